This design comes from an exercise in tuning for small area on the open sky130 flow, not from production work.
Only simulation tests tie the RTL to the original design; equivalence was not proved.
The runs stand in the order in which they began. Some may have run side by side, so a run need not build on the results above it, and the first need not be the original design.
Some runs may be left out. An edit can pass the tests and still lose a function that they never use.
Power figures rest on the tool's default switching activity, not on a simulated workload.

<file path="flow/run.sh">
#!/bin/bash
# synth_recipe.tcl (not shown) runs the flow's synth.tcl, then flattens the netlist and writes it again
# the make line also repeats each setting of config.mk as NAME=value (left out here)
make -C /OpenROAD-flow-scripts/flow DESIGN_CONFIG=/design/flow/config.mk WORK_HOME=/design/flow/orfs CLKGATE_MAP_FILE= SYNTH_SCRIPT=/design/flow/synth_recipe.tcl finish
</file>
<file path="flow/config.mk">
export PLATFORM = sky130hd
export DESIGN_NAME = pid
export DESIGN_NICKNAME = pid
export VERILOG_FILES = /design/flow/design.v
export SDC_FILE = /design/flow/constraint.sdc
export NUM_CORES = 4
export LEC_CHECK = 0
export CAP_MARGIN = 20
export CORE_MARGIN = 2
export CORE_UTILIZATION = 40
export SLEW_MARGIN = 20
</file>
<file path="flow/constraint.sdc">
create_clock -name core_clock -period 60.0 [get_ports {clk}]
set_input_delay 12.0000 -clock core_clock [delete_from_list [all_inputs] [get_ports {clk}]]
set_output_delay 12.0000 -clock core_clock [all_outputs]
set_load 0.01 [all_outputs]
</file>
<file path="flow/design.v">
module seven_segment (
	input en,
	input [3:0]i,
	output reg [6:0]o
);
always@(*)
	begin
		if (en)
			begin
				case (i)
					4'b0000: o = 7'b0000001;
					4'b0001: o = 7'b1001111;
					4'b0010: o = 7'b0010010;
					4'b0011: o = 7'b0000110;
					4'b0100: o = 7'b1001100;
					4'b0101: o = 7'b0100100;
					4'b0110: o = 7'b0100000;
					4'b0111: o = 7'b0001111;
					4'b1000: o = 7'b0000000;
					4'b1001: o = 7'b0000100;
					default: o = 7'b1111111;
				endcase
			end
		else
			begin
				o = 7'b1111111;
			end
	end
endmodule 
module seg7_act_val (
	input [11:0]val_p,
	input [11:0]val_i,
	input [11:0]val_d,
	input [15:0]val_c,
	input [3:0]ui_select,
	output reg [6:0]k_active,
	output reg [6:0]k_equals,
	output [6:0]seg7_thousands,
	output [6:0]seg7_hundreds,
	output [6:0]seg7_tens,
	output [6:0]seg7_ones
);
reg [3:0]res_thousands;
reg [3:0]res_hundreds;
reg [3:0]res_tens;
reg [3:0]res_ones;
reg disp_vals;
always @(*)
	begin
		case (ui_select)
			4'b1000:
				begin
					res_thousands = val_c / 1000;
					res_hundreds = (val_c / 100) % 10;
					res_tens = (val_c / 10) % 10;
					res_ones = val_c % 10;
					k_active = 7'b0110001;
					k_equals = 7'b1110110;
					disp_vals = 1'b1;
				end
			4'b0100:
				begin
					res_thousands = 4'd0;
					res_hundreds = val_p / 100;
					res_tens = (val_p / 10) % 10;
					res_ones = val_p % 10;
					k_active = 7'b0011000;
					k_equals = 7'b1110110;
					disp_vals = 1'b1;
				end
			4'b0010:
				begin
					res_thousands = 4'd0;
					res_hundreds = val_i / 100;
					res_tens = (val_i / 10) % 10;
					res_ones = val_i % 10;
					k_active = 7'b1111001;
					k_equals = 7'b1110110;
					disp_vals = 1'b1;
				end
			4'b0001:
				begin
					res_thousands = 4'd0;
					res_hundreds = val_d / 100;
					res_tens = (val_d / 10) % 10;
					res_ones = val_d % 10;
					k_active = 7'b1000010;
					k_equals = 7'b1110110;
					disp_vals = 1'b1;
				end
			default:
				begin
					res_thousands = 4'd0;
					res_hundreds = 4'd0;
					res_tens = 4'd0;
					res_ones = 4'd0;
					k_active = 7'b1111111;
					k_equals = 7'b1111111;
					disp_vals = 1'b0;
				end
		endcase
	end
seven_segment thousands(disp_vals, res_thousands, seg7_thousands);
seven_segment hundreds(disp_vals, res_hundreds, seg7_hundreds);
seven_segment tens(disp_vals, res_tens, seg7_tens);
seven_segment ones(disp_vals, res_ones, seg7_ones);
endmodule 
module decimal_val(
	input [11:0]val,
	output reg [7:0]ascii_hundreds,
	output reg [7:0]ascii_tens,
	output reg [7:0]ascii_ones
);
reg [3:0]dec_hundreds;
reg [3:0]dec_tens;
reg [3:0]dec_ones;
always @(*)
	begin
		dec_hundreds = val / 100;
		dec_tens = (val / 10) % 10;
		dec_ones = val % 10;
		case (dec_hundreds)
			4'd0:
				begin
					ascii_hundreds = 8'd48;
				end
			4'd1:
				begin
					ascii_hundreds = 8'd49;
				end
			4'd2:
				begin
					ascii_hundreds = 8'd50;
				end
			4'd3:
				begin
					ascii_hundreds = 8'd51;
				end
			4'd4:
				begin
					ascii_hundreds = 8'd52;
				end
			4'd5:
				begin
					ascii_hundreds = 8'd53;
				end
			4'd6:
				begin
					ascii_hundreds = 8'd54;
				end
			4'd7:
				begin
					ascii_hundreds = 8'd55;
				end
			4'd8:
				begin
					ascii_hundreds = 8'd56;
				end
			4'd9:
				begin
					ascii_hundreds = 8'd57;
				end
			default:
				begin
					ascii_hundreds = 8'd3;
				end
		endcase
		case (dec_tens)
			4'd0:
				begin
					ascii_tens = 8'd48;
				end
			4'd1:
				begin
					ascii_tens = 8'd49;
				end
			4'd2:
				begin
					ascii_tens = 8'd50;
				end
			4'd3:
				begin
					ascii_tens = 8'd51;
				end
			4'd4:
				begin
					ascii_tens = 8'd52;
				end
			4'd5:
				begin
					ascii_tens = 8'd53;
				end
			4'd6:
				begin
					ascii_tens = 8'd54;
				end
			4'd7:
				begin
					ascii_tens = 8'd55;
				end
			4'd8:
				begin
					ascii_tens = 8'd56;
				end
			4'd9:
				begin
					ascii_tens = 8'd57;
				end
			default:
				begin
					ascii_tens = 8'd3;
				end
		endcase
		case (dec_ones)
			4'd0:
				begin
					ascii_ones = 8'd48;
				end
			4'd1:
				begin
					ascii_ones = 8'd49;
				end
			4'd2:
				begin
					ascii_ones = 8'd50;
				end
			4'd3:
				begin
					ascii_ones = 8'd51;
				end
			4'd4:
				begin
					ascii_ones = 8'd52;
				end
			4'd5:
				begin
					ascii_ones = 8'd53;
				end
			4'd6:
				begin
					ascii_ones = 8'd54;
				end
			4'd7:
				begin
					ascii_ones = 8'd55;
				end
			4'd8:
				begin
					ascii_ones = 8'd56;
				end
			4'd9:
				begin
					ascii_ones = 8'd57;
				end
			default:
				begin
					ascii_ones = 8'd3;
				end
		endcase
	end
endmodule 
module velocity_decimal_val(
	input signed [15:0]val,
	output reg [7:0]ascii_thousands,
	output reg [7:0]ascii_hundreds,
	output reg [7:0]ascii_tens,
	output reg [7:0]ascii_ones
);
reg [3:0]dec_thousands;
reg [3:0]dec_hundreds;
reg [3:0]dec_tens;
reg [3:0]dec_ones;
always @(*)
	begin
		dec_thousands = val / 1000;
		dec_hundreds = (val / 100) % 10;
		dec_tens = (val / 10) % 10;
		dec_ones = val % 10;
		case (dec_thousands)
			4'd0:
				begin
					ascii_thousands = 8'd48;
				end
			4'd1:
				begin
					ascii_thousands = 8'd49;
				end
			4'd2:
				begin
					ascii_thousands = 8'd50;
				end
			4'd3:
				begin
					ascii_thousands = 8'd51;
				end
			4'd4:
				begin
					ascii_thousands = 8'd52;
				end
			4'd5:
				begin
					ascii_thousands = 8'd53;
				end
			4'd6:
				begin
					ascii_thousands = 8'd54;
				end
			4'd7:
				begin
					ascii_thousands = 8'd55;
				end
			4'd8:
				begin
					ascii_thousands = 8'd56;
				end
			4'd9:
				begin
					ascii_thousands = 8'd57;
				end
			default:
				begin
					ascii_thousands = 8'd3;
				end
		endcase
		case (dec_hundreds)
			4'd0:
				begin
					ascii_hundreds = 8'd48;
				end
			4'd1:
				begin
					ascii_hundreds = 8'd49;
				end
			4'd2:
				begin
					ascii_hundreds = 8'd50;
				end
			4'd3:
				begin
					ascii_hundreds = 8'd51;
				end
			4'd4:
				begin
					ascii_hundreds = 8'd52;
				end
			4'd5:
				begin
					ascii_hundreds = 8'd53;
				end
			4'd6:
				begin
					ascii_hundreds = 8'd54;
				end
			4'd7:
				begin
					ascii_hundreds = 8'd55;
				end
			4'd8:
				begin
					ascii_hundreds = 8'd56;
				end
			4'd9:
				begin
					ascii_hundreds = 8'd57;
				end
			default:
				begin
					ascii_hundreds = 8'd3;
				end
		endcase
		case (dec_tens)
			4'd0:
				begin
					ascii_tens = 8'd48;
				end
			4'd1:
				begin
					ascii_tens = 8'd49;
				end
			4'd2:
				begin
					ascii_tens = 8'd50;
				end
			4'd3:
				begin
					ascii_tens = 8'd51;
				end
			4'd4:
				begin
					ascii_tens = 8'd52;
				end
			4'd5:
				begin
					ascii_tens = 8'd53;
				end
			4'd6:
				begin
					ascii_tens = 8'd54;
				end
			4'd7:
				begin
					ascii_tens = 8'd55;
				end
			4'd8:
				begin
					ascii_tens = 8'd56;
				end
			4'd9:
				begin
					ascii_tens = 8'd57;
				end
			default:
				begin
					ascii_tens = 8'd3;
				end
		endcase
		case (dec_ones)
			4'd0:
				begin
					ascii_ones = 8'd48;
				end
			4'd1:
				begin
					ascii_ones = 8'd49;
				end
			4'd2:
				begin
					ascii_ones = 8'd50;
				end
			4'd3:
				begin
					ascii_ones = 8'd51;
				end
			4'd4:
				begin
					ascii_ones = 8'd52;
				end
			4'd5:
				begin
					ascii_ones = 8'd53;
				end
			4'd6:
				begin
					ascii_ones = 8'd54;
				end
			4'd7:
				begin
					ascii_ones = 8'd55;
				end
			4'd8:
				begin
					ascii_ones = 8'd56;
				end
			4'd9:
				begin
					ascii_ones = 8'd57;
				end
			default:
				begin
					ascii_ones = 8'd3;
				end
		endcase
	end
endmodule 
module motor_rpm_count(
	input clk,
	input res,
	input motor_rot_pulse,
	output wire [15:0]rpm_output
);
reg [31:0]pulse_count;
always @(posedge clk)
	begin
		if (res == 1'b0)
			begin
				pulse_count <= 32'd0;
			end
		else if (pulse_count == 31'd0)
			begin
				pulse_count <= 31'd2_000 - 1;
			end
		else
			begin
				pulse_count <= pulse_count - 1;
			end
	end
reg last_scan_value;
always @(posedge clk)
	begin
		if (res == 1'b0)
			last_scan_value <= 1'b0;
		else
			last_scan_value <= motor_rot_pulse;
	end
reg [15:0]pulse_count_qty;
reg [15:0]output_count_qty;
always @(posedge clk)
	begin
		if (res == 1'b0)
			begin
				output_count_qty <= 16'd0;
				pulse_count_qty <= 16'd0;
			end
		else if (pulse_count == 0)
			begin
				output_count_qty <= pulse_count_qty;
				pulse_count_qty <= 0;
			end
		else if (~last_scan_value && motor_rot_pulse)
			begin
				pulse_count_qty <= pulse_count_qty + 1;
			end
	end
assign rpm_output = output_count_qty;
endmodule 
module output_pwm_gen(
	input clk,
	input res,
	input [15:0]rpm_command,
	output pwm
);
reg [31:0]counter;
always @(posedge clk)
	begin
		if (res == 1'b0)
			begin
				counter <= 0;
			end
		else if (counter < 50000)
			begin
				counter <= counter + 1;
			end
		else
			begin
				counter <= 0;
			end
	end
assign pwm = (counter < (rpm_command * 5)) ? 1 : 0;
endmodule
module lcd(
	input clk,
	input rst_n,
	input step,
	input res,
	input [71:0]k_params,
	input [63:0]v_params,
	output reg lcd_rs,
	output lcd_rw,
	output lcd_en,
	output reg [7:0]lcd_data
);
parameter	INIT = 3'd0,
				LOAD = 3'd1,
				PUSH = 3'd2,
				IDLE = 3'd3;
reg [5:0] index;
reg [2:0]S;
always @(posedge clk) 
	begin
		if (!rst_n || !res) 
			begin
				index <= 0;
				S <= INIT;
			end
		else if (step)
			begin
				case (S)
					INIT: 
						begin
							index <= 0;
							S <= LOAD;
						end	
					LOAD: 
						begin
							if (index > 36)
								begin
									S <= IDLE;
								end
							else
								begin
									S <= PUSH;
								end							
						end
					PUSH: 
						begin
							index <= index + 1;
							S <= LOAD;
						end
					IDLE: 
						begin
							S <= IDLE;
						end
					default: 
						begin
							index <= 0;
							S <= INIT;
						end
				endcase
		end
	end
assign lcd_en = (S == PUSH);
assign lcd_rw = 0;
always @(*)
	begin
		case (index)
			0: {lcd_rs, lcd_data} = {1'b0, 8'b0011_1000};		 
			1: {lcd_rs, lcd_data} = {1'b0, 8'b0000_0110};		 
			2: {lcd_rs, lcd_data} = {1'b0, 8'b0000_0001};		 
			3: {lcd_rs, lcd_data} = {1'b1,  "K"};
			4: {lcd_rs, lcd_data} = {1'b1,  "p"};
			5: {lcd_rs, lcd_data} = {1'b1,  " "};
			6: {lcd_rs, lcd_data} = {1'b1,  " "};
			7: {lcd_rs, lcd_data} = {1'b1,  "K"};
			8: {lcd_rs, lcd_data} = {1'b1,  "i"};
			9: {lcd_rs, lcd_data} = {1'b1,  " "};
			10: {lcd_rs, lcd_data} = {1'b1,  " "};
			11: {lcd_rs, lcd_data} = {1'b1,  "K"};
			12: {lcd_rs, lcd_data} = {1'b1,  "d"};
			13: {lcd_rs, lcd_data} = {1'b1,  " "};
			14: {lcd_rs, lcd_data} = {1'b1,  " "};
			15: {lcd_rs, lcd_data} = {1'b1,  v_params[63:56]};
			16: {lcd_rs, lcd_data} = {1'b1,  v_params[55:48]};
			17: {lcd_rs, lcd_data} = {1'b1,  v_params[47:40]};
			18: {lcd_rs, lcd_data} = {1'b1,  v_params[39:32]};
			19: {lcd_rs, lcd_data} = {1'b0, 8'b1100_0000};		 
			20: {lcd_rs, lcd_data} = {1'b1,  k_params[71:64]};
			21: {lcd_rs, lcd_data} = {1'b1,  k_params[63:56]};
			22: {lcd_rs, lcd_data} = {1'b1,  k_params[55:48]};
			23: {lcd_rs, lcd_data} = {1'b1,  " "};
			24: {lcd_rs, lcd_data} = {1'b1,  k_params[47:40]};
			25: {lcd_rs, lcd_data} = {1'b1,  k_params[39:32]};
			26: {lcd_rs, lcd_data} = {1'b1,  k_params[31:24]};
			27: {lcd_rs, lcd_data} = {1'b1,  " "};
			28: {lcd_rs, lcd_data} = {1'b1,  k_params[23:16]};
			29: {lcd_rs, lcd_data} = {1'b1,  k_params[15:8]};
			30: {lcd_rs, lcd_data} = {1'b1,  k_params[7:0]};
			31: {lcd_rs, lcd_data} = {1'b1,  " "};
			32: {lcd_rs, lcd_data} = {1'b1,  v_params[31:24]};
			33: {lcd_rs, lcd_data} = {1'b1,  v_params[23:16]};
			34: {lcd_rs, lcd_data} = {1'b1,  v_params[15:8]};
			35: {lcd_rs, lcd_data} = {1'b1,  v_params[7:0]};
			default: {lcd_rs, lcd_data} = {1'b0, 8'b1000_0000};		 
		endcase 
	end
endmodule 
module pid (
	input clk,
	input res,
	input c_active,
	input kp_active,
	input ki_active,
	input kd_active,
	input inc_up,
	input inc_dn,
	input motor_rot_pulse,
	output disp_rs,
	output disp_rw,
	output disp_en,
	output display_on,
	output [7:0]disp_data,
	output [6:0]seg7_k,
	output [6:0]seg7_eq,
	output [6:0]seg7_thousands,
	output [6:0]seg7_hundreds,
	output [6:0]seg7_tens,
	output [6:0]seg7_ones,
	output velocity_command_pulse,
	output [15:0]command_speed_out
);
reg signed [15:0]command_speed;					 
reg signed [15:0]prev_command_speed; 			 
reg signed [15:0]current_error;					 
reg signed [15:0]last_error;						 
reg signed [15:0]prior_error;						 
reg signed [15:0]user_control_speed;			 
reg signed [15:0]feedback_speed;					 
wire [15:0]motor_rpm_return;						 
reg [71:0]kval_to_lcd;
reg [63:0]velocity_to_lcd;
reg signed [11:0]k_p;
reg signed [11:0]k_i;
reg signed [11:0]k_d;
wire [7:0]p100;
wire [7:0]p10;
wire [7:0]p1;
wire [7:0]i100;
wire [7:0]i10;
wire [7:0]i1;
wire [7:0]d100;
wire [7:0]d10;
wire [7:0]d1;
wire [7:0]c1000;
wire [7:0]c100;
wire [7:0]c10;
wire [7:0]c1;
wire [7:0]s1000;
wire [7:0]s100;
wire [7:0]s10;
wire [7:0]s1;
reg signed [15:0]k_1;
reg signed [15:0]k_2;
reg signed [15:0]k_3;
reg [3:0]active_ui_control;
reg [3:0]ui_clock_counter;
reg [15:0]lcd_clock_counter;
reg [31:0]lcd_reset_counter;
reg ui_clock_pulse;
reg lcd_clock_pulse;
reg lcd_reset_pulse;
wire ui_tick = (ui_clock_counter == 4'b1111) && !ui_clock_pulse;
wire lcd_tick = (lcd_clock_counter == 16'd4) && !lcd_clock_pulse;
 assign command_speed_out = command_speed;
 assign display_on = 1'b1;
 always @(posedge clk)
 	begin
		if (res == 1'b0)
			begin
				k_1 <= 16'd0;
				k_2 <= 16'd0;
				k_3 <= 16'd0;
			end
		else
			begin
 				k_1 <= k_p + k_i + k_d;
 				k_2 <= -k_p - (2 * k_d);
 				k_3 <= k_d; 
			end
 	end
always @(posedge clk)
	begin
		if (res == 1'b0)
			begin
				prev_command_speed <= 16'd0;
				current_error <= 16'd0;
				last_error <= 16'd0;
				prior_error <= 16'd0;
				command_speed <= 16'd0;
			end
		else
			begin
				prev_command_speed <= command_speed;
				prior_error <= last_error;
				last_error <= current_error;
				current_error <= user_control_speed - feedback_speed;
				command_speed <= prev_command_speed + (((k_1 * current_error) + (k_2 * last_error) + (k_3 * prior_error)) / 10000);
			end
	end
always @(posedge clk)
	begin
	if (res == 1'b0)
		begin
			active_ui_control <= 4'b0000;
			k_p <= 12'd0;
			k_i <= 12'd0;
			k_d <= 12'd0;
			user_control_speed <= 16'd1000;
			kval_to_lcd <= 72'd0;
			velocity_to_lcd <= 64'd0;
		end
	else if (ui_tick)
		begin
		active_ui_control<= {c_active, kp_active, ki_active, kd_active};
		case (active_ui_control)
		4'b1000:
			begin
				if (~inc_up && inc_dn && user_control_speed < 16'd9999)
					begin
						user_control_speed <= user_control_speed + 1'b1;
					end
				else if (~inc_up && inc_dn && user_control_speed == 16'd9999)
					begin
						user_control_speed <= 16'd0;
					end
				else if (inc_up && ~inc_dn && user_control_speed > 16'd0)
					begin
						user_control_speed <= user_control_speed - 1'b1;
					end
				else if (inc_up && ~inc_dn && user_control_speed == 16'd0)
					begin
						user_control_speed <= 16'd9999;
					end
				else
					begin
						user_control_speed <= user_control_speed;
					end
			end
		4'b0100:
			begin
				if (~inc_up && inc_dn && k_p < 12'd999)
					begin
						k_p <= k_p + 1'b1;
					end
				else if (~inc_up && inc_dn && k_p == 12'd999)
					begin
						k_p <= 12'd0;
					end
				else if (inc_up && ~inc_dn && k_p > 12'd0)
					begin
						k_p <= k_p - 1'b1;
					end
				else if (inc_up && ~inc_dn && k_p == 12'd0)
					begin
						k_p <= 12'd999;
					end
				else
					begin
						k_p <= k_p;
					end
			end
		4'b0010:
			begin
				if (~inc_up && inc_dn && k_i < 12'd999)
					begin
						k_i <= k_i + 1'b1;
					end
				else if (~inc_up && inc_dn && k_i == 12'd999)
					begin
						k_i <= 12'd0;
					end
				else if (inc_up && ~inc_dn && k_i > 12'd0)
					begin
						k_i <= k_i - 1'b1;
					end
				else if (inc_up && ~inc_dn && k_i == 12'd0)
					begin
						k_i <= 12'd999;
					end
				else
					begin
						k_i <= k_i;
					end
			end
		4'b0001:
			begin
				if (~inc_up && inc_dn && k_d < 12'd999)
					begin
						k_d <= k_d + 1'b1;
					end
				else if (~inc_up && inc_dn && k_d == 12'd999)
					begin
						k_d <= 12'd0;
					end
				else if (inc_up && ~inc_dn && k_d > 12'd0)
					begin
						k_d <= k_d - 1'b1;
					end
				else if (inc_up && ~inc_dn && k_d == 12'd0)
					begin
						k_d <= 12'd999;
					end
				else
					begin
						k_d <= k_d;
					end
			end
		default:
			begin
				k_p <= k_p;
				k_i <= k_i;
				k_d <= k_d;
				user_control_speed <= user_control_speed;
			end
		endcase
		kval_to_lcd <= {p100, p10, p1, i100, i10, i1, d100, d10, d1};
		velocity_to_lcd <= {c1000, c100, c10, c1, s1000, s100, s10, s1};
		end
	end
decimal_val kp_ascii(k_p, p100, p10, p1);
decimal_val ki_ascii(k_i, i100, i10, i1);
decimal_val kd_ascii(k_d, d100, d10, d1);
velocity_decimal_val comm_ascii(command_speed, c1000, c100, c10, c1);
velocity_decimal_val sens_ascii(feedback_speed, s1000, s100, s10, s1);
always @(posedge clk)
	begin
		ui_clock_counter <= ui_clock_counter + 1'b1;
		if (res == 1'b0)
			begin
				ui_clock_counter <= 4'd0;
				ui_clock_pulse <= 1'b0;
			end
		else if (ui_clock_counter == 4'b1111)
			begin
				ui_clock_counter <= 4'd0;
				ui_clock_pulse <= ~ui_clock_pulse;
			end
	end
always @(posedge clk)
	begin
		lcd_clock_counter <= lcd_clock_counter + 1'b1;
		if (res == 1'b0)
			begin
				lcd_clock_counter <= 16'd0;
				lcd_clock_pulse <= 1'b0;
			end
		else if (lcd_clock_counter == 16'd4)
			begin
				lcd_clock_counter <= 0;
				lcd_clock_pulse <= ~lcd_clock_pulse;
			end
	end
always @(posedge clk)
	begin
		if (res == 1'b0)
			begin
				lcd_reset_counter <= 32'd0;
				lcd_reset_pulse <= 1'b0;
			end
		else if (lcd_reset_counter == 32'd0)
			begin
				lcd_reset_counter <= 32'd1_000;
				lcd_reset_pulse <= ~lcd_reset_pulse;
			end
		else 
			begin
				lcd_reset_counter <= lcd_reset_counter - 1'b1;
			end
	end
motor_rpm_count count_pulse(clk, res, motor_rot_pulse, motor_rpm_return);
always @(*)
	begin
		feedback_speed <= motor_rpm_return;
	end
output_pwm_gen out_pulse(clk, res, command_speed, velocity_command_pulse);
seg7_act_val kval_disp(k_p, k_i, k_d, user_control_speed, active_ui_control, seg7_k, seg7_eq, seg7_thousands, seg7_hundreds, seg7_tens, seg7_ones);
lcd lcd(clk, res, lcd_tick, lcd_reset_pulse, kval_to_lcd, velocity_to_lcd, disp_rs, disp_rw, disp_en, disp_data);
endmodule 
</file>
==> impl_metrics.tcl, run 1 <==
set metrics [dict create \
    synth_ff_type "dfxtp_1" \
    rows 164 \
    crit_start "user_control_speed[14]$_SDFFE_PN0P_" \
    clk_pin_slew_ps 70 \
    synthCells 10640 \
    status "timing/DRC/antenna clean" \
    worst-setup-path-type "reg2out" \
    worstReg2RegStart "k_2[15]$_SDFF_PN0_" \
    required_ps 48000 \
    dp_cells 13004 \
    synth-edff-count 0 \
    portBuffers 72 \
    area_delta_synth_final_pct 6.40 \
    layout_common_cells "nand2_1 (1187), inv_1 (1028), nor2_1 (1000)" \
    final_common_cell "nand2_1" \
    peakVddDrop_uv 34.9 \
    drc 0 \
    period_share 0.582 \
    grt_pass1_vias 73078 \
    reg2reg_to "command_speed[15]$_SDFF_PN0_" \
    wl_per_cell_um 19.1 \
    min_period_ps 34930 \
    worst_setup_path_end_kind "output port" \
    rsz0062_at_grt "false" \
    synthDistinctLibCells 137 \
    antenna_found_initial 6 \
    slew_violations 0 \
    via_per_inst 5.78 \
    place_congestion 0.932 \
    cap_violations 0 \
    nets 11614 \
    post_cts_buffers 0 \
    avgSynthCellArea_um2 7.52 \
    firstDrtPassIters 7 \
    start_util 0.401 \
    drt_iter0_drc 6295 \
    cp_data_arrival_time_ps 22930 \
    tritoncts.num_buffers 54 \
    synth_seq_cells 423 \
    mappedNetlistArea_mm2 0.0800 \
    grt_max_degree 83 \
    die_area_mm2 0.204 \
    cts_resized 0 \
    wirelength_mm 250 \
    die_y_um 451 \
    yosysSeqAreaShare 0.106 \
    powerDensity_mw_per_mm2 9.18 \
    finalHoldViolCount 0 \
    leakage_nw 36.9 \
    reg2reg_depth 104 \
    slew-limit-headroom 0.239 \
    hpwl_mm 198 \
    die_w_um 451 \
    track_usage 0.239 \
    layout.cells.non_filler 13111 \
    hold_path_startpoint "lcd_reset_counter[0]$_SDFF_PP0_" \
    grt_pass1_wl_mm 402 \
    cts_tree "built" \
    clock_latency_ps 730 \
    num_vias 75765 \
    crit_slowest_cell "dfxtp_1" \
    crit_end "seg7_tens[6]" \
    async_reset_ff_frac 0 \
    h-tree-depth 2 \
    worstPathMaxFanout 25 \
    core-area_mm2 0.199 \
    cp_common_cell "a21oi_1" \
    max_clock_freq_mhz 28.6 \
    fin_setup_tns_ps 0 \
    antenna_left 0 \
    drive_above_1_share 0.0440 \
    num_io_pins 80 \
    cp-start-kind "flip-flop" \
    slowest_delay_ps 850 \
    reg2reg_slack_ps 25860 \
    cts-root-buf "clkbuf_16" \
    grt.overflow.total 0 \
    setup_violations 0 \
    synth_warnings 8 \
    cts_hold_buf 0 \
    cts_sinks 423 \
    skew_ps 114 \
    clockBufferDepth 3 \
    max_slew.worst_pin.slew_ps 1130 \
    hold_class "reg2reg" \
]
==> cells in the mapped netlist, types with 44 or more instances <==
library cell | count | area (µm²)
dfxtp_1 | 423 | 8470
a22oi_1 | 59 | 443
clkbuf_1 | 449 | 1690
xnor2_1 | 576 | 5040
o21ai_0 | 578 | 2890
a31oi_1 | 111 | 694
or4_1 | 48 | 360
a21o_1 | 84 | 631
fa_1 | 818 | 16400
nand2b_1 | 145 | 907
mux2i_1 | 104 | 1040
ha_1 | 378 | 4730
xor2_1 | 196 | 1720
o211ai_1 | 85 | 638
nand3_1 | 254 | 1270
o21a_1 | 58 | 435
o22ai_1 | 86 | 538
nor4_1 | 67 | 419
or3_1 | 98 | 613
a211oi_1 | 97 | 728
and2_1 | 355 | 2220
a21oi_1 | 718 | 3590
a221oi_1 | 46 | 403
nand4_1 | 81 | 507
and3_1 | 86 | 538
or2_2 | 63 | 394
nand2_1 | 1187 | 4460
nor3_1 | 291 | 1460
nor2b_1 | 75 | 469
o21ai_1 | 44 | 220
nor2_1 | 1003 | 3760
maj3_1 | 70 | 701
inv_1 | 1028 | 3860
o31ai_1 | 79 | 593
==> area by class of cell <==
cell class	instances	area, µm²
Timing Repair Buffer	197	1650
Clock buffer	67	1470
Tap cell	2656	3320
Sequential cell	423	8470
Inverter	1046	3930
Fill cell	20067	114000
Multi-Input combinational cell	8687	65800
Clock inverter	33	452
Antenna cell	2	5.00
==> logic make-up (layout without fill, tap and decap cells) <==
kind of cell,Yosys count,in the layout,share of synthesized area
buffers and inverters,1551,1343,0.0737
and+or+nand+nor,3885,3885,0.231
AOI/OAI and AO/OA,2590,2590,0.212
DFF,423,423,0.106
adders and majority gates,1266,1266,0.273
muxes,147,147,0.0193
xor gates and xnor gates,776,776,0.0853
other,2,25,0.0000939
==> worst max-delay path: cells and delay by family, from the launching register on <==
kind	cells	cell delay [ps]
mux	4	940
flops	1	850
compound gates	21	7220
fa+ha+maj	5	2030
simple gates	27	9140
xor+xnor	4	660
buf+inv	4	1330
==> state kept, by name, indices dropped and copies added (netlist names), 32 cells and up <==
name and count:
out_pulse.counter 32, kval_to_lcd 45, lcd_reset_counter 32, velocity_to_lcd 40
count_pulse.pulse_count 32
==> worst min-delay path by stage <==
stage          cells past startpoint  slack [ps]                         endpoint
4_1_cts                            1         440  lcd_reset_counter[0]$_SDFF_PP0_
6_report                           1         440  lcd_reset_counter[0]$_SDFF_PP0_
3_3_place_gp                       1         420  lcd_reset_counter[0]$_SDFF_PP0_
3_5_place_dp                       1         430  lcd_reset_counter[0]$_SDFF_PP0_
2_1_floorplan                      1         410  lcd_reset_counter[0]$_SDFF_PP0_
5_1_grt                            1         470  lcd_reset_counter[0]$_SDFF_PP0_
==> where the power goes <==
| group | total, mW | internal (mW) | switching [mW] |
|---|---|---|---|
| clock | 0.358 | 0.204 | 0.155 |
| combinational | 0.101 | 0.0426 | 0.0582 |
| sequential | 0.322 | 0.301 | 0.0210 |
| total | 0.782 | 0.547 | 0.234 |
==> through the flow <==
stage | worst slack [ps] | util | hold WS, ps | total power, mW | area [µm²]
global route | 22920 | 0.427 | 466 | 0.816 | 85100
detailed placement | 25680 | 0.417 | 434 | 0.429 | 83100
finish | 25070 | 0.427 | 442 | 0.782 | 85100
global placement | 26080 | 0.417 | 418 | 0.424 | 83100
floorplan | 30710 | - | 407 | 0.405 | 80100
CTS | 24770 | 0.427 | 442 | 0.789 | 85000
==> layer usage <==
metal / global-route usage / vias to the layer above / routed length (µm)
li1: - / 36156 / -
met1: 0.326 / 36869 / 111000
met2: 0.393 / 2354 / 115000
met3: 0.0302 / 386 / 15500
met4: 0.0737 / 0 / 8080
met5: 0 / - / 0
==> run 2, diff against run 1 <==
==> flow/design.v (replaced) <==
module csa_fa(input a, input b, input c, output s, output co);
  assign s = a ^ b ^ c;
  assign co = (a & b) | (a & c) | (b & c);
endmodule
module csa_ha(input a, input b, output s, output co);
  assign s = a ^ b;
  assign co = a & b;
endmodule
module rca #(parameter W = 8) (input [W-1:0] a, input [W-1:0] b, input ci, output [W-1:0] s);
  wire [W:0] c;
  assign c[0] = ci;
  genvar i;
  generate for (i = 0; i < W; i = i + 1) begin : g
    csa_fa f (a[i], b[i], c[i], s[i], c[i+1]);
  end endgenerate
endmodule
module seg_dec(input [3:0] d, output reg [6:0] o);
  always @(*)
    case (d)
      4'd0: o = 7'b0000001;
      4'd1: o = 7'b1001111;
      4'd2: o = 7'b0010010;
      4'd3: o = 7'b0000110;
      4'd4: o = 7'b1001100;
      4'd5: o = 7'b0100100;
      4'd6: o = 7'b0100000;
      4'd7: o = 7'b0001111;
      4'd8: o = 7'b0000000;
      default: o = 7'b0000100;
    endcase
endmodule
module pid_mac(input [9:0] kp, input [9:0] ki, input [9:0] kd,
               input [14:0] d1, input [14:0] e0, input [14:0] d2, output [26:0] s);
  wire [26:0] sx;
  wire m1, m2; csa_fa u_m1 (~(kp[0] & d1[0]), ~(ki[0] & e0[0]), ~(kd[0] & d2[0]), m1, m2);
  wire m3, m4; csa_fa u_m3 (~(kp[0] & d1[1]), ~(kp[1] & d1[0]), ~(ki[0] & e0[1]), m3, m4);
  wire m5, m6; csa_fa u_m5 (~(ki[1] & e0[0]), ~(kd[0] & d2[1]), ~(kd[1] & d2[0]), m5, m6);
  wire m7, m8; csa_fa u_m7 (m2, m3, m5, m7, m8);
  wire m9, m10; csa_fa u_m9 (~(kp[0] & d1[2]), ~(kp[1] & d1[1]), ~(kp[2] & d1[0]), m9, m10);
  wire m11, m12; csa_fa u_m11 (~(ki[0] & e0[2]), ~(ki[1] & e0[1]), ~(ki[2] & e0[0]), m11, m12);
  wire m13, m14; csa_fa u_m13 (~(kd[0] & d2[2]), ~(kd[1] & d2[1]), ~(kd[2] & d2[0]), m13, m14);
  wire m15, m16; csa_fa u_m15 (m4, m6, m9, m15, m16);
  wire m17, m18; csa_fa u_m17 (m11, m13, m8, m17, m18);
  wire m19 = ~(m15 ^ m17); wire m20 = m15 | m17;
  wire m21, m22; csa_fa u_m21 (~(kp[0] & d1[3]), ~(kp[1] & d1[2]), ~(kp[2] & d1[1]), m21, m22);
  wire m23, m24; csa_fa u_m23 (~(kp[3] & d1[0]), ~(ki[0] & e0[3]), ~(ki[1] & e0[2]), m23, m24);
  wire m25, m26; csa_fa u_m25 (~(ki[2] & e0[1]), ~(ki[3] & e0[0]), ~(kd[0] & d2[3]), m25, m26);
  wire m27, m28; csa_fa u_m27 (~(kd[1] & d2[2]), ~(kd[2] & d2[1]), ~(kd[3] & d2[0]), m27, m28);
  wire m29, m30; csa_fa u_m29 (m10, m12, m14, m29, m30);
  wire m31, m32; csa_fa u_m31 (m21, m23, m25, m31, m32);
  wire m33, m34; csa_fa u_m33 (m27, m16, m29, m33, m34);
  wire m35, m36; csa_fa u_m35 (m31, m18, m33, m35, m36);
  wire m37 = ~(m20 ^ m35); wire m38 = m20 | m35;
  wire m39, m40; csa_fa u_m39 (~(kp[0] & d1[4]), ~(kp[1] & d1[3]), ~(kp[2] & d1[2]), m39, m40);
  wire m41, m42; csa_fa u_m41 (~(kp[3] & d1[1]), ~(kp[4] & d1[0]), ~(ki[0] & e0[4]), m41, m42);
  wire m43, m44; csa_fa u_m43 (~(ki[1] & e0[3]), ~(ki[2] & e0[2]), ~(ki[3] & e0[1]), m43, m44);
  wire m45, m46; csa_fa u_m45 (~(ki[4] & e0[0]), ~(kd[0] & d2[4]), ~(kd[1] & d2[3]), m45, m46);
  wire m47, m48; csa_fa u_m47 (~(kd[2] & d2[2]), ~(kd[3] & d2[1]), ~(kd[4] & d2[0]), m47, m48);
  wire m49, m50; csa_fa u_m49 (m22, m24, m26, m49, m50);
  wire m51, m52; csa_fa u_m51 (m28, m39, m41, m51, m52);
  wire m53, m54; csa_fa u_m53 (m43, m45, m47, m53, m54);
  wire m55, m56; csa_fa u_m55 (m30, m32, m49, m55, m56);
  wire m57, m58; csa_fa u_m57 (m51, m53, m34, m57, m58);
  wire m59, m60; csa_fa u_m59 (m55, m36, m57, m59, m60);
  wire m61 = ~(m38 ^ m59); wire m62 = m38 | m59;
  wire m63, m64; csa_fa u_m63 (~(kp[0] & d1[5]), ~(kp[1] & d1[4]), ~(kp[2] & d1[3]), m63, m64);
  wire m65, m66; csa_fa u_m65 (~(kp[3] & d1[2]), ~(kp[4] & d1[1]), ~(kp[5] & d1[0]), m65, m66);
  wire m67, m68; csa_fa u_m67 (~(ki[0] & e0[5]), ~(ki[1] & e0[4]), ~(ki[2] & e0[3]), m67, m68);
  wire m69, m70; csa_fa u_m69 (~(ki[3] & e0[2]), ~(ki[4] & e0[1]), ~(ki[5] & e0[0]), m69, m70);
  wire m71, m72; csa_fa u_m71 (~(kd[0] & d2[5]), ~(kd[1] & d2[4]), ~(kd[2] & d2[3]), m71, m72);
  wire m73, m74; csa_fa u_m73 (~(kd[3] & d2[2]), ~(kd[4] & d2[1]), ~(kd[5] & d2[0]), m73, m74);
  wire m75, m76; csa_fa u_m75 (m40, m42, m44, m75, m76);
  wire m77, m78; csa_fa u_m77 (m46, m48, m63, m77, m78);
  wire m79, m80; csa_fa u_m79 (m65, m67, m69, m79, m80);
  wire m81, m82; csa_fa u_m81 (m71, m73, m50, m81, m82);
  wire m83, m84; csa_fa u_m83 (m52, m54, m75, m83, m84);
  wire m85, m86; csa_fa u_m85 (m77, m79, m56, m85, m86);
  wire m87, m88; csa_fa u_m87 (m81, m83, m58, m87, m88);
  wire m89, m90; csa_fa u_m89 (m85, m60, m87, m89, m90);
  wire m91 = ~(m62 ^ m89); wire m92 = m62 | m89;
  wire m93, m94; csa_fa u_m93 (~(kp[0] & d1[6]), ~(kp[1] & d1[5]), ~(kp[2] & d1[4]), m93, m94);
  wire m95, m96; csa_fa u_m95 (~(kp[3] & d1[3]), ~(kp[4] & d1[2]), ~(kp[5] & d1[1]), m95, m96);
  wire m97, m98; csa_fa u_m97 (~(kp[6] & d1[0]), ~(ki[0] & e0[6]), ~(ki[1] & e0[5]), m97, m98);
  wire m99, m100; csa_fa u_m99 (~(ki[2] & e0[4]), ~(ki[3] & e0[3]), ~(ki[4] & e0[2]), m99, m100);
  wire m101, m102; csa_fa u_m101 (~(ki[5] & e0[1]), ~(ki[6] & e0[0]), ~(kd[0] & d2[6]), m101, m102);
  wire m103, m104; csa_fa u_m103 (~(kd[1] & d2[5]), ~(kd[2] & d2[4]), ~(kd[3] & d2[3]), m103, m104);
  wire m105, m106; csa_fa u_m105 (~(kd[4] & d2[2]), ~(kd[5] & d2[1]), ~(kd[6] & d2[0]), m105, m106);
  wire m107, m108; csa_fa u_m107 (m64, m66, m68, m107, m108);
  wire m109, m110; csa_fa u_m109 (m70, m72, m74, m109, m110);
  wire m111, m112; csa_fa u_m111 (m93, m95, m97, m111, m112);
  wire m113, m114; csa_fa u_m113 (m99, m101, m103, m113, m114);
  wire m115, m116; csa_fa u_m115 (m105, m76, m78, m115, m116);
  wire m117, m118; csa_fa u_m117 (m80, m107, m109, m117, m118);
  wire m119, m120; csa_fa u_m119 (m111, m113, m82, m119, m120);
  wire m121, m122; csa_fa u_m121 (m84, m115, m117, m121, m122);
  wire m123, m124; csa_fa u_m123 (m86, m119, m121, m123, m124);
  wire m125, m126; csa_fa u_m125 (m88, m123, m90, m125, m126);
  wire m127 = ~(m92 ^ m125); wire m128 = m92 | m125;
  wire m129, m130; csa_fa u_m129 (~(kp[0] & d1[7]), ~(kp[1] & d1[6]), ~(kp[2] & d1[5]), m129, m130);
  wire m131, m132; csa_fa u_m131 (~(kp[3] & d1[4]), ~(kp[4] & d1[3]), ~(kp[5] & d1[2]), m131, m132);
  wire m133, m134; csa_fa u_m133 (~(kp[6] & d1[1]), ~(kp[7] & d1[0]), ~(ki[0] & e0[7]), m133, m134);
  wire m135, m136; csa_fa u_m135 (~(ki[1] & e0[6]), ~(ki[2] & e0[5]), ~(ki[3] & e0[4]), m135, m136);
  wire m137, m138; csa_fa u_m137 (~(ki[4] & e0[3]), ~(ki[5] & e0[2]), ~(ki[6] & e0[1]), m137, m138);
  wire m139, m140; csa_fa u_m139 (~(ki[7] & e0[0]), ~(kd[0] & d2[7]), ~(kd[1] & d2[6]), m139, m140);
  wire m141, m142; csa_fa u_m141 (~(kd[2] & d2[5]), ~(kd[3] & d2[4]), ~(kd[4] & d2[3]), m141, m142);
  wire m143, m144; csa_fa u_m143 (~(kd[5] & d2[2]), ~(kd[6] & d2[1]), ~(kd[7] & d2[0]), m143, m144);
  wire m145, m146; csa_fa u_m145 (m94, m96, m98, m145, m146);
  wire m147, m148; csa_fa u_m147 (m100, m102, m104, m147, m148);
  wire m149, m150; csa_fa u_m149 (m106, m129, m131, m149, m150);
  wire m151, m152; csa_fa u_m151 (m133, m135, m137, m151, m152);
  wire m153, m154; csa_fa u_m153 (m139, m141, m143, m153, m154);
  wire m155, m156; csa_fa u_m155 (m108, m110, m112, m155, m156);
  wire m157, m158; csa_fa u_m157 (m114, m145, m147, m157, m158);
  wire m159, m160; csa_fa u_m159 (m149, m151, m153, m159, m160);
  wire m161, m162; csa_fa u_m161 (m116, m118, m155, m161, m162);
  wire m163, m164; csa_fa u_m163 (m157, m159, m120, m163, m164);
  wire m165, m166; csa_fa u_m165 (m122, m161, m124, m165, m166);
  wire m167, m168; csa_fa u_m167 (m163, m165, m126, m167, m168);
  wire m169 = ~(m128 ^ m167); wire m170 = m128 | m167;
  wire m171, m172; csa_fa u_m171 (~(kp[0] & d1[8]), ~(kp[1] & d1[7]), ~(kp[2] & d1[6]), m171, m172);
  wire m173, m174; csa_fa u_m173 (~(kp[3] & d1[5]), ~(kp[4] & d1[4]), ~(kp[5] & d1[3]), m173, m174);
  wire m175, m176; csa_fa u_m175 (~(kp[6] & d1[2]), ~(kp[7] & d1[1]), ~(kp[8] & d1[0]), m175, m176);
  wire m177, m178; csa_fa u_m177 (~(ki[0] & e0[8]), ~(ki[1] & e0[7]), ~(ki[2] & e0[6]), m177, m178);
  wire m179, m180; csa_fa u_m179 (~(ki[3] & e0[5]), ~(ki[4] & e0[4]), ~(ki[5] & e0[3]), m179, m180);
  wire m181, m182; csa_fa u_m181 (~(ki[6] & e0[2]), ~(ki[7] & e0[1]), ~(ki[8] & e0[0]), m181, m182);
  wire m183, m184; csa_fa u_m183 (~(kd[0] & d2[8]), ~(kd[1] & d2[7]), ~(kd[2] & d2[6]), m183, m184);
  wire m185, m186; csa_fa u_m185 (~(kd[3] & d2[5]), ~(kd[4] & d2[4]), ~(kd[5] & d2[3]), m185, m186);
  wire m187, m188; csa_fa u_m187 (~(kd[6] & d2[2]), ~(kd[7] & d2[1]), ~(kd[8] & d2[0]), m187, m188);
  wire m189, m190; csa_fa u_m189 (m130, m132, m134, m189, m190);
  wire m191, m192; csa_fa u_m191 (m136, m138, m140, m191, m192);
  wire m193, m194; csa_fa u_m193 (m142, m144, m171, m193, m194);
  wire m195, m196; csa_fa u_m195 (m173, m175, m177, m195, m196);
  wire m197, m198; csa_fa u_m197 (m179, m181, m183, m197, m198);
  wire m199, m200; csa_fa u_m199 (m185, m187, m146, m199, m200);
  wire m201, m202; csa_fa u_m201 (m148, m150, m152, m201, m202);
  wire m203, m204; csa_fa u_m203 (m154, m189, m191, m203, m204);
  wire m205, m206; csa_fa u_m205 (m193, m195, m197, m205, m206);
  wire m207, m208; csa_fa u_m207 (m156, m158, m160, m207, m208);
  wire m209, m210; csa_fa u_m209 (m199, m201, m203, m209, m210);
  wire m211, m212; csa_fa u_m211 (m205, m162, m207, m211, m212);
  wire m213, m214; csa_fa u_m213 (m209, m164, m211, m213, m214);
  wire m215, m216; csa_fa u_m215 (m166, m213, m168, m215, m216);
  wire m217 = ~(m170 ^ m215); wire m218 = m170 | m215;
  wire m219, m220; csa_fa u_m219 (~(kp[0] & d1[9]), ~(kp[1] & d1[8]), ~(kp[2] & d1[7]), m219, m220);
  wire m221, m222; csa_fa u_m221 (~(kp[3] & d1[6]), ~(kp[4] & d1[5]), ~(kp[5] & d1[4]), m221, m222);
  wire m223, m224; csa_fa u_m223 (~(kp[6] & d1[3]), ~(kp[7] & d1[2]), ~(kp[8] & d1[1]), m223, m224);
  wire m225, m226; csa_fa u_m225 (~(kp[9] & d1[0]), ~(ki[0] & e0[9]), ~(ki[1] & e0[8]), m225, m226);
  wire m227, m228; csa_fa u_m227 (~(ki[2] & e0[7]), ~(ki[3] & e0[6]), ~(ki[4] & e0[5]), m227, m228);
  wire m229, m230; csa_fa u_m229 (~(ki[5] & e0[4]), ~(ki[6] & e0[3]), ~(ki[7] & e0[2]), m229, m230);
  wire m231, m232; csa_fa u_m231 (~(ki[8] & e0[1]), ~(ki[9] & e0[0]), ~(kd[0] & d2[9]), m231, m232);
  wire m233, m234; csa_fa u_m233 (~(kd[1] & d2[8]), ~(kd[2] & d2[7]), ~(kd[3] & d2[6]), m233, m234);
  wire m235, m236; csa_fa u_m235 (~(kd[4] & d2[5]), ~(kd[5] & d2[4]), ~(kd[6] & d2[3]), m235, m236);
  wire m237, m238; csa_fa u_m237 (~(kd[7] & d2[2]), ~(kd[8] & d2[1]), ~(kd[9] & d2[0]), m237, m238);
  wire m239, m240; csa_fa u_m239 (m172, m174, m176, m239, m240);
  wire m241, m242; csa_fa u_m241 (m178, m180, m182, m241, m242);
  wire m243, m244; csa_fa u_m243 (m184, m186, m188, m243, m244);
  wire m245, m246; csa_fa u_m245 (m219, m221, m223, m245, m246);
  wire m247, m248; csa_fa u_m247 (m225, m227, m229, m247, m248);
  wire m249, m250; csa_fa u_m249 (m231, m233, m235, m249, m250);
  wire m251, m252; csa_fa u_m251 (m237, m190, m192, m251, m252);
  wire m253, m254; csa_fa u_m253 (m194, m196, m198, m253, m254);
  wire m255, m256; csa_fa u_m255 (m239, m241, m243, m255, m256);
  wire m257, m258; csa_fa u_m257 (m245, m247, m249, m257, m258);
  wire m259, m260; csa_fa u_m259 (m200, m202, m204, m259, m260);
  wire m261, m262; csa_fa u_m261 (m206, m251, m253, m261, m262);
  wire m263, m264; csa_fa u_m263 (m255, m257, m208, m263, m264);
  wire m265, m266; csa_fa u_m265 (m210, m259, m261, m265, m266);
  wire m267, m268; csa_fa u_m267 (m212, m263, m265, m267, m268);
  wire m269, m270; csa_fa u_m269 (m214, m267, m216, m269, m270);
  wire m271 = ~(m218 ^ m269); wire m272 = m218 | m269;
  wire m273, m274; csa_fa u_m273 (~(kp[0] & d1[10]), ~(kp[1] & d1[9]), ~(kp[2] & d1[8]), m273, m274);
  wire m275, m276; csa_fa u_m275 (~(kp[3] & d1[7]), ~(kp[4] & d1[6]), ~(kp[5] & d1[5]), m275, m276);
  wire m277, m278; csa_fa u_m277 (~(kp[6] & d1[4]), ~(kp[7] & d1[3]), ~(kp[8] & d1[2]), m277, m278);
  wire m279, m280; csa_fa u_m279 (~(kp[9] & d1[1]), ~(ki[0] & e0[10]), ~(ki[1] & e0[9]), m279, m280);
  wire m281, m282; csa_fa u_m281 (~(ki[2] & e0[8]), ~(ki[3] & e0[7]), ~(ki[4] & e0[6]), m281, m282);
  wire m283, m284; csa_fa u_m283 (~(ki[5] & e0[5]), ~(ki[6] & e0[4]), ~(ki[7] & e0[3]), m283, m284);
  wire m285, m286; csa_fa u_m285 (~(ki[8] & e0[2]), ~(ki[9] & e0[1]), ~(kd[0] & d2[10]), m285, m286);
  wire m287, m288; csa_fa u_m287 (~(kd[1] & d2[9]), ~(kd[2] & d2[8]), ~(kd[3] & d2[7]), m287, m288);
  wire m289, m290; csa_fa u_m289 (~(kd[4] & d2[6]), ~(kd[5] & d2[5]), ~(kd[6] & d2[4]), m289, m290);
  wire m291, m292; csa_fa u_m291 (~(kd[7] & d2[3]), ~(kd[8] & d2[2]), ~(kd[9] & d2[1]), m291, m292);
  wire m293, m294; csa_fa u_m293 (m220, m222, m224, m293, m294);
  wire m295, m296; csa_fa u_m295 (m226, m228, m230, m295, m296);
  wire m297, m298; csa_fa u_m297 (m232, m234, m236, m297, m298);
  wire m299, m300; csa_fa u_m299 (m238, m273, m275, m299, m300);
  wire m301, m302; csa_fa u_m301 (m277, m279, m281, m301, m302);
  wire m303, m304; csa_fa u_m303 (m283, m285, m287, m303, m304);
  wire m305, m306; csa_fa u_m305 (m289, m291, m240, m305, m306);
  wire m307, m308; csa_fa u_m307 (m242, m244, m246, m307, m308);
  wire m309, m310; csa_fa u_m309 (m248, m250, m293, m309, m310);
  wire m311, m312; csa_fa u_m311 (m295, m297, m299, m311, m312);
  wire m313, m314; csa_fa u_m313 (m301, m303, m252, m313, m314);
  wire m315, m316; csa_fa u_m315 (m254, m256, m258, m315, m316);
  wire m317, m318; csa_fa u_m317 (m305, m307, m309, m317, m318);
  wire m319, m320; csa_fa u_m319 (m311, m260, m262, m319, m320);
  wire m321, m322; csa_fa u_m321 (m313, m315, m317, m321, m322);
  wire m323, m324; csa_fa u_m323 (m264, m266, m319, m323, m324);
  wire m325, m326; csa_fa u_m325 (m321, m268, m323, m325, m326);
  wire m327, m328; csa_fa u_m327 (m325, m270, m272, m327, m328);
  wire m329, m330; csa_fa u_m329 (~(kp[0] & d1[11]), ~(kp[1] & d1[10]), ~(kp[2] & d1[9]), m329, m330);
  wire m331, m332; csa_fa u_m331 (~(kp[3] & d1[8]), ~(kp[4] & d1[7]), ~(kp[5] & d1[6]), m331, m332);
  wire m333, m334; csa_fa u_m333 (~(kp[6] & d1[5]), ~(kp[7] & d1[4]), ~(kp[8] & d1[3]), m333, m334);
  wire m335, m336; csa_fa u_m335 (~(kp[9] & d1[2]), ~(ki[0] & e0[11]), ~(ki[1] & e0[10]), m335, m336);
  wire m337, m338; csa_fa u_m337 (~(ki[2] & e0[9]), ~(ki[3] & e0[8]), ~(ki[4] & e0[7]), m337, m338);
  wire m339, m340; csa_fa u_m339 (~(ki[5] & e0[6]), ~(ki[6] & e0[5]), ~(ki[7] & e0[4]), m339, m340);
  wire m341, m342; csa_fa u_m341 (~(ki[8] & e0[3]), ~(ki[9] & e0[2]), ~(kd[0] & d2[11]), m341, m342);
  wire m343, m344; csa_fa u_m343 (~(kd[1] & d2[10]), ~(kd[2] & d2[9]), ~(kd[3] & d2[8]), m343, m344);
  wire m345, m346; csa_fa u_m345 (~(kd[4] & d2[7]), ~(kd[5] & d2[6]), ~(kd[6] & d2[5]), m345, m346);
  wire m347, m348; csa_fa u_m347 (~(kd[7] & d2[4]), ~(kd[8] & d2[3]), ~(kd[9] & d2[2]), m347, m348);
  wire m349, m350; csa_fa u_m349 (m274, m276, m278, m349, m350);
  wire m351, m352; csa_fa u_m351 (m280, m282, m284, m351, m352);
  wire m353, m354; csa_fa u_m353 (m286, m288, m290, m353, m354);
  wire m355, m356; csa_fa u_m355 (m292, m329, m331, m355, m356);
  wire m357, m358; csa_fa u_m357 (m333, m335, m337, m357, m358);
  wire m359, m360; csa_fa u_m359 (m339, m341, m343, m359, m360);
  wire m361, m362; csa_fa u_m361 (m345, m347, m294, m361, m362);
  wire m363, m364; csa_fa u_m363 (m296, m298, m300, m363, m364);
  wire m365, m366; csa_fa u_m365 (m302, m304, m349, m365, m366);
  wire m367, m368; csa_fa u_m367 (m351, m353, m355, m367, m368);
  wire m369, m370; csa_fa u_m369 (m357, m359, m306, m369, m370);
  wire m371, m372; csa_fa u_m371 (m308, m310, m312, m371, m372);
  wire m373, m374; csa_fa u_m373 (m361, m363, m365, m373, m374);
  wire m375, m376; csa_fa u_m375 (m367, m314, m316, m375, m376);
  wire m377, m378; csa_fa u_m377 (m318, m369, m371, m377, m378);
  wire m379, m380; csa_fa u_m379 (m373, m320, m322, m379, m380);
  wire m381, m382; csa_fa u_m381 (m375, m377, m324, m381, m382);
  wire m383, m384; csa_fa u_m383 (m379, m326, m381, m383, m384);
  wire m385 = ~(m383 ^ m328); wire m386 = m383 | m328;
  wire m387, m388; csa_fa u_m387 (~(kp[0] & d1[12]), ~(kp[1] & d1[11]), ~(kp[2] & d1[10]), m387, m388);
  wire m389, m390; csa_fa u_m389 (~(kp[3] & d1[9]), ~(kp[4] & d1[8]), ~(kp[5] & d1[7]), m389, m390);
  wire m391, m392; csa_fa u_m391 (~(kp[6] & d1[6]), ~(kp[7] & d1[5]), ~(kp[8] & d1[4]), m391, m392);
  wire m393, m394; csa_fa u_m393 (~(kp[9] & d1[3]), ~(ki[0] & e0[12]), ~(ki[1] & e0[11]), m393, m394);
  wire m395, m396; csa_fa u_m395 (~(ki[2] & e0[10]), ~(ki[3] & e0[9]), ~(ki[4] & e0[8]), m395, m396);
  wire m397, m398; csa_fa u_m397 (~(ki[5] & e0[7]), ~(ki[6] & e0[6]), ~(ki[7] & e0[5]), m397, m398);
  wire m399, m400; csa_fa u_m399 (~(ki[8] & e0[4]), ~(ki[9] & e0[3]), ~(kd[0] & d2[12]), m399, m400);
  wire m401, m402; csa_fa u_m401 (~(kd[1] & d2[11]), ~(kd[2] & d2[10]), ~(kd[3] & d2[9]), m401, m402);
  wire m403, m404; csa_fa u_m403 (~(kd[4] & d2[8]), ~(kd[5] & d2[7]), ~(kd[6] & d2[6]), m403, m404);
  wire m405, m406; csa_fa u_m405 (~(kd[7] & d2[5]), ~(kd[8] & d2[4]), ~(kd[9] & d2[3]), m405, m406);
  wire m407, m408; csa_fa u_m407 (m330, m332, m334, m407, m408);
  wire m409, m410; csa_fa u_m409 (m336, m338, m340, m409, m410);
  wire m411, m412; csa_fa u_m411 (m342, m344, m346, m411, m412);
  wire m413, m414; csa_fa u_m413 (m348, m387, m389, m413, m414);
  wire m415, m416; csa_fa u_m415 (m391, m393, m395, m415, m416);
  wire m417, m418; csa_fa u_m417 (m397, m399, m401, m417, m418);
  wire m419, m420; csa_fa u_m419 (m403, m405, m350, m419, m420);
  wire m421, m422; csa_fa u_m421 (m352, m354, m356, m421, m422);
  wire m423, m424; csa_fa u_m423 (m358, m360, m407, m423, m424);
  wire m425, m426; csa_fa u_m425 (m409, m411, m413, m425, m426);
  wire m427, m428; csa_fa u_m427 (m415, m417, m362, m427, m428);
  wire m429, m430; csa_fa u_m429 (m364, m366, m368, m429, m430);
  wire m431, m432; csa_fa u_m431 (m419, m421, m423, m431, m432);
  wire m433, m434; csa_fa u_m433 (m425, m370, m372, m433, m434);
  wire m435, m436; csa_fa u_m435 (m374, m427, m429, m435, m436);
  wire m437, m438; csa_fa u_m437 (m431, m376, m378, m437, m438);
  wire m439, m440; csa_fa u_m439 (m433, m435, m380, m439, m440);
  wire m441, m442; csa_fa u_m441 (m437, m382, m439, m441, m442);
  wire m443, m444; csa_fa u_m443 (m384, m441, m386, m443, m444);
  wire m445, m446; csa_fa u_m445 (~(kp[0] & d1[13]), ~(kp[1] & d1[12]), ~(kp[2] & d1[11]), m445, m446);
  wire m447, m448; csa_fa u_m447 (~(kp[3] & d1[10]), ~(kp[4] & d1[9]), ~(kp[5] & d1[8]), m447, m448);
  wire m449, m450; csa_fa u_m449 (~(kp[6] & d1[7]), ~(kp[7] & d1[6]), ~(kp[8] & d1[5]), m449, m450);
  wire m451, m452; csa_fa u_m451 (~(kp[9] & d1[4]), ~(ki[0] & e0[13]), ~(ki[1] & e0[12]), m451, m452);
  wire m453, m454; csa_fa u_m453 (~(ki[2] & e0[11]), ~(ki[3] & e0[10]), ~(ki[4] & e0[9]), m453, m454);
  wire m455, m456; csa_fa u_m455 (~(ki[5] & e0[8]), ~(ki[6] & e0[7]), ~(ki[7] & e0[6]), m455, m456);
  wire m457, m458; csa_fa u_m457 (~(ki[8] & e0[5]), ~(ki[9] & e0[4]), ~(kd[0] & d2[13]), m457, m458);
  wire m459, m460; csa_fa u_m459 (~(kd[1] & d2[12]), ~(kd[2] & d2[11]), ~(kd[3] & d2[10]), m459, m460);
  wire m461, m462; csa_fa u_m461 (~(kd[4] & d2[9]), ~(kd[5] & d2[8]), ~(kd[6] & d2[7]), m461, m462);
  wire m463, m464; csa_fa u_m463 (~(kd[7] & d2[6]), ~(kd[8] & d2[5]), ~(kd[9] & d2[4]), m463, m464);
  wire m465, m466; csa_fa u_m465 (m388, m390, m392, m465, m466);
  wire m467, m468; csa_fa u_m467 (m394, m396, m398, m467, m468);
  wire m469, m470; csa_fa u_m469 (m400, m402, m404, m469, m470);
  wire m471, m472; csa_fa u_m471 (m406, m445, m447, m471, m472);
  wire m473, m474; csa_fa u_m473 (m449, m451, m453, m473, m474);
  wire m475, m476; csa_fa u_m475 (m455, m457, m459, m475, m476);
  wire m477, m478; csa_fa u_m477 (m461, m463, m408, m477, m478);
  wire m479, m480; csa_fa u_m479 (m410, m412, m414, m479, m480);
  wire m481, m482; csa_fa u_m481 (m416, m418, m465, m481, m482);
  wire m483, m484; csa_fa u_m483 (m467, m469, m471, m483, m484);
  wire m485, m486; csa_fa u_m485 (m473, m475, m420, m485, m486);
  wire m487, m488; csa_fa u_m487 (m422, m424, m426, m487, m488);
  wire m489, m490; csa_fa u_m489 (m477, m479, m481, m489, m490);
  wire m491, m492; csa_fa u_m491 (m483, m428, m430, m491, m492);
  wire m493, m494; csa_fa u_m493 (m432, m485, m487, m493, m494);
  wire m495, m496; csa_fa u_m495 (m489, m434, m436, m495, m496);
  wire m497, m498; csa_fa u_m497 (m491, m493, m438, m497, m498);
  wire m499, m500; csa_fa u_m499 (m495, m440, m497, m499, m500);
  wire m501, m502; csa_fa u_m501 (m442, m499, m444, m501, m502);
  wire m503, m504; csa_ha u_m503 ((kp[0] & d1[14]), ~(kp[1] & d1[13]), m503, m504);
  wire m505, m506; csa_fa u_m505 (~(kp[2] & d1[12]), ~(kp[3] & d1[11]), ~(kp[4] & d1[10]), m505, m506);
  wire m507, m508; csa_fa u_m507 (~(kp[5] & d1[9]), ~(kp[6] & d1[8]), ~(kp[7] & d1[7]), m507, m508);
  wire m509, m510; csa_fa u_m509 (~(kp[8] & d1[6]), ~(kp[9] & d1[5]), (ki[0] & e0[14]), m509, m510);
  wire m511, m512; csa_fa u_m511 (~(ki[1] & e0[13]), ~(ki[2] & e0[12]), ~(ki[3] & e0[11]), m511, m512);
  wire m513, m514; csa_fa u_m513 (~(ki[4] & e0[10]), ~(ki[5] & e0[9]), ~(ki[6] & e0[8]), m513, m514);
  wire m515, m516; csa_fa u_m515 (~(ki[7] & e0[7]), ~(ki[8] & e0[6]), ~(ki[9] & e0[5]), m515, m516);
  wire m517, m518; csa_fa u_m517 ((kd[0] & d2[14]), ~(kd[1] & d2[13]), ~(kd[2] & d2[12]), m517, m518);
  wire m519, m520; csa_fa u_m519 (~(kd[3] & d2[11]), ~(kd[4] & d2[10]), ~(kd[5] & d2[9]), m519, m520);
  wire m521, m522; csa_fa u_m521 (~(kd[6] & d2[8]), ~(kd[7] & d2[7]), ~(kd[8] & d2[6]), m521, m522);
  wire m523, m524; csa_fa u_m523 (~(kd[9] & d2[5]), m446, m448, m523, m524);
  wire m525, m526; csa_fa u_m525 (m450, m452, m454, m525, m526);
  wire m527, m528; csa_fa u_m527 (m456, m458, m460, m527, m528);
  wire m529, m530; csa_fa u_m529 (m462, m464, m503, m529, m530);
  wire m531, m532; csa_fa u_m531 (m505, m507, m509, m531, m532);
  wire m533, m534; csa_fa u_m533 (m511, m513, m515, m533, m534);
  wire m535, m536; csa_fa u_m535 (m517, m519, m521, m535, m536);
  wire m537, m538; csa_fa u_m537 (m466, m468, m470, m537, m538);
  wire m539, m540; csa_fa u_m539 (m472, m474, m476, m539, m540);
  wire m541, m542; csa_fa u_m541 (m523, m525, m527, m541, m542);
  wire m543, m544; csa_fa u_m543 (m529, m531, m533, m543, m544);
  wire m545, m546; csa_fa u_m545 (m535, m478, m480, m545, m546);
  wire m547, m548; csa_fa u_m547 (m482, m484, m537, m547, m548);
  wire m549, m550; csa_fa u_m549 (m539, m541, m543, m549, m550);
  wire m551, m552; csa_fa u_m551 (m486, m488, m490, m551, m552);
  wire m553, m554; csa_fa u_m553 (m545, m547, m549, m553, m554);
  wire m555, m556; csa_fa u_m555 (m492, m494, m551, m555, m556);
  wire m557, m558; csa_fa u_m557 (m553, m496, m555, m557, m558);
  wire m559, m560; csa_fa u_m559 (m498, m557, m500, m559, m560);
  wire m561 = ~(m559 ^ m502); wire m562 = m559 | m502;
  wire m563, m564; csa_ha u_m563 ((kp[1] & d1[14]), ~(kp[2] & d1[13]), m563, m564);
  wire m565, m566; csa_fa u_m565 (~(kp[3] & d1[12]), ~(kp[4] & d1[11]), ~(kp[5] & d1[10]), m565, m566);
  wire m567, m568; csa_fa u_m567 (~(kp[6] & d1[9]), ~(kp[7] & d1[8]), ~(kp[8] & d1[7]), m567, m568);
  wire m569, m570; csa_fa u_m569 (~(kp[9] & d1[6]), (ki[1] & e0[14]), ~(ki[2] & e0[13]), m569, m570);
  wire m571, m572; csa_fa u_m571 (~(ki[3] & e0[12]), ~(ki[4] & e0[11]), ~(ki[5] & e0[10]), m571, m572);
  wire m573, m574; csa_fa u_m573 (~(ki[6] & e0[9]), ~(ki[7] & e0[8]), ~(ki[8] & e0[7]), m573, m574);
  wire m575, m576; csa_fa u_m575 (~(ki[9] & e0[6]), (kd[1] & d2[14]), ~(kd[2] & d2[13]), m575, m576);
  wire m577, m578; csa_fa u_m577 (~(kd[3] & d2[12]), ~(kd[4] & d2[11]), ~(kd[5] & d2[10]), m577, m578);
  wire m579, m580; csa_fa u_m579 (~(kd[6] & d2[9]), ~(kd[7] & d2[8]), ~(kd[8] & d2[7]), m579, m580);
  wire m581, m582; csa_fa u_m581 (~(kd[9] & d2[6]), m504, m506, m581, m582);
  wire m583, m584; csa_fa u_m583 (m508, m510, m512, m583, m584);
  wire m585, m586; csa_fa u_m585 (m514, m516, m518, m585, m586);
  wire m587, m588; csa_fa u_m587 (m520, m522, m563, m587, m588);
  wire m589, m590; csa_fa u_m589 (m565, m567, m569, m589, m590);
  wire m591, m592; csa_fa u_m591 (m571, m573, m575, m591, m592);
  wire m593, m594; csa_fa u_m593 (m577, m579, m524, m593, m594);
  wire m595, m596; csa_fa u_m595 (m526, m528, m530, m595, m596);
  wire m597, m598; csa_fa u_m597 (m532, m534, m536, m597, m598);
  wire m599, m600; csa_fa u_m599 (m581, m583, m585, m599, m600);
  wire m601, m602; csa_fa u_m601 (m587, m589, m591, m601, m602);
  wire m603, m604; csa_fa u_m603 (m538, m540, m542, m603, m604);
  wire m605, m606; csa_fa u_m605 (m544, m593, m595, m605, m606);
  wire m607, m608; csa_fa u_m607 (m597, m599, m601, m607, m608);
  wire m609, m610; csa_fa u_m609 (m546, m548, m550, m609, m610);
  wire m611, m612; csa_fa u_m611 (m603, m605, m607, m611, m612);
  wire m613, m614; csa_fa u_m613 (m552, m554, m609, m613, m614);
  wire m615, m616; csa_fa u_m615 (m611, m556, m613, m615, m616);
  wire m617, m618; csa_fa u_m617 (m558, m615, m560, m617, m618);
  wire m619 = ~(m617 ^ m562); wire m620 = m617 | m562;
  wire m621, m622; csa_fa u_m621 ((kp[2] & d1[14]), ~(kp[3] & d1[13]), ~(kp[4] & d1[12]), m621, m622);
  wire m623, m624; csa_fa u_m623 (~(kp[5] & d1[11]), ~(kp[6] & d1[10]), ~(kp[7] & d1[9]), m623, m624);
  wire m625, m626; csa_fa u_m625 (~(kp[8] & d1[8]), ~(kp[9] & d1[7]), (ki[2] & e0[14]), m625, m626);
  wire m627, m628; csa_fa u_m627 (~(ki[3] & e0[13]), ~(ki[4] & e0[12]), ~(ki[5] & e0[11]), m627, m628);
  wire m629, m630; csa_fa u_m629 (~(ki[6] & e0[10]), ~(ki[7] & e0[9]), ~(ki[8] & e0[8]), m629, m630);
  wire m631, m632; csa_fa u_m631 (~(ki[9] & e0[7]), (kd[2] & d2[14]), ~(kd[3] & d2[13]), m631, m632);
  wire m633, m634; csa_fa u_m633 (~(kd[4] & d2[12]), ~(kd[5] & d2[11]), ~(kd[6] & d2[10]), m633, m634);
  wire m635, m636; csa_fa u_m635 (~(kd[7] & d2[9]), ~(kd[8] & d2[8]), ~(kd[9] & d2[7]), m635, m636);
  wire m637, m638; csa_fa u_m637 (m564, m566, m568, m637, m638);
  wire m639, m640; csa_fa u_m639 (m570, m572, m574, m639, m640);
  wire m641, m642; csa_fa u_m641 (m576, m578, m580, m641, m642);
  wire m643, m644; csa_fa u_m643 (m621, m623, m625, m643, m644);
  wire m645, m646; csa_fa u_m645 (m627, m629, m631, m645, m646);
  wire m647, m648; csa_fa u_m647 (m633, m635, m582, m647, m648);
  wire m649, m650; csa_fa u_m649 (m584, m586, m588, m649, m650);
  wire m651, m652; csa_fa u_m651 (m590, m592, m637, m651, m652);
  wire m653, m654; csa_fa u_m653 (m639, m641, m643, m653, m654);
  wire m655, m656; csa_fa u_m655 (m645, m594, m596, m655, m656);
  wire m657, m658; csa_fa u_m657 (m598, m600, m602, m657, m658);
  wire m659, m660; csa_fa u_m659 (m647, m649, m651, m659, m660);
  wire m661, m662; csa_fa u_m661 (m653, m604, m606, m661, m662);
  wire m663, m664; csa_fa u_m663 (m608, m655, m657, m663, m664);
  wire m665, m666; csa_fa u_m665 (m659, m610, m612, m665, m666);
  wire m667, m668; csa_fa u_m667 (m661, m663, m614, m667, m668);
  wire m669, m670; csa_fa u_m669 (m665, m616, m667, m669, m670);
  wire m671, m672; csa_fa u_m671 (m669, m618, m620, m671, m672);
  wire m673, m674; csa_fa u_m673 ((kp[3] & d1[14]), ~(kp[4] & d1[13]), ~(kp[5] & d1[12]), m673, m674);
  wire m675, m676; csa_fa u_m675 (~(kp[6] & d1[11]), ~(kp[7] & d1[10]), ~(kp[8] & d1[9]), m675, m676);
  wire m677, m678; csa_fa u_m677 (~(kp[9] & d1[8]), (ki[3] & e0[14]), ~(ki[4] & e0[13]), m677, m678);
  wire m679, m680; csa_fa u_m679 (~(ki[5] & e0[12]), ~(ki[6] & e0[11]), ~(ki[7] & e0[10]), m679, m680);
  wire m681, m682; csa_fa u_m681 (~(ki[8] & e0[9]), ~(ki[9] & e0[8]), (kd[3] & d2[14]), m681, m682);
  wire m683, m684; csa_fa u_m683 (~(kd[4] & d2[13]), ~(kd[5] & d2[12]), ~(kd[6] & d2[11]), m683, m684);
  wire m685, m686; csa_fa u_m685 (~(kd[7] & d2[10]), ~(kd[8] & d2[9]), ~(kd[9] & d2[8]), m685, m686);
  wire m687, m688; csa_fa u_m687 (m622, m624, m626, m687, m688);
  wire m689, m690; csa_fa u_m689 (m628, m630, m632, m689, m690);
  wire m691, m692; csa_fa u_m691 (m634, m636, m673, m691, m692);
  wire m693, m694; csa_fa u_m693 (m675, m677, m679, m693, m694);
  wire m695, m696; csa_fa u_m695 (m681, m683, m685, m695, m696);
  wire m697, m698; csa_fa u_m697 (m638, m640, m642, m697, m698);
  wire m699, m700; csa_fa u_m699 (m644, m646, m687, m699, m700);
  wire m701, m702; csa_fa u_m701 (m689, m691, m693, m701, m702);
  wire m703, m704; csa_fa u_m703 (m695, m648, m650, m703, m704);
  wire m705, m706; csa_fa u_m705 (m652, m654, m697, m705, m706);
  wire m707, m708; csa_fa u_m707 (m699, m701, m656, m707, m708);
  wire m709, m710; csa_fa u_m709 (m658, m660, m703, m709, m710);
  wire m711, m712; csa_fa u_m711 (m705, m662, m664, m711, m712);
  wire m713, m714; csa_fa u_m713 (m707, m709, m666, m713, m714);
  wire m715, m716; csa_fa u_m715 (m711, m668, m713, m715, m716);
  wire m717, m718; csa_fa u_m717 (m670, m715, m672, m717, m718);
  wire m719, m720; csa_fa u_m719 ((kp[4] & d1[14]), ~(kp[5] & d1[13]), ~(kp[6] & d1[12]), m719, m720);
  wire m721, m722; csa_fa u_m721 (~(kp[7] & d1[11]), ~(kp[8] & d1[10]), ~(kp[9] & d1[9]), m721, m722);
  wire m723, m724; csa_fa u_m723 ((ki[4] & e0[14]), ~(ki[5] & e0[13]), ~(ki[6] & e0[12]), m723, m724);
  wire m725, m726; csa_fa u_m725 (~(ki[7] & e0[11]), ~(ki[8] & e0[10]), ~(ki[9] & e0[9]), m725, m726);
  wire m727, m728; csa_fa u_m727 ((kd[4] & d2[14]), ~(kd[5] & d2[13]), ~(kd[6] & d2[12]), m727, m728);
  wire m729, m730; csa_fa u_m729 (~(kd[7] & d2[11]), ~(kd[8] & d2[10]), ~(kd[9] & d2[9]), m729, m730);
  wire m731, m732; csa_fa u_m731 (m674, m676, m678, m731, m732);
  wire m733, m734; csa_fa u_m733 (m680, m682, m684, m733, m734);
  wire m735, m736; csa_fa u_m735 (m686, m719, m721, m735, m736);
  wire m737, m738; csa_fa u_m737 (m723, m725, m727, m737, m738);
  wire m739, m740; csa_fa u_m739 (m729, m688, m690, m739, m740);
  wire m741, m742; csa_fa u_m741 (m692, m694, m696, m741, m742);
  wire m743, m744; csa_fa u_m743 (m731, m733, m735, m743, m744);
  wire m745, m746; csa_fa u_m745 (m737, m698, m700, m745, m746);
  wire m747, m748; csa_fa u_m747 (m702, m739, m741, m747, m748);
  wire m749, m750; csa_fa u_m749 (m743, m704, m706, m749, m750);
  wire m751, m752; csa_fa u_m751 (m745, m747, m708, m751, m752);
  wire m753, m754; csa_fa u_m753 (m710, m749, m712, m753, m754);
  wire m755, m756; csa_fa u_m755 (m751, m714, m753, m755, m756);
  wire m757, m758; csa_fa u_m757 (m716, m755, m718, m757, m758);
  wire m759, m760; csa_fa u_m759 ((kp[5] & d1[14]), ~(kp[6] & d1[13]), ~(kp[7] & d1[12]), m759, m760);
  wire m761, m762; csa_fa u_m761 (~(kp[8] & d1[11]), ~(kp[9] & d1[10]), (ki[5] & e0[14]), m761, m762);
  wire m763, m764; csa_fa u_m763 (~(ki[6] & e0[13]), ~(ki[7] & e0[12]), ~(ki[8] & e0[11]), m763, m764);
  wire m765, m766; csa_fa u_m765 (~(ki[9] & e0[10]), (kd[5] & d2[14]), ~(kd[6] & d2[13]), m765, m766);
  wire m767, m768; csa_fa u_m767 (~(kd[7] & d2[12]), ~(kd[8] & d2[11]), ~(kd[9] & d2[10]), m767, m768);
  wire m769, m770; csa_fa u_m769 (m720, m722, m724, m769, m770);
  wire m771, m772; csa_fa u_m771 (m726, m728, m730, m771, m772);
  wire m773, m774; csa_fa u_m773 (m759, m761, m763, m773, m774);
  wire m775, m776; csa_fa u_m775 (m765, m767, m732, m775, m776);
  wire m777, m778; csa_fa u_m777 (m734, m736, m738, m777, m778);
  wire m779, m780; csa_fa u_m779 (m769, m771, m773, m779, m780);
  wire m781, m782; csa_fa u_m781 (m740, m742, m744, m781, m782);
  wire m783, m784; csa_fa u_m783 (m775, m777, m779, m783, m784);
  wire m785, m786; csa_fa u_m785 (m746, m748, m781, m785, m786);
  wire m787, m788; csa_fa u_m787 (m783, m750, m785, m787, m788);
  wire m789, m790; csa_fa u_m789 (m752, m787, m754, m789, m790);
  wire m791, m792; csa_fa u_m791 (m756, m789, m758, m791, m792);
  wire m793, m794; csa_fa u_m793 ((kp[6] & d1[14]), ~(kp[7] & d1[13]), ~(kp[8] & d1[12]), m793, m794);
  wire m795, m796; csa_fa u_m795 (~(kp[9] & d1[11]), (ki[6] & e0[14]), ~(ki[7] & e0[13]), m795, m796);
  wire m797, m798; csa_fa u_m797 (~(ki[8] & e0[12]), ~(ki[9] & e0[11]), (kd[6] & d2[14]), m797, m798);
  wire m799, m800; csa_fa u_m799 (~(kd[7] & d2[13]), ~(kd[8] & d2[12]), ~(kd[9] & d2[11]), m799, m800);
  wire m801, m802; csa_fa u_m801 (m760, m762, m764, m801, m802);
  wire m803, m804; csa_fa u_m803 (m766, m768, m793, m803, m804);
  wire m805, m806; csa_fa u_m805 (m795, m797, m799, m805, m806);
  wire m807, m808; csa_fa u_m807 (m770, m772, m774, m807, m808);
  wire m809, m810; csa_fa u_m809 (m801, m803, m805, m809, m810);
  wire m811, m812; csa_fa u_m811 (m776, m778, m780, m811, m812);
  wire m813, m814; csa_fa u_m813 (m807, m809, m782, m813, m814);
  wire m815, m816; csa_fa u_m815 (m784, m811, m786, m815, m816);
  wire m817, m818; csa_fa u_m817 (m813, m788, m815, m817, m818);
  wire m819, m820; csa_fa u_m819 (m817, m790, m792, m819, m820);
  wire m821, m822; csa_fa u_m821 ((kp[7] & d1[14]), ~(kp[8] & d1[13]), ~(kp[9] & d1[12]), m821, m822);
  wire m823, m824; csa_fa u_m823 ((ki[7] & e0[14]), ~(ki[8] & e0[13]), ~(ki[9] & e0[12]), m823, m824);
  wire m825, m826; csa_fa u_m825 ((kd[7] & d2[14]), ~(kd[8] & d2[13]), ~(kd[9] & d2[12]), m825, m826);
  wire m827, m828; csa_fa u_m827 (m794, m796, m798, m827, m828);
  wire m829, m830; csa_fa u_m829 (m800, m821, m823, m829, m830);
  wire m831, m832; csa_fa u_m831 (m825, m802, m804, m831, m832);
  wire m833, m834; csa_fa u_m833 (m806, m827, m829, m833, m834);
  wire m835, m836; csa_fa u_m835 (m808, m810, m831, m835, m836);
  wire m837, m838; csa_fa u_m837 (m833, m812, m835, m837, m838);
  wire m839, m840; csa_fa u_m839 (m814, m837, m816, m839, m840);
  wire m841, m842; csa_fa u_m841 (m818, m839, m820, m841, m842);
  wire m843, m844; csa_fa u_m843 ((kp[8] & d1[14]), ~(kp[9] & d1[13]), (ki[8] & e0[14]), m843, m844);
  wire m845, m846; csa_fa u_m845 (~(ki[9] & e0[13]), (kd[8] & d2[14]), ~(kd[9] & d2[13]), m845, m846);
  wire m847, m848; csa_fa u_m847 (m822, m824, m826, m847, m848);
  wire m849, m850; csa_fa u_m849 (m843, m845, m828, m849, m850);
  wire m851, m852; csa_fa u_m851 (m830, m847, m832, m851, m852);
  wire m853, m854; csa_fa u_m853 (m834, m849, m836, m853, m854);
  wire m855, m856; csa_fa u_m855 (m851, m838, m853, m855, m856);
  wire m857, m858; csa_fa u_m857 (m855, m840, m842, m857, m858);
  wire m859, m860; csa_fa u_m859 ((kp[9] & d1[14]), (ki[9] & e0[14]), (kd[9] & d2[14]), m859, m860);
  wire m861, m862; csa_fa u_m861 (m844, m846, m859, m861, m862);
  wire m863, m864; csa_fa u_m863 (m848, m861, m850, m863, m864);
  wire m865, m866; csa_fa u_m865 (m852, m863, m854, m865, m866);
  wire m867, m868; csa_fa u_m867 (m856, m865, m858, m867, m868);
  wire m869, m870; csa_ha u_m869 (m860, m862, m869, m870);
  wire m871, m872; csa_fa u_m871 (m869, m864, m866, m871, m872);
  wire m873 = ~(m871 ^ m868); wire m874 = m871 | m868;
  wire m875, m876; csa_fa u_m875 (m870, m872, m874, m875, m876);
  wire m877 = ~m876; wire m878 = m876;
  assign sx = {m877, m875, m873, m867, m857, m841, m819, m791, m757, m717, m671, m619, m561, m501, m443, m385, m327, m271, m217, m169, m127, m91, m61, m37, m19, m7, m1};
  assign s = ~sx;
endmodule
module pid (
	input clk,
	input res,
	input c_active,
	input kp_active,
	input ki_active,
	input kd_active,
	input inc_up,
	input inc_dn,
	input motor_rot_pulse,
	output disp_rs,
	output disp_rw,
	output disp_en,
	output display_on,
	output [7:0]disp_data,
	output [6:0]seg7_k,
	output [6:0]seg7_eq,
	output [6:0]seg7_thousands,
	output [6:0]seg7_hundreds,
	output [6:0]seg7_tens,
	output [6:0]seg7_ones,
	output velocity_command_pulse,
	output [15:0]command_speed_out
);
  function [4:0] bcd_step(input [3:0] d, input up);
    begin
      if (up) bcd_step = (d == 4'd9) ? {1'b1, 4'd0} : {1'b0, d + 4'd1};
      else    bcd_step = (d == 4'd0) ? {1'b1, 4'd9} : {1'b0, d - 4'd1};
    end
  endfunction
  reg [4:0] ui_cnt;
  wire ui_tick = (ui_cnt == 5'd15);
  reg [2:0] lc;
  reg lp;
  wire lcd_tick = lc[2] & ~lp;
  reg [9:0] lrc;
  reg lrp;
  reg [7:0] win;
  wire win_end = (win == 8'd0) & (lc == 3'd0) & ~lp;
  reg [13:0] pq;
  reg [2:0] pr;
  wire pq_end = pq[13] & pq[10] & pq[9] & pq[8] & pq[4];
  always @(posedge clk) begin
    if (!res) begin
      ui_cnt <= 5'd0;
      lc <= 3'd0; lp <= 1'b0;
      lrc <= 10'd0; lrp <= 1'b0;
      win <= 8'd0;
      pq <= 14'd0; pr <= 3'd0;
    end else begin
      ui_cnt <= ui_cnt + 5'd1;
      if (lc[2]) begin lc <= 3'd0; lp <= ~lp; end
      else lc <= lc + 3'd1;
      if (lrc == 10'd0) begin lrc <= 10'd1000; lrp <= ~lrp; end
      else lrc <= lrc - 10'd1;
      if (lc[2] & lp) win <= (win == 8'd199) ? 8'd0 : win + 8'd1;
      if (pq_end) begin pq <= 14'd0; pr <= 3'd0; end
      else if (pr[2]) begin pr <= 3'd0; pq <= pq + 14'd1; end
      else pr <= pr + 3'd1;
    end
  end
  reg [3:0] act;                   
  reg [15:0] ucs;                  
  reg [11:0] kp, ki, kd;           
  reg [13:0] ucs_b;                
  wire up = ~inc_up & inc_dn;
  wire dn = inc_up & ~inc_dn;
  wire selc = (act == 4'b1000);
  wire selp = (act == 4'b0100);
  wire seli = (act == 4'b0010);
  wire seld = (act == 4'b0001);
  wire step = ui_tick & (up | dn);
  wire [11:0] ksel = selp ? kp : seli ? ki : kd;
  wire [4:0] k0 = bcd_step(ksel[3:0], up);
  wire [4:0] k1 = bcd_step(ksel[7:4], up);
  wire [4:0] k2 = bcd_step(ksel[11:8], up);
  wire [11:0] knext = {k0[4] & k1[4] ? k2[3:0] : ksel[11:8],
                       k0[4] ? k1[3:0] : ksel[7:4], k0[3:0]};
  wire [4:0] u0 = bcd_step(ucs[3:0], up);
  wire [4:0] u1 = bcd_step(ucs[7:4], up);
  wire [4:0] u2 = bcd_step(ucs[11:8], up);
  wire [4:0] u3 = bcd_step(ucs[15:12], up);
  wire [15:0] unext = {u0[4] & u1[4] & u2[4] ? u3[3:0] : ucs[15:12],
                       u0[4] & u1[4] ? u2[3:0] : ucs[11:8],
                       u0[4] ? u1[3:0] : ucs[7:4], u0[3:0]};
  wire [13:0] ucs_bn = up ? ((ucs_b == 14'd9999) ? 14'd0 : ucs_b + 14'd1)
                          : ((ucs_b == 14'd0) ? 14'd9999 : ucs_b - 14'd1);
  reg [11:0] kold;
  reg [1:0] ktag;                  
  reg pend;
  reg pend_up;
  reg [1:0] pend_sel;              
  reg [9:0] kp_d, ki_d, kd_d;      
  wire [9:0] kb = (pend_sel == 2'd1) ? kp_d : (pend_sel == 2'd2) ? ki_d : kd_d;
  wire [9:0] kbn = pend_up ? ((kb == 10'd999) ? 10'd0 : kb + 10'd1)
                           : ((kb == 10'd0) ? 10'd999 : kb - 10'd1);
  always @(posedge clk) begin
    if (!res) begin
      act <= 4'd0;
      ucs <= 16'h1000; ucs_b <= 14'd1000;
      kp <= 12'd0; ki <= 12'd0; kd <= 12'd0;
      kold <= 12'd0; ktag <= 2'd0;
      pend <= 1'b0; pend_up <= 1'b0; pend_sel <= 2'd0;
      kp_d <= 10'd0; ki_d <= 10'd0; kd_d <= 10'd0;
    end else begin
      pend <= 1'b0;
      if (ui_tick) begin
        act <= {c_active, kp_active, ki_active, kd_active};
        ktag <= 2'd0;
        if (step & selc) begin ucs <= unext; ucs_b <= ucs_bn; end
        if (step & (selp | seli | seld)) begin
          kold <= ksel;
          ktag <= selp ? 2'd1 : seli ? 2'd2 : 2'd3;
          pend <= 1'b1; pend_up <= up;
          pend_sel <= selp ? 2'd1 : seli ? 2'd2 : 2'd3;
        end
        if (step & selp) kp <= knext;
        if (step & seli) ki <= knext;
        if (step & seld) kd <= knext;
      end
      if (pend) begin
        if (pend_sel == 2'd1) kp_d <= kbn;
        if (pend_sel == 2'd2) ki_d <= kbn;
        if (pend_sel == 2'd3) kd_d <= kbn;
      end
    end
  end
  reg last_pulse;
  reg [9:0] pcq;                   
  reg [9:0] fb;                    
  always @(posedge clk) begin
    last_pulse <= motor_rot_pulse;
    if (!res) begin
      pcq <= 10'd0; fb <= 10'd0;
    end else if (win_end) begin
      fb <= pcq; pcq <= 10'd0;
    end else if (~last_pulse & motor_rot_pulse)
      pcq <= pcq + 10'd1;
  end
  reg [14:0] e0, d1, d2;           
  reg [15:0] cmd, prv;
  wire [14:0] e0n, d1n, d2n;
  rca #(15) sub_e (.a({1'b0, ucs_b}), .b(~{5'd0, fb}), .ci(1'b1), .s(e0n));
  rca #(15) sub_1 (.a(e0n), .b(~e0), .ci(1'b1), .s(d1n));
  rca #(15) sub_2 (.a(d1n), .b(~d1), .ci(1'b1), .s(d2n));
  wire [26:0] sacc;                
  pid_mac mac (.kp(kp_d), .ki(ki_d), .kd(kd_d), .d1(d1), .e0(e0), .d2(d2), .s(sacc));
  wire sgn = sacc[26];
  wire [25:0] am = sacc[25:0] ^ {26{sgn}};
  reg [12:0] quo;
  reg [10:0] rr;
  reg [10:0] rd;
  reg bw;
  integer i, j;
  localparam [10:0] D625 = 11'd625;
  always @(*) begin
    rr = 11'd0;
    quo = 13'd0;
    for (i = 21; i >= 0; i = i - 1) begin
      rr = {rr[9:0], am[i + 4]};
      bw = 1'b0;
      for (j = 0; j < 11; j = j + 1) begin
        rd[j] = rr[j] ^ D625[j] ^ bw;
        bw = D625[j] ? (~rr[j] | bw) : (~rr[j] & bw);
      end
      if (!bw) rr = rd;
      if (i < 13) quo[i] = ~bw;
    end
  end
  wire bump = (rr[9:0] == 10'd624) & (&am[3:0]);
  wire [15:0] cmdn;
  rca #(16) add_c (.a(prv), .b({{3{sgn}}, quo ^ {13{sgn}}}), .ci(sgn & ~bump), .s(cmdn));
  always @(posedge clk) begin
    if (!res) begin
      e0 <= 15'd0; d1 <= 15'd0; d2 <= 15'd0;
      cmd <= 16'd0; prv <= 16'd0;
    end else begin
      e0 <= e0n; d1 <= d1n; d2 <= d2n;
      prv <= cmd;
      cmd <= cmdn;
    end
  end
  assign command_speed_out = cmd;
  assign velocity_command_pulse = ({2'b00, pq} < cmd);
  wire anysel = selc | selp | seli | seld;
  wire [15:0] dsel = selc ? ucs : {4'd0, selp ? kp : seli ? ki : kd};
  wire [6:0] s3, s2, s1, s0;
  seg_dec dec3 (dsel[15:12], s3);
  seg_dec dec2 (dsel[11:8], s2);
  seg_dec dec1 (dsel[7:4], s1);
  seg_dec dec0 (dsel[3:0], s0);
  assign seg7_thousands = anysel ? s3 : 7'b1111111;
  assign seg7_hundreds  = anysel ? s2 : 7'b1111111;
  assign seg7_tens      = anysel ? s1 : 7'b1111111;
  assign seg7_ones      = anysel ? s0 : 7'b1111111;
  assign seg7_k  = selc ? 7'b0110001 : selp ? 7'b0011000 : seli ? 7'b1111001 :
                   seld ? 7'b1000010 : 7'b1111111;
  assign seg7_eq = anysel ? 7'b1110110 : 7'b1111111;
  reg [5:0] idx;
  reg [1:0] st;                    
  always @(posedge clk) begin
    if (!res || !lrp) begin
      idx <= 6'd0; st <= 2'd0;
    end else if (lcd_tick) begin
      case (st)
        2'd0: begin idx <= 6'd0; st <= 2'd1; end
        2'd1: st <= (idx[5] & idx[2] & idx[0]) ? 2'd3 : 2'd2;
        2'd2: begin idx <= idx + 6'd1; st <= 2'd1; end
        default: st <= 2'd3;
      endcase
    end
  end
  assign disp_en = (st == 2'd2);
  assign disp_rw = 1'b0;
  assign display_on = 1'b1;
  reg [15:0] vcmd;
  reg [9:0] vfb;
  always @(posedge clk) begin
    if (!res) begin
      vcmd <= 16'd0; vfb <= 10'd0;
    end else if (ui_tick) begin
      vcmd <= cmd; vfb <= fb;
    end
  end
  wire vsel_fb = idx[5];           
  wire vneg = ~vsel_fb & vcmd[15];
  wire [15:0] vval = vsel_fb ? {6'd0, vfb} : vcmd;
  wire [15:0] vmag = vneg ? (~vval + 16'd1) : vval;
  reg [35:0] z;
  integer bi;
  always @(*) begin
    z = {20'd0, vmag};
    for (bi = 0; bi < 16; bi = bi + 1) begin
      if (z[19:16] > 4'd4) z[19:16] = z[19:16] + 4'd3;
      if (z[23:20] > 4'd4) z[23:20] = z[23:20] + 4'd3;
      if (z[27:24] > 4'd4) z[27:24] = z[27:24] + 4'd3;
      if (z[31:28] > 4'd4) z[31:28] = z[31:28] + 4'd3;
      z = z << 1;
    end
  end
  wire [3:0] thou4 = {z[32], 3'b000} + {1'b0, z[33:32], 1'b0} + z[31:28];  
  wire [3:0] vdig = (idx == 6'd15 || idx == 6'd32) ? thou4 :
                    (idx == 6'd16 || idx == 6'd33) ? z[27:24] :
                    (idx == 6'd17 || idx == 6'd34) ? z[23:20] : z[19:16];
  wire [3:0] vdig_s = vneg ? (4'd0 - vdig) : vdig;
  wire [7:0] vchar = (vdig_s <= 4'd9) ? {4'h3, vdig_s} : 8'd3;
  wire [11:0] kpl = (ktag == 2'd1) ? kold : kp;
  wire [11:0] kil = (ktag == 2'd2) ? kold : ki;
  wire [11:0] kdl = (ktag == 2'd3) ? kold : kd;
  reg [8:0] lcd_out;
  always @(*) begin
    case (idx)
      6'd0: lcd_out = {1'b0, 8'b0011_1000};
      6'd1: lcd_out = {1'b0, 8'b0000_0110};
      6'd2: lcd_out = {1'b0, 8'b0000_0001};
      6'd3: lcd_out = {1'b1, "K"};
      6'd4: lcd_out = {1'b1, "p"};
      6'd5: lcd_out = {1'b1, " "};
      6'd6: lcd_out = {1'b1, " "};
      6'd7: lcd_out = {1'b1, "K"};
      6'd8: lcd_out = {1'b1, "i"};
      6'd9: lcd_out = {1'b1, " "};
      6'd10: lcd_out = {1'b1, " "};
      6'd11: lcd_out = {1'b1, "K"};
      6'd12: lcd_out = {1'b1, "d"};
      6'd13: lcd_out = {1'b1, " "};
      6'd14: lcd_out = {1'b1, " "};
      6'd15, 6'd16, 6'd17, 6'd18: lcd_out = {1'b1, vchar};
      6'd19: lcd_out = {1'b0, 8'b1100_0000};
      6'd20: lcd_out = {1'b1, 4'h3, kpl[11:8]};
      6'd21: lcd_out = {1'b1, 4'h3, kpl[7:4]};
      6'd22: lcd_out = {1'b1, 4'h3, kpl[3:0]};
      6'd23: lcd_out = {1'b1, " "};
      6'd24: lcd_out = {1'b1, 4'h3, kil[11:8]};
      6'd25: lcd_out = {1'b1, 4'h3, kil[7:4]};
      6'd26: lcd_out = {1'b1, 4'h3, kil[3:0]};
      6'd27: lcd_out = {1'b1, " "};
      6'd28: lcd_out = {1'b1, 4'h3, kdl[11:8]};
      6'd29: lcd_out = {1'b1, 4'h3, kdl[7:4]};
      6'd30: lcd_out = {1'b1, 4'h3, kdl[3:0]};
      6'd31: lcd_out = {1'b1, " "};
      6'd32, 6'd33, 6'd34, 6'd35: lcd_out = {1'b1, vchar};
      default: lcd_out = {1'b0, 8'b1000_0000};
    endcase
  end
  assign disp_rs = lcd_out[8];
  assign disp_data = lcd_out[7:0];
endmodule
--- a/flow/config.mk
+++ b/flow/config.mk
@@ -11 +11,2 @@
 export SLEW_MARGIN = 20
+export SYNTH_HIERARCHICAL = 1
==> impl_metrics.tcl, run 2 <==
set metrics [dict create \
    status "timing/DRC/antenna clean" \
    synth_warnings 8 \
    cts_tree "built" \
    h-tree-depth 2 \
    skew_ps 27.7 \
    mappedNetlistArea_mm2 0.0369 \
    netlist_top_cells_area "fa_1 (26%), dfxtp_1 (16%), ha_1 (8.7%), nand2_1 (6.9%), mux2i_1 (3.9%)" \
    final.fill_count 9084 \
    cp_common_cell "ha_1" \
    cts_resized 0 \
    die_area_mm2 0.0947 \
    post_cts_buffers 0 \
    synth_top_area_cell "fa_1" \
    synth-simple-area-share 0.199 \
    num_io_pins 80 \
    rows 111 \
    cap_violations 0 \
    nets 4871 \
    grt.overflow.total 0 \
    min_period_ps 48110 \
    core-area_mm2 0.0915 \
    antenna_found_initial 1 \
    fin_setup_tns_ps 0 \
    hold_class "reg2reg" \
    place_ws_ps 11060 \
    drive_above_1_share 0.0683 \
    async_reset_ff_frac 0 \
    synth_compound_area_frac 0.128 \
    fin_ws_ps 11890 \
    fin_worst_hold_slack_ps 433 \
    start_util 0.403 \
    slew_violations 0 \
    tritoncts.num_buffers 37 \
    drt_iter0_drc 2183 \
    die_y_um 308 \
    worst-setup-path-type "reg2reg" \
    clock_latency_ps 570 \
    synth_seq_cells 295 \
    synthDistinctLibCells 110 \
    peakVddDrop_uv 16.7 \
    clk_pin_slew_ps 60 \
    place_congestion 0.930 \
    slowest_delay_ps 800 \
    synthCells 4184 \
    yosysSeqAreaShare 0.160 \
    firstDrtPassIters 6 \
    track_usage 0.210 \
    synth_fa_ha_area_frac 0.351 \
    worstPathMaxFanout 40 \
    drc 0 \
    final_common_cell "nand2_1" \
    die_w_um 308 \
    max_clock_freq_mhz 20.8 \
    worst_setup_path_end_kind "flip-flop" \
    finalHoldViolCount 0 \
    via_per_inst 5.55 \
    grt_pass1_vias 29335 \
    grt_max_degree 93 \
    wirelength_mm 99.4 \
    synth_top_area_share 0.263 \
    rsz0062_at_grt "false" \
    powerDensity_mw_per_mm2 12.7 \
    layout_common_cells "nand2_1 (676), fa_1 (484), nor2_1 (334)" \
    required_ps 60460 \
    antenna_cells 0 \
    leakage_nw 13.2 \
    num_vias 29573 \
    cts_hold_buf 0 \
    cp_data_arrival_time_ps 48570 \
    synth_ff_type "dfxtp_1" \
    wl_per_cell_um 18.6 \
    clockBufferDepth 3 \
    area_delta_synth_final_pct 7.10 \
    crit_slowest_cell "a211oi_2" \
    muxShareOfSynthArea 0.0670 \
    slew-limit-headroom 0.277 \
    grt_pass1_wl_mm 160 \
    hpwl_mm 78.0 \
    portBuffers 72 \
    yosysMostFrequentCell "nand2_1" \
    avgSynthCellArea_um2 8.82 \
    period_share 0.802 \
    antenna_left 0 \
    synth_xor_area_frac 0.0365 \
    cp-start-kind "flip-flop" \
    cts-root-buf "clkbuf_16" \
    setup_violations 0 \
    cts_sinks 295 \
    max_slew.worst_pin.slew_ps 1080 \
    synth_top_family_by_area "adder cells" \
    synthTopCellsByCount "nand2_1 (676), fa_1 (485), nor2_1 (334), dfxtp_1 (295), ha_1 (258)" \
    synth-edff-count 0 \
]
run 2: changes by cell type after synthesis, moves of 120 or more:
cell,delta
a21oi_1,-509
and2_1,-232
clkbuf_1,-331
dfxtp_1,-128
fa_1,-333
ha_1,-120
inv_1,-790
nand2_1,-511
nand3_1,-188
nor2_1,-669
nor3_1,-224
o21ai_0,-465
xnor2_1,-482
xor2_1,-138
run 2: kinds of logic (layout without fill, tap and decap cells):
logic type / Yosys count / count (layout)
and+or+nand+nor: 1575 / 1575
adders and majority gates: 743 / 743
xor gates and xnor gates: 153 / 153
buffers and inverters: 478 / 425
muxes: 233 / 233
DFF: 295 / 295
other: 2 / 16
AOI/OAI and AO/OA: 705 / 705
run 2: worst paths after layout:
| path | slack (ps) | end | cells past startpoint | start |
|---|---|---|---|---|
| min reg2reg | 430 | pr[0]$_SDFF_PP0_ | 1 | pr[0]$_SDFF_PP0_ |
| min | 430 | pr[0]$_SDFF_PP0_ | 1 | pr[0]$_SDFF_PP0_ |
| max reg2reg | 11890 | cmd[15]$_SDFF_PN0_ | 236 | kp_d[0]$_SDFFE_PN0P_ |
| max | 11890 | cmd[15]$_SDFF_PN0_ | 236 | kp_d[0]$_SDFFE_PN0P_ |
run 2: per-module statistics from Yosys (local to each module, per instance), excerpt:
module	area, µm²	cells	copies in the design	flops+latches
seg_dec	196	26	4	0
csa_fa	20.0	1	484	0
csa_ha	12.5	1	3	0
pid	23800	3024	1	295
pid_mac	2600	569	1	0
run 2: worst max-delay path, delay by kind of cell, from the launching register on:
family,cells,cell delay (ps)
AOI/OAI and AO/OA,13,5730
xor gates and xnor gates,11,2690
adders and majority gates,157,33900
buffers and inverters,48,2530
DFF,1,760
muxes,2,720
and+or+nand+nor,5,1670
run 2: layer usage:
layer / GRT usage / part of all wire
met5: 0 / 0
met4: 0.0496 / 0.022
met3: 0.0299 / 0.060
met2: 0.343 / 0.46
met1: 0.294 / 0.46
run 2: area by class of cell:
| class | instances | area (µm²) | area share |
|---|---|---|---|
| well taps | 1186 | 1480 | 0.0375 |
| repair buffers | 118 | 1060 | 0.0268 |
| clock buffers | 45 | 986 | 0.0249 |
| multi-input cells | 3425 | 28900 | 0.731 |
| clock inverters | 20 | 269 | 0.00681 |
| flip-flops and latches | 295 | 5910 | 0.149 |
| inverters | 242 | 913 | 0.0231 |
run 2: per-stage QoR:
step	util	total power, mW	cell area, µm²	instances
6_report	0.432	0.502	39500	5331
3_3_place_gp	0.418	0.272	38200	5264
5_1_grt	0.432	0.525	39500	5331
2_1_floorplan	-	0.257	37000	4198
3_5_place_dp	0.418	0.273	38300	5266
4_1_cts	0.432	0.509	39500	5331
run 2: report_power, final:
part | internal, mW | leakage (nW) | total (mW) | switching (mW)
logic | 0.0176 | 10.2 | 0.0399 | 0.0223
registers | 0.205 | 2.39 | 0.229 | 0.0240
clock network | 0.136 | 0.617 | 0.233 | 0.0964
total | 0.359 | 13.2 | 0.502 | 0.143
==> run 3, diff against run 2 <==
--- a/flow/design.v
+++ b/flow/design.v
@@ -627,4 +627,4 @@
   reg [10:0] rr;
-  reg [10:0] rd;
-  reg bw;
+  reg [11:0] bw;
+  reg ge;
   integer i, j;
@@ -636,9 +636,9 @@
       rr = {rr[9:0], am[i + 4]};
-      bw = 1'b0;
-      for (j = 0; j < 11; j = j + 1) begin
-        rd[j] = rr[j] ^ D625[j] ^ bw;
-        bw = D625[j] ? (~rr[j] | bw) : (~rr[j] & bw);
-      end
-      if (!bw) rr = rd;
-      if (i < 13) quo[i] = ~bw;
+      bw[0] = 1'b0;
+      for (j = 0; j < 11; j = j + 1)
+        bw[j+1] = D625[j] ? (~rr[j] | bw[j]) : (~rr[j] & bw[j]);
+      ge = ~bw[11];
+      for (j = 0; j < 11; j = j + 1)
+        rr[j] = rr[j] ^ (ge & (D625[j] ^ bw[j]));
+      if (i < 13) quo[i] = ge;
     end
@@ -703,3 +703,11 @@
   wire [15:0] vval = vsel_fb ? {6'd0, vfb} : vcmd;
-  wire [15:0] vmag = vneg ? (~vval + 16'd1) : vval;
+  wire [15:0] vmag = (vval ^ {16{vneg}}) + {15'd0, vneg};
+  function [3:0] add3(input [3:0] d);
+    begin
+      add3[3] = d[3] | (d[2] & (d[1] | d[0]));
+      add3[2] = (d[2] & ~d[1] & ~d[0]) | (d[3] & d[0]);
+      add3[1] = (~d[2] & d[1]) | (d[1] & d[0]) | (d[3] & ~d[0]);
+      add3[0] = (~d[3] & ~d[2] & d[0]) | (d[2] & d[1] & ~d[0]) | (d[3] & ~d[0]);
+    end
+  endfunction
   reg [35:0] z;
@@ -709,6 +717,6 @@
     for (bi = 0; bi < 16; bi = bi + 1) begin
-      if (z[19:16] > 4'd4) z[19:16] = z[19:16] + 4'd3;
-      if (z[23:20] > 4'd4) z[23:20] = z[23:20] + 4'd3;
-      if (z[27:24] > 4'd4) z[27:24] = z[27:24] + 4'd3;
-      if (z[31:28] > 4'd4) z[31:28] = z[31:28] + 4'd3;
+      z[19:16] = add3(z[19:16]);
+      z[23:20] = add3(z[23:20]);
+      z[27:24] = add3(z[27:24]);
+      z[31:28] = add3(z[31:28]);
       z = z << 1;
--- a/flow/config.mk
+++ b/flow/config.mk
@@ -7,2 +7,4 @@
 export LEC_CHECK = 0
+export ABC_AREA = 1
+export ABC_CLOCK_PERIOD_IN_PS = 60000
 export CAP_MARGIN = 20
==> impl_metrics.tcl, run 3 <==
set metrics [dict create \
    switching_share 0.310 \
    clk_pin_slew_ps 60 \
    via_per_inst 5.05 \
    die_area_mm2 0.0845 \
    grt_max_degree 90 \
    worst_setup_path_end_kind "flip-flop" \
    synth_warnings 8 \
    reg2reg_to "cmd[15]$_SDFF_PN0_" \
    async_reset_ff_frac 0 \
    grt_pass1_wl_mm 146 \
    netlist_top_cells_area "fa_1 (30%), dfxtp_1 (18%), nand2_1 (12%), inv_1 (8.4%), o21ai_0 (4.8%)" \
    met3_length_mm 4.81 \
    p_sw_mw 0.170 \
    leakage_nw 14.2 \
    slowest_delay_ps 990 \
    antenna_cells 0 \
    hold_path_startpoint "pr[0]$_SDFF_PP0_" \
    dr_wl_met2_mm 42.2 \
    p_comb_frac 0.129 \
    cts_hold_buf 0 \
    cts_sinks 295 \
    post_cts_buffers 0 \
    required_ps 60490 \
    utilization 0.435 \
    skew_ps 27.5 \
    hpwl_mm 70.6 \
    hold_path_depth 1 \
    cp_common_cell "fa_1" \
    synthTopCellsByCount "nand2_1 (1068), inv_1 (737), fa_1 (485), nor2_1 (351), o21ai_0 (318)" \
    slew-limit-headroom 0.285 \
    h-tree-depth 2 \
    drc 0 \
    powerDensity_mw_per_mm2 15.4 \
    critPathBufInv 12 \
    crit_slowest_cell "dfxtp_1" \
    wirelength_mm 90.5 \
    drt_iter0_drc 2090 \
    cts_tree "built" \
    wl_per_cell_um 16.5 \
    synth-edff-count 0 \
    fin_setup_tns_ps 0 \
    portBuffers 72 \
    period_share 0.570 \
    start_util 0.402 \
    num_io_pins 80 \
    antenna_found_initial 0 \
    synth_seq_cells 295 \
    cts-root-buf "clkbuf_16" \
    synthCells 4395 \
    antenna_left 0 \
    max_clock_freq_mhz 29.2 \
    tritoncts.num_buffers 36 \
    min_period_ps 34220 \
    power_frac_seq 0.448 \
    area_delta_synth_final_pct 8.09 \
    synth_ff_type "dfxtp_1" \
    die_w_um 291 \
    cts_resized 0 \
    nets 4963 \
    grt_pass1_vias 27137 \
    grt.overflow.total 0 \
    worst-setup-path-type "reg2reg" \
    cp-start-kind "flip-flop" \
    layout_common_cells "nand2_1 (1068), inv_1 (737), fa_1 (484)" \
    rsz0062_at_grt "false" \
    place_congestion 0.933 \
    min_to "pr[0]$_SDFF_PP0_" \
    cp_top_family "adder cells" \
    worstPathMaxFanout 38 \
    synthDistinctLibCells 65 \
    core-area_mm2 0.0817 \
    final_common_cell "nand2_1" \
    clock_latency_ps 560 \
    avgSynthCellArea_um2 7.48 \
    yosysSeqAreaShare 0.180 \
    top_layer "met4" \
    reg2reg_slack_ps 25780 \
    cap_violations 0 \
    drive_above_1_share 0.0451 \
    yosysMostFrequentCell "nand2_1" \
    max_slew.worst_pin.slew_ps 1070 \
    slew_violations 0 \
    peakVddDrop_uv 17.4 \
    firstDrtPassIters 5 \
    mappedNetlistArea_mm2 0.0329 \
    clockPowerShare 0.423 \
    synth_top_area_cell "fa_1" \
    num_vias 27690 \
    clockBufferDepth 3 \
    finalHoldViolCount 0 \
    rows 105 \
    die_y_um 291 \
    track_usage 0.214 \
    wl_met1_mm 40.7 \
    cp_data_arrival_time_ps 34710 \
    worstReg2RegStart "kd_d[2]$_SDFFE_PN0P_" \
    setup_violations 0 \
    p_int_mw 0.377 \
    synth_top_area_share 0.295 \
    hold_class "reg2reg" \
    status "timing/DRC/antenna clean" \
    reg2reg_depth 166 \
]
## run 3: cell count changes after synthesis, sizes merged, moves of 57 or more
cell | previous run | this run
inv | 239 | 752
nand2 | 677 | 1100
o21ai | 126 | 324
ha | 258 | 83
mux2i | 145 | 0
and2 | 125 | 2
mux2 | 87 | 0
nand3 | 66 | 146
a21oi | 209 | 267
a211oi | 62 | 5
## run 3: area by class of cell
| cell class | count | area [µm²] |
|---|---|---|
| flip-flops and latches | 295 | 5910 |
| inverters | 756 | 2840 |
| clock buffers | 51 | 1060 |
| clock inverters | 14 | 194 |
| well taps | 1070 | 1340 |
| repair buffers | 108 | 988 |
| fillers | 8279 | 46200 |
| multi-input cells | 3189 | 23200 |
## run 3: how the worst max path moves through the flow
| stage | start | end | slack, ps | cells after the start |
|---|---|---|---|---|
| 2_1_floorplan | kp_d[0]$_SDFFE_PN0P_ | cmd[15]$_SDFF_PN0_ | 29080 | 169 |
| 3_3_place_gp | kd_d[2]$_SDFFE_PN0P_ | cmd[15]$_SDFF_PN0_ | 26540 | 166 |
| 3_5_place_dp | kd_d[2]$_SDFFE_PN0P_ | cmd[15]$_SDFF_PN0_ | 25850 | 167 |
| 4_1_cts | kd_d[2]$_SDFFE_PN0P_ | cmd[15]$_SDFF_PN0_ | 25850 | 166 |
| 5_1_grt | kd_d[2]$_SDFFE_PN0P_ | cmd[15]$_SDFF_PN0_ | 23090 | 167 |
| 6_report | kd_d[2]$_SDFFE_PN0P_ | cmd[15]$_SDFF_PN0_ | 25780 | 166 |
## run 3: logic make-up (layout without fill, tap and decap cells)
kind of cell / after synthesis / count (layout) / share of synthesized area
xor gates and xnor gates: 131 / 131 / 0.0354
and+or+nand+nor: 1737 / 1737 / 0.218
buffers and inverters: 925 / 929 / 0.116
other: 2 / 16 / 0.000229
adders and majority gates: 568 / 568 / 0.327
AOI/OAI and AO/OA: 737 / 737 / 0.123
DFF: 295 / 295 / 0.180
## run 3: power groups by stage
stage,logic (mW),clock network (mW),registers [mW]
after floorplan,0.0717,0,0.218
after global placement,0.0694,0,0.248
after detailed placement,0.0715,0,0.248
after CTS,0.0717,0.237,0.244
after global routing,0.0824,0.245,0.246
final,0.0706,0.231,0.245
## run 3: worst reg2reg max path, delay by kind of cell (launching register included)
family | cells | cell delay [ps]
AO/OA/AOI/OAI | 1 | 120
AND/OR/NAND/NOR | 96 | 11390
XOR/XNOR | 1 | 150
adder cells (fa/ha/maj) | 56 | 20300
buffers and inverters | 12 | 1230
flip-flops | 1 | 990
## run 3: Yosys stat by module (local to each module, per instance), excerpt
module | area, µm² | copies in the design | cells inside
seg_dec | 164 | 4 | 30
pid | 19800 | 1 | 3186
csa_ha | 12.5 | 3 | 1
pid_mac | 2650 | 1 | 602
csa_fa | 20.0 | 484 | 1
## run 3: per-stage QoR
step	cell area (µm²)	setup slack, ps	hold WS, ps	std cells	power [mW]
floorplan	32900	29080	399	4409	0.289
global placement	34300	26540	409	5418	0.317
detailed placement	34300	25850	414	5418	0.320
CTS	35500	25850	428	5483	0.553
global route	35500	23090	471	5483	0.574
finish	35500	25780	428	5483	0.547
## run 3: layer usage
layer,GRT usage,up-vias
met5,0,-
met4,0.0633,0
met1,0.292,13172
met2,0.356,775
li1,-,13578
met3,0.0262,165
==> run 4, diff against run 3 <==
==> flow/flow/run.sh (new file) <==
#!/bin/bash
# Layout flow: the standard synthesis, then the combinational logic of the
# synthesized netlist is re-mapped by ABC for area (registers, full/half adders and
# tie cells are kept as they are), then the standard layout from the netlist on.
set -euo pipefail
HERE=$(pwd)
RES=$HERE/orfs/results/$FLOW_PLATFORM/pid/base
LIB=$FLOW_HOME/platforms/$FLOW_PLATFORM/lib/sky130_fd_sc_hd__tt_025C_1v80.lib

# 1. standard synthesis up to the Yosys netlist
bash standard.sh "$RES/1_2_yosys.v" > synth.log 2>&1
cp "$RES/1_2_yosys.v" "$HERE/1_2_yosys_standard.v"

# 2. area re-mapping of the combinational logic
DONT_USE=""
for c in $(sed -n '/^export DONT_USE_CELLS/,/^$/p' "$FLOW_HOME/platforms/$FLOW_PLATFORM/config.mk" | grep -o 'sky130_fd_sc_hd__[a-z0-9_]*'); do
  DONT_USE="$DONT_USE -dont_use $c"
done
cat > remap.abc <<'A'
strash
&get -n
&deepsyn -T 120
&put
dch -f
amap
topo
A
cat > remap.ys <<Y
read_liberty -ignore_miss_func $LIB
blackbox sky130_fd_sc_hd__dfxtp_1 sky130_fd_sc_hd__fa_1 sky130_fd_sc_hd__ha_1 sky130_fd_sc_hd__conb_1
read_verilog $HERE/1_2_yosys_standard.v
hierarchy -top $FLOW_TOP
flatten
opt_clean
abc -liberty $LIB -script $HERE/remap.abc $DONT_USE
opt_clean -purge
read_liberty -lib -ignore_miss_func $LIB
splitnets
opt_clean -purge
hilomap -singleton -hicell sky130_fd_sc_hd__conb_1 HI -locell sky130_fd_sc_hd__conb_1 LO
insbuf -buf sky130_fd_sc_hd__buf_4 A X
check -assert
tee -o $HERE/remap_stat.txt stat -liberty $LIB
write_verilog -noattr -nohex -nodec $HERE/1_2_yosys_remap.v
Y
YOSYS=$FLOW_HOME/../tools/install/yosys/bin/yosys
if "$YOSYS" -s remap.ys > remap.log 2>&1 && [[ -s "$HERE/1_2_yosys_remap.v" ]]; then
  cp "$HERE/1_2_yosys_remap.v" "$RES/1_2_yosys.v"
  touch "$RES/1_2_yosys.v"
else
  echo "remap failed; keeping the standard netlist" >> remap.log
fi

# 3. standard layout from the re-mapped netlist
bash standard.sh finish > layout.log 2>&1
==> flow/standard.sh (new file) <==
#!/bin/bash
# synth_recipe.tcl (not shown) runs the flow's synth.tcl, then flattens the netlist and writes it again
# the make line also repeats each setting of config.mk as NAME=value (left out here)
make -C /OpenROAD-flow-scripts/flow DESIGN_CONFIG=/design/flow/config.mk WORK_HOME=/design/flow/orfs CLKGATE_MAP_FILE= SYNTH_SCRIPT=/design/flow/synth_recipe.tcl "${@:-finish}"
removed: flow/run.sh
==> impl_metrics.tcl, run 4 <==
set metrics [dict create \
    status "timing/DRC/antenna clean" \
    cts-root-buf "clkbuf_16" \
    clockBufferDepth 3 \
    finalHoldViolCount 0 \
    cp_common_cell "fa_1" \
    antenna_found_initial 0 \
    area_delta_synth_final_pct 11.0 \
    clk_pin_slew_ps 70 \
    synth_warnings 8 \
    num_vias 24890 \
    hold_path_depth 1 \
    skew_ps 19.4 \
    antenna_cells 0 \
    cts_hold_buf 0 \
    setup_violations 0 \
    num_io_pins 80 \
    grt_pass1_wl_mm 137 \
    portBuffers 72 \
    worst-setup-path-type "reg2reg" \
    tritoncts.num_buffers 35 \
    layout_common_cells "nand2_1 (594), fa_1 (485), clkinv_1 (458)" \
    slowest_delay_ps 830 \
    die_area_mm2 0.0747 \
    cp_top_family "adder cells" \
    fin_setup_tns_ps 0 \
    min_to "pr[0]$_SDFF_PP0_" \
    max_clock_freq_mhz 23.5 \
    layout.cells.non_filler 4547 \
    drt_iter0_drc 2046 \
    die_y_um 273 \
    start_util 0.405 \
    post_cts_buffers 0 \
    reg2reg_to "cmd[15]$_SDFF_PN0_" \
    avgSynthCellArea_um2 8.43 \
    powerDensity_mw_per_mm2 15.5 \
    clock_latency_ps 560 \
    wirelength_mm 86.1 \
    grt.overflow.total 0 \
    worstPathMaxFanout 41 \
    drive_above_1_share 0.0239 \
    grt_pass1_vias 24887 \
    firstDrtPassIters 5 \
    crit_slowest_cell "dfxtp_1" \
    period_share 0.709 \
    cp-start-kind "flip-flop" \
    slew-limit-headroom 0.295 \
    place_congestion 0.926 \
    wl_per_cell_um 18.9 \
    hold_path_startpoint "pr[0]$_SDFF_PP0_" \
    required_ps 60410 \
    critPathBufInv 26 \
    reg2reg_depth 165 \
    rows 98 \
    core-area_mm2 0.0716 \
    h-tree-depth 2 \
    die_w_um 273 \
    dp_cells 4489 \
    peakVddDrop_uv 18.0 \
    antenna_left 0 \
    hold_class "reg2reg" \
    min_period_ps 42530 \
    reg2reg_slack_ps 17470 \
    track_usage 0.234 \
    nets 4153 \
    worstReg2RegStart "kd_d[0]$_SDFFE_PN0P_" \
    worst_setup_path_end_kind "flip-flop" \
    rsz0062_at_grt "false" \
    via_per_inst 5.47 \
    cts_tree "built" \
    slew_violations 0 \
    synthCells 3444 \
    cts_resized 0 \
    final.fill_count 7110 \
    final_common_cell "nand2_1" \
    cts_sinks 295 \
    hpwl_mm 68.4 \
    drc 0 \
    cap_violations 0 \
    leakage_nw 9.10 \
    mappedNetlistArea_mm2 0.0290 \
    cp_data_arrival_time_ps 42940 \
    max_slew.worst_pin.slew_ps 1040 \
    grt_max_degree 70 \
]
-- run 4: through the flow --
step / instance area (µm²) / setup slack (ps) / utilization / total power [mW] / hold slack, ps
6_report: 32200 / 17470 / 0.450 / 0.501 / 427
5_1_grt: 32200 / 13480 / 0.450 / 0.521 / 452
4_1_cts: 32200 / 17810 / 0.450 / 0.505 / 432
3_5_place_dp: 31100 / 17940 / 0.434 / 0.286 / 418
3_3_place_gp: 31100 / 19190 / 0.434 / 0.285 / 416
2_1_floorplan: 29100 / 22830 / - / 0.260 / 398
-- run 4: worst max path at each step --
stage,startpoint,endpoint,cells past startpoint
after floorplan,kp_d[0]$_SDFFE_PN0P_,cmd[15]$_SDFF_PN0_,164
after global placement,kd_d[0]$_SDFFE_PN0P_,cmd[15]$_SDFF_PN0_,165
after detailed placement,kd_d[0]$_SDFFE_PN0P_,cmd[15]$_SDFF_PN0_,165
after CTS,kd_d[0]$_SDFFE_PN0P_,cmd[15]$_SDFF_PN0_,165
after global routing,kd_d[0]$_SDFFE_PN0P_,cmd[15]$_SDFF_PN0_,165
final,kd_d[0]$_SDFFE_PN0P_,cmd[15]$_SDFF_PN0_,165
-- run 4: area by class of cell --
cell class	instances	area (µm²)	share of cell area
tap	950	1190	0.0369
multi-input combinational	2680	21300	0.660
sequential	295	5910	0.183
clock buffer	49	988	0.0307
timing repair buffer	105	963	0.0299
inverter	459	1730	0.0536
clock inverter	9	166	0.00517
-- run 4: layer usage --
metal / wire, µm / global-route usage / up-vias
met5: 0 / 0 / -
met3: 5890 / 0.0395 / 186
met1: 36600 / 0.306 / 12001
li1: - / - / 11883
met4: 3510 / 0.0913 / 0
met2: 40000 / 0.386 / 820
-- run 4: worst reg2reg max path: cells and delay by family (launching register included) --
| kind | cells | cell delay, ps |
|---|---|---|
| AOI/OAI and AO/OA | 34 | 9300 |
| adders and majority gates | 46 | 16970 |
| buffers and inverters | 26 | 4760 |
| DFF | 1 | 830 |
| and+or+nand+nor | 59 | 10630 |
-- run 4: report_power, final --
| group | total, mW | switching [mW] | internal [mW] |
|---|---|---|---|
| Combinational | 0.0468 | 0.0265 | 0.0203 |
| Sequential | 0.236 | 0.0295 | 0.206 |
| Clock | 0.218 | 0.0893 | 0.129 |
| Total | 0.501 | 0.145 | 0.355 |
==> run 5, diff against run 4 <==
==> flow/design.v (replaced) <==
module csa_fa(input a, input b, input c, output s, output co);
  assign s = a ^ b ^ c;
  assign co = (a & b) | (a & c) | (b & c);
endmodule
module csa_ha(input a, input b, output s, output co);
  assign s = a ^ b;
  assign co = a & b;
endmodule
module rca #(parameter W = 8) (input [W-1:0] a, input [W-1:0] b, input ci, output [W-1:0] s);
  wire [W:0] c;
  assign c[0] = ci;
  genvar i;
  generate for (i = 0; i < W; i = i + 1) begin : g
    csa_fa f (a[i], b[i], c[i], s[i], c[i+1]);
  end endgenerate
endmodule
module seg_dec(input [3:0] d, output reg [6:0] o);
  always @(*)
    case (d)
      4'd0: o = 7'b0000001;
      4'd1: o = 7'b1001111;
      4'd2: o = 7'b0010010;
      4'd3: o = 7'b0000110;
      4'd4: o = 7'b1001100;
      4'd5: o = 7'b0100100;
      4'd6: o = 7'b0100000;
      4'd7: o = 7'b0001111;
      4'd8: o = 7'b0000000;
      default: o = 7'b0000100;
    endcase
endmodule
module pid_upd(input [27:0] s, input [11:0] k, input [14:0] xp, input [11:0] nk,
               input [11:0] tx, input tn, output [27:0] o);
  wire [27:0] ox;
  wire m1, m2; csa_fa u_m1 (~s[0], ~nk[0], ~tx[0], m1, m2);
  wire m3, m4; csa_fa u_m3 (~tn, ~(k[0] & xp[0]), m1, m3, m4);
  wire m5, m6; csa_fa u_m5 (~s[1], ~nk[1], ~tx[1], m5, m6);
  wire m7, m8; csa_fa u_m7 (~(k[0] & xp[1]), ~(k[1] & xp[0]), m2, m7, m8);
  wire m9, m10; csa_fa u_m9 (m5, m4, m7, m9, m10);
  wire m11, m12; csa_fa u_m11 (~s[2], ~nk[2], ~tx[2], m11, m12);
  wire m13, m14; csa_fa u_m13 (~(k[0] & xp[2]), ~(k[1] & xp[1]), ~(k[2] & xp[0]), m13, m14);
  wire m15, m16; csa_fa u_m15 (m6, m11, m8, m15, m16);
  wire m17, m18; csa_fa u_m17 (m13, m10, m15, m17, m18);
  wire m19, m20; csa_fa u_m19 (~s[3], ~nk[3], ~tx[3], m19, m20);
  wire m21, m22; csa_fa u_m21 (~(k[0] & xp[3]), ~(k[1] & xp[2]), ~(k[2] & xp[1]), m21, m22);
  wire m23, m24; csa_fa u_m23 (~(k[3] & xp[0]), m12, m19, m23, m24);
  wire m25, m26; csa_fa u_m25 (m14, m21, m23, m25, m26);
  wire m27, m28; csa_fa u_m27 (m16, m25, m18, m27, m28);
  wire m29, m30; csa_fa u_m29 (~s[4], ~nk[4], ~tx[4], m29, m30);
  wire m31, m32; csa_fa u_m31 (~(k[0] & xp[4]), ~(k[1] & xp[3]), ~(k[2] & xp[2]), m31, m32);
  wire m33, m34; csa_fa u_m33 (~(k[3] & xp[1]), ~(k[4] & xp[0]), m20, m33, m34);
  wire m35, m36; csa_fa u_m35 (m29, m22, m24, m35, m36);
  wire m37, m38; csa_fa u_m37 (m31, m33, m26, m37, m38);
  wire m39, m40; csa_fa u_m39 (m35, m37, m28, m39, m40);
  wire m41, m42; csa_fa u_m41 (~s[5], ~nk[5], ~tx[5], m41, m42);
  wire m43, m44; csa_fa u_m43 (~(k[0] & xp[5]), ~(k[1] & xp[4]), ~(k[2] & xp[3]), m43, m44);
  wire m45, m46; csa_fa u_m45 (~(k[3] & xp[2]), ~(k[4] & xp[1]), ~(k[5] & xp[0]), m45, m46);
  wire m47, m48; csa_fa u_m47 (m30, m41, m32, m47, m48);
  wire m49, m50; csa_fa u_m49 (m34, m43, m45, m49, m50);
  wire m51, m52; csa_fa u_m51 (m36, m47, m49, m51, m52);
  wire m53, m54; csa_fa u_m53 (m38, m51, m40, m53, m54);
  wire m55, m56; csa_fa u_m55 (~s[6], ~nk[6], ~tx[6], m55, m56);
  wire m57, m58; csa_fa u_m57 (~(k[0] & xp[6]), ~(k[1] & xp[5]), ~(k[2] & xp[4]), m57, m58);
  wire m59, m60; csa_fa u_m59 (~(k[3] & xp[3]), ~(k[4] & xp[2]), ~(k[5] & xp[1]), m59, m60);
  wire m61, m62; csa_fa u_m61 (~(k[6] & xp[0]), m42, m55, m61, m62);
  wire m63, m64; csa_fa u_m63 (m44, m46, m57, m63, m64);
  wire m65, m66; csa_fa u_m65 (m59, m61, m48, m65, m66);
  wire m67, m68; csa_fa u_m67 (m50, m63, m52, m67, m68);
  wire m69, m70; csa_fa u_m69 (m65, m67, m54, m69, m70);
  wire m71, m72; csa_fa u_m71 (~s[7], ~nk[7], ~tx[7], m71, m72);
  wire m73, m74; csa_fa u_m73 (~(k[0] & xp[7]), ~(k[1] & xp[6]), ~(k[2] & xp[5]), m73, m74);
  wire m75, m76; csa_fa u_m75 (~(k[3] & xp[4]), ~(k[4] & xp[3]), ~(k[5] & xp[2]), m75, m76);
  wire m77, m78; csa_fa u_m77 (~(k[6] & xp[1]), ~(k[7] & xp[0]), m56, m77, m78);
  wire m79, m80; csa_fa u_m79 (m71, m58, m60, m79, m80);
  wire m81, m82; csa_fa u_m81 (m62, m73, m75, m81, m82);
  wire m83, m84; csa_fa u_m83 (m77, m64, m79, m83, m84);
  wire m85, m86; csa_fa u_m85 (m81, m66, m83, m85, m86);
  wire m87, m88; csa_fa u_m87 (m68, m85, m70, m87, m88);
  wire m89, m90; csa_fa u_m89 (~s[8], ~nk[8], ~tx[8], m89, m90);
  wire m91, m92; csa_fa u_m91 (~(k[0] & xp[8]), ~(k[1] & xp[7]), ~(k[2] & xp[6]), m91, m92);
  wire m93, m94; csa_fa u_m93 (~(k[3] & xp[5]), ~(k[4] & xp[4]), ~(k[5] & xp[3]), m93, m94);
  wire m95, m96; csa_fa u_m95 (~(k[6] & xp[2]), ~(k[7] & xp[1]), ~(k[8] & xp[0]), m95, m96);
  wire m97, m98; csa_fa u_m97 (m72, m89, m74, m97, m98);
  wire m99, m100; csa_fa u_m99 (m76, m78, m91, m99, m100);
  wire m101, m102; csa_fa u_m101 (m93, m95, m80, m101, m102);
  wire m103, m104; csa_fa u_m103 (m82, m97, m99, m103, m104);
  wire m105, m106; csa_fa u_m105 (m84, m101, m103, m105, m106);
  wire m107, m108; csa_fa u_m107 (m86, m105, m88, m107, m108);
  wire m109, m110; csa_fa u_m109 (~s[9], ~nk[9], ~tx[9], m109, m110);
  wire m111, m112; csa_fa u_m111 (~(k[0] & xp[9]), ~(k[1] & xp[8]), ~(k[2] & xp[7]), m111, m112);
  wire m113, m114; csa_fa u_m113 (~(k[3] & xp[6]), ~(k[4] & xp[5]), ~(k[5] & xp[4]), m113, m114);
  wire m115, m116; csa_fa u_m115 (~(k[6] & xp[3]), ~(k[7] & xp[2]), ~(k[8] & xp[1]), m115, m116);
  wire m117, m118; csa_fa u_m117 (~(k[9] & xp[0]), m90, m109, m117, m118);
  wire m119, m120; csa_fa u_m119 (m92, m94, m96, m119, m120);
  wire m121, m122; csa_fa u_m121 (m111, m113, m115, m121, m122);
  wire m123, m124; csa_fa u_m123 (m117, m98, m100, m123, m124);
  wire m125, m126; csa_fa u_m125 (m119, m121, m102, m125, m126);
  wire m127, m128; csa_fa u_m127 (m104, m123, m106, m127, m128);
  wire m129, m130; csa_fa u_m129 (m125, m127, m108, m129, m130);
  wire m131, m132; csa_fa u_m131 (~s[10], ~nk[10], ~tx[10], m131, m132);
  wire m133, m134; csa_fa u_m133 (~(k[0] & xp[10]), ~(k[1] & xp[9]), ~(k[2] & xp[8]), m133, m134);
  wire m135, m136; csa_fa u_m135 (~(k[3] & xp[7]), ~(k[4] & xp[6]), ~(k[5] & xp[5]), m135, m136);
  wire m137, m138; csa_fa u_m137 (~(k[6] & xp[4]), ~(k[7] & xp[3]), ~(k[8] & xp[2]), m137, m138);
  wire m139, m140; csa_fa u_m139 (~(k[9] & xp[1]), ~(k[10] & xp[0]), m110, m139, m140);
  wire m141, m142; csa_fa u_m141 (m131, m112, m114, m141, m142);
  wire m143, m144; csa_fa u_m143 (m116, m118, m133, m143, m144);
  wire m145, m146; csa_fa u_m145 (m135, m137, m139, m145, m146);
  wire m147, m148; csa_fa u_m147 (m120, m122, m141, m147, m148);
  wire m149, m150; csa_fa u_m149 (m143, m145, m124, m149, m150);
  wire m151, m152; csa_fa u_m151 (m147, m126, m149, m151, m152);
  wire m153, m154; csa_fa u_m153 (m128, m151, m130, m153, m154);
  wire m155, m156; csa_fa u_m155 (~s[11], ~nk[11], ~tx[11], m155, m156);
  wire m157, m158; csa_fa u_m157 (~(k[0] & xp[11]), ~(k[1] & xp[10]), ~(k[2] & xp[9]), m157, m158);
  wire m159, m160; csa_fa u_m159 (~(k[3] & xp[8]), ~(k[4] & xp[7]), ~(k[5] & xp[6]), m159, m160);
  wire m161, m162; csa_fa u_m161 (~(k[6] & xp[5]), ~(k[7] & xp[4]), ~(k[8] & xp[3]), m161, m162);
  wire m163, m164; csa_fa u_m163 (~(k[9] & xp[2]), ~(k[10] & xp[1]), ~(k[11] & xp[0]), m163, m164);
  wire m165, m166; csa_fa u_m165 (m132, m155, m134, m165, m166);
  wire m167, m168; csa_fa u_m167 (m136, m138, m140, m167, m168);
  wire m169, m170; csa_fa u_m169 (m157, m159, m161, m169, m170);
  wire m171, m172; csa_fa u_m171 (m163, m142, m144, m171, m172);
  wire m173, m174; csa_fa u_m173 (m146, m165, m167, m173, m174);
  wire m175, m176; csa_fa u_m175 (m169, m148, m171, m175, m176);
  wire m177, m178; csa_fa u_m177 (m173, m150, m175, m177, m178);
  wire m179, m180; csa_fa u_m179 (m152, m177, m154, m179, m180);
  wire m181, m182; csa_ha u_m181 (~s[12], tn, m181, m182);
  wire m183, m184; csa_fa u_m183 (~(k[0] & xp[12]), ~(k[1] & xp[11]), ~(k[2] & xp[10]), m183, m184);
  wire m185, m186; csa_fa u_m185 (~(k[3] & xp[9]), ~(k[4] & xp[8]), ~(k[5] & xp[7]), m185, m186);
  wire m187, m188; csa_fa u_m187 (~(k[6] & xp[6]), ~(k[7] & xp[5]), ~(k[8] & xp[4]), m187, m188);
  wire m189, m190; csa_fa u_m189 (~(k[9] & xp[3]), ~(k[10] & xp[2]), ~(k[11] & xp[1]), m189, m190);
  wire m191, m192; csa_fa u_m191 (m156, m181, m158, m191, m192);
  wire m193, m194; csa_fa u_m193 (m160, m162, m164, m193, m194);
  wire m195, m196; csa_fa u_m195 (m183, m185, m187, m195, m196);
  wire m197, m198; csa_fa u_m197 (m189, m166, m168, m197, m198);
  wire m199, m200; csa_fa u_m199 (m170, m191, m193, m199, m200);
  wire m201, m202; csa_fa u_m201 (m195, m172, m174, m201, m202);
  wire m203, m204; csa_fa u_m203 (m197, m199, m176, m203, m204);
  wire m205, m206; csa_fa u_m205 (m201, m178, m203, m205, m206);
  wire m207 = ~(m205 ^ m180); wire m208 = m205 | m180;
  wire m209, m210; csa_ha u_m209 (~s[13], ~(k[0] & xp[13]), m209, m210);
  wire m211, m212; csa_fa u_m211 (~(k[1] & xp[12]), ~(k[2] & xp[11]), ~(k[3] & xp[10]), m211, m212);
  wire m213, m214; csa_fa u_m213 (~(k[4] & xp[9]), ~(k[5] & xp[8]), ~(k[6] & xp[7]), m213, m214);
  wire m215, m216; csa_fa u_m215 (~(k[7] & xp[6]), ~(k[8] & xp[5]), ~(k[9] & xp[4]), m215, m216);
  wire m217, m218; csa_fa u_m217 (~(k[10] & xp[3]), ~(k[11] & xp[2]), m182, m217, m218);
  wire m219, m220; csa_fa u_m219 (m184, m186, m188, m219, m220);
  wire m221, m222; csa_fa u_m221 (m190, m209, m211, m221, m222);
  wire m223, m224; csa_fa u_m223 (m213, m215, m217, m223, m224);
  wire m225, m226; csa_fa u_m225 (m192, m194, m196, m225, m226);
  wire m227, m228; csa_fa u_m227 (m219, m221, m223, m227, m228);
  wire m229, m230; csa_fa u_m229 (m198, m200, m225, m229, m230);
  wire m231, m232; csa_fa u_m231 (m227, m202, m229, m231, m232);
  wire m233, m234; csa_fa u_m233 (m204, m231, m206, m233, m234);
  wire m235 = ~(m233 ^ m208); wire m236 = m233 | m208;
  wire m237, m238; csa_fa u_m237 (~s[14], (k[0] & xp[14]), ~(k[1] & xp[13]), m237, m238);
  wire m239, m240; csa_fa u_m239 (~(k[2] & xp[12]), ~(k[3] & xp[11]), ~(k[4] & xp[10]), m239, m240);
  wire m241, m242; csa_fa u_m241 (~(k[5] & xp[9]), ~(k[6] & xp[8]), ~(k[7] & xp[7]), m241, m242);
  wire m243, m244; csa_fa u_m243 (~(k[8] & xp[6]), ~(k[9] & xp[5]), ~(k[10] & xp[4]), m243, m244);
  wire m245, m246; csa_fa u_m245 (~(k[11] & xp[3]), m210, m212, m245, m246);
  wire m247, m248; csa_fa u_m247 (m214, m216, m218, m247, m248);
  wire m249, m250; csa_fa u_m249 (m237, m239, m241, m249, m250);
  wire m251, m252; csa_fa u_m251 (m243, m220, m222, m251, m252);
  wire m253, m254; csa_fa u_m253 (m224, m245, m247, m253, m254);
  wire m255, m256; csa_fa u_m255 (m249, m226, m228, m255, m256);
  wire m257, m258; csa_fa u_m257 (m251, m253, m230, m257, m258);
  wire m259, m260; csa_fa u_m259 (m255, m232, m257, m259, m260);
  wire m261, m262; csa_fa u_m261 (m259, m234, m236, m261, m262);
  wire m263, m264; csa_fa u_m263 (~s[15], (k[1] & xp[14]), ~(k[2] & xp[13]), m263, m264);
  wire m265, m266; csa_fa u_m265 (~(k[3] & xp[12]), ~(k[4] & xp[11]), ~(k[5] & xp[10]), m265, m266);
  wire m267, m268; csa_fa u_m267 (~(k[6] & xp[9]), ~(k[7] & xp[8]), ~(k[8] & xp[7]), m267, m268);
  wire m269, m270; csa_fa u_m269 (~(k[9] & xp[6]), ~(k[10] & xp[5]), ~(k[11] & xp[4]), m269, m270);
  wire m271, m272; csa_fa u_m271 (m238, m240, m242, m271, m272);
  wire m273, m274; csa_fa u_m273 (m244, m263, m265, m273, m274);
  wire m275, m276; csa_fa u_m275 (m267, m269, m246, m275, m276);
  wire m277, m278; csa_fa u_m277 (m248, m250, m271, m277, m278);
  wire m279, m280; csa_fa u_m279 (m273, m252, m254, m279, m280);
  wire m281, m282; csa_fa u_m281 (m275, m277, m256, m281, m282);
  wire m283, m284; csa_fa u_m283 (m279, m258, m281, m283, m284);
  wire m285, m286; csa_fa u_m285 (m260, m283, m262, m285, m286);
  wire m287, m288; csa_fa u_m287 (~s[16], (k[2] & xp[14]), ~(k[3] & xp[13]), m287, m288);
  wire m289, m290; csa_fa u_m289 (~(k[4] & xp[12]), ~(k[5] & xp[11]), ~(k[6] & xp[10]), m289, m290);
  wire m291, m292; csa_fa u_m291 (~(k[7] & xp[9]), ~(k[8] & xp[8]), ~(k[9] & xp[7]), m291, m292);
  wire m293, m294; csa_fa u_m293 (~(k[10] & xp[6]), ~(k[11] & xp[5]), m264, m293, m294);
  wire m295, m296; csa_fa u_m295 (m266, m268, m270, m295, m296);
  wire m297, m298; csa_fa u_m297 (m287, m289, m291, m297, m298);
  wire m299, m300; csa_fa u_m299 (m272, m274, m293, m299, m300);
  wire m301, m302; csa_fa u_m301 (m295, m297, m276, m301, m302);
  wire m303, m304; csa_fa u_m303 (m278, m299, m280, m303, m304);
  wire m305, m306; csa_fa u_m305 (m301, m282, m303, m305, m306);
  wire m307, m308; csa_fa u_m307 (m284, m305, m286, m307, m308);
  wire m309, m310; csa_fa u_m309 (~s[17], (k[3] & xp[14]), ~(k[4] & xp[13]), m309, m310);
  wire m311, m312; csa_fa u_m311 (~(k[5] & xp[12]), ~(k[6] & xp[11]), ~(k[7] & xp[10]), m311, m312);
  wire m313, m314; csa_fa u_m313 (~(k[8] & xp[9]), ~(k[9] & xp[8]), ~(k[10] & xp[7]), m313, m314);
  wire m315, m316; csa_fa u_m315 (~(k[11] & xp[6]), m288, m290, m315, m316);
  wire m317, m318; csa_fa u_m317 (m292, m309, m311, m317, m318);
  wire m319, m320; csa_fa u_m319 (m313, m294, m296, m319, m320);
  wire m321, m322; csa_fa u_m321 (m298, m315, m317, m321, m322);
  wire m323, m324; csa_fa u_m323 (m300, m319, m321, m323, m324);
  wire m325, m326; csa_fa u_m325 (m302, m323, m304, m325, m326);
  wire m327, m328; csa_fa u_m327 (m306, m325, m308, m327, m328);
  wire m329, m330; csa_fa u_m329 (~s[18], (k[4] & xp[14]), ~(k[5] & xp[13]), m329, m330);
  wire m331, m332; csa_fa u_m331 (~(k[6] & xp[12]), ~(k[7] & xp[11]), ~(k[8] & xp[10]), m331, m332);
  wire m333, m334; csa_fa u_m333 (~(k[9] & xp[9]), ~(k[10] & xp[8]), ~(k[11] & xp[7]), m333, m334);
  wire m335, m336; csa_fa u_m335 (m310, m312, m314, m335, m336);
  wire m337, m338; csa_fa u_m337 (m329, m331, m333, m337, m338);
  wire m339, m340; csa_fa u_m339 (m316, m318, m335, m339, m340);
  wire m341, m342; csa_fa u_m341 (m337, m320, m322, m341, m342);
  wire m343, m344; csa_fa u_m343 (m339, m324, m341, m343, m344);
  wire m345, m346; csa_fa u_m345 (m343, m326, m328, m345, m346);
  wire m347, m348; csa_fa u_m347 (~s[19], (k[5] & xp[14]), ~(k[6] & xp[13]), m347, m348);
  wire m349, m350; csa_fa u_m349 (~(k[7] & xp[12]), ~(k[8] & xp[11]), ~(k[9] & xp[10]), m349, m350);
  wire m351, m352; csa_fa u_m351 (~(k[10] & xp[9]), ~(k[11] & xp[8]), m330, m351, m352);
  wire m353, m354; csa_fa u_m353 (m332, m334, m347, m353, m354);
  wire m355, m356; csa_fa u_m355 (m349, m336, m338, m355, m356);
  wire m357, m358; csa_fa u_m357 (m351, m353, m340, m357, m358);
  wire m359, m360; csa_fa u_m359 (m355, m342, m357, m359, m360);
  wire m361, m362; csa_fa u_m361 (m344, m359, m346, m361, m362);
  wire m363, m364; csa_fa u_m363 (~s[20], (k[6] & xp[14]), ~(k[7] & xp[13]), m363, m364);
  wire m365, m366; csa_fa u_m365 (~(k[8] & xp[12]), ~(k[9] & xp[11]), ~(k[10] & xp[10]), m365, m366);
  wire m367, m368; csa_fa u_m367 (~(k[11] & xp[9]), m348, m350, m367, m368);
  wire m369, m370; csa_fa u_m369 (m363, m365, m352, m369, m370);
  wire m371, m372; csa_fa u_m371 (m354, m367, m356, m371, m372);
  wire m373, m374; csa_fa u_m373 (m369, m358, m371, m373, m374);
  wire m375, m376; csa_fa u_m375 (m360, m373, m362, m375, m376);
  wire m377, m378; csa_fa u_m377 (~s[21], (k[7] & xp[14]), ~(k[8] & xp[13]), m377, m378);
  wire m379, m380; csa_fa u_m379 (~(k[9] & xp[12]), ~(k[10] & xp[11]), ~(k[11] & xp[10]), m379, m380);
  wire m381, m382; csa_fa u_m381 (m364, m366, m377, m381, m382);
  wire m383, m384; csa_fa u_m383 (m379, m368, m381, m383, m384);
  wire m385, m386; csa_fa u_m385 (m370, m383, m372, m385, m386);
  wire m387, m388; csa_fa u_m387 (m374, m385, m376, m387, m388);
  wire m389, m390; csa_fa u_m389 (~s[22], (k[8] & xp[14]), ~(k[9] & xp[13]), m389, m390);
  wire m391, m392; csa_fa u_m391 (~(k[10] & xp[12]), ~(k[11] & xp[11]), m378, m391, m392);
  wire m393, m394; csa_fa u_m393 (m380, m389, m382, m393, m394);
  wire m395, m396; csa_fa u_m395 (m391, m384, m393, m395, m396);
  wire m397, m398; csa_fa u_m397 (m395, m386, m388, m397, m398);
  wire m399, m400; csa_fa u_m399 (~s[23], (k[9] & xp[14]), ~(k[10] & xp[13]), m399, m400);
  wire m401, m402; csa_fa u_m401 (~(k[11] & xp[12]), m390, m399, m401, m402);
  wire m403, m404; csa_fa u_m403 (m392, m401, m394, m403, m404);
  wire m405, m406; csa_fa u_m405 (m396, m403, m398, m405, m406);
  wire m407, m408; csa_fa u_m407 (~s[24], (k[10] & xp[14]), ~(k[11] & xp[13]), m407, m408);
  wire m409, m410; csa_fa u_m409 (m400, m407, m402, m409, m410);
  wire m411, m412; csa_fa u_m411 (m409, m404, m406, m411, m412);
  wire m413, m414; csa_fa u_m413 (~s[25], (k[11] & xp[14]), m408, m413, m414);
  wire m415, m416; csa_fa u_m415 (m413, m410, m412, m415, m416);
  wire m417, m418; csa_ha u_m417 (~s[26], m414, m417, m418);
  wire m419 = ~(m417 ^ m416); wire m420 = m417 | m416;
  wire m421, m422; csa_ha u_m421 (~s[27], m418, m421, m422);
  wire m423 = ~(m421 ^ m420); wire m424 = m421 | m420;
  assign ox = {m423, m419, m415, m411, m405, m397, m387, m375, m361, m345, m327, m307, m285, m261, m235, m207, m179, m153, m129, m107, m87, m69, m53, m39, m27, m17, m9, m3};
  assign o = ~ox;
endmodule
module pid (
	input clk,
	input res,
	input c_active,
	input kp_active,
	input ki_active,
	input kd_active,
	input inc_up,
	input inc_dn,
	input motor_rot_pulse,
	output disp_rs,
	output disp_rw,
	output disp_en,
	output display_on,
	output [7:0]disp_data,
	output [6:0]seg7_k,
	output [6:0]seg7_eq,
	output [6:0]seg7_thousands,
	output [6:0]seg7_hundreds,
	output [6:0]seg7_tens,
	output [6:0]seg7_ones,
	output velocity_command_pulse,
	output [15:0]command_speed_out
);
  function [4:0] bcd_step(input [3:0] d, input up);
    begin
      if (up) bcd_step = (d == 4'd9) ? {1'b1, 4'd0} : {1'b0, d + 4'd1};
      else    bcd_step = (d == 4'd0) ? {1'b1, 4'd9} : {1'b0, d - 4'd1};
    end
  endfunction
  reg [4:0] ui_cnt;
  wire ui_tick = (ui_cnt == 5'd15);
  reg [2:0] lc;
  reg lp;
  wire lcd_tick = lc[2] & ~lp;
  reg [9:0] lrc;
  reg lrp;
  reg [7:0] win;
  wire win_end = (win == 8'd0) & (lc == 3'd0) & ~lp;
  reg [13:0] pq;
  reg [2:0] pr;
  wire pq_end = pq[13] & pq[10] & pq[9] & pq[8] & pq[4];
  always @(posedge clk) begin
    if (!res) begin
      ui_cnt <= 5'd0;
      lc <= 3'd0; lp <= 1'b0;
      lrc <= 10'd0; lrp <= 1'b0;
      win <= 8'd0;
      pq <= 14'd0; pr <= 3'd0;
    end else begin
      ui_cnt <= ui_cnt + 5'd1;
      if (lc[2]) begin lc <= 3'd0; lp <= ~lp; end
      else lc <= lc + 3'd1;
      if (lrc == 10'd0) begin lrc <= 10'd1000; lrp <= ~lrp; end
      else lrc <= lrc - 10'd1;
      if (lc[2] & lp) win <= (win == 8'd199) ? 8'd0 : win + 8'd1;
      if (pq_end) begin pq <= 14'd0; pr <= 3'd0; end
      else if (pr[2]) begin pr <= 3'd0; pq <= pq + 14'd1; end
      else pr <= pr + 3'd1;
    end
  end
  reg [3:0] act;                   
  reg [15:0] ucs;                  
  reg [11:0] kp, ki, kd;           
  reg [13:0] ucs_b;                
  wire up = ~inc_up & inc_dn;
  wire dn = inc_up & ~inc_dn;
  wire selc = (act == 4'b1000);
  wire selp = (act == 4'b0100);
  wire seli = (act == 4'b0010);
  wire seld = (act == 4'b0001);
  wire step = ui_tick & (up | dn);
  wire [11:0] ksel = selp ? kp : seli ? ki : kd;
  wire [4:0] k0 = bcd_step(ksel[3:0], up);
  wire [4:0] k1 = bcd_step(ksel[7:4], up);
  wire [4:0] k2 = bcd_step(ksel[11:8], up);
  wire [11:0] knext = {k0[4] & k1[4] ? k2[3:0] : ksel[11:8],
                       k0[4] ? k1[3:0] : ksel[7:4], k0[3:0]};
  wire [4:0] u0 = bcd_step(ucs[3:0], up);
  wire [4:0] u1 = bcd_step(ucs[7:4], up);
  wire [4:0] u2 = bcd_step(ucs[11:8], up);
  wire [4:0] u3 = bcd_step(ucs[15:12], up);
  wire [15:0] unext = {u0[4] & u1[4] & u2[4] ? u3[3:0] : ucs[15:12],
                       u0[4] & u1[4] ? u2[3:0] : ucs[11:8],
                       u0[4] ? u1[3:0] : ucs[7:4], u0[3:0]};
  wire [13:0] ucs_bn = up ? ((ucs_b == 14'd9999) ? 14'd0 : ucs_b + 14'd1)
                          : ((ucs_b == 14'd0) ? 14'd9999 : ucs_b - 14'd1);
  reg [11:0] kold;
  reg [1:0] ktag;                  
  reg [9:0] kpb, kib, kdb;
  wire [9:0] kb = selp ? kpb : seli ? kib : kdb;
  wire [9:0] kbn = up ? ((kb == 10'd999) ? 10'd0 : kb + 10'd1)
                      : ((kb == 10'd0) ? 10'd999 : kb - 10'd1);
  wire ucs_wrap = up ? (ucs_b == 14'd9999) : (ucs_b == 14'd0);
  wire ki_wrap = up ? (kib == 10'd999) : (kib == 10'd0);
  reg uev, uup, uwr, kev, kup, kwr;
  always @(posedge clk) begin
    if (!res) begin
      act <= 4'd0;
      ucs <= 16'h1000; ucs_b <= 14'd1000;
      kp <= 12'd0; ki <= 12'd0; kd <= 12'd0;
      kold <= 12'd0; ktag <= 2'd0;
      kpb <= 10'd0; kib <= 10'd0; kdb <= 10'd0;
      uev <= 1'b0; uup <= 1'b0; uwr <= 1'b0; kev <= 1'b0; kup <= 1'b0; kwr <= 1'b0;
    end else begin
      if (ui_tick) begin
        uev <= step & selc; uup <= up; uwr <= ucs_wrap;
        kev <= step & seli; kup <= up; kwr <= ki_wrap;
        act <= {c_active, kp_active, ki_active, kd_active};
        ktag <= 2'd0;
        if (step & selc) begin ucs <= unext; ucs_b <= ucs_bn; end
        if (step & (selp | seli | seld)) begin
          kold <= ksel;
          ktag <= selp ? 2'd1 : seli ? 2'd2 : 2'd3;
        end
        if (step & selp) begin kp <= knext; kpb <= kbn; end
        if (step & seli) begin ki <= knext; kib <= kbn; end
        if (step & seld) begin kd <= knext; kdb <= kbn; end
      end
    end
  end
  reg last_pulse;
  reg [9:0] pcq;                   
  reg [9:0] fb;                    
  reg [10:0] dl;                   
  wire [10:0] dln;
  rca #(11) sub_f (.a({1'b0, fb}), .b(~{1'b0, pcq}), .ci(1'b1), .s(dln));
  always @(posedge clk) begin
    last_pulse <= motor_rot_pulse;
    if (!res) begin
      pcq <= 10'd0; fb <= 10'd0; dl <= 11'd0;
    end else if (win_end) begin
      fb <= pcq; pcq <= 10'd0; dl <= dln;
    end else if (~last_pulse & motor_rot_pulse)
      pcq <= pcq + 10'd1;
  end
  reg [15:0] cmd, prv;
  wire P16 = (ui_cnt == 5'd16);
  wire P17 = (ui_cnt == 5'd17);
  wire P18 = (ui_cnt == 5'd18);
  wire P19 = (ui_cnt == 5'd19);
  wire P20 = (ui_cnt == 5'd20);
  wire wz = (win == 8'd0) & ~lp;
  wire W1 = wz & (lc == 3'd1);
  wire W2 = wz & (lc == 3'd2);
  wire W3 = wz & (lc == 3'd3);
  wire [11:0] kpi, ks1, m, dik;
  rca #(12) add_k0 (.a({2'b00, kpb}), .b({2'b00, kib}), .ci(1'b0), .s(kpi));
  rca #(12) add_k1 (.a(kpi), .b({2'b00, kdb}), .ci(1'b0), .s(ks1));           
  rca #(12) add_m  (.a({2'b00, kpb}), .b({1'b0, kdb, 1'b0}), .ci(1'b0), .s(m));  
  rca #(12) sub_ik (.a({2'b00, kib}), .b(~{2'b00, kdb}), .ci(1'b1), .s(dik));   
  wire [14:0] e;                   
  rca #(15) sub_e (.a({1'b0, ucs_b}), .b(~{5'd0, fb}), .ci(1'b1), .s(e));
  wire mk = P16 & kev;
  wire mf = P20 & uev & uwr;
  wire [11:0] K = W1 ? ks1 : W2 ? m : W3 ? {2'b00, kdb} :
                  mk ? (kwr ? 12'd999 : 12'd1) : mf ? {2'b00, kib} : 12'd0;
  wire [14:0] X = (W1 | W2 | W3) ? {{4{dl[10]}}, dl} : mk ? e : 15'd10000;
  wire neg = W2 | (mk & ~(kup ^ kwr)) | (mf & uup);
  wire [14:0] Xp = X ^ {15{neg}};
  wire [11:0] NK = K & {12{neg}};
  wire [11:0] Kt = ~uev ? 12'd0 : P16 ? ks1 : P17 ? m : P18 ? {2'b00, kdb} : 12'd0;
  wire tneg = uev & (P16 | P17 | P18) & (~uup ^ P17);
  wire [11:0] TX = Kt ^ {12{tneg}};
  reg [27:0] S;
  wire [27:0] Sn;
  pid_upd upd (.s(S), .k(K), .xp(Xp), .nk(NK), .tx(TX), .tn(tneg), .o(Sn));
  wire hact = uev & uwr;
  wire [12:0] Hs = ~hact ? 13'd0 : P17 ? {1'b0, ks1} : P18 ? {dik[11], dik} :
                   (P19 | P20) ? {3'b000, kib} : 13'd0;
  wire hneg = hact & uup;
  wire sgn = S[27];
  wire [26:0] am = S[26:0] ^ {27{sgn}};
  reg [13:0] quo;
  reg [10:0] rr;
  reg [11:0] bw;
  reg ge;
  integer i, j;
  localparam [10:0] D625 = 11'd625;
  always @(*) begin
    rr = 11'd0;
    quo = 14'd0;
    for (i = 22; i >= 0; i = i - 1) begin
      rr = {rr[9:0], am[i + 4]};
      bw[0] = 1'b0;
      for (j = 0; j < 11; j = j + 1)
        bw[j+1] = D625[j] ? (~rr[j] | bw[j]) : (~rr[j] & bw[j]);
      ge = ~bw[11];
      for (j = 0; j < 11; j = j + 1)
        rr[j] = rr[j] ^ (ge & (D625[j] ^ bw[j]));
      if (i < 14) quo[i] = ge;
    end
  end
  wire [14:0] qf = {sgn, quo ^ {14{sgn}}};
  wire rem_nz = sgn ? ~((rr[9:0] == 10'd624) & (&am[3:0])) : ((|rr[9:0]) | (|am[3:0]));
  wire [14:0] y;
  rca #(15) add_h (.a(qf), .b({{2{Hs[12]}}, Hs} ^ {15{hneg}}), .ci(hneg), .s(y));
  wire [15:0] cmdn;
  rca #(16) add_c (.a(prv), .b({y[14], y}), .ci(y[14] & rem_nz), .s(cmdn));
  always @(posedge clk) begin
    if (!res) begin
      S <= 28'd0;
      cmd <= 16'd0; prv <= 16'd0;
    end else begin
      S <= Sn;
      prv <= cmd;
      cmd <= cmdn;
    end
  end
  assign command_speed_out = cmd;
  assign velocity_command_pulse = ({2'b00, pq} < cmd);
  wire anysel = selc | selp | seli | seld;
  wire [15:0] dsel = selc ? ucs : {4'd0, selp ? kp : seli ? ki : kd};
  wire [6:0] s3, s2, s1, s0;
  seg_dec dec3 (dsel[15:12], s3);
  seg_dec dec2 (dsel[11:8], s2);
  seg_dec dec1 (dsel[7:4], s1);
  seg_dec dec0 (dsel[3:0], s0);
  assign seg7_thousands = anysel ? s3 : 7'b1111111;
  assign seg7_hundreds  = anysel ? s2 : 7'b1111111;
  assign seg7_tens      = anysel ? s1 : 7'b1111111;
  assign seg7_ones      = anysel ? s0 : 7'b1111111;
  assign seg7_k  = selc ? 7'b0110001 : selp ? 7'b0011000 : seli ? 7'b1111001 :
                   seld ? 7'b1000010 : 7'b1111111;
  assign seg7_eq = anysel ? 7'b1110110 : 7'b1111111;
  reg [5:0] idx;
  reg [1:0] st;                    
  always @(posedge clk) begin
    if (!res || !lrp) begin
      idx <= 6'd0; st <= 2'd0;
    end else if (lcd_tick) begin
      case (st)
        2'd0: begin idx <= 6'd0; st <= 2'd1; end
        2'd1: st <= (idx[5] & idx[2] & idx[0]) ? 2'd3 : 2'd2;
        2'd2: begin idx <= idx + 6'd1; st <= 2'd1; end
        default: st <= 2'd3;
      endcase
    end
  end
  assign disp_en = (st == 2'd2);
  assign disp_rw = 1'b0;
  assign display_on = 1'b1;
  reg [15:0] vcmd;
  reg [9:0] vfb;
  always @(posedge clk) begin
    if (!res) begin
      vcmd <= 16'd0; vfb <= 10'd0;
    end else if (ui_tick) begin
      vcmd <= cmd; vfb <= fb;
    end
  end
  wire vsel_fb = idx[5];           
  wire vneg = ~vsel_fb & vcmd[15];
  wire [15:0] vval = vsel_fb ? {6'd0, vfb} : vcmd;
  wire [15:0] vmag = (vval ^ {16{vneg}}) + {15'd0, vneg};
  function [3:0] add3(input [3:0] d);
    begin
      add3[3] = d[3] | (d[2] & (d[1] | d[0]));
      add3[2] = (d[2] & ~d[1] & ~d[0]) | (d[3] & d[0]);
      add3[1] = (~d[2] & d[1]) | (d[1] & d[0]) | (d[3] & ~d[0]);
      add3[0] = (~d[3] & ~d[2] & d[0]) | (d[2] & d[1] & ~d[0]) | (d[3] & ~d[0]);
    end
  endfunction
  reg [35:0] z;
  integer bi;
  always @(*) begin
    z = {20'd0, vmag};
    for (bi = 0; bi < 16; bi = bi + 1) begin
      z[19:16] = add3(z[19:16]);
      z[23:20] = add3(z[23:20]);
      z[27:24] = add3(z[27:24]);
      z[31:28] = add3(z[31:28]);
      z = z << 1;
    end
  end
  wire [3:0] thou4 = {z[32], 3'b000} + {1'b0, z[33:32], 1'b0} + z[31:28];  
  wire [3:0] vdig = (idx == 6'd15 || idx == 6'd32) ? thou4 :
                    (idx == 6'd16 || idx == 6'd33) ? z[27:24] :
                    (idx == 6'd17 || idx == 6'd34) ? z[23:20] : z[19:16];
  wire [3:0] vdig_s = vneg ? (4'd0 - vdig) : vdig;
  wire [7:0] vchar = (vdig_s <= 4'd9) ? {4'h3, vdig_s} : 8'd3;
  wire [11:0] kpl = (ktag == 2'd1) ? kold : kp;
  wire [11:0] kil = (ktag == 2'd2) ? kold : ki;
  wire [11:0] kdl = (ktag == 2'd3) ? kold : kd;
  reg [8:0] lcd_out;
  always @(*) begin
    case (idx)
      6'd0: lcd_out = {1'b0, 8'b0011_1000};
      6'd1: lcd_out = {1'b0, 8'b0000_0110};
      6'd2: lcd_out = {1'b0, 8'b0000_0001};
      6'd3: lcd_out = {1'b1, "K"};
      6'd4: lcd_out = {1'b1, "p"};
      6'd5: lcd_out = {1'b1, " "};
      6'd6: lcd_out = {1'b1, " "};
      6'd7: lcd_out = {1'b1, "K"};
      6'd8: lcd_out = {1'b1, "i"};
      6'd9: lcd_out = {1'b1, " "};
      6'd10: lcd_out = {1'b1, " "};
      6'd11: lcd_out = {1'b1, "K"};
      6'd12: lcd_out = {1'b1, "d"};
      6'd13: lcd_out = {1'b1, " "};
      6'd14: lcd_out = {1'b1, " "};
      6'd15, 6'd16, 6'd17, 6'd18: lcd_out = {1'b1, vchar};
      6'd19: lcd_out = {1'b0, 8'b1100_0000};
      6'd20: lcd_out = {1'b1, 4'h3, kpl[11:8]};
      6'd21: lcd_out = {1'b1, 4'h3, kpl[7:4]};
      6'd22: lcd_out = {1'b1, 4'h3, kpl[3:0]};
      6'd23: lcd_out = {1'b1, " "};
      6'd24: lcd_out = {1'b1, 4'h3, kil[11:8]};
      6'd25: lcd_out = {1'b1, 4'h3, kil[7:4]};
      6'd26: lcd_out = {1'b1, 4'h3, kil[3:0]};
      6'd27: lcd_out = {1'b1, " "};
      6'd28: lcd_out = {1'b1, 4'h3, kdl[11:8]};
      6'd29: lcd_out = {1'b1, 4'h3, kdl[7:4]};
      6'd30: lcd_out = {1'b1, 4'h3, kdl[3:0]};
      6'd31: lcd_out = {1'b1, " "};
      6'd32, 6'd33, 6'd34, 6'd35: lcd_out = {1'b1, vchar};
      default: lcd_out = {1'b0, 8'b1000_0000};
    endcase
  end
  assign disp_rs = lcd_out[8];
  assign disp_data = lcd_out[7:0];
endmodule
==> impl_metrics.tcl, run 5 <==
set metrics [dict create \
    grt_max_degree 67 \
    slew-limit-headroom 0.245 \
    clockBufferDepth 3 \
    final.fill_count 6452 \
    start_util 0.406 \
    tritoncts.num_buffers 38 \
    wirelength_mm 76.9 \
    grtUsageMet2 0.364 \
    met1_usage 0.326 \
    rsz0062_at_grt "false" \
    cap_violations 0 \
    required_ps 60420 \
    cts_hold_buf 0 \
    synthCells 3284 \
    status "timing/DRC/antenna clean" \
    cts_tree "built" \
    rows 93 \
    crit_start "S[27]$_SDFF_PN0_" \
    antenna_found_initial 0 \
    grt.overflow.total 0 \
    skew_ps 26.0 \
    nets 3850 \
    multiInputGateArea_mm2 0.0186 \
    drc 0 \
    setup_violations 0 \
    worstPathMaxFanout 37 \
    period_share 0.628 \
    synth_warnings 8 \
    grt_pass1_vias 23246 \
    avgSynthCellArea_um2 8.00 \
    clk_pin_slew_ps 60 \
    via_per_inst 5.50 \
    cp_top_family "adder cells" \
    firstDrtPassIters 7 \
    mappedNetlistArea_mm2 0.0263 \
    slowest_delay_ps 680 \
    grt_pass1_wl_mm 125 \
    max_flop_register "S" \
    hpwl_mm 59.7 \
    worst_setup_path_end_kind "flip-flop" \
    wl_per_cell_um 17.7 \
    post_cts_buffers 0 \
    drt_iter0_drc 2041 \
    area_delta_synth_final_pct 13.3 \
    track_usage 0.230 \
    hold_class "reg2reg" \
    cts_resized 0 \
    die_y_um 260 \
    crit_slowest_cell "a211oi_1" \
    fin_worst_hold_slack_ps 423 \
    cp_common_cell "fa_1" \
    min_period_ps 37670 \
    drive_above_1_share 0.0357 \
    core-area_mm2 0.0647 \
    die_area_mm2 0.0677 \
    num_io_pins 80 \
    finalHoldViolCount 0 \
    slew_violations 0 \
    cp_data_arrival_time_ps 38090 \
    die_w_um 260 \
    h-tree-depth 2 \
    cts-root-buf "clkbuf_16" \
    final_common_cell "nor2_1" \
    use_met3 0.0296 \
    layout_common_cells "nor2_1 (519), clkinv_1 (465), fa_1 (310)" \
    cp-start-kind "flip-flop" \
    cts_sinks 290 \
    antenna_cells 0 \
    critPathBufInv 19 \
    max_slew.worst_pin.slew_ps 1130 \
    hold_path_startpoint "pr[0]$_SDFF_PP0_" \
    worst-setup-path-type "reg2reg" \
    seqCellArea_mm2 0.00581 \
    num_vias 23814 \
    max_clock_freq_mhz 26.5 \
    portBuffers 72 \
    largest_reg_flops 28 \
    top_usage_layer "met2" \
    fin_setup_tns_ps 0 \
    clock_latency_ps 580 \
    antenna_left 0 \
    worstReg2RegStart "S[27]$_SDFF_PN0_" \
    place_congestion 0.897 \
]
## run 5: cell count changes in the layout (fill, tap and decap cells not counted), moves of 19 or more
cell | previous run | this run
nor2b_1 | 85 | 57
nand2_1 | 594 | 232
or2_0 | 22 | 170
a21oi_1 | 129 | 149
conb_1 | 16 | 35
nor2_1 | 452 | 519
o21ai_0 | 172 | 234
fa_1 | 485 | 310
a31oi_1 | 29 | 49
buf_4 | 33 | 53
## run 5: through the flow
step	std cells	instance area, µm²	setup slack, ps	util
final	4333	29700	22330	0.460
after global routing	4333	29700	17990	0.460
after CTS	4331	29700	22660	0.460
after detailed placement	4262	28400	22930	0.439
after global placement	4262	28400	23570	0.439
after floorplan	3317	26400	26350	-
## run 5: metal layers
layer | wire length, µm | vias to the layer above
met4 | 2230 | 0
met3 | 4220 | 129
met5 | 0 | -
met2 | 34200 | 721
met1 | 36200 | 11174
li1 | - | 11790
## run 5: layout make-up
cell class                 count  area share
multi-input combinational   2527       0.627
sequential                   290       0.195
inverter                     466      0.0589
timing repair buffer         126      0.0378
tap                          855      0.0360
clock buffer                  50      0.0358
clock inverter                19     0.00951
## run 5: path summary, 6_finish.rpt
check	endpoint	slack, ps	cells past startpoint
max	cmd[15]$_SDFF_PN0_	22330	145
min	pr[0]$_SDFF_PP0_	420	1
max reg2reg	cmd[15]$_SDFF_PN0_	22330	145
min reg2reg	pr[0]$_SDFF_PP0_	420	1
Power of run 5 is not shown: default switching activity piles up to over one toggle a cycle in this logic, so the estimate is an artifact.
==> run 6, diff against run 5 <==
--- a/flow/design.v
+++ b/flow/design.v
@@ -16,20 +16,14 @@
 endmodule
-module seg_dec(input [3:0] d, output reg [6:0] o);
-  always @(*)
-    case (d)
-      4'd0: o = 7'b0000001;
-      4'd1: o = 7'b1001111;
-      4'd2: o = 7'b0010010;
-      4'd3: o = 7'b0000110;
-      4'd4: o = 7'b1001100;
-      4'd5: o = 7'b0100100;
-      4'd6: o = 7'b0100000;
-      4'd7: o = 7'b0001111;
-      4'd8: o = 7'b0000000;
-      default: o = 7'b0000100;
-    endcase
+module seg_dec(input [3:0] d, output [6:0] o);
+  assign o[6] = (~d[3] & ~d[2] & ~d[1] & d[0]) | (d[2] & ~d[1] & ~d[0]);
+  assign o[5] = (d[2] & ~d[1] & d[0]) | (d[2] & d[1] & ~d[0]);
+  assign o[4] = ~d[2] & d[1] & ~d[0];
+  assign o[3] = (~d[3] & ~d[2] & ~d[1] & d[0]) | (d[2] & ~d[1] & ~d[0]) | (d[2] & d[1] & d[0]);
+  assign o[2] = (d[2] & ~d[1]) | d[0];
+  assign o[1] = (~d[3] & ~d[2] & d[0]) | (~d[2] & d[1]) | (d[1] & d[0]);
+  assign o[0] = (~d[3] & ~d[2] & ~d[1]) | (d[2] & d[1] & d[0]);
 endmodule
-module pid_upd(input [27:0] s, input [11:0] k, input [14:0] xp, input [11:0] nk,
-               input [11:0] tx, input tn, output [27:0] o);
-  wire [27:0] ox;
+module pid_upd(input [26:0] s, input [11:0] k, input [14:0] xp, input [11:0] nk,
+               input [11:0] tx, input tn, output [26:0] o);
+  wire [26:0] ox;
   wire m1, m2; csa_fa u_m1 (~s[0], ~nk[0], ~tx[0], m1, m2);
@@ -244,5 +238,3 @@
   wire m419 = ~(m417 ^ m416); wire m420 = m417 | m416;
-  wire m421, m422; csa_ha u_m421 (~s[27], m418, m421, m422);
-  wire m423 = ~(m421 ^ m420); wire m424 = m421 | m420;
-  assign ox = {m423, m419, m415, m411, m405, m397, m387, m375, m361, m345, m327, m307, m285, m261, m235, m207, m179, m153, m129, m107, m87, m69, m53, m39, m27, m17, m9, m3};
+  assign ox = {m419, m415, m411, m405, m397, m387, m375, m361, m345, m327, m307, m285, m261, m235, m207, m179, m153, m129, m107, m87, m69, m53, m39, m27, m17, m9, m3};
   assign o = ~ox;
@@ -313,3 +305,2 @@
   reg [11:0] kp, ki, kd;           
-  reg [13:0] ucs_b;                
   wire up = ~inc_up & inc_dn;
@@ -334,4 +325,2 @@
                        u0[4] ? u1[3:0] : ucs[7:4], u0[3:0]};
-  wire [13:0] ucs_bn = up ? ((ucs_b == 14'd9999) ? 14'd0 : ucs_b + 14'd1)
-                          : ((ucs_b == 14'd0) ? 14'd9999 : ucs_b - 14'd1);
   reg [11:0] kold;
@@ -342,3 +331,3 @@
                       : ((kb == 10'd0) ? 10'd999 : kb - 10'd1);
-  wire ucs_wrap = up ? (ucs_b == 14'd9999) : (ucs_b == 14'd0);
+  wire ucs_wrap = up ? (ucs == 16'h9999) : (ucs == 16'h0000);
   wire ki_wrap = up ? (kib == 10'd999) : (kib == 10'd0);
@@ -348,3 +337,3 @@
       act <= 4'd0;
-      ucs <= 16'h1000; ucs_b <= 14'd1000;
+      ucs <= 16'h1000;
       kp <= 12'd0; ki <= 12'd0; kd <= 12'd0;
@@ -359,3 +348,3 @@
         ktag <= 2'd0;
-        if (step & selc) begin ucs <= unext; ucs_b <= ucs_bn; end
+        if (step & selc) ucs <= unext;
         if (step & (selp | seli | seld)) begin
@@ -395,9 +384,12 @@
   wire W3 = wz & (lc == 3'd3);
-  wire [11:0] kpi, ks1, m, dik;
-  rca #(12) add_k0 (.a({2'b00, kpb}), .b({2'b00, kib}), .ci(1'b0), .s(kpi));
-  rca #(12) add_k1 (.a(kpi), .b({2'b00, kdb}), .ci(1'b0), .s(ks1));           
-  rca #(12) add_m  (.a({2'b00, kpb}), .b({1'b0, kdb, 1'b0}), .ci(1'b0), .s(m));  
+  wire [11:0] kpd, ks1, m, dik;
+  rca #(12) add_k0 (.a({2'b00, kpb}), .b({2'b00, kdb}), .ci(1'b0), .s(kpd));     
+  rca #(12) add_k1 (.a(kpd), .b({2'b00, kib}), .ci(1'b0), .s(ks1));             
+  rca #(12) add_m  (.a(kpd), .b({2'b00, kdb}), .ci(1'b0), .s(m));               
   rca #(12) sub_ik (.a({2'b00, kib}), .b(~{2'b00, kdb}), .ci(1'b1), .s(dik));   
-  wire [14:0] e;                   
-  rca #(15) sub_e (.a({1'b0, ucs_b}), .b(~{5'd0, fb}), .ci(1'b1), .s(e));
+  reg [14:0] e;
+  wire [14:0] de = win_end ? {{4{dln[10]}}, dln} :
+                   (step & selc) ? (ucs_wrap ? (up ? -15'sd9999 : 15'sd9999) : (up ? 15'sd1 : -15'sd1)) : 15'd0;
+  wire [14:0] en;
+  rca #(15) add_e (.a(e), .b(de), .ci(1'b0), .s(en));
   wire mk = P16 & kev;
@@ -413,4 +405,4 @@
   wire [11:0] TX = Kt ^ {12{tneg}};
-  reg [27:0] S;
-  wire [27:0] Sn;
+  reg [26:0] S;
+  wire [26:0] Sn;
   pid_upd upd (.s(S), .k(K), .xp(Xp), .nk(NK), .tx(TX), .tn(tneg), .o(Sn));
@@ -420,5 +412,5 @@
   wire hneg = hact & uup;
-  wire sgn = S[27];
-  wire [26:0] am = S[26:0] ^ {27{sgn}};
-  reg [13:0] quo;
+  wire sgn = S[26];
+  wire [25:0] am = S[25:0] ^ {26{sgn}};
+  reg [12:0] quo;
   reg [10:0] rr;
@@ -430,4 +422,4 @@
     rr = 11'd0;
-    quo = 14'd0;
-    for (i = 22; i >= 0; i = i - 1) begin
+    quo = 13'd0;
+    for (i = 21; i >= 0; i = i - 1) begin
       rr = {rr[9:0], am[i + 4]};
@@ -439,6 +431,6 @@
         rr[j] = rr[j] ^ (ge & (D625[j] ^ bw[j]));
-      if (i < 14) quo[i] = ge;
+      if (i < 13) quo[i] = ge;
     end
   end
-  wire [14:0] qf = {sgn, quo ^ {14{sgn}}};
+  wire [14:0] qf = {sgn, sgn, quo ^ {13{sgn}}};
   wire rem_nz = sgn ? ~((rr[9:0] == 10'd624) & (&am[3:0])) : ((|rr[9:0]) | (|am[3:0]));
@@ -450,6 +442,6 @@
     if (!res) begin
-      S <= 28'd0;
+      S <= 27'd0; e <= 15'd1000;
       cmd <= 16'd0; prv <= 16'd0;
     end else begin
-      S <= Sn;
+      S <= Sn; e <= en;
       prv <= cmd;
==> impl_metrics.tcl, run 6 <==
set metrics [dict create \
    synth_warnings 7 \
    firstDrtPassIters 6 \
    area_delta_synth_final_pct 12.9 \
    slew_violations 0 \
    skew_ps 14.3 \
    worstPathMaxFanout 37 \
    min_to "pr[0]$_SDFF_PP0_" \
    finalHoldViolCount 0 \
    cts_sinks 290 \
    wirelength_mm 71.6 \
    portBuffers 72 \
    fin_setup_tns_ps 0 \
    largest_reg_flops 27 \
    layout_common_cells "nor2_1 (497), clkinv_1 (455), fa_1 (310)" \
    cp-start-kind "flip-flop" \
    synthCells 3102 \
    cp_common_cell "fa_1" \
    max_clock_freq_mhz 27.4 \
    hold_class "reg2reg" \
    place_congestion 0.943 \
    slew-limit-headroom 0.296 \
    grt_pass1_vias 21213 \
    min_period_ps 36460 \
    drt_iter0_drc 1569 \
    via_per_inst 5.44 \
    slowest_delay_ps 570 \
    antenna_found_initial 0 \
    cts_tree "built" \
    num_vias 22408 \
    cts_resized 0 \
    grt.overflow.total 0 \
    cp_data_arrival_time_ps 36880 \
    grt_pass1_wl_mm 116 \
    nets 3621 \
    drive_above_1_share 0.0324 \
    final_common_cell "nor2_1" \
    cp_top_family "adder cells" \
    mappedNetlistArea_mm2 0.0252 \
    cts_hold_buf 0 \
    reg2reg_depth 140 \
    post_cts_buffers 0 \
    worst-setup-path-type "reg2reg" \
    rsz0062_at_grt "false" \
    cts-root-buf "clkbuf_16" \
    cap_violations 0 \
    critPathBufInv 17 \
    hold_path_startpoint "pr[0]$_SDFF_PP0_" \
    tritoncts.num_buffers 37 \
    wl_per_cell_um 17.4 \
    period_share 0.608 \
    clock_latency_ps 550 \
    track_usage 0.223 \
    die_area_mm2 0.0650 \
    crit_slowest_cell "fa_1" \
    reg2reg_slack_ps 23540 \
    worstReg2RegStart "S[26]$_SDFF_PN0_" \
    die_y_um 255 \
    hold_path_depth 1 \
    avgSynthCellArea_um2 8.12 \
    worst_setup_path_end_kind "flip-flop" \
    final.fill_count 6293 \
    core-area_mm2 0.0626 \
    grt_max_degree 68 \
    max_flop_register "S" \
    status "timing/DRC/antenna clean" \
    drc 0 \
    num_io_pins 80 \
    reg2reg_to "cmd[15]$_SDFF_PN0_" \
    antenna_cells 0 \
    max_slew.worst_pin.slew_ps 1060 \
    h-tree-depth 2 \
    start_util 0.402 \
    setup_violations 0 \
    die_w_um 255 \
    clockBufferDepth 3 \
    clk_pin_slew_ps 60 \
    hpwl_mm 55.9 \
    rows 92 \
    antenna_left 0 \
    required_ps 60420 \
]
==> run 6: per-layer routing <==
layer  vias up  track usage  share of wire
met2       558        0.356           0.45
met3        72       0.0323          0.056
met4         0       0.0431          0.014
met1     10725        0.323           0.47
met5         -            0              0
li1      11053            -              -
==> run 6: how the worst max path moves through the flow <==
stage / startpoint / end / slack [ps] / cells past startpoint
6_report: S[26]$_SDFF_PN0_ / cmd[15]$_SDFF_PN0_ / 23540 / 140
5_1_grt: S[26]$_SDFF_PN0_ / cmd[15]$_SDFF_PN0_ / 19790 / 139
4_1_cts: S[26]$_SDFF_PN0_ / cmd[15]$_SDFF_PN0_ / 23570 / 140
2_1_floorplan: S[26]$_SDFF_PN0_ / cmd[15]$_SDFF_PN0_ / 27090 / 141
3_3_place_gp: S[26]$_SDFF_PN0_ / cmd[15]$_SDFF_PN0_ / 24440 / 139
3_5_place_dp: S[26]$_SDFF_PN0_ / cmd[15]$_SDFF_PN0_ / 23690 / 140
==> run 6: through the flow <==
step                worst slack [ps]  utilization  hold WS [ps]  instances  cell area (µm²)
floorplan                      27090            -           396       3127            25300
global placement               24440        0.434           412       4051            27200
detailed placement             23690        0.434           414       4051            27200
CTS                            23570        0.454           422       4116            28500
global route                   19790        0.454           444       4116            28500
finish                         23540        0.454           414       4116            28500
==> run 6: layout make-up <==
class | count | area (µm²) | share of cell area
multi-input cells | 2347 | 17600 | 0.618
well taps | 846 | 1060 | 0.0372
clock inverters | 13 | 174 | 0.00611
flip-flops and latches | 290 | 5810 | 0.204
repair buffers | 112 | 1020 | 0.0359
inverters | 456 | 1710 | 0.0602
clock buffers | 52 | 1090 | 0.0384
Power of run 6 is left out for the same reason.
==> run 7, diff against run 6 <==
==> flow/flow/run.sh (replaced) <==
#!/bin/bash
# Layout flow: the standard synthesis; the combinational logic of the synthesized
# netlist is then re-mapped by ABC for area (registers, full/half adders and tie cells
# are kept as they are); then the standard layout from the netlist on, with the
# ports buffered by the smallest buffer and a clock tree of small buffers without
# dummy loads. Each tool's output goes to its own log here.
set -euo pipefail
HERE=$(pwd)
RES=$HERE/orfs/results/$FLOW_PLATFORM/pid/base
LIB=$FLOW_HOME/platforms/$FLOW_PLATFORM/lib/sky130_fd_sc_hd__tt_025C_1v80.lib
YOSYS=$FLOW_HOME/../tools/install/yosys/bin/yosys

# 1. standard synthesis up to the Yosys netlist
bash standard.sh "$RES/1_2_yosys.v" > synth.log 2>&1
cp "$RES/1_2_yosys.v" "$HERE/1_2_yosys_standard.v"

# 2. area re-mapping of the combinational logic
DONT_USE=""
for c in $(sed -n '/^export DONT_USE_CELLS/,/^$/p' "$FLOW_HOME/platforms/$FLOW_PLATFORM/config.mk" | grep -o 'sky130_fd_sc_hd__[a-z0-9_]*'); do
  DONT_USE="$DONT_USE -dont_use $c"
done
cat > remap.abc <<'A'
strash
&get -n
&deepsyn -T 120
&put
dch -f
amap
topo
A
cat > remap.ys <<Y
read_liberty -ignore_miss_func $LIB
blackbox sky130_fd_sc_hd__*df* sky130_fd_sc_hd__*dl* sky130_fd_sc_hd__*sdf* sky130_fd_sc_hd__fa_* sky130_fd_sc_hd__ha_* sky130_fd_sc_hd__conb_*
read_verilog $HERE/1_2_yosys_standard.v
hierarchy -top $FLOW_TOP
flatten
opt_clean
abc -liberty $LIB -script $HERE/remap.abc $DONT_USE
opt_clean -purge
read_liberty -lib -ignore_miss_func $LIB
splitnets
opt_clean -purge
hilomap -singleton -hicell sky130_fd_sc_hd__conb_1 HI -locell sky130_fd_sc_hd__conb_1 LO
insbuf -buf sky130_fd_sc_hd__buf_1 A X
check -assert
select -assert-none t:\$*
tee -o $HERE/remap_stat.txt stat -liberty $LIB
write_verilog -noattr -nohex -nodec $HERE/1_2_yosys_remap.v
Y
# keep the re-mapped netlist only if it has the same registers (names and cell types)
regs() { grep -oE '^ *sky130_fd_sc_hd__[a-z0-9_]*(df|dl)[a-z0-9_]* +[^ ]+' "$1" | sed 's/^ *//' | sort; }
if "$YOSYS" -s remap.ys > remap.log 2>&1 && [[ -s "$HERE/1_2_yosys_remap.v" ]] \
   && [[ "$(regs "$HERE/1_2_yosys_standard.v")" == "$(regs "$HERE/1_2_yosys_remap.v")" ]]; then
  cp "$HERE/1_2_yosys_remap.v" "$RES/1_2_yosys.v"
  touch "$RES/1_2_yosys.v"
  echo "re-mapped netlist in use" >> remap.log
else
  echo "re-mapping failed or changed the registers; keeping the standard netlist" >> remap.log
fi

# 3. standard layout from the netlist
export BUFFER_PORTS_ARGS="-buffer_cell sky130_fd_sc_hd__buf_1"
export CTS_ARGS="-sink_clustering_enable -repair_clock_nets -dont_use_dummy_load -buf_list sky130_fd_sc_hd__clkbuf_4"
bash standard.sh finish > layout.log 2>&1
==> impl_metrics.tcl, run 7 <==
set metrics [dict create \
    status "timing/DRC/antenna clean" \
    start_util 0.405 \
    cts_hold_buf 0 \
    place_congestion 0.919 \
    reg2reg_to "cmd[15]$_SDFF_PN0_" \
    h-tree-depth 3 \
    crit_start "S[26]$_SDFF_PN0_" \
    max_slew.worst_pin.slew_ps 993 \
    finalInstanceArea_mm2 0.0274 \
    final_common_cell "nor2_1" \
    fin_ws_ps 23730 \
    cap_violations 0 \
    finalHoldViolCount 0 \
    critPathBufInv 18 \
    rsz0062_at_grt "false" \
    num_vias 22511 \
    cts_resized 0 \
    hpwl_mm 55.8 \
    antenna_left 0 \
    slowest_delay_ps 550 \
    grt_pass1_wl_mm 115 \
    slew-limit-headroom 0.334 \
    worstPathMaxFanout 37 \
    rows 91 \
    reg2reg_slack_ps 23730 \
    clock_latency_ps 880 \
    worst-setup-path-type "reg2reg" \
    cp_top_family "adder cells" \
    clk_pin_slew_ps 50 \
    cts-root-buf "clkbuf_4" \
    worst_setup_path_end_kind "flip-flop" \
    placed_cell_area_mm2 0.0267 \
    cp-start-kind "flip-flop" \
    num_io_pins 80 \
    cp_num_cells 139 \
    min_period_ps 36270 \
    required_ps 60640 \
    die_y_um 255 \
    firstDrtPassIters 6 \
    grt.overflow.total 0 \
    antenna_found_initial 3 \
    die_area_mm2 0.0648 \
    tritoncts.num_buffers 87 \
    skew_ps 174 \
    clockBufferDepth 3 \
    wl_per_cell_um 17.2 \
    synthCells 3102 \
    reg2reg_depth 139 \
    avgSynthCellArea_um2 8.09 \
    wirelength_mm 71.1 \
    place_ws_ps 23730 \
    mappedNetlistArea_mm2 0.0251 \
    layout_common_cells "nor2_1 (497), clkinv_1 (455), fa_1 (310)" \
    period_share 0.604 \
    cp_common_cell "fa_1" \
    grt_max_degree 52 \
    core-area_mm2 0.0619 \
    synth_warnings 7 \
    cts_sinks 290 \
    fin_setup_tns_ps 0 \
    area_delta_synth_final_pct 9.14 \
    drive_above_1_share 0.0412 \
    grt_pass1_vias 21646 \
    crit_slowest_cell "fa_1" \
    hold_path_depth 1 \
    crit_end "cmd[15]$_SDFF_PN0_" \
    portBuffers 72 \
    worstReg2RegStart "S[26]$_SDFF_PN0_" \
    hold_class "reg2reg" \
    die_w_um 255 \
    dp_cells 4047 \
    drc 0 \
    max_clock_freq_mhz 27.6 \
    via_per_inst 5.44 \
    track_usage 0.223 \
    largest_reg_flops 27 \
    cp_data_arrival_time_ps 36910 \
    max_flop_register "S" \
    setup_violations 0 \
    post_cts_buffers 0 \
    nets 3676 \
    drt_iter0_drc 1647 \
    slew_violations 0 \
    final.fill_count 6288 \
    cts_tree "built" \
    layout.cells.non_filler 4135 \
]
## run 7: layout make-up
cell class	instances	area, µm²	share of cell area
multi-input cells	2347	17600	0.641
flip-flops and latches	290	5810	0.212
inverters	456	1710	0.0625
well taps	837	1050	0.0382
clock buffers	87	653	0.0238
repair buffers	117	608	0.0222
diodes	1	2.50	0.0000913
## run 7: worst min-delay path by stage
stage | end | slack [ps] | startpoint
after CTS | pr[0]$_SDFF_PP0_ | 420 | pr[0]$_SDFF_PP0_
after detailed placement | pr[0]$_SDFF_PP0_ | 420 | pr[0]$_SDFF_PP0_
after global routing | lrc[0]$_SDFF_PP0_ | 460 | lrc[0]$_SDFF_PP0_
after global placement | pr[0]$_SDFF_PP0_ | 410 | pr[0]$_SDFF_PP0_
final | pr[0]$_SDFF_PP0_ | 420 | pr[0]$_SDFF_PP0_
after floorplan | pr[0]$_SDFF_PP0_ | 400 | pr[0]$_SDFF_PP0_
## run 7: per-stage QoR
step	hold slack [ps]	utilization
final	419	0.442
after global routing	461	0.442
after CTS	425	0.442
after detailed placement	418	0.432
after global placement	412	0.432
after floorplan	396	-
## run 7: routing by layer
layer  track usage  vias up  part of all wire
li1              -    11147                 -
met1         0.309    10633              0.47
met2         0.356      622              0.45
met3        0.0460      105             0.067
met4        0.0570        4             0.018
met5             0        -           0.00035
Power of run 7 is left out for the same reason.
==> run 8, diff against run 7 <==
--- a/flow/config.mk
+++ b/flow/config.mk
@@ -11,3 +11,3 @@
 export CORE_MARGIN = 2
-export CORE_UTILIZATION = 40
+export CORE_UTILIZATION = 60
 export SLEW_MARGIN = 20
==> impl_metrics.tcl, run 8 <==
set metrics [dict create \
    cts_sinks 290 \
    synth_warnings 7 \
    period_share 0.615 \
    die_y_um 209 \
    firstDrtPassIters 10 \
    reg2reg_depth 140 \
    cp-start-kind "flip-flop" \
    grt_pass1_vias 23070 \
    reg2reg_slack_ps 23070 \
    max_flop_register "S" \
    hold_path_startpoint "lrc[0]$_SDFF_PP0_" \
    antenna_left 0 \
    final.fill_count 3512 \
    drt_iter0_drc 2394 \
    drc 0 \
    largest_reg_flops 27 \
    die_w_um 209 \
    num_vias 23529 \
    grt.overflow.total 0 \
    final_common_cell "nor2_1" \
    wirelength_mm 73.8 \
    tritoncts.num_buffers 79 \
    cap_violations 0 \
    cp_common_cell "fa_1" \
    drive_above_1_share 0.0410 \
    mappedNetlistArea_mm2 0.0251 \
    clock_latency_ps 800 \
    place_congestion 0.962 \
    rsz0062_at_grt "false" \
    max_slew.worst_pin.slew_ps 1160 \
    avgSynthCellArea_um2 8.14 \
    hold_path_depth 1 \
    worst_setup_path_end_kind "flip-flop" \
    status "timing/DRC/antenna clean" \
    reg2reg_to "cmd[15]$_SDFF_PN0_" \
    clk_pin_slew_ps 60 \
    num_io_pins 80 \
    cts_resized 0 \
    track_usage 0.346 \
    max_clock_freq_mhz 27.1 \
    wl_per_cell_um 19.4 \
    slew-limit-headroom 0.230 \
    worst-setup-path-type "reg2reg" \
    cp_top_family "adder cells" \
    slew_violations 0 \
    hpwl_mm 57.5 \
    setup_violations 0 \
    slowest_delay_ps 550 \
    required_ps 60610 \
    post_cts_buffers 0 \
    start_util 0.612 \
    critPathBufInv 12 \
    cts_tree "built" \
    worstReg2RegStart "S[26]$_SDFF_PN0_" \
    worstPathMaxFanout 29 \
    crit_slowest_cell "o21ai_0" \
    cp_data_arrival_time_ps 37530 \
    core-area_mm2 0.0410 \
    cts-root-buf "clkbuf_4" \
    grt_pass1_wl_mm 120 \
    grt_max_degree 71 \
    min_period_ps 36930 \
    hold_class "reg2reg" \
    rows 74 \
    h-tree-depth 3 \
    skew_ps 87.3 \
    fin_setup_tns_ps 0 \
    finalHoldViolCount 0 \
    min_to "lrc[0]$_SDFF_PP0_" \
    area_delta_synth_final_pct 7.53 \
    portBuffers 72 \
    nets 3646 \
    cts_hold_buf 0 \
    die_area_mm2 0.0435 \
    clockBufferDepth 3 \
    layout_common_cells "nor2_1 (475), clkinv_1 (436), fa_1 (310)" \
    antenna_found_initial 1 \
    synthCells 3083 \
    via_per_inst 6.19 \
]
-- run 8: cell types whose count changed in the layout (fill, tap and decap cells not counted), moves of 9 or more --
cell	before	now
nor2_1	497	475
a21oi_1	166	125
clkinv_1	455	436
nor4_1	25	14
and3_1	10	20
o21ai_0	194	215
a211oi_1	31	45
nand2_1	175	188
nor3_1	79	70
-- run 8: area by class of cell --
cell class,instances,area [µm²],area share
Inverter,437,1640,0.0609
Sequential cell,290,5810,0.215
Clock buffer,79,593,0.0220
Multi-Input combinational cell,2347,17700,0.656
Timing Repair Buffer,114,586,0.0217
Tap cell,532,666,0.0247
Antenna cell,1,2.50,0.0000927
-- run 8: worst max path at each step --
stage,cells after the start,from,to,slack (ps)
2_1_floorplan,141,S[26]$_SDFF_PN0_,cmd[15]$_SDFF_PN0_,27360
3_3_place_gp,141,S[26]$_SDFF_PN0_,cmd[15]$_SDFF_PN0_,25050
3_5_place_dp,140,S[26]$_SDFF_PN0_,cmd[15]$_SDFF_PN0_,23730
4_1_cts,140,S[26]$_SDFF_PN0_,cmd[15]$_SDFF_PN0_,23650
5_1_grt,142,S[26]$_SDFF_PN0_,cmd[15]$_SDFF_PN0_,19640
6_report,140,S[26]$_SDFF_PN0_,cmd[15]$_SDFF_PN0_,23070
-- run 8: routing by layer --
metal  vias to the layer above  global-route usage  share of wire
met3                       170              0.0880          0.089
li1                      11079                   -              -
met4                         0               0.116          0.028
met1                     11249               0.470           0.43
met5                         -                   0              0
met2                      1031               0.541           0.45
-- run 8: metrics by stage --
stage	util	instances	hold WS, ps	setup slack [ps]	instance area (µm²)
detailed placement	0.643	3719	432	23730	26400
CTS	0.658	3798	440	23650	27000
global placement	0.643	3719	406	25050	26400
floorplan	-	3108	396	27360	25200
finish	0.658	3800	441	23070	27000
global route	0.658	3800	449	19640	27000
Power of run 8 is left out for the same reason.
==> run 9, diff against run 8 <==
--- a/flow/design.v
+++ b/flow/design.v
@@ -304,3 +304,2 @@
   reg [15:0] ucs;                  
-  reg [11:0] kp, ki, kd;           
   wire up = ~inc_up & inc_dn;
@@ -312,8 +311,2 @@
   wire step = ui_tick & (up | dn);
-  wire [11:0] ksel = selp ? kp : seli ? ki : kd;
-  wire [4:0] k0 = bcd_step(ksel[3:0], up);
-  wire [4:0] k1 = bcd_step(ksel[7:4], up);
-  wire [4:0] k2 = bcd_step(ksel[11:8], up);
-  wire [11:0] knext = {k0[4] & k1[4] ? k2[3:0] : ksel[11:8],
-                       k0[4] ? k1[3:0] : ksel[7:4], k0[3:0]};
   wire [4:0] u0 = bcd_step(ucs[3:0], up);
@@ -325,3 +318,3 @@
                        u0[4] ? u1[3:0] : ucs[7:4], u0[3:0]};
-  reg [11:0] kold;
+  reg [9:0] kold;
   reg [1:0] ktag;                  
@@ -338,4 +331,3 @@
       ucs <= 16'h1000;
-      kp <= 12'd0; ki <= 12'd0; kd <= 12'd0;
-      kold <= 12'd0; ktag <= 2'd0;
+      kold <= 10'd0; ktag <= 2'd0;
       kpb <= 10'd0; kib <= 10'd0; kdb <= 10'd0;
@@ -350,8 +342,8 @@
         if (step & (selp | seli | seld)) begin
-          kold <= ksel;
+          kold <= kb;
           ktag <= selp ? 2'd1 : seli ? 2'd2 : 2'd3;
         end
-        if (step & selp) begin kp <= knext; kpb <= kbn; end
-        if (step & seli) begin ki <= knext; kib <= kbn; end
-        if (step & seld) begin kd <= knext; kdb <= kbn; end
+        if (step & selp) kpb <= kbn;
+        if (step & seli) kib <= kbn;
+        if (step & seld) kdb <= kbn;
       end
@@ -452,4 +444,24 @@
   assign velocity_command_pulse = ({2'b00, pq} < cmd);
+  function [3:0] add3(input [3:0] d);
+    begin
+      add3[3] = d[3] | (d[2] & (d[1] | d[0]));
+      add3[2] = (d[2] & ~d[1] & ~d[0]) | (d[3] & d[0]);
+      add3[1] = (~d[2] & d[1]) | (d[1] & d[0]) | (d[3] & ~d[0]);
+      add3[0] = (~d[3] & ~d[2] & d[0]) | (d[2] & d[1] & ~d[0]) | (d[3] & ~d[0]);
+    end
+  endfunction
+  function [11:0] bcd3(input [9:0] b);
+    integer n; reg [21:0] w;
+    begin
+      w = {12'd0, b};
+      for (n = 0; n < 10; n = n + 1) begin
+        w[13:10] = add3(w[13:10]);
+        w[17:14] = add3(w[17:14]);
+        w = w << 1;
+      end
+      bcd3 = w[21:10];
+    end
+  endfunction
   wire anysel = selc | selp | seli | seld;
-  wire [15:0] dsel = selc ? ucs : {4'd0, selp ? kp : seli ? ki : kd};
+  wire [15:0] dsel = selc ? ucs : {4'd0, bcd3(kb)};
   wire [6:0] s3, s2, s1, s0;
@@ -492,14 +504,11 @@
   end
+  wire [9:0] kpl = (ktag == 2'd1) ? kold : kpb;
+  wire [9:0] kil = (ktag == 2'd2) ? kold : kib;
+  wire [9:0] kdl = (ktag == 2'd3) ? kold : kdb;
   wire vsel_fb = idx[5];           
-  wire vneg = ~vsel_fb & vcmd[15];
-  wire [15:0] vval = vsel_fb ? {6'd0, vfb} : vcmd;
+  wire vsel_k = ~idx[5] & idx[4] & (idx[3] | idx[2]);    
+  wire [9:0] klcd = (idx[3:2] == 2'b01) ? kpl : (idx[3:2] == 2'b10) ? kil : kdl;
+  wire vneg = ~vsel_fb & ~vsel_k & vcmd[15];
+  wire [15:0] vval = vsel_k ? {6'd0, klcd} : vsel_fb ? {6'd0, vfb} : vcmd;
   wire [15:0] vmag = (vval ^ {16{vneg}}) + {15'd0, vneg};
-  function [3:0] add3(input [3:0] d);
-    begin
-      add3[3] = d[3] | (d[2] & (d[1] | d[0]));
-      add3[2] = (d[2] & ~d[1] & ~d[0]) | (d[3] & d[0]);
-      add3[1] = (~d[2] & d[1]) | (d[1] & d[0]) | (d[3] & ~d[0]);
-      add3[0] = (~d[3] & ~d[2] & d[0]) | (d[2] & d[1] & ~d[0]) | (d[3] & ~d[0]);
-    end
-  endfunction
   reg [35:0] z;
@@ -517,10 +526,7 @@
   wire [3:0] thou4 = {z[32], 3'b000} + {1'b0, z[33:32], 1'b0} + z[31:28];  
-  wire [3:0] vdig = (idx == 6'd15 || idx == 6'd32) ? thou4 :
-                    (idx == 6'd16 || idx == 6'd33) ? z[27:24] :
-                    (idx == 6'd17 || idx == 6'd34) ? z[23:20] : z[19:16];
+  wire [1:0] vpos = idx[5] ? idx[1:0] : idx[1:0] + 2'd1;
+  wire [3:0] vdig = (vpos == 2'd0) ? thou4 : (vpos == 2'd1) ? z[27:24] :
+                    (vpos == 2'd2) ? z[23:20] : z[19:16];
   wire [3:0] vdig_s = vneg ? (4'd0 - vdig) : vdig;
   wire [7:0] vchar = (vdig_s <= 4'd9) ? {4'h3, vdig_s} : 8'd3;
-  wire [11:0] kpl = (ktag == 2'd1) ? kold : kp;
-  wire [11:0] kil = (ktag == 2'd2) ? kold : ki;
-  wire [11:0] kdl = (ktag == 2'd3) ? kold : kd;
   reg [8:0] lcd_out;
@@ -545,13 +551,7 @@
       6'd19: lcd_out = {1'b0, 8'b1100_0000};
-      6'd20: lcd_out = {1'b1, 4'h3, kpl[11:8]};
-      6'd21: lcd_out = {1'b1, 4'h3, kpl[7:4]};
-      6'd22: lcd_out = {1'b1, 4'h3, kpl[3:0]};
+      6'd20, 6'd21, 6'd22: lcd_out = {1'b1, vchar};
       6'd23: lcd_out = {1'b1, " "};
-      6'd24: lcd_out = {1'b1, 4'h3, kil[11:8]};
-      6'd25: lcd_out = {1'b1, 4'h3, kil[7:4]};
-      6'd26: lcd_out = {1'b1, 4'h3, kil[3:0]};
+      6'd24, 6'd25, 6'd26: lcd_out = {1'b1, vchar};
       6'd27: lcd_out = {1'b1, " "};
-      6'd28: lcd_out = {1'b1, 4'h3, kdl[11:8]};
-      6'd29: lcd_out = {1'b1, 4'h3, kdl[7:4]};
-      6'd30: lcd_out = {1'b1, 4'h3, kdl[3:0]};
+      6'd28, 6'd29, 6'd30: lcd_out = {1'b1, vchar};
       6'd31: lcd_out = {1'b1, " "};
--- a/flow/flow/run.sh
+++ b/flow/flow/run.sh
@@ -25,5 +25,4 @@
 &deepsyn -T 120
+&nf -R 1000
 &put
-dch -f
-amap
 topo
==> impl_metrics.tcl, run 9 <==
set metrics [dict create \
    max_flop_register "S" \
    die_area_mm2 0.0411 \
    layout_common_cells "nand2_1 (395), fa_1 (310), nor2_1 (293)" \
    slowest_delay_ps 790 \
    cp-start-kind "flip-flop" \
    wl_per_cell_um 19.3 \
    fin_ws_ps 25520 \
    grt_max_degree 55 \
    largest_reg_flops 27 \
    place_ws_ps 25720 \
    post_cts_buffers 0 \
    reg2reg_slack_ps 25520 \
    grt_pass1_vias 20981 \
    num_io_pins 80 \
    crit_slowest_cell "a21boi_0" \
    mappedNetlistArea_mm2 0.0237 \
    num_vias 21371 \
    multiInputGateArea_mm2 0.0181 \
    wirelength_mm 66.5 \
    seqCellArea_mm2 0.00505 \
    hpwl_mm 51.4 \
    slew_violations 0 \
    drive_above_1_share 0.0428 \
    h-tree-depth 3 \
    finalHoldViolCount 0 \
    tritoncts.num_buffers 74 \
    cts-root-buf "clkbuf_4" \
    nets 3300 \
    max_slew.worst_pin.slew_ps 1080 \
    cts_hold_buf 0 \
    hold_path_startpoint "pr[0]$_SDFF_PP0_" \
    worstPathMaxFanout 39 \
    track_usage 0.333 \
    drc 0 \
    rsz0062_at_grt "false" \
    cp_top_family "adder cells" \
    fin_setup_tns_ps 0 \
    grt.overflow.total 0 \
    worst_setup_path_end_kind "flip-flop" \
    worst-setup-path-type "reg2reg" \
    cp_common_cell "fa_1" \
    portBuffers 72 \
    area_delta_synth_final_pct 7.72 \
    cts_tree "built" \
    antenna_left 0 \
    clk_pin_slew_ps 60 \
    hold_class "reg2reg" \
    place_congestion 0.972 \
    cap_violations 0 \
    via_per_inst 6.21 \
    status "timing/DRC/antenna clean" \
    antenna_found_initial 2 \
    setup_violations 0 \
    avgSynthCellArea_um2 8.66 \
    critPathBufInv 13 \
    final.fill_count 3335 \
    drt_iter0_drc 1795 \
    required_ps 60650 \
    clockBufferDepth 3 \
    start_util 0.610 \
    period_share 0.575 \
    cp_data_arrival_time_ps 35130 \
    skew_ps 68.9 \
    core-area_mm2 0.0388 \
    min_period_ps 34490 \
    die_w_um 203 \
    synth_warnings 7 \
    crit_start "S[26]$_SDFF_PN0_" \
    synthCells 2735 \
    firstDrtPassIters 8 \
    max_clock_freq_mhz 29.0 \
    die_y_um 203 \
    rows 72 \
    cts_sinks 252 \
    clock_latency_ps 760 \
    slew-limit-headroom 0.280 \
    final_common_cell "nand2_1" \
    worstReg2RegStart "S[26]$_SDFF_PN0_" \
    grt_pass1_wl_mm 109 \
    cts_resized 0 \
]
-- run 9: changes by cell type in the layout (fill, tap and decap cells not counted), moves of 93 or more --
| cell | change |
|---|---|
| nand2_1 | +207 |
| o22ai_1 | -144 |
| xnor2_1 | +93 |
| or2_0 | -176 |
| clkinv_1 | -278 |
| nor2_1 | -182 |
-- run 9: per-stage QoR --
step | std cells | hold slack [ps] | area (µm²) | utilization
floorplan | 2760 | 408 | 23800 | -
global placement | 3364 | 419 | 24900 | 0.642
detailed placement | 3364 | 432 | 24900 | 0.642
CTS | 3438 | 442 | 25500 | 0.657
global route | 3440 | 465 | 25500 | 0.657
finish | 3440 | 434 | 25500 | 0.657
-- run 9: area by class of cell --
type | count | area share
Multi-Input combinational cell | 2326 | 0.710
Sequential cell | 252 | 0.198
Tap cell | 518 | 0.0254
Inverter | 159 | 0.0234
Clock buffer | 74 | 0.0218
Timing Repair Buffer | 109 | 0.0215
Antenna cell | 2 | 0.000196
-- run 9: routing by layer --
layer | vias up | share of wire | track usage
li1 | 9913 | - | -
met1 | 10463 | 0.42 | 0.436
met2 | 837 | 0.48 | 0.553
met3 | 158 | 0.064 | 0.0480
met4 | 0 | 0.041 | 0.146
met5 | - | 0 | 0
-- run 9: path summary, 6_finish.rpt --
kind | endpoint | cells after the start
max reg2reg | cmd[15]$_SDFF_PN0_ | 136
min reg2reg | pr[0]$_SDFF_PP0_ | 1
max | cmd[15]$_SDFF_PN0_ | 136
min | pr[0]$_SDFF_PP0_ | 1
Power of run 9 is left out for the same reason.
==> run 10, diff against run 9 <==
==> flow/design.v (replaced) <==
module csa_fa(input a, input b, input c, output s, output co);
  assign s = a ^ b ^ c;
  assign co = (a & b) | (a & c) | (b & c);
endmodule
module csa_ha(input a, input b, output s, output co);
  assign s = a ^ b;
  assign co = a & b;
endmodule
module rca #(parameter W = 8) (input [W-1:0] a, input [W-1:0] b, input ci, output [W-1:0] s);
  wire [W:0] c;
  assign c[0] = ci;
  genvar i;
  generate for (i = 0; i < W; i = i + 1) begin : g
    csa_fa f (a[i], b[i], c[i], s[i], c[i+1]);
  end endgenerate
endmodule
module seg_dec(input [3:0] d, output [6:0] o);
  assign o[6] = (~d[3] & ~d[2] & ~d[1] & d[0]) | (d[2] & ~d[1] & ~d[0]);
  assign o[5] = (d[2] & ~d[1] & d[0]) | (d[2] & d[1] & ~d[0]);
  assign o[4] = ~d[2] & d[1] & ~d[0];
  assign o[3] = (~d[3] & ~d[2] & ~d[1] & d[0]) | (d[2] & ~d[1] & ~d[0]) | (d[2] & d[1] & d[0]);
  assign o[2] = (d[2] & ~d[1]) | d[0];
  assign o[1] = (~d[3] & ~d[2] & d[0]) | (~d[2] & d[1]) | (d[1] & d[0]);
  assign o[0] = (~d[3] & ~d[2] & ~d[1]) | (d[2] & d[1] & d[0]);
endmodule
module pid_upd(input [13:0] r, input [11:0] k, input [14:0] xp, input [11:0] nk,
               input [11:0] tx, input tn, output [24:0] o);
  wire [24:0] ox;
  wire m1, m2; csa_fa u_m1 (~r[0], ~nk[0], ~tx[0], m1, m2);
  wire m3, m4; csa_fa u_m3 (~tn, ~(k[0] & xp[0]), m1, m3, m4);
  wire m5, m6; csa_fa u_m5 (~r[1], ~nk[1], ~tx[1], m5, m6);
  wire m7, m8; csa_fa u_m7 (~(k[0] & xp[1]), ~(k[1] & xp[0]), m2, m7, m8);
  wire m9, m10; csa_fa u_m9 (m5, m4, m7, m9, m10);
  wire m11, m12; csa_fa u_m11 (~r[2], ~nk[2], ~tx[2], m11, m12);
  wire m13, m14; csa_fa u_m13 (~(k[0] & xp[2]), ~(k[1] & xp[1]), ~(k[2] & xp[0]), m13, m14);
  wire m15, m16; csa_fa u_m15 (m6, m11, m8, m15, m16);
  wire m17, m18; csa_fa u_m17 (m13, m10, m15, m17, m18);
  wire m19, m20; csa_fa u_m19 (~r[3], ~nk[3], ~tx[3], m19, m20);
  wire m21, m22; csa_fa u_m21 (~(k[0] & xp[3]), ~(k[1] & xp[2]), ~(k[2] & xp[1]), m21, m22);
  wire m23, m24; csa_fa u_m23 (~(k[3] & xp[0]), m12, m19, m23, m24);
  wire m25, m26; csa_fa u_m25 (m14, m21, m23, m25, m26);
  wire m27, m28; csa_fa u_m27 (m16, m25, m18, m27, m28);
  wire m29, m30; csa_fa u_m29 (~r[4], ~nk[4], ~tx[4], m29, m30);
  wire m31, m32; csa_fa u_m31 (~(k[0] & xp[4]), ~(k[1] & xp[3]), ~(k[2] & xp[2]), m31, m32);
  wire m33, m34; csa_fa u_m33 (~(k[3] & xp[1]), ~(k[4] & xp[0]), m20, m33, m34);
  wire m35, m36; csa_fa u_m35 (m29, m22, m24, m35, m36);
  wire m37, m38; csa_fa u_m37 (m31, m33, m26, m37, m38);
  wire m39, m40; csa_fa u_m39 (m35, m37, m28, m39, m40);
  wire m41, m42; csa_fa u_m41 (~r[5], ~nk[5], ~tx[5], m41, m42);
  wire m43, m44; csa_fa u_m43 (~(k[0] & xp[5]), ~(k[1] & xp[4]), ~(k[2] & xp[3]), m43, m44);
  wire m45, m46; csa_fa u_m45 (~(k[3] & xp[2]), ~(k[4] & xp[1]), ~(k[5] & xp[0]), m45, m46);
  wire m47, m48; csa_fa u_m47 (m30, m41, m32, m47, m48);
  wire m49, m50; csa_fa u_m49 (m34, m43, m45, m49, m50);
  wire m51, m52; csa_fa u_m51 (m36, m47, m49, m51, m52);
  wire m53, m54; csa_fa u_m53 (m38, m51, m40, m53, m54);
  wire m55, m56; csa_fa u_m55 (~r[6], ~nk[6], ~tx[6], m55, m56);
  wire m57, m58; csa_fa u_m57 (~(k[0] & xp[6]), ~(k[1] & xp[5]), ~(k[2] & xp[4]), m57, m58);
  wire m59, m60; csa_fa u_m59 (~(k[3] & xp[3]), ~(k[4] & xp[2]), ~(k[5] & xp[1]), m59, m60);
  wire m61, m62; csa_fa u_m61 (~(k[6] & xp[0]), m42, m55, m61, m62);
  wire m63, m64; csa_fa u_m63 (m44, m46, m57, m63, m64);
  wire m65, m66; csa_fa u_m65 (m59, m61, m48, m65, m66);
  wire m67, m68; csa_fa u_m67 (m50, m63, m52, m67, m68);
  wire m69, m70; csa_fa u_m69 (m65, m67, m54, m69, m70);
  wire m71, m72; csa_fa u_m71 (~r[7], ~nk[7], ~tx[7], m71, m72);
  wire m73, m74; csa_ha u_m73 (~(k[0] & xp[7]), ~(k[1] & xp[6]), m73, m74);
  wire m75, m76; csa_fa u_m75 (~(k[2] & xp[5]), ~(k[3] & xp[4]), ~(k[4] & xp[3]), m75, m76);
  wire m77, m78; csa_fa u_m77 (~(k[5] & xp[2]), ~(k[6] & xp[1]), ~(k[7] & xp[0]), m77, m78);
  wire m79, m80; csa_fa u_m79 (m56, m71, m58, m79, m80);
  wire m81, m82; csa_fa u_m81 (m60, m62, m73, m81, m82);
  wire m83, m84; csa_fa u_m83 (m75, m77, m64, m83, m84);
  wire m85, m86; csa_fa u_m85 (m79, m81, m66, m85, m86);
  wire m87, m88; csa_fa u_m87 (m83, m68, m85, m87, m88);
  wire m89 = ~(m87 ^ m70); wire m90 = m87 | m70;
  wire m91, m92; csa_fa u_m91 (~r[8], ~nk[8], ~tx[8], m91, m92);
  wire m93, m94; csa_fa u_m93 (~(k[0] & xp[8]), ~(k[1] & xp[7]), ~(k[2] & xp[6]), m93, m94);
  wire m95, m96; csa_fa u_m95 (~(k[3] & xp[5]), ~(k[4] & xp[4]), ~(k[5] & xp[3]), m95, m96);
  wire m97, m98; csa_fa u_m97 (~(k[6] & xp[2]), ~(k[7] & xp[1]), ~(k[8] & xp[0]), m97, m98);
  wire m99, m100; csa_fa u_m99 (m72, m91, m74, m99, m100);
  wire m101, m102; csa_fa u_m101 (m76, m78, m93, m101, m102);
  wire m103, m104; csa_fa u_m103 (m95, m97, m80, m103, m104);
  wire m105, m106; csa_fa u_m105 (m82, m99, m101, m105, m106);
  wire m107, m108; csa_fa u_m107 (m84, m103, m105, m107, m108);
  wire m109, m110; csa_fa u_m109 (m86, m107, m88, m109, m110);
  wire m111 = ~(m109 ^ m90); wire m112 = m109 | m90;
  wire m113, m114; csa_fa u_m113 (~r[9], ~nk[9], ~tx[9], m113, m114);
  wire m115, m116; csa_ha u_m115 (~(k[0] & xp[9]), ~(k[1] & xp[8]), m115, m116);
  wire m117, m118; csa_fa u_m117 (~(k[2] & xp[7]), ~(k[3] & xp[6]), ~(k[4] & xp[5]), m117, m118);
  wire m119, m120; csa_fa u_m119 (~(k[5] & xp[4]), ~(k[6] & xp[3]), ~(k[7] & xp[2]), m119, m120);
  wire m121, m122; csa_fa u_m121 (~(k[8] & xp[1]), ~(k[9] & xp[0]), m92, m121, m122);
  wire m123, m124; csa_fa u_m123 (m113, m94, m96, m123, m124);
  wire m125, m126; csa_fa u_m125 (m98, m115, m117, m125, m126);
  wire m127, m128; csa_fa u_m127 (m119, m121, m100, m127, m128);
  wire m129, m130; csa_fa u_m129 (m102, m123, m125, m129, m130);
  wire m131, m132; csa_fa u_m131 (m104, m106, m127, m131, m132);
  wire m133, m134; csa_fa u_m133 (m129, m108, m131, m133, m134);
  wire m135, m136; csa_fa u_m135 (m133, m110, m112, m135, m136);
  wire m137, m138; csa_fa u_m137 (~r[10], ~nk[10], ~tx[10], m137, m138);
  wire m139, m140; csa_ha u_m139 (~(k[0] & xp[10]), ~(k[1] & xp[9]), m139, m140);
  wire m141, m142; csa_fa u_m141 (~(k[2] & xp[8]), ~(k[3] & xp[7]), ~(k[4] & xp[6]), m141, m142);
  wire m143, m144; csa_fa u_m143 (~(k[5] & xp[5]), ~(k[6] & xp[4]), ~(k[7] & xp[3]), m143, m144);
  wire m145, m146; csa_fa u_m145 (~(k[8] & xp[2]), ~(k[9] & xp[1]), ~(k[10] & xp[0]), m145, m146);
  wire m147, m148; csa_fa u_m147 (m114, m137, m116, m147, m148);
  wire m149, m150; csa_fa u_m149 (m118, m120, m122, m149, m150);
  wire m151, m152; csa_fa u_m151 (m139, m141, m143, m151, m152);
  wire m153, m154; csa_fa u_m153 (m145, m124, m126, m153, m154);
  wire m155, m156; csa_fa u_m155 (m147, m149, m151, m155, m156);
  wire m157, m158; csa_fa u_m157 (m128, m130, m153, m157, m158);
  wire m159, m160; csa_fa u_m159 (m155, m132, m157, m159, m160);
  wire m161, m162; csa_fa u_m161 (m134, m159, m136, m161, m162);
  wire m163, m164; csa_fa u_m163 (~r[11], ~nk[11], ~tx[11], m163, m164);
  wire m165, m166; csa_fa u_m165 (~(k[0] & xp[11]), ~(k[1] & xp[10]), ~(k[2] & xp[9]), m165, m166);
  wire m167, m168; csa_fa u_m167 (~(k[3] & xp[8]), ~(k[4] & xp[7]), ~(k[5] & xp[6]), m167, m168);
  wire m169, m170; csa_fa u_m169 (~(k[6] & xp[5]), ~(k[7] & xp[4]), ~(k[8] & xp[3]), m169, m170);
  wire m171, m172; csa_fa u_m171 (~(k[9] & xp[2]), ~(k[10] & xp[1]), ~(k[11] & xp[0]), m171, m172);
  wire m173, m174; csa_fa u_m173 (m138, m163, m140, m173, m174);
  wire m175, m176; csa_fa u_m175 (m142, m144, m146, m175, m176);
  wire m177, m178; csa_fa u_m177 (m165, m167, m169, m177, m178);
  wire m179, m180; csa_fa u_m179 (m171, m148, m150, m179, m180);
  wire m181, m182; csa_fa u_m181 (m152, m173, m175, m181, m182);
  wire m183, m184; csa_fa u_m183 (m177, m154, m156, m183, m184);
  wire m185, m186; csa_fa u_m185 (m179, m181, m158, m185, m186);
  wire m187, m188; csa_fa u_m187 (m183, m160, m185, m187, m188);
  wire m189 = ~(m187 ^ m162); wire m190 = m187 | m162;
  wire m191, m192; csa_fa u_m191 (~r[12], tn, ~(k[0] & xp[12]), m191, m192);
  wire m193, m194; csa_fa u_m193 (~(k[1] & xp[11]), ~(k[2] & xp[10]), ~(k[3] & xp[9]), m193, m194);
  wire m195, m196; csa_fa u_m195 (~(k[4] & xp[8]), ~(k[5] & xp[7]), ~(k[6] & xp[6]), m195, m196);
  wire m197, m198; csa_fa u_m197 (~(k[7] & xp[5]), ~(k[8] & xp[4]), ~(k[9] & xp[3]), m197, m198);
  wire m199, m200; csa_fa u_m199 (~(k[10] & xp[2]), ~(k[11] & xp[1]), m164, m199, m200);
  wire m201, m202; csa_fa u_m201 (m166, m168, m170, m201, m202);
  wire m203, m204; csa_fa u_m203 (m172, m191, m193, m203, m204);
  wire m205, m206; csa_fa u_m205 (m195, m197, m199, m205, m206);
  wire m207, m208; csa_fa u_m207 (m174, m176, m178, m207, m208);
  wire m209, m210; csa_fa u_m209 (m201, m203, m205, m209, m210);
  wire m211, m212; csa_fa u_m211 (m180, m182, m207, m211, m212);
  wire m213, m214; csa_fa u_m213 (m209, m184, m211, m213, m214);
  wire m215, m216; csa_fa u_m215 (m186, m213, m188, m215, m216);
  wire m217 = ~(m215 ^ m190); wire m218 = m215 | m190;
  wire m219, m220; csa_fa u_m219 (~r[13], ~(k[0] & xp[13]), ~(k[1] & xp[12]), m219, m220);
  wire m221, m222; csa_fa u_m221 (~(k[2] & xp[11]), ~(k[3] & xp[10]), ~(k[4] & xp[9]), m221, m222);
  wire m223, m224; csa_fa u_m223 (~(k[5] & xp[8]), ~(k[6] & xp[7]), ~(k[7] & xp[6]), m223, m224);
  wire m225, m226; csa_fa u_m225 (~(k[8] & xp[5]), ~(k[9] & xp[4]), ~(k[10] & xp[3]), m225, m226);
  wire m227, m228; csa_fa u_m227 (~(k[11] & xp[2]), m192, m194, m227, m228);
  wire m229, m230; csa_fa u_m229 (m196, m198, m200, m229, m230);
  wire m231, m232; csa_fa u_m231 (m219, m221, m223, m231, m232);
  wire m233, m234; csa_fa u_m233 (m225, m202, m204, m233, m234);
  wire m235, m236; csa_fa u_m235 (m206, m227, m229, m235, m236);
  wire m237, m238; csa_fa u_m237 (m231, m208, m210, m237, m238);
  wire m239, m240; csa_fa u_m239 (m233, m235, m212, m239, m240);
  wire m241, m242; csa_fa u_m241 (m237, m214, m239, m241, m242);
  wire m243, m244; csa_fa u_m243 (m241, m216, m218, m243, m244);
  wire m245, m246; csa_ha u_m245 ((k[0] & xp[14]), ~(k[1] & xp[13]), m245, m246);
  wire m247, m248; csa_fa u_m247 (~(k[2] & xp[12]), ~(k[3] & xp[11]), ~(k[4] & xp[10]), m247, m248);
  wire m249, m250; csa_fa u_m249 (~(k[5] & xp[9]), ~(k[6] & xp[8]), ~(k[7] & xp[7]), m249, m250);
  wire m251, m252; csa_fa u_m251 (~(k[8] & xp[6]), ~(k[9] & xp[5]), ~(k[10] & xp[4]), m251, m252);
  wire m253, m254; csa_fa u_m253 (~(k[11] & xp[3]), m220, m222, m253, m254);
  wire m255, m256; csa_fa u_m255 (m224, m226, m245, m255, m256);
  wire m257, m258; csa_fa u_m257 (m247, m249, m251, m257, m258);
  wire m259, m260; csa_fa u_m259 (m228, m230, m232, m259, m260);
  wire m261, m262; csa_fa u_m261 (m253, m255, m257, m261, m262);
  wire m263, m264; csa_fa u_m263 (m234, m236, m259, m263, m264);
  wire m265, m266; csa_fa u_m265 (m261, m238, m263, m265, m266);
  wire m267, m268; csa_fa u_m267 (m240, m265, m242, m267, m268);
  wire m269 = ~(m267 ^ m244); wire m270 = m267 | m244;
  wire m271, m272; csa_ha u_m271 ((k[1] & xp[14]), ~(k[2] & xp[13]), m271, m272);
  wire m273, m274; csa_fa u_m273 (~(k[3] & xp[12]), ~(k[4] & xp[11]), ~(k[5] & xp[10]), m273, m274);
  wire m275, m276; csa_fa u_m275 (~(k[6] & xp[9]), ~(k[7] & xp[8]), ~(k[8] & xp[7]), m275, m276);
  wire m277, m278; csa_fa u_m277 (~(k[9] & xp[6]), ~(k[10] & xp[5]), ~(k[11] & xp[4]), m277, m278);
  wire m279, m280; csa_fa u_m279 (m246, m248, m250, m279, m280);
  wire m281, m282; csa_fa u_m281 (m252, m271, m273, m281, m282);
  wire m283, m284; csa_fa u_m283 (m275, m277, m254, m283, m284);
  wire m285, m286; csa_fa u_m285 (m256, m258, m279, m285, m286);
  wire m287, m288; csa_fa u_m287 (m281, m260, m262, m287, m288);
  wire m289, m290; csa_fa u_m289 (m283, m285, m264, m289, m290);
  wire m291, m292; csa_fa u_m291 (m287, m266, m289, m291, m292);
  wire m293, m294; csa_fa u_m293 (m291, m268, m270, m293, m294);
  wire m295, m296; csa_fa u_m295 ((k[2] & xp[14]), ~(k[3] & xp[13]), ~(k[4] & xp[12]), m295, m296);
  wire m297, m298; csa_fa u_m297 (~(k[5] & xp[11]), ~(k[6] & xp[10]), ~(k[7] & xp[9]), m297, m298);
  wire m299, m300; csa_fa u_m299 (~(k[8] & xp[8]), ~(k[9] & xp[7]), ~(k[10] & xp[6]), m299, m300);
  wire m301, m302; csa_fa u_m301 (~(k[11] & xp[5]), m272, m274, m301, m302);
  wire m303, m304; csa_fa u_m303 (m276, m278, m295, m303, m304);
  wire m305, m306; csa_fa u_m305 (m297, m299, m280, m305, m306);
  wire m307, m308; csa_fa u_m307 (m282, m301, m303, m307, m308);
  wire m309, m310; csa_fa u_m309 (m284, m286, m305, m309, m310);
  wire m311, m312; csa_fa u_m311 (m307, m288, m309, m311, m312);
  wire m313, m314; csa_fa u_m313 (m290, m311, m292, m313, m314);
  wire m315 = ~(m313 ^ m294); wire m316 = m313 | m294;
  wire m317, m318; csa_fa u_m317 ((k[3] & xp[14]), ~(k[4] & xp[13]), ~(k[5] & xp[12]), m317, m318);
  wire m319, m320; csa_fa u_m319 (~(k[6] & xp[11]), ~(k[7] & xp[10]), ~(k[8] & xp[9]), m319, m320);
  wire m321, m322; csa_fa u_m321 (~(k[9] & xp[8]), ~(k[10] & xp[7]), ~(k[11] & xp[6]), m321, m322);
  wire m323, m324; csa_fa u_m323 (m296, m298, m300, m323, m324);
  wire m325, m326; csa_fa u_m325 (m317, m319, m321, m325, m326);
  wire m327, m328; csa_fa u_m327 (m302, m304, m323, m327, m328);
  wire m329, m330; csa_fa u_m329 (m325, m306, m308, m329, m330);
  wire m331, m332; csa_fa u_m331 (m327, m310, m329, m331, m332);
  wire m333, m334; csa_fa u_m333 (m312, m331, m314, m333, m334);
  wire m335 = ~(m333 ^ m316); wire m336 = m333 | m316;
  wire m337, m338; csa_fa u_m337 ((k[4] & xp[14]), ~(k[5] & xp[13]), ~(k[6] & xp[12]), m337, m338);
  wire m339, m340; csa_fa u_m339 (~(k[7] & xp[11]), ~(k[8] & xp[10]), ~(k[9] & xp[9]), m339, m340);
  wire m341, m342; csa_fa u_m341 (~(k[10] & xp[8]), ~(k[11] & xp[7]), m318, m341, m342);
  wire m343, m344; csa_fa u_m343 (m320, m322, m337, m343, m344);
  wire m345, m346; csa_fa u_m345 (m339, m324, m326, m345, m346);
  wire m347, m348; csa_fa u_m347 (m341, m343, m328, m347, m348);
  wire m349, m350; csa_fa u_m349 (m345, m330, m347, m349, m350);
  wire m351, m352; csa_fa u_m351 (m332, m349, m334, m351, m352);
  wire m353 = ~(m351 ^ m336); wire m354 = m351 | m336;
  wire m355, m356; csa_ha u_m355 ((k[5] & xp[14]), ~(k[6] & xp[13]), m355, m356);
  wire m357, m358; csa_fa u_m357 (~(k[7] & xp[12]), ~(k[8] & xp[11]), ~(k[9] & xp[10]), m357, m358);
  wire m359, m360; csa_fa u_m359 (~(k[10] & xp[9]), ~(k[11] & xp[8]), m338, m359, m360);
  wire m361, m362; csa_fa u_m361 (m340, m355, m357, m361, m362);
  wire m363, m364; csa_fa u_m363 (m342, m344, m359, m363, m364);
  wire m365, m366; csa_fa u_m365 (m361, m346, m363, m365, m366);
  wire m367, m368; csa_fa u_m367 (m348, m365, m350, m367, m368);
  wire m369, m370; csa_fa u_m369 (m367, m352, m354, m369, m370);
  wire m371, m372; csa_ha u_m371 ((k[6] & xp[14]), ~(k[7] & xp[13]), m371, m372);
  wire m373, m374; csa_fa u_m373 (~(k[8] & xp[12]), ~(k[9] & xp[11]), ~(k[10] & xp[10]), m373, m374);
  wire m375, m376; csa_fa u_m375 (~(k[11] & xp[9]), m356, m358, m375, m376);
  wire m377, m378; csa_fa u_m377 (m371, m373, m360, m377, m378);
  wire m379, m380; csa_fa u_m379 (m362, m375, m364, m379, m380);
  wire m381, m382; csa_fa u_m381 (m377, m366, m379, m381, m382);
  wire m383, m384; csa_fa u_m383 (m381, m368, m370, m383, m384);
  wire m385, m386; csa_fa u_m385 ((k[7] & xp[14]), ~(k[8] & xp[13]), ~(k[9] & xp[12]), m385, m386);
  wire m387, m388; csa_fa u_m387 (~(k[10] & xp[11]), ~(k[11] & xp[10]), m372, m387, m388);
  wire m389, m390; csa_fa u_m389 (m374, m385, m376, m389, m390);
  wire m391, m392; csa_fa u_m391 (m387, m378, m389, m391, m392);
  wire m393, m394; csa_fa u_m393 (m380, m391, m382, m393, m394);
  wire m395 = ~(m393 ^ m384); wire m396 = m393 | m384;
  wire m397, m398; csa_fa u_m397 ((k[8] & xp[14]), ~(k[9] & xp[13]), ~(k[10] & xp[12]), m397, m398);
  wire m399, m400; csa_fa u_m399 (~(k[11] & xp[11]), m386, m397, m399, m400);
  wire m401, m402; csa_fa u_m401 (m388, m399, m390, m401, m402);
  wire m403, m404; csa_fa u_m403 (m392, m401, m394, m403, m404);
  wire m405 = ~(m403 ^ m396); wire m406 = m403 | m396;
  wire m407, m408; csa_ha u_m407 ((k[9] & xp[14]), ~(k[10] & xp[13]), m407, m408);
  wire m409, m410; csa_fa u_m409 (~(k[11] & xp[12]), m398, m407, m409, m410);
  wire m411, m412; csa_fa u_m411 (m400, m409, m402, m411, m412);
  wire m413, m414; csa_fa u_m413 (m411, m404, m406, m413, m414);
  wire m415, m416; csa_fa u_m415 ((k[10] & xp[14]), ~(k[11] & xp[13]), m408, m415, m416);
  wire m417, m418; csa_fa u_m417 (m410, m415, m412, m417, m418);
  wire m419 = ~(m417 ^ m414); wire m420 = m417 | m414;
  assign ox = {m419, m413, m405, m395, m383, m369, m353, m335, m315, m293, m269, m243, m217, m189, m161, m135, m111, m89, m69, m53, m39, m27, m17, m9, m3};
  assign o = ~ox;
endmodule
module pid_qupd(input [13:0] q, input [10:0] d, input [11:0] w, input wn, output [13:0] o);
  wire [13:0] ox;
  wire n1, n2; csa_fa u_n1 (~q[0], ~d[0], ~w[0], n1, n2);
  wire n3 = ~(~wn ^ n1); wire n4 = ~wn | n1;
  wire n5, n6; csa_fa u_n5 (~q[1], ~d[1], ~w[1], n5, n6);
  wire n7, n8; csa_fa u_n7 (n2, n5, n4, n7, n8);
  wire n9, n10; csa_fa u_n9 (~q[2], ~d[2], ~w[2], n9, n10);
  wire n11, n12; csa_fa u_n11 (n6, n9, n8, n11, n12);
  wire n13, n14; csa_fa u_n13 (~q[3], ~d[3], ~w[3], n13, n14);
  wire n15, n16; csa_ha u_n15 (n10, n13, n15, n16);
  wire n17 = ~(n15 ^ n12); wire n18 = n15 | n12;
  wire n19, n20; csa_fa u_n19 (~q[4], ~d[4], ~w[4], n19, n20);
  wire n21, n22; csa_ha u_n21 (n14, n19, n21, n22);
  wire n23, n24; csa_fa u_n23 (n16, n21, n18, n23, n24);
  wire n25, n26; csa_fa u_n25 (~q[5], ~d[5], ~w[5], n25, n26);
  wire n27, n28; csa_fa u_n27 (n20, n25, n22, n27, n28);
  wire n29 = ~(n27 ^ n24); wire n30 = n27 | n24;
  wire n31, n32; csa_fa u_n31 (~q[6], ~d[6], ~w[6], n31, n32);
  wire n33, n34; csa_fa u_n33 (n26, n31, n28, n33, n34);
  wire n35 = ~(n33 ^ n30); wire n36 = n33 | n30;
  wire n37, n38; csa_fa u_n37 (~q[7], ~d[7], ~w[7], n37, n38);
  wire n39, n40; csa_fa u_n39 (n32, n37, n34, n39, n40);
  wire n41 = ~(n39 ^ n36); wire n42 = n39 | n36;
  wire n43, n44; csa_fa u_n43 (~q[8], ~d[8], ~w[8], n43, n44);
  wire n45, n46; csa_fa u_n45 (n38, n43, n40, n45, n46);
  wire n47 = ~(n45 ^ n42); wire n48 = n45 | n42;
  wire n49, n50; csa_fa u_n49 (~q[9], ~d[9], ~w[9], n49, n50);
  wire n51, n52; csa_fa u_n51 (n44, n49, n46, n51, n52);
  wire n53 = ~(n51 ^ n48); wire n54 = n51 | n48;
  wire n55, n56; csa_fa u_n55 (~q[10], ~d[10], ~w[10], n55, n56);
  wire n57, n58; csa_ha u_n57 (n50, n55, n57, n58);
  wire n59, n60; csa_fa u_n59 (n57, n52, n54, n59, n60);
  wire n61, n62; csa_ha u_n61 (~q[11], ~w[11], n61, n62);
  wire n63, n64; csa_fa u_n63 (n56, n61, n58, n63, n64);
  wire n65 = ~(n63 ^ n60); wire n66 = n63 | n60;
  wire n67, n68; csa_ha u_n67 (~q[12], ~wn, n67, n68);
  wire n69, n70; csa_fa u_n69 (n62, n67, n64, n69, n70);
  wire n71 = ~(n69 ^ n66); wire n72 = n69 | n66;
  wire n73, n74; csa_ha u_n73 (~q[13], ~wn, n73, n74);
  wire n75, n76; csa_fa u_n75 (n68, n73, n70, n75, n76);
  wire n77 = ~(n75 ^ n72); wire n78 = n75 | n72;
  assign ox = {n77, n71, n65, n59, n53, n47, n41, n35, n29, n23, n17, n11, n7, n3};
  assign o = ~ox;
endmodule
module pid (
	input clk,
	input res,
	input c_active,
	input kp_active,
	input ki_active,
	input kd_active,
	input inc_up,
	input inc_dn,
	input motor_rot_pulse,
	output disp_rs,
	output disp_rw,
	output disp_en,
	output display_on,
	output [7:0]disp_data,
	output [6:0]seg7_k,
	output [6:0]seg7_eq,
	output [6:0]seg7_thousands,
	output [6:0]seg7_hundreds,
	output [6:0]seg7_tens,
	output [6:0]seg7_ones,
	output velocity_command_pulse,
	output [15:0]command_speed_out
);
  function [4:0] bcd_step(input [3:0] d, input up);
    begin
      if (up) bcd_step = (d == 4'd9) ? {1'b1, 4'd0} : {1'b0, d + 4'd1};
      else    bcd_step = (d == 4'd0) ? {1'b1, 4'd9} : {1'b0, d - 4'd1};
    end
  endfunction
  reg [4:0] ui_cnt;
  wire ui_tick = (ui_cnt == 5'd15);
  reg [2:0] lc;
  reg lp;
  wire lcd_tick = lc[2] & ~lp;
  reg [9:0] lrc;
  reg lrp;
  reg [7:0] win;
  wire win_end = (win == 8'd0) & (lc == 3'd0) & ~lp;
  reg [13:0] pq;
  reg [2:0] pr;
  wire pq_end = pq[13] & pq[10] & pq[9] & pq[8] & pq[4];
  always @(posedge clk) begin
    if (!res) begin
      ui_cnt <= 5'd0;
      lc <= 3'd0; lp <= 1'b0;
      lrc <= 10'd0; lrp <= 1'b0;
      win <= 8'd0;
      pq <= 14'd0; pr <= 3'd0;
    end else begin
      ui_cnt <= ui_cnt + 5'd1;
      if (lc[2]) begin lc <= 3'd0; lp <= ~lp; end
      else lc <= lc + 3'd1;
      if (lrc == 10'd0) begin lrc <= 10'd1000; lrp <= ~lrp; end
      else lrc <= lrc - 10'd1;
      if (lc[2] & lp) win <= (win == 8'd199) ? 8'd0 : win + 8'd1;
      if (pq_end) begin pq <= 14'd0; pr <= 3'd0; end
      else if (pr[2]) begin pr <= 3'd0; pq <= pq + 14'd1; end
      else pr <= pr + 3'd1;
    end
  end
  reg [3:0] act;                   
  reg [15:0] ucs;                  
  wire up = ~inc_up & inc_dn;
  wire dn = inc_up & ~inc_dn;
  wire selc = (act == 4'b1000);
  wire selp = (act == 4'b0100);
  wire seli = (act == 4'b0010);
  wire seld = (act == 4'b0001);
  wire step = ui_tick & (up | dn);
  wire [4:0] u0 = bcd_step(ucs[3:0], up);
  wire [4:0] u1 = bcd_step(ucs[7:4], up);
  wire [4:0] u2 = bcd_step(ucs[11:8], up);
  wire [4:0] u3 = bcd_step(ucs[15:12], up);
  wire [15:0] unext = {u0[4] & u1[4] & u2[4] ? u3[3:0] : ucs[15:12],
                       u0[4] & u1[4] ? u2[3:0] : ucs[11:8],
                       u0[4] ? u1[3:0] : ucs[7:4], u0[3:0]};
  reg [9:0] kold;
  reg [1:0] ktag;                  
  reg [9:0] kpb, kib, kdb;
  wire [9:0] kb = selp ? kpb : seli ? kib : kdb;
  wire [9:0] kbn = up ? ((kb == 10'd999) ? 10'd0 : kb + 10'd1)
                      : ((kb == 10'd0) ? 10'd999 : kb - 10'd1);
  wire ucs_wrap = up ? (ucs == 16'h9999) : (ucs == 16'h0000);
  wire ki_wrap = up ? (kib == 10'd999) : (kib == 10'd0);
  reg uev, uup, uwr, kev, kup, kwr;
  always @(posedge clk) begin
    if (!res) begin
      act <= 4'd0;
      ucs <= 16'h1000;
      kold <= 10'd0; ktag <= 2'd0;
      kpb <= 10'd0; kib <= 10'd0; kdb <= 10'd0;
      uev <= 1'b0; uup <= 1'b0; uwr <= 1'b0; kev <= 1'b0; kup <= 1'b0; kwr <= 1'b0;
    end else begin
      if (ui_tick) begin
        uev <= step & selc; uup <= up; uwr <= ucs_wrap;
        kev <= step & seli; kup <= up; kwr <= ki_wrap;
        act <= {c_active, kp_active, ki_active, kd_active};
        ktag <= 2'd0;
        if (step & selc) ucs <= unext;
        if (step & (selp | seli | seld)) begin
          kold <= kb;
          ktag <= selp ? 2'd1 : seli ? 2'd2 : 2'd3;
        end
        if (step & selp) kpb <= kbn;
        if (step & seli) kib <= kbn;
        if (step & seld) kdb <= kbn;
      end
    end
  end
  reg last_pulse;
  reg [9:0] pcq;                   
  reg [9:0] fb;                    
  reg [10:0] dl;                   
  wire [10:0] dln;
  rca #(11) sub_f (.a({1'b0, fb}), .b(~{1'b0, pcq}), .ci(1'b1), .s(dln));
  always @(posedge clk) begin
    last_pulse <= motor_rot_pulse;
    if (!res) begin
      pcq <= 10'd0; fb <= 10'd0; dl <= 11'd0;
    end else if (win_end) begin
      fb <= pcq; pcq <= 10'd0; dl <= dln;
    end else if (~last_pulse & motor_rot_pulse)
      pcq <= pcq + 10'd1;
  end
  reg [15:0] cmd, prv;
  wire P16 = (ui_cnt == 5'd16);
  wire P17 = (ui_cnt == 5'd17);
  wire P18 = (ui_cnt == 5'd18);
  wire wz = (win == 8'd0) & ~lp;
  wire W1 = wz & (lc == 3'd1);
  wire W2 = wz & (lc == 3'd2);
  wire W3 = wz & (lc == 3'd3);
  wire [11:0] kpd, ks1, m;
  rca #(12) add_k0 (.a({2'b00, kpb}), .b({2'b00, kdb}), .ci(1'b0), .s(kpd));     
  rca #(12) add_k1 (.a(kpd), .b({2'b00, kib}), .ci(1'b0), .s(ks1));             
  rca #(12) add_m  (.a(kpd), .b({2'b00, kdb}), .ci(1'b0), .s(m));               
  reg [14:0] e;
  wire [14:0] de = win_end ? {{4{dln[10]}}, dln} :
                   (step & selc) ? (ucs_wrap ? (up ? -15'sd9999 : 15'sd9999) : (up ? 15'sd1 : -15'sd1)) : 15'd0;
  wire [14:0] en;
  rca #(15) add_e (.a(e), .b(de), .ci(1'b0), .s(en));
  wire mk = P16 & kev;
  wire [11:0] K = W1 ? ks1 : W2 ? m : W3 ? {2'b00, kdb} : mk ? (kwr ? 12'd999 : 12'd1) : 12'd0;
  wire [14:0] X = (W1 | W2 | W3) ? {{4{dl[10]}}, dl} : e;
  wire neg = W2 | (mk & ~(kup ^ kwr));
  wire [14:0] Xp = X ^ {15{neg}};
  wire [11:0] NK = K & {12{neg}};
  wire [11:0] Kt = ~uev ? 12'd0 : P16 ? ks1 : P17 ? m : P18 ? {2'b00, kdb} : 12'd0;
  wire tneg = uev & (P16 | P17 | P18) & (~uup ^ P17);
  wire [11:0] TX = Kt ^ {12{tneg}};
  wire [11:0] Kw = uwr ? Kt : 12'd0;
  wire wneg = uwr & uev & (P16 | P17 | P18) & ~tneg;
  reg [13:0] Q;                    
  reg [13:0] R;                    
  wire [24:0] rb;
  pid_upd upd (.r(R), .k(K), .xp(Xp), .nk(NK), .tx(TX), .tn(tneg), .o(rb));
  reg [10:0] quo;
  reg [10:0] rr;
  reg [11:0] bw;
  reg ge;
  integer i, j;
  localparam [10:0] D625 = 11'd625;
  always @(*) begin
    rr = 11'd0;
    quo = 11'd0;
    for (i = 20; i >= 0; i = i - 1) begin
      rr = {rr[9:0], rb[i + 4]};
      bw[0] = 1'b0;
      for (j = 0; j < 11; j = j + 1)
        bw[j+1] = D625[j] ? (~rr[j] | bw[j]) : (~rr[j] & bw[j]);
      ge = ~bw[11];
      for (j = 0; j < 11; j = j + 1)
        rr[j] = rr[j] ^ (ge & (D625[j] ^ bw[j]));
      if (i < 11) quo[i] = ge;
    end
  end
  wire [13:0] Rn = {rr[9:0], rb[3:0]};
  wire [13:0] Qn;
  pid_qupd qupd (.q(Q), .d(quo), .w(Kw ^ {12{wneg}}), .wn(wneg), .o(Qn));
  wire [15:0] cmdn;
  rca #(16) add_c (.a(prv), .b({{2{Q[13]}}, Q}), .ci(Q[13] & (|R)), .s(cmdn));
  always @(posedge clk) begin
    if (!res) begin
      Q <= 14'd0; R <= 14'd0; e <= 15'd1000;
      cmd <= 16'd0; prv <= 16'd0;
    end else begin
      Q <= Qn; R <= Rn; e <= en;
      prv <= cmd;
      cmd <= cmdn;
    end
  end
  assign command_speed_out = cmd;
  assign velocity_command_pulse = ({2'b00, pq} < cmd);
  function [3:0] add3(input [3:0] d);
    begin
      add3[3] = d[3] | (d[2] & (d[1] | d[0]));
      add3[2] = (d[2] & ~d[1] & ~d[0]) | (d[3] & d[0]);
      add3[1] = (~d[2] & d[1]) | (d[1] & d[0]) | (d[3] & ~d[0]);
      add3[0] = (~d[3] & ~d[2] & d[0]) | (d[2] & d[1] & ~d[0]) | (d[3] & ~d[0]);
    end
  endfunction
  function [11:0] bcd3(input [9:0] b);
    integer n; reg [21:0] w;
    begin
      w = {12'd0, b};
      for (n = 0; n < 10; n = n + 1) begin
        w[13:10] = add3(w[13:10]);
        w[17:14] = add3(w[17:14]);
        w = w << 1;
      end
      bcd3 = w[21:10];
    end
  endfunction
  wire anysel = selc | selp | seli | seld;
  wire [15:0] dsel = selc ? ucs : {4'd0, bcd3(kb)};
  wire [6:0] s3, s2, s1, s0;
  seg_dec dec3 (dsel[15:12], s3);
  seg_dec dec2 (dsel[11:8], s2);
  seg_dec dec1 (dsel[7:4], s1);
  seg_dec dec0 (dsel[3:0], s0);
  assign seg7_thousands = anysel ? s3 : 7'b1111111;
  assign seg7_hundreds  = anysel ? s2 : 7'b1111111;
  assign seg7_tens      = anysel ? s1 : 7'b1111111;
  assign seg7_ones      = anysel ? s0 : 7'b1111111;
  assign seg7_k  = selc ? 7'b0110001 : selp ? 7'b0011000 : seli ? 7'b1111001 :
                   seld ? 7'b1000010 : 7'b1111111;
  assign seg7_eq = anysel ? 7'b1110110 : 7'b1111111;
  reg [5:0] idx;
  reg [1:0] st;                    
  always @(posedge clk) begin
    if (!res || !lrp) begin
      idx <= 6'd0; st <= 2'd0;
    end else if (lcd_tick) begin
      case (st)
        2'd0: begin idx <= 6'd0; st <= 2'd1; end
        2'd1: st <= (idx[5] & idx[2] & idx[0]) ? 2'd3 : 2'd2;
        2'd2: begin idx <= idx + 6'd1; st <= 2'd1; end
        default: st <= 2'd3;
      endcase
    end
  end
  assign disp_en = (st == 2'd2);
  assign disp_rw = 1'b0;
  assign display_on = 1'b1;
  reg [15:0] vcmd;
  reg [9:0] vfb;
  always @(posedge clk) begin
    if (!res) begin
      vcmd <= 16'd0; vfb <= 10'd0;
    end else if (ui_tick) begin
      vcmd <= cmd; vfb <= fb;
    end
  end
  wire [9:0] kpl = (ktag == 2'd1) ? kold : kpb;
  wire [9:0] kil = (ktag == 2'd2) ? kold : kib;
  wire [9:0] kdl = (ktag == 2'd3) ? kold : kdb;
  wire vsel_fb = idx[5];           
  wire vsel_k = ~idx[5] & idx[4] & (idx[3] | idx[2]);    
  wire [9:0] klcd = (idx[3:2] == 2'b01) ? kpl : (idx[3:2] == 2'b10) ? kil : kdl;
  wire vneg = ~vsel_fb & ~vsel_k & vcmd[15];
  wire [15:0] vval = vsel_k ? {6'd0, klcd} : vsel_fb ? {6'd0, vfb} : vcmd;
  wire [15:0] vmag = (vval ^ {16{vneg}}) + {15'd0, vneg};
  reg [35:0] z;
  integer bi;
  always @(*) begin
    z = {20'd0, vmag};
    for (bi = 0; bi < 16; bi = bi + 1) begin
      z[19:16] = add3(z[19:16]);
      z[23:20] = add3(z[23:20]);
      z[27:24] = add3(z[27:24]);
      z[31:28] = add3(z[31:28]);
      z = z << 1;
    end
  end
  wire [3:0] thou4 = {z[32], 3'b000} + {1'b0, z[33:32], 1'b0} + z[31:28];  
  wire [1:0] vpos = idx[5] ? idx[1:0] : idx[1:0] + 2'd1;
  wire [3:0] vdig = (vpos == 2'd0) ? thou4 : (vpos == 2'd1) ? z[27:24] :
                    (vpos == 2'd2) ? z[23:20] : z[19:16];
  wire [3:0] vdig_s = vneg ? (4'd0 - vdig) : vdig;
  wire [7:0] vchar = (vdig_s <= 4'd9) ? {4'h3, vdig_s} : 8'd3;
  reg [8:0] lcd_out;
  always @(*) begin
    case (idx)
      6'd0: lcd_out = {1'b0, 8'b0011_1000};
      6'd1: lcd_out = {1'b0, 8'b0000_0110};
      6'd2: lcd_out = {1'b0, 8'b0000_0001};
      6'd3: lcd_out = {1'b1, "K"};
      6'd4: lcd_out = {1'b1, "p"};
      6'd5: lcd_out = {1'b1, " "};
      6'd6: lcd_out = {1'b1, " "};
      6'd7: lcd_out = {1'b1, "K"};
      6'd8: lcd_out = {1'b1, "i"};
      6'd9: lcd_out = {1'b1, " "};
      6'd10: lcd_out = {1'b1, " "};
      6'd11: lcd_out = {1'b1, "K"};
      6'd12: lcd_out = {1'b1, "d"};
      6'd13: lcd_out = {1'b1, " "};
      6'd14: lcd_out = {1'b1, " "};
      6'd15, 6'd16, 6'd17, 6'd18: lcd_out = {1'b1, vchar};
      6'd19: lcd_out = {1'b0, 8'b1100_0000};
      6'd20, 6'd21, 6'd22: lcd_out = {1'b1, vchar};
      6'd23: lcd_out = {1'b1, " "};
      6'd24, 6'd25, 6'd26: lcd_out = {1'b1, vchar};
      6'd27: lcd_out = {1'b1, " "};
      6'd28, 6'd29, 6'd30: lcd_out = {1'b1, vchar};
      6'd31: lcd_out = {1'b1, " "};
      6'd32, 6'd33, 6'd34, 6'd35: lcd_out = {1'b1, vchar};
      default: lcd_out = {1'b0, 8'b1000_0000};
    endcase
  end
  assign disp_rs = lcd_out[8];
  assign disp_data = lcd_out[7:0];
endmodule
--- a/flow/config.mk
+++ b/flow/config.mk
@@ -11,3 +11,3 @@
 export CORE_MARGIN = 2
-export CORE_UTILIZATION = 60
+export CORE_UTILIZATION = 40
 export SLEW_MARGIN = 20
==> impl_metrics.tcl, run 10 <==
set metrics [dict create \
    die_area_mm2 0.0596 \
    hpwl_mm 52.2 \
    die_w_um 244 \
    area_delta_synth_final_pct 8.64 \
    die_y_um 244 \
    cp-start-kind "flip-flop" \
    final_common_cell "nand2_1" \
    via_per_inst 5.56 \
    drt_iter0_drc 1324 \
    period_share 0.607 \
    cp_data_arrival_time_ps 37030 \
    cts_tree "built" \
    post_cts_buffers 0 \
    h-tree-depth 3 \
    skew_ps 117 \
    clock_latency_ps 790 \
    firstDrtPassIters 6 \
    setup_violations 0 \
    cp_common_cell "fa_1" \
    max_slew.worst_pin.slew_ps 1100 \
    worstPathMaxFanout 9 \
    clockBufferDepth 3 \
    antenna_found_initial 1 \
    drive_above_1_share 0.0394 \
    num_vias 19916 \
    worst_setup_path_end_kind "flip-flop" \
    avgSynthCellArea_um2 8.70 \
    synth_warnings 7 \
    crit_slowest_cell "o21ai_0" \
    grt.overflow.total 0 \
    slowest_delay_ps 640 \
    cts_sinks 253 \
    layout_common_cells "nand2_1 (397), fa_1 (293), nor2_1 (273)" \
    worst-setup-path-type "reg2reg" \
    nets 3210 \
    start_util 0.402 \
    mappedNetlistArea_mm2 0.0231 \
    cap_violations 0 \
    cts-root-buf "clkbuf_4" \
    portBuffers 72 \
    num_io_pins 80 \
    drc 0 \
    finalHoldViolCount 0 \
    grt_pass1_wl_mm 106 \
    core-area_mm2 0.0574 \
    antenna_left 0 \
    utilization 0.437 \
    track_usage 0.222 \
    fin_setup_tns_ps 0 \
    slew-limit-headroom 0.263 \
    rows 88 \
    slew_violations 0 \
    clk_pin_slew_ps 60 \
    grt_pass1_vias 19892 \
    cts_hold_buf 0 \
    required_ps 60620 \
    max_clock_freq_mhz 27.5 \
    wirelength_mm 65.8 \
    synthCells 2653 \
    rsz0062_at_grt "false" \
    tritoncts.num_buffers 72 \
    grt_max_degree 51 \
    wl_per_cell_um 18.3 \
    hold_class "reg2reg" \
    status "timing/DRC/antenna clean" \
    min_period_ps 36400 \
    place_congestion 0.924 \
    cts_resized 0 \
]
## run 10: changes by cell type in the layout (fill, tap and decap cells not counted), moves of 13 or more
cell,change
a21oi_1,-37
a22o_1,-17
a31oi_1,-20
and2_0,+24
clkinv_1,+23
fa_1,-17
ha_1,+28
mux2i_1,-13
nor2_1,-20
o221ai_1,+16
o22ai_1,-27
xnor2_1,-30
## run 10: stage by stage
step | hold WS, ps | worst slack [ps] | area [µm²] | std cells
global route | 455 | 20560 | 25100 | 3585
detailed placement | 421 | 23650 | 24500 | 3512
floorplan | 404 | 27160 | 23200 | 2673
finish | 427 | 23600 | 25100 | 3585
CTS | 430 | 23600 | 25100 | 3584
global placement | 416 | 24640 | 24500 | 3511
## run 10: final cells by class
class | instances | area, µm²
diodes | 1 | 2.50
clock buffers | 72 | 541
inverters | 182 | 683
fillers | 5650 | 32300
multi-input cells | 2208 | 17300
well taps | 765 | 957
flip-flops and latches | 253 | 5060
repair buffers | 104 | 512
## run 10: layer usage
layer / track usage / part of all wire
met4: 0.0782 / 0.034
met3: 0.0404 / 0.063
met5: 0 / 0
met1: 0.299 / 0.45
met2: 0.358 / 0.45
## run 10: worst max-delay path, delay by kind of cell (launching register included)
| kind | cells | cell delay, ps |
|---|---|---|
| simple gates | 50 | 10420 |
| mux | 1 | 370 |
| fa+ha+maj | 54 | 16800 |
| xor+xnor | 10 | 2110 |
| compound gates | 12 | 3560 |
| flops | 1 | 480 |
| buf+inv | 25 | 2550 |
## run 10: path summary, 6_finish.rpt
kind	slack, ps	cells after the start	endpoint	start
worst min register to register	430	1	pr[0]$_SDFF_PP0_	pr[0]$_SDFF_PP0_
worst min-delay path	430	1	pr[0]$_SDFF_PP0_	pr[0]$_SDFF_PP0_
worst max register to register	23600	152	Q[13]$_SDFF_PN0_	kdb[0]$_SDFFE_PN0P_
worst max-delay path	23600	152	Q[13]$_SDFF_PN0_	kdb[0]$_SDFFE_PN0P_
Power of run 10 is left out for the same reason.
==> run 11, diff against run 10 <==
==> flow/design.v (replaced) <==
module csa_fa(input a, input b, input c, output s, output co);
  assign s = a ^ b ^ c;
  assign co = (a & b) | (a & c) | (b & c);
endmodule
module csa_ha(input a, input b, output s, output co);
  assign s = a ^ b;
  assign co = a & b;
endmodule
module rca #(parameter W = 8) (input [W-1:0] a, input [W-1:0] b, input ci, output [W-1:0] s);
  wire [W:0] c;
  assign c[0] = ci;
  genvar i;
  generate for (i = 0; i < W; i = i + 1) begin : g
    csa_fa f (a[i], b[i], c[i], s[i], c[i+1]);
  end endgenerate
endmodule
module seg_dec(input [3:0] d, output [6:0] o);
  assign o[6] = (~d[3] & ~d[2] & ~d[1] & d[0]) | (d[2] & ~d[1] & ~d[0]);
  assign o[5] = (d[2] & ~d[1] & d[0]) | (d[2] & d[1] & ~d[0]);
  assign o[4] = ~d[2] & d[1] & ~d[0];
  assign o[3] = (~d[3] & ~d[2] & ~d[1] & d[0]) | (d[2] & ~d[1] & ~d[0]) | (d[2] & d[1] & d[0]);
  assign o[2] = (d[2] & ~d[1]) | d[0];
  assign o[1] = (~d[3] & ~d[2] & d[0]) | (~d[2] & d[1]) | (d[1] & d[0]);
  assign o[0] = (~d[3] & ~d[2] & ~d[1]) | (d[2] & d[1] & d[0]);
endmodule
module pid_upd(input [13:0] r, input [14:0] k, input [10:0] x,
               input [11:0] tx, input tn, output [24:0] o);
  wire [24:0] ox;
  wire m1, m2; csa_fa u_m1 (~r[0], ~tx[0], ~tn, m1, m2);
  wire m3 = ~(~(k[0] & x[0]) ^ m1); wire m4 = ~(k[0] & x[0]) | m1;
  wire m5, m6; csa_fa u_m5 (~r[1], ~tx[1], ~(k[0] & x[1]), m5, m6);
  wire m7, m8; csa_fa u_m7 (~(k[1] & x[0]), m2, m4, m7, m8);
  wire m9 = ~(m5 ^ m7); wire m10 = m5 | m7;
  wire m11, m12; csa_fa u_m11 (~r[2], ~tx[2], ~(k[0] & x[2]), m11, m12);
  wire m13, m14; csa_fa u_m13 (~(k[1] & x[1]), ~(k[2] & x[0]), m6, m13, m14);
  wire m15, m16; csa_fa u_m15 (m11, m8, m13, m15, m16);
  wire m17 = ~(m10 ^ m15); wire m18 = m10 | m15;
  wire m19, m20; csa_fa u_m19 (~r[3], ~tx[3], ~(k[0] & x[3]), m19, m20);
  wire m21, m22; csa_fa u_m21 (~(k[1] & x[2]), ~(k[2] & x[1]), ~(k[3] & x[0]), m21, m22);
  wire m23, m24; csa_fa u_m23 (m12, m19, m21, m23, m24);
  wire m25, m26; csa_fa u_m25 (m14, m23, m16, m25, m26);
  wire m27 = ~(m18 ^ m25); wire m28 = m18 | m25;
  wire m29, m30; csa_fa u_m29 (~r[4], ~tx[4], ~(k[0] & x[4]), m29, m30);
  wire m31, m32; csa_fa u_m31 (~(k[1] & x[3]), ~(k[2] & x[2]), ~(k[3] & x[1]), m31, m32);
  wire m33, m34; csa_fa u_m33 (~(k[4] & x[0]), m20, m22, m33, m34);
  wire m35, m36; csa_fa u_m35 (m29, m31, m24, m35, m36);
  wire m37, m38; csa_fa u_m37 (m33, m35, m26, m37, m38);
  wire m39 = ~(m28 ^ m37); wire m40 = m28 | m37;
  wire m41, m42; csa_fa u_m41 (~r[5], ~tx[5], ~(k[0] & x[5]), m41, m42);
  wire m43, m44; csa_fa u_m43 (~(k[1] & x[4]), ~(k[2] & x[3]), ~(k[3] & x[2]), m43, m44);
  wire m45, m46; csa_fa u_m45 (~(k[4] & x[1]), ~(k[5] & x[0]), m30, m45, m46);
  wire m47, m48; csa_fa u_m47 (m32, m41, m43, m47, m48);
  wire m49, m50; csa_fa u_m49 (m34, m45, m47, m49, m50);
  wire m51, m52; csa_fa u_m51 (m36, m49, m38, m51, m52);
  wire m53 = ~(m40 ^ m51); wire m54 = m40 | m51;
  wire m55, m56; csa_fa u_m55 (~r[6], ~tx[6], ~(k[0] & x[6]), m55, m56);
  wire m57, m58; csa_fa u_m57 (~(k[1] & x[5]), ~(k[2] & x[4]), ~(k[3] & x[3]), m57, m58);
  wire m59, m60; csa_fa u_m59 (~(k[4] & x[2]), ~(k[5] & x[1]), ~(k[6] & x[0]), m59, m60);
  wire m61, m62; csa_fa u_m61 (m42, m44, m55, m61, m62);
  wire m63, m64; csa_fa u_m63 (m57, m59, m46, m63, m64);
  wire m65, m66; csa_fa u_m65 (m48, m61, m50, m65, m66);
  wire m67, m68; csa_fa u_m67 (m63, m65, m52, m67, m68);
  wire m69 = ~(m54 ^ m67); wire m70 = m54 | m67;
  wire m71, m72; csa_ha u_m71 (~r[7], ~tx[7], m71, m72);
  wire m73, m74; csa_fa u_m73 (~(k[0] & x[7]), ~(k[1] & x[6]), ~(k[2] & x[5]), m73, m74);
  wire m75, m76; csa_fa u_m75 (~(k[3] & x[4]), ~(k[4] & x[3]), ~(k[5] & x[2]), m75, m76);
  wire m77, m78; csa_fa u_m77 (~(k[6] & x[1]), ~(k[7] & x[0]), m71, m77, m78);
  wire m79, m80; csa_fa u_m79 (m56, m58, m60, m79, m80);
  wire m81, m82; csa_fa u_m81 (m73, m75, m77, m81, m82);
  wire m83, m84; csa_fa u_m83 (m62, m79, m81, m83, m84);
  wire m85, m86; csa_fa u_m85 (m64, m83, m66, m85, m86);
  wire m87, m88; csa_fa u_m87 (m85, m68, m70, m87, m88);
  wire m89, m90; csa_fa u_m89 (~r[8], ~tx[8], ~(k[0] & x[8]), m89, m90);
  wire m91, m92; csa_fa u_m91 (~(k[1] & x[7]), ~(k[2] & x[6]), ~(k[3] & x[5]), m91, m92);
  wire m93, m94; csa_fa u_m93 (~(k[4] & x[4]), ~(k[5] & x[3]), ~(k[6] & x[2]), m93, m94);
  wire m95, m96; csa_fa u_m95 (~(k[7] & x[1]), ~(k[8] & x[0]), m72, m95, m96);
  wire m97, m98; csa_fa u_m97 (m74, m76, m78, m97, m98);
  wire m99, m100; csa_fa u_m99 (m89, m91, m93, m99, m100);
  wire m101, m102; csa_fa u_m101 (m95, m80, m82, m101, m102);
  wire m103, m104; csa_fa u_m103 (m97, m99, m84, m103, m104);
  wire m105, m106; csa_fa u_m105 (m101, m103, m86, m105, m106);
  wire m107 = ~(m105 ^ m88); wire m108 = m105 | m88;
  wire m109, m110; csa_ha u_m109 (~r[9], ~tx[9], m109, m110);
  wire m111, m112; csa_fa u_m111 (~(k[0] & x[9]), ~(k[1] & x[8]), ~(k[2] & x[7]), m111, m112);
  wire m113, m114; csa_fa u_m113 (~(k[3] & x[6]), ~(k[4] & x[5]), ~(k[5] & x[4]), m113, m114);
  wire m115, m116; csa_fa u_m115 (~(k[6] & x[3]), ~(k[7] & x[2]), ~(k[8] & x[1]), m115, m116);
  wire m117, m118; csa_fa u_m117 (~(k[9] & x[0]), m109, m90, m117, m118);
  wire m119, m120; csa_fa u_m119 (m92, m94, m96, m119, m120);
  wire m121, m122; csa_fa u_m121 (m111, m113, m115, m121, m122);
  wire m123, m124; csa_fa u_m123 (m98, m100, m117, m123, m124);
  wire m125, m126; csa_fa u_m125 (m119, m121, m102, m125, m126);
  wire m127, m128; csa_fa u_m127 (m123, m104, m125, m127, m128);
  wire m129, m130; csa_fa u_m129 (m127, m106, m108, m129, m130);
  wire m131, m132; csa_fa u_m131 (~r[10], ~tx[10], (k[0] & x[10]), m131, m132);
  wire m133, m134; csa_fa u_m133 (~(k[1] & x[9]), ~(k[2] & x[8]), ~(k[3] & x[7]), m133, m134);
  wire m135, m136; csa_fa u_m135 (~(k[4] & x[6]), ~(k[5] & x[5]), ~(k[6] & x[4]), m135, m136);
  wire m137, m138; csa_fa u_m137 (~(k[7] & x[3]), ~(k[8] & x[2]), ~(k[9] & x[1]), m137, m138);
  wire m139, m140; csa_fa u_m139 (~(k[10] & x[0]), m110, m112, m139, m140);
  wire m141, m142; csa_fa u_m141 (m114, m116, m131, m141, m142);
  wire m143, m144; csa_fa u_m143 (m133, m135, m137, m143, m144);
  wire m145, m146; csa_fa u_m145 (m118, m120, m122, m145, m146);
  wire m147, m148; csa_fa u_m147 (m139, m141, m143, m147, m148);
  wire m149, m150; csa_fa u_m149 (m124, m145, m147, m149, m150);
  wire m151, m152; csa_fa u_m151 (m126, m149, m128, m151, m152);
  wire m153 = ~(m151 ^ m130); wire m154 = m151 | m130;
  wire m155, m156; csa_ha u_m155 (~r[11], ~tx[11], m155, m156);
  wire m157, m158; csa_fa u_m157 ((k[1] & x[10]), ~(k[2] & x[9]), ~(k[3] & x[8]), m157, m158);
  wire m159, m160; csa_fa u_m159 (~(k[4] & x[7]), ~(k[5] & x[6]), ~(k[6] & x[5]), m159, m160);
  wire m161, m162; csa_fa u_m161 (~(k[7] & x[4]), ~(k[8] & x[3]), ~(k[9] & x[2]), m161, m162);
  wire m163, m164; csa_fa u_m163 (~(k[10] & x[1]), ~(k[11] & x[0]), m155, m163, m164);
  wire m165, m166; csa_fa u_m165 (m132, m134, m136, m165, m166);
  wire m167, m168; csa_fa u_m167 (m138, m157, m159, m167, m168);
  wire m169, m170; csa_fa u_m169 (m161, m163, m140, m169, m170);
  wire m171, m172; csa_fa u_m171 (m142, m144, m165, m171, m172);
  wire m173, m174; csa_fa u_m173 (m167, m146, m148, m173, m174);
  wire m175, m176; csa_fa u_m175 (m169, m171, m150, m175, m176);
  wire m177, m178; csa_fa u_m177 (m173, m175, m152, m177, m178);
  wire m179 = ~(m177 ^ m154); wire m180 = m177 | m154;
  wire m181, m182; csa_fa u_m181 (~r[12], tn, (k[2] & x[10]), m181, m182);
  wire m183, m184; csa_fa u_m183 (~(k[3] & x[9]), ~(k[4] & x[8]), ~(k[5] & x[7]), m183, m184);
  wire m185, m186; csa_fa u_m185 (~(k[6] & x[6]), ~(k[7] & x[5]), ~(k[8] & x[4]), m185, m186);
  wire m187, m188; csa_fa u_m187 (~(k[9] & x[3]), ~(k[10] & x[2]), ~(k[11] & x[1]), m187, m188);
  wire m189, m190; csa_fa u_m189 (~(k[12] & x[0]), m156, m158, m189, m190);
  wire m191, m192; csa_fa u_m191 (m160, m162, m164, m191, m192);
  wire m193, m194; csa_fa u_m193 (m181, m183, m185, m193, m194);
  wire m195, m196; csa_fa u_m195 (m187, m166, m168, m195, m196);
  wire m197, m198; csa_fa u_m197 (m189, m191, m193, m197, m198);
  wire m199, m200; csa_fa u_m199 (m170, m172, m195, m199, m200);
  wire m201, m202; csa_fa u_m201 (m197, m174, m199, m201, m202);
  wire m203, m204; csa_fa u_m203 (m176, m201, m178, m203, m204);
  wire m205 = ~(m203 ^ m180); wire m206 = m203 | m180;
  wire m207, m208; csa_fa u_m207 (~r[13], (k[3] & x[10]), ~(k[4] & x[9]), m207, m208);
  wire m209, m210; csa_fa u_m209 (~(k[5] & x[8]), ~(k[6] & x[7]), ~(k[7] & x[6]), m209, m210);
  wire m211, m212; csa_fa u_m211 (~(k[8] & x[5]), ~(k[9] & x[4]), ~(k[10] & x[3]), m211, m212);
  wire m213, m214; csa_fa u_m213 (~(k[11] & x[2]), ~(k[12] & x[1]), ~(k[13] & x[0]), m213, m214);
  wire m215, m216; csa_fa u_m215 (m182, m184, m186, m215, m216);
  wire m217, m218; csa_fa u_m217 (m188, m207, m209, m217, m218);
  wire m219, m220; csa_fa u_m219 (m211, m213, m190, m219, m220);
  wire m221, m222; csa_fa u_m221 (m192, m194, m215, m221, m222);
  wire m223, m224; csa_fa u_m223 (m217, m196, m198, m223, m224);
  wire m225, m226; csa_fa u_m225 (m219, m221, m200, m225, m226);
  wire m227, m228; csa_fa u_m227 (m223, m202, m225, m227, m228);
  wire m229, m230; csa_fa u_m229 (m227, m204, m206, m229, m230);
  wire m231, m232; csa_ha u_m231 ((k[4] & x[10]), ~(k[5] & x[9]), m231, m232);
  wire m233, m234; csa_fa u_m233 (~(k[6] & x[8]), ~(k[7] & x[7]), ~(k[8] & x[6]), m233, m234);
  wire m235, m236; csa_fa u_m235 (~(k[9] & x[5]), ~(k[10] & x[4]), ~(k[11] & x[3]), m235, m236);
  wire m237, m238; csa_fa u_m237 (~(k[12] & x[2]), ~(k[13] & x[1]), (k[14] & x[0]), m237, m238);
  wire m239, m240; csa_fa u_m239 (m208, m210, m212, m239, m240);
  wire m241, m242; csa_fa u_m241 (m214, m231, m233, m241, m242);
  wire m243, m244; csa_fa u_m243 (m235, m237, m216, m243, m244);
  wire m245, m246; csa_fa u_m245 (m218, m239, m241, m245, m246);
  wire m247, m248; csa_fa u_m247 (m220, m222, m243, m247, m248);
  wire m249, m250; csa_fa u_m249 (m245, m224, m247, m249, m250);
  wire m251, m252; csa_fa u_m251 (m226, m249, m228, m251, m252);
  wire m253 = ~(m251 ^ m230); wire m254 = m251 | m230;
  wire m255, m256; csa_ha u_m255 ((k[5] & x[10]), ~(k[6] & x[9]), m255, m256);
  wire m257, m258; csa_fa u_m257 (~(k[7] & x[8]), ~(k[8] & x[7]), ~(k[9] & x[6]), m257, m258);
  wire m259, m260; csa_fa u_m259 (~(k[10] & x[5]), ~(k[11] & x[4]), ~(k[12] & x[3]), m259, m260);
  wire m261, m262; csa_fa u_m261 (~(k[13] & x[2]), (k[14] & x[1]), m232, m261, m262);
  wire m263, m264; csa_fa u_m263 (m234, m236, m238, m263, m264);
  wire m265, m266; csa_fa u_m265 (m255, m257, m259, m265, m266);
  wire m267, m268; csa_fa u_m267 (m240, m242, m261, m267, m268);
  wire m269, m270; csa_fa u_m269 (m263, m265, m244, m269, m270);
  wire m271, m272; csa_fa u_m271 (m246, m267, m248, m271, m272);
  wire m273, m274; csa_fa u_m273 (m269, m250, m271, m273, m274);
  wire m275, m276; csa_fa u_m275 (m273, m252, m254, m275, m276);
  wire m277, m278; csa_fa u_m277 ((k[6] & x[10]), ~(k[7] & x[9]), ~(k[8] & x[8]), m277, m278);
  wire m279, m280; csa_fa u_m279 (~(k[9] & x[7]), ~(k[10] & x[6]), ~(k[11] & x[5]), m279, m280);
  wire m281, m282; csa_fa u_m281 (~(k[12] & x[4]), ~(k[13] & x[3]), (k[14] & x[2]), m281, m282);
  wire m283, m284; csa_fa u_m283 (m256, m258, m260, m283, m284);
  wire m285, m286; csa_fa u_m285 (m277, m279, m281, m285, m286);
  wire m287, m288; csa_fa u_m287 (m262, m264, m266, m287, m288);
  wire m289, m290; csa_fa u_m289 (m283, m285, m268, m289, m290);
  wire m291, m292; csa_fa u_m291 (m287, m270, m289, m291, m292);
  wire m293, m294; csa_fa u_m293 (m272, m291, m274, m293, m294);
  wire m295 = ~(m293 ^ m276); wire m296 = m293 | m276;
  wire m297, m298; csa_fa u_m297 ((k[7] & x[10]), ~(k[8] & x[9]), ~(k[9] & x[8]), m297, m298);
  wire m299, m300; csa_fa u_m299 (~(k[10] & x[7]), ~(k[11] & x[6]), ~(k[12] & x[5]), m299, m300);
  wire m301, m302; csa_fa u_m301 (~(k[13] & x[4]), (k[14] & x[3]), m278, m301, m302);
  wire m303, m304; csa_fa u_m303 (m280, m282, m297, m303, m304);
  wire m305, m306; csa_fa u_m305 (m299, m284, m286, m305, m306);
  wire m307, m308; csa_fa u_m307 (m301, m303, m288, m307, m308);
  wire m309, m310; csa_fa u_m309 (m305, m290, m307, m309, m310);
  wire m311, m312; csa_fa u_m311 (m292, m309, m294, m311, m312);
  wire m313 = ~(m311 ^ m296); wire m314 = m311 | m296;
  wire m315, m316; csa_fa u_m315 ((k[8] & x[10]), ~(k[9] & x[9]), ~(k[10] & x[8]), m315, m316);
  wire m317, m318; csa_fa u_m317 (~(k[11] & x[7]), ~(k[12] & x[6]), ~(k[13] & x[5]), m317, m318);
  wire m319, m320; csa_fa u_m319 ((k[14] & x[4]), m298, m300, m319, m320);
  wire m321, m322; csa_fa u_m321 (m315, m317, m302, m321, m322);
  wire m323, m324; csa_fa u_m323 (m304, m319, m306, m323, m324);
  wire m325, m326; csa_fa u_m325 (m321, m308, m323, m325, m326);
  wire m327, m328; csa_fa u_m327 (m310, m325, m312, m327, m328);
  wire m329 = ~(m327 ^ m314); wire m330 = m327 | m314;
  wire m331, m332; csa_ha u_m331 ((k[9] & x[10]), ~(k[10] & x[9]), m331, m332);
  wire m333, m334; csa_fa u_m333 (~(k[11] & x[8]), ~(k[12] & x[7]), ~(k[13] & x[6]), m333, m334);
  wire m335, m336; csa_fa u_m335 ((k[14] & x[5]), m316, m318, m335, m336);
  wire m337, m338; csa_fa u_m337 (m331, m333, m320, m337, m338);
  wire m339, m340; csa_fa u_m339 (m335, m322, m337, m339, m340);
  wire m341, m342; csa_fa u_m341 (m324, m339, m326, m341, m342);
  wire m343, m344; csa_fa u_m343 (m341, m328, m330, m343, m344);
  wire m345, m346; csa_ha u_m345 ((k[10] & x[10]), ~(k[11] & x[9]), m345, m346);
  wire m347, m348; csa_fa u_m347 (~(k[12] & x[8]), ~(k[13] & x[7]), (k[14] & x[6]), m347, m348);
  wire m349, m350; csa_fa u_m349 (m332, m334, m345, m349, m350);
  wire m351, m352; csa_fa u_m351 (m347, m336, m349, m351, m352);
  wire m353, m354; csa_fa u_m353 (m338, m351, m340, m353, m354);
  wire m355, m356; csa_fa u_m355 (m353, m342, m344, m355, m356);
  wire m357, m358; csa_fa u_m357 ((k[11] & x[10]), ~(k[12] & x[9]), ~(k[13] & x[8]), m357, m358);
  wire m359, m360; csa_fa u_m359 ((k[14] & x[7]), m346, m348, m359, m360);
  wire m361, m362; csa_fa u_m361 (m357, m350, m359, m361, m362);
  wire m363, m364; csa_fa u_m363 (m352, m361, m354, m363, m364);
  wire m365 = ~(m363 ^ m356); wire m366 = m363 | m356;
  wire m367, m368; csa_fa u_m367 ((k[12] & x[10]), ~(k[13] & x[9]), (k[14] & x[8]), m367, m368);
  wire m369, m370; csa_fa u_m369 (m358, m367, m360, m369, m370);
  wire m371, m372; csa_fa u_m371 (m362, m369, m364, m371, m372);
  wire m373 = ~(m371 ^ m366); wire m374 = m371 | m366;
  wire m375, m376; csa_ha u_m375 ((k[13] & x[10]), (k[14] & x[9]), m375, m376);
  wire m377, m378; csa_fa u_m377 (m368, m375, m370, m377, m378);
  wire m379, m380; csa_fa u_m379 (m377, m372, m374, m379, m380);
  wire m381, m382; csa_fa u_m381 (~(k[14] & x[10]), m376, m378, m381, m382);
  wire m383 = ~(m381 ^ m380); wire m384 = m381 | m380;
  assign ox = {m383, m379, m373, m365, m355, m343, m329, m313, m295, m275, m253, m229, m205, m179, m153, m129, m107, m87, m69, m53, m39, m27, m17, m9, m3};
  assign o = ~ox;
endmodule
module pid_qupd(input [13:0] q, input [10:0] d, input [11:0] w, input wn, output [13:0] o);
  wire [13:0] ox;
  wire n1, n2; csa_fa u_n1 (~q[0], ~d[0], ~w[0], n1, n2);
  wire n3 = ~(~wn ^ n1); wire n4 = ~wn | n1;
  wire n5, n6; csa_fa u_n5 (~q[1], ~d[1], ~w[1], n5, n6);
  wire n7, n8; csa_fa u_n7 (n2, n5, n4, n7, n8);
  wire n9, n10; csa_fa u_n9 (~q[2], ~d[2], ~w[2], n9, n10);
  wire n11, n12; csa_fa u_n11 (n6, n9, n8, n11, n12);
  wire n13, n14; csa_fa u_n13 (~q[3], ~d[3], ~w[3], n13, n14);
  wire n15, n16; csa_ha u_n15 (n10, n13, n15, n16);
  wire n17 = ~(n15 ^ n12); wire n18 = n15 | n12;
  wire n19, n20; csa_fa u_n19 (~q[4], ~d[4], ~w[4], n19, n20);
  wire n21, n22; csa_ha u_n21 (n14, n19, n21, n22);
  wire n23, n24; csa_fa u_n23 (n16, n21, n18, n23, n24);
  wire n25, n26; csa_fa u_n25 (~q[5], ~d[5], ~w[5], n25, n26);
  wire n27, n28; csa_fa u_n27 (n20, n25, n22, n27, n28);
  wire n29 = ~(n27 ^ n24); wire n30 = n27 | n24;
  wire n31, n32; csa_fa u_n31 (~q[6], ~d[6], ~w[6], n31, n32);
  wire n33, n34; csa_fa u_n33 (n26, n31, n28, n33, n34);
  wire n35 = ~(n33 ^ n30); wire n36 = n33 | n30;
  wire n37, n38; csa_fa u_n37 (~q[7], ~d[7], ~w[7], n37, n38);
  wire n39, n40; csa_fa u_n39 (n32, n37, n34, n39, n40);
  wire n41 = ~(n39 ^ n36); wire n42 = n39 | n36;
  wire n43, n44; csa_fa u_n43 (~q[8], ~d[8], ~w[8], n43, n44);
  wire n45, n46; csa_fa u_n45 (n38, n43, n40, n45, n46);
  wire n47 = ~(n45 ^ n42); wire n48 = n45 | n42;
  wire n49, n50; csa_fa u_n49 (~q[9], ~d[9], ~w[9], n49, n50);
  wire n51, n52; csa_fa u_n51 (n44, n49, n46, n51, n52);
  wire n53 = ~(n51 ^ n48); wire n54 = n51 | n48;
  wire n55, n56; csa_fa u_n55 (~q[10], ~d[10], ~w[10], n55, n56);
  wire n57, n58; csa_ha u_n57 (n50, n55, n57, n58);
  wire n59, n60; csa_fa u_n59 (n57, n52, n54, n59, n60);
  wire n61, n62; csa_ha u_n61 (~q[11], ~w[11], n61, n62);
  wire n63, n64; csa_fa u_n63 (n56, n61, n58, n63, n64);
  wire n65 = ~(n63 ^ n60); wire n66 = n63 | n60;
  wire n67, n68; csa_ha u_n67 (~q[12], ~wn, n67, n68);
  wire n69, n70; csa_fa u_n69 (n62, n67, n64, n69, n70);
  wire n71 = ~(n69 ^ n66); wire n72 = n69 | n66;
  wire n73, n74; csa_ha u_n73 (~q[13], ~wn, n73, n74);
  wire n75, n76; csa_fa u_n75 (n68, n73, n70, n75, n76);
  wire n77 = ~(n75 ^ n72); wire n78 = n75 | n72;
  assign ox = {n77, n71, n65, n59, n53, n47, n41, n35, n29, n23, n17, n11, n7, n3};
  assign o = ~ox;
endmodule
module pid (
	input clk,
	input res,
	input c_active,
	input kp_active,
	input ki_active,
	input kd_active,
	input inc_up,
	input inc_dn,
	input motor_rot_pulse,
	output disp_rs,
	output disp_rw,
	output disp_en,
	output display_on,
	output [7:0]disp_data,
	output [6:0]seg7_k,
	output [6:0]seg7_eq,
	output [6:0]seg7_thousands,
	output [6:0]seg7_hundreds,
	output [6:0]seg7_tens,
	output [6:0]seg7_ones,
	output velocity_command_pulse,
	output [15:0]command_speed_out
);
  function [4:0] bcd_step(input [3:0] d, input up);
    begin
      if (up) bcd_step = (d == 4'd9) ? {1'b1, 4'd0} : {1'b0, d + 4'd1};
      else    bcd_step = (d == 4'd0) ? {1'b1, 4'd9} : {1'b0, d - 4'd1};
    end
  endfunction
  reg [4:0] ui_cnt;
  wire ui_tick = (ui_cnt == 5'd15);
  reg [2:0] lc;
  reg lp;
  wire lcd_tick = lc[2] & ~lp;
  reg [9:0] lrc;
  reg lrp;
  reg [7:0] win;
  wire win_end = (win == 8'd0) & (lc == 3'd0) & ~lp;
  reg [13:0] pq;
  reg [2:0] pr;
  wire pq_end = pq[13] & pq[10] & pq[9] & pq[8] & pq[4];
  always @(posedge clk) begin
    if (!res) begin
      ui_cnt <= 5'd0;
      lc <= 3'd0; lp <= 1'b0;
      lrc <= 10'd0; lrp <= 1'b0;
      win <= 8'd0;
      pq <= 14'd0; pr <= 3'd0;
    end else begin
      ui_cnt <= ui_cnt + 5'd1;
      if (lc[2]) begin lc <= 3'd0; lp <= ~lp; end
      else lc <= lc + 3'd1;
      if (lrc == 10'd0) begin lrc <= 10'd1000; lrp <= ~lrp; end
      else lrc <= lrc - 10'd1;
      if (lc[2] & lp) win <= (win == 8'd199) ? 8'd0 : win + 8'd1;
      if (pq_end) begin pq <= 14'd0; pr <= 3'd0; end
      else if (pr[2]) begin pr <= 3'd0; pq <= pq + 14'd1; end
      else pr <= pr + 3'd1;
    end
  end
  reg [3:0] act;                   
  reg [15:0] ucs;                  
  wire up = ~inc_up & inc_dn;
  wire dn = inc_up & ~inc_dn;
  wire selc = (act == 4'b1000);
  wire selp = (act == 4'b0100);
  wire seli = (act == 4'b0010);
  wire seld = (act == 4'b0001);
  wire step = ui_tick & (up | dn);
  wire [4:0] u0 = bcd_step(ucs[3:0], up);
  wire [4:0] u1 = bcd_step(ucs[7:4], up);
  wire [4:0] u2 = bcd_step(ucs[11:8], up);
  wire [4:0] u3 = bcd_step(ucs[15:12], up);
  wire [15:0] unext = {u0[4] & u1[4] & u2[4] ? u3[3:0] : ucs[15:12],
                       u0[4] & u1[4] ? u2[3:0] : ucs[11:8],
                       u0[4] ? u1[3:0] : ucs[7:4], u0[3:0]};
  reg [9:0] kold;
  reg [1:0] ktag;                  
  reg [9:0] kpb, kib, kdb;
  wire [9:0] kb = selp ? kpb : seli ? kib : kdb;
  wire [9:0] kbn = up ? ((kb == 10'd999) ? 10'd0 : kb + 10'd1)
                      : ((kb == 10'd0) ? 10'd999 : kb - 10'd1);
  wire ucs_wrap = up ? (ucs == 16'h9999) : (ucs == 16'h0000);
  wire ki_wrap = up ? (kib == 10'd999) : (kib == 10'd0);
  reg uev, uup, uwr, kev, kup, kwr;
  always @(posedge clk) begin
    if (!res) begin
      act <= 4'd0;
      ucs <= 16'h1000;
      kold <= 10'd0; ktag <= 2'd0;
      kpb <= 10'd0; kib <= 10'd0; kdb <= 10'd0;
      uev <= 1'b0; uup <= 1'b0; uwr <= 1'b0; kev <= 1'b0; kup <= 1'b0; kwr <= 1'b0;
    end else begin
      if (ui_tick) begin
        uev <= step & selc; uup <= up; uwr <= ucs_wrap;
        kev <= step & seli; kup <= up; kwr <= ki_wrap;
        act <= {c_active, kp_active, ki_active, kd_active};
        ktag <= 2'd0;
        if (step & selc) ucs <= unext;
        if (step & (selp | seli | seld)) begin
          kold <= kb;
          ktag <= selp ? 2'd1 : seli ? 2'd2 : 2'd3;
        end
        if (step & selp) kpb <= kbn;
        if (step & seli) kib <= kbn;
        if (step & seld) kdb <= kbn;
      end
    end
  end
  reg last_pulse;
  reg [9:0] pcq;                   
  reg [9:0] fb;                    
  reg [10:0] dl;                   
  wire [10:0] dln;
  rca #(11) sub_f (.a({1'b0, fb}), .b(~{1'b0, pcq}), .ci(1'b1), .s(dln));
  always @(posedge clk) begin
    last_pulse <= motor_rot_pulse;
    if (!res) begin
      pcq <= 10'd0; fb <= 10'd0; dl <= 11'd0;
    end else if (win_end) begin
      fb <= pcq; pcq <= 10'd0; dl <= dln;
    end else if (~last_pulse & motor_rot_pulse)
      pcq <= pcq + 10'd1;
  end
  reg [15:0] cmd, prv;
  wire P16 = (ui_cnt == 5'd16);
  wire P17 = (ui_cnt == 5'd17);
  wire P18 = (ui_cnt == 5'd18);
  wire wz = (win == 8'd0) & ~lp;
  wire W1 = wz & (lc == 3'd1);
  wire W2 = wz & (lc == 3'd2);
  wire W3 = wz & (lc == 3'd3);
  wire [11:0] kpd, ks1, m;
  rca #(12) add_k0 (.a({2'b00, kpb}), .b({2'b00, kdb}), .ci(1'b0), .s(kpd));     
  rca #(12) add_k1 (.a(kpd), .b({2'b00, kib}), .ci(1'b0), .s(ks1));             
  rca #(12) add_m  (.a(kpd), .b({2'b00, kdb}), .ci(1'b0), .s(m));               
  reg [14:0] e;
  wire [14:0] de = win_end ? {{4{dln[10]}}, dln} :
                   (step & selc) ? (ucs_wrap ? (up ? -15'sd9999 : 15'sd9999) : (up ? 15'sd1 : -15'sd1)) : 15'd0;
  wire [14:0] en;
  rca #(15) add_e (.a(e), .b(de), .ci(1'b0), .s(en));
  wire mk = P16 & kev;
  wire [14:0] mn = ~{3'b000, m} + 15'd1;    
  wire [14:0] K = W1 ? {3'b000, ks1} : W2 ? mn : W3 ? {5'd0, kdb} : mk ? e : 15'd0;
  wire [10:0] X = (W1 | W2 | W3) ? dl :
                  kup ? (kwr ? -11'sd999 : 11'sd1) : (kwr ? 11'sd999 : -11'sd1);
  wire [11:0] Kt = ~uev ? 12'd0 : P16 ? ks1 : P17 ? m : P18 ? {2'b00, kdb} : 12'd0;
  wire tneg = uev & (P16 | P17 | P18) & (~uup ^ P17);
  wire [11:0] TX = Kt ^ {12{tneg}};
  wire [11:0] Kw = uwr ? Kt : 12'd0;
  wire wneg = uwr & uev & (P16 | P17 | P18) & ~tneg;
  reg [13:0] Q;                    
  reg [13:0] R;                    
  wire [24:0] rb;
  pid_upd upd (.r(R), .k(K), .x(X), .tx(TX), .tn(tneg), .o(rb));
  reg [10:0] quo;
  reg [10:0] rr;
  reg [11:0] bw;
  reg ge;
  integer i, j;
  localparam [10:0] D625 = 11'd625;
  always @(*) begin
    rr = 11'd0;
    quo = 11'd0;
    for (i = 20; i >= 0; i = i - 1) begin
      rr = {rr[9:0], rb[i + 4]};
      bw[0] = 1'b0;
      for (j = 0; j < 11; j = j + 1)
        bw[j+1] = D625[j] ? (~rr[j] | bw[j]) : (~rr[j] & bw[j]);
      ge = ~bw[11];
      for (j = 0; j < 11; j = j + 1)
        rr[j] = rr[j] ^ (ge & (D625[j] ^ bw[j]));
      if (i < 11) quo[i] = ge;
    end
  end
  wire [13:0] Rn = {rr[9:0], rb[3:0]};
  wire [13:0] Qn;
  pid_qupd qupd (.q(Q), .d(quo), .w(Kw ^ {12{wneg}}), .wn(wneg), .o(Qn));
  wire [15:0] cmdn;
  rca #(16) add_c (.a(prv), .b({{2{Q[13]}}, Q}), .ci(Q[13] & (|R)), .s(cmdn));
  always @(posedge clk) begin
    if (!res) begin
      Q <= 14'd0; R <= 14'd0; e <= 15'd1000;
      cmd <= 16'd0; prv <= 16'd0;
    end else begin
      Q <= Qn; R <= Rn; e <= en;
      prv <= cmd;
      cmd <= cmdn;
    end
  end
  assign command_speed_out = cmd;
  assign velocity_command_pulse = ({2'b00, pq} < cmd);
  function [3:0] add3(input [3:0] d);
    begin
      add3[3] = d[3] | (d[2] & (d[1] | d[0]));
      add3[2] = (d[2] & ~d[1] & ~d[0]) | (d[3] & d[0]);
      add3[1] = (~d[2] & d[1]) | (d[1] & d[0]) | (d[3] & ~d[0]);
      add3[0] = (~d[3] & ~d[2] & d[0]) | (d[2] & d[1] & ~d[0]) | (d[3] & ~d[0]);
    end
  endfunction
  function [11:0] bcd3(input [9:0] b);
    integer n; reg [21:0] w;
    begin
      w = {12'd0, b};
      for (n = 0; n < 10; n = n + 1) begin
        w[13:10] = add3(w[13:10]);
        w[17:14] = add3(w[17:14]);
        w = w << 1;
      end
      bcd3 = w[21:10];
    end
  endfunction
  wire anysel = selc | selp | seli | seld;
  wire [15:0] dsel = selc ? ucs : {4'd0, bcd3(kb)};
  wire [6:0] s3, s2, s1, s0;
  seg_dec dec3 (dsel[15:12], s3);
  seg_dec dec2 (dsel[11:8], s2);
  seg_dec dec1 (dsel[7:4], s1);
  seg_dec dec0 (dsel[3:0], s0);
  assign seg7_thousands = anysel ? s3 : 7'b1111111;
  assign seg7_hundreds  = anysel ? s2 : 7'b1111111;
  assign seg7_tens      = anysel ? s1 : 7'b1111111;
  assign seg7_ones      = anysel ? s0 : 7'b1111111;
  assign seg7_k  = selc ? 7'b0110001 : selp ? 7'b0011000 : seli ? 7'b1111001 :
                   seld ? 7'b1000010 : 7'b1111111;
  assign seg7_eq = anysel ? 7'b1110110 : 7'b1111111;
  reg [5:0] idx;
  reg [1:0] st;                    
  always @(posedge clk) begin
    if (!res || !lrp) begin
      idx <= 6'd0; st <= 2'd0;
    end else if (lcd_tick) begin
      case (st)
        2'd0: begin idx <= 6'd0; st <= 2'd1; end
        2'd1: st <= (idx[5] & idx[2] & idx[0]) ? 2'd3 : 2'd2;
        2'd2: begin idx <= idx + 6'd1; st <= 2'd1; end
        default: st <= 2'd3;
      endcase
    end
  end
  assign disp_en = (st == 2'd2);
  assign disp_rw = 1'b0;
  assign display_on = 1'b1;
  reg [15:0] vcmd;
  reg [9:0] vfb;
  always @(posedge clk) begin
    if (!res) begin
      vcmd <= 16'd0; vfb <= 10'd0;
    end else if (ui_tick) begin
      vcmd <= cmd; vfb <= fb;
    end
  end
  wire [9:0] kpl = (ktag == 2'd1) ? kold : kpb;
  wire [9:0] kil = (ktag == 2'd2) ? kold : kib;
  wire [9:0] kdl = (ktag == 2'd3) ? kold : kdb;
  wire vsel_fb = idx[5];           
  wire vsel_k = ~idx[5] & idx[4] & (idx[3] | idx[2]);    
  wire [9:0] klcd = (idx[3:2] == 2'b01) ? kpl : (idx[3:2] == 2'b10) ? kil : kdl;
  wire vneg = ~vsel_fb & ~vsel_k & vcmd[15];
  wire [15:0] vval = vsel_k ? {6'd0, klcd} : vsel_fb ? {6'd0, vfb} : vcmd;
  wire [15:0] vmag = (vval ^ {16{vneg}}) + {15'd0, vneg};
  reg [35:0] z;
  integer bi;
  always @(*) begin
    z = {20'd0, vmag};
    for (bi = 0; bi < 16; bi = bi + 1) begin
      z[19:16] = add3(z[19:16]);
      z[23:20] = add3(z[23:20]);
      z[27:24] = add3(z[27:24]);
      z[31:28] = add3(z[31:28]);
      z = z << 1;
    end
  end
  wire [3:0] thou4 = {z[32], 3'b000} + {1'b0, z[33:32], 1'b0} + z[31:28];  
  wire [1:0] vpos = idx[5] ? idx[1:0] : idx[1:0] + 2'd1;
  wire [3:0] vdig = (vpos == 2'd0) ? thou4 : (vpos == 2'd1) ? z[27:24] :
                    (vpos == 2'd2) ? z[23:20] : z[19:16];
  wire [3:0] vdig_s = vneg ? (4'd0 - vdig) : vdig;
  wire [7:0] vchar = (vdig_s <= 4'd9) ? {4'h3, vdig_s} : 8'd3;
  reg [8:0] lcd_out;
  always @(*) begin
    case (idx)
      6'd0: lcd_out = {1'b0, 8'b0011_1000};
      6'd1: lcd_out = {1'b0, 8'b0000_0110};
      6'd2: lcd_out = {1'b0, 8'b0000_0001};
      6'd3: lcd_out = {1'b1, "K"};
      6'd4: lcd_out = {1'b1, "p"};
      6'd5: lcd_out = {1'b1, " "};
      6'd6: lcd_out = {1'b1, " "};
      6'd7: lcd_out = {1'b1, "K"};
      6'd8: lcd_out = {1'b1, "i"};
      6'd9: lcd_out = {1'b1, " "};
      6'd10: lcd_out = {1'b1, " "};
      6'd11: lcd_out = {1'b1, "K"};
      6'd12: lcd_out = {1'b1, "d"};
      6'd13: lcd_out = {1'b1, " "};
      6'd14: lcd_out = {1'b1, " "};
      6'd15, 6'd16, 6'd17, 6'd18: lcd_out = {1'b1, vchar};
      6'd19: lcd_out = {1'b0, 8'b1100_0000};
      6'd20, 6'd21, 6'd22: lcd_out = {1'b1, vchar};
      6'd23: lcd_out = {1'b1, " "};
      6'd24, 6'd25, 6'd26: lcd_out = {1'b1, vchar};
      6'd27: lcd_out = {1'b1, " "};
      6'd28, 6'd29, 6'd30: lcd_out = {1'b1, vchar};
      6'd31: lcd_out = {1'b1, " "};
      6'd32, 6'd33, 6'd34, 6'd35: lcd_out = {1'b1, vchar};
      default: lcd_out = {1'b0, 8'b1000_0000};
    endcase
  end
  assign disp_rs = lcd_out[8];
  assign disp_data = lcd_out[7:0];
endmodule
==> impl_metrics.tcl, run 11 <==
set metrics [dict create \
    utilization 0.438 \
    cts_hold_buf 0 \
    worstPathMaxFanout 8 \
    drive_above_1_share 0.0328 \
    start_util 0.405 \
    layout_common_cells "nand2_1 (379), nor2_1 (282), fa_1 (268)" \
    track_usage 0.217 \
    mappedNetlistArea_mm2 0.0228 \
    drt_iter0_drc 1570 \
    grt_max_degree 61 \
    cp_data_arrival_time_ps 35780 \
    slew_violations 0 \
    cp_top_family "adder cells" \
    h-tree-depth 3 \
    rsz0062_at_grt "false" \
    die_y_um 243 \
    final_common_cell "nand2_1" \
    finalInstanceArea_mm2 0.0247 \
    hold_class "reg2reg" \
    antenna_left 0 \
    placed_cell_area_mm2 0.0242 \
    cp_common_cell "fa_1" \
    worst_setup_path_end_kind "flip-flop" \
    num_io_pins 80 \
    cap_violations 0 \
    post_cts_buffers 0 \
    cp-start-kind "flip-flop" \
    rows 87 \
    wl_per_cell_um 17.7 \
    drc 0 \
    synthCells 2685 \
    cts_sinks 253 \
    tritoncts.num_buffers 68 \
    clockBufferDepth 3 \
    skew_ps 68.8 \
    cts_resized 0 \
    avgSynthCellArea_um2 8.51 \
    critPathBufInv 24 \
    hpwl_mm 49.6 \
    max_slew.worst_pin.slew_ps 1070 \
    clock_latency_ps 740 \
    period_share 0.586 \
    fin_worst_hold_slack_ps 433 \
    num_vias 19999 \
    portBuffers 72 \
    cts-root-buf "clkbuf_4" \
    grt.overflow.total 0 \
    cts_tree "built" \
    grt_pass1_wl_mm 104 \
    clk_pin_slew_ps 60 \
    status "timing/DRC/antenna clean" \
    via_per_inst 5.56 \
    crit_slowest_cell "a21boi_0" \
    fin_setup_tns_ps 0 \
    required_ps 60610 \
    nets 3211 \
    grt_pass1_vias 19986 \
    wirelength_mm 63.5 \
    setup_violations 0 \
    synth_warnings 7 \
    die_area_mm2 0.0590 \
    max_clock_freq_mhz 28.4 \
    place_congestion 0.907 \
    firstDrtPassIters 6 \
    antenna_found_initial 1 \
    area_delta_synth_final_pct 8.20 \
    die_w_um 243 \
    slew-limit-headroom 0.286 \
    worst-setup-path-type "reg2reg" \
    finalHoldViolCount 0 \
    core-area_mm2 0.0564 \
    slowest_delay_ps 700 \
    min_period_ps 35170 \
]
==> run 11: changes by cell type in the layout (fill, tap and decap cells not counted), moves of 17 or more <==
cell | before | now
fa_1 | 293 | 268
a22o_1 | 65 | 82
clkinv_1 | 181 | 212
nand2_1 | 397 | 379
o221ai_1 | 23 | 6
or2_0 | 15 | 32
a21oi_1 | 119 | 137
xor2_1 | 70 | 43
==> run 11: through the flow <==
stage | worst slack [ps] | std cells
floorplan | 27910 | 2705
global placement | 25840 | 3527
detailed placement | 24780 | 3527
CTS | 24730 | 3595
global route | 21810 | 3596
finish | 24830 | 3596
==> run 11: final cells by class <==
type,count,area (µm²)
sequential,253,5060
timing repair buffer,93,429
antenna,1,2.50
fill,5643,31700
inverter,212,796
tap,756,946
clock buffer,68,510
multi-input combinational,2213,17000
==> run 11: path summary, 6_finish.rpt <==
check                 startpoint               end  slack [ps]  depth (start not counted)
max reg2reg  kdb[0]$_SDFFE_PN0P_  Q[13]$_SDFF_PN0_       24830                        150
max          kdb[0]$_SDFFE_PN0P_  Q[13]$_SDFF_PN0_       24830                        150
min             pr[0]$_SDFF_PP0_  pr[0]$_SDFF_PP0_         430                          1
min reg2reg     pr[0]$_SDFF_PP0_  pr[0]$_SDFF_PP0_         430                          1
==> run 11: worst register-to-register path: cells and delay by family, from the launching register on <==
family | cells | cell delay, ps
muxes | 1 | 390
xor gates and xnor gates | 7 | 1270
DFF | 1 | 490
adders and majority gates | 53 | 16480
AOI/OAI and AO/OA | 15 | 4990
and+or+nand+nor | 50 | 9410
buffers and inverters | 24 | 2090
==> run 11: per-layer routing <==
layer | wire [µm] | part of all wire | GRT usage | vias up
met2 | 29300 | 0.46 | 0.351 | 645
met3 | 3880 | 0.061 | 0.0396 | 107
li1 | - | - | - | 9544
met5 | 0 | 0 | 0 | -
met1 | 29000 | 0.46 | 0.295 | 9703
met4 | 1310 | 0.021 | 0.0632 | 0
Power of run 11 is left out for the same reason.
==> run 12, diff against run 11 <==
--- a/flow/flow/run.sh
+++ b/flow/flow/run.sh
@@ -61,3 +61,3 @@
 export BUFFER_PORTS_ARGS="-buffer_cell sky130_fd_sc_hd__buf_1"
-export CTS_ARGS="-sink_clustering_enable -repair_clock_nets -dont_use_dummy_load -buf_list sky130_fd_sc_hd__clkbuf_4"
+export CTS_ARGS="-sink_clustering_enable -repair_clock_nets -dont_use_dummy_load -buf_list sky130_fd_sc_hd__clkbuf_8 -sink_clustering_size 12 -sink_clustering_max_diameter 50"
 bash standard.sh finish > layout.log 2>&1
==> impl_metrics.tcl, run 12 <==
set metrics [dict create \
    die_w_um 243 \
    grt_pass1_vias 19665 \
    cts_hold_buf 0 \
    fin_setup_tns_ps 0 \
    cap_violations 0 \
    cp-start-kind "flip-flop" \
    period_share 0.587 \
    via_per_inst 5.56 \
    worstPathMaxFanout 8 \
    final_common_cell "nand2_1" \
    clk_pin_slew_ps 80 \
    placed_cell_area_mm2 0.0242 \
    grt_max_degree 61 \
    rows 87 \
    fin_worst_hold_slack_ps 435 \
    multiInputGateArea_mm2 0.0170 \
    firstDrtPassIters 6 \
    clock_latency_ps 600 \
    hpwl_mm 49.6 \
    antenna_left 0 \
    place_congestion 0.907 \
    clockBufferDepth 3 \
    slowest_delay_ps 700 \
    max_clock_freq_mhz 28.4 \
    max_slew.worst_pin.slew_ps 1060 \
    grt.overflow.total 0 \
    grt_pass1_wl_mm 103 \
    min_to "pr[0]$_SDFF_PP0_" \
    drive_above_1_share 0.0189 \
    slew-limit-headroom 0.292 \
    antenna_found_initial 0 \
    hold_path_depth 1 \
    met3_length_mm 3.88 \
    status "timing/DRC/antenna clean" \
    final.fill_count 5640 \
    min_period_ps 35240 \
    wl_per_cell_um 17.7 \
    reg2reg_to "Q[13]$_SDFF_PN0_" \
    drt_iter0_drc 1417 \
    finalHoldViolCount 0 \
    die_y_um 243 \
    reg2reg_depth 150 \
    die_area_mm2 0.0590 \
    num_io_pins 80 \
    synthCells 2685 \
    hold_class "reg2reg" \
    cts-root-buf "clkbuf_8" \
    worst_setup_path_end_kind "flip-flop" \
    h-tree-depth 1 \
    area_delta_synth_final_pct 7.64 \
    start_util 0.405 \
    core-area_mm2 0.0564 \
    dr_wl_met2_mm 29.0 \
    nets 3171 \
    cts_tree "built" \
    cts_resized 0 \
    top_layer "met4" \
    reg2reg_slack_ps 24760 \
    cp_common_cell "fa_1" \
    drc 0 \
    seqCellArea_mm2 0.00506 \
    wirelength_mm 62.8 \
    tritoncts.num_buffers 28 \
    cp_data_arrival_time_ps 35700 \
    portBuffers 72 \
    cts_sinks 253 \
    worstReg2RegStart "kdb[0]$_SDFFE_PN0P_" \
    track_usage 0.212 \
    finalInstanceArea_mm2 0.0246 \
    setup_violations 0 \
    wl_met1_mm 28.5 \
    crit_slowest_cell "a21boi_0" \
    skew_ps 43.4 \
    slew_violations 0 \
    num_vias 19777 \
    hold_path_startpoint "pr[0]$_SDFF_PP0_" \
    avgSynthCellArea_um2 8.51 \
    worst-setup-path-type "reg2reg" \
    fin_ws_ps 24760 \
    layout_common_cells "nand2_1 (379), nor2_1 (282), fa_1 (268)" \
    post_cts_buffers 0 \
    antenna_cells 0 \
    required_ps 60470 \
    rsz0062_at_grt "false" \
    mappedNetlistArea_mm2 0.0228 \
    place_ws_ps 24780 \
    synth_warnings 7 \
]
[run 12: layout make-up]
cell class,count,share of cell area
Clock buffer,28,0.0157
Inverter,212,0.0324
Multi-Input combinational cell,2213,0.690
Sequential cell,253,0.206
Tap cell,756,0.0385
Timing Repair Buffer,93,0.0175
[run 12: worst max path at each step]
stage / to / slack (ps) / startpoint / depth (start not counted)
detailed placement: Q[13]$_SDFF_PN0_ / 24780 / kdb[0]$_SDFFE_PN0P_ / 150
global placement: Q[13]$_SDFF_PN0_ / 25840 / kdb[0]$_SDFFE_PN0P_ / 149
CTS: Q[13]$_SDFF_PN0_ / 24680 / kdb[0]$_SDFFE_PN0P_ / 150
floorplan: Q[13]$_SDFF_PN0_ / 27910 / kdb[0]$_SDFFE_PN0P_ / 150
global route: Q[13]$_SDFF_PN0_ / 21760 / kdb[0]$_SDFFE_PN0P_ / 149
finish: Q[13]$_SDFF_PN0_ / 24760 / kdb[0]$_SDFFE_PN0P_ / 150
[run 12: per-stage QoR]
stage / util / cells
detailed placement: 0.429 / 3527
CTS: 0.436 / 3555
floorplan: - / 2705
finish: 0.436 / 3555
global route: 0.436 / 3555
global placement: 0.429 / 3527
[run 12: routing by layer]
metal,global-route usage,vias up
met5,0,-
met4,0.0514,0
met3,0.0292,100
met2,0.352,635
met1,0.293,9590
li1,-,9452
[run 12: worst max-delay path: cells and delay by family, from the launching register on]
kind | cells | cell delay (ps)
xor gates and xnor gates | 7 | 1270
and+or+nand+nor | 50 | 9410
buffers and inverters | 24 | 2080
DFF | 1 | 500
muxes | 1 | 420
AOI/OAI and AO/OA | 15 | 5000
adders and majority gates | 53 | 16420
Power of run 12 is left out for the same reason.

afterwards: timing with drivers on the ports:
In the flow no input, the clock included, has a driving cell. The finished layouts below were timed again as built, in two steps.
Step 1: set_driving_cell puts a clkbuf_16 on clk and a buf_2 on each other input, an assumption about the parent block.
Step 2 adds t to the input delays and takes it off the output delays; t is the mean of the earliest and latest rising clock arrival at the registers after step 1. Input paths then give back, and output paths get back, about the clock's delay inside the block.
Three values: ideal ports, drivers, drivers and shift; two values: the first two.
run	t (ns)	setup WS [ns]	worst setup path at the end	slew at the worst register clock pin (ns)
run 1	0.760	25.068 / 24.980 / 25.740	register to output	0.08 / 0.08
run 2	0.625	11.892 / 11.891 / 11.891	register to register	0.08 / 0.08
run 3	0.600	25.782 / 25.782 / 25.782	register to register	0.06 / 0.06
run 4	0.615	17.471 / 17.471 / 17.471	register to register	0.07 / 0.07
run 5	0.624	22.327 / 22.327 / 22.327	register to register	0.06 / 0.06
run 6	0.609	23.537 / 23.537 / 23.537	register to register	0.06 / 0.06
run 7	0.855	23.732 / 23.732 / 23.732	register to register	0.07 / 0.07
run 8	0.819	23.072 / 23.072 / 23.072	register to register	0.07 / 0.07
run 9	0.774	25.515 / 25.515 / 25.515	register to register	0.06 / 0.06
run 10	0.782	23.597 / 23.597 / 23.597	register to register	0.07 / 0.07
run 11	0.762	24.831 / 24.831 / 24.831	register to register	0.08 / 0.08
run 12	0.635	24.764 / 24.764 / 24.764	register to register	0.09 / 0.09
After both steps every run listed still meets setup and hold. For run 2, which loses most, drivers alone change the setup slack by -0.001 ns; drivers and shift together by -0.001 ns.
